What follows belongs to an exercise in optimizing a design on an open flow for small area, a short achievable clock period and few clock cycles per item; a production flow would make more cautious choices.
Where RTL was checked, it was by simulation tests only, not by an equivalence proof against the original.
The runs stand in the order in which they began. Some may have run side by side, so a run need not build on the results above it, and the first need not be the original design.
The series may have gaps, and a smaller design here may also do less where the tests do not look.
Function not checked in runs 1 to 9, 18, 22, 23, 26, 27, 32, 33 and 36: the RTL went through the layout flow alone.
Power is estimated from default activity; no workload was simulated.

==> design/flow/design.v <==
`timescale 1ns / 1ps
module mul (	
            input clk, reset, enable,
			input [8-1 :0]num_1, num_2,
			output reg [2*8 - 1 :0] out_num
			);
parameter word_length = 2* 8;
always@(posedge clk)
    begin
        if (!reset)
            out_num <={word_length{1'b0}};
        else if (enable)
            out_num <= num_1 * num_2;
        end            
endmodule
`timescale 1ns / 1ps
module adder #(parameter num_width = (2*8))(
                input [num_width -1 : 0] num_1, num_2,
                input clk, reset, enable,
                output reg [num_width : 0] out_num
                );
parameter word_length = num_width + 1;
always@(posedge clk)
    begin
        if (!reset)
            out_num <= {word_length{1'b0}};
            else if (enable)
            out_num <= num_1 + num_2;
    end
endmodule
`timescale 1ns / 1ps
module multiplier_array #(parameter array_size = 16,
                          parameter num_width = 8 )(
                    clk,
                    reset,
                    enable,
                    num_1,
                    num_2,
                    out_num
                    );
input clk;
input reset;
input enable;
input [(num_width * array_size )-1:0] num_1;
input [(num_width * array_size )-1:0] num_2;
output  [(2*num_width * array_size) -1 : 0] out_num;
wire [num_width - 1: 0] w_num_1 [array_size - 1 : 0];
wire [num_width - 1: 0] w_num_2 [array_size - 1 : 0];
wire [2*num_width - 1 : 0] w_out_num [array_size -1 : 0];
parameter input_width = (num_width * array_size);
genvar i;
for (i = 0; i < array_size ; i = i + 1) begin
    assign w_num_1[i] = num_1[((i+1)*input_width/(array_size) -1 ):(i*input_width/(array_size))];
    assign w_num_2[i] = num_2[((i+1)*input_width/(array_size) -1 ):(i*input_width/(array_size))];
    end
generate 
for (i = 0; i < array_size; i = i + 1) begin
        mul #(num_width) mo(
               .clk(clk),
               .reset(reset),
               .enable(enable),
               .num_1(w_num_1[i]),
               .num_2(w_num_2[i]),
               .out_num(w_out_num[i])         
                );
    end 
    endgenerate   
assign out_num = { w_out_num[15], w_out_num[14], w_out_num[13], w_out_num[12],
                         w_out_num[11],w_out_num[10],w_out_num[9],w_out_num[8],
                         w_out_num[7], w_out_num[6], w_out_num[5], w_out_num[4], 
                         w_out_num[3], w_out_num[2], w_out_num[1], w_out_num[0]};        
endmodule
`timescale 1ns / 1ps
module L1_adder_array #(parameter data_width = 16,
                        parameter array_size = 8)
                        (
                        clk,
                        reset,
                        enable,
                        num_1,
                        num_2,
                        out_num                            
                        );
input clk;
input reset;
input enable;
input [(data_width * array_size )-1:0] num_1;           
input [(data_width * array_size )-1:0] num_2; 
output [((data_width  * array_size ) + array_size - 1) :0] out_num;         
wire [data_width-1: 0]w_num_1[array_size-1 : 0];
wire [data_width-1: 0]w_num_2[array_size-1 : 0];
wire [data_width : 0] w_out_num [array_size -1 : 0];
parameter output_width = (data_width  * array_size ) + array_size ;      
genvar i;
for (i = 0 ; i < array_size ; i = i +1) begin
    assign w_num_1[i] = num_1[((i+1)*data_width - 1 ): (i*data_width)];
    assign w_num_2[i] = num_2[((i+1)*data_width - 1 ): (i*data_width)];
 end
generate
for(i = 0; i < array_size; i = i + 1) begin
        adder #(.num_width(16)) a0(
                  .clk(clk),
                  .reset(reset),
                  .enable(enable),
                  .num_1(w_num_1[i]),
                  .num_2(w_num_2[i]),
                  .out_num(w_out_num[i])  
                  );
end
endgenerate
for (i = 0 ; i < array_size; i = i + 1) begin
assign out_num[((i+1)*output_width/array_size)-1 : ((i)*output_width/array_size)] = w_out_num[i];
end
endmodule
`timescale 1ns / 1ps
module L2_adder_array #(parameter data_width = 17,
                        parameter array_size = 4
                        )(
                        clk,
                        reset,
                        enable,
                        num_1,
                        num_2,
                        out_num                            
                        );
input clk;
input reset;
input enable;
input [(data_width * array_size )-1:0] num_1;           
input [(data_width * array_size )-1:0] num_2; 
output [((data_width  * array_size ) + array_size - 1) :0] out_num;         
wire [data_width-1: 0] w_num_1 [array_size-1 : 0];
wire [data_width-1: 0] w_num_2[array_size-1 : 0];
wire [data_width : 0] w_out_num [array_size -1 : 0];
parameter output_width = (data_width  * array_size ) + array_size;
genvar i;
for (i = 0 ; i < array_size ; i = i + 1) begin
    assign w_num_1[i] = num_1[((i+1)*data_width) -1 :(i*data_width)];
    assign w_num_2[i] = num_2[((i+1)*data_width) -1 :(i*data_width)];
end
generate
for(i = 0; i < array_size; i = i + 1) begin
        adder #(.num_width(17)) a0(
                  .clk(clk),
                  .reset(reset),
                  .enable(enable),
                  .num_1(w_num_1[i]),
                  .num_2(w_num_2[i]),
                  .out_num(w_out_num[i])  
                  );
end
endgenerate
for (i = 0 ; i < array_size; i = i + 1) begin
assign out_num[((i+1)*output_width/array_size)-1 : ((i)*output_width/array_size)] = w_out_num[i];
end
endmodule
`timescale 1ns / 1ps
module L3_adder_array #(parameter data_width = 18,
                        parameter array_size = 2
                        )(
                        clk,
                        reset,
                        enable,
                        num_1,
                        num_2,
                        out_num                            
                        );
input clk;
input reset;
input enable;
input [(data_width * array_size )-1:0] num_1;           
input [(data_width * array_size )-1:0] num_2; 
output [((data_width  * array_size ) + array_size - 1) :0] out_num;         
wire [data_width-1: 0] w_num_1 [array_size-1 : 0];
wire [data_width-1: 0] w_num_2[array_size-1 : 0];
wire [data_width : 0] w_out_num [array_size -1 : 0];
parameter output_width = (data_width  * array_size ) + array_size;
genvar i;
for (i = 0 ; i < array_size ; i = i + 1) begin
    assign w_num_1[i] = num_1[((i+1)*data_width) -1 :(i*data_width)];
    assign w_num_2[i] = num_2[((i+1)*data_width) -1 :(i*data_width)];
end
generate
for(i = 0; i < array_size; i = i + 1) begin
        adder #(.num_width(18)) a0(
                  .clk(clk),
                  .reset(reset),
                  .enable(enable),
                  .num_1(w_num_1[i]),
                  .num_2(w_num_2[i]),
                  .out_num(w_out_num[i])  
                  );
end
endgenerate
    for (i = 0 ; i < array_size; i = i + 1) begin
    assign out_num[((i+1)*output_width/array_size)-1 : ((i)*output_width/array_size)] = w_out_num[i];
    end
endmodule
`timescale 1ns / 1ps
module L4_adder_array #(parameter data_width = 19,
                        parameter array_size = 1
                        )(
                        clk,
                        reset,
                        enable,
                        num_1,
                        num_2,
                        out_num                            
                        );
input clk;
input reset;
input enable;
input [(data_width * array_size )-1:0] num_1;           
input [(data_width * array_size )-1:0] num_2; 
output  [((data_width  * array_size ) + array_size - 1) :0] out_num;         
wire [data_width-1: 0] w_num_1 [array_size-1 : 0];
wire [data_width-1: 0] w_num_2[array_size-1 : 0];
wire [data_width : 0] w_out_num [array_size -1 : 0];
parameter output_width = (data_width  * array_size ) + array_size;
genvar i;
for (i = 0 ; i < array_size ; i = i + 1) begin
    assign w_num_1[i] = num_1[((i+1)*data_width) -1 :(i*data_width)];
    assign w_num_2[i] = num_2[((i+1)*data_width) -1 :(i*data_width)];
end
generate
for(i = 0; i < array_size; i = i + 1) begin
        adder #(.num_width(19)) a0(
                  .clk(clk),
                  .reset(reset),
                  .enable(enable),
                  .num_1(w_num_1[i]),
                  .num_2(w_num_2[i]),
                  .out_num(w_out_num[i])  
                  );
end
endgenerate
    for (i = 0 ; i < array_size; i = i + 1) begin
    assign out_num[((i+1)*output_width/array_size)-1 : ((i)*output_width/array_size)] = w_out_num[i];
    end
endmodule
`timescale 1ns / 1ps
module DataPath #(parameter mul_out_width = 256, 
                  parameter l1_adder_out_width = 136,
                  parameter l2_adder_out_width = 72,
                  parameter l3_adder_out_width = 38,
                  parameter l4_adder_out_width = 20)(
                clk, reset,
                mul_enable,
                l1_add_enable,
                l2_add_enable,
                l3_add_enable,
                l4_add_enable,
                input_matrix_reg,
                filter_matrix_reg,
                conv_out
                );
input clk;
input reset;
input mul_enable;
input l1_add_enable;
input l2_add_enable;
input l3_add_enable;
input l4_add_enable;
input [127:0]input_matrix_reg;      
input [127:0] filter_matrix_reg;    
output reg [l4_adder_out_width -1 :0] conv_out;
wire [mul_out_width -1 : 0] multiplier_out;
wire [l1_adder_out_width -1 : 0] l1_adder_out;
wire [l2_adder_out_width -1 : 0] l2_adder_out;
wire [l3_adder_out_width -1 : 0] l3_adder_out;
wire [l4_adder_out_width -1 : 0] l4_adder_out;
multiplier_array #(16,8) m0 (
                          .clk(clk),
                          .reset(reset),
                          .enable(mul_enable),
                          .num_1(input_matrix_reg),
                          .num_2(filter_matrix_reg),
                          .out_num(multiplier_out)  
                          );
L1_adder_array a0 (
                        .clk(clk),
                        .reset(reset),
                        .enable(l1_add_enable),
                        .num_1(multiplier_out[255:128]),
                        .num_2(multiplier_out[127:0]),
                        .out_num(l1_adder_out)
                        );
L2_adder_array a1 (
                    .clk(clk),
                    .reset(reset),
                    .enable(l2_add_enable),
                    .num_1(l1_adder_out[135:68]),
                    .num_2(l1_adder_out[67:0]),
                    .out_num(l2_adder_out)
                    );
L3_adder_array a2 (
                    .clk(clk),
                    .reset(reset),
                    .enable(l3_add_enable),
                    .num_1(l2_adder_out[71:36]),
                    .num_2(l2_adder_out[35:0]),
                    .out_num(l3_adder_out)
                    );          
L4_adder_array a3 (
                    .clk(clk),
                    .reset(reset),
                    .enable(l4_add_enable),
                    .num_1(l3_adder_out[37:19]),
                    .num_2(l3_adder_out[18:0]),
                    .out_num(l4_adder_out)
                    );                              
always@(posedge clk)
    begin
        if(!reset)
        conv_out <= {l4_adder_out_width{1'b0}};
        else
        conv_out <= l4_adder_out;
    end                                           
endmodule
`timescale 1ns / 1ps
module controller(  
                    clk,
                    reset,   
                    START,
                    BUSY,
                    DONE,
                    input_matrix_ram_en,
                    input_matrix_ram_read_en,
                    input_matrix_ram_address,
                    filter_matrix_rom_en,
                    filter_matrix_rom_read_en,
                    filter_matrix_rom_address,
                    data_path_signal,
                    result_valid                             
    );
input clk;
input reset;
input START;      
output reg BUSY;
output reg DONE;
output reg input_matrix_ram_en;
output reg input_matrix_ram_read_en;
output reg [9:0] input_matrix_ram_address;
output reg filter_matrix_rom_en;
output reg filter_matrix_rom_read_en;
output reg filter_matrix_rom_address;
output reg [4:0] data_path_signal;           
output reg result_valid;                     
parameter counter_size = 10;
reg [counter_size-1:0] count, count_next;
reg [counter_size-1:0] state_counter, state_counter_next; 
reg [9:0] w_input_matrix_ram_address, w_input_matrix_ram_address_next; 
reg w_filter_matrix_rom_address, w_filter_matrix_rom_address_next;
   parameter STATE_SIZE = 8;
   parameter INIT = 8'd0,
             LOAD = 8'd1,
             MULT = 8'd2,
             L1_ADD = 8'd3,
             L2_ADD = 8'd4,
             L3_ADD = 8'd5,
             L4_ADD = 8'd6,
             MEM_STORE = 8'd7;
reg [STATE_SIZE-1: 0] current_state, next_state;
always@(posedge clk)
    begin
    if(!reset) begin
        current_state <= INIT;
        count <= {counter_size{1'b0}};
        state_counter <= {counter_size{1'b0}};
        w_input_matrix_ram_address <= {10{1'b0}};
        w_filter_matrix_rom_address <= 1'b0;
        end
        else
        begin
        current_state <= next_state;
        count <= count_next;
        state_counter <= state_counter_next;
        w_input_matrix_ram_address <= w_input_matrix_ram_address_next;
        w_filter_matrix_rom_address <= w_filter_matrix_rom_address_next;
        end  
        end           
always@(*)
begin
    next_state = current_state;       
    count_next = count + 1;           
    state_counter_next = state_counter;     
    w_input_matrix_ram_address_next = w_input_matrix_ram_address;  
    w_filter_matrix_rom_address_next = w_filter_matrix_rom_address;    
    DONE = 1'b0;
    case(current_state)
    INIT: if(START) begin
            next_state = LOAD;           
            w_input_matrix_ram_address_next = {10{1'b0}};  
            w_filter_matrix_rom_address_next = 1'b0;
            state_counter_next = {counter_size{1'b0}}; 
            count_next = {counter_size{1'b0}}; 
          end  
    LOAD: begin
            w_filter_matrix_rom_address_next = w_filter_matrix_rom_address + 1 ; 
            w_input_matrix_ram_address_next = w_input_matrix_ram_address + 1;
            if(count == 1) begin
            next_state = MULT;                           
            count_next = {counter_size{1'b0}};           
           end 
           end
    MULT: 
            if(count == 15) begin
            next_state = L1_ADD;
            count_next = {counter_size{1'b0}};
            end
    L1_ADD: if (count == 7)begin
            next_state = L2_ADD;
            count_next = {counter_size{1'b0}};
            end
    L2_ADD: if (count == 7)begin
            next_state = L3_ADD;
            count_next = {counter_size{1'b0}};
            end
    L3_ADD: if (count == 7)begin
            next_state = L4_ADD;
            count_next = {counter_size{1'b0}};
            end
    L4_ADD: if (count == 7)begin
            next_state = MEM_STORE;
            count_next = {counter_size{1'b0}};
            end
   MEM_STORE:  
            if (state_counter == 256) begin
                next_state = INIT;
                DONE = 1'b1;
                end
                else
                    begin
                        if (count == 10)begin            
                        next_state = LOAD;
                        state_counter_next = state_counter + 1; 
                        count_next = {counter_size{1'b0}};
                        end
                        end
   default: next_state = INIT;
    endcase
end
always@(*)
begin
    BUSY = 1'b1;
    input_matrix_ram_en = 1'b0;
    input_matrix_ram_read_en = 1'b0;
    filter_matrix_rom_en = 1'b0;
    filter_matrix_rom_read_en = 1'b0;   
    data_path_signal = 5'b00000;   
    input_matrix_ram_address = w_input_matrix_ram_address;
    filter_matrix_rom_address = w_filter_matrix_rom_address;
    result_valid = 1'b0;
    case(current_state)
    INIT: begin
          BUSY = 1'b0;
          end
    LOAD: 
           begin           
           input_matrix_ram_en = 1'b1;
           filter_matrix_rom_en = 1'b1;
           data_path_signal = 5'b00000;
           end  
    MULT:
           begin          
           data_path_signal = 5'b10000;          
           end           
    L1_ADD:
           begin
           data_path_signal = 5'b01000;
           end 
    L2_ADD:
           begin
           data_path_signal = 5'b00100;
           end 
    L3_ADD:
           begin
           data_path_signal = 5'b00010;
           end 
    L4_ADD:
           begin
           data_path_signal = 5'b00001;
           end 
    MEM_STORE:
           begin
           data_path_signal = 5'b00000;
           result_valid = (count == 0);
           end              
    default : 
           begin
           data_path_signal = 5'b00000;   
           end                                                                      
    endcase
end
endmodule   
`timescale 1ns / 1ps
module top_module(  clk,
                    reset,
                    INIT,
                    READY,
                    DONE,
                    input_ram_en,
                    input_ram_addr,
                    input_ram_data,
                    filter_rom_en,
                    filter_rom_addr,
                    filter_rom_data,
                    conv_valid,
                    conv_out
                    );
input clk;
input reset;
input INIT;
output reg READY;
output reg DONE;
output input_ram_en;
output [9:0] input_ram_addr;
input [63:0] input_ram_data;
output filter_rom_en;
output filter_rom_addr;
input [63:0] filter_rom_data;
output conv_valid;
output [19:0] conv_out;
wire w_START;
wire w_ready;
wire w_input_matrix_ram_en;
reg w_input_matrix_ram_wea;
wire [9:0] w_input_matrix_ram_address;
reg [63:0] w_input_matrix_ram_dina;             
wire [63:0] w_input_matrix_ram_douta;
wire w_filter_matrix_rom_read_en;
wire w_filter_matrix_rom_en;
wire [0:0] w_filter_matrix_rom_address;      
wire [63:0]w_filter_matrix_rom_douta;
reg [127:0] w_input_matrix_reg;
reg [127:0] w_filter_matrix_reg;
wire [4:0]w_data_path_signal;
wire w_mul_enable;
wire w_l1_add_enable;
wire w_l2_add_enable;
wire w_l3_add_enable;
wire w_l4_add_enable;
wire [19:0] w_conv_out;
wire w_BUSY;
wire w_DONE;
wire w_conv_valid;
wire w_input_matrix_ram_read_en;
assign input_ram_en = w_input_matrix_ram_en;
assign input_ram_addr = w_input_matrix_ram_address;
assign w_input_matrix_ram_douta = input_ram_data;
assign filter_rom_en = w_filter_matrix_rom_en;
assign filter_rom_addr = w_filter_matrix_rom_address;
assign w_filter_matrix_rom_douta = filter_rom_data;
 controller controller_0(  
                    .clk(clk),
                    .reset(reset),   
                    .START(w_START),         
                    .BUSY(w_BUSY),
                    .DONE(w_DONE),
                    .input_matrix_ram_en(w_input_matrix_ram_en),
                    .input_matrix_ram_read_en(w_input_matrix_ram_read_en),
                    .input_matrix_ram_address(w_input_matrix_ram_address),
                    .filter_matrix_rom_en(w_filter_matrix_rom_en),
                    .filter_matrix_rom_read_en(w_filter_matrix_rom_read_en),
                    .filter_matrix_rom_address(w_filter_matrix_rom_address),
                    .data_path_signal(w_data_path_signal),
                    .result_valid(w_conv_valid)                             
    );
assign {w_mul_enable, w_l1_add_enable, w_l2_add_enable, w_l3_add_enable, w_l4_add_enable} = {w_data_path_signal};
DataPath data_path_0 (
                    .clk(clk), 
                    .reset(reset),
                    .mul_enable(w_mul_enable),                           
                    .l1_add_enable(w_l1_add_enable),                     
                    .l2_add_enable(w_l2_add_enable),                     
                    .l3_add_enable(w_l3_add_enable),                     
                    .l4_add_enable(w_l4_add_enable),                     
                    .input_matrix_reg(w_input_matrix_reg),
                    .filter_matrix_reg(w_filter_matrix_reg),
                    .conv_out(w_conv_out)
                    );
assign conv_out = w_conv_out;
assign conv_valid = w_conv_valid;
reg w_input_matrix_ram_valid;
reg w_filter_matrix_rom_valid;
always@(posedge clk)
    begin
    if(!reset) begin
    w_input_matrix_ram_valid <= 1'b0;
    w_filter_matrix_rom_valid <= 1'b0;
    end
    else begin
    w_input_matrix_ram_valid <= w_input_matrix_ram_en;
    w_filter_matrix_rom_valid <= w_filter_matrix_rom_en;
    end
    end
always@(posedge clk)
    begin
    if(w_input_matrix_ram_valid) begin
    w_input_matrix_reg[63:0] <= w_input_matrix_ram_douta;
    w_input_matrix_reg[127:64] <= w_input_matrix_reg[63:0];
    end
    if(w_filter_matrix_rom_valid) begin   
    w_filter_matrix_reg[63:0] <= w_filter_matrix_rom_douta;
    w_filter_matrix_reg[127:64] <= w_filter_matrix_reg[63:0];
    end
end
always@(*)
    begin
     w_input_matrix_ram_wea = 1'b0;    
     w_input_matrix_ram_dina = {64{1'b0}};
     READY = ~ w_BUSY;
     DONE = w_DONE;
    end
assign w_START = INIT;   
endmodule
==> design/flow/run.sh <==
#!/bin/bash
# synth_recipe.tcl (not shown) runs the flow's synth.tcl, then flattens the netlist and writes it again
# the make line also repeats each setting of config.mk as NAME=value (left out here)
make -C /OpenROAD-flow-scripts/flow DESIGN_CONFIG=/design/flow/config.mk WORK_HOME=/design/flow/orfs CLKGATE_MAP_FILE= SYNTH_SCRIPT=/design/flow/synth_recipe.tcl finish
==> design/flow/config.mk <==
export PLATFORM = sky130hd
export DESIGN_NAME = top_module
export DESIGN_NICKNAME = top_module
export VERILOG_FILES = /design/flow/design.v
export SDC_FILE = /design/flow/constraint.sdc
export NUM_CORES = 4
export LEC_CHECK = 0
export CAP_MARGIN = 20
export CORE_MARGIN = 2
export CORE_UTILIZATION = 40
export PLACE_DENSITY = 0.6
export SLEW_MARGIN = 20
==> design/flow/constraint.sdc <==
create_clock -name core_clock -period 6.0 [get_ports {clk}]
set_input_delay 1.2000 -clock core_clock [delete_from_list [all_inputs] [get_ports {clk}]]
set_output_delay 1.2000 -clock core_clock [all_outputs]
set_load 0.01 [all_outputs]
==> results_dict.tcl, run 1 <==
set metrics [dict create \
    area_growth_pct 10.8 \
    grt_usage_pct 19.1 \
    synth_top_area_share_pct 16.6 \
    synth_cell_types 82 \
    holdPathStages 2 \
    dr_total_vias 53700 \
    synth_compound_gate_area_share_pct 12.4 \
    syn_inst 7915 \
    timing.final.max_slew_violations 0 \
    cts_setup_buffers 0 \
    final_core_util_pct 44.4 \
    yosys.area_share.simple_pct 19.4 \
    ioPinCount 167 \
    period_needed_ns 4.69 \
    antenna_found_initial 0 \
    seq_area_frac_synth_pct 26.9 \
    tritoncts "done" \
    wl_per_cell_microns 16.5 \
    synth_fa_ha_area_share_pct 31.2 \
    ant_nets 0 \
    via_per_inst 5.14 \
    ir_drop_v 0.000373 \
    core-area_sq_um 178000 \
    multi_input_area_sq_um 48000 \
    first_iter_violations 3064 \
    grt_pass1_wl_mm 286 \
    hold_class "reg -> reg" \
    cp.depth 16 \
    synth.area.mux_share_pct 0.0560 \
    rsz0062_at_grt "no" \
    clk_latency_ns 0.73 \
    chipWidth_microns 427 \
    maxCapViolations 0 \
    cts_made_buffers 103 \
    max_freq_mhz 213 \
    drtPass1Iterations 6 \
    drive_gt1_share_pct 2.88 \
    cts_htree_levels 3 \
    nNetsFinal 9551 \
    rows 155 \
    synth_edf_count 256 \
    die_h_microns 427 \
    fin_total_pwr_mw 40.4 \
    fillers 17400 \
    clock-skew-final_ns 0.0223 \
    routabilityCongestion 0.860 \
    drc 0 \
    yosys-top-cells-count "nand2_1 (1043), inv_1 (912), ha_1 (834), and2_1 (830), a21oi_1 (615)" \
    wl_mm 173 \
    max_slew_margin_pct 28.2 \
    start_kind "flop" \
    path_buf_inv 4 \
    reg2regPathDepth 16 \
    cts_resized 0 \
    regMostFlops "data_path_0.m0.genblk2.mo.out_num" \
    synth.avg_cell_area_sq_um 9.03 \
    grt_pass1_vias 54500 \
    dp_hpwl_mm 131 \
    synthFlopType "dfxtp_1" \
    synth-xor-area-share_pct 4.02 \
    cp-end-kind "flop" \
    crit_type "reg -> reg" \
    largest_reg_flops 256 \
    fp.dieArea_sq_um 182000 \
    worstPathMaxFanout 9 \
    status "complete, no violations" \
    top_regs "data_path_0.m0.genblk2.mo.out_num x256, data_path_0.a0.genblk2.a0.out_num x136" \
    critPathSlowestCell "fa_1" \
    post-route-period-util_pct 78.2 \
    synth_top_family_by_area "adder cells" \
    cp_top_family "adder cells" \
    postCtsHoldBufs 0 \
    critPathMaxStageDelay_ns 0.53 \
    path_cells "and2_1 > fa_1 > inv_1 > fa_1 > inv_1 > fa_1 > inv_1 > fa_1 > inv_1 > ha_1 > a21boi_0 > o21ai_0 > o21ai_0 > a22oi_1 > or4_1 > nand4_1" \
    cp.required_ns 6.65 \
    grt_start_max_net_pins 176 \
    total_leakage_power_nw 35.6 \
    register_area_sq_um 19200 \
    netlist_area_sq_um 71400 \
    antennaDiodeCount 0 \
    synthTopCellsByArea "fa_1 (17%), dfxtp_1 (16%), ha_1 (15%)" \
    powerDensity_nw_per_um2 510 \
    synth-async-reset-ratio_pct 0 \
    clock_path_buffers 3 \
    port_buffers 166 \
    overflow 0 \
    start_util_pct 40.1 \
    yosysWarnings 13 \
    cts_root_buffer "clkbuf_16" \
    hold_ws_ns 0.450 \
    tns_ns 0 \
    yosysMostFrequentCell "nand2_1" \
    hold_viol_final 0 \
    clkSinkCount 833 \
    clk_transition_reported_paths_ns 0.06 \
    synth-seq-cells 833 \
    yosysTopAreaCell "fa_1" \
    worstPathArrival_ns 5.35 \
    tightest_slew_ns 1.08 \
    report.final.setup_viol 0 \
]
## cell usage in the layout (no fill, tap or decap), types with 34 or more instances in the layout
cell / count
nand2b_1: 57
o211ai_1: 45
nor2_1: 232
nand2_1: 1042
clkdlybuf4s50_1: 165
a31oi_1: 34
or3_1: 53
nand4_1: 70
a21oi_1: 615
nor3_1: 36
nor2b_1: 71
and3_1: 85
dfxtp_1: 576
clkbuf_16: 109
and2_1: 830
xor2_1: 109
o21a_1: 36
fa_1: 591
a21o_1: 162
ha_1: 834
o21ai_0: 242
nand3_1: 172
edfxtp_1: 256
inv_1: 911
a211oi_1: 109
xnor2_1: 219
## report_power, final
| part | internal [mW] | leakage, nW | total (mW) | switching [mW] |
|---|---|---|---|---|
| combinational | 11.0 | 26.8 | 25.8 | 14.8 |
| clock | 3.92 | 1.76 | 6.60 | 2.68 |
| sequential | 6.84 | 7.01 | 7.98 | 1.14 |
| total | 21.8 | 35.6 | 40.4 | 18.6 |
## layout make-up
cell class,count,area share [%]
timing repair buffer,187,2.45
clock buffer,140,3.77
inverter,913,4.34
sequential,833,24.3
clock inverter,53,0.756
multi-input combinational,5957,60.6
tap,2355,3.72
## through the flow
stage	std cells	worst slack [ns]	instance area (sq um)
6_report	10400	1.31	79100
5_1_grt	10400	0.995	79100
4_1_cts	10400	1.31	79100
3_5_place_dp	10200	1.32	75500
3_3_place_gp	10200	1.37	75500
2_1_floorplan	7915	1.72	71400
## kinds of logic after synthesis
family,Yosys count
and+or+nand+nor,2748
AOI/OAI and AO/OA,1452
adders and majority gates,1425
buffers and inverters,1125
DFF,833
xor gates and xnor gates,328
muxes,4
## metal layers
layer / GRT usage (%) / vias to the layer above / routed length, microns
met5: 0 / - / 0
met1: 25.7 / 26000 / 80500
met3: 1.95 / 200 / 5530
met4: 5.16 / 0 / 3870
li1: - / 26700 / -
met2: 32.6 / 787 / 82600
## worst paths after layout
check                                                        startpoint                                  endpoint  slack [ns]
worst min-delay path            data_path_0.a3.genblk2[0].a0.out_num[9]   data_path_0.a3.genblk2[0].a0.out_num[9]        0.45
worst max-delay path                            w_filter_matrix_reg[34]  data_path_0.m0.genblk2[4].mo.out_num[13]        1.31
worst min register to register  data_path_0.a3.genblk2[0].a0.out_num[9]   data_path_0.a3.genblk2[0].a0.out_num[9]        0.45
worst max register to register                  w_filter_matrix_reg[34]  data_path_0.m0.genblk2[4].mo.out_num[13]        1.31
## worst min-delay path, stage by stage, from the launching register on
cell,delay [ns]
dfxtp_1,0.31
nand2_1,0.05
a21oi_1,0.05
==> run 2: too many edits to list; what changed since run 1 <==
design/flow/design.v: 616 -> 2832 lines; modules unchanged: 0
  top_module: edited, 120 -> 2828 lines, shown in part
  fa_cell: new, 4 lines
  removed: mul, adder, multiplier_array, L1_adder_array, L2_adder_array, L3_adder_array, L4_adder_array, DataPath, controller
  code outside the modules changed too, not shown
==> module top_module, changes in run 2, first 20 of 2933 lines <==
@@ -1,22 +1,12 @@
-module top_module(  clk,
-                    reset,
-                    INIT,
-                    READY,
-                    DONE,
-                    input_ram_en,
-                    input_ram_addr,
-                    input_ram_data,
-                    filter_rom_en,
-                    filter_rom_addr,
-                    filter_rom_data,
-                    conv_valid,
-                    conv_out
-                    );
+module top_module(clk, reset, INIT, READY, DONE,
+                  input_ram_en, input_ram_addr, input_ram_data,
+                  filter_rom_en, filter_rom_addr, filter_rom_data,
+                  conv_valid, conv_out);
 input clk;
==> module fa_cell as of run 2 <==
module fa_cell(input a, input b, input c, output s, output co);
assign s = a ^ b ^ c;
assign co = (a & b) | (a & c) | (b & c);
endmodule
--- a/design/flow/config.mk
+++ b/design/flow/config.mk
@@ -10,3 +10,5 @@
 export CORE_UTILIZATION = 40
 export PLACE_DENSITY = 0.6
 export SLEW_MARGIN = 20
+export SYNTH_HIERARCHICAL = 1
+export SYNTH_MINIMUM_KEEP_SIZE = 0
==> results_dict.tcl, run 2 <==
set metrics [dict create \
    status "complete, no violations" \
    nNetsFinal 2442 \
    clock-skew-final_ns 0.0359 \
    cts_made_buffers 37 \
    grt_pass1_wl_mm 84.5 \
    area_growth_pct 16.2 \
    core-area_sq_um 50200 \
    timing.final.max_slew_violations 0 \
    drc 0 \
    grt_usage_pct 21.3 \
    cts_root_buffer "clkbuf_16" \
    post-route-period-util_pct 61.5 \
    grt_start_max_net_pins 22 \
    tightest_slew_ns 0.759 \
    final_cell_mix "nand2_1 (539), fa_1 (495), dfxtp_1 (317)" \
    yosys-top-cells-count "nand2_1 (539), fa_1 (495), dfxtp_1 (317), clkbuf_1 (131), ha_1 (41)" \
    cp_top_family "adder cells" \
    clk_latency_ns 0.56 \
    critPathLaunch "vo_p[3]" \
    final_common_cell "nand2_1" \
    drtPass1Iterations 4 \
    via_per_inst 4.98 \
    cts_resized 0 \
    synthFlopType "dfxtp_1" \
    wl_per_cell_microns 21.6 \
    top_regs "f_q x64, x_q x64, acc x20" \
    worstPathArrival_ns 4.14 \
    yosysWarnings 7 \
    clk_transition_reported_paths_ns 0.06 \
    worstHoldStart "r1308" \
    ioPinCount 167 \
    worstPathMaxFanout 21 \
    max_freq_mhz 271 \
    synth-seq-cells 317 \
    hold_viol_final 0 \
    maxCapViolations 0 \
    path_buf_inv 0 \
    ir_drop_v 0.000359 \
    synth_cell_types 38 \
    die_h_microns 230 \
    critPathMaxStageDelay_ns 0.81 \
    clkSinkCount 317 \
    chipWidth_microns 230 \
    first_iter_violations 745 \
    port_buffers 166 \
    synth_top_area_share_pct 48.6 \
    p_int_mw 7.60 \
    overflow 0 \
    synthTopCellsByArea "fa_1 (49%), dfxtp_1 (31%), nand2_1 (9.9%)" \
    cts_htree_levels 2 \
    clock_path_buffers 3 \
    combPwrFrac_pct 54.4 \
    routabilityCongestion 0.906 \
    synth-async-reset-ratio_pct 0 \
    p_sw_share_pct 39.4 \
    fin_total_pwr_mw 12.5 \
    report.final.setup_viol 0 \
    postCtsHoldBufs 0 \
    powerDensity_nw_per_um2 530 \
    clkPwrFrac_pct 19.3 \
    final_core_util_pct 47.2 \
    synth_edf_count 0 \
    period_needed_ns 3.69 \
    r2r_start "vo_p[3]" \
    r2r_slack_ns 2.31 \
    netlist_area_sq_um 20400 \
    antenna_found_initial 1 \
    tritoncts "done" \
    syn_inst 1706 \
    drive_gt1_share_pct 3.61 \
    fp.dieArea_sq_um 52700 \
    dr_total_vias 12300 \
    antennaDiodeCount 0 \
    total_leakage_power_nw 8.77 \
    ant_nets 0 \
    hold_class "reg -> reg" \
    p_sw_mw 4.94 \
    crit_type "reg -> reg" \
    cts_setup_buffers 0 \
    seq_power_share_pct 26.4 \
    grt_pass1_vias 14300 \
    start_kind "flop" \
    tns_ns 0 \
    rows 82 \
    max_slew_margin_pct 49.3 \
    synth.avg_cell_area_sq_um 11.9 \
    rsz0062_at_grt "no" \
    start_util_pct 40.6 \
    yosysMostFrequentCell "nand2_1" \
    yosysTopAreaCell "fa_1" \
    fillers 4469 \
    seq_area_frac_synth_pct 31.2 \
    path_cells "and2_1 > fa_1 > ha_1 > fa_1 > a211o_1 > a21oi_2 > a21oi_2 > a2111oi_2 > xnor2_1" \
    dp_hpwl_mm 46.4 \
    cp.required_ns 6.45 \
    critPathSlowestCell "dfxtp_1" \
    wl_mm 53.4 \
    cp-end-kind "flop" \
]
[run 2: cell types whose count changed after synthesis, moves of 97 or more]
cell / before / now
a21o_1: 162 / 5
inv_1: 912 / 35
and2_1: 830 / 21
ha_1: 834 / 41
a211oi_1: 109 / 6
nor2_1: 235 / 19
o21ai_0: 242 / 7
edfxtp_1: 256 / 0
dfxtp_1: 577 / 317
xor2_1: 109 / 12
nand2_1: 1043 / 539
xnor2_1: 219 / 10
a21oi_1: 615 / 15
nand3_1: 172 / 3
[run 2: path summary, 6_finish.rpt]
check,endpoint,cells past startpoint
setup reg to reg,acc[18],9
hold reg to reg,r1589,0
setup / recovery,acc[18],9
hold / removal,r1589,0
[run 2: final cells by class]
| class | count | area, sq um | share of cell area [%] |
|---|---|---|---|
| Multi-Input combinational cell | 1218 | 13400 | 56.5 |
| Sequential cell | 317 | 6350 | 26.8 |
| Timing Repair Buffer | 166 | 1660 | 7.02 |
| Clock buffer | 50 | 1080 | 4.55 |
| Tap cell | 672 | 841 | 3.55 |
| Clock inverter | 16 | 245 | 1.04 |
| Inverter | 35 | 131 | 0.555 |
[run 2: power by group through the flow]
| stage | combinational, mW | sequential (mW) | clock (mW) |
|---|---|---|---|
| after global placement | 6.73 | 3.36 | 0 |
| after detailed placement | 6.97 | 3.36 | 0 |
| final | 6.82 | 3.31 | 2.42 |
| after CTS | 6.98 | 3.32 | 2.48 |
| after global routing | 7.91 | 3.38 | 2.57 |
| after floorplan | 4.66 | 3.17 | 0 |
[run 2: kinds of logic (layout without fill, tap and decap cells)]
logic type,after synthesis,in the layout,synth area share [%]
compound gates,55,55,1.83
xor+xnor,22,22,0.946
fa+ha+maj,536,536,51.2
buf+inv,171,267,3.19
flops,317,317,31.2
simple gates,605,605,11.7
[run 2: worst register-to-register path: cells and delay by family (launching register included)]
family | cells | cell delay (ns)
adders and majority gates | 3 | 1.26
AOI/OAI and AO/OA | 4 | 1.13
DFF | 1 | 0.81
and+or+nand+nor | 1 | 0.25
xor gates and xnor gates | 1 | 0.16
[run 2: through the flow]
step                      instance area (sq um)  setup WS, ns  std cells  hold WS (ns)
after global placement                    22400          2.38       2408         0.313
final                                     23700          2.31       2474         0.327
after floorplan                           20400          2.88       1706         0.310
after CTS                                 23700          2.28       2474         0.326
after detailed placement                  22400          2.30       2408         0.316
after global routing                      23700          2.07       2474         0.340
[run 2: modules after synthesis (local to each module, per instance)]
| module | flops+latches | times used | cells inside |
|---|---|---|---|
| fa_cell | 0 | 480 | 1 |
| top_module | 317 | 1 | 1226 |
[run 2: routing by layer]
metal / vias up / track usage [%] / wire length, microns
met4: 0 / 4.95 / 1030
met2: 406 / 38.1 / 27500
li1: 5281 / - / -
met1: 6544 / 26.8 / 21500
met5: - / 0 / 0
met3: 82 / 3.94 / 3260
==> run 3, diff against run 2 <==
--- a/design/flow/config.mk
+++ b/design/flow/config.mk
@@ -9,6 +9,7 @@
 export CORE_MARGIN = 2
 export CORE_UTILIZATION = 40
 export PLACE_DENSITY = 0.6
+export SETUP_SLACK_MARGIN = 3.6
 export SLEW_MARGIN = 20
 export SYNTH_HIERARCHICAL = 1
 export SYNTH_MINIMUM_KEEP_SIZE = 0
==> results_dict.tcl, run 3 <==
set metrics [dict create \
    nNetsFinal 2565 \
    cp-end-kind "flop" \
    synthTopCellsByArea "fa_1 (49%), dfxtp_1 (31%), nand2_1 (9.9%)" \
    clock_path_buffers 3 \
    synth-async-reset-ratio_pct 0 \
    wl_mm 58.3 \
    overflow 0 \
    grt_pass1_vias 15200 \
    cts_made_buffers 37 \
    synthFlopType "dfxtp_1" \
    tightest_slew_ns 0.365 \
    cts_htree_levels 2 \
    crit_type "reg -> reg" \
    post-route-period-util_pct 50.0 \
    final_common_cell "nand2_1" \
    r2r_start "vo_p[3]" \
    netlist_area_sq_um 20400 \
    hold_viol_final 0 \
    ant_nets 0 \
    fp.dieArea_sq_um 52700 \
    top_regs "f_q x64, x_q x64, acc x20" \
    r2r_slack_ns 3.00 \
    dr_total_vias 13000 \
    fin_total_pwr_mw 13.7 \
    report.final.setup_viol 0 \
    fillers 4160 \
    die_h_microns 230 \
    reg2regPathDepth 11 \
    place_inst 2408 \
    routabilityCongestion 0.919 \
    via_per_inst 4.99 \
    tns_ns 0 \
    drc 0 \
    clk_latency_ns 0.58 \
    maxCapViolations 0 \
    synth_edf_count 0 \
    grt_start_max_net_pins 14 \
    yosysTopAreaCell "fa_1" \
    rsz0062_at_grt "yes" \
    grt_usage_pct 23.0 \
    worstHoldStart "r1308" \
    timing.final.max_slew_violations 0 \
    period_needed_ns 3.00 \
    synth-seq-cells 317 \
    port_buffers 166 \
    synth.avg_cell_area_sq_um 11.9 \
    status "complete, no violations" \
    max_slew_margin_pct 75.6 \
    drtPass1Iterations 5 \
    total_leakage_power_nw 9.82 \
    grt_pass1_wl_mm 89.7 \
    hold_class "reg -> reg" \
    ioPinCount 167 \
    yosys-top-cells-count "nand2_1 (539), fa_1 (495), dfxtp_1 (317), clkbuf_1 (131), ha_1 (41)" \
    start_util_pct 40.6 \
    final_cell_mix "nand2_1 (361), fa_2 (320), fa_1 (175)" \
    wl_per_cell_microns 22.4 \
    synth_cell_types 38 \
    syn_inst 1706 \
    final_core_util_pct 54.3 \
    core-area_sq_um 50200 \
    holdPathStages 0 \
    max_freq_mhz 333 \
    cp.required_ns 6.44 \
    clk_transition_reported_paths_ns 0.06 \
    seq_area_frac_synth_pct 31.2 \
    cts_root_buffer "clkbuf_16" \
    r2r-end "acc[18]" \
    yosysMostFrequentCell "nand2_1" \
    clock-skew-final_ns 0.0247 \
    rows 82 \
    postCtsHoldBufs 0 \
    area_growth_pct 33.7 \
    ir_drop_v 0.000350 \
    antenna_found_initial 1 \
    start_kind "flop" \
    synth_top_area_share_pct 48.6 \
    multi_input_area_sq_um 15200 \
    final_cells 2599 \
    worstPathArrival_ns 3.44 \
    powerDensity_nw_per_um2 504 \
    chipWidth_microns 230 \
    dp_hpwl_mm 48.7 \
    drive_gt1_share_pct 47.1 \
    tritoncts "done" \
    worstPathMaxFanout 10 \
    yosysWarnings 7 \
    clkSinkCount 317 \
    hold_path_end "r1589" \
    register_area_sq_um 6890 \
    first_iter_violations 721 \
]
-- run 3: changes by cell type in the layout (fill, tap and decap cells not counted), moves of 27 or more --
cell / previous run / this run
fa_1: 495 / 175
buf_4: 0 / 61
nand2_4: 0 / 60
dfxtp_2: 0 / 27
clkdlybuf4s50_1: 166 / 130
dfxtp_4: 0 / 136
nand2_1: 539 / 361
fa_2: 0 / 320
nand2_2: 0 / 118
buf_6: 0 / 55
dfxtp_1: 317 / 154
-- run 3: where the power goes --
part | switching, mW | leakage (nW) | internal [mW] | total, mW
logic | 4.03 | 6.48 | 3.95 | 7.98
registers | 0.470 | 2.71 | 2.87 | 3.34
clock network | 0.944 | 0.639 | 1.48 | 2.42
total | 5.44 | 9.82 | 8.30 | 13.7
-- run 3: how the worst max path moves through the flow --
stage | endpoint | slack, ns | from
after detailed placement | acc[19] | 2.75 | vo_p[3]
after global placement | acc[19] | 2.75 | vo_p[3]
final | acc[18] | 3.00 | vo_p[3]
after CTS | acc[18] | 2.94 | vo_p[3]
after global routing | acc[18] | 2.89 | vo_p[3]
after floorplan | acc[18] | 3.18 | vo_p[3]
-- run 3: Yosys stat by module, one instance, submodules excluded --
module	flops+latches	cells inside	cell area (sq um)
top_module	317	1226	10800
fa_cell	0	1	20.0
-- run 3: layout make-up --
type / instances / area share, %
flip-flops and latches: 317 / 25.3
repair buffers: 289 / 10.6
multi-input cells: 1218 / 55.7
clock buffers: 49 / 3.75
inverters: 35 / 0.482
diodes: 1 / 0.00918
well taps: 672 / 3.09
clock inverters: 18 / 1.12
-- run 3: worst max-delay path, cell delays in order, from the launching register on --
cell and delay [ns]:
dfxtp_4 0.36, buf_6 0.15, and2_1 0.15, fa_2 0.35, ha_4 0.18, ha_4 0.17
fa_2 0.41, a211o_1 0.32, a21oi_4 0.24, a21oi_4 0.11, a2111oi_4 0.31, xnor2_1 0.10
-- run 3: per-layer routing --
layer,vias up,global-route usage [%],share of wire [%]
met4,2,7.45,3.2
met2,406,41.2,52
met1,6895,28.4,40
li1,5538,-,-
met5,-,0,0.022
met3,126,3.67,5.1
-- run 3: timing repair --
action / in CTS / in global routing
endpoints found under the setup margin: 172 / 138
setup buffers: 78 / 45
resized for setup: 620 / 116
cloned: 0 / 0
pin swaps: 181 / 111
hold endpoints to repair: 0 / 0
-- run 3: logic make-up after synthesis --
family	share of synthesized area, %
compound gates	1.83
xor+xnor	0.946
fa+ha+maj	51.2
buf+inv	3.19
flops	31.2
simple gates	11.7
-- run 3: per-stage QoR --
stage / setup slack, ns / cell area (sq um) / hold WS [ns]
floorplan: 3.18 / 22600 / 0.310
global placement: 2.75 / 23300 / 0.316
detailed placement: 2.75 / 23300 / 0.312
CTS: 2.94 / 26500 / 0.327
global route: 2.89 / 27200 / 0.336
finish: 3.00 / 27200 / 0.326
==> run 4, diff against run 3 <==
--- a/design/flow/config.mk
+++ b/design/flow/config.mk
@@ -9,7 +9,7 @@
 export CORE_MARGIN = 2
 export CORE_UTILIZATION = 40
 export PLACE_DENSITY = 0.6
-export SETUP_SLACK_MARGIN = 3.6
+export SETUP_SLACK_MARGIN = 3.0
 export SLEW_MARGIN = 20
 export SYNTH_HIERARCHICAL = 1
 export SYNTH_MINIMUM_KEEP_SIZE = 0
==> results_dict.tcl, run 4 <==
set metrics [dict create \
    reg2regPathDepth 12 \
    antennaDiodeCount 0 \
    wl_mm 54.9 \
    total_leakage_power_nw 8.87 \
    cp-end-kind "flop" \
    synth_top_area_share_pct 48.6 \
    cp.required_ns 6.43 \
    antenna_found_initial 1 \
    yosys-top-cells-count "nand2_1 (539), fa_1 (495), dfxtp_1 (317), clkbuf_1 (131), ha_1 (41)" \
    yosysWarnings 7 \
    clock_path_buffers 3 \
    tns_ns 0 \
    port_buffers 166 \
    rows 82 \
    max_slew_margin_pct 68.5 \
    critPathSlowestCell "fa_2" \
    max_freq_mhz 335 \
    synth_cell_types 38 \
    critPathMaxStageDelay_ns 0.37 \
    hold_class "reg -> reg" \
    r2r_slack_ns 3.01 \
    report.final.setup_viol 0 \
    rsz0062_at_grt "yes" \
    dr_total_vias 12500 \
    drtPass1Iterations 5 \
    synth-async-reset-ratio_pct 0 \
    synth.avg_cell_area_sq_um 11.9 \
    critPathCapture "acc[18]" \
    first_iter_violations 745 \
    holdPathStages 0 \
    clk_transition_reported_paths_ns 0.06 \
    hold_viol_final 0 \
    cts_root_buffer "clkbuf_16" \
    wl_per_cell_microns 22.0 \
    powerDensity_nw_per_um2 535 \
    synth_edf_count 0 \
    hold_ws_ns 0.324 \
    die_h_microns 230 \
    fin_total_pwr_mw 13.0 \
    worstPathArrival_ns 3.42 \
    start_util_pct 40.6 \
    syn_inst 1706 \
    cp_top_family "adder cells" \
    grt_pass1_vias 14800 \
    via_per_inst 5.00 \
    grt_start_max_net_pins 15 \
    grt_usage_pct 21.7 \
    synthTopCellsByArea "fa_1 (49%), dfxtp_1 (31%), nand2_1 (9.9%)" \
    routabilityCongestion 0.909 \
    worstPathMaxFanout 5 \
    core-area_sq_um 50200 \
    final_core_util_pct 48.4 \
    r2r-end "acc[18]" \
    maxCapViolations 0 \
    status "complete, no violations" \
    ioPinCount 167 \
    final_cells 2496 \
    nNetsFinal 2465 \
    cts_made_buffers 37 \
    top_regs "f_q x64, x_q x64, acc x20" \
    grt_pass1_wl_mm 85.2 \
    cts_htree_levels 2 \
    critPathLaunch "vo_p[3]" \
    crit_type "reg -> reg" \
    place_inst 2408 \
    ant_nets 0 \
    period_needed_ns 2.99 \
    clkSinkCount 317 \
    cp.depth 12 \
    drc 0 \
    drive_gt1_share_pct 12.6 \
    dp_hpwl_mm 46.6 \
    start_kind "flop" \
    final_common_cell "nand2_1" \
    timing.final.max_slew_violations 0 \
    seq_area_frac_synth_pct 31.2 \
    yosysTopAreaCell "fa_1" \
    clk_latency_ns 0.57 \
    post-route-period-util_pct 49.8 \
    chipWidth_microns 230 \
    tritoncts "done" \
    area_growth_pct 19.1 \
    netlist_area_sq_um 20400 \
    yosysMostFrequentCell "nand2_1" \
    fillers 4390 \
    ir_drop_v 0.000343 \
    synthFlopType "dfxtp_1" \
    overflow 0 \
    path_cells "buf_6 > buf_8 > and2_4 > fa_2 > ha_4 > ha_4 > fa_2 > a211o_1 > a21oi_4 > a21oi_4 > a2111oi_4 > xnor2_1" \
    tightest_slew_ns 0.472 \
    path_buf_inv 2 \
    synth-seq-cells 317 \
    r2r_start "vo_p[3]" \
    clock-skew-final_ns 0.0196 \
    fp.dieArea_sq_um 52700 \
    final_cell_mix "nand2_1 (538), fa_1 (485), dfxtp_1 (221)" \
]
-- run 4: power by group --
group / internal (mW) / switching [mW]
registers: 2.89 / 0.437
clock network: 1.39 / 0.915
logic: 3.51 / 3.85
total: 7.78 / 5.20
-- run 4: timing repair --
item	CTS	global route
setup buffers	12	11
endpoints found under the setup margin	27	42
resized for setup	59	110
hold buffers	0	0
pin swaps	12	30
-- run 4: worst min path at each step --
stage	from	endpoint	slack (ns)
final	r1309	r1590	0.32
after global routing	r1309	r1590	0.32
after CTS	r1309	r1590	0.32
after detailed placement	r1309	r1590	0.31
after global placement	r1308	r1589	0.31
after floorplan	r1307	r1588	0.31
-- run 4: cell families (layout without fill, tap and decap cells) --
group                    Yosys count  count (layout)  synth area share, %
buffers and inverters            171             289                 3.19
XOR/XNOR                          22              22                0.946
AND/OR/NAND/NOR                  605             605                 11.7
flip-flops                       317             317                 31.2
adder cells (fa/ha/maj)          536             536                 51.2
AO/OA/AOI/OAI                     55              55                 1.83
-- run 4: through the flow --
stage               cell area (sq um)  worst slack [ns]
floorplan                       20400              3.01
global placement                22400              2.43
detailed placement              22400              2.34
CTS                             23900              2.93
global route                    24300              2.87
finish                          24300              3.01
-- run 4: per-module statistics from Yosys (local to each module, per instance) --
module	times used	cells inside
top_module	1	1226
fa_cell	480	1
-- run 4: area by class of cell --
cell class              instances  area, sq um  area share, %
clock buffers                  47         1030           4.23
clock inverters                18          221          0.912
well taps                     672          841           3.46
repair buffers                189         1880           7.74
flip-flops and latches        317         6470           26.7
multi-input cells            1218        13700           56.5
inverters                      35          131          0.541
-- run 4: routing by layer --
metal	vias to the layer above	share of wire (%)	global-route usage, %
li1	5324	-	-
met1	6512	38	25.4
met2	510	51	38.1
met3	143	7.7	6.23
met4	2	3.5	7.75
met5	-	0.027	0
==> run 5, diff against run 4 <==
--- a/design/flow/design.v
+++ b/design/flow/design.v
@@ -42,24 +42,29 @@
 assign input_ram_addr = rd_addr;
 assign filter_rom_en = rd_en;
 assign filter_rom_addr = rd_addr[0];
-reg [4:0] vo_p;    
-reg [4:0] last_p;
+reg [5:0] vo_p;
+reg [5:0] last_p;
 always @(posedge clk) begin
     if (!reset) begin
-        vo_p <= 5'd0;
-        last_p <= 5'd0;
+        vo_p <= 6'd0;
+        last_p <= 6'd0;
     end else begin
-        vo_p <= {vo_p[3:0], rd_en & rd_addr[0]};
-        last_p <= {last_p[3:0], rd_en & rd_last};
+        vo_p <= {vo_p[4:0], rd_en & rd_addr[0]};
+        last_p <= {last_p[4:0], rd_en & rd_last};
     end
 end
-assign conv_valid = vo_p[4];
-assign DONE = last_p[4];
+assign conv_valid = vo_p[5];
+assign DONE = last_p[5];
+reg [0:0] g_q;
+always @(posedge clk)
+    g_q <= {1{vo_p[2]}};
 reg [63:0] x_q, f_q;
 always @(posedge clk) begin
     x_q <= input_ram_data;
     f_q <= filter_rom_data;
 end
+reg [19:0] cs0, cs1;    
+reg [19:0] acc;
 wire p1;
 wire p2;
 wire p3;
@@ -1518,20 +1523,142 @@
 wire c1571;
 wire s1572;
 wire c1573;
-wire s1574;
-wire c1575;
-wire s1576;
-wire c1577;
-wire s1578;
-wire c1579;
-wire s1580;
-wire c1581;
-wire s1582;
-wire c1583;
-wire s1584;
-wire c1585;
-wire s1586;
-wire c1587;
+wire a1613;
+wire a1614;
+wire a1615;
+wire a1616;
+wire a1617;
+wire a1618;
+wire a1619;
+wire a1620;
+wire a1621;
+wire a1622;
+wire a1623;
+wire a1624;
+wire a1625;
+wire a1626;
+wire a1627;
+wire a1628;
+wire a1629;
+wire a1630;
+wire a1631;
+wire a1632;
+wire a1633;
+wire a1634;
+wire a1635;
+wire a1636;
+wire a1637;
+wire a1638;
+wire a1639;
+wire a1640;
+wire a1641;
+wire a1642;
+wire a1643;
+wire a1644;
+wire a1645;
+wire a1646;
+wire a1647;
+wire a1648;
+wire a1649;
+wire a1650;
+wire a1651;
+wire a1652;
+wire s1653;
+wire c1654;
+wire s1655;
+wire c1656;
+wire s1657;
+wire c1658;
+wire s1659;
+wire c1660;
+wire s1661;
+wire c1662;
+wire s1663;
+wire c1664;
+wire s1665;
+wire c1666;
+wire s1667;
+wire c1668;
+wire s1669;
+wire c1670;
+wire s1671;
+wire c1672;
+wire s1673;
+wire c1674;
+wire s1675;
+wire c1676;
+wire s1677;
+wire c1678;
+wire s1679;
+wire c1680;
+wire s1681;
+wire c1682;
+wire s1683;
+wire c1684;
+wire s1685;
+wire c1686;
+wire s1687;
+wire c1688;
+wire s1689;
+wire c1690;
+wire s1691;
+wire c1692;
+wire s1693;
+wire c1694;
+wire s1695;
+wire c1696;
+wire s1697;
+wire c1698;
+wire s1699;
+wire c1700;
+wire s1701;
+wire c1702;
+wire s1703;
+wire c1704;
+wire s1705;
+wire c1706;
+wire s1707;
+wire c1708;
+wire s1709;
+wire c1710;
+wire s1711;
+wire c1712;
+wire s1713;
+wire c1714;
+wire s1715;
+wire c1716;
+wire s1717;
+wire c1718;
+wire s1719;
+wire c1720;
+wire s1721;
+wire c1722;
+wire s1723;
+wire c1724;
+wire s1725;
+wire c1726;
+wire s1727;
+wire c1728;
+wire s1729;
+wire c1730;
+wire s1731;
+wire c1732;
+wire s1733;
+wire c1734;
+wire s1735;
+wire c1736;
+wire s1737;
+wire c1738;
+wire s1739;
+wire c1740;
+wire s1741;
+wire c1742;
+wire s1743;
+wire c1744;
+wire s1745;
+wire c1746;
+wire s1747;
+wire c1748;
 assign p1 = ~(x_q[0] & f_q[0]);
 assign p2 = ~(x_q[0] & f_q[1]);
 assign p3 = ~(x_q[0] & f_q[2]);
@@ -2441,72 +2568,72 @@
 fa_cell u_s1301 (.a(c1196), .b(c1198), .c(c1200), .s(s1301), .co(c1302));
 fa_cell u_s1303 (.a(c1202), .b(s1203), .c(s1205), .s(s1303), .co(c1304));
 fa_cell u_s1305 (.a(c1204), .b(c1206), .c(s1207), .s(s1305), .co(c1306));
-fa_cell u_s1422 (.a(r1310), .b(r1311), .c(r1312), .s(s1422), .co(c1423));
-fa_cell u_s1424 (.a(r1313), .b(r1314), .c(r1315), .s(s1424), .co(c1425));
-fa_cell u_s1426 (.a(r1316), .b(r1317), .c(r1318), .s(s1426), .co(c1427));
-fa_cell u_s1428 (.a(r1319), .b(r1320), .c(r1321), .s(s1428), .co(c1429));
-fa_cell u_s1430 (.a(r1322), .b(r1323), .c(r1324), .s(s1430), .co(c1431));
-fa_cell u_s1432 (.a(r1325), .b(r1326), .c(r1327), .s(s1432), .co(c1433));
-fa_cell u_s1434 (.a(r1330), .b(r1331), .c(r1332), .s(s1434), .co(c1435));
-fa_cell u_s1436 (.a(r1333), .b(r1334), .c(r1335), .s(s1436), .co(c1437));
-fa_cell u_s1438 (.a(r1338), .b(r1339), .c(r1340), .s(s1438), .co(c1439));
-fa_cell u_s1440 (.a(r1341), .b(r1342), .c(r1343), .s(s1440), .co(c1441));
-fa_cell u_s1442 (.a(r1344), .b(r1345), .c(r1346), .s(s1442), .co(c1443));
-fa_cell u_s1444 (.a(r1349), .b(r1350), .c(r1351), .s(s1444), .co(c1445));
-fa_cell u_s1446 (.a(r1352), .b(r1353), .c(r1354), .s(s1446), .co(c1447));
-fa_cell u_s1448 (.a(r1355), .b(r1356), .c(r1357), .s(s1448), .co(c1449));
-fa_cell u_s1450 (.a(r1360), .b(r1361), .c(r1362), .s(s1450), .co(c1451));
-fa_cell u_s1452 (.a(r1363), .b(r1364), .c(r1365), .s(s1452), .co(c1453));
-fa_cell u_s1454 (.a(r1366), .b(r1367), .c(r1368), .s(s1454), .co(c1455));
-fa_cell u_s1456 (.a(r1369), .b(r1370), .c(r1371), .s(s1456), .co(c1457));
-fa_cell u_s1458 (.a(r1372), .b(r1373), .c(r1374), .s(s1458), .co(c1459));
-fa_cell u_s1460 (.a(r1375), .b(r1376), .c(r1377), .s(s1460), .co(c1461));
-fa_cell u_s1462 (.a(r1378), .b(r1379), .c(r1380), .s(s1462), .co(c1463));
-fa_cell u_s1464 (.a(r1383), .b(r1384), .c(r1385), .s(s1464), .co(c1465));
-fa_cell u_s1466 (.a(r1386), .b(r1387), .c(r1388), .s(s1466), .co(c1467));
-fa_cell u_s1468 (.a(r1389), .b(r1390), .c(r1391), .s(s1468), .co(c1469));
-fa_cell u_s1470 (.a(r1394), .b(r1395), .c(r1396), .s(s1470), .co(c1471));
-fa_cell u_s1472 (.a(r1397), .b(r1398), .c(r1399), .s(s1472), .co(c1473));
-fa_cell u_s1474 (.a(r1402), .b(r1403), .c(r1404), .s(s1474), .co(c1475));
-fa_cell u_s1476 (.a(r1405), .b(r1406), .c(r1407), .s(s1476), .co(c1477));
-fa_cell u_s1478 (.a(r1410), .b(r1411), .c(r1412), .s(s1478), .co(c1479));
-fa_cell u_s1480 (.a(r1415), .b(r1416), .c(r1417), .s(s1480), .co(c1481));
+fa_cell u_s1422 (.a(k1_1310), .b(k1_1311), .c(k1_1312), .s(s1422), .co(c1423));
+fa_cell u_s1424 (.a(k1_1313), .b(k1_1314), .c(k1_1315), .s(s1424), .co(c1425));
+fa_cell u_s1426 (.a(k1_1316), .b(k1_1317), .c(k1_1318), .s(s1426), .co(c1427));
+fa_cell u_s1428 (.a(k1_1319), .b(k1_1320), .c(k1_1321), .s(s1428), .co(c1429));
+fa_cell u_s1430 (.a(k1_1322), .b(k1_1323), .c(k1_1324), .s(s1430), .co(c1431));
+fa_cell u_s1432 (.a(k1_1325), .b(k1_1326), .c(k1_1327), .s(s1432), .co(c1433));
+fa_cell u_s1434 (.a(k1_1330), .b(k1_1331), .c(k1_1332), .s(s1434), .co(c1435));
+fa_cell u_s1436 (.a(k1_1333), .b(k1_1334), .c(k1_1335), .s(s1436), .co(c1437));
+fa_cell u_s1438 (.a(k1_1338), .b(k1_1339), .c(k1_1340), .s(s1438), .co(c1439));
+fa_cell u_s1440 (.a(k1_1341), .b(k1_1342), .c(k1_1343), .s(s1440), .co(c1441));
+fa_cell u_s1442 (.a(k1_1344), .b(k1_1345), .c(k1_1346), .s(s1442), .co(c1443));
+fa_cell u_s1444 (.a(k1_1349), .b(k1_1350), .c(k1_1351), .s(s1444), .co(c1445));
+fa_cell u_s1446 (.a(k1_1352), .b(k1_1353), .c(k1_1354), .s(s1446), .co(c1447));
+fa_cell u_s1448 (.a(k1_1355), .b(k1_1356), .c(k1_1357), .s(s1448), .co(c1449));
+fa_cell u_s1450 (.a(k1_1360), .b(k1_1361), .c(k1_1362), .s(s1450), .co(c1451));
+fa_cell u_s1452 (.a(k1_1363), .b(k1_1364), .c(k1_1365), .s(s1452), .co(c1453));
+fa_cell u_s1454 (.a(k1_1366), .b(k1_1367), .c(k1_1368), .s(s1454), .co(c1455));
+fa_cell u_s1456 (.a(k1_1369), .b(k1_1370), .c(k1_1371), .s(s1456), .co(c1457));
+fa_cell u_s1458 (.a(k1_1372), .b(k1_1373), .c(k1_1374), .s(s1458), .co(c1459));
+fa_cell u_s1460 (.a(k1_1375), .b(k1_1376), .c(k1_1377), .s(s1460), .co(c1461));
+fa_cell u_s1462 (.a(k1_1378), .b(k1_1379), .c(k1_1380), .s(s1462), .co(c1463));
+fa_cell u_s1464 (.a(k1_1383), .b(k1_1384), .c(k1_1385), .s(s1464), .co(c1465));
+fa_cell u_s1466 (.a(k1_1386), .b(k1_1387), .c(k1_1388), .s(s1466), .co(c1467));
+fa_cell u_s1468 (.a(k1_1389), .b(k1_1390), .c(k1_1391), .s(s1468), .co(c1469));
+fa_cell u_s1470 (.a(k1_1394), .b(k1_1395), .c(k1_1396), .s(s1470), .co(c1471));
+fa_cell u_s1472 (.a(k1_1397), .b(k1_1398), .c(k1_1399), .s(s1472), .co(c1473));
+fa_cell u_s1474 (.a(k1_1402), .b(k1_1403), .c(k1_1404), .s(s1474), .co(c1475));
+fa_cell u_s1476 (.a(k1_1405), .b(k1_1406), .c(k1_1407), .s(s1476), .co(c1477));
+fa_cell u_s1478 (.a(k1_1410), .b(k1_1411), .c(k1_1412), .s(s1478), .co(c1479));
+fa_cell u_s1480 (.a(k1_1415), .b(k1_1416), .c(k1_1417), .s(s1480), .co(c1481));
 fa_cell u_s1482 (.a(c1425), .b(s1426), .c(s1428), .s(s1482), .co(c1483));
 fa_cell u_s1484 (.a(c1427), .b(c1429), .c(s1430), .s(s1484), .co(c1485));
-fa_cell u_s1486 (.a(s1432), .b(r1328), .c(r1329), .s(s1486), .co(c1487));
+fa_cell u_s1486 (.a(s1432), .b(k1_1328), .c(k1_1329), .s(s1486), .co(c1487));
 fa_cell u_s1488 (.a(c1431), .b(c1433), .c(s1434), .s(s1488), .co(c1489));
-fa_cell u_s1490 (.a(s1436), .b(r1336), .c(r1337), .s(s1490), .co(c1491));
+fa_cell u_s1490 (.a(s1436), .b(k1_1336), .c(k1_1337), .s(s1490), .co(c1491));
 fa_cell u_s1492 (.a(c1435), .b(c1437), .c(s1438), .s(s1492), .co(c1493));
-fa_cell u_s1494 (.a(s1440), .b(s1442), .c(r1347), .s(s1494), .co(c1495));
+fa_cell u_s1494 (.a(s1440), .b(s1442), .c(k1_1347), .s(s1494), .co(c1495));
 fa_cell u_s1496 (.a(c1439), .b(c1441), .c(c1443), .s(s1496), .co(c1497));
 fa_cell u_s1498 (.a(s1444), .b(s1446), .c(s1448), .s(s1498), .co(c1499));
 fa_cell u_s1500 (.a(c1445), .b(c1447), .c(c1449), .s(s1500), .co(c1501));
 fa_cell u_s1502 (.a(s1450), .b(s1452), .c(s1454), .s(s1502), .co(c1503));
 fa_cell u_s1504 (.a(c1451), .b(c1453), .c(c1455), .s(s1504), .co(c1505));
 fa_cell u_s1506 (.a(c1457), .b(s1458), .c(s1460), .s(s1506), .co(c1507));
-fa_cell u_s1508 (.a(s1462), .b(r1381), .c(r1382), .s(s1508), .co(c1509));
+fa_cell u_s1508 (.a(s1462), .b(k1_1381), .c(k1_1382), .s(s1508), .co(c1509));
 fa_cell u_s1510 (.a(c1459), .b(c1461), .c(c1463), .s(s1510), .co(c1511));
 fa_cell u_s1512 (.a(s1464), .b(s1466), .c(s1468), .s(s1512), .co(c1513));
 fa_cell u_s1514 (.a(c1465), .b(c1467), .c(c1469), .s(s1514), .co(c1515));
-fa_cell u_s1516 (.a(s1470), .b(s1472), .c(r1400), .s(s1516), .co(c1517));
+fa_cell u_s1516 (.a(s1470), .b(s1472), .c(k1_1400), .s(s1516), .co(c1517));
 fa_cell u_s1518 (.a(c1471), .b(c1473), .c(s1474), .s(s1518), .co(c1519));
-fa_cell u_s1520 (.a(s1476), .b(r1408), .c(r1409), .s(s1520), .co(c1521));
+fa_cell u_s1520 (.a(s1476), .b(k1_1408), .c(k1_1409), .s(s1520), .co(c1521));
 fa_cell u_s1522 (.a(c1475), .b(c1477), .c(s1478), .s(s1522), .co(c1523));
-fa_cell u_s1524 (.a(c1479), .b(s1480), .c(r1418), .s(s1524), .co(c1525));
-fa_cell u_s1526 (.a(c1481), .b(r1420), .c(r1421), .s(s1526), .co(c1527));
+fa_cell u_s1524 (.a(c1479), .b(s1480), .c(k1_1418), .s(s1524), .co(c1525));
+fa_cell u_s1526 (.a(c1481), .b(k1_1420), .c(k1_1421), .s(s1526), .co(c1527));
 fa_cell u_s1528 (.a(c1483), .b(s1484), .c(s1486), .s(s1528), .co(c1529));
 fa_cell u_s1530 (.a(c1485), .b(c1487), .c(s1488), .s(s1530), .co(c1531));
 fa_cell u_s1532 (.a(c1489), .b(c1491), .c(s1492), .s(s1532), .co(c1533));
 fa_cell u_s1534 (.a(c1493), .b(c1495), .c(s1496), .s(s1534), .co(c1535));
-fa_cell u_s1536 (.a(s1498), .b(r1358), .c(r1359), .s(s1536), .co(c1537));
+fa_cell u_s1536 (.a(s1498), .b(k1_1358), .c(k1_1359), .s(s1536), .co(c1537));
 fa_cell u_s1538 (.a(c1497), .b(c1499), .c(s1500), .s(s1538), .co(c1539));
 fa_cell u_s1540 (.a(c1501), .b(c1503), .c(s1504), .s(s1540), .co(c1541));
 fa_cell u_s1542 (.a(c1505), .b(c1507), .c(c1509), .s(s1542), .co(c1543));
-fa_cell u_s1544 (.a(s1510), .b(s1512), .c(r1392), .s(s1544), .co(c1545));
+fa_cell u_s1544 (.a(s1510), .b(s1512), .c(k1_1392), .s(s1544), .co(c1545));
 fa_cell u_s1546 (.a(c1511), .b(c1513), .c(s1514), .s(s1546), .co(c1547));
 fa_cell u_s1548 (.a(c1515), .b(c1517), .c(s1518), .s(s1548), .co(c1549));
 fa_cell u_s1550 (.a(c1519), .b(c1521), .c(s1522), .s(s1550), .co(c1551));
-fa_cell u_s1552 (.a(c1523), .b(s1524), .c(r1419), .s(s1552), .co(c1553));
+fa_cell u_s1552 (.a(c1523), .b(s1524), .c(k1_1419), .s(s1552), .co(c1553));
 fa_cell u_s1554 (.a(c1529), .b(s1530), .c(s1490), .s(s1554), .co(c1555));
 fa_cell u_s1556 (.a(c1531), .b(s1532), .c(s1494), .s(s1556), .co(c1557));
 fa_cell u_s1558 (.a(c1533), .b(s1534), .c(s1536), .s(s1558), .co(c1559));
@@ -2515,318 +2642,418 @@
 fa_cell u_s1564 (.a(c1541), .b(s1542), .c(s1544), .s(s1564), .co(c1565));
 fa_cell u_s1566 (.a(c1543), .b(c1545), .c(s1546), .s(s1566), .co(c1567));
 fa_cell u_s1568 (.a(c1547), .b(s1548), .c(s1520), .s(s1568), .co(c1569));
-fa_cell u_s1570 (.a(c1549), .b(s1550), .c(r1413), .s(s1570), .co(c1571));
+fa_cell u_s1570 (.a(c1549), .b(s1550), .c(k1_1413), .s(s1570), .co(c1571));
 fa_cell u_s1572 (.a(c1553), .b(c1525), .c(s1526), .s(s1572), .co(c1573));
-fa_cell u_s1574 (.a(c1555), .b(s1556), .c(r1348), .s(s1574), .co(c1575));
-fa_cell u_s1576 (.a(c1559), .b(s1560), .c(s1502), .s(s1576), .co(c1577));
-fa_cell u_s1578 (.a(c1561), .b(s1562), .c(s1508), .s(s1578), .co(c1579));
-fa_cell u_s1580 (.a(c1563), .b(s1564), .c(r1393), .s(s1580), .co(c1581));
-fa_cell u_s1582 (.a(c1565), .b(s1566), .c(s1516), .s(s1582), .co(c1583));
-fa_cell u_s1584 (.a(c1569), .b(s1570), .c(r1414), .s(s1584), .co(c1585));
-fa_cell u_s1586 (.a(c1571), .b(c1551), .c(s1552), .s(s1586), .co(c1587));
-reg r1307;
-reg r1308;
-reg r1309;
-reg r1310;
-reg r1311;
-reg r1312;
-reg r1313;
-reg r1314;
-reg r1315;
-reg r1316;
-reg r1317;
-reg r1318;
-reg r1319;
-reg r1320;
-reg r1321;
-reg r1322;
-reg r1323;
-reg r1324;
-reg r1325;
-reg r1326;
-reg r1327;
-reg r1328;
-reg r1329;
-reg r1330;
-reg r1331;
-reg r1332;
-reg r1333;
-reg r1334;
-reg r1335;
-reg r1336;
-reg r1337;
-reg r1338;
-reg r1339;
-reg r1340;
-reg r1341;
-reg r1342;
-reg r1343;
-reg r1344;
-reg r1345;
-reg r1346;
-reg r1347;
-reg r1348;
-reg r1349;
-reg r1350;
-reg r1351;
-reg r1352;
-reg r1353;
-reg r1354;
-reg r1355;
-reg r1356;
-reg r1357;
-reg r1358;
-reg r1359;
-reg r1360;
-reg r1361;
-reg r1362;
-reg r1363;
-reg r1364;
-reg r1365;
-reg r1366;
-reg r1367;
-reg r1368;
-reg r1369;
-reg r1370;
-reg r1371;
-reg r1372;
-reg r1373;
-reg r1374;
-reg r1375;
-reg r1376;
-reg r1377;
-reg r1378;
-reg r1379;
-reg r1380;
-reg r1381;
-reg r1382;
-reg r1383;
-reg r1384;
-reg r1385;
-reg r1386;
-reg r1387;
-reg r1388;
-reg r1389;
-reg r1390;
-reg r1391;
-reg r1392;
-reg r1393;
-reg r1394;
-reg r1395;
-reg r1396;
-reg r1397;
-reg r1398;
-reg r1399;
-reg r1400;
-reg r1401;
-reg r1402;
-reg r1403;
-reg r1404;
-reg r1405;
-reg r1406;
-reg r1407;
-reg r1408;
-reg r1409;
-reg r1410;
-reg r1411;
-reg r1412;
-reg r1413;
-reg r1414;
-reg r1415;
-reg r1416;
-reg r1417;
-reg r1418;
-reg r1419;
-reg r1420;
-reg r1421;
-reg r1588;
-reg r1589;
-reg r1590;
-reg r1591;
-reg r1592;
-reg r1593;
-reg r1594;
-reg r1595;
-reg r1596;
-reg r1597;
-reg r1598;
-reg r1599;
-reg r1600;
-reg r1601;
-reg r1602;
-reg r1603;
-reg r1604;
-reg r1605;
-reg r1606;
-reg r1607;
-reg r1608;
-reg r1609;
-reg r1610;
-reg r1611;
-reg r1612;
-reg r1613;
-reg r1614;
-reg r1615;
-reg r1616;
-reg r1617;
-reg r1618;
-reg r1619;
+assign a1613 = ~(~cs0[0] & g_q[0]);
+assign a1614 = ~(~cs0[1] & g_q[0]);
+assign a1615 = ~(~cs0[2] & g_q[0]);
+assign a1616 = ~(~cs0[3] & g_q[0]);
+assign a1617 = ~(~cs0[4] & g_q[0]);
+assign a1618 = ~(~cs0[5] & g_q[0]);
+assign a1619 = ~(~cs0[6] & g_q[0]);
+assign a1620 = ~(~cs0[7] & g_q[0]);
+assign a1621 = ~(~cs0[8] & g_q[0]);
+assign a1622 = ~(~cs0[9] & g_q[0]);
+assign a1623 = ~(~cs0[10] & g_q[0]);
+assign a1624 = ~(~cs0[11] & g_q[0]);
+assign a1625 = ~(~cs0[12] & g_q[0]);
+assign a1626 = ~(~cs0[13] & g_q[0]);
+assign a1627 = ~(~cs0[14] & g_q[0]);
+assign a1628 = ~(~cs0[15] & g_q[0]);
+assign a1629 = ~(~cs0[16] & g_q[0]);
+assign a1630 = ~(~cs0[17] & g_q[0]);
+assign a1631 = ~(~cs0[18] & g_q[0]);
+assign a1632 = ~(~cs0[19] & g_q[0]);
+assign a1633 = ~(~cs1[0] & g_q[0]);
+assign a1634 = ~(~cs1[1] & g_q[0]);
+assign a1635 = ~(~cs1[2] & g_q[0]);
+assign a1636 = ~(~cs1[3] & g_q[0]);
+assign a1637 = ~(~cs1[4] & g_q[0]);
+assign a1638 = ~(~cs1[5] & g_q[0]);
+assign a1639 = ~(~cs1[6] & g_q[0]);
+assign a1640 = ~(~cs1[7] & g_q[0]);
+assign a1641 = ~(~cs1[8] & g_q[0]);
+assign a1642 = ~(~cs1[9] & g_q[0]);
+assign a1643 = ~(~cs1[10] & g_q[0]);
+assign a1644 = ~(~cs1[11] & g_q[0]);
+assign a1645 = ~(~cs1[12] & g_q[0]);
+assign a1646 = ~(~cs1[13] & g_q[0]);
+assign a1647 = ~(~cs1[14] & g_q[0]);
+assign a1648 = ~(~cs1[15] & g_q[0]);
+assign a1649 = ~(~cs1[16] & g_q[0]);
+assign a1650 = ~(~cs1[17] & g_q[0]);
+assign a1651 = ~(~cs1[18] & g_q[0]);
+assign a1652 = ~(~cs1[19] & g_q[0]);
+fa_cell u_s1653 (.a(k2_1574), .b(k2_1575), .c(a1613), .s(s1653), .co(c1654));
+fa_cell u_s1655 (.a(k2_1576), .b(a1614), .c(a1634), .s(s1655), .co(c1656));
+fa_cell u_s1657 (.a(k2_1577), .b(a1615), .c(a1635), .s(s1657), .co(c1658));
+fa_cell u_s1659 (.a(k2_1578), .b(k2_1579), .c(a1616), .s(s1659), .co(c1660));
+fa_cell u_s1661 (.a(k2_1580), .b(a1617), .c(a1637), .s(s1661), .co(c1662));
+fa_cell u_s1663 (.a(k2_1581), .b(a1618), .c(a1638), .s(s1663), .co(c1664));
+fa_cell u_s1665 (.a(k2_1582), .b(a1619), .c(a1639), .s(s1665), .co(c1666));
+fa_cell u_s1667 (.a(k2_1583), .b(k2_1584), .c(k2_1585), .s(s1667), .co(c1668));
+fa_cell u_s1669 (.a(k2_1586), .b(k2_1587), .c(a1621), .s(s1669), .co(c1670));
+fa_cell u_s1671 (.a(k2_1588), .b(k2_1589), .c(k2_1590), .s(s1671), .co(c1672));
+fa_cell u_s1673 (.a(k2_1591), .b(a1622), .c(a1642), .s(s1673), .co(c1674));
+fa_cell u_s1675 (.a(k2_1592), .b(k2_1593), .c(k2_1594), .s(s1675), .co(c1676));
+fa_cell u_s1677 (.a(k2_1595), .b(k2_1596), .c(k2_1597), .s(s1677), .co(c1678));
+fa_cell u_s1679 (.a(k2_1598), .b(k2_1599), .c(k2_1600), .s(s1679), .co(c1680));
+fa_cell u_s1681 (.a(k2_1601), .b(a1625), .c(a1645), .s(s1681), .co(c1682));
+fa_cell u_s1683 (.a(k2_1602), .b(k2_1603), .c(a1626), .s(s1683), .co(c1684));
+fa_cell u_s1685 (.a(k2_1604), .b(k2_1605), .c(k2_1606), .s(s1685), .co(c1686));
+fa_cell u_s1687 (.a(k2_1607), .b(k2_1608), .c(k2_1609), .s(s1687), .co(c1688));
+fa_cell u_s1689 (.a(k2_1610), .b(a1629), .c(a1649), .s(s1689), .co(c1690));
+fa_cell u_s1691 (.a(k2_1611), .b(k2_1612), .c(a1630), .s(s1691), .co(c1692));
+fa_cell u_s1693 (.a(c1658), .b(s1659), .c(a1636), .s(s1693), .co(c1694));
+fa_cell u_s1695 (.a(c1666), .b(s1667), .c(a1620), .s(s1695), .co(c1696));
+fa_cell u_s1697 (.a(c1668), .b(s1669), .c(a1641), .s(s1697), .co(c1698));
+fa_cell u_s1699 (.a(c1670), .b(s1671), .c(s1673), .s(s1699), .co(c1700));
+fa_cell u_s1701 (.a(c1672), .b(c1674), .c(s1675), .s(s1701), .co(c1702));
+fa_cell u_s1703 (.a(c1676), .b(s1677), .c(a1624), .s(s1703), .co(c1704));
+fa_cell u_s1705 (.a(c1678), .b(s1679), .c(s1681), .s(s1705), .co(c1706));
+fa_cell u_s1707 (.a(c1680), .b(c1682), .c(s1683), .s(s1707), .co(c1708));
+fa_cell u_s1709 (.a(c1684), .b(s1685), .c(a1627), .s(s1709), .co(c1710));
+fa_cell u_s1711 (.a(c1686), .b(s1687), .c(a1628), .s(s1711), .co(c1712));
+fa_cell u_s1713 (.a(c1690), .b(s1691), .c(a1650), .s(s1713), .co(c1714));
+fa_cell u_s1715 (.a(c1692), .b(a1631), .c(a1651), .s(s1715), .co(c1716));
+fa_cell u_s1717 (.a(c1694), .b(c1660), .c(s1661), .s(s1717), .co(c1718));
+fa_cell u_s1719 (.a(c1700), .b(s1701), .c(a1623), .s(s1719), .co(c1720));
+fa_cell u_s1721 (.a(c1702), .b(s1703), .c(a1644), .s(s1721), .co(c1722));
+fa_cell u_s1723 (.a(c1706), .b(s1707), .c(a1646), .s(s1723), .co(c1724));
+fa_cell u_s1725 (.a(c1708), .b(s1709), .c(a1647), .s(s1725), .co(c1726));
+fa_cell u_s1727 (.a(c1710), .b(s1711), .c(a1648), .s(s1727), .co(c1728));
+fa_cell u_s1729 (.a(c1712), .b(c1688), .c(s1689), .s(s1729), .co(c1730));
+fa_cell u_s1731 (.a(c1716), .b(a1632), .c(a1652), .s(s1731), .co(c1732));
+hai_cell u_s1733 (.a(c1718), .b(c1662), .s(s1733), .co(c1734));
+hai_cell u_s1735 (.a(c1664), .b(s1665), .s(s1735), .co(c1736));
+hai_cell u_s1737 (.a(s1695), .b(a1640), .s(s1737), .co(c1738));
+hai_cell u_s1739 (.a(c1696), .b(s1697), .s(s1739), .co(c1740));
+hai_cell u_s1741 (.a(c1698), .b(s1699), .s(s1741), .co(c1742));
+hai_cell u_s1743 (.a(s1719), .b(a1643), .s(s1743), .co(c1744));
+hai_cell u_s1745 (.a(c1720), .b(s1721), .s(s1745), .co(c1746));
+fa_cell u_s1747 (.a(c1722), .b(c1704), .c(s1705), .s(s1747), .co(c1748));
+reg k1_1307;
+reg k1_1308;
+reg k1_1309;
+reg k1_1310;
+reg k1_1311;
+reg k1_1312;
+reg k1_1313;
+reg k1_1314;
+reg k1_1315;
+reg k1_1316;
+reg k1_1317;
+reg k1_1318;
+reg k1_1319;
+reg k1_1320;
+reg k1_1321;
+reg k1_1322;
+reg k1_1323;
+reg k1_1324;
+reg k1_1325;
+reg k1_1326;
+reg k1_1327;
+reg k1_1328;
+reg k1_1329;
+reg k1_1330;
+reg k1_1331;
+reg k1_1332;
+reg k1_1333;
+reg k1_1334;
+reg k1_1335;
+reg k1_1336;
+reg k1_1337;
+reg k1_1338;
+reg k1_1339;
+reg k1_1340;
+reg k1_1341;
+reg k1_1342;
+reg k1_1343;
+reg k1_1344;
+reg k1_1345;
+reg k1_1346;
+reg k1_1347;
+reg k1_1348;
+reg k1_1349;
+reg k1_1350;
+reg k1_1351;
+reg k1_1352;
+reg k1_1353;
+reg k1_1354;
+reg k1_1355;
+reg k1_1356;
+reg k1_1357;
+reg k1_1358;
+reg k1_1359;
+reg k1_1360;
+reg k1_1361;
+reg k1_1362;
+reg k1_1363;
+reg k1_1364;
+reg k1_1365;
+reg k1_1366;
+reg k1_1367;
+reg k1_1368;
+reg k1_1369;
+reg k1_1370;
+reg k1_1371;
+reg k1_1372;
+reg k1_1373;
+reg k1_1374;
+reg k1_1375;
+reg k1_1376;
+reg k1_1377;
+reg k1_1378;
+reg k1_1379;
+reg k1_1380;
+reg k1_1381;
+reg k1_1382;
+reg k1_1383;
+reg k1_1384;
+reg k1_1385;
+reg k1_1386;
+reg k1_1387;
+reg k1_1388;
+reg k1_1389;
+reg k1_1390;
+reg k1_1391;
+reg k1_1392;
+reg k1_1393;
+reg k1_1394;
+reg k1_1395;
+reg k1_1396;
+reg k1_1397;
+reg k1_1398;
+reg k1_1399;
+reg k1_1400;
+reg k1_1401;
+reg k1_1402;
+reg k1_1403;
+reg k1_1404;
+reg k1_1405;
+reg k1_1406;
+reg k1_1407;
+reg k1_1408;
+reg k1_1409;
+reg k1_1410;
+reg k1_1411;
+reg k1_1412;
+reg k1_1413;
+reg k1_1414;
+reg k1_1415;
+reg k1_1416;
+reg k1_1417;
+reg k1_1418;
+reg k1_1419;
+reg k1_1420;
+reg k1_1421;
+reg k2_1574;
+reg k2_1575;
+reg k2_1576;
+reg k2_1577;
+reg k2_1578;
+reg k2_1579;
+reg k2_1580;
+reg k2_1581;
+reg k2_1582;
+reg k2_1583;
+reg k2_1584;
+reg k2_1585;
+reg k2_1586;
+reg k2_1587;
+reg k2_1588;
+reg k2_1589;
+reg k2_1590;
+reg k2_1591;
+reg k2_1592;
+reg k2_1593;
+reg k2_1594;
+reg k2_1595;
+reg k2_1596;
+reg k2_1597;
+reg k2_1598;
+reg k2_1599;
+reg k2_1600;
+reg k2_1601;
+reg k2_1602;
+reg k2_1603;
+reg k2_1604;
+reg k2_1605;
+reg k2_1606;
+reg k2_1607;
+reg k2_1608;
+reg k2_1609;
+reg k2_1610;
+reg k2_1611;
+reg k2_1612;
 always @(posedge clk) begin
-    r1307 <= s843;
-    r1308 <= p449;
-    r1309 <= s1209;
-    r1310 <= c1210;
-    r1311 <= s1211;
-    r1312 <= s541;
-    r1313 <= c1212;
-    r1314 <= s1213;
-    r1315 <= s1215;
-    r1316 <= c1214;
-    r1317 <= c1216;
-    r1318 <= s1217;
-    r1319 <= s1219;
-    r1320 <= s1221;
-    r1321 <= s883;
-    r1322 <= c1218;
-    r1323 <= c1220;
-    r1324 <= c1222;
-    r1325 <= s1223;
-    r1326 <= s1225;
-    r1327 <= s1227;
-    r1328 <= s1095;
-    r1329 <= s619;
-    r1330 <= c1224;
-    r1331 <= c1226;
-    r1332 <= c1228;
-    r1333 <= s1229;
-    r1334 <= s1231;
-    r1335 <= s1233;
-    r1336 <= s1235;
-    r1337 <= s1109;
-    r1338 <= c1230;
-    r1339 <= c1232;
-    r1340 <= c1234;
-    r1341 <= c1236;
-    r1342 <= s1237;
-    r1343 <= s1239;
-    r1344 <= s1241;
-    r1345 <= s1243;
-    r1346 <= s1245;
-    r1347 <= s951;
-    r1348 <= p505;
-    r1349 <= c1238;
-    r1350 <= c1240;
-    r1351 <= c1242;
-    r1352 <= c1244;
-    r1353 <= c1246;
-    r1354 <= s1247;
-    r1355 <= s1249;
-    r1356 <= s1251;
-    r1357 <= s1253;
-    r1358 <= s1255;
-    r1359 <= s1257;
-    r1360 <= c1248;
-    r1361 <= c1250;
-    r1362 <= c1252;
-    r1363 <= c1254;
-    r1364 <= c1256;
-    r1365 <= c1258;
-    r1366 <= s1259;
-    r1367 <= s1261;
-    r1368 <= s1263;
-    r1369 <= s1265;
-    r1370 <= s1267;
-    r1371 <= s1269;
-    r1372 <= c1260;
-    r1373 <= c1262;
-    r1374 <= c1264;
-    r1375 <= c1266;
-    r1376 <= c1268;
-    r1377 <= c1270;
-    r1378 <= s1271;
-    r1379 <= s1273;
-    r1380 <= s1275;
-    r1381 <= s1277;
-    r1382 <= s1279;
-    r1383 <= c1272;
-    r1384 <= c1274;
-    r1385 <= c1276;
-    r1386 <= c1278;
-    r1387 <= c1280;
-    r1388 <= s1281;
-    r1389 <= s1283;
-    r1390 <= s1285;
-    r1391 <= s1287;
-    r1392 <= s1185;
-    r1393 <= p509;
-    r1394 <= c1282;
-    r1395 <= c1284;
-    r1396 <= c1286;
-    r1397 <= c1288;
-    r1398 <= s1289;
-    r1399 <= s1291;
-    r1400 <= s1293;
-    r1401 <= s1295;
-    r1402 <= c1290;
-    r1403 <= c1292;
-    r1404 <= c1294;
-    r1405 <= c1296;
-    r1406 <= s1297;
-    r1407 <= s1299;
-    r1408 <= s1199;
-    r1409 <= s1201;
-    r1410 <= c1298;
-    r1411 <= c1300;
-    r1412 <= s1301;
-    r1413 <= s1303;
-    r1414 <= s1061;
-    r1415 <= c1302;
-    r1416 <= c1304;
-    r1417 <= s1305;
-    r1418 <= c840;
-    r1419 <= c842;
-    r1420 <= c1306;
-    r1421 <= c1208;
-    r1588 <= r1307;
-    r1589 <= r1308;
-    r1590 <= r1309;
-    r1591 <= s1422;
-    r1592 <= c1423;
-    r1593 <= s1424;
-    r1594 <= s1482;
-    r1595 <= s1528;
-    r1596 <= s1554;
-    r1597 <= s1574;
-    r1598 <= c1575;
-    r1599 <= c1557;
-    r1600 <= s1558;
-    r1601 <= s1576;
-    r1602 <= s1456;
-    r1603 <= c1577;
-    r1604 <= s1578;
-    r1605 <= c1579;
-    r1606 <= s1580;
-    r1607 <= c1581;
-    r1608 <= s1582;
-    r1609 <= r1401;
-    r1610 <= c1583;
-    r1611 <= c1567;
-    r1612 <= s1568;
-    r1613 <= s1584;
-    r1614 <= c1585;
-    r1615 <= s1586;
-    r1616 <= c1587;
-    r1617 <= s1572;
-    r1618 <= c1573;
-    r1619 <= c1527;
+    k1_1307 <= s843;
+    k1_1308 <= p449;
+    k1_1309 <= s1209;
+    k1_1310 <= c1210;
+    k1_1311 <= s1211;
+    k1_1312 <= s541;
+    k1_1313 <= c1212;
+    k1_1314 <= s1213;
+    k1_1315 <= s1215;
+    k1_1316 <= c1214;
+    k1_1317 <= c1216;
+    k1_1318 <= s1217;
+    k1_1319 <= s1219;
+    k1_1320 <= s1221;
+    k1_1321 <= s883;
+    k1_1322 <= c1218;
+    k1_1323 <= c1220;
+    k1_1324 <= c1222;
+    k1_1325 <= s1223;
+    k1_1326 <= s1225;
+    k1_1327 <= s1227;
+    k1_1328 <= s1095;
+    k1_1329 <= s619;
+    k1_1330 <= c1224;
+    k1_1331 <= c1226;
+    k1_1332 <= c1228;
+    k1_1333 <= s1229;
+    k1_1334 <= s1231;
+    k1_1335 <= s1233;
+    k1_1336 <= s1235;
+    k1_1337 <= s1109;
+    k1_1338 <= c1230;
+    k1_1339 <= c1232;
+    k1_1340 <= c1234;
+    k1_1341 <= c1236;
+    k1_1342 <= s1237;
+    k1_1343 <= s1239;
+    k1_1344 <= s1241;
+    k1_1345 <= s1243;
+    k1_1346 <= s1245;
+    k1_1347 <= s951;
+    k1_1348 <= p505;
+    k1_1349 <= c1238;
+    k1_1350 <= c1240;
+    k1_1351 <= c1242;
+    k1_1352 <= c1244;
+    k1_1353 <= c1246;
+    k1_1354 <= s1247;
+    k1_1355 <= s1249;
+    k1_1356 <= s1251;
+    k1_1357 <= s1253;
+    k1_1358 <= s1255;
+    k1_1359 <= s1257;
+    k1_1360 <= c1248;
+    k1_1361 <= c1250;
+    k1_1362 <= c1252;
+    k1_1363 <= c1254;
+    k1_1364 <= c1256;
+    k1_1365 <= c1258;
+    k1_1366 <= s1259;
+    k1_1367 <= s1261;
+    k1_1368 <= s1263;
+    k1_1369 <= s1265;
+    k1_1370 <= s1267;
+    k1_1371 <= s1269;
+    k1_1372 <= c1260;
+    k1_1373 <= c1262;
+    k1_1374 <= c1264;
+    k1_1375 <= c1266;
+    k1_1376 <= c1268;
+    k1_1377 <= c1270;
+    k1_1378 <= s1271;
+    k1_1379 <= s1273;
+    k1_1380 <= s1275;
+    k1_1381 <= s1277;
+    k1_1382 <= s1279;
+    k1_1383 <= c1272;
+    k1_1384 <= c1274;
+    k1_1385 <= c1276;
+    k1_1386 <= c1278;
+    k1_1387 <= c1280;
+    k1_1388 <= s1281;
+    k1_1389 <= s1283;
+    k1_1390 <= s1285;
+    k1_1391 <= s1287;
+    k1_1392 <= s1185;
+    k1_1393 <= p509;
+    k1_1394 <= c1282;
+    k1_1395 <= c1284;
+    k1_1396 <= c1286;
+    k1_1397 <= c1288;
+    k1_1398 <= s1289;
+    k1_1399 <= s1291;
+    k1_1400 <= s1293;
+    k1_1401 <= s1295;
+    k1_1402 <= c1290;
+    k1_1403 <= c1292;
+    k1_1404 <= c1294;
+    k1_1405 <= c1296;
+    k1_1406 <= s1297;
+    k1_1407 <= s1299;
+    k1_1408 <= s1199;
+    k1_1409 <= s1201;
+    k1_1410 <= c1298;
+    k1_1411 <= c1300;
+    k1_1412 <= s1301;
+    k1_1413 <= s1303;
+    k1_1414 <= s1061;
+    k1_1415 <= c1302;
+    k1_1416 <= c1304;
+    k1_1417 <= s1305;
+    k1_1418 <= c840;
+    k1_1419 <= c842;
+    k1_1420 <= c1306;
+    k1_1421 <= c1208;
+    k2_1574 <= k1_1307;
+    k2_1575 <= k1_1308;
+    k2_1576 <= k1_1309;
+    k2_1577 <= s1422;
+    k2_1578 <= c1423;
+    k2_1579 <= s1424;
+    k2_1580 <= s1482;
+    k2_1581 <= s1528;
+    k2_1582 <= s1554;
+    k2_1583 <= c1555;
+    k2_1584 <= s1556;
+    k2_1585 <= k1_1348;
+    k2_1586 <= c1557;
+    k2_1587 <= s1558;
+    k2_1588 <= c1559;
+    k2_1589 <= s1560;
+    k2_1590 <= s1502;
+    k2_1591 <= s1456;
+    k2_1592 <= c1561;
+    k2_1593 <= s1562;
+    k2_1594 <= s1508;
+    k2_1595 <= c1563;
+    k2_1596 <= s1564;
+    k2_1597 <= k1_1393;
+    k2_1598 <= c1565;
+    k2_1599 <= s1566;
+    k2_1600 <= s1516;
+    k2_1601 <= k1_1401;
+    k2_1602 <= c1567;
+    k2_1603 <= s1568;
+    k2_1604 <= c1569;
+    k2_1605 <= s1570;
+    k2_1606 <= k1_1414;
+    k2_1607 <= c1571;
+    k2_1608 <= c1551;
+    k2_1609 <= s1552;
+    k2_1610 <= s1572;
+    k2_1611 <= c1573;
+    k2_1612 <= c1527;
 end
-reg [19:0] acc;
-wire [19:0] acc_in = acc & {20{vo_p[3]}};
-always @(posedge clk)
-    acc <= acc_in + {1'b0, 1'b0, ~r1618, ~r1616, ~r1614, ~r1613, ~r1610, ~r1607, ~r1605, ~r1603, ~r1601, ~r1598, ~r1597, ~r1596, ~r1595, ~r1594, ~r1592, ~r1591, ~r1590, ~r1588} + {1'b0, 1'b0, ~r1619, ~r1617, ~r1615, 1'b0, ~r1611, ~r1608, ~r1606, ~r1604, ~r1602, ~r1599, 1'b0, 1'b0, 1'b0, 1'b0, ~r1593, 1'b0, 1'b0, ~r1589} + {1'b0, 1'b0, 1'b0, 1'b0, 1'b0, 1'b0, ~r1612, ~r1609, 1'b0, 1'b0, 1'b0, ~r1600, 1'b0, 1'b0, 1'b0, 1'b0, 1'b0, 1'b0, 1'b0, 1'b0};
-assign conv_out = acc[19:0];
+always @(posedge clk) begin
+    cs0 <= {s1731, c1714, c1730, c1728, c1726, c1724, s1723, s1747, s1745, s1743, s1741, s1739, s1737, s1735, s1733, s1717, s1693, c1656, c1654, s1653};
+    cs1 <= {1'b1, s1715, s1713, s1729, s1727, s1725, c1748, c1746, c1744, c1742, c1740, c1738, c1736, c1734, s1663, 1'b1, 1'b1, s1657, s1655, a1633};
+    acc <= ~(cs0 + cs1 + 20'd1);
+end
+assign conv_out = acc;
 endmodule
 module fa_cell(input a, input b, input c, output s, output co);
 assign s = a ^ b ^ c;
 assign co = (a & b) | (a & c) | (b & c);
 endmodule
+module hai_cell(input a, input b, output s, output co);
+assign s = ~(a ^ b);
+assign co = a | b;
+endmodule
--- a/design/flow/config.mk
+++ b/design/flow/config.mk
@@ -9,7 +9,7 @@
 export CORE_MARGIN = 2
 export CORE_UTILIZATION = 40
 export PLACE_DENSITY = 0.6
-export SETUP_SLACK_MARGIN = 3.0
+export SETUP_SLACK_MARGIN = 3.6
 export SLEW_MARGIN = 20
 export SYNTH_HIERARCHICAL = 1
 export SYNTH_MINIMUM_KEEP_SIZE = 0
==> results_dict.tcl, run 5 <==
set metrics [dict create \
    status "complete, no violations" \
    crit_type "reg -> reg" \
    rsz0062_at_grt "yes" \
    grt_pass1_wl_mm 90.9 \
    fp.dieArea_sq_um 55800 \
    report.final.setup_viol 0 \
    yosysMostFrequentCell "nand2_1" \
    via_per_inst 4.96 \
    die_h_microns 236 \
    path_cells "nand2_2 > fa_1 > fa_2 > fa_2 > fa_2" \
    synth.avg_cell_area_sq_um 12.3 \
    top_regs "f_q x64, x_q x64" \
    clk_latency_ns 0.58 \
    cts_root_buffer "clkbuf_16" \
    drtPass1Iterations 5 \
    netlist_area_sq_um 21600 \
    clock-skew-final_ns 0.0270 \
    yosysTopAreaCell "fa_1" \
    yosys-top-cells-count "nand2_1 (534), fa_1 (515), dfxtp_1 (364), clkbuf_1 (130)" \
    clk_transition_reported_paths_ns 0.06 \
    drive_gt1_share_pct 42.5 \
    dp_hpwl_mm 50.2 \
    clock_path_buffers 3 \
    port_buffers 166 \
    worstPathMaxFanout 8 \
    grt_usage_pct 22.3 \
    synthTopCellsByArea "fa_1 (48%), dfxtp_1 (34%), nand2_1 (9.3%)" \
    period_needed_ns 2.76 \
    dr_total_vias 13000 \
    timing.final.max_slew_violations 0 \
    yosysWarnings 7 \
    cp.required_ns 6.51 \
    synthFlopType "dfxtp_1" \
    post-route-period-util_pct 46.0 \
    ioPinCount 167 \
    antenna_found_initial 0 \
    synth-async-reset-ratio_pct 0 \
    start_kind "flop" \
    synth_top_area_share_pct 47.8 \
    ir_drop_v 0.000245 \
    start_util_pct 40.3 \
    cp_top_family "adder cells" \
    seq_area_frac_synth_pct 33.8 \
    maxCapViolations 0 \
    clkSinkCount 364 \
    routabilityCongestion 0.981 \
    total_leakage_power_nw 9.81 \
    hold_class "reg -> reg" \
    path_buf_inv 0 \
    fin_total_pwr_mw 12.8 \
    grt_start_max_net_pins 19 \
    cp-end-kind "flop" \
    tritoncts "done" \
    critPathSlowestCell "fa_2" \
    overflow 0 \
    wl_per_cell_microns 22.9 \
    hold_viol_final 0 \
    wl_mm 60.1 \
    syn_inst 1762 \
    path_common_cell "fa_2" \
    critPathMaxStageDelay_ns 0.67 \
    rows 85 \
    nNetsFinal 2571 \
    synth-seq-cells 364 \
    cts_htree_levels 2 \
    max_freq_mhz 362 \
    core-area_sq_um 53600 \
    multi_input_area_sq_um 15200 \
    area_growth_pct 29.0 \
    ant_nets 0 \
    synth_cell_types 43 \
    final_area_sq_um 27900 \
    placed_cell_area_sq_um 24100 \
    grt_pass1_vias 15300 \
    register_area_sq_um 7810 \
    chipWidth_microns 236 \
    drc 0 \
    fillers 4554 \
    first_iter_violations 744 \
    tns_ns 0 \
    cts_made_buffers 42 \
    hold_ws_ns 0.325 \
    final_cell_mix "nand2_1 (362), fa_2 (344), dfxtp_1 (218)" \
    synth_edf_count 0 \
    final_common_cell "nand2_1" \
    worstPathArrival_ns 3.27 \
    powerDensity_nw_per_um2 460 \
]
-- run 5: cell count changes in the layout (fill, tap and decap cells not counted), sizes merged, moves of 7 or more --
cell / delta
a21oi: -7
nand2b: +32
and2: -9
clkdlybuf4s50: -36
clkdlybuf4s15: +15
ha: -15
fa: +20
buf: +40
dlygate4sd2: +15
clkbuf: +10
dfxtp: +47
-- run 5: cells by family after synthesis --
| kind of cell | count (synthesis) | share of synthesized area (%) |
|---|---|---|
| mux | 1 | 0.0464 |
| flops | 364 | 33.8 |
| xor+xnor | 25 | 1.01 |
| compound gates | 39 | 1.23 |
| buf+inv | 170 | 2.99 |
| fa+ha+maj | 541 | 49.3 |
| simple gates | 621 | 11.7 |
| other cells | 1 | 0.0174 |
-- run 5: worst reg2reg max path: cells and delay by family (launching register included) --
kind / cells / cell delay [ns]
simple gates: 1 / 0.08
flops: 1 / 0.44
fa+ha+maj: 4 / 2.19
-- run 5: final cells by class --
type,count,area share [%]
Antenna cell,1,0.00898
Tap cell,696,3.13
Inverter,34,0.458
Multi-Input combinational cell,1230,54.6
Sequential cell,364,28.0
Timing Repair Buffer,227,8.23
Clock buffer,53,4.25
Clock inverter,21,1.30
-- run 5: timing repair --
| action | 4_1_cts | 5_1_grt |
|---|---|---|
| endpoints found under the setup margin | 160 | 134 |
| hold endpoints to repair | 0 | 0 |
| pin swaps | 150 | 137 |
| resized for setup | 578 | 164 |
| hold buffers | 0 | 0 |
| buffers inserted | 40 | 21 |
-- run 5: path summary, 6_finish.rpt --
kind,from,end,slack [ns],cells past startpoint
setup reg to reg,x_q[5],k1_1371,3.24,5
hold reg to reg,k1_1309,k2_1576,0.33,0
setup / recovery,x_q[5],k1_1371,3.24,5
hold / removal,k1_1309,k2_1576,0.33,0
-- run 5: power by group --
| part | total (mW) | switching [mW] | internal (mW) |
|---|---|---|---|
| sequential | 3.78 | 0.525 | 3.25 |
| combinational | 6.18 | 3.10 | 3.08 |
| clock | 2.85 | 1.06 | 1.79 |
| total | 12.8 | 4.69 | 8.12 |
-- run 5: modules after synthesis, one instance, submodules excluded --
module      area, sq um  cells
fa_cell            20.0      1
top_module        11100   1213
hai_cell           27.5      5
-- run 5: metrics by stage --
stage	setup slack (ns)	utilization, %	std cells
3_5_place_dp	2.92	45.0	2490
3_3_place_gp	2.95	45.0	2490
5_1_grt	3.22	52.0	2625
4_1_cts	3.29	50.8	2604
2_1_floorplan	3.41	-	1764
6_report	3.24	52.0	2626
-- run 5: per-layer routing --
| metal | GRT usage (%) | vias to the layer above | wire length (microns) |
|---|---|---|---|
| met1 | 27.2 | 6917 | 23600 |
| met3 | 4.63 | 125 | 3510 |
| met4 | 7.25 | 0 | 1950 |
| li1 | - | 5561 | - |
| met5 | 0 | - | 0 |
| met2 | 39.5 | 431 | 31000 |
==> run 6, diff against run 5 <==
--- a/design/flow/design.v
+++ b/design/flow/design.v
@@ -42,19 +42,19 @@
 assign input_ram_addr = rd_addr;
 assign filter_rom_en = rd_en;
 assign filter_rom_addr = rd_addr[0];
-reg [5:0] vo_p;
-reg [5:0] last_p;
+reg [4:0] vo_p;
+reg [4:0] last_p;
 always @(posedge clk) begin
     if (!reset) begin
-        vo_p <= 6'd0;
-        last_p <= 6'd0;
+        vo_p <= 5'd0;
+        last_p <= 5'd0;
     end else begin
-        vo_p <= {vo_p[4:0], rd_en & rd_addr[0]};
-        last_p <= {last_p[4:0], rd_en & rd_last};
+        vo_p <= {vo_p[3:0], rd_en & rd_addr[0]};
+        last_p <= {last_p[3:0], rd_en & rd_last};
     end
 end
-assign conv_valid = vo_p[5];
-assign DONE = last_p[5];
+assign conv_valid = vo_p[4];
+assign DONE = last_p[4];
 reg [0:0] g_q;
 always @(posedge clk)
     g_q <= {1{vo_p[2]}};
@@ -63,7 +63,6 @@
     x_q <= input_ram_data;
     f_q <= filter_rom_data;
 end
-reg [19:0] cs0, cs1;    
 reg [19:0] acc;
 wire p1;
 wire p2;
@@ -1523,13 +1522,20 @@
 wire c1571;
 wire s1572;
 wire c1573;
-wire a1613;
-wire a1614;
-wire a1615;
-wire a1616;
-wire a1617;
-wire a1618;
-wire a1619;
+wire s1574;
+wire c1575;
+wire s1576;
+wire c1577;
+wire s1578;
+wire c1579;
+wire s1580;
+wire c1581;
+wire s1582;
+wire c1583;
+wire s1584;
+wire c1585;
+wire s1586;
+wire c1587;
 wire a1620;
 wire a1621;
 wire a1622;
@@ -1550,115 +1556,54 @@
 wire a1637;
 wire a1638;
 wire a1639;
-wire a1640;
-wire a1641;
-wire a1642;
-wire a1643;
-wire a1644;
-wire a1645;
-wire a1646;
-wire a1647;
-wire a1648;
-wire a1649;
-wire a1650;
-wire a1651;
-wire a1652;
-wire s1653;
-wire c1654;
-wire s1655;
-wire c1656;
-wire s1657;
-wire c1658;
-wire s1659;
-wire c1660;
-wire s1661;
-wire c1662;
-wire s1663;
-wire c1664;
-wire s1665;
-wire c1666;
-wire s1667;
-wire c1668;
-wire s1669;
-wire c1670;
-wire s1671;
-wire c1672;
-wire s1673;
-wire c1674;
-wire s1675;
-wire c1676;
-wire s1677;
-wire c1678;
-wire s1679;
-wire c1680;
-wire s1681;
-wire c1682;
-wire s1683;
-wire c1684;
-wire s1685;
-wire c1686;
-wire s1687;
-wire c1688;
-wire s1689;
-wire c1690;
-wire s1691;
-wire c1692;
-wire s1693;
-wire c1694;
-wire s1695;
-wire c1696;
-wire s1697;
-wire c1698;
-wire s1699;
-wire c1700;
-wire s1701;
-wire c1702;
-wire s1703;
-wire c1704;
-wire s1705;
-wire c1706;
-wire s1707;
-wire c1708;
-wire s1709;
-wire c1710;
-wire s1711;
-wire c1712;
-wire s1713;
-wire c1714;
-wire s1715;
-wire c1716;
-wire s1717;
-wire c1718;
-wire s1719;
-wire c1720;
-wire s1721;
-wire c1722;
-wire s1723;
-wire c1724;
-wire s1725;
-wire c1726;
-wire s1727;
-wire c1728;
-wire s1729;
-wire c1730;
-wire s1731;
-wire c1732;
-wire s1733;
-wire c1734;
-wire s1735;
-wire c1736;
-wire s1737;
-wire c1738;
-wire s1739;
-wire c1740;
-wire s1741;
-wire c1742;
-wire s1743;
-wire c1744;
-wire s1745;
-wire c1746;
-wire s1747;
-wire c1748;
+wire s1640;
+wire c1641;
+wire s1642;
+wire c1643;
+wire s1644;
+wire c1645;
+wire s1646;
+wire c1647;
+wire s1648;
+wire c1649;
+wire s1650;
+wire c1651;
+wire s1652;
+wire c1653;
+wire s1654;
+wire c1655;
+wire s1656;
+wire c1657;
+wire s1658;
+wire c1659;
+wire s1660;
+wire c1661;
+wire s1662;
+wire c1663;
+wire s1664;
+wire c1665;
+wire s1666;
+wire c1667;
+wire s1668;
+wire c1669;
+wire s1670;
+wire c1671;
+wire s1672;
+wire c1673;
+wire s1674;
+wire c1675;
+wire s1676;
+wire c1677;
+wire s1678;
+wire c1679;
+wire s1680;
+wire c1681;
+wire s1682;
+wire c1683;
+wire s1684;
+wire c1685;
+wire s1686;
+wire c1687;
 assign p1 = ~(x_q[0] & f_q[0]);
 assign p2 = ~(x_q[0] & f_q[1]);
 assign p3 = ~(x_q[0] & f_q[2]);
@@ -2644,94 +2589,57 @@
 fa_cell u_s1568 (.a(c1547), .b(s1548), .c(s1520), .s(s1568), .co(c1569));
 fa_cell u_s1570 (.a(c1549), .b(s1550), .c(k1_1413), .s(s1570), .co(c1571));
 fa_cell u_s1572 (.a(c1553), .b(c1525), .c(s1526), .s(s1572), .co(c1573));
-assign a1613 = ~(~cs0[0] & g_q[0]);
-assign a1614 = ~(~cs0[1] & g_q[0]);
-assign a1615 = ~(~cs0[2] & g_q[0]);
-assign a1616 = ~(~cs0[3] & g_q[0]);
-assign a1617 = ~(~cs0[4] & g_q[0]);
-assign a1618 = ~(~cs0[5] & g_q[0]);
-assign a1619 = ~(~cs0[6] & g_q[0]);
-assign a1620 = ~(~cs0[7] & g_q[0]);
-assign a1621 = ~(~cs0[8] & g_q[0]);
-assign a1622 = ~(~cs0[9] & g_q[0]);
-assign a1623 = ~(~cs0[10] & g_q[0]);
-assign a1624 = ~(~cs0[11] & g_q[0]);
-assign a1625 = ~(~cs0[12] & g_q[0]);
-assign a1626 = ~(~cs0[13] & g_q[0]);
-assign a1627 = ~(~cs0[14] & g_q[0]);
-assign a1628 = ~(~cs0[15] & g_q[0]);
-assign a1629 = ~(~cs0[16] & g_q[0]);
-assign a1630 = ~(~cs0[17] & g_q[0]);
-assign a1631 = ~(~cs0[18] & g_q[0]);
-assign a1632 = ~(~cs0[19] & g_q[0]);
-assign a1633 = ~(~cs1[0] & g_q[0]);
-assign a1634 = ~(~cs1[1] & g_q[0]);
-assign a1635 = ~(~cs1[2] & g_q[0]);
-assign a1636 = ~(~cs1[3] & g_q[0]);
-assign a1637 = ~(~cs1[4] & g_q[0]);
-assign a1638 = ~(~cs1[5] & g_q[0]);
-assign a1639 = ~(~cs1[6] & g_q[0]);
-assign a1640 = ~(~cs1[7] & g_q[0]);
-assign a1641 = ~(~cs1[8] & g_q[0]);
-assign a1642 = ~(~cs1[9] & g_q[0]);
-assign a1643 = ~(~cs1[10] & g_q[0]);
-assign a1644 = ~(~cs1[11] & g_q[0]);
-assign a1645 = ~(~cs1[12] & g_q[0]);
-assign a1646 = ~(~cs1[13] & g_q[0]);
-assign a1647 = ~(~cs1[14] & g_q[0]);
-assign a1648 = ~(~cs1[15] & g_q[0]);
-assign a1649 = ~(~cs1[16] & g_q[0]);
-assign a1650 = ~(~cs1[17] & g_q[0]);
-assign a1651 = ~(~cs1[18] & g_q[0]);
-assign a1652 = ~(~cs1[19] & g_q[0]);
-fa_cell u_s1653 (.a(k2_1574), .b(k2_1575), .c(a1613), .s(s1653), .co(c1654));
-fa_cell u_s1655 (.a(k2_1576), .b(a1614), .c(a1634), .s(s1655), .co(c1656));
-fa_cell u_s1657 (.a(k2_1577), .b(a1615), .c(a1635), .s(s1657), .co(c1658));
-fa_cell u_s1659 (.a(k2_1578), .b(k2_1579), .c(a1616), .s(s1659), .co(c1660));
-fa_cell u_s1661 (.a(k2_1580), .b(a1617), .c(a1637), .s(s1661), .co(c1662));
-fa_cell u_s1663 (.a(k2_1581), .b(a1618), .c(a1638), .s(s1663), .co(c1664));
-fa_cell u_s1665 (.a(k2_1582), .b(a1619), .c(a1639), .s(s1665), .co(c1666));
-fa_cell u_s1667 (.a(k2_1583), .b(k2_1584), .c(k2_1585), .s(s1667), .co(c1668));
-fa_cell u_s1669 (.a(k2_1586), .b(k2_1587), .c(a1621), .s(s1669), .co(c1670));
-fa_cell u_s1671 (.a(k2_1588), .b(k2_1589), .c(k2_1590), .s(s1671), .co(c1672));
-fa_cell u_s1673 (.a(k2_1591), .b(a1622), .c(a1642), .s(s1673), .co(c1674));
-fa_cell u_s1675 (.a(k2_1592), .b(k2_1593), .c(k2_1594), .s(s1675), .co(c1676));
-fa_cell u_s1677 (.a(k2_1595), .b(k2_1596), .c(k2_1597), .s(s1677), .co(c1678));
-fa_cell u_s1679 (.a(k2_1598), .b(k2_1599), .c(k2_1600), .s(s1679), .co(c1680));
-fa_cell u_s1681 (.a(k2_1601), .b(a1625), .c(a1645), .s(s1681), .co(c1682));
-fa_cell u_s1683 (.a(k2_1602), .b(k2_1603), .c(a1626), .s(s1683), .co(c1684));
-fa_cell u_s1685 (.a(k2_1604), .b(k2_1605), .c(k2_1606), .s(s1685), .co(c1686));
-fa_cell u_s1687 (.a(k2_1607), .b(k2_1608), .c(k2_1609), .s(s1687), .co(c1688));
-fa_cell u_s1689 (.a(k2_1610), .b(a1629), .c(a1649), .s(s1689), .co(c1690));
-fa_cell u_s1691 (.a(k2_1611), .b(k2_1612), .c(a1630), .s(s1691), .co(c1692));
-fa_cell u_s1693 (.a(c1658), .b(s1659), .c(a1636), .s(s1693), .co(c1694));
-fa_cell u_s1695 (.a(c1666), .b(s1667), .c(a1620), .s(s1695), .co(c1696));
-fa_cell u_s1697 (.a(c1668), .b(s1669), .c(a1641), .s(s1697), .co(c1698));
-fa_cell u_s1699 (.a(c1670), .b(s1671), .c(s1673), .s(s1699), .co(c1700));
-fa_cell u_s1701 (.a(c1672), .b(c1674), .c(s1675), .s(s1701), .co(c1702));
-fa_cell u_s1703 (.a(c1676), .b(s1677), .c(a1624), .s(s1703), .co(c1704));
-fa_cell u_s1705 (.a(c1678), .b(s1679), .c(s1681), .s(s1705), .co(c1706));
-fa_cell u_s1707 (.a(c1680), .b(c1682), .c(s1683), .s(s1707), .co(c1708));
-fa_cell u_s1709 (.a(c1684), .b(s1685), .c(a1627), .s(s1709), .co(c1710));
-fa_cell u_s1711 (.a(c1686), .b(s1687), .c(a1628), .s(s1711), .co(c1712));
-fa_cell u_s1713 (.a(c1690), .b(s1691), .c(a1650), .s(s1713), .co(c1714));
-fa_cell u_s1715 (.a(c1692), .b(a1631), .c(a1651), .s(s1715), .co(c1716));
-fa_cell u_s1717 (.a(c1694), .b(c1660), .c(s1661), .s(s1717), .co(c1718));
-fa_cell u_s1719 (.a(c1700), .b(s1701), .c(a1623), .s(s1719), .co(c1720));
-fa_cell u_s1721 (.a(c1702), .b(s1703), .c(a1644), .s(s1721), .co(c1722));
-fa_cell u_s1723 (.a(c1706), .b(s1707), .c(a1646), .s(s1723), .co(c1724));
-fa_cell u_s1725 (.a(c1708), .b(s1709), .c(a1647), .s(s1725), .co(c1726));
-fa_cell u_s1727 (.a(c1710), .b(s1711), .c(a1648), .s(s1727), .co(c1728));
-fa_cell u_s1729 (.a(c1712), .b(c1688), .c(s1689), .s(s1729), .co(c1730));
-fa_cell u_s1731 (.a(c1716), .b(a1632), .c(a1652), .s(s1731), .co(c1732));
-hai_cell u_s1733 (.a(c1718), .b(c1662), .s(s1733), .co(c1734));
-hai_cell u_s1735 (.a(c1664), .b(s1665), .s(s1735), .co(c1736));
-hai_cell u_s1737 (.a(s1695), .b(a1640), .s(s1737), .co(c1738));
-hai_cell u_s1739 (.a(c1696), .b(s1697), .s(s1739), .co(c1740));
-hai_cell u_s1741 (.a(c1698), .b(s1699), .s(s1741), .co(c1742));
-hai_cell u_s1743 (.a(s1719), .b(a1643), .s(s1743), .co(c1744));
-hai_cell u_s1745 (.a(c1720), .b(s1721), .s(s1745), .co(c1746));
-fa_cell u_s1747 (.a(c1722), .b(c1704), .c(s1705), .s(s1747), .co(c1748));
+fa_cell u_s1574 (.a(c1555), .b(s1556), .c(k1_1348), .s(s1574), .co(c1575));
+fa_cell u_s1576 (.a(c1559), .b(s1560), .c(s1502), .s(s1576), .co(c1577));
+fa_cell u_s1578 (.a(c1561), .b(s1562), .c(s1508), .s(s1578), .co(c1579));
+fa_cell u_s1580 (.a(c1563), .b(s1564), .c(k1_1393), .s(s1580), .co(c1581));
+fa_cell u_s1582 (.a(c1565), .b(s1566), .c(s1516), .s(s1582), .co(c1583));
+fa_cell u_s1584 (.a(c1569), .b(s1570), .c(k1_1414), .s(s1584), .co(c1585));
+fa_cell u_s1586 (.a(c1571), .b(c1551), .c(s1552), .s(s1586), .co(c1587));
+assign a1620 = ~(acc[0] & g_q[0]);
+assign a1621 = ~(acc[1] & g_q[0]);
+assign a1622 = ~(acc[2] & g_q[0]);
+assign a1623 = ~(acc[3] & g_q[0]);
+assign a1624 = ~(acc[4] & g_q[0]);
+assign a1625 = ~(acc[5] & g_q[0]);
+assign a1626 = ~(acc[6] & g_q[0]);
+assign a1627 = ~(acc[7] & g_q[0]);
+assign a1628 = ~(acc[8] & g_q[0]);
+assign a1629 = ~(acc[9] & g_q[0]);
+assign a1630 = ~(acc[10] & g_q[0]);
+assign a1631 = ~(acc[11] & g_q[0]);
+assign a1632 = ~(acc[12] & g_q[0]);
+assign a1633 = ~(acc[13] & g_q[0]);
+assign a1634 = ~(acc[14] & g_q[0]);
+assign a1635 = ~(acc[15] & g_q[0]);
+assign a1636 = ~(acc[16] & g_q[0]);
+assign a1637 = ~(acc[17] & g_q[0]);
+assign a1638 = ~(acc[18] & g_q[0]);
+assign a1639 = ~(acc[19] & g_q[0]);
+fa_cell u_s1640 (.a(k2_1588), .b(k2_1589), .c(a1620), .s(s1640), .co(c1641));
+fa_cell u_s1642 (.a(k2_1592), .b(k2_1593), .c(a1623), .s(s1642), .co(c1643));
+fa_cell u_s1644 (.a(k2_1598), .b(k2_1599), .c(k2_1600), .s(s1644), .co(c1645));
+fa_cell u_s1646 (.a(k2_1601), .b(k2_1602), .c(a1629), .s(s1646), .co(c1647));
+fa_cell u_s1648 (.a(k2_1603), .b(k2_1604), .c(a1630), .s(s1648), .co(c1649));
+fa_cell u_s1650 (.a(k2_1605), .b(k2_1606), .c(a1631), .s(s1650), .co(c1651));
+fa_cell u_s1652 (.a(k2_1607), .b(k2_1608), .c(k2_1609), .s(s1652), .co(c1653));
+fa_cell u_s1654 (.a(k2_1610), .b(k2_1611), .c(k2_1612), .s(s1654), .co(c1655));
+fa_cell u_s1656 (.a(k2_1614), .b(k2_1615), .c(a1635), .s(s1656), .co(c1657));
+fa_cell u_s1658 (.a(k2_1616), .b(k2_1617), .c(a1636), .s(s1658), .co(c1659));
+fa_cell u_s1660 (.a(k2_1618), .b(k2_1619), .c(a1637), .s(s1660), .co(c1661));
+hai_cell u_s1662 (.a(c1641), .b(k2_1590), .s(s1662), .co(c1663));
+hai_cell u_s1664 (.a(k2_1591), .b(a1622), .s(s1664), .co(c1665));
+hai_cell u_s1666 (.a(c1643), .b(k2_1594), .s(s1666), .co(c1667));
+hai_cell u_s1668 (.a(k2_1595), .b(a1625), .s(s1668), .co(c1669));
+hai_cell u_s1670 (.a(k2_1596), .b(a1626), .s(s1670), .co(c1671));
+hai_cell u_s1672 (.a(k2_1597), .b(a1627), .s(s1672), .co(c1673));
+hai_cell u_s1674 (.a(s1644), .b(a1628), .s(s1674), .co(c1675));
+hai_cell u_s1676 (.a(c1645), .b(s1646), .s(s1676), .co(c1677));
+hai_cell u_s1678 (.a(c1647), .b(s1648), .s(s1678), .co(c1679));
+hai_cell u_s1680 (.a(c1649), .b(s1650), .s(s1680), .co(c1681));
+fa_cell u_s1682 (.a(c1651), .b(s1652), .c(a1632), .s(s1682), .co(c1683));
+fa_cell u_s1684 (.a(c1653), .b(s1654), .c(a1633), .s(s1684), .co(c1685));
+fa_cell u_s1686 (.a(c1655), .b(k2_1613), .c(a1634), .s(s1686), .co(c1687));
 reg k1_1307;
 reg k1_1308;
 reg k1_1309;
@@ -2847,20 +2755,6 @@
 reg k1_1419;
 reg k1_1420;
 reg k1_1421;
-reg k2_1574;
-reg k2_1575;
-reg k2_1576;
-reg k2_1577;
-reg k2_1578;
-reg k2_1579;
-reg k2_1580;
-reg k2_1581;
-reg k2_1582;
-reg k2_1583;
-reg k2_1584;
-reg k2_1585;
-reg k2_1586;
-reg k2_1587;
 reg k2_1588;
 reg k2_1589;
 reg k2_1590;
@@ -2886,6 +2780,13 @@
 reg k2_1610;
 reg k2_1611;
 reg k2_1612;
+reg k2_1613;
+reg k2_1614;
+reg k2_1615;
+reg k2_1616;
+reg k2_1617;
+reg k2_1618;
+reg k2_1619;
 always @(posedge clk) begin
     k1_1307 <= s843;
     k1_1308 <= p449;
@@ -3002,51 +2903,41 @@
     k1_1419 <= c842;
     k1_1420 <= c1306;
     k1_1421 <= c1208;
-    k2_1574 <= k1_1307;
-    k2_1575 <= k1_1308;
-    k2_1576 <= k1_1309;
-    k2_1577 <= s1422;
-    k2_1578 <= c1423;
-    k2_1579 <= s1424;
-    k2_1580 <= s1482;
-    k2_1581 <= s1528;
-    k2_1582 <= s1554;
-    k2_1583 <= c1555;
-    k2_1584 <= s1556;
-    k2_1585 <= k1_1348;
-    k2_1586 <= c1557;
-    k2_1587 <= s1558;
-    k2_1588 <= c1559;
-    k2_1589 <= s1560;
-    k2_1590 <= s1502;
-    k2_1591 <= s1456;
-    k2_1592 <= c1561;
-    k2_1593 <= s1562;
-    k2_1594 <= s1508;
-    k2_1595 <= c1563;
-    k2_1596 <= s1564;
-    k2_1597 <= k1_1393;
-    k2_1598 <= c1565;
-    k2_1599 <= s1566;
-    k2_1600 <= s1516;
-    k2_1601 <= k1_1401;
-    k2_1602 <= c1567;
-    k2_1603 <= s1568;
-    k2_1604 <= c1569;
-    k2_1605 <= s1570;
-    k2_1606 <= k1_1414;
-    k2_1607 <= c1571;
-    k2_1608 <= c1551;
-    k2_1609 <= s1552;
-    k2_1610 <= s1572;
-    k2_1611 <= c1573;
-    k2_1612 <= c1527;
-end
-always @(posedge clk) begin
-    cs0 <= {s1731, c1714, c1730, c1728, c1726, c1724, s1723, s1747, s1745, s1743, s1741, s1739, s1737, s1735, s1733, s1717, s1693, c1656, c1654, s1653};
-    cs1 <= {1'b1, s1715, s1713, s1729, s1727, s1725, c1748, c1746, c1744, c1742, c1740, c1738, c1736, c1734, s1663, 1'b1, 1'b1, s1657, s1655, a1633};
-    acc <= ~(cs0 + cs1 + 20'd1);
+    k2_1588 <= k1_1307;
+    k2_1589 <= k1_1308;
+    k2_1590 <= k1_1309;
+    k2_1591 <= s1422;
+    k2_1592 <= c1423;
+    k2_1593 <= s1424;
+    k2_1594 <= s1482;
+    k2_1595 <= s1528;
+    k2_1596 <= s1554;
+    k2_1597 <= s1574;
+    k2_1598 <= c1575;
+    k2_1599 <= c1557;
+    k2_1600 <= s1558;
+    k2_1601 <= s1576;
+    k2_1602 <= s1456;
+    k2_1603 <= c1577;
+    k2_1604 <= s1578;
+    k2_1605 <= c1579;
+    k2_1606 <= s1580;
+    k2_1607 <= c1581;
+    k2_1608 <= s1582;
+    k2_1609 <= k1_1401;
+    k2_1610 <= c1583;
+    k2_1611 <= c1567;
+    k2_1612 <= s1568;
+    k2_1613 <= s1584;
+    k2_1614 <= c1585;
+    k2_1615 <= s1586;
+    k2_1616 <= c1587;
+    k2_1617 <= s1572;
+    k2_1618 <= c1573;
+    k2_1619 <= c1527;
 end
+always @(posedge clk)
+    acc <= ~({a1639, c1661, c1659, c1657, s1656, s1686, s1684, s1682, s1680, s1678, s1676, s1674, s1672, s1670, s1668, s1666, s1642, s1664, s1662, s1640} + {1'b1, a1638, s1660, s1658, c1687, c1685, c1683, c1681, c1679, c1677, c1675, c1673, c1671, c1669, c1667, a1624, c1665, c1663, a1621, 1'b1} + 20'd1);
 assign conv_out = acc;
 endmodule
 module fa_cell(input a, input b, input c, output s, output co);
--- a/design/flow/config.mk
+++ b/design/flow/config.mk
@@ -9,7 +9,7 @@
 export CORE_MARGIN = 2
 export CORE_UTILIZATION = 40
 export PLACE_DENSITY = 0.6
-export SETUP_SLACK_MARGIN = 3.6
+export SETUP_SLACK_MARGIN = 3.4
 export SLEW_MARGIN = 20
 export SYNTH_HIERARCHICAL = 1
 export SYNTH_MINIMUM_KEEP_SIZE = 0
==> results_dict.tcl, run 6 <==
set metrics [dict create \
    met3_usage_pct 5.99 \
    syn_inst 1692 \
    wl_per_cell_microns 22.7 \
    grt_usage_pct 22.5 \
    dr_total_vias 12600 \
    path_buf_inv 0 \
    synth-async-reset-ratio_pct 0 \
    met2_usage_pct 40.4 \
    synth_edf_count 0 \
    hold_ws_ns 0.324 \
    hold_viol_final 0 \
    yosysMostFrequentCell "nand2_1" \
    routabilityCongestion 0.925 \
    period_needed_ns 2.97 \
    holdPathStages 0 \
    cts_root_buffer "clkbuf_16" \
    grtUsageMet1_pct 26.2 \
    wl_mm 57.6 \
    yosysTopAreaCell "fa_1" \
    post-route-period-util_pct 49.5 \
    cp_top_family "adder cells" \
    final_core_util_pct 51.7 \
    start_kind "flop" \
    grt_pass1_vias 14600 \
    overflow 0 \
    first_iter_violations 876 \
    timing.final.max_slew_violations 0 \
    status "complete, no violations" \
    dp_hpwl_mm 48.1 \
    ioPinCount 167 \
    cts_made_buffers 38 \
    tns_ns 0 \
    hold_path_end "k2_1590" \
    top_regs "f_q x64, x_q x64, acc x20" \
    fin_total_pwr_mw 14.4 \
    synthTopCellsByArea "fa_1 (49%), dfxtp_1 (32%), nand2_1 (10%)" \
    tightest_slew_ns 0.346 \
    fp.dieArea_sq_um 52300 \
    clkSinkCount 318 \
    postCtsHoldBufs 0 \
    final_cell_mix "nand2_1 (449), fa_1 (265), fa_2 (230)" \
    nNetsFinal 2488 \
    antenna_found_initial 2 \
    rsz0062_at_grt "yes" \
    area_growth_pct 27.9 \
    tritoncts "done" \
    final_common_cell "nand2_1" \
    drc 0 \
    reg2regPathDepth 5 \
    worstHoldStart "k1_1309" \
    maxCapViolations 0 \
    rows 82 \
    busiest_layer "met2" \
    r2r_start "k1_1412" \
    port_buffers 166 \
    yosysWarnings 7 \
    cp.depth 5 \
    grt_start_max_net_pins 14 \
    report.final.setup_viol 0 \
    total_leakage_power_nw 9.19 \
    path_common_cell "fa_1" \
    netlist_area_sq_um 20200 \
    cp.required_ns 6.42 \
    clock_path_buffers 3 \
    ant_nets 0 \
    critPathMaxStageDelay_ns 0.57 \
    final_area_sq_um 25800 \
    worstPathMaxFanout 1 \
    via_per_inst 4.99 \
    drive_gt1_share_pct 34.9 \
    synth_cell_types 39 \
    powerDensity_nw_per_um2 556 \
    die_h_microns 229 \
    cts_htree_levels 2 \
    clk_latency_ns 0.56 \
    worstPathArrival_ns 3.38 \
    hold_class "reg -> reg" \
    synthFlopType "dfxtp_1" \
    grt_pass1_wl_mm 86.8 \
    placed_cell_area_sq_um 22300 \
    synth_top_area_share_pct 49.1 \
    max_slew_margin_pct 76.9 \
    seq_area_frac_synth_pct 31.5 \
    core-area_sq_um 50000 \
    crit_type "reg -> reg" \
    r2r-end "k2_1613" \
    synth-seq-cells 318 \
    path_cells "fa_1 > fa_1 > fa_1 > fa_2 > fa_1" \
    antennaDiodeCount 0 \
    start_util_pct 40.4 \
    clk_transition_reported_paths_ns 0.06 \
    max_freq_mhz 337 \
    r2r_slack_ns 3.03 \
    cp-end-kind "flop" \
    synth.avg_cell_area_sq_um 11.9 \
    ir_drop_v 0.000391 \
    critPathSlowestCell "fa_2" \
    drtPass1Iterations 5 \
    chipWidth_microns 229 \
    clock-skew-final_ns 0.0249 \
    yosys-top-cells-count "nand2_1 (548), fa_1 (495), dfxtp_1 (318), clkbuf_1 (130), inv_1 (46)" \
]
-- run 6: area by class of cell --
type / count / area, sq um
repair buffers: 234 / 2280
clock buffers: 47 / 1030
well taps: 672 / 841
multi-input cells: 1194 / 14400
fillers: 4275 / 24100
inverters: 46 / 175
clock inverters: 20 / 229
flip-flops and latches: 318 / 6870
-- run 6: what timing repair did --
item                                    in CTS  in global routing
gates cloned                                 0                  0
pin swaps                                  136                157
setup buffers                               25                 43
gates resized for setup                    491                210
endpoints found under the setup margin     160                100
-- run 6: how the worst max path moves through the flow --
stage	start	slack (ns)	endpoint
floorplan	k1_1391	3.18	k2_1606
global placement	g_q	2.89	acc[18]
detailed placement	g_q	2.84	acc[18]
CTS	k1_1410	3.04	k2_1613
global route	k1_1412	3.00	k2_1613
finish	k1_1412	3.03	k2_1613
-- run 6: logic make-up (layout without fill, tap and decap cells) --
kind of cell,Yosys count,after routing,synth area share [%]
xor gates and xnor gates,24,24,1.04
and+or+nand+nor,600,600,11.6
buffers and inverters,180,347,3.39
adders and majority gates,525,525,51.0
AOI/OAI and AO/OA,45,45,1.48
DFF,318,318,31.5
-- run 6: worst register-to-register path: cells and delay by family, from the launching register on --
| family | cells | cell delay [ns] |
|---|---|---|
| fa+ha+maj | 5 | 2.51 |
| flops | 1 | 0.32 |
-- run 6: Yosys stat by module (local to each module, per instance) --
| module | cells inside | times used | area [sq um] | flip-flops and latches |
|---|---|---|---|---|
| hai_cell | 5 | 10 | 27.5 | 0 |
| fa_cell | 1 | 494 | 20.0 | 0 |
| top_module | 1148 | 1 | 10000 | 318 |
-- run 6: power breakdown --
group          switching [mW]  internal [mW]  total (mW)  leakage, nW
Sequential              0.456           2.89        3.35         2.71
Clock                   0.935           1.40        2.34        0.630
Combinational            4.37           4.30        8.67         5.85
-- run 6: metrics by stage --
stage | setup WS [ns] | instances
final | 3.03 | 2531
after global routing | 3.00 | 2531
after CTS | 3.04 | 2488
after detailed placement | 2.84 | 2396
after global placement | 2.89 | 2396
after floorplan | 3.18 | 1692
-- run 6: routing by layer --
metal  up-vias  part of all wire (%)
met1      6639                    38
met3       146                   7.6
met2       495                    51
li1       5346                     -
met5         -                 0.023
met4         2                   3.5
==> run 7: too many edits to list; what changed since run 6 <==
design/flow/design.v: 2950 -> 2945 lines; modules unchanged: 2
  top_module: edited, 2942 -> 2937 lines, shown in part
==> module top_module, changes in run 7, first 28 of 1068 lines <==
@@ -42,27 +42,22 @@
 assign input_ram_addr = rd_addr;
 assign filter_rom_en = rd_en;
 assign filter_rom_addr = rd_addr[0];
-reg [4:0] vo_p;
-reg [4:0] last_p;
+reg [3:0] vo_p;
+reg [3:0] last_p;
 always @(posedge clk) begin
     if (!reset) begin
-        vo_p <= 5'd0;
-        last_p <= 5'd0;
+        vo_p <= 4'd0;
+        last_p <= 4'd0;
     end else begin
-        vo_p <= {vo_p[3:0], rd_en & rd_addr[0]};
-        last_p <= {last_p[3:0], rd_en & rd_last};
+        vo_p <= {vo_p[2:0], rd_en & rd_addr[0]};
+        last_p <= {last_p[2:0], rd_en & rd_last};
     end
 end
-assign conv_valid = vo_p[4];
-assign DONE = last_p[4];
+assign conv_valid = vo_p[3];
+assign DONE = last_p[3];
 reg [0:0] g_q;
 always @(posedge clk)
-    g_q <= {1{vo_p[2]}};
--- a/design/flow/config.mk
+++ b/design/flow/config.mk
@@ -9,7 +9,7 @@
 export CORE_MARGIN = 2
 export CORE_UTILIZATION = 40
 export PLACE_DENSITY = 0.6
-export SETUP_SLACK_MARGIN = 3.4
+export SETUP_SLACK_MARGIN = 3.0
 export SLEW_MARGIN = 20
 export SYNTH_HIERARCHICAL = 1
 export SYNTH_MINIMUM_KEEP_SIZE = 0
==> results_dict.tcl, run 7 <==
set metrics [dict create \
    postCtsHoldBufs 0 \
    combPwrFrac_pct 69.9 \
    synth_edf_count 0 \
    yosys-top-cells-count "nand2_1 (548), fa_1 (495), dfxtp_1 (188), clkbuf_1 (129), inv_1 (46)" \
    ioPinCount 167 \
    multi_input_area_sq_um 14700 \
    post-route-period-util_pct 52.7 \
    wl_mm 53.2 \
    first_iter_violations 619 \
    synth-async-reset-ratio_pct 0 \
    cts_htree_levels 4 \
    rows 76 \
    worstPathArrival_ns 3.51 \
    path_cells "buf_12 > nand2_4 > fa_2 > fa_2 > fa_2 > fa_2" \
    cp-end-kind "flop" \
    register_area_sq_um 3770 \
    clock-skew-final_ns 0.0124 \
    critPathMaxStageDelay_ns 0.64 \
    fillers 3701 \
    largest_reg_flops 20 \
    port_buffers 166 \
    fp.dieArea_sq_um 45600 \
    die_h_microns 214 \
    grt_usage_pct 24.5 \
    rsz0062_at_grt "yes" \
    reg2regPathDepth 5 \
    synth-seq-cells 188 \
    crit_type "in -> reg" \
    p_sw_mw 5.07 \
    synthFlopType "dfxtp_1" \
    period_needed_ns 3.16 \
    syn_inst 1558 \
    maxCapViolations 0 \
    nNetsFinal 2290 \
    ant_nets 0 \
    critPathSlowestCell "fa_2" \
    tightest_slew_ns 0.394 \
    r2r_slack_ns 3.01 \
    path_buf_inv 1 \
    regMostFlops "acc" \
    yosysWarnings 7 \
    synthTopCellsByArea "fa_1 (56%), dfxtp_1 (21%), nand2_1 (12%)" \
    clkSinkCount 188 \
    cts_made_buffers 17 \
    via_per_inst 5.13 \
    overflow 0 \
    pre_cts_slack_ns 1.58 \
    yosysMostFrequentCell "nand2_1" \
    setup_slack_ns 2.84 \
    synth_top_area_share_pct 56.4 \
    antenna_found_initial 1 \
    start_util_pct 40.7 \
    p_int_mw 6.54 \
    hold_viol_final 0 \
    start_kind "input pin" \
    clk_transition_reported_paths_ns 0.07 \
    cp_top_family "adder cells" \
    antennaDiodeCount 0 \
    status "complete, no violations" \
    yosysTopAreaCell "fa_1" \
    hold_class "reg -> reg" \
    dr_total_vias 11400 \
    grt_start_max_net_pins 18 \
    ir_drop_v 0.000390 \
    top_regs "acc x20, rd_addr x10" \
    dp_hpwl_mm 46.3 \
    r2r_start "k1_1412" \
    cp.required_ns 6.34 \
    grt_pass1_wl_mm 79.4 \
    netlist_area_sq_um 17600 \
    powerDensity_nw_per_um2 510 \
    final_area_sq_um 22800 \
    tritoncts "done" \
    drc 0 \
    p_sw_share_pct 43.7 \
    fin_total_pwr_mw 11.6 \
    clk_latency_ns 0.47 \
    tns_ns 0 \
    wl_per_cell_microns 23.8 \
    cts_root_buffer "clkbuf_16" \
    critPathLaunch "input_ram_data[2]" \
    cp.depth 6 \
    path_common_cell "fa_2" \
    synth.avg_cell_area_sq_um 11.3 \
    timing.final.max_slew_violations 0 \
    routabilityCongestion 0.967 \
    seq_area_frac_synth_pct 21.4 \
    holdPathStages 0 \
    seq_power_share_pct 19.8 \
    drtPass1Iterations 5 \
    grt_pass1_vias 13200 \
    drive_gt1_share_pct 42.1 \
    worstHoldStart "k1_1309" \
    area_growth_pct 29.7 \
    final_cell_mix "nand2_1 (350), fa_2 (280), fa_1 (215)" \
    core-area_sq_um 43200 \
    synth_cell_types 39 \
    report.final.setup_viol 0 \
    placed_cell_area_sq_um 20200 \
    chipWidth_microns 214 \
    clock_path_buffers 2 \
    worstPathMaxFanout 8 \
    max_slew_margin_pct 73.7 \
    total_leakage_power_nw 8.08 \
    max_freq_mhz 316 \
    final_common_cell "nand2_1" \
    clkPwrFrac_pct 10.3 \
]
run 7: path summary, 6_finish.rpt:
path / end
max: k1_1346
min: k2_1590
max reg2reg: k2_1613
min reg2reg: k2_1590
run 7: routing by layer:
layer | part of all wire (%) | up-vias | GRT usage [%]
li1 | - | 4801 | -
met1 | 39 | 6170 | 29.9
met2 | 53 | 398 | 43.6
met3 | 6.2 | 76 | 5.30
met4 | 2.1 | 0 | 7.59
met5 | 0 | - | 0
run 7: metrics by stage:
step	hold slack (ns)	std cells	utilization, %
floorplan	0.310	1558	-
finish	0.330	2232	52.8
global placement	0.310	2176	46.9
global route	0.340	2232	52.8
detailed placement	0.313	2176	46.9
CTS	0.329	2220	50.9
run 7: power groups by stage:
stage                     Clock (mW)  Combinational, mW  Sequential (mW)
final                           1.20               8.12             2.30
after global routing            1.27               9.23             2.36
after CTS                       1.23               7.97             2.29
after detailed placement           0               7.64             2.32
after global placement             0               7.39             2.31
after floorplan                    0               5.26             2.26
run 7: cell families (layout without fill, tap and decap cells):
family	after synthesis	after routing	synth area share, %
AO/OA/AOI/OAI	41	41	1.59
flip-flops	188	188	21.4
adder cells (fa/ha/maj)	525	525	58.6
XOR/XNOR	26	26	1.30
buffers and inverters	180	269	3.90
AND/OR/NAND/NOR	598	598	13.2
run 7: layout make-up:
class / count / share of cell area, %
clock buffers: 20 / 2.00
clock inverters: 12 / 0.686
inverters: 46 / 0.758
multi-input cells: 1190 / 64.5
flip-flops and latches: 188 / 16.6
well taps: 585 / 3.21
repair buffers: 191 / 12.3
run 7: repair_timing:
action,CTS,global route
resized for setup,1140,211
endpoints found under the setup margin,116,69
pin swaps,142,177
buffers inserted,11,11
hold endpoints to repair,0,0
gates cloned,1,1
run 7: Yosys stat by module, one instance, submodules excluded:
module | cells inside | area, sq um
fa_cell | 1 | 20.0
hai_cell | 5 | 27.5
top_module | 1014 | 7400
==> run 8, diff against run 7 <==
--- a/design/flow/config.mk
+++ b/design/flow/config.mk
@@ -8,6 +8,8 @@
 export CAP_MARGIN = 20
 export CORE_MARGIN = 2
 export CORE_UTILIZATION = 40
+export CTS_BUF_LIST = sky130_fd_sc_hd__clkbuf_8
+export CTS_CLUSTER_SIZE = 20
 export PLACE_DENSITY = 0.6
 export SETUP_SLACK_MARGIN = 3.0
 export SLEW_MARGIN = 20
==> results_dict.tcl, run 8 <==
set metrics [dict create \
    status "complete, no violations" \
    top_regs "acc x20, rd_addr x10" \
    synth-seq-cells 188 \
    chipWidth_microns 214 \
    synth.avg_cell_area_sq_um 11.3 \
    tritoncts "done" \
    powerDensity_nw_per_um2 508 \
    start_kind "input pin" \
    path_common_cell "fa_2" \
    fillers 3759 \
    setup_slack_ns 2.91 \
    yosysMostFrequentCell "nand2_1" \
    grt_pass1_wl_mm 79.5 \
    cts_made_buffers 17 \
    max_freq_mhz 324 \
    postCtsHoldBufs 0 \
    final_cell_mix "nand2_1 (370), fa_1 (257), fa_2 (238)" \
    wl_mm 53.1 \
    start_util_pct 40.7 \
    dr_total_vias 11400 \
    cts_htree_levels 4 \
    grt_start_max_net_pins 18 \
    fp.dieArea_sq_um 45600 \
    clk_transition_reported_paths_ns 0.10 \
    period_needed_ns 3.09 \
    grt_pass1_vias 13200 \
    final_core_util_pct 51.5 \
    multi_input_area_sq_um 14500 \
    drtPass1Iterations 5 \
    dp_hpwl_mm 46.3 \
    tns_ns 0 \
    area_growth_pct 26.5 \
    die_h_microns 214 \
    critPathMaxStageDelay_ns 0.64 \
    rsz0062_at_grt "yes" \
    overflow 0 \
    path_cells "buf_12 > nand2_4 > fa_2 > fa_2 > fa_2 > fa_1" \
    hold_viol_final 0 \
    final_common_cell "nand2_1" \
    critPathSlowestCell "fa_2" \
    synthFlopType "dfxtp_1" \
    ioPinCount 167 \
    largest_reg_flops 20 \
    report.final.setup_viol 0 \
    ir_drop_v 0.000380 \
    worstPathMaxFanout 8 \
    cp.required_ns 6.39 \
    register_area_sq_um 3780 \
    ant_nets 0 \
    synth-async-reset-ratio_pct 0 \
    rows 76 \
    wl_per_cell_microns 23.8 \
    total_leakage_power_nw 7.88 \
    port_buffers 166 \
    post-route-period-util_pct 51.5 \
    timing.final.max_slew_violations 0 \
    tightest_slew_ns 0.378 \
    netlist_area_sq_um 17600 \
    antenna_found_initial 0 \
    synth_edf_count 0 \
    cp-end-kind "flop" \
    grt_usage_pct 24.5 \
    placed_cell_area_sq_um 20200 \
    seq_area_frac_synth_pct 21.4 \
    synth_top_area_share_pct 56.4 \
    clk_latency_ns 0.53 \
    drive_gt1_share_pct 38.3 \
    crit_type "in -> reg" \
    maxCapViolations 0 \
    pre_cts_slack_ns 1.58 \
    hold_ws_ns 0.335 \
    synth_cell_types 39 \
    final_area_sq_um 22200 \
    via_per_inst 5.10 \
    yosys-top-cells-count "nand2_1 (548), fa_1 (495), dfxtp_1 (188), clkbuf_1 (129), inv_1 (46)" \
    core-area_sq_um 43200 \
    drc 0 \
    clkSinkCount 188 \
    nNetsFinal 2283 \
    yosysTopAreaCell "fa_1" \
    synthTopCellsByArea "fa_1 (56%), dfxtp_1 (21%), nand2_1 (12%)" \
    max_slew_margin_pct 74.7 \
    hold_class "reg -> reg" \
    yosysWarnings 7 \
    cts_root_buffer "clkbuf_8" \
    worstPathArrival_ns 3.48 \
    clock_path_buffers 2 \
    clock-skew-final_ns 0.0219 \
    routabilityCongestion 0.967 \
    first_iter_violations 601 \
    regMostFlops "acc" \
    syn_inst 1558 \
]
==> run 8: critical path: cells and delay by family <==
family / cells / cell delay [ns]
adders and majority gates: 4 / 2.09
buffers and inverters: 1 / 0.12
and+or+nand+nor: 1 / 0.05
==> run 8: worst paths after layout <==
check	startpoint	to	slack [ns]	cells past startpoint
worst min-delay path	k1_1307	k2_1588	0.34	0
worst max-delay path	input_ram_data[1]	k1_1346	2.91	6
worst max register to register	g_q	acc[14]	3.01	11
worst min register to register	k1_1307	k2_1588	0.34	0
==> run 8: cells by family (layout without fill, tap and decap cells) <==
family | count (synthesis) | count (layout) | synth area share (%)
buffers and inverters | 180 | 262 | 3.90
XOR/XNOR | 26 | 26 | 1.30
AO/OA/AOI/OAI | 41 | 41 | 1.59
adder cells (fa/ha/maj) | 525 | 525 | 58.6
other | 0 | 1 | 0
AND/OR/NAND/NOR | 598 | 598 | 13.2
flip-flops | 188 | 188 | 21.4
==> run 8: area by class of cell <==
class	instances	area share, %
clock inverter	13	0.721
inverter	46	0.777
clock buffer	19	1.18
multi-input combinational	1190	65.3
tap	585	3.29
timing repair buffer	184	11.8
sequential	188	17.0
antenna	1	0.0113
==> run 8: what timing repair did <==
| action | CTS | global route |
|---|---|---|
| cloned | 1 | 0 |
| buffers inserted | 6 | 10 |
| pin swaps | 107 | 147 |
| resized for setup | 1060 | 197 |
| endpoints found under the setup margin | 117 | 55 |
==> run 8: power by group <==
group,switching (mW),total [mW],internal [mW]
logic,4.20,8.07,3.87
clock network,0.521,0.924,0.403
registers,0.302,2.29,1.99
==> run 8: routing by layer <==
| layer | vias up | global-route usage [%] | part of all wire (%) |
|---|---|---|---|
| met5 | - | 0 | 0 |
| met4 | 0 | 7.14 | 2.0 |
| met3 | 75 | 4.99 | 6.4 |
| met2 | 396 | 43.6 | 52 |
| met1 | 6101 | 30.3 | 39 |
| li1 | 4785 | - | - |
==> run 8: modules after synthesis, one instance, submodules excluded <==
module,cells inside,cell area (sq um)
hai_cell,5,27.5
top_module,1014,7400
fa_cell,1,20.0
==> run 8: stage by stage <==
stage	power, mW	instances
4_1_cts	11.1	2215
5_1_grt	12.5	2225
3_5_place_dp	9.97	2176
2_1_floorplan	7.52	1558
6_report	11.3	2226
3_3_place_gp	9.69	2176
==> run 9: too many edits to list; what changed since run 8 <==
design/flow/design.v: 2945 -> 3009 lines; modules unchanged: 2
  top_module: edited, 2937 -> 3001 lines, shown in part
==> module top_module as of run 9, first 29 of 3001 lines <==
module top_module(clk, reset, INIT, READY, DONE,
                  input_ram_en, input_ram_addr, input_ram_data,
                  filter_rom_en, filter_rom_addr, filter_rom_data,
                  conv_valid, conv_out);
input clk;
input reset;
input INIT;
output READY;
output DONE;
output input_ram_en;
output [9:0] input_ram_addr;
input [63:0] input_ram_data;
output filter_rom_en;
output filter_rom_addr;
input [63:0] filter_rom_data;
output conv_valid;
output [19:0] conv_out;
reg ready_q;
reg rd_en;
reg [9:0] rd_addr;
wire start = ready_q & INIT;
wire rd_last = (rd_addr == 10'd513);
always @(posedge clk) begin
    if (!reset) begin
        ready_q <= 1'b1;
        rd_en <= 1'b0;
        rd_addr <= 10'd0;
    end else begin
        if (start) begin
--- a/design/flow/config.mk
+++ b/design/flow/config.mk
@@ -9,7 +9,7 @@
 export CORE_MARGIN = 2
 export CORE_UTILIZATION = 40
 export CTS_BUF_LIST = sky130_fd_sc_hd__clkbuf_8
-export CTS_CLUSTER_SIZE = 20
+export CTS_CLUSTER_SIZE = 16
 export PLACE_DENSITY = 0.6
 export SETUP_SLACK_MARGIN = 3.0
 export SLEW_MARGIN = 20
==> results_dict.tcl, run 9 <==
set metrics [dict create \
    final_area_sq_um 21900 \
    cp.required_ns 6.52 \
    grt_pass1_vias 14000 \
    ant_nets 0 \
    ioPinCount 167 \
    regMostFlops "acc" \
    yosysMostFrequentCell "nand2_1" \
    grt_start_max_net_pins 21 \
    path_common_cell "fa_2" \
    fp.dieArea_sq_um 47700 \
    ir_drop_v 0.000355 \
    drive_gt1_share_pct 33.3 \
    worstPathMaxFanout 8 \
    rows 78 \
    synth_edf_count 0 \
    cp-end-kind "flop" \
    clock-skew-final_ns 0.0569 \
    overflow 0 \
    nNetsFinal 2353 \
    pre_cts_slack_ns 1.73 \
    cp.depth 6 \
    netlist_area_sq_um 18400 \
    antenna_found_initial 1 \
    synth_cell_types 46 \
    path_cells "buf_2 > nand2_1 > fa_2 > fa_2 > fa_2 > fa_2" \
    critPathLaunch "filter_rom_data[44]" \
    worstPathArrival_ns 3.53 \
    final_common_cell "nand2_1" \
    first_iter_violations 955 \
    synth.avg_cell_area_sq_um 11.3 \
    grt_pass1_wl_mm 91.0 \
    hold_class "reg -> reg" \
    place_inst 2253 \
    maxCapViolations 0 \
    cts_root_buffer "clkbuf_8" \
    routabilityCongestion 0.987 \
    tightest_slew_ns 0.504 \
    post-route-period-util_pct 50.3 \
    die_h_microns 218 \
    r2r_slack_ns 3.09 \
    via_per_inst 5.35 \
    cts_htree_levels 2 \
    final_cells 2325 \
    start_kind "input pin" \
    dp_hpwl_mm 51.6 \
    drtPass1Iterations 5 \
    tritoncts "done" \
    clock_path_buffers 3 \
    final_cell_mix "nand2_1 (460), fa_2 (267), fa_1 (227)" \
    path_buf_inv 1 \
    status "complete, no violations" \
    clk_transition_reported_paths_ns 0.06 \
    core-area_sq_um 45400 \
    rsz0062_at_grt "yes" \
    fin_total_pwr_mw 12.4 \
    tns_ns 0 \
    synth-seq-cells 220 \
    hold_viol_final 0 \
    total_leakage_power_nw 7.85 \
    reg2regPathDepth 10 \
    top_regs "acc x20, rd_addr x10" \
    critPathCapture "k1_1337" \
    yosys-top-cells-count "nand2_1 (552), fa_1 (494), dfxtp_1 (220), clkbuf_1 (128), inv_1 (52)" \
    synth_top_area_share_pct 53.8 \
    synthTopCellsByArea "fa_1 (54%), dfxtp_1 (24%), nand2_1 (11%)" \
    cts_made_buffers 39 \
    max_slew_margin_pct 66.2 \
    critPathSlowestCell "fa_2" \
    grt_usage_pct 27.0 \
    powerDensity_nw_per_um2 568 \
    start_util_pct 40.5 \
    drc 0 \
    clkSinkCount 220 \
    r2r-end "acc[15]" \
    syn_inst 1622 \
    chipWidth_microns 218 \
    largest_reg_flops 20 \
    period_needed_ns 3.02 \
    synthFlopType "dfxtp_1" \
    wl_mm 62.1 \
    seq_area_frac_synth_pct 23.9 \
    cp_top_family "adder cells" \
    postCtsHoldBufs 0 \
    yosysWarnings 7 \
    r2r_start "g_q" \
    yosysTopAreaCell "fa_1" \
    max_freq_mhz 332 \
    crit_type "in -> reg" \
    critPathMaxStageDelay_ns 0.53 \
    placed_cell_area_sq_um 21400 \
    dr_total_vias 12400 \
    report.final.setup_viol 0 \
    area_growth_pct 19.0 \
    wl_per_cell_microns 26.7 \
    synth-async-reset-ratio_pct 0 \
    clk_latency_ns 0.62 \
    setup_slack_ns 2.98 \
    port_buffers 166 \
    timing.final.max_slew_violations 0 \
]
run 9: cell count changes in the layout (fill, tap and decap cells not counted), moves of 29 or more:
cell | previous run | this run
nand2_1 | 370 | 460
buf_2 | 0 | 78
nand2_2 | 133 | 59
buf_12 | 57 | 1
buf_8 | 39 | 0
dfxtp_1 | 181 | 219
clkdlybuf4s15_2 | 0 | 34
fa_1 | 257 | 227
buf_6 | 29 | 0
clkbuf_8 | 19 | 48
fa_2 | 238 | 267
run 9: cell type report:
class                      count  area, sq um
fill                        4075        23500
multi-input combinational   1214        14400
sequential                   220         4410
timing repair buffer         169         1320
tap                          600          751
clock buffer                  48          661
inverter                      52          195
clock inverter                21          140
antenna                        1         2.50
run 9: cell families (layout without fill, tap and decap cells):
family,count (synthesis),after routing,share of synthesized area (%)
adders and majority gates,526,526,55.9
DFF,220,220,23.9
and+or+nand+nor,607,607,12.9
xor gates and xnor gates,25,25,1.19
other,0,1,0
buffers and inverters,188,290,3.90
AOI/OAI and AO/OA,56,56,2.14
run 9: metal layers:
| layer | GRT usage [%] | wire (microns) | vias up |
|---|---|---|---|
| met5 | 0 | 0 | - |
| met4 | 11.5 | 2900 | 0 |
| met3 | 6.07 | 5260 | 144 |
| met2 | 45.8 | 30400 | 683 |
| met1 | 33.3 | 23600 | 6607 |
| li1 | - | - | 4999 |
run 9: per-module statistics from Yosys, one instance, submodules excluded:
module / area [sq um] / cells
top_module: 8220 / 1074
hai_cell: 27.5 / 5
fa_cell: 20.0 / 1
run 9: through the flow:
stage / hold WS [ns] / utilization, %
4_1_cts: 0.322 / 48.8
2_1_floorplan: 0.310 / -
5_1_grt: 0.348 / 48.2
3_3_place_gp: 0.313 / 47.0
3_5_place_dp: 0.312 / 47.0
6_report: 0.326 / 48.2
run 9: worst reg2reg max path: stages (launching register included):
cell      delay [ns]
dfxtp_1         0.36
buf_12          0.17
nand2_1         0.09
fa_1            0.53
fa_1            0.45
ha_4            0.34
nand2_1         0.08
a211o_1         0.27
nand3b_1        0.18
a31oi_2         0.15
xor2_1          0.18
run 9: worst min path at each step:
stage                        from  depth (start not counted)  endpoint  slack [ns]
final                     k1_1254                          0   k2_1606        0.33
after global routing      k1_1253                          0   k2_1605        0.35
after CTS                 k1_1254                          0   k2_1606        0.32
after detailed placement  k1_1254                          0   k2_1606        0.31
after global placement    k1_1253                          0   k2_1605        0.31
after floorplan           k1_1253                          0   k2_1605        0.31
run 9: timing repair:
action                     4_1_cts  5_1_grt
pin swaps                        2        2
resized for setup              457      127
buffers inserted                 1        1
setup endpoints to repair      139       31
run 9: where the power goes:
group	leakage, nW	internal [mW]	switching (mW)
logic	5.57	3.87	4.50
clock network	0.444	0.773	0.668
registers	1.84	2.29	0.337
==> run 10: too many edits to list; what changed since run 9 <==
design/flow/design.v: 3009 -> 3173 lines; modules unchanged: 2
  top_module: edited, 3001 -> 3165 lines, shown in part
==> module top_module, changes in run 10, first 27 of 2017 lines <==
@@ -42,22 +42,22 @@
 assign input_ram_addr = rd_addr;
 assign filter_rom_en = rd_en;
 assign filter_rom_addr = rd_addr[0];
-reg [3:0] vo_p;
-reg [3:0] last_p;
+reg [4:0] vo_p;
+reg [4:0] last_p;
 always @(posedge clk) begin
     if (!reset) begin
-        vo_p <= 4'd0;
-        last_p <= 4'd0;
+        vo_p <= 5'd0;
+        last_p <= 5'd0;
     end else begin
-        vo_p <= {vo_p[2:0], rd_en & rd_addr[0]};
-        last_p <= {last_p[2:0], rd_en & rd_last};
+        vo_p <= {vo_p[3:0], rd_en & rd_addr[0]};
+        last_p <= {last_p[3:0], rd_en & rd_last};
     end
 end
-assign conv_valid = vo_p[3];
-assign DONE = last_p[3];
+assign conv_valid = vo_p[4];
+assign DONE = last_p[4];
 reg [0:0] g_q;
 always @(posedge clk)
--- a/design/flow/config.mk
+++ b/design/flow/config.mk
@@ -11,7 +11,7 @@
 export CTS_BUF_LIST = sky130_fd_sc_hd__clkbuf_8
 export CTS_CLUSTER_SIZE = 16
 export PLACE_DENSITY = 0.6
-export SETUP_SLACK_MARGIN = 3.0
+export SETUP_SLACK_MARGIN = 3.4
 export SLEW_MARGIN = 20
 export SYNTH_HIERARCHICAL = 1
 export SYNTH_MINIMUM_KEEP_SIZE = 0
==> results_dict.tcl, run 10 <==
set metrics [dict create \
    status "complete, no violations" \
    seq_area_frac_synth_pct 30.3 \
    multi_input_area_sq_um 14700 \
    clk_transition_reported_paths_ns 0.06 \
    register_area_sq_um 6100 \
    rows 82 \
    via_per_inst 5.20 \
    yosysTopAreaCell "fa_1" \
    yosys-top-cells-count "nand2_1 (552), fa_1 (494), dfxtp_1 (304), clkbuf_1 (128), inv_1 (52)" \
    area_growth_pct 21.7 \
    powerDensity_nw_per_um2 496 \
    top_regs "acc x20, rd_addr x10" \
    antenna_found_initial 3 \
    nNetsFinal 2457 \
    ioPinCount 167 \
    placed_cell_area_sq_um 23300 \
    grt_usage_pct 25.2 \
    start_util_pct 40.3 \
    synth_cell_types 46 \
    period_needed_ns 2.66 \
    chipWidth_microns 228 \
    synth_top_area_share_pct 49.2 \
    tightest_slew_ns 0.450 \
    synth_edf_count 0 \
    synth-seq-cells 304 \
    cts_htree_levels 2 \
    tritoncts "done" \
    cts_made_buffers 55 \
    synth-async-reset-ratio_pct 0 \
    first_iter_violations 863 \
    clk_latency_ns 0.66 \
    syn_inst 1709 \
    max_slew_margin_pct 69.8 \
    timing.final.max_slew_violations 0 \
    post-route-period-util_pct 44.3 \
    hold_ws_ns 0.323 \
    setup_slack_ns 3.34 \
    grt_pass1_wl_mm 95.2 \
    fillers 4507 \
    port_buffers 166 \
    synthFlopType "dfxtp_1" \
    regMostFlops "acc" \
    clock_path_buffers 3 \
    cp.required_ns 6.49 \
    drtPass1Iterations 5 \
    largest_reg_flops 20 \
    rsz0062_at_grt "yes" \
    ant_nets 0 \
    worstPathMaxFanout 8 \
    max_freq_mhz 376 \
    core-area_sq_um 49900 \
    final_cell_mix "nand2_1 (401), dfxtp_1 (296), fa_1 (256)" \
    synthTopCellsByArea "fa_1 (49%), dfxtp_1 (30%), nand2_1 (10%)" \
    pre_cts_slack_ns 2.05 \
    drc 0 \
    yosysWarnings 7 \
    die_h_microns 228 \
    drive_gt1_share_pct 35.4 \
    worstPathArrival_ns 3.15 \
    routabilityCongestion 0.955 \
    cp-end-kind "flop" \
    ir_drop_v 0.000267 \
    clock-skew-final_ns 0.0470 \
    maxCapViolations 0 \
    dp_hpwl_mm 52.6 \
    start_kind "input pin" \
    grt_start_max_net_pins 16 \
    cts_root_buffer "clkbuf_8" \
    overflow 0 \
    yosysMostFrequentCell "nand2_1" \
    report.final.setup_viol 0 \
    grt_pass1_vias 14900 \
    netlist_area_sq_um 20100 \
    wl_mm 64.2 \
    synth.avg_cell_area_sq_um 11.8 \
    hold_viol_final 0 \
    final_area_sq_um 24400 \
    dr_total_vias 13100 \
    hold_class "reg -> reg" \
    fin_total_pwr_mw 12.1 \
    clkSinkCount 304 \
    final_common_cell "nand2_1" \
    fp.dieArea_sq_um 52000 \
    crit_type "in -> reg" \
    postCtsHoldBufs 0 \
    total_leakage_power_nw 9.06 \
    wl_per_cell_microns 25.5 \
    tns_ns 0 \
]
[run 10: cell count changes in the layout (fill, tap and decap cells not counted), moves of 18 or more]
cell	before	now
dfxtp_1	219	296
clkbuf_8	48	73
dlygate4sd2_1	0	36
clkdlybuf4s50_1	38	2
fa_1	227	256
nand2_4	33	51
nand2_2	59	100
fa_2	267	238
nand2_1	460	401
[run 10: where the power goes]
group / leakage [nW] / internal, mW / switching [mW]
clock network: 0.716 / 1.36 / 0.931
registers: 2.55 / 2.96 / 0.454
logic: 5.80 / 2.95 / 3.47
[run 10: layer usage]
metal | vias to the layer above | part of all wire [%] | track usage [%]
met5 | - | 0 | 0
met4 | 0 | 2.9 | 7.88
met3 | 139 | 9.8 | 6.28
met2 | 748 | 47 | 41.6
met1 | 6896 | 40 | 33.0
li1 | 5316 | - | -
[run 10: kinds of logic after synthesis]
kind of cell / Yosys count / synth area share [%]
simple gates: 610 / 11.9
fa+ha+maj: 526 / 51.2
compound gates: 56 / 1.96
xor+xnor: 25 / 1.09
buf+inv: 188 / 3.56
flops: 304 / 30.3
[run 10: per-module statistics from Yosys, one instance, submodules excluded]
module | copies in the design | area, sq um | flops+latches | cells
top_module | 1 | 9920 | 304 | 1161
hai_cell | 11 | 27.5 | 0 | 5
fa_cell | 493 | 20.0 | 0 | 1
[run 10: worst paths after layout]
| path | startpoint | endpoint | slack, ns | cells past startpoint |
|---|---|---|---|---|
| worst min-delay path | k2_1624 | k3_1716 | 0.32 | 0 |
| worst max-delay path | input_ram_data[26] | k1_1213 | 3.34 | 5 |
| worst min register to register | k2_1624 | k3_1716 | 0.32 | 0 |
| worst max register to register | g_q | acc[13] | 3.46 | 9 |
[run 10: what timing repair did]
action | 4_1_cts | 5_1_grt
resized for setup | 494 | 131
setup buffers | 3 | 1
endpoints found under the setup margin | 229 | 47
pin swaps | 2 | 7
[run 10: cell type report]
cell class | instances | area share [%]
multi-input cells | 1217 | 60.0
flip-flops and latches | 304 | 25.0
repair buffers | 170 | 5.42
clock buffers | 73 | 4.11
well taps | 672 | 3.44
clock inverters | 31 | 1.30
inverters | 52 | 0.798
diodes | 2 | 0.0205
[run 10: through the flow]
step           std cells  utilization, %
2_1_floorplan       1709               -
3_3_place_gp        2411            46.7
3_5_place_dp        2411            46.7
4_1_cts             2518            49.4
5_1_grt             2520            49.0
6_report            2521            49.0
[run 10: worst max-delay path, cell delays in order]
cell,delay [ns]
clkdlybuf4s18_2,0.34
nand2_2,0.11
fa_2,0.40
fa_1,0.54
fa_1,0.55
Testbench counts for the RTL of run 10, summed over its fixed seeds: cycles 8,320, items 4,112.
==> run 11, diff against run 10 <==
==> design/flow/flow/run.sh (new file) <==
#!/bin/bash
# Layout flow: the standard ORFS flow (standard.sh), unchanged except that the
# port buffers that global placement inserts on every input and output are
# sky130_fd_sc_hd__buf_1 cells (timing repair may still resize them).
# The whole make output goes to flow_make.log in the work folder; ORFS also keeps
# each step's own log under orfs/logs/.
set -euo pipefail
export BUFFER_PORTS_ARGS="-buffer_cell sky130_fd_sc_hd__buf_1"
bash standard.sh "BUFFER_PORTS_ARGS=-buffer_cell sky130_fd_sc_hd__buf_1" finish > flow_make.log 2>&1
==> design/flow/standard.sh (new file) <==
#!/bin/bash
# synth_recipe.tcl (not shown) runs the flow's synth.tcl, then flattens the netlist and writes it again
# the make line also repeats each setting of config.mk as NAME=value (left out here)
make -C /OpenROAD-flow-scripts/flow DESIGN_CONFIG=/design/flow/config.mk WORK_HOME=/design/flow/orfs CLKGATE_MAP_FILE= SYNTH_SCRIPT=/design/flow/synth_recipe.tcl "${@:-finish}"
removed: design/flow/run.sh
==> results_dict.tcl, run 11 <==
set metrics [dict create \
    wl_per_cell_microns 25.5 \
    ioPinCount 167 \
    final_common_cell "nand2_1" \
    postCtsHoldBufs 0 \
    area_growth_pct 19.0 \
    chipWidth_microns 228 \
    cp.required_ns 6.52 \
    grt_start_max_net_pins 16 \
    core-area_sq_um 49900 \
    synth_top_area_share_pct 49.2 \
    max_freq_mhz 383 \
    rows 82 \
    synthFlopType "dfxtp_1" \
    rsz0062_at_grt "yes" \
    status "complete, no violations" \
    largest_reg_flops 20 \
    crit_type "reg -> reg" \
    r2r_slack_ns 3.39 \
    period_needed_ns 2.61 \
    placed_cell_area_sq_um 22300 \
    ant_nets 0 \
    final_area_sq_um 23900 \
    tns_ns 0 \
    start_kind "flop" \
    seq_area_frac_synth_pct 30.3 \
    clock_path_buffers 3 \
    synth_cell_types 46 \
    synth_edf_count 0 \
    antenna_found_initial 3 \
    synth-async-reset-ratio_pct 0 \
    max_slew_margin_pct 60.4 \
    fp.dieArea_sq_um 52000 \
    tritoncts "done" \
    r2r-end "acc[18]" \
    cp-end-kind "flop" \
    ir_drop_v 0.000249 \
    synthTopCellsByArea "fa_1 (49%), dfxtp_1 (30%), nand2_1 (10%)" \
    clk_transition_reported_paths_ns 0.06 \
    yosysWarnings 7 \
    timing.final.max_slew_violations 0 \
    worstPathMaxFanout 5 \
    syn_inst 1709 \
    worstPathArrival_ns 3.13 \
    die_h_microns 228 \
    drc 0 \
    top_regs "acc x20, rd_addr x10" \
    critPathLaunch "g_q" \
    drtPass1Iterations 5 \
    reg2regPathDepth 13 \
    yosysTopAreaCell "fa_1" \
    antennaDiodeCount 0 \
    yosysMostFrequentCell "nand2_1" \
    critPathCapture "acc[18]" \
    regMostFlops "acc" \
    drive_gt1_share_pct 35.2 \
    netlist_area_sq_um 20100 \
    synth-seq-cells 304 \
    nNetsFinal 2464 \
    synth.avg_cell_area_sq_um 11.8 \
    via_per_inst 5.19 \
    clock-skew-final_ns 0.0385 \
    total_leakage_power_nw 8.81 \
    final_cell_mix "nand2_1 (400), dfxtp_1 (302), fa_1 (256)" \
    dp_hpwl_mm 52.4 \
    grt_pass1_vias 14800 \
    report.final.setup_viol 0 \
    start_util_pct 40.3 \
    overflow 0 \
    clk_latency_ns 0.67 \
    clkSinkCount 304 \
    routabilityCongestion 0.961 \
    grt_usage_pct 25.1 \
    hold_viol_final 0 \
    wl_mm 64.1 \
    port_buffers 166 \
    yosys-top-cells-count "nand2_1 (552), fa_1 (494), dfxtp_1 (304), clkbuf_1 (128), inv_1 (52)" \
    hold_class "reg -> reg" \
    powerDensity_nw_per_um2 500 \
    first_iter_violations 977 \
    dr_total_vias 13100 \
    maxCapViolations 0 \
    cts_made_buffers 55 \
    cts_root_buffer "clkbuf_8" \
    post-route-period-util_pct 43.5 \
    grt_pass1_wl_mm 94.6 \
    tightest_slew_ns 0.587 \
    r2r_start "g_q" \
    cts_htree_levels 2 \
]
run 11: changes by cell type in the layout (fill, tap and decap cells not counted), moves of 3 or more:
cell / delta
buf_1: +38
buf_2: +48
buf_4: +4
clkbuf_2: +3
clkbuf_8: -7
clkdlybuf4s15_2: -38
clkdlybuf4s18_2: -14
dfxtp_1: +6
dfxtp_2: -5
dlygate4sd2_1: -36
run 11: cell type report:
type                    instances  area, sq um
clock inverters                29          251
inverters                      52          195
flip-flops and latches        304         6090
well taps                     672          841
repair buffers                177          925
clock buffers                  66          908
fillers                      4544        26000
multi-input cells            1217        14700
run 11: cell families after synthesis:
group / share of synthesized area, %
xor+xnor: 1.09
simple gates: 11.9
fa+ha+maj: 51.2
compound gates: 1.96
buf+inv: 3.56
flops: 30.3
run 11: Yosys stat by module, one instance, submodules excluded:
module | times used | flops+latches
hai_cell | 11 | 0
top_module | 1 | 304
fa_cell | 493 | 0
run 11: report_power, final:
group | switching [mW] | internal [mW] | leakage [nW]
registers | 0.465 | 2.96 | 2.55
logic | 3.50 | 2.94 | 5.62
clock network | 0.905 | 1.17 | 0.646
run 11: timing repair:
action	CTS	global route
buffers inserted	2	6
pin swaps	5	19
cloned	1	1
gates resized for setup	163	36
endpoints found under the setup margin	117	35
run 11: critical path: stages, from the launching register on:
cell,delay (ns)
dfxtp_4,0.37
buf_12,0.14
nand2_1,0.05
inv_1,0.05
ha_1,0.26
inv_1,0.07
inv_1,0.06
fa_2,0.40
nand2b_4,0.17
a21oi_4,0.18
o2111ai_4,0.19
a21oi_4,0.24
o221a_2,0.22
o211ai_1,0.08
run 11: how the worst min path moves through the flow:
stage	from	end	slack (ns)	depth (start not counted)
3_5_place_dp	k2_1621	k3_1713	0.31	0
3_3_place_gp	k2_1619	k3_1711	0.31	0
6_report	k2_1625	k3_1717	0.32	0
2_1_floorplan	k1_1173	k2_1619	0.31	0
4_1_cts	k2_1622	k3_1714	0.33	0
5_1_grt	k2_1620	k3_1712	0.33	0
run 11: stage by stage:
stage,hold WS [ns],cells,setup WS [ns],utilization (%),power (mW)
5_1_grt,0.335,2517,3.27,47.9,13.1
4_1_cts,0.326,2510,3.39,47.7,11.9
6_report,0.325,2517,3.39,47.9,11.9
3_3_place_gp,0.313,2412,2.37,44.7,9.47
2_1_floorplan,0.310,1709,3.14,-,7.70
3_5_place_dp,0.312,2412,2.35,44.7,9.66
run 11: layer usage:
| metal | vias to the layer above | track usage (%) | part of all wire (%) |
|---|---|---|---|
| met5 | - | 0 | 0.020 |
| met4 | 2 | 7.60 | 2.7 |
| met3 | 126 | 5.96 | 8.6 |
| met2 | 662 | 40.8 | 47 |
| met1 | 6939 | 33.5 | 42 |
| li1 | 5329 | - | - |
==> run 12, diff against run 11 <==
--- a/design/flow/config.mk
+++ b/design/flow/config.mk
@@ -8,8 +8,6 @@
 export CAP_MARGIN = 20
 export CORE_MARGIN = 2
 export CORE_UTILIZATION = 40
-export CTS_BUF_LIST = sky130_fd_sc_hd__clkbuf_8
-export CTS_CLUSTER_SIZE = 16
 export PLACE_DENSITY = 0.6
 export SETUP_SLACK_MARGIN = 3.4
 export SLEW_MARGIN = 20
==> results_dict.tcl, run 12 <==
set metrics [dict create \
    worstPathArrival_ns 3.03 \
    total_leakage_power_nw 8.81 \
    largest_reg_flops 20 \
    seq_area_frac_synth_pct 30.3 \
    grt_pass1_wl_mm 94.2 \
    synth-xor-area-share_pct 1.09 \
    worstPathMaxFanout 8 \
    multi_input_area_sq_um 14800 \
    grt_usage_pct 25.0 \
    yosys-top-cells-count "nand2_1 (552), fa_1 (494), dfxtp_1 (304), clkbuf_1 (128), inv_1 (52)" \
    fillers 4501 \
    maxCapViolations 0 \
    critPathLaunch "input_ram_data[21]" \
    drive_gt1_share_pct 35.0 \
    period_needed_ns 2.63 \
    place_inst 2412 \
    cp.required_ns 6.40 \
    clock-skew-final_ns 0.0202 \
    synth-seq-cells 304 \
    crit_type "in -> reg" \
    p_int_mw 7.39 \
    synth.area.mux_share_pct 0 \
    cts_root_buffer "clkbuf_16" \
    port_buffers 166 \
    tns_ns 0 \
    via_per_inst 5.20 \
    cp-end-kind "flop" \
    hold_class "reg -> reg" \
    synth_top_area_share_pct 49.2 \
    clk_latency_ns 0.55 \
    dp_hpwl_mm 52.4 \
    yosys.area_share.simple_pct 11.9 \
    ioPinCount 167 \
    synth-async-reset-ratio_pct 0 \
    yosysMostFrequentCell "nand2_1" \
    ant_nets 0 \
    rows 82 \
    core-area_sq_um 49900 \
    final_core_util_pct 48.5 \
    final_common_cell "nand2_1" \
    nNetsFinal 2443 \
    syn_inst 1709 \
    synth_edf_count 0 \
    die_h_microns 228 \
    regMostFlops "acc" \
    cts_made_buffers 35 \
    post-route-period-util_pct 43.9 \
    cts_htree_levels 2 \
    wl_per_cell_microns 25.7 \
    max_freq_mhz 380 \
    overflow 0 \
    met3_usage_pct 5.86 \
    yosysWarnings 7 \
    clock_path_buffers 3 \
    chipWidth_microns 228 \
    clk_transition_reported_paths_ns 0.06 \
    area_growth_pct 20.4 \
    synth_fa_ha_area_share_pct 51.2 \
    first_iter_violations 1143 \
    tritoncts "done" \
    timing.final.max_slew_violations 0 \
    hold_viol_final 0 \
    final_cells 2485 \
    antenna_found_initial 3 \
    grt_start_max_net_pins 14 \
    start_util_pct 40.3 \
    grt_pass1_vias 14400 \
    synthFlopType "dfxtp_1" \
    max_slew_margin_pct 74.0 \
    seq_power_share_pct 27.9 \
    clkPwrFrac_pct 18.3 \
    postCtsHoldBufs 0 \
    worstHoldStart "k2_1621" \
    synth_cell_types 46 \
    top_regs "acc x20, rd_addr x10" \
    netlist_area_sq_um 20100 \
    drc 0 \
    antennaDiodeCount 0 \
    clkSinkCount 304 \
    synth.avg_cell_area_sq_um 11.8 \
    r2r_start "g_q" \
    register_area_sq_um 6090 \
    p_sw_share_pct 39.8 \
    final_cell_mix "nand2_1 (397), dfxtp_1 (303), fa_1 (254)" \
    rsz0062_at_grt "yes" \
    ir_drop_v 0.000292 \
    grtUsageMet1_pct 33.9 \
    dr_total_vias 12900 \
    yosysTopAreaCell "fa_1" \
    routabilityCongestion 0.961 \
    p_sw_mw 4.89 \
    synthTopCellsByArea "fa_1 (49%), dfxtp_1 (30%), nand2_1 (10%)" \
    hold_ws_ns 0.325 \
    start_kind "input pin" \
    met2_usage_pct 40.7 \
    powerDensity_nw_per_um2 508 \
    busiest_layer "met2" \
    report.final.setup_viol 0 \
    drtPass1Iterations 5 \
    synth_compound_gate_area_share_pct 1.96 \
    wl_mm 63.9 \
    synth_top_family_by_area "adder cells" \
    combPwrFrac_pct 53.8 \
    tightest_slew_ns 0.387 \
    status "complete, no violations" \
    fp.dieArea_sq_um 52000 \
]
## run 12: path summary, 6_finish.rpt
check / slack [ns] / end / depth (start not counted)
min: 0.32 / k3_1713 / 0
max: 3.37 / k1_1229 / 5
min reg2reg: 0.32 / k3_1713 / 0
max reg2reg: 3.42 / acc[15] / 10
## run 12: cell families (layout without fill, tap and decap cells)
logic type	Yosys count	count (layout)
xor gates and xnor gates	25	25
buffers and inverters	188	292
adders and majority gates	526	526
AOI/OAI and AO/OA	56	56
and+or+nand+nor	610	610
DFF	304	304
## run 12: timing repair
item / in CTS / in global routing
gates resized for setup: 185 / 101
endpoints found under the setup margin: 150 / 40
pin swaps: 8 / 17
setup buffers: 2 / 6
cloned: 1 / 0
## run 12: worst max-delay path, stage by stage
cell and delay (ns):
buf_2 0.28, nand2_1 0.13, fa_2 0.40, fa_2 0.56, fa_1 0.46
## run 12: routing by layer
| layer | part of all wire [%] | wire length [microns] |
|---|---|---|
| met1 | 41 | 26100 |
| met2 | 47 | 29900 |
| met3 | 9.9 | 6300 |
| met4 | 2.5 | 1570 |
| met5 | 0 | 0 |
## run 12: per-stage QoR
step / worst slack, ns / power (mW) / cell area, sq um
finish: 3.37 / 12.3 / 24200
global route: 3.30 / 13.5 / 24200
floorplan: 3.14 / 7.70 / 23300
detailed placement: 2.35 / 9.66 / 22300
CTS: 3.37 / 12.1 / 23800
global placement: 2.37 / 9.47 / 22300
## run 12: power by group through the flow
stage / registers (mW) / logic, mW / clock network (mW)
final: 3.42 / 6.61 / 2.25
after global routing: 3.51 / 7.58 / 2.38
after CTS: 3.43 / 6.36 / 2.30
after detailed placement: 3.47 / 6.18 / 0
after global placement: 3.45 / 6.02 / 0
after floorplan: 3.35 / 4.35 / 0
## run 12: area by class of cell
class                   instances  area share, %
multi-input cells            1217           61.1
well taps                     672           3.48
clock inverters                17          0.869
inverters                      52          0.807
clock buffers                  47           4.14
flip-flops and latches        304           25.2
repair buffers                176           4.47
## run 12: modules after synthesis (local to each module, per instance)
module	cell area, sq um	cells inside	copies in the design
hai_cell	27.5	5	11
fa_cell	20.0	1	493
top_module	9920	1161	1
==> run 13, diff against run 12 <==
--- a/design/flow/config.mk
+++ b/design/flow/config.mk
@@ -8,6 +8,8 @@
 export CAP_MARGIN = 20
 export CORE_MARGIN = 2
 export CORE_UTILIZATION = 40
+export CTS_BUF_LIST = sky130_fd_sc_hd__clkbuf_8
+export CTS_CLUSTER_SIZE = 30
 export PLACE_DENSITY = 0.6
 export SETUP_SLACK_MARGIN = 3.4
 export SLEW_MARGIN = 20
==> results_dict.tcl, run 13 <==
set metrics [dict create \
    tns_ns 0 \
    regMostFlops "acc" \
    yosys-top-cells-count "nand2_1 (552), fa_1 (494), dfxtp_1 (304), clkbuf_1 (128), inv_1 (52)" \
    grt_start_max_net_pins 16 \
    largest_reg_flops 20 \
    tightest_slew_ns 0.587 \
    ir_drop_v 0.000249 \
    p_sw_mw 4.86 \
    synth_edf_count 0 \
    crit_type "reg -> reg" \
    cts_made_buffers 55 \
    drtPass1Iterations 5 \
    clk_latency_ns 0.67 \
    syn_inst 1709 \
    postCtsHoldBufs 0 \
    dr_total_vias 13100 \
    status "complete, no violations" \
    top_regs "acc x20, rd_addr x10" \
    fin_total_pwr_mw 11.9 \
    r2r_start "g_q" \
    clkSinkCount 304 \
    grt_pass1_vias 14800 \
    critPathCapture "acc[18]" \
    clock_path_buffers 3 \
    wl_per_cell_microns 25.5 \
    antenna_found_initial 3 \
    synthFlopType "dfxtp_1" \
    hold_class "reg -> reg" \
    tritoncts "done" \
    synth-async-reset-ratio_pct 0 \
    clk_transition_reported_paths_ns 0.06 \
    port_buffers 166 \
    final_cells 2517 \
    p_sw_share_pct 40.7 \
    final_common_cell "nand2_1" \
    hold_viol_final 0 \
    cp.required_ns 6.52 \
    ant_nets 0 \
    maxCapViolations 0 \
    ioPinCount 167 \
    place_inst 2412 \
    worstPathMaxFanout 5 \
    seq_power_share_pct 28.7 \
    start_kind "flop" \
    clock-skew-final_ns 0.0385 \
    total_leakage_power_nw 8.81 \
    seq_area_frac_synth_pct 30.3 \
    via_per_inst 5.19 \
    die_h_microns 228 \
    max_slew_margin_pct 60.4 \
    fp.dieArea_sq_um 52000 \
    critPathLaunch "g_q" \
    routabilityCongestion 0.961 \
    worstPathArrival_ns 3.13 \
    yosysWarnings 7 \
    clkPwrFrac_pct 17.4 \
    rows 82 \
    synth_cell_types 46 \
    synth.avg_cell_area_sq_um 11.8 \
    first_iter_violations 977 \
    drc 0 \
    yosysTopAreaCell "fa_1" \
    rsz0062_at_grt "yes" \
    overflow 0 \
    wl_mm 64.1 \
    drive_gt1_share_pct 35.2 \
    r2r_slack_ns 3.39 \
    report.final.setup_viol 0 \
    grt_pass1_wl_mm 94.6 \
    nNetsFinal 2464 \
    netlist_area_sq_um 20100 \
    final_cell_mix "nand2_1 (400), dfxtp_1 (302), fa_1 (256)" \
    powerDensity_nw_per_um2 500 \
    cp-end-kind "flop" \
    r2r-end "acc[18]" \
    antennaDiodeCount 0 \
    period_needed_ns 2.61 \
    post-route-period-util_pct 43.5 \
    core-area_sq_um 49900 \
    synthTopCellsByArea "fa_1 (49%), dfxtp_1 (30%), nand2_1 (10%)" \
    max_freq_mhz 383 \
    cts_root_buffer "clkbuf_8" \
    cts_htree_levels 2 \
    chipWidth_microns 228 \
    combPwrFrac_pct 53.9 \
    timing.final.max_slew_violations 0 \
    grt_usage_pct 25.1 \
    yosysMostFrequentCell "nand2_1" \
    start_util_pct 40.3 \
    fillers 4544 \
    reg2regPathDepth 13 \
    synth_top_area_share_pct 49.2 \
    p_int_mw 7.07 \
    synth-seq-cells 304 \
    dp_hpwl_mm 52.4 \
    area_growth_pct 19.0 \
]
-- run 13: cell counts after synthesis --
Identical to the previous run, type by type.
-- run 13: timing repair --
item,4_1_cts,5_1_grt
pin swaps,5,19
endpoints found under the hold margin,0,0
gates cloned,1,1
resized for setup,163,36
endpoints found under the setup margin,117,35
setup buffers,2,6
-- run 13: cell type report --
class | count | area (sq um) | area share [%]
Timing Repair Buffer | 177 | 925 | 3.87
Multi-Input combinational cell | 1217 | 14700 | 61.5
Sequential cell | 304 | 6090 | 25.5
Inverter | 52 | 195 | 0.817
Tap cell | 672 | 841 | 3.52
Clock buffer | 66 | 908 | 3.80
Clock inverter | 29 | 251 | 1.05
-- run 13: cell families (layout without fill, tap and decap cells) --
family | Yosys count | in the layout | synth area share (%)
xor+xnor | 25 | 25 | 1.09
simple gates | 610 | 610 | 11.9
flops | 304 | 304 | 30.3
fa+ha+maj | 526 | 526 | 51.2
buf+inv | 188 | 324 | 3.56
compound gates | 56 | 56 | 1.96
-- run 13: power groups by stage --
stage | clock network [mW] | registers (mW) | logic, mW
2_1_floorplan | 0 | 3.35 | 4.35
3_3_place_gp | 0 | 3.45 | 6.02
3_5_place_dp | 0 | 3.47 | 6.18
4_1_cts | 2.12 | 3.43 | 6.35
5_1_grt | 2.22 | 3.51 | 7.41
6_report | 2.07 | 3.43 | 6.44
-- run 13: per-stage QoR --
step           utilization [%]  worst slack, ns  instance area (sq um)  hold slack (ns)
2_1_floorplan                -             3.14                  23300            0.310
3_3_place_gp              44.7             2.37                  22300            0.313
3_5_place_dp              44.7             2.35                  22300            0.312
4_1_cts                   47.7             3.39                  23800            0.326
5_1_grt                   47.9             3.27                  23900            0.335
6_report                  47.9             3.39                  23900            0.325
-- run 13: worst min path at each step --
| stage | from | end | slack, ns | depth (start not counted) |
|---|---|---|---|---|
| 2_1_floorplan | k1_1173 | k2_1619 | 0.31 | 0 |
| 3_3_place_gp | k2_1619 | k3_1711 | 0.31 | 0 |
| 3_5_place_dp | k2_1621 | k3_1713 | 0.31 | 0 |
| 4_1_cts | k2_1622 | k3_1714 | 0.33 | 0 |
| 5_1_grt | k2_1620 | k3_1712 | 0.33 | 0 |
| 6_report | k2_1625 | k3_1717 | 0.32 | 0 |
-- run 13: per-module statistics from Yosys, one instance, submodules excluded --
module | copies in the design | area [sq um] | flops+latches | cells
top_module | 1 | 9920 | 304 | 1161
hai_cell | 11 | 27.5 | 0 | 5
fa_cell | 493 | 20.0 | 0 | 1
-- run 13: layer usage --
layer | wire (microns) | part of all wire [%] | global-route usage (%) | up-vias
li1 | - | - | - | 5329
met2 | 30000 | 47 | 40.8 | 662
met4 | 1750 | 2.7 | 7.60 | 2
met3 | 5530 | 8.6 | 5.96 | 126
met5 | 13 | 0.020 | 0 | -
met1 | 26800 | 42 | 33.5 | 6939
-- run 13: critical path: stages, from the launching register on --
cell	delay, ns
dfxtp_4	0.37
buf_12	0.14
nand2_1	0.05
inv_1	0.05
ha_1	0.26
inv_1	0.07
inv_1	0.06
fa_2	0.40
nand2b_4	0.17
a21oi_4	0.18
o2111ai_4	0.19
a21oi_4	0.24
o221a_2	0.22
o211ai_1	0.08
==> run 14, diff against run 13 <==
==> design/flow/flow/run.sh (replaced) <==
#!/bin/bash
# Layout flow: the standard ORFS flow (standard.sh), with two changes:
#  - the port buffers that global placement puts on every input and output are
#    sky130_fd_sc_hd__buf_1 cells (timing repair may still resize them);
#  - clock tree synthesis arguments: -sink_clustering_enable -repair_clock_nets -dont_use_dummy_load -buf_list sky130_fd_sc_hd__clkbuf_8 -sink_clustering_size 15 -sink_clustering_max_diameter 60
# The whole make output goes to flow_make.log in the work folder; ORFS also keeps
# each step's own log under orfs/logs/.
set -euo pipefail
export BUFFER_PORTS_ARGS="-buffer_cell sky130_fd_sc_hd__buf_1"
export CTS_ARGS="-sink_clustering_enable -repair_clock_nets -dont_use_dummy_load -buf_list sky130_fd_sc_hd__clkbuf_8 -sink_clustering_size 15 -sink_clustering_max_diameter 60"
bash standard.sh "BUFFER_PORTS_ARGS=$BUFFER_PORTS_ARGS" "CTS_ARGS=$CTS_ARGS" finish > flow_make.log 2>&1
--- a/design/flow/config.mk
+++ b/design/flow/config.mk
@@ -8,8 +8,6 @@
 export CAP_MARGIN = 20
 export CORE_MARGIN = 2
 export CORE_UTILIZATION = 40
-export CTS_BUF_LIST = sky130_fd_sc_hd__clkbuf_8
-export CTS_CLUSTER_SIZE = 30
 export PLACE_DENSITY = 0.6
 export SETUP_SLACK_MARGIN = 3.4
 export SLEW_MARGIN = 20
==> results_dict.tcl, run 14 <==
set metrics [dict create \
    worstPathMaxFanout 8 \
    start_kind "input pin" \
    netlist_area_sq_um 20100 \
    tritoncts "done" \
    first_iter_violations 1028 \
    yosys-top-cells-count "nand2_1 (552), fa_1 (494), dfxtp_1 (304), clkbuf_1 (128), inv_1 (52)" \
    synth_edf_count 0 \
    fp.dieArea_sq_um 52000 \
    start_util_pct 40.3 \
    grt_pass1_vias 14500 \
    dr_total_vias 12800 \
    core-area_sq_um 49900 \
    postCtsHoldBufs 0 \
    tns_ns 0 \
    worstPathArrival_ns 3.10 \
    status "complete, no violations" \
    cp.required_ns 6.49 \
    synth_cell_types 46 \
    regMostFlops "acc" \
    grt_usage_pct 24.8 \
    cts_htree_levels 1 \
    max_freq_mhz 383 \
    timing.final.max_slew_violations 0 \
    grt_start_max_net_pins 16 \
    r2r_slack_ns 3.40 \
    antenna_found_initial 2 \
    die_h_microns 228 \
    area_growth_pct 15.1 \
    overflow 0 \
    top_layer_used "met4" \
    port_buffers 166 \
    cts_made_buffers 31 \
    final_core_util_pct 46.4 \
    yosysTopAreaCell "fa_1" \
    total_leakage_power_nw 8.34 \
    powerDensity_nw_per_um2 475 \
    yosysWarnings 7 \
    cp.depth 5 \
    clk_transition_reported_paths_ns 0.09 \
    ant_nets 0 \
    critPathSlowestCell "fa_2" \
    top_regs "acc x20, rd_addr x10" \
    clkSinkCount 304 \
    fin_total_pwr_mw 11.0 \
    report.final.setup_viol 0 \
    maxCapViolations 0 \
    r2r-end "acc[15]" \
    syn_inst 1709 \
    routabilityCongestion 0.961 \
    critPathLaunch "filter_rom_data[2]" \
    drt-met1-wl_mm 26.0 \
    yosysMostFrequentCell "nand2_1" \
    path_cells "buf_2 > nand2_4 > fa_2 > fa_2 > fa_1" \
    drive_gt1_share_pct 33.5 \
    synth-seq-cells 304 \
    clk_latency_ns 0.66 \
    clock_path_buffers 3 \
    ir_drop_v 0.000249 \
    period_needed_ns 2.61 \
    crit_type "in -> reg" \
    seq_area_frac_synth_pct 30.3 \
    rows 82 \
    ioPinCount 167 \
    cts_root_buffer "clkbuf_8" \
    hold_viol_final 0 \
    clock-skew-final_ns 0.0590 \
    rsz0062_at_grt "yes" \
    synthTopCellsByArea "fa_1 (49%), dfxtp_1 (30%), nand2_1 (10%)" \
    cp_top_family "adder cells" \
    final_cell_mix "nand2_1 (401), dfxtp_1 (302), fa_1 (256)" \
    synth-async-reset-ratio_pct 0 \
    holdPathStages 0 \
    final_common_cell "nand2_1" \
    post-route-period-util_pct 43.5 \
    hold_class "reg -> reg" \
    chipWidth_microns 228 \
    grt_pass1_wl_mm 93.8 \
    critPathCapture "k1_1229" \
    wl_per_cell_microns 25.9 \
    max_slew_margin_pct 71.8 \
    path_common_cell "fa_2" \
    critPathMaxStageDelay_ns 0.63 \
    path_buf_inv 1 \
    reg2regPathDepth 10 \
    dp_hpwl_mm 52.4 \
    r2r_start "g_q" \
    drtPass1Iterations 7 \
    drc 0 \
    wl_met3_mm 6.13 \
    via_per_inst 5.24 \
    met2WireLength_mm 29.4 \
    synthFlopType "dfxtp_1" \
    cp-end-kind "flop" \
    synth.avg_cell_area_sq_um 11.8 \
    largest_reg_flops 20 \
    tightest_slew_ns 0.423 \
    nNetsFinal 2434 \
    wl_mm 63.4 \
    synth_top_area_share_pct 49.2 \
]
## run 14: cell counts after synthesis
Identical to the previous run, type by type.
## run 14: per-module statistics from Yosys (local to each module, per instance)
| module | cells inside | copies in the design |
|---|---|---|
| top_module | 1161 | 1 |
| hai_cell | 5 | 11 |
| fa_cell | 1 | 493 |
## run 14: area by class of cell
type	instances	area, sq um
multi-input combinational	1217	14700
inverter	52	195
sequential	304	6090
clock buffer	31	427
antenna	1	2.50
timing repair buffer	171	863
tap	672	841
fill	4607	26700
## run 14: layer usage
| metal | up-vias | track usage (%) |
|---|---|---|
| met4 | 0 | 6.19 |
| met5 | - | 0 |
| met2 | 704 | 40.5 |
| met3 | 136 | 5.81 |
| li1 | 5225 | - |
| met1 | 6763 | 33.5 |
## run 14: power breakdown
group / internal, mW / switching, mW
Combinational: 2.93 / 3.48
Clock: 0.455 / 0.695
Sequential: 2.96 / 0.463
## run 14: cells by family after synthesis
group	Yosys count	share of synthesized area, %
and+or+nand+nor	610	11.9
DFF	304	30.3
adders and majority gates	526	51.2
xor gates and xnor gates	25	1.09
buffers and inverters	188	3.56
AOI/OAI and AO/OA	56	1.96
## run 14: timing repair
item / in CTS / in global routing
endpoints found under the setup margin: 119 / 39
hold endpoints to repair: 0 / 0
pin swaps: 4 / 8
gates resized for setup: 165 / 36
buffers inserted: 1 / 2
gates cloned: 1 / 0
## run 14: worst min-delay path by stage
stage                        from      end  slack (ns)
after floorplan           k1_1173  k2_1619        0.31
after global placement    k2_1619  k3_1711        0.31
after detailed placement  k2_1621  k3_1713        0.31
after CTS                 k2_1621  k3_1713        0.33
after global routing      k2_1620  k3_1712        0.34
final                     k2_1621  k3_1713        0.33
## run 14: worst register-to-register path: stages, from the launching register on
cell and delay [ns]:
dfxtp_4 0.37, buf_12 0.13, nand2_1 0.07, fa_1 0.48, ha_4 0.32, o211a_1 0.18
o31ai_4 0.10, a211o_1 0.35, nand3b_1 0.18, a31oi_2 0.13, xor2_1 0.16
## run 14: metrics by stage
step | worst slack [ns] | cells | area (sq um) | hold slack (ns)
after floorplan | 3.14 | 1709 | 23300 | 0.310
after global placement | 2.37 | 2412 | 22300 | 0.313
after detailed placement | 2.35 | 2412 | 22300 | 0.312
after CTS | 3.40 | 2445 | 23000 | 0.333
after global routing | 3.27 | 2448 | 23100 | 0.344
final | 3.39 | 2448 | 23100 | 0.332
==> run 15, diff against run 14 <==
--- a/design/flow/design.v
+++ b/design/flow/design.v
@@ -2614,18 +2614,29 @@
 assign a1757 = ~(acc[17] & g_q[0]);
 assign a1758 = ~(acc[18] & g_q[0]);
 assign a1759 = ~(acc[19] & g_q[0]);
-hai_cell u_s1760 (.a(k3_1722), .b(k3_1723), .s(s1760), .co(c1761));
-hai_cell u_s1762 (.a(k3_1725), .b(k3_1726), .s(s1762), .co(c1763));
-hai_cell u_s1764 (.a(k3_1727), .b(k3_1728), .s(s1764), .co(c1765));
-hai_cell u_s1766 (.a(k3_1711), .b(k3_1712), .s(s1766), .co(c1767));
-hai_cell u_s1768 (.a(k3_1713), .b(a1741), .s(s1768), .co(c1769));
-hai_cell u_s1770 (.a(k3_1714), .b(a1742), .s(s1770), .co(c1771));
+xnor_cell u_s1760 (.a(k3_1722), .b(k3_1723), .y(s1760));
+or_cell u_c1761 (.a(k3_1722), .b(k3_1723), .y(c1761));
+xnor_cell u_s1762 (.a(k3_1725), .b(k3_1726), .y(s1762));
+or_cell u_c1763 (.a(k3_1725), .b(k3_1726), .y(c1763));
+xnor_cell u_s1764 (.a(k3_1727), .b(k3_1728), .y(s1764));
+or_cell u_c1765 (.a(k3_1727), .b(k3_1728), .y(c1765));
+xnor_cell u_s1766 (.a(k3_1711), .b(k3_1712), .y(s1766));
+or_cell u_c1767 (.a(k3_1711), .b(k3_1712), .y(c1767));
+xnor_cell u_s1768 (.a(k3_1713), .b(a1741), .y(s1768));
+or_cell u_c1769 (.a(k3_1713), .b(a1741), .y(c1769));
+xnor_cell u_s1770 (.a(k3_1714), .b(a1742), .y(s1770));
+or_cell u_c1771 (.a(k3_1714), .b(a1742), .y(c1771));
 fa_cell u_s1772 (.a(k3_1715), .b(k3_1716), .c(a1743), .s(s1772), .co(c1773));
-hai_cell u_s1774 (.a(k3_1717), .b(a1744), .s(s1774), .co(c1775));
-hai_cell u_s1776 (.a(k3_1718), .b(a1745), .s(s1776), .co(c1777));
-hai_cell u_s1778 (.a(k3_1719), .b(a1746), .s(s1778), .co(c1779));
-hai_cell u_s1780 (.a(k3_1720), .b(a1747), .s(s1780), .co(c1781));
-hai_cell u_s1782 (.a(k3_1721), .b(a1748), .s(s1782), .co(c1783));
+xnor_cell u_s1774 (.a(k3_1717), .b(a1744), .y(s1774));
+or_cell u_c1775 (.a(k3_1717), .b(a1744), .y(c1775));
+xnor_cell u_s1776 (.a(k3_1718), .b(a1745), .y(s1776));
+or_cell u_c1777 (.a(k3_1718), .b(a1745), .y(c1777));
+xnor_cell u_s1778 (.a(k3_1719), .b(a1746), .y(s1778));
+or_cell u_c1779 (.a(k3_1719), .b(a1746), .y(c1779));
+xnor_cell u_s1780 (.a(k3_1720), .b(a1747), .y(s1780));
+or_cell u_c1781 (.a(k3_1720), .b(a1747), .y(c1781));
+xnor_cell u_s1782 (.a(k3_1721), .b(a1748), .y(s1782));
+or_cell u_c1783 (.a(k3_1721), .b(a1748), .y(c1783));
 fa_cell u_s1784 (.a(k3_1724), .b(a1749), .c(s1760), .s(s1784), .co(c1785));
 fa_cell u_s1786 (.a(a1750), .b(c1761), .c(s1762), .s(s1786), .co(c1787));
 fa_cell u_s1788 (.a(a1751), .b(c1763), .c(s1764), .s(s1788), .co(c1789));
@@ -3167,7 +3178,9 @@
 assign s = a ^ b ^ c;
 assign co = (a & b) | (a & c) | (b & c);
 endmodule
-module hai_cell(input a, input b, output s, output co);
-assign s = ~(a ^ b);
-assign co = a | b;
+module xnor_cell(input a, input b, output y);
+assign y = ~(a ^ b);
+endmodule
+module or_cell(input a, input b, output y);
+assign y = a | b;
 endmodule
==> results_dict.tcl, run 15 <==
set metrics [dict create \
    synthTopCellsByArea "fa_1 (50%), dfxtp_1 (31%), nand2_1 (10%)" \
    path_buf_inv 1 \
    fp.dieArea_sq_um 51700 \
    final_cells 2413 \
    final_common_cell "nand2_1" \
    regMostFlops "acc" \
    cp.required_ns 6.46 \
    postCtsHoldBufs 0 \
    nNetsFinal 2395 \
    status "complete, no violations" \
    drtPass1Iterations 5 \
    drive_gt1_share_pct 33.9 \
    synth-seq-cells 304 \
    syn_inst 1676 \
    fin_total_pwr_mw 10.9 \
    post-route-period-util_pct 44.0 \
    rsz0062_at_grt "yes" \
    drc 0 \
    cts_made_buffers 30 \
    ant_nets 0 \
    hold_class "reg -> reg" \
    overflow 0 \
    report.final.setup_viol 0 \
    hold_viol_final 0 \
    routabilityCongestion 0.951 \
    dr_total_vias 12500 \
    port_buffers 166 \
    clk_transition_reported_paths_ns 0.09 \
    powerDensity_nw_per_um2 474 \
    start_util_pct 40.7 \
    die_h_microns 227 \
    cp_top_family "adder cells" \
    area_growth_pct 15.3 \
    rows 81 \
    path_cells "buf_2 > nand2_1 > fa_2 > fa_1 > fa_1" \
    netlist_area_sq_um 20000 \
    synthFlopType "dfxtp_1" \
    setup_slack_ns 3.36 \
    clock-skew-final_ns 0.0785 \
    yosysTopAreaCell "fa_1" \
    start_kind "input pin" \
    top_regs "acc x20, rd_addr x10" \
    critPathSlowestCell "fa_1" \
    chipWidth_microns 227 \
    fillers 4460 \
    dp_hpwl_mm 51.8 \
    timing.final.max_slew_violations 0 \
    cp-end-kind "flop" \
    total_leakage_power_nw 8.09 \
    wl_mm 62.1 \
    worstPathMaxFanout 8 \
    synth_cell_types 47 \
    grt_usage_pct 25.1 \
    ioPinCount 167 \
    clock_path_buffers 3 \
    synth.avg_cell_area_sq_um 11.9 \
    max_freq_mhz 379 \
    max_slew_margin_pct 72.8 \
    yosysWarnings 7 \
    cts_root_buffer "clkbuf_8" \
    seq_area_frac_synth_pct 30.5 \
    synth_top_area_share_pct 49.6 \
    maxCapViolations 0 \
    cts_htree_levels 1 \
    largest_reg_flops 20 \
    cp.depth 5 \
    holdPathStages 0 \
    tns_ns 0 \
    via_per_inst 5.18 \
    clkSinkCount 304 \
    crit_type "in -> reg" \
    reg2regPathDepth 10 \
    path_common_cell "fa_1" \
    clk_latency_ns 0.65 \
    wl_per_cell_microns 25.7 \
    ir_drop_v 0.000264 \
    first_iter_violations 913 \
    antenna_found_initial 1 \
    grt_pass1_vias 14400 \
    synth-async-reset-ratio_pct 0 \
    worstPathArrival_ns 3.11 \
    tritoncts "done" \
    critPathMaxStageDelay_ns 0.62 \
    final_cell_mix "nand2_1 (400), dfxtp_1 (302), fa_1 (255)" \
    pre_cts_slack_ns 2.33 \
    place_inst 2371 \
    tightest_slew_ns 0.408 \
    synth_edf_count 0 \
    core-area_sq_um 49100 \
    grt_pass1_wl_mm 92.0 \
    period_needed_ns 2.64 \
    grt_start_max_net_pins 16 \
    yosys-top-cells-count "nand2_1 (552), fa_1 (494), dfxtp_1 (304), clkbuf_1 (128), nor2_1 (22)" \
    yosysMostFrequentCell "nand2_1" \
]
==> run 15: worst paths after layout <==
path,from,end,slack (ns)
setup / recovery,filter_rom_data[29],k1_1268,3.36
hold / removal,k2_1620,k3_1712,0.33
setup reg to reg,g_q,acc[15],3.43
hold reg to reg,k2_1620,k3_1712,0.33
==> run 15: final cells by class <==
class / count / area (sq um) / share of cell area [%]
multi-input combinational: 1228 / 14700 / 63.8
sequential: 304 / 6090 / 26.5
timing repair buffer: 177 / 956 / 4.16
tap: 664 / 831 / 3.61
clock buffer: 30 / 413 / 1.79
inverter: 8 / 30.0 / 0.131
antenna: 2 / 5.00 / 0.0218
==> run 15: Yosys stat by module, one instance, submodules excluded <==
| module | flops+latches | times used |
|---|---|---|
| fa_cell | 0 | 493 |
| top_module | 304 | 1 |
| or_cell | 0 | 11 |
| xnor_cell | 0 | 11 |
==> run 15: through the flow <==
stage | hold WS, ns | utilization, % | instance area [sq um]
final | 0.332 | 46.9 | 23000
after global routing | 0.337 | 46.9 | 23000
after CTS | 0.334 | 46.6 | 22800
after detailed placement | 0.312 | 45.1 | 22100
after global placement | 0.313 | 45.1 | 22100
after floorplan | 0.310 | - | 23200
==> run 15: layer usage <==
| metal | vias to the layer above | track usage [%] | part of all wire (%) |
|---|---|---|---|
| met4 | 0 | 7.44 | 2.8 |
| met3 | 132 | 8.21 | 10 |
| li1 | 5172 | - | - |
| met5 | - | 0 | 0 |
| met1 | 6601 | 32.3 | 40 |
| met2 | 583 | 40.6 | 47 |
==> run 15: kinds of logic (layout without fill, tap and decap cells) <==
family	Yosys count	count (layout)	synth area share, %
simple gates	621	621	12.3
fa+ha+maj	515	515	50.9
flops	304	304	30.5
buf+inv	144	215	2.76
compound gates	56	56	1.98
xor+xnor	36	36	1.58
other cells	0	2	0
==> run 15: power by group <==
group          internal [mW]  leakage, nW  switching, mW
Clock                  0.442        0.216          0.686
Combinational           2.92         5.33           3.43
Sequential              2.96         2.55          0.471
==> run 15: what timing repair did <==
action	4_1_cts	5_1_grt
resized for setup	144	45
endpoints found under the setup margin	115	32
gates cloned	1	0
setup buffers	3	6
pin swaps	6	17
Testbench counts for the RTL of run 15, summed over its fixed seeds: cycles 8,320, items 4,112.
==> run 16, diff against run 15 <==
--- a/design/flow/config.mk
+++ b/design/flow/config.mk
@@ -7,8 +7,8 @@
 export LEC_CHECK = 0
 export CAP_MARGIN = 20
 export CORE_MARGIN = 2
-export CORE_UTILIZATION = 40
-export PLACE_DENSITY = 0.6
+export CORE_UTILIZATION = 55
+export PLACE_DENSITY = 0.75
 export SETUP_SLACK_MARGIN = 3.4
 export SLEW_MARGIN = 20
 export SYNTH_HIERARCHICAL = 1
==> results_dict.tcl, run 16 <==
set metrics [dict create \
    drtPass1Iterations 5 \
    final_area_sq_um 22600 \
    worstHoldStart "k2_1620" \
    ant_nets 0 \
    status "complete, no violations" \
    synthTopCellsByArea "fa_1 (50%), dfxtp_1 (31%), nand2_1 (10%)" \
    regMostFlops "acc" \
    r2r_start "g_q" \
    ir_drop_v 0.000231 \
    grt_start_max_net_pins 16 \
    clk_transition_reported_paths_ns 0.09 \
    final_cell_mix "nand2_1 (401), dfxtp_1 (302), fa_1 (256)" \
    syn_inst 1676 \
    start_util_pct 56.0 \
    period_needed_ns 2.61 \
    p_sw_share_pct 41.8 \
    cts_htree_levels 1 \
    p_sw_mw 4.51 \
    cts_root_buffer "clkbuf_8" \
    report.final.setup_viol 0 \
    synth-async-reset-ratio_pct 0 \
    synthFlopType "dfxtp_1" \
    post-route-period-util_pct 43.5 \
    die_h_microns 194 \
    synth.avg_cell_area_sq_um 11.9 \
    tritoncts "done" \
    netlist_area_sq_um 20000 \
    yosysMostFrequentCell "nand2_1" \
    top_regs "acc x20, rd_addr x10" \
    grt_pass1_wl_mm 86.9 \
    yosysWarnings 7 \
    combPwrFrac_pct 58.0 \
    tns_ns 0 \
    clock-skew-final_ns 0.0471 \
    chipWidth_microns 194 \
    clkSinkCount 304 \
    ioPinCount 167 \
    grt_usage_pct 31.9 \
    largest_reg_flops 20 \
    tightest_slew_ns 0.424 \
    overflow 0 \
    rows 69 \
    clock_path_buffers 3 \
    setup_slack_ns 3.39 \
    worstPathArrival_ns 3.07 \
    drive_gt1_share_pct 33.5 \
    synth-seq-cells 304 \
    p_int_mw 6.28 \
    total_leakage_power_nw 8.03 \
    wl_per_cell_microns 26.4 \
    final_common_cell "nand2_1" \
    cp-end-kind "flop" \
    timing.final.max_slew_violations 0 \
    synth_cell_types 47 \
    port_buffers 166 \
    worstPathMaxFanout 8 \
    clkPwrFrac_pct 10.1 \
    start_kind "input pin" \
    routabilityCongestion 0.993 \
    antenna_found_initial 1 \
    area_growth_pct 13.3 \
    yosysTopAreaCell "fa_1" \
    first_iter_violations 963 \
    seq_area_frac_synth_pct 30.5 \
    crit_type "in -> reg" \
    dp_hpwl_mm 48.8 \
    seq_power_share_pct 31.9 \
    maxCapViolations 0 \
    nNetsFinal 2386 \
    via_per_inst 5.74 \
    max_slew_margin_pct 71.5 \
    powerDensity_nw_per_um2 477 \
    cts_made_buffers 29 \
    r2r_slack_ns 3.46 \
    drc 0 \
    yosys-top-cells-count "nand2_1 (552), fa_1 (494), dfxtp_1 (304), clkbuf_1 (128), nor2_1 (22)" \
    core-area_sq_um 35700 \
    synth_edf_count 0 \
    rsz0062_at_grt "yes" \
    dr_total_vias 12600 \
    synth_top_area_share_pct 49.6 \
    hold_class "reg -> reg" \
    hold_viol_final 0 \
    grt_pass1_vias 14300 \
    pre_cts_slack_ns 2.44 \
    wl_mm 58.1 \
    antennaDiodeCount 0 \
    placed_cell_area_sq_um 21900 \
    critPathLaunch "input_ram_data[3]" \
    fp.dieArea_sq_um 37800 \
    cp.required_ns 6.46 \
    max_freq_mhz 384 \
    clk_latency_ns 0.61 \
]
## run 16: cell counts after synthesis
No cell type changed its count.
## run 16: cell type report
| cell class | instances | area [sq um] |
|---|---|---|
| tap | 461 | 577 |
| inverter | 8 | 30.0 |
| clock buffer | 29 | 399 |
| fill | 2759 | 13000 |
| sequential | 304 | 6090 |
| multi-input combinational | 1228 | 14700 |
| timing repair buffer | 169 | 840 |
## run 16: what timing repair did
item	4_1_cts	5_1_grt
setup buffers	3	0
pin swaps	4	5
setup endpoints to repair	122	24
hold buffers	0	0
gates resized for setup	141	37
## run 16: worst paths after layout
| kind | end | cells past startpoint |
|---|---|---|
| max | k1_1229 | 5 |
| min | k3_1712 | 0 |
| max reg2reg | acc[16] | 9 |
| min reg2reg | k3_1712 | 0 |
## run 16: metrics by stage
stage	hold slack [ns]	total power [mW]	util [%]	instances
floorplan	0.310	7.70	-	1676
global placement	0.315	9.27	61.3	2167
detailed placement	0.313	9.61	61.3	2167
CTS	0.336	10.8	63.1	2199
global route	0.336	11.9	63.4	2199
finish	0.332	10.8	63.4	2199
## run 16: kinds of logic after synthesis
kind of cell    count (synthesis)  share of synthesized area (%)
simple gates                  621                           12.3
fa+ha+maj                     515                           50.9
flops                         304                           30.5
buf+inv                       144                           2.76
compound gates                 56                           1.98
xor+xnor                       36                           1.58
## run 16: worst max-delay path, cell delays in order
cell     delay [ns]
buf_2          0.27
nand2_4        0.08
fa_2           0.41
fa_2           0.63
fa_1           0.47
## run 16: routing by layer
layer  global-route usage [%]  vias to the layer above  routed length [microns]
met5                        0                        -                       10
met2                     51.0                      728                    26900
met4                     10.7                        2                     2130
li1                         -                     5145                        -
met1                     40.9                     6583                    22200
met3                     11.2                      166                     6980
## run 16: modules after synthesis (local to each module, per instance)
| module | copies in the design | cell area (sq um) | flip-flops and latches | cells inside |
|---|---|---|---|---|
| fa_cell | 493 | 20.0 | 0 | 1 |
| xnor_cell | 11 | 8.76 | 0 | 1 |
| top_module | 1 | 9920 | 304 | 1161 |
| or_cell | 11 | 6.26 | 0 | 1 |
## run 16: power by group through the flow
stage                     clock network [mW]  registers, mW  logic (mW)
after floorplan                            0           3.36        4.34
after global placement                     0           3.47        5.80
after detailed placement                   0           3.49        6.12
after CTS                               1.12           3.44        6.19
after global routing                    1.20           3.53        7.16
final                                   1.09           3.44        6.26
==> run 17, diff against run 16 <==
--- a/design/flow/config.mk
+++ b/design/flow/config.mk
@@ -7,8 +7,8 @@
 export LEC_CHECK = 0
 export CAP_MARGIN = 20
 export CORE_MARGIN = 2
-export CORE_UTILIZATION = 55
-export PLACE_DENSITY = 0.75
+export CORE_UTILIZATION = 70
+export PLACE_DENSITY = 0.85
 export SETUP_SLACK_MARGIN = 3.4
 export SLEW_MARGIN = 20
 export SYNTH_HIERARCHICAL = 1
==> results_dict.tcl, run 17 <==
set metrics [dict create \
    status "complete, no violations" \
    max_slew_margin_pct 69.1 \
    cts_made_buffers 25 \
    timing.final.max_slew_violations 0 \
    postCtsHoldBufs 0 \
    clk_transition_reported_paths_ns 0.10 \
    synth_top_area_share_pct 49.6 \
    final_common_cell "nand2_1" \
    start_util_pct 71.4 \
    clock_path_buffers 3 \
    worstHoldStart "k2_1620" \
    cp.required_ns 6.52 \
    drive_gt1_share_pct 33.6 \
    synthTopCellsByArea "fa_1 (50%), dfxtp_1 (31%), nand2_1 (10%)" \
    critPathSlowestCell "ha_1" \
    core-area_sq_um 27900 \
    synth_edf_count 0 \
    r2r_slack_ns 3.33 \
    synthFlopType "dfxtp_1" \
    grt_pass1_wl_mm 92.1 \
    chipWidth_microns 173 \
    netlist_area_sq_um 20000 \
    area_growth_pct 13.0 \
    rsz0062_at_grt "yes" \
    ioPinCount 167 \
    worstPathMaxFanout 9 \
    synth-seq-cells 304 \
    synth.avg_cell_area_sq_um 11.9 \
    tightest_slew_ns 0.456 \
    cts_htree_levels 1 \
    ant_nets 0 \
    synth_cell_types 47 \
    maxCapViolations 0 \
    crit_type "reg -> reg" \
    cp-end-kind "flop" \
    grt_start_max_net_pins 16 \
    synth-async-reset-ratio_pct 0 \
    ir_drop_v 0.000330 \
    total_leakage_power_nw 8.03 \
    dr_total_vias 13300 \
    clk_latency_ns 0.59 \
    wl_mm 62.7 \
    via_per_inst 6.29 \
    hold_ws_ns 0.331 \
    first_iter_violations 1520 \
    die_h_microns 173 \
    period_needed_ns 2.67 \
    r2r-end "acc[19]" \
    max_freq_mhz 375 \
    port_buffers 166 \
    seq_area_frac_synth_pct 30.5 \
    hold_viol_final 0 \
    dp_hpwl_mm 50.3 \
    path_common_cell "nand2_1" \
    drc 0 \
    cp_top_family "adder cells" \
    pre_cts_slack_ns 2.35 \
    synth_top_family_by_area "adder cells" \
    post-route-period-util_pct 44.4 \
    nNetsFinal 2384 \
    yosysTopAreaCell "fa_1" \
    r2r_start "g_q" \
    yosysMostFrequentCell "nand2_1" \
    start_kind "flop" \
    path_buf_inv 1 \
    grt_usage_pct 42.8 \
    worstPathArrival_ns 3.18 \
    clkSinkCount 304 \
    fin_total_pwr_mw 11.4 \
    regMostFlops "acc" \
    yosysWarnings 7 \
    synth_compound_gate_area_share_pct 1.98 \
    powerDensity_nw_per_um2 506 \
    setup_slack_ns 3.33 \
    final_cell_mix "nand2_1 (400), dfxtp_1 (303), fa_1 (254)" \
    hold_path_end "k3_1712" \
    reg2regPathDepth 10 \
    syn_inst 1676 \
    report.final.setup_viol 0 \
    holdPathStages 0 \
    cts_root_buffer "clkbuf_8" \
    fp.dieArea_sq_um 29900 \
    routabilityCongestion 1.01 \
    wl_per_cell_microns 29.7 \
    synth_fa_ha_area_share_pct 50.9 \
    synth-xor-area-share_pct 1.58 \
    tritoncts "done" \
    yosys.area_share.simple_pct 12.3 \
    overflow 0 \
    rows 61 \
    largest_reg_flops 20 \
    synth.area.mux_share_pct 0 \
    clock-skew-final_ns 0.0484 \
    top_regs "acc x20, rd_addr x10" \
    tns_ns 0 \
    yosys-top-cells-count "nand2_1 (552), fa_1 (494), dfxtp_1 (304), clkbuf_1 (128), nor2_1 (22)" \
    path_cells "buf_6 > nand2_1 > fa_1 > ha_1 > nand2_1 > o21ai_0 > nor2_1 > a21oi_1 > nand2_1 > xnor2_1" \
    critPathMaxStageDelay_ns 0.50 \
    hold_class "reg -> reg" \
    antenna_found_initial 5 \
    drtPass1Iterations 7 \
    grt_pass1_vias 15000 \
]
## run 17: layout make-up
class / instances / area (sq um)
antenna: 1 / 2.50
multi-input combinational: 1228 / 14700
tap: 378 / 473
clock buffer: 25 / 344
timing repair buffer: 171 / 925
fill: 1548 / 5390
sequential: 304 / 6090
inverter: 8 / 30.0
## run 17: metrics by stage
step / cells / util (%) / instance area (sq um)
detailed placement: 2084 / 77.9 / 21800
global route: 2114 / 80.7 / 22500
finish: 2115 / 80.7 / 22500
global placement: 2084 / 77.9 / 21800
CTS: 2110 / 79.9 / 22300
floorplan: 1676 / - / 23200
## run 17: timing repair
item,in CTS,in global routing
pin swaps,3,12
resized for setup,145,52
cloned,0,1
endpoints found under the setup margin,130,27
setup buffers,1,3
## run 17: logic make-up after synthesis
logic type | Yosys count
xor gates and xnor gates | 36
and+or+nand+nor | 621
buffers and inverters | 144
AOI/OAI and AO/OA | 56
DFF | 304
adders and majority gates | 515
## run 17: per-layer routing
metal / share of wire (%) / vias to the layer above / global-route usage, %
met3: 13 / 230 / 12.8
met1: 35 / 6813 / 56.2
li1: - / 5142 / -
met5: 0.059 / - / 0
met2: 47 / 1116 / 69.5
met4: 4.0 / 4 / 14.4
## run 17: where the power goes
group	leakage, nW	internal [mW]	switching (mW)	total (mW)
clock	0.180	0.371	0.669	1.04
sequential	2.55	2.96	0.506	3.46
combinational	5.30	3.10	3.80	6.90
## run 17: worst max-delay path by stage
| stage | from | endpoint | slack (ns) | cells past startpoint |
|---|---|---|---|---|
| 5_1_grt | g_q | acc[19] | 3.23 | 10 |
| 3_5_place_dp | filter_rom_data[12] | k1_1333 | 2.35 | 5 |
| 3_3_place_gp | filter_rom_data[12] | k1_1333 | 2.43 | 5 |
| 6_report | g_q | acc[19] | 3.33 | 10 |
| 4_1_cts | filter_rom_data[35] | k1_1249 | 3.40 | 5 |
| 2_1_floorplan | input_ram_data[34] | k1_1229 | 3.14 | 5 |
## run 17: modules after synthesis, one instance, submodules excluded
| module | times used | flip-flops and latches | area (sq um) | cells inside |
|---|---|---|---|---|
| top_module | 1 | 304 | 9920 | 1161 |
| fa_cell | 493 | 0 | 20.0 | 1 |
| xnor_cell | 11 | 0 | 8.76 | 1 |
| or_cell | 11 | 0 | 6.26 | 1 |
==> run 18: too many edits to list; what changed since run 17 <==
design/flow/design.v: 3186 -> 3302 lines; modules unchanged: 3
  top_module: edited, 3176 -> 3292 lines, shown in part
==> module top_module as of run 18, first 25 of 3292 lines <==
module top_module(clk, reset, INIT, READY, DONE,
                  input_ram_en, input_ram_addr, input_ram_data,
                  filter_rom_en, filter_rom_addr, filter_rom_data,
                  conv_valid, conv_out);
input clk;
input reset;
input INIT;
output READY;
output DONE;
output input_ram_en;
output [9:0] input_ram_addr;
input [63:0] input_ram_data;
output filter_rom_en;
output filter_rom_addr;
input [63:0] filter_rom_data;
output conv_valid;
output [19:0] conv_out;
reg ready_q;
reg rd_en;
reg [9:0] rd_addr;
wire start = ready_q & INIT;
wire rd_last = (rd_addr == 10'd513);
always @(posedge clk) begin
    if (!reset) begin
        ready_q <= 1'b1;
--- a/design/flow/config.mk
+++ b/design/flow/config.mk
@@ -7,9 +7,9 @@
 export LEC_CHECK = 0
 export CAP_MARGIN = 20
 export CORE_MARGIN = 2
-export CORE_UTILIZATION = 70
-export PLACE_DENSITY = 0.85
-export SETUP_SLACK_MARGIN = 3.4
+export CORE_UTILIZATION = 55
+export PLACE_DENSITY = 0.75
+export SETUP_SLACK_MARGIN = 3.55
 export SLEW_MARGIN = 20
 export SYNTH_HIERARCHICAL = 1
 export SYNTH_MINIMUM_KEEP_SIZE = 0
==> results_dict.tcl, run 18 <==
set metrics [dict create \
    tritoncts "done" \
    clock_path_buffers 3 \
    ir_drop_v 0.000293 \
    cts_made_buffers 36 \
    grt_usage_pct 32.7 \
    final_core_util_pct 64.2 \
    status "complete, no violations" \
    yosysWarnings 7 \
    drtPass1Iterations 5 \
    max_slew_margin_pct 59.9 \
    fp.dieArea_sq_um 40000 \
    port_buffers 166 \
    first_iter_violations 1036 \
    yosys-top-cells-count "nand2_1 (552), fa_1 (494), dfxtp_1 (362), clkbuf_1 (128), nor2_1 (22)" \
    nNetsFinal 2466 \
    crit_type "reg -> reg" \
    synth_cell_types 47 \
    grt_pass1_vias 14600 \
    synth-async-reset-ratio_pct 0 \
    core-area_sq_um 37800 \
    start_kind "flop" \
    final_common_cell "nand2_1" \
    tns_ns 0 \
    wl_per_cell_microns 26.5 \
    ioPinCount 167 \
    grt_start_max_net_pins 16 \
    yosysMostFrequentCell "nand2_1" \
    total_leakage_power_nw 8.79 \
    powerDensity_nw_per_um2 498 \
    timing.final.max_slew_violations 0 \
    top_regs "acc x20, rd_addr x10" \
    synthTopCellsByArea "fa_1 (47%), dfxtp_1 (34%), nand2_1 (9.8%)" \
    wl_mm 61.7 \
    regMostFlops "acc" \
    netlist_area_sq_um 21100 \
    clkSinkCount 362 \
    drive_gt1_share_pct 31.7 \
    dp_hpwl_mm 50.8 \
    dr_total_vias 13200 \
    drc 0 \
    maxCapViolations 0 \
    synth_top_area_share_pct 46.8 \
    grt_pass1_wl_mm 91.5 \
    postCtsHoldBufs 0 \
    rsz0062_at_grt "yes" \
    largest_reg_flops 20 \
    clock-skew-final_ns 0.0711 \
    clk_latency_ns 0.58 \
    cts_root_buffer "clkbuf_8" \
    start_util_pct 55.9 \
    clk_transition_reported_paths_ns 0.09 \
    post-route-period-util_pct 43.1 \
    fin_total_pwr_mw 12.1 \
    antenna_found_initial 5 \
    hold_viol_final 0 \
    worstPathArrival_ns 3.04 \
    synth.avg_cell_area_sq_um 12.2 \
    report.final.setup_viol 0 \
    cts_htree_levels 2 \
    final_cell_mix "nand2_1 (371), dfxtp_1 (356), fa_1 (332)" \
    tightest_slew_ns 0.602 \
    synth_edf_count 0 \
    routabilityCongestion 1.02 \
    syn_inst 1734 \
    chipWidth_microns 200 \
    die_h_microns 200 \
    hold_class "reg -> reg" \
    overflow 0 \
    cp-end-kind "flop" \
    synth-seq-cells 362 \
    seq_area_frac_synth_pct 34.3 \
    via_per_inst 5.66 \
    area_growth_pct 14.7 \
    worstPathMaxFanout 4 \
    synthFlopType "dfxtp_1" \
    rows 71 \
    period_needed_ns 2.58 \
    ant_nets 0 \
    cp.required_ns 6.45 \
    max_freq_mhz 387 \
    yosysTopAreaCell "fa_1" \
]
==> run 18: cell types whose count changed in the layout (fill, tap and decap cells not counted), moves of 6 or more <==
cell / before / now
fa_2: 240 / 162
fa_1: 254 / 332
nand2_4: 51 / 61
dfxtp_1: 303 / 356
buf_2: 96 / 83
nand2_2: 101 / 120
clkbuf_4: 25 / 36
buf_4: 7 / 21
ha_4: 2 / 8
nand2_1: 400 / 371
clkbuf_8: 25 / 36
==> run 18: modules after synthesis (local to each module, per instance) <==
module	flops+latches	area, sq um	copies in the design	cells inside
xnor_cell	0	8.76	11	1
top_module	362	11100	1	1219
or_cell	0	6.26	11	1
fa_cell	0	20.0	493	1
==> run 18: final timing paths <==
check                from       to  slack, ns  cells after the start
setup reg to reg  k3_1782  acc[17]       3.42                     10
setup / recovery  k3_1782  acc[17]       3.42                     10
hold / removal    k2_1686  k3_1792       0.33                      0
hold reg to reg   k2_1686  k3_1792       0.33                      0
==> run 18: worst max-delay path, stage by stage, from the launching register on <==
cell and delay (ns):
dfxtp_2 0.33, fa_2 0.57, fa_2 0.45, ha_4 0.26
buf_4 0.14, buf_6 0.12, nand3_1 0.07, a31oi_1 0.08
o21ai_1 0.16, o311ai_2 0.15, xnor2_1 0.15
==> run 18: report_power, final <==
group,internal [mW],leakage (nW),total (mW),switching (mW)
clock network,0.537,0.259,1.34,0.805
logic,3.26,5.50,6.92,3.66
registers,3.35,3.03,3.81,0.461
==> run 18: per-stage QoR <==
stage          instance area, sq um  setup WS [ns]  instances  hold slack (ns)
2_1_floorplan                 24400           3.26       1734            0.310
3_3_place_gp                  23000           2.54       2275            0.314
3_5_place_dp                  23000           2.50       2275            0.312
4_1_cts                       24000           3.49       2323            0.329
5_1_grt                       24200           3.34       2330            0.333
6_report                      24200           3.42       2331            0.328
==> run 18: cell type report <==
type                            instances  area [sq um]
Inverter                                8          30.0
Tap cell                              511           639
Antenna cell                            2          5.00
Multi-Input combinational cell       1228         14800
Clock buffer                           36           495
Timing Repair Buffer                  184          1050
Sequential cell                       362          7260
Fill cell                            2815         13500
==> run 18: kinds of logic (layout without fill, tap and decap cells) <==
group | after synthesis | after routing | synth area share, %
AO/OA/AOI/OAI | 56 | 56 | 1.87
XOR/XNOR | 36 | 36 | 1.49
adder cells (fa/ha/maj) | 515 | 515 | 48.1
buffers and inverters | 144 | 228 | 2.61
flip-flops | 362 | 362 | 34.3
other | 0 | 2 | 0
AND/OR/NAND/NOR | 621 | 621 | 11.6
==> run 18: per-layer routing <==
layer / routed length [microns] / GRT usage, % / vias to the layer above
li1: - / - / 5368
met1: 24000 / 43.1 / 6886
met2: 28800 / 52.0 / 763
met3: 6390 / 9.39 / 175
met4: 2500 / 12.0 / 4
met5: 27 / 0 / -
==> run 18: what timing repair did <==
item	in CTS	in global routing
setup endpoints to repair	145	33
gates resized for setup	189	68
setup buffers	12	6
pin swaps	33	20
gates cloned	0	0
==> run 19, diff against run 18 <==
==> design/flow/design.v: back to that of run 15 <==
==> design/flow/flow/run.sh (replaced) <==
#!/bin/bash
# Layout flow: the standard ORFS flow (standard.sh), with these changes:
#  - port buffers: at the start of global placement, flow/pre_gpl.tcl removes the
#    synthesis buffers (as the standard flow does there) and puts a
#    sky130_fd_sc_hd__buf_2 on every input port and a sky130_fd_sc_hd__buf_1 on every
#    output port, in place of the standard buffer_ports call; they are kept through
#    the step's own remove_buffers and released for timing repair by
#    flow/post_gpl.tcl;
#  - clock tree synthesis arguments: -sink_clustering_enable -repair_clock_nets -dont_use_dummy_load -buf_list sky130_fd_sc_hd__clkbuf_8 -sink_clustering_size 15 -sink_clustering_max_diameter 60
# The whole make output goes to flow_make.log in the work folder; ORFS also keeps
# each step's own log under orfs/logs/.
set -euo pipefail
export CTS_ARGS="-sink_clustering_enable -repair_clock_nets -dont_use_dummy_load -buf_list sky130_fd_sc_hd__clkbuf_8 -sink_clustering_size 15 -sink_clustering_max_diameter 60"
bash standard.sh "DONT_BUFFER_PORTS=1" "PRE_GLOBAL_PLACE_TCL=$PWD/flow/pre_gpl.tcl" "POST_GLOBAL_PLACE_TCL=$PWD/flow/post_gpl.tcl" "CTS_ARGS=$CTS_ARGS" finish > flow_make.log 2>&1
==> design/flow/flow/post_gpl.tcl (new file) <==
# Let timing repair resize the port buffers again.
unset_dont_touch [get_cells {input* output*}]
==> design/flow/flow/pre_gpl.tcl (new file) <==
# Buffer every input and output port (the standard flow's buffer_ports, with chosen cells).
remove_buffers
buffer_ports -inputs -buffer_cell sky130_fd_sc_hd__buf_2
buffer_ports -outputs -buffer_cell sky130_fd_sc_hd__buf_1
set_dont_touch [get_cells {input* output*}]
puts "port buffers: [llength [get_cells {input* output*}]]"
--- a/design/flow/config.mk
+++ b/design/flow/config.mk
@@ -9,7 +9,7 @@
 export CORE_MARGIN = 2
 export CORE_UTILIZATION = 55
 export PLACE_DENSITY = 0.75
-export SETUP_SLACK_MARGIN = 3.55
+export SETUP_SLACK_MARGIN = 3.4
 export SLEW_MARGIN = 20
 export SYNTH_HIERARCHICAL = 1
 export SYNTH_MINIMUM_KEEP_SIZE = 0
==> results_dict.tcl, run 19 <==
set metrics [dict create \
    grt_usage_pct 32.1 \
    tightest_slew_ns 0.488 \
    yosysMostFrequentCell "nand2_1" \
    synthTopCellsByArea "fa_1 (50%), dfxtp_1 (31%), nand2_1 (10%)" \
    drtPass1Iterations 5 \
    clk_transition_reported_paths_ns 0.09 \
    final_cell_mix "nand2_1 (401), dfxtp_1 (302), fa_1 (255)" \
    maxCapViolations 0 \
    critPathMaxStageDelay_ns 0.53 \
    grt_start_max_net_pins 16 \
    via_per_inst 5.68 \
    chipWidth_microns 194 \
    busiest_layer "met2" \
    dr_total_vias 12500 \
    syn_inst 1676 \
    nNetsFinal 2387 \
    seq_area_frac_synth_pct 30.5 \
    met3_usage_pct 10.0 \
    timing.final.max_slew_violations 0 \
    cts_made_buffers 29 \
    die_h_microns 194 \
    clk_latency_ns 0.61 \
    tritoncts "done" \
    regMostFlops "acc" \
    ant_nets 0 \
    synth-async-reset-ratio_pct 0 \
    rows 69 \
    cp.required_ns 6.48 \
    port_buffers 166 \
    yosysWarnings 7 \
    total_leakage_power_nw 8.04 \
    synthFlopType "dfxtp_1" \
    powerDensity_nw_per_um2 474 \
    critPathSlowestCell "fa_1" \
    wl_per_cell_microns 26.6 \
    antenna_found_initial 3 \
    fin_total_pwr_mw 10.7 \
    clock-skew-final_ns 0.0708 \
    synth_cell_types 47 \
    clkSinkCount 304 \
    clock_path_buffers 3 \
    drive_gt1_share_pct 33.4 \
    worstPathArrival_ns 3.08 \
    netlist_area_sq_um 20000 \
    drc 0 \
    postCtsHoldBufs 0 \
    max_slew_margin_pct 67.3 \
    start_kind "input pin" \
    ir_drop_v 0.000277 \
    top_regs "acc x20, rd_addr x10" \
    start_util_pct 56.0 \
    grtUsageMet1_pct 40.2 \
    met2_usage_pct 53.8 \
    grt_pass1_vias 14200 \
    first_iter_violations 913 \
    cp-end-kind "flop" \
    synth_edf_count 0 \
    rsz0062_at_grt "yes" \
    final_common_cell "nand2_1" \
    fp.dieArea_sq_um 37800 \
    ioPinCount 167 \
    dp_hpwl_mm 49.3 \
    yosysTopAreaCell "fa_1" \
    yosys-top-cells-count "nand2_1 (552), fa_1 (494), dfxtp_1 (304), clkbuf_1 (128), nor2_1 (22)" \
    hold_class "reg -> reg" \
    report.final.setup_viol 0 \
    core-area_sq_um 35700 \
    cts_htree_levels 1 \
    tns_ns 0 \
    period_needed_ns 2.60 \
    post-route-period-util_pct 43.4 \
    worstPathMaxFanout 8 \
    wl_mm 58.4 \
    grt_pass1_wl_mm 86.7 \
    path_cells "buf_2 > nand2_1 > fa_1 > fa_1 > fa_1" \
    status "complete, no violations" \
    cts_root_buffer "clkbuf_8" \
    overflow 0 \
    synth-seq-cells 304 \
    synth.avg_cell_area_sq_um 11.9 \
    path_common_cell "fa_1" \
    max_freq_mhz 384 \
    largest_reg_flops 20 \
    antennaDiodeCount 0 \
    crit_type "in -> reg" \
    hold_viol_final 0 \
    area_growth_pct 13.2 \
    synth_top_area_share_pct 49.6 \
]
==> run 19: final cells by class <==
type	instances	area, sq um
multi-input cells	1228	14600
inverters	8	30.0
clock buffers	29	399
repair buffers	170	865
well taps	461	577
fillers	2764	13100
flip-flops and latches	304	6090
==> run 19: per-stage QoR <==
stage	hold WS, ns	worst slack, ns	cell area, sq um	util, %	cells
final	0.334	3.40	22600	63.4	2200
after global routing	0.343	3.38	22600	63.4	2200
after CTS	0.334	3.40	22500	63.0	2200
after detailed placement	0.312	2.74	22000	61.8	2167
after global placement	0.313	2.77	22000	61.8	2167
after floorplan	0.310	3.14	23200	-	1676
==> run 19: per-layer routing <==
metal	share of wire [%]	vias to the layer above
met5	0	-
met4	3.6	0
met3	11	148
met2	48	684
met1	38	6528
li1	-	5146
==> run 19: cells by family (layout without fill, tap and decap cells) <==
| group | Yosys count | in the layout | synth area share [%] |
|---|---|---|---|
| and+or+nand+nor | 621 | 621 | 12.3 |
| buffers and inverters | 144 | 207 | 2.76 |
| adders and majority gates | 515 | 515 | 50.9 |
| DFF | 304 | 304 | 30.5 |
| AOI/OAI and AO/OA | 56 | 56 | 1.98 |
| xor gates and xnor gates | 36 | 36 | 1.58 |
==> run 19: power by group <==
part	switching, mW	internal, mW	total (mW)
logic	3.35	2.85	6.20
clock network	0.659	0.427	1.09
registers	0.460	2.96	3.42
total	4.47	6.24	10.7
==> run 19: modules after synthesis, one instance, submodules excluded <==
module      copies in the design  cells
top_module                     1   1161
xnor_cell                     11      1
fa_cell                      493      1
or_cell                       11      1
==> run 19: worst max-delay path, delay by kind of cell <==
family                     cells  cell delay [ns]
adders and majority gates      3             1.46
buffers and inverters          1             0.28
and+or+nand+nor                1             0.13
==> run 19: worst paths after layout <==
path,start,endpoint,slack (ns),cells past startpoint
setup reg to reg,g_q,acc[13],3.49,9
hold reg to reg,k2_1620,k3_1712,0.33,0
hold / removal,k2_1620,k3_1712,0.33,0
setup / recovery,input_ram_data[1],k1_1288,3.40,5
==> run 19: timing repair <==
item,in CTS,in global routing
endpoints found under the hold margin,0,0
pin swaps,3,1
resized for setup,8,34
setup buffers,4,0
gates cloned,0,0
setup endpoints to repair,16,24
Testbench counts for the RTL of run 19, summed over its fixed seeds: cycles 8,320, items 4,112.
==> run 20, diff against run 19 <==
--- a/design/flow/flow/run.sh
+++ b/design/flow/flow/run.sh
@@ -2,7 +2,7 @@
 # Layout flow: the standard ORFS flow (standard.sh), with these changes:
 #  - port buffers: at the start of global placement, flow/pre_gpl.tcl removes the
 #    synthesis buffers (as the standard flow does there) and puts a
-#    sky130_fd_sc_hd__buf_2 on every input port and a sky130_fd_sc_hd__buf_1 on every
+#    sky130_fd_sc_hd__buf_4 on every input port and a sky130_fd_sc_hd__buf_1 on every
 #    output port, in place of the standard buffer_ports call; they are kept through
 #    the step's own remove_buffers and released for timing repair by
 #    flow/post_gpl.tcl;
==> design/flow/flow/pre_gpl.tcl (replaced) <==
# Buffer every input and output port (the standard flow's buffer_ports, with chosen cells).
remove_buffers
buffer_ports -inputs -buffer_cell sky130_fd_sc_hd__buf_4
buffer_ports -outputs -buffer_cell sky130_fd_sc_hd__buf_1
set_dont_touch [get_cells {input* output*}]
puts "port buffers: [llength [get_cells {input* output*}]]"
==> results_dict.tcl, run 20 <==
set metrics [dict create \
    cts_made_buffers 27 \
    netlist_area_sq_um 20000 \
    tritoncts "done" \
    rows 69 \
    yosysTopAreaCell "fa_1" \
    wl_per_cell_microns 26.8 \
    via_per_inst 5.69 \
    worstHoldStart "k2_1620" \
    antenna_found_initial 4 \
    hold_viol_final 0 \
    maxCapViolations 0 \
    ioPinCount 167 \
    grt_start_max_net_pins 16 \
    core-area_sq_um 35700 \
    start_util_pct 56.0 \
    fp.dieArea_sq_um 37800 \
    final_common_cell "nand2_1" \
    worstPathMaxFanout 8 \
    dp_hpwl_mm 49.8 \
    timing.final.max_slew_violations 0 \
    critPathMaxStageDelay_ns 0.67 \
    path_common_cell "fa_1" \
    powerDensity_nw_per_um2 477 \
    start_kind "input pin" \
    clock-skew-final_ns 0.0479 \
    synth_edf_count 0 \
    tns_ns 0 \
    r2r_slack_ns 3.49 \
    fillers 2730 \
    drive_gt1_share_pct 33.6 \
    clk_latency_ns 0.59 \
    synth_cell_types 47 \
    postCtsHoldBufs 0 \
    holdPathStages 0 \
    final_cells 2197 \
    critPathLaunch "filter_rom_data[6]" \
    first_iter_violations 912 \
    syn_inst 1676 \
    hold_path_end "k3_1712" \
    grt_usage_pct 32.2 \
    path_cells "buf_4 > nand2_2 > fa_2 > fa_1 > fa_1" \
    ant_nets 0 \
    wl_mm 58.8 \
    chipWidth_microns 194 \
    max_freq_mhz 389 \
    nNetsFinal 2384 \
    crit_type "in -> reg" \
    overflow 0 \
    place_inst 2167 \
    synth.avg_cell_area_sq_um 11.9 \
    grt_pass1_wl_mm 87.4 \
    r2r-end "k2_1637" \
    worstPathArrival_ns 3.05 \
    cp_top_family "adder cells" \
    hold_ws_ns 0.334 \
    synth-async-reset-ratio_pct 0 \
    port_buffers 166 \
    yosysMostFrequentCell "nand2_1" \
    yosys-top-cells-count "nand2_1 (552), fa_1 (494), dfxtp_1 (304), clkbuf_1 (128), nor2_1 (22)" \
    regMostFlops "acc" \
    cp-end-kind "flop" \
    max_slew_margin_pct 69.9 \
    period_needed_ns 2.57 \
    cp.required_ns 6.48 \
    critPathSlowestCell "fa_1" \
    cp.depth 5 \
    top_regs "acc x20, rd_addr x10" \
    largest_reg_flops 20 \
    drc 0 \
    die_h_microns 194 \
    tightest_slew_ns 0.449 \
    path_buf_inv 1 \
    antennaDiodeCount 0 \
    synth_top_area_share_pct 49.6 \
    hold_class "reg -> reg" \
    rsz0062_at_grt "yes" \
    area_growth_pct 14.6 \
    status "complete, no violations" \
    clock_path_buffers 3 \
    clkSinkCount 304 \
    total_leakage_power_nw 8.12 \
    report.final.setup_viol 0 \
    final_cell_mix "nand2_1 (400), dfxtp_1 (303), fa_1 (256)" \
    drtPass1Iterations 7 \
    synth-seq-cells 304 \
    reg2regPathDepth 4 \
    synthTopCellsByArea "fa_1 (50%), dfxtp_1 (31%), nand2_1 (10%)" \
    seq_area_frac_synth_pct 30.5 \
    post-route-period-util_pct 42.8 \
    ir_drop_v 0.000264 \
    yosysWarnings 7 \
    cts_root_buffer "clkbuf_8" \
    dr_total_vias 12500 \
    synthFlopType "dfxtp_1" \
    clk_transition_reported_paths_ns 0.09 \
    cts_htree_levels 1 \
    grt_pass1_vias 14000 \
    r2r_start "k1_1234" \
]
==> run 20: cell counts after synthesis <==
No cell type changed its count.
==> run 20: cells by family after synthesis <==
group                      synth area share, %
buffers and inverters                     2.76
xor gates and xnor gates                  1.58
and+or+nand+nor                           12.3
AOI/OAI and AO/OA                         1.98
adders and majority gates                 50.9
DFF                                       30.5
==> run 20: how the worst max path moves through the flow <==
stage / endpoint
floorplan: k1_1229
global placement: k1_1319
detailed placement: k1_1289
CTS: acc[18]
global route: acc[16]
finish: k1_1289
==> run 20: routing by layer <==
| layer | global-route usage, % | up-vias | routed length (microns) |
|---|---|---|---|
| met1 | 42.4 | 6483 | 22500 |
| li1 | - | 5147 | - |
| met2 | 52.4 | 726 | 27800 |
| met5 | 0 | - | 13 |
| met3 | 8.42 | 147 | 6170 |
| met4 | 11.0 | 2 | 2280 |
==> run 20: report_power, final <==
part           leakage, nW  switching (mW)  internal [mW]
registers             2.55           0.451           2.96
clock network        0.194           0.661          0.400
logic                 5.38            3.45           2.99
==> run 20: layout make-up <==
type	count	area, sq um	area share [%]
multi-input combinational	1228	14700	64.1
sequential	304	6090	26.6
timing repair buffer	169	1140	4.97
tap	461	577	2.52
clock buffer	27	372	1.62
inverter	8	30.0	0.131
==> run 20: per-module statistics from Yosys, one instance, submodules excluded <==
module | copies in the design | area (sq um)
or_cell | 11 | 6.26
fa_cell | 493 | 20.0
top_module | 1 | 9920
xnor_cell | 11 | 8.76
==> run 20: metrics by stage <==
stage	setup slack, ns	power [mW]	utilization [%]	instance area, sq um
final	3.43	10.9	64.1	22900
after detailed placement	2.86	9.76	62.7	22300
after global routing	3.38	12.0	64.1	22900
after global placement	2.88	9.40	62.7	22300
after CTS	3.44	10.8	63.8	22800
after floorplan	3.14	7.70	-	23200
==> run 20: timing repair <==
item / 4_1_cts / 5_1_grt
setup endpoints to repair: 13 / 7
cloned: 0 / 0
pin swaps: 3 / 4
setup buffers: 3 / 0
resized for setup: 7 / 25
hold endpoints to repair: 0 / 0
--- run 21: outline of the changes from run 20 ---
design/flow/design.v: 3186 -> 3282 lines; modules unchanged: 3
  top_module: edited, 3176 -> 3272 lines, shown in part
==> module top_module as of run 21, first 29 of 3272 lines <==
module top_module(clk, reset, INIT, READY, DONE,
                  input_ram_en, input_ram_addr, input_ram_data,
                  filter_rom_en, filter_rom_addr, filter_rom_data,
                  conv_valid, conv_out);
input clk;
input reset;
input INIT;
output READY;
output DONE;
output input_ram_en;
output [9:0] input_ram_addr;
input [63:0] input_ram_data;
output filter_rom_en;
output filter_rom_addr;
input [63:0] filter_rom_data;
output conv_valid;
output [19:0] conv_out;
reg ready_q;
reg rd_en;
reg [9:0] rd_addr;
wire start = ready_q & INIT;
wire rd_last = (rd_addr == 10'd513);
always @(posedge clk) begin
    if (!reset) begin
        ready_q <= 1'b1;
        rd_en <= 1'b0;
        rd_addr <= 10'd0;
    end else begin
        if (start) begin
changed, not shown: design/flow/flow/run.sh
--- a/design/flow/config.mk
+++ b/design/flow/config.mk
@@ -9,7 +9,7 @@
 export CORE_MARGIN = 2
 export CORE_UTILIZATION = 55
 export PLACE_DENSITY = 0.75
-export SETUP_SLACK_MARGIN = 3.4
+export SETUP_SLACK_MARGIN = 3.5
 export SLEW_MARGIN = 20
 export SYNTH_HIERARCHICAL = 1
 export SYNTH_MINIMUM_KEEP_SIZE = 0
==> results_dict.tcl, run 21 <==
set metrics [dict create \
    synth_top_area_share_pct 47.3 \
    regMostFlops "acc" \
    first_iter_violations 1393 \
    clk_transition_reported_paths_ns 0.09 \
    setup_slack_ns 3.46 \
    final_cells 2304 \
    synthTopCellsByArea "fa_1 (47%), dfxtp_1 (34%), nand2_1 (9.9%)" \
    tns_ns 0 \
    critPathMaxStageDelay_ns 0.43 \
    largest_reg_flops 20 \
    drtPass1Iterations 6 \
    fp.dieArea_sq_um 39600 \
    status "complete, no violations" \
    hold_viol_final 0 \
    rows 71 \
    synth-async-reset-ratio_pct 0 \
    grt_pass1_vias 14400 \
    powerDensity_nw_per_um2 492 \
    r2r_slack_ns 3.46 \
    cp_top_family "compound AO/OA/AOI/OAI gates" \
    crit_type "reg -> reg" \
    critPathLaunch "g_q" \
    chipWidth_microns 199 \
    fillers 2916 \
    area_growth_pct 9.33 \
    max_slew_margin_pct 69.4 \
    synthFlopType "dfxtp_1" \
    critPathSlowestCell "dfxtp_4" \
    max_freq_mhz 394 \
    path_cells "buf_4 > nand2_1 > or2_1 > ha_1 > a21o_1 > nor2b_4 > a211o_1 > nand3b_1 > a31oi_2 > xor2_1" \
    r2r_start "g_q" \
    start_kind "flop" \
    overflow 0 \
    pre_cts_slack_ns 2.82 \
    yosysWarnings 7 \
    netlist_area_sq_um 20900 \
    dp_hpwl_mm 49.8 \
    clk_latency_ns 0.62 \
    grt_start_max_net_pins 16 \
    nNetsFinal 2439 \
    place_inst 2265 \
    post-route-period-util_pct 42.3 \
    die_h_microns 199 \
    dr_total_vias 13200 \
    cp.depth 10 \
    top_regs "acc x20, rd_addr x10" \
    clkSinkCount 352 \
    start_util_pct 55.7 \
    via_per_inst 5.74 \
    drc 0 \
    rsz0062_at_grt "yes" \
    cts_htree_levels 1 \
    reg2regPathDepth 10 \
    cts_made_buffers 29 \
    drive_gt1_share_pct 12.3 \
    clock-skew-final_ns 0.0615 \
    ioPinCount 167 \
    yosysMostFrequentCell "nand2_1" \
    tightest_slew_ns 0.456 \
    report.final.setup_viol 0 \
    seq_area_frac_synth_pct 33.7 \
    core-area_sq_um 37600 \
    antenna_found_initial 12 \
    synth.avg_cell_area_sq_um 12.1 \
    worstPathArrival_ns 3.10 \
    synth_cell_types 47 \
    final_common_cell "nand2_1" \
    worstPathMaxFanout 8 \
    ir_drop_v 0.000237 \
    maxCapViolations 0 \
    postCtsHoldBufs 0 \
    final_cell_mix "nand2_1 (550), fa_1 (488), dfxtp_1 (347)" \
    clock_path_buffers 3 \
    total_leakage_power_nw 8.32 \
    critPathCapture "acc[15]" \
    yosys-top-cells-count "nand2_1 (552), fa_1 (494), dfxtp_1 (352), clkbuf_1 (128), nor2_1 (22)" \
    port_buffers 166 \
    r2r-end "acc[15]" \
    cts_root_buffer "clkbuf_8" \
    period_needed_ns 2.54 \
    wl_per_cell_microns 25.7 \
    path_buf_inv 1 \
    yosysTopAreaCell "fa_1" \
    syn_inst 1724 \
    hold_class "reg -> reg" \
    cp.required_ns 6.56 \
    ant_nets 0 \
    tritoncts "done" \
    synth_edf_count 0 \
    timing.final.max_slew_violations 0 \
    grt_pass1_wl_mm 87.8 \
    synth-seq-cells 352 \
    grt_usage_pct 31.3 \
    cp-end-kind "flop" \
    wl_mm 59.3 \
]
[run 21: worst register-to-register path: stages, from the launching register on]
cell      delay, ns
dfxtp_4        0.43
buf_4          0.14
nand2_1        0.07
or2_1          0.25
ha_1           0.39
a21o_1         0.23
nor2b_4        0.15
a211o_1        0.18
nand3b_1       0.19
a31oi_2        0.29
xor2_1         0.16
[run 21: how the worst min path moves through the flow]
stage,slack (ns),start,to,cells after the start
6_report,0.33,k2_1637,k3_1757,0
5_1_grt,0.35,k2_1640,k3_1760,0
4_1_cts,0.33,k2_1637,k3_1757,0
3_5_place_dp,0.31,k2_1637,k3_1757,0
3_3_place_gp,0.31,k2_1638,k3_1758,0
2_1_floorplan,0.31,k1_1099,k2_1636,0
[run 21: cells by family (layout without fill, tap and decap cells)]
| family | after synthesis | count (layout) | synth area share (%) |
|---|---|---|---|
| adder cells (fa/ha/maj) | 515 | 515 | 48.5 |
| XOR/XNOR | 36 | 36 | 1.51 |
| AO/OA/AOI/OAI | 56 | 56 | 1.88 |
| AND/OR/NAND/NOR | 621 | 621 | 11.7 |
| buffers and inverters | 144 | 211 | 2.63 |
| flip-flops | 352 | 352 | 33.7 |
| other | 0 | 2 | 0 |
[run 21: per-module statistics from Yosys, one instance, submodules excluded]
| module | area (sq um) | cells |
|---|---|---|
| or_cell | 6.26 | 1 |
| top_module | 10900 | 1209 |
| xnor_cell | 8.76 | 1 |
| fa_cell | 20.0 | 1 |
[run 21: layer usage]
layer  up-vias  track usage (%)  part of all wire (%)
li1       5294                -                     -
met1      6709             40.4                    36
met2       990             51.3                    47
met3       221             8.31                    13
met4         2             11.6                   4.6
met5         -                0                 0.022
[run 21: where the power goes]
part | internal, mW | switching [mW]
Combinational | 2.93 | 3.46
Clock | 0.429 | 0.741
Sequential | 3.25 | 0.437
[run 21: per-stage QoR]
step	utilization, %	area, sq um	hold WS, ns	power [mW]
floorplan	-	20900	0.310	7.59
global placement	58.9	22100	0.312	9.44
detailed placement	58.9	22100	0.312	9.73
CTS	60.5	22700	0.335	11.1
global route	60.8	22900	0.348	12.2
finish	60.8	22900	0.333	11.2
[run 21: area by class of cell]
type                    count  area, sq um  share of cell area [%]
diodes                      2         5.00                  0.0219
flip-flops and latches    352         7060                    30.9
clock buffers              29          399                    1.75
inverters                   8         30.0                   0.131
repair buffers            174         1170                    5.14
well taps                 511          639                    2.80
multi-input cells        1228        13600                    59.3
[run 21: what timing repair did]
action,4_1_cts,5_1_grt
gates resized for setup,29,29
buffers inserted,4,4
setup endpoints to repair,19,17
pin swaps,7,9
Testbench counts for the RTL of run 21, summed over its fixed seeds: cycles 8,320, items 4,112.
--- run 22: outline of the changes from run 21 ---
design/flow/design.v: 3282 -> 3206 lines; modules unchanged: 3
  top_module: edited, 3272 -> 3196 lines, not shown
==> design/flow/flow/run.sh (replaced) <==
#!/bin/bash
# Layout flow: the standard ORFS flow (standard.sh), with these changes:
#  - port buffers: at the start of global placement, flow/pre_gpl.tcl removes the
#    synthesis buffers (as the standard flow does there) and puts a
#    sky130_fd_sc_hd__buf_4 on every input port and a sky130_fd_sc_hd__buf_1 on every
#    output port, in place of the standard buffer_ports call; they are kept through
#    the step's own remove_buffers and released for timing repair by
#    flow/post_gpl.tcl;
#  - clock tree synthesis arguments: -sink_clustering_enable -repair_clock_nets -dont_use_dummy_load -buf_list sky130_fd_sc_hd__clkbuf_8 -sink_clustering_size 15 -sink_clustering_max_diameter 60
# The whole make output goes to flow_make.log in the work folder; ORFS also keeps
# each step's own log under orfs/logs/.
set -euo pipefail
export CTS_ARGS="-sink_clustering_enable -repair_clock_nets -dont_use_dummy_load -buf_list sky130_fd_sc_hd__clkbuf_8 -sink_clustering_size 15 -sink_clustering_max_diameter 60"
bash standard.sh "DONT_BUFFER_PORTS=1" "PRE_GLOBAL_PLACE_TCL=$PWD/flow/pre_gpl.tcl" "POST_GLOBAL_PLACE_TCL=$PWD/flow/post_gpl.tcl" "CTS_ARGS=$CTS_ARGS" finish > flow_make.log 2>&1
--- a/design/flow/config.mk
+++ b/design/flow/config.mk
@@ -9,7 +9,7 @@
 export CORE_MARGIN = 2
 export CORE_UTILIZATION = 55
 export PLACE_DENSITY = 0.75
-export SETUP_SLACK_MARGIN = 3.5
+export SETUP_SLACK_MARGIN = 3.55
 export SLEW_MARGIN = 20
 export SYNTH_HIERARCHICAL = 1
 export SYNTH_MINIMUM_KEEP_SIZE = 0
==> results_dict.tcl, run 22 <==
set metrics [dict create \
    cts_htree_levels 1 \
    chipWidth_microns 195 \
    fp.dieArea_sq_um 38200 \
    dp_hpwl_mm 49.9 \
    max_slew_margin_pct 73.3 \
    via_per_inst 5.64 \
    rows 70 \
    largest_reg_flops 20 \
    ir_drop_v 0.000232 \
    clkSinkCount 314 \
    crit_type "in -> reg" \
    final_cell_mix "nand2_1 (334), dfxtp_1 (307), fa_2 (247), fa_1 (247), nand2_2 (126)" \
    worstPathArrival_ns 2.86 \
    yosys-top-cells-count "nand2_1 (552), fa_1 (494), dfxtp_1 (314), clkbuf_1 (128), nor2_1 (22)" \
    drc 0 \
    p_int_mw 6.47 \
    dr_total_vias 12600 \
    status "complete, no violations" \
    register_area_sq_um 6300 \
    top_regs "acc x20, rd_addr x10" \
    r2r-end "acc[13]" \
    placed_cell_area_sq_um 22900 \
    drive_gt1_share_pct 39.3 \
    max_freq_mhz 404 \
    die_h_microns 195 \
    synth.avg_cell_area_sq_um 12.0 \
    period_needed_ns 2.47 \
    maxCapViolations 0 \
    wl_per_cell_microns 26.6 \
    port_buffers 166 \
    synth_cell_types 47 \
    synth-seq-cells 314 \
    area_growth_pct 21.6 \
    synthTopCellsByArea "fa_1 (49%), dfxtp_1 (31%), nand2_1 (10%)" \
    clkPwrFrac_pct 10.0 \
    place_inst 2184 \
    worstPathMaxFanout 8 \
    r2r_start "g_q" \
    regMostFlops "acc" \
    setup_slack_ns 3.53 \
    timing.final.max_slew_violations 0 \
    report.final.setup_viol 0 \
    final_cells 2232 \
    fillers 2566 \
    combPwrFrac_pct 58.0 \
    core-area_sq_um 36300 \
    holdPathStages 0 \
    grt_usage_pct 32.0 \
    hold_viol_final 0 \
    overflow 0 \
    total_leakage_power_nw 8.80 \
    first_iter_violations 1094 \
    cts_root_buffer "clkbuf_8" \
    start_kind "input pin" \
    antenna_found_initial 2 \
    critPathLaunch "filter_rom_data[44]" \
    final_common_cell "nand2_1" \
    drtPass1Iterations 6 \
    clk_latency_ns 0.61 \
    synth_top_area_share_pct 49.1 \
    cp.required_ns 6.38 \
    reg2regPathDepth 9 \
    seq_power_share_pct 32.1 \
    grt_pass1_wl_mm 87.3 \
    ioPinCount 167 \
    antennaDiodeCount 0 \
    grt_start_max_net_pins 16 \
    syn_inst 1686 \
    tightest_slew_ns 0.397 \
    clock_path_buffers 3 \
    multi_input_area_sq_um 15200 \
    start_util_pct 55.4 \
    rsz0062_at_grt "yes" \
    critPathCapture "k1_1269" \
    netlist_area_sq_um 20200 \
    seq_area_frac_synth_pct 31.2 \
    synthFlopType "dfxtp_1" \
    yosysMostFrequentCell "nand2_1" \
    p_sw_share_pct 40.9 \
    yosysWarnings 7 \
    nNetsFinal 2412 \
    yosysTopAreaCell "fa_1" \
    post-route-period-util_pct 41.2 \
    fin_total_pwr_mw 10.9 \
    powerDensity_nw_per_um2 446 \
    hold_class "reg -> reg" \
    wl_mm 59.3 \
    final_area_sq_um 24500 \
    cp-end-kind "flop" \
    tritoncts "done" \
    synth-async-reset-ratio_pct 0 \
    cts_made_buffers 28 \
    synth_edf_count 0 \
    clk_transition_reported_paths_ns 0.10 \
    grt_pass1_vias 14300 \
    clock-skew-final_ns 0.0825 \
    p_sw_mw 4.47 \
    tns_ns 0 \
    r2r_slack_ns 3.53 \
    ant_nets 0 \
    pre_cts_slack_ns 2.87 \
    postCtsHoldBufs 0 \
]
## run 22: metal layers
metal | wire length [microns] | global-route usage [%]
met5 | 0 | 0
met4 | 1790 | 9.92
met3 | 5630 | 7.10
met2 | 28700 | 52.8
met1 | 23200 | 42.7
## run 22: layout make-up
| class | count | area share (%) |
|---|---|---|
| multi-input combinational | 1228 | 61.9 |
| sequential | 314 | 25.7 |
| timing repair buffer | 186 | 8.30 |
| tap | 468 | 2.39 |
| clock buffer | 28 | 1.57 |
| inverter | 8 | 0.123 |
## run 22: modules after synthesis (local to each module, per instance)
module	flops+latches	times used	cell area, sq um
top_module	314	1	10100
xnor_cell	0	11	8.76
fa_cell	0	493	20.0
or_cell	0	11	6.26
## run 22: repair_timing
item / in CTS / in global routing
pin swaps: 21 / 44
setup endpoints to repair: 36 / 40
gates resized for setup: 108 / 156
setup buffers: 8 / 12
## run 22: how the worst min path moves through the flow
stage,from,end
after floorplan,k1_1173,k2_1601
final,k2_1604,k3_1721
after global routing,k2_1604,k3_1721
after global placement,k2_1601,k3_1718
after detailed placement,k1_1174,k2_1602
after CTS,k2_1604,k3_1721
## run 22: critical path, stage by stage
cell and delay (ns):
buf_6 0.13, nand2_1 0.10, fa_2 0.38, fa_1 0.55, fa_1 0.49
## run 22: kinds of logic after synthesis
group | after synthesis | share of synthesized area (%)
flip-flops | 314 | 31.2
AND/OR/NAND/NOR | 621 | 12.2
AO/OA/AOI/OAI | 56 | 1.96
adder cells (fa/ha/maj) | 515 | 50.4
XOR/XNOR | 36 | 1.56
buffers and inverters | 144 | 2.73
## run 22: stage by stage
| stage | hold WS [ns] | util [%] |
|---|---|---|
| after detailed placement | 0.313 | 62.9 |
| after global placement | 0.313 | 62.9 |
| after floorplan | 0.310 | - |
| after global routing | 0.333 | 67.4 |
| final | 0.326 | 67.4 |
| after CTS | 0.329 | 65.3 |
## run 22: power groups by stage
stage	clock network, mW	registers (mW)	logic (mW)
3_5_place_dp	0	3.56	5.88
6_report	1.09	3.51	6.34
3_3_place_gp	0	3.53	5.66
2_1_floorplan	0	3.46	4.11
4_1_cts	1.11	3.51	6.09
5_1_grt	1.19	3.60	7.14
--- run 23: outline of the changes from run 22 ---
design/flow/design.v: 3206 -> 3150 lines; modules unchanged: 3
  top_module: edited, 3196 -> 3140 lines, shown in part
==> module top_module, changes in run 23, first 58 of 1944 lines <==
@@ -1231,24 +1231,42 @@
 wire c1170;
 wire s1171;
 wire c1172;
-wire s1355;
-wire c1356;
-wire s1357;
-wire c1358;
-wire s1359;
-wire c1360;
-wire s1361;
-wire c1362;
-wire s1363;
-wire c1364;
-wire s1365;
-wire c1366;
-wire s1367;
-wire c1368;
-wire s1369;
-wire c1370;
-wire s1371;
-wire c1372;
+wire s1173;
+wire c1174;
+wire s1175;
+wire c1176;
+wire s1177;
+wire c1178;
+wire s1179;
+wire c1180;
+wire s1181;
+wire c1182;
+wire s1183;
+wire c1184;
+wire s1185;
+wire c1186;
+wire s1187;
+wire c1188;
+wire s1189;
+wire c1190;
+wire s1191;
+wire c1192;
+wire s1193;
+wire c1194;
+wire s1195;
+wire c1196;
+wire s1197;
+wire c1198;
+wire s1199;
+wire c1200;
+wire s1201;
+wire c1202;
+wire s1203;
+wire c1204;
+wire s1205;
+wire c1206;
+wire s1207;
+wire c1208;
--- a/design/flow/config.mk
+++ b/design/flow/config.mk
@@ -9,7 +9,7 @@
 export CORE_MARGIN = 2
 export CORE_UTILIZATION = 55
 export PLACE_DENSITY = 0.75
-export SETUP_SLACK_MARGIN = 3.55
+export SETUP_SLACK_MARGIN = 3.45
 export SLEW_MARGIN = 20
 export SYNTH_HIERARCHICAL = 1
 export SYNTH_MINIMUM_KEEP_SIZE = 0
==> results_dict.tcl, run 23 <==
set metrics [dict create \
    clk_latency_ns 0.57 \
    drtPass1Iterations 6 \
    synthTopCellsByArea "fa_1 (50%), dfxtp_1 (29%), nand2_1 (11%)" \
    hold_class "reg -> reg" \
    worstPathArrival_ns 3.08 \
    worstHoldStart "k2_1601" \
    report.final.setup_viol 0 \
    multi_input_area_sq_um 14700 \
    seq_area_frac_synth_pct 29.2 \
    timing.final.max_slew_violations 0 \
    p_sw_share_pct 41.7 \
    status "complete, no violations" \
    ir_drop_v 0.000355 \
    wl_per_cell_microns 27.6 \
    overflow 0 \
    nNetsFinal 2364 \
    dr_total_vias 12600 \
    regMostFlops "acc" \
    synth_top_area_share_pct 50.5 \
    path_common_cell "fa_2" \
    clock-skew-final_ns 0.0580 \
    yosysWarnings 7 \
    tns_ns 0 \
    path_cells "buf_8 > nand2_2 > fa_2 > fa_1 > fa_2" \
    ioPinCount 167 \
    area_growth_pct 18.1 \
    synth-async-reset-ratio_pct 0 \
    synth-seq-cells 286 \
    rsz0062_at_grt "yes" \
    holdPathStages 0 \
    hold_path_end "k3_1693" \
    r2r_slack_ns 3.51 \
    post-route-period-util_pct 43.0 \
    drc 0 \
    final_common_cell "nand2_1" \
    p_int_mw 6.00 \
    yosysMostFrequentCell "nand2_1" \
    powerDensity_nw_per_um2 445 \
    grt_pass1_wl_mm 87.8 \
    max_slew_margin_pct 69.0 \
    dp_hpwl_mm 50.2 \
    critPathSlowestCell "fa_2" \
    port_buffers 166 \
    start_kind "input pin" \
    reg2regPathDepth 4 \
    total_leakage_power_nw 8.20 \
    critPathMaxStageDelay_ns 0.66 \
    grt_start_max_net_pins 16 \
    via_per_inst 5.77 \
    maxCapViolations 0 \
    netlist_area_sq_um 19600 \
    yosysTopAreaCell "fa_1" \
    tightest_slew_ns 0.462 \
    synth_cell_types 47 \
    period_needed_ns 2.58 \
    seq_power_share_pct 31.5 \
    yosys-top-cells-count "nand2_1 (552), fa_1 (494), dfxtp_1 (286), clkbuf_1 (128), nor2_1 (22)" \
    syn_inst 1658 \
    antennaDiodeCount 0 \
    synth_edf_count 0 \
    clock_path_buffers 3 \
    clkPwrFrac_pct 9.4 \
    wl_mm 60.1 \
    first_iter_violations 1097 \
    fp.dieArea_sq_um 37100 \
    worstPathMaxFanout 8 \
    die_h_microns 193 \
    placed_cell_area_sq_um 21800 \
    chipWidth_microns 193 \
    cts_htree_levels 1 \
    hold_viol_final 0 \
    largest_reg_flops 20 \
    grt_pass1_vias 13700 \
    start_util_pct 55.5 \
    register_area_sq_um 5730 \
    antenna_found_initial 3 \
    combPwrFrac_pct 59.1 \
    crit_type "in -> reg" \
    fillers 2654 \
    top_regs "acc x20, rd_addr x10" \
    r2r-end "k2_1640" \
    p_sw_mw 4.29 \
    postCtsHoldBufs 0 \
    grt_usage_pct 34.0 \
    cts_root_buffer "clkbuf_8" \
    rows 69 \
    cp.required_ns 6.50 \
    cp-end-kind "flop" \
    tritoncts "done" \
    final_cell_mix "nand2_1 (382), dfxtp_1 (284), fa_1 (280)" \
    final_area_sq_um 23100 \
    synth.avg_cell_area_sq_um 11.8 \
    max_freq_mhz 388 \
    cts_made_buffers 25 \
    ant_nets 0 \
    synthFlopType "dfxtp_1" \
    drive_gt1_share_pct 33.6 \
    clk_transition_reported_paths_ns 0.09 \
    clkSinkCount 286 \
    r2r_start "k1_1326" \
    core-area_sq_um 35300 \
]
## run 23: changes by cell type in the layout (fill, tap and decap cells not counted), moves of 7 or more
| cell | delta |
|---|---|
| nand2_4 | -41 |
| fa_2 | -33 |
| fa_1 | +33 |
| dfxtp_1 | -23 |
| buf_4 | -26 |
| nand2_1 | +48 |
| buf_8 | +16 |
| nand2_2 | -7 |
| buf_6 | +20 |
| buf_12 | -27 |
## run 23: cell families (layout without fill, tap and decap cells)
kind of cell	after synthesis	in the layout	share of synthesized area, %
simple gates	621	621	12.5
fa+ha+maj	515	515	51.8
flops	286	286	29.2
buf+inv	144	202	2.81
compound gates	56	56	2.01
xor+xnor	36	36	1.61
## run 23: layout make-up
| type | count | share of cell area (%) |
|---|---|---|
| Multi-Input combinational cell | 1228 | 63.5 |
| Sequential cell | 286 | 24.8 |
| Timing Repair Buffer | 169 | 7.62 |
| Tap cell | 461 | 2.49 |
| Clock buffer | 25 | 1.49 |
| Inverter | 8 | 0.130 |
## run 23: power by group through the flow
| stage | clock network [mW] | registers, mW | logic, mW |
|---|---|---|---|
| 4_1_cts | 0.996 | 3.25 | 5.91 |
| 3_3_place_gp | 0 | 3.27 | 5.61 |
| 5_1_grt | 1.06 | 3.33 | 6.88 |
| 2_1_floorplan | 0 | 3.20 | 4.03 |
| 3_5_place_dp | 0 | 3.30 | 5.82 |
| 6_report | 0.972 | 3.24 | 6.08 |
## run 23: metrics by stage
stage	setup WS (ns)	utilization (%)	std cells	hold slack, ns	total power, mW
floorplan	3.03	-	1658	0.310	7.22
global placement	2.72	61.7	2149	0.312	8.88
detailed placement	2.74	61.7	2149	0.312	9.12
CTS	3.43	63.9	2176	0.330	10.2
global route	3.41	65.5	2177	0.341	11.3
finish	3.42	65.5	2177	0.328	10.3
## run 23: layer usage
| layer | share of wire [%] | GRT usage, % | vias to the layer above | routed length [microns] |
|---|---|---|---|---|
| li1 | - | - | 5093 | - |
| met1 | 38 | 45.6 | 6554 | 22800 |
| met2 | 47 | 55.7 | 761 | 28500 |
| met3 | 9.3 | 5.42 | 160 | 5590 |
| met4 | 5.4 | 14.1 | 0 | 3260 |
| met5 | 0 | 0 | - | 0 |
## run 23: critical path: cells and delay by family
| kind | cells | cell delay, ns |
|---|---|---|
| adder cells (fa/ha/maj) | 3 | 1.69 |
| buffers and inverters | 1 | 0.12 |
| AND/OR/NAND/NOR | 1 | 0.07 |
## run 23: worst max path at each step
stage                                    from      end  slack, ns  cells past startpoint
after global placement     filter_rom_data[0]  k1_1244       2.72                      5
final                     filter_rom_data[54]  k1_1257       3.42                      5
after global routing                      g_q  acc[18]       3.41                      9
after floorplan           filter_rom_data[31]  k1_1273       3.03                      5
after CTS                                 g_q  acc[18]       3.43                     10
after detailed placement   filter_rom_data[0]  k1_1244       2.74                      5
## run 23: Yosys stat by module, one instance, submodules excluded
module	flip-flops and latches	times used
top_module	286	1
fa_cell	0	493
xnor_cell	0	11
or_cell	0	11
## run 23: what timing repair did
item / 4_1_cts / 5_1_grt
endpoints found under the setup margin: 48 / 35
gates resized for setup: 114 / 152
cloned: 0 / 0
pin swaps: 33 / 66
buffers inserted: 2 / 1
==> run 24, diff against run 23 <==
==> design/flow/design.v: back to that of run 21 <==
--- a/design/flow/config.mk
+++ b/design/flow/config.mk
@@ -9,7 +9,7 @@
 export CORE_MARGIN = 2
 export CORE_UTILIZATION = 55
 export PLACE_DENSITY = 0.75
-export SETUP_SLACK_MARGIN = 3.45
+export SETUP_SLACK_MARGIN = 3.6
 export SLEW_MARGIN = 20
 export SYNTH_HIERARCHICAL = 1
 export SYNTH_MINIMUM_KEEP_SIZE = 0
==> results_dict.tcl, run 24 <==
set metrics [dict create \
    status "complete, no violations" \
    largest_reg_flops 20 \
    clkSinkCount 352 \
    synth_top_family_by_area "adder cells" \
    hold_ws_ns 0.333 \
    post-route-period-util_pct 41.3 \
    r2r_start "g_q" \
    synth-seq-cells 352 \
    clk_transition_reported_paths_ns 0.09 \
    fp.dieArea_sq_um 39600 \
    die_h_microns 199 \
    yosysMostFrequentCell "nand2_1" \
    grt_pass1_wl_mm 91.3 \
    netlist_area_sq_um 20900 \
    regMostFlops "acc" \
    total_leakage_power_nw 8.74 \
    synth_fa_ha_area_share_pct 48.5 \
    port_buffers 166 \
    clock_path_buffers 3 \
    dr_total_vias 12900 \
    worstHoldStart "k2_1640" \
    cp.required_ns 6.51 \
    core-area_sq_um 37600 \
    first_iter_violations 814 \
    synth-xor-area-share_pct 1.51 \
    dp_hpwl_mm 51.9 \
    max_slew_margin_pct 75.2 \
    path_cells "buf_12 > nand2_4 > fa_1 > ha_4 > o211a_1 > o31ai_4 > a211o_1 > nand3b_1 > a31oi_1 > xor2_1" \
    tritoncts "done" \
    rsz0062_at_grt "yes" \
    tns_ns 0 \
    cp-end-kind "flop" \
    yosys-top-cells-count "nand2_1 (552), fa_1 (494), dfxtp_1 (352), clkbuf_1 (128), nor2_1 (22)" \
    final_cells 2308 \
    via_per_inst 5.58 \
    ioPinCount 167 \
    drtPass1Iterations 8 \
    synth.avg_cell_area_sq_um 12.1 \
    drive_gt1_share_pct 35.8 \
    grt_start_max_net_pins 16 \
    clock-skew-final_ns 0.0537 \
    synthFlopType "dfxtp_1" \
    maxCapViolations 0 \
    hold_class "reg -> reg" \
    drc 0 \
    ir_drop_v 0.000295 \
    crit_type "reg -> reg" \
    synth_top_area_share_pct 47.3 \
    cts_htree_levels 1 \
    timing.final.max_slew_violations 0 \
    yosys.area_share.simple_pct 11.7 \
    synth.area.mux_share_pct 0 \
    critPathLaunch "g_q" \
    yosysTopAreaCell "fa_1" \
    tightest_slew_ns 0.370 \
    postCtsHoldBufs 0 \
    fin_total_pwr_mw 11.5 \
    cp_top_family "adder cells" \
    setup_slack_ns 3.52 \
    powerDensity_nw_per_um2 473 \
    worstPathMaxFanout 4 \
    cts_made_buffers 31 \
    grt_pass1_vias 14500 \
    max_freq_mhz 403 \
    synth_compound_gate_area_share_pct 1.88 \
    seq_area_frac_synth_pct 33.7 \
    overflow 0 \
    ant_nets 0 \
    start_kind "flop" \
    wl_mm 62.4 \
    final_common_cell "nand2_1" \
    grt_usage_pct 33.2 \
    synth_edf_count 0 \
    critPathSlowestCell "fa_1" \
    place_inst 2265 \
    period_needed_ns 2.48 \
    cts_root_buffer "clkbuf_8" \
    path_buf_inv 1 \
    synthTopCellsByArea "fa_1 (47%), dfxtp_1 (34%), nand2_1 (9.9%)" \
    wl_per_cell_microns 27.1 \
    rows 71 \
    clk_latency_ns 0.64 \
    chipWidth_microns 199 \
    start_util_pct 55.7 \
    nNetsFinal 2444 \
    synth_cell_types 47 \
    area_growth_pct 15.9 \
    synth-async-reset-ratio_pct 0 \
    syn_inst 1724 \
    final_cell_mix "nand2_1 (354), dfxtp_1 (335), fa_1 (297)" \
    top_regs "acc x20, rd_addr x10" \
    pre_cts_slack_ns 2.99 \
    yosysWarnings 7 \
    antenna_found_initial 5 \
    hold_viol_final 0 \
    report.final.setup_viol 0 \
    worstPathArrival_ns 2.99 \
    critPathMaxStageDelay_ns 0.48 \
]
==> run 24: cell types whose count changed in the layout (fill, tap and decap cells not counted), moves of 7 or more <==
cell	before	now
dfxtp_1	284	335
nand2_2	119	139
dfxtp_2	1	12
fa_2	214	197
nand2_4	51	59
nand2_1	382	354
buf_6	65	1
buf_8	37	0
buf_2	0	9
buf_4	23	139
fa_1	280	297
buf_1	36	21
ha_1	11	4
==> run 24: stage by stage <==
step / area (sq um) / utilization, %
3_5_place_dp: 23400 / 62.2
5_1_grt: 24200 / 64.5
3_3_place_gp: 23400 / 62.2
2_1_floorplan: 24300 / -
4_1_cts: 24100 / 64.0
6_report: 24200 / 64.5
==> run 24: cells by family (layout without fill, tap and decap cells) <==
group / Yosys count / in the layout
compound gates: 56 / 56
xor+xnor: 36 / 36
fa+ha+maj: 515 / 515
buf+inv: 144 / 216
flops: 352 / 352
other cells: 0 / 1
simple gates: 621 / 621
==> run 24: area by class of cell <==
type                       count  area [sq um]
multi-input combinational   1228         14800
fill                        2760         13300
sequential                   352          7080
timing repair buffer         177          1230
tap                          511           639
clock buffer                  31           427
inverter                       8          30.0
antenna                        1          2.50
==> run 24: worst register-to-register path, stage by stage (launching register included) <==
cell      delay (ns)
dfxtp_4         0.38
buf_12          0.12
nand2_4         0.04
fa_1            0.48
ha_4            0.31
o211a_1         0.18
o31ai_4         0.11
a211o_1         0.32
nand3b_1        0.16
a31oi_1         0.13
xor2_1          0.15
==> run 24: worst paths after layout <==
check | end | slack, ns | depth (start not counted)
max | acc[15] | 3.52 | 10
min | k3_1760 | 0.33 | 0
max reg2reg | acc[15] | 3.52 | 10
min reg2reg | k3_1760 | 0.33 | 0
==> run 24: what timing repair did <==
item | 4_1_cts | 5_1_grt
endpoints found under the setup margin | 33 | 30
hold endpoints to repair | 0 | 0
buffers inserted | 8 | 3
pin swaps | 16 | 18
gates resized for setup | 59 | 50
==> run 24: where the power goes <==
| group | switching, mW | leakage (nW) | internal (mW) | total, mW |
|---|---|---|---|---|
| Sequential | 0.439 | 2.95 | 3.26 | 3.70 |
| Combinational | 3.47 | 5.57 | 3.09 | 6.56 |
| Clock | 0.763 | 0.223 | 0.457 | 1.22 |
==> run 24: per-layer routing <==
layer  track usage, %  wire length, microns
met1             42.4                 23800
met2             55.2                 30200
met3             7.56                  5520
met4             14.0                  2900
met5                0                    36
==> run 24: per-module statistics from Yosys (local to each module, per instance) <==
module	cells inside	flip-flops and latches	times used	area (sq um)
fa_cell	1	0	493	20.0
xnor_cell	1	0	11	8.76
or_cell	1	0	11	6.26
top_module	1209	352	1	10900
Testbench counts for the RTL of run 24, summed over its fixed seeds: cycles 8,320, items 4,112.
==> run 25, diff against run 24 <==
--- a/design/flow/config.mk
+++ b/design/flow/config.mk
@@ -9,7 +9,7 @@
 export CORE_MARGIN = 2
 export CORE_UTILIZATION = 55
 export PLACE_DENSITY = 0.75
-export SETUP_SLACK_MARGIN = 3.6
+export SETUP_SLACK_MARGIN = 3.7
 export SLEW_MARGIN = 20
 export SYNTH_HIERARCHICAL = 1
 export SYNTH_MINIMUM_KEEP_SIZE = 0
==> results_dict.tcl, run 25 <==
set metrics [dict create \
    clk_transition_reported_paths_ns 0.09 \
    port_buffers 166 \
    path_cells "buf_12 > nand2_4 > fa_1 > ha_4 > o211ai_4 > a21oi_4 > o2111ai_4 > a21oi_4 > o41ai_2 > xnor2_1" \
    path_common_cell "a21oi_4" \
    post-route-period-util_pct 41.8 \
    final_cell_mix "fa_2 (309), nand2_1 (300), dfxtp_1 (293)" \
    ioPinCount 167 \
    via_per_inst 5.51 \
    worstPathArrival_ns 3.04 \
    rsz0062_at_grt "yes" \
    final_core_util_pct 67.8 \
    powerDensity_nw_per_um2 470 \
    clk_latency_ns 0.62 \
    clkPwrFrac_pct 10.1 \
    synth_top_area_share_pct 47.3 \
    hold_viol_final 0 \
    hold_class "reg -> reg" \
    start_kind "flop" \
    period_needed_ns 2.51 \
    grt_pass1_wl_mm 89.4 \
    r2r_start "g_q" \
    r2r-end "acc[16]" \
    status "complete, no violations" \
    multi_input_area_sq_um 15500 \
    overflow 0 \
    ant_nets 0 \
    chipWidth_microns 199 \
    fillers 2668 \
    final_common_cell "fa_2" \
    regMostFlops "acc" \
    busiest_layer "met2" \
    seq_power_share_pct 31.4 \
    reg2regPathDepth 10 \
    ir_drop_v 0.000243 \
    grtUsageMet1_pct 40.5 \
    start_util_pct 55.7 \
    cp_top_family "compound AO/OA/AOI/OAI gates" \
    grt_pass1_vias 14600 \
    synth.avg_cell_area_sq_um 12.1 \
    timing.final.max_slew_violations 0 \
    core-area_sq_um 37600 \
    path_buf_inv 1 \
    place_inst 2265 \
    combPwrFrac_pct 58.5 \
    nNetsFinal 2463 \
    max_slew_margin_pct 69.5 \
    drtPass1Iterations 7 \
    largest_reg_flops 20 \
    antenna_found_initial 4 \
    synth-seq-cells 352 \
    seq_area_frac_synth_pct 33.7 \
    clock_path_buffers 3 \
    cts_made_buffers 31 \
    worstHoldStart "k1_1099" \
    synth-async-reset-ratio_pct 0 \
    p_sw_mw 4.84 \
    rows 71 \
    yosysMostFrequentCell "nand2_1" \
    netlist_area_sq_um 20900 \
    hold_path_end "k2_1636" \
    grt_start_max_net_pins 16 \
    tritoncts "done" \
    cts_root_buffer "clkbuf_8" \
    report.final.setup_viol 0 \
    dp_hpwl_mm 50.4 \
    tns_ns 0 \
    worstPathMaxFanout 5 \
    maxCapViolations 0 \
    p_sw_share_pct 40.4 \
    cts_htree_levels 1 \
    max_freq_mhz 399 \
    postCtsHoldBufs 0 \
    area_growth_pct 21.9 \
    clock-skew-final_ns 0.0470 \
    met2_usage_pct 53.0 \
    met3_usage_pct 9.41 \
    yosysTopAreaCell "fa_1" \
    wl_mm 61.3 \
    drc 0 \
    synthTopCellsByArea "fa_1 (47%), dfxtp_1 (34%), nand2_1 (9.9%)" \
    crit_type "reg -> reg" \
    p_int_mw 7.13 \
    r2r_slack_ns 3.49 \
    die_h_microns 199 \
    register_area_sq_um 7140 \
    synth_edf_count 0 \
    critPathSlowestCell "fa_1" \
    clkSinkCount 352 \
    grt_usage_pct 32.2 \
    critPathMaxStageDelay_ns 0.53 \
    first_iter_violations 838 \
    cp.required_ns 6.53 \
    tightest_slew_ns 0.455 \
    top_regs "acc x20, rd_addr x10" \
    cp-end-kind "flop" \
    wl_per_cell_microns 26.3 \
    holdPathStages 0 \
    drive_gt1_share_pct 49.3 \
    dr_total_vias 12800 \
    yosys-top-cells-count "nand2_1 (552), fa_1 (494), dfxtp_1 (352), clkbuf_1 (128), nor2_1 (22)" \
    final_cells 2327 \
    yosysWarnings 7 \
    synthFlopType "dfxtp_1" \
    fp.dieArea_sq_um 39600 \
    total_leakage_power_nw 9.23 \
    syn_inst 1724 \
    synth_cell_types 47 \
]
## run 25: cell counts after synthesis
No cell type changed its count.
## run 25: what timing repair did
item | 4_1_cts | 5_1_grt
pin swaps | 33 | 44
setup buffers | 17 | 12
gates cloned | 0 | 1
gates resized for setup | 163 | 125
setup endpoints to repair | 79 | 80
## run 25: through the flow
stage	power, mW	hold slack (ns)	cell area [sq um]	worst slack [ns]
finish	12.0	0.321	25500	3.49
global route	13.0	0.339	25500	3.40
CTS	11.5	0.330	24900	3.45
detailed placement	9.88	0.313	23900	3.04
global placement	9.64	0.313	23900	3.05
floorplan	7.93	0.310	25100	3.26
## run 25: layer usage
layer / part of all wire [%] / wire length [microns]
met5: 0.16 / 97
met4: 4.0 / 2440
met3: 9.2 / 5660
met2: 49 / 29900
met1: 38 / 23200
## run 25: layout make-up
type / count / share of cell area [%]
Antenna cell: 1 / 0.00982
Clock buffer: 31 / 1.67
Inverter: 8 / 0.118
Multi-Input combinational cell: 1228 / 61.0
Sequential cell: 352 / 28.0
Tap cell: 511 / 2.51
Timing Repair Buffer: 196 / 6.71
## run 25: cells by family after synthesis
group,Yosys count,synth area share [%]
adder cells (fa/ha/maj),515,48.5
buffers and inverters,144,2.63
XOR/XNOR,36,1.51
flip-flops,352,33.7
AND/OR/NAND/NOR,621,11.7
AO/OA/AOI/OAI,56,1.88
## run 25: power groups by stage
stage | Clock (mW) | Combinational, mW | Sequential (mW)
after detailed placement | 0 | 6.10 | 3.78
after CTS | 1.23 | 6.52 | 3.74
after global routing | 1.32 | 7.84 | 3.84
final | 1.21 | 7.00 | 3.76
after global placement | 0 | 5.89 | 3.75
after floorplan | 0 | 4.26 | 3.67
## run 25: worst reg2reg max path, delay by kind of cell, from the launching register on
family	cells	cell delay, ns
AO/OA/AOI/OAI	5	0.98
AND/OR/NAND/NOR	1	0.05
buffers and inverters	1	0.12
flip-flops	1	0.36
adder cells (fa/ha/maj)	2	0.76
XOR/XNOR	1	0.16
## run 25: how the worst max path moves through the flow
stage | start | endpoint | slack [ns] | depth (start not counted)
3_5_place_dp | filter_rom_data[5] | k1_1263 | 3.04 | 5
4_1_cts | g_q | acc[16] | 3.45 | 9
2_1_floorplan | filter_rom_data[41] | k1_1222 | 3.26 | 5
6_report | g_q | acc[16] | 3.49 | 10
5_1_grt | g_q | acc[15] | 3.40 | 11
3_3_place_gp | filter_rom_data[7] | k1_1295 | 3.05 | 5
## run 25: modules after synthesis (local to each module, per instance)
| module | copies in the design | area [sq um] |
|---|---|---|
| xnor_cell | 11 | 8.76 |
| fa_cell | 493 | 20.0 |
| top_module | 1 | 10900 |
| or_cell | 11 | 6.26 |
## Run 26: large edit since run 25, in outline
design/flow/design.v: 3282 -> 3194 lines; modules unchanged: 3
  top_module: edited, 3272 -> 3184 lines, shown in part
==> module top_module as of run 26, first 29 of 3184 lines <==
module top_module(clk, reset, INIT, READY, DONE,
                  input_ram_en, input_ram_addr, input_ram_data,
                  filter_rom_en, filter_rom_addr, filter_rom_data,
                  conv_valid, conv_out);
input clk;
input reset;
input INIT;
output READY;
output DONE;
output input_ram_en;
output [9:0] input_ram_addr;
input [63:0] input_ram_data;
output filter_rom_en;
output filter_rom_addr;
input [63:0] filter_rom_data;
output conv_valid;
output [19:0] conv_out;
reg ready_q;
reg rd_en;
reg [9:0] rd_addr;
wire start = ready_q & INIT;
wire rd_last = (rd_addr == 10'd513);
always @(posedge clk) begin
    if (!reset) begin
        ready_q <= 1'b1;
        rd_en <= 1'b0;
        rd_addr <= 10'd0;
    end else begin
        if (start) begin
--- a/design/flow/config.mk
+++ b/design/flow/config.mk
@@ -9,7 +9,7 @@
 export CORE_MARGIN = 2
 export CORE_UTILIZATION = 55
 export PLACE_DENSITY = 0.75
-export SETUP_SLACK_MARGIN = 3.7
+export SETUP_SLACK_MARGIN = 3.5
 export SLEW_MARGIN = 20
 export SYNTH_HIERARCHICAL = 1
 export SYNTH_MINIMUM_KEEP_SIZE = 0
==> results_dict.tcl, run 26 <==
set metrics [dict create \
    status "complete, no violations" \
    worstPathMaxFanout 8 \
    crit_type "in -> reg" \
    dr_total_vias 12600 \
    postCtsHoldBufs 0 \
    overflow 0 \
    hold_ws_ns 0.332 \
    final_common_cell "nand2_1" \
    drc 0 \
    yosysWarnings 7 \
    yosys-top-cells-count "nand2_1 (552), fa_1 (494), dfxtp_1 (308), clkbuf_1 (128), nor2_1 (22)" \
    powerDensity_nw_per_um2 460 \
    timing.final.max_slew_violations 0 \
    hold_class "reg -> reg" \
    total_leakage_power_nw 8.38 \
    clk_transition_reported_paths_ns 0.09 \
    clkSinkCount 308 \
    grt_pass1_vias 14200 \
    max_freq_mhz 392 \
    ant_nets 0 \
    regMostFlops "acc" \
    rows 69 \
    setup_slack_ns 3.45 \
    worstHoldStart "k1_1173" \
    post-route-period-util_pct 42.6 \
    cts_made_buffers 29 \
    synthTopCellsByArea "fa_1 (49%), dfxtp_1 (31%), nand2_1 (10%)" \
    first_iter_violations 883 \
    top_regs "acc x20, rd_addr x10" \
    wl_mm 58.7 \
    maxCapViolations 0 \
    synth-async-reset-ratio_pct 0 \
    nNetsFinal 2396 \
    largest_reg_flops 20 \
    syn_inst 1680 \
    r2r_start "g_q" \
    chipWidth_microns 195 \
    max_slew_margin_pct 71.3 \
    grt_usage_pct 32.0 \
    die_h_microns 195 \
    start_kind "input pin" \
    ir_drop_v 0.000224 \
    critPathLaunch "input_ram_data[45]" \
    hold_viol_final 0 \
    yosysMostFrequentCell "nand2_1" \
    synthFlopType "dfxtp_1" \
    grt_pass1_wl_mm 87.3 \
    core-area_sq_um 35700 \
    cp.required_ns 6.45 \
    yosysTopAreaCell "fa_1" \
    drtPass1Iterations 5 \
    wl_per_cell_microns 26.6 \
    drive_gt1_share_pct 37.1 \
    worstPathArrival_ns 3.00 \
    netlist_area_sq_um 20000 \
    ioPinCount 167 \
    antenna_found_initial 5 \
    clk_latency_ns 0.60 \
    clock-skew-final_ns 0.0515 \
    seq_area_frac_synth_pct 30.8 \
    place_inst 2172 \
    synth-seq-cells 308 \
    dp_hpwl_mm 49.5 \
    grt_start_max_net_pins 16 \
    cts_htree_levels 1 \
    synth_cell_types 47 \
    pre_cts_slack_ns 2.83 \
    tns_ns 0 \
    synth_edf_count 0 \
    start_util_pct 56.0 \
    period_needed_ns 2.55 \
    cts_root_buffer "clkbuf_8" \
    cp-end-kind "flop" \
    clock_path_buffers 3 \
    report.final.setup_viol 0 \
    synth.avg_cell_area_sq_um 11.9 \
    fp.dieArea_sq_um 38000 \
    tritoncts "done" \
    rsz0062_at_grt "yes" \
    tightest_slew_ns 0.428 \
    synth_top_area_share_pct 49.4 \
    final_cells 2210 \
    area_growth_pct 17.0 \
    port_buffers 166 \
    final_cell_mix "nand2_1 (358), dfxtp_1 (305), fa_1 (252)" \
    via_per_inst 5.72 \
]
==> run 26: cell types whose count changed in the layout (fill, tap and decap cells not counted), moves of 12 or more <==
cell | previous run | this run
buf_1 | 0 | 36
nand2_1 | 300 | 358
nand2_4 | 109 | 72
nand2_2 | 143 | 122
dfxtp_1 | 293 | 305
buf_6 | 59 | 19
dfxtp_2 | 52 | 2
fa_2 | 309 | 242
fa_1 | 185 | 252
==> run 26: stage by stage <==
stage / util, % / power (mW) / instance area [sq um]
5_1_grt: 65.6 / 11.8 / 23400
3_3_place_gp: 63.4 / 9.15 / 22700
6_report: 65.6 / 10.8 / 23400
4_1_cts: 65.2 / 10.7 / 23300
3_5_place_dp: 63.4 / 9.48 / 22700
2_1_floorplan: - / 7.55 / 23700
==> run 26: what timing repair did <==
item / 4_1_cts / 5_1_grt
setup endpoints to repair: 14 / 16
resized for setup: 28 / 42
cloned: 2 / 0
setup buffers: 5 / 1
pin swaps: 8 / 16
==> run 26: path summary, 6_finish.rpt <==
check	to	slack, ns	cells after the start
worst max-delay path	k1_1333	3.45	5
worst min-delay path	k2_1611	0.33	0
worst max register to register	acc[16]	3.52	10
worst min register to register	k2_1611	0.33	0
==> run 26: final cells by class <==
type / instances / area (sq um)
well taps: 461 / 577
clock buffers: 29 / 399
flip-flops and latches: 308 / 6170
repair buffers: 175 / 1300
diodes: 1 / 2.50
multi-input cells: 1228 / 15000
fillers: 2737 / 12300
inverters: 8 / 30.0
==> run 26: power breakdown <==
| group | leakage [nW] | total [mW] | internal [mW] | switching (mW) |
|---|---|---|---|---|
| logic | 5.59 | 6.23 | 2.95 | 3.28 |
| clock network | 0.209 | 1.10 | 0.427 | 0.668 |
| registers | 2.58 | 3.45 | 2.99 | 0.465 |
| total | 8.38 | 10.8 | 6.37 | 4.41 |
==> run 26: worst max-delay path, stage by stage <==
cell     delay (ns)
buf_4          0.21
nand2_2        0.11
fa_2           0.50
fa_2           0.43
fa_1           0.54
==> run 26: layer usage <==
| metal | up-vias | global-route usage (%) | wire length (microns) |
|---|---|---|---|
| met5 | - | 0 | 27 |
| met4 | 4 | 10.6 | 2090 |
| li1 | 5174 | - | - |
| met1 | 6617 | 42.6 | 22900 |
| met3 | 148 | 7.10 | 5660 |
| met2 | 692 | 52.7 | 28100 |
==> run 26: kinds of logic after synthesis <==
logic type | count (synthesis) | synth area share (%)
buffers and inverters | 144 | 2.75
xor gates and xnor gates | 36 | 1.57
and+or+nand+nor | 621 | 12.3
DFF | 308 | 30.8
adders and majority gates | 515 | 50.7
AOI/OAI and AO/OA | 56 | 1.97
==> run 26: per-module statistics from Yosys, one instance, submodules excluded <==
module	flops+latches	copies in the design
fa_cell	0	493
or_cell	0	11
top_module	308	1
xnor_cell	0	11
==> run 27: too many edits to list; what changed since run 26 <==
design/flow/design.v: 3194 -> 3282 lines; modules unchanged: 3
  top_module: edited, 3184 -> 3272 lines, shown in part
==> module top_module as of run 27, first 29 of 3272 lines <==
module top_module(clk, reset, INIT, READY, DONE,
                  input_ram_en, input_ram_addr, input_ram_data,
                  filter_rom_en, filter_rom_addr, filter_rom_data,
                  conv_valid, conv_out);
input clk;
input reset;
input INIT;
output READY;
output DONE;
output input_ram_en;
output [9:0] input_ram_addr;
input [63:0] input_ram_data;
output filter_rom_en;
output filter_rom_addr;
input [63:0] filter_rom_data;
output conv_valid;
output [19:0] conv_out;
reg ready_q;
reg rd_en;
reg [9:0] rd_addr;
wire start = ready_q & INIT;
wire rd_last = (rd_addr == 10'd513);
always @(posedge clk) begin
    if (!reset) begin
        ready_q <= 1'b1;
        rd_en <= 1'b0;
        rd_addr <= 10'd0;
    end else begin
        if (start) begin
--- a/design/flow/config.mk
+++ b/design/flow/config.mk
@@ -9,7 +9,7 @@
 export CORE_MARGIN = 2
 export CORE_UTILIZATION = 55
 export PLACE_DENSITY = 0.75
-export SETUP_SLACK_MARGIN = 3.5
+export SETUP_SLACK_MARGIN = 3.6
 export SLEW_MARGIN = 20
 export SYNTH_HIERARCHICAL = 1
 export SYNTH_MINIMUM_KEEP_SIZE = 0
==> results_dict.tcl, run 27 <==
set metrics [dict create \
    synth_cell_types 47 \
    port_buffers 166 \
    clk_latency_ns 0.57 \
    yosysWarnings 7 \
    antenna_found_initial 3 \
    synthTopCellsByArea "fa_1 (47%), dfxtp_1 (34%), nand2_1 (9.9%)" \
    synthFlopType "dfxtp_1" \
    final_cell_mix "nand2_1 (349), dfxtp_1 (341), fa_1 (304)" \
    report.final.setup_viol 0 \
    total_leakage_power_nw 8.78 \
    critPathSlowestCell "fa_1" \
    cts_htree_levels 2 \
    first_iter_violations 1024 \
    tritoncts "done" \
    hold_ws_ns 0.331 \
    wl_per_cell_microns 27.6 \
    grt_pass1_wl_mm 92.9 \
    cts_root_buffer "clkbuf_8" \
    holdPathStages 0 \
    clk_transition_reported_paths_ns 0.09 \
    netlist_area_sq_um 20900 \
    synth_edf_count 0 \
    post-route-period-util_pct 41.7 \
    yosysTopAreaCell "fa_1" \
    critPathMaxStageDelay_ns 0.54 \
    synth_top_area_share_pct 47.3 \
    hold_path_end "k3_1768" \
    path_buf_inv 1 \
    final_core_util_pct 65.0 \
    nNetsFinal 2444 \
    reg2regPathDepth 10 \
    met3_usage_pct 7.46 \
    worstPathMaxFanout 8 \
    fp.dieArea_sq_um 39600 \
    grt_start_max_net_pins 16 \
    wl_mm 63.8 \
    maxCapViolations 0 \
    top_regs "acc x20, rd_addr x10" \
    tightest_slew_ns 0.457 \
    area_growth_pct 16.9 \
    drc 0 \
    hold_viol_final 0 \
    start_kind "flop" \
    synth-async-reset-ratio_pct 0 \
    chipWidth_microns 199 \
    clock-skew-final_ns 0.0615 \
    rsz0062_at_grt "yes" \
    timing.final.max_slew_violations 0 \
    worstPathArrival_ns 2.98 \
    worstHoldStart "k2_1640" \
    rows 71 \
    dr_total_vias 13100 \
    yosysMostFrequentCell "nand2_1" \
    dp_hpwl_mm 52.9 \
    cp.required_ns 6.48 \
    ioPinCount 167 \
    synth-seq-cells 352 \
    cp_top_family "adder cells" \
    ant_nets 0 \
    period_needed_ns 2.50 \
    core-area_sq_um 37600 \
    final_area_sq_um 24400 \
    synth.avg_cell_area_sq_um 12.1 \
    cp-end-kind "flop" \
    grt_pass1_vias 14500 \
    placed_cell_area_sq_um 23400 \
    regMostFlops "acc" \
    largest_reg_flops 20 \
    busiest_layer "met2" \
    status "complete, no violations" \
    via_per_inst 5.67 \
    drtPass1Iterations 5 \
    final_common_cell "nand2_1" \
    start_util_pct 55.7 \
    hold_class "reg -> reg" \
    max_freq_mhz 400 \
    overflow 0 \
    ir_drop_v 0.000251 \
    r2r-end "acc[15]" \
    max_slew_margin_pct 69.3 \
    postCtsHoldBufs 0 \
    yosys-top-cells-count "nand2_1 (552), fa_1 (494), dfxtp_1 (352), clkbuf_1 (128), nor2_1 (22)" \
    cts_made_buffers 34 \
    clock_path_buffers 3 \
    tns_ns 0 \
    clkSinkCount 352 \
    grtUsageMet1_pct 43.5 \
    syn_inst 1724 \
    path_cells "buf_4 > nand2_1 > fa_1 > ha_4 > a21oi_2 > nor2_1 > a21oi_1 > nand3b_1 > a31oi_1 > xor2_1" \
    r2r_start "g_q" \
    seq_area_frac_synth_pct 33.7 \
    crit_type "reg -> reg" \
    die_h_microns 199 \
    grt_usage_pct 33.8 \
    drive_gt1_share_pct 34.4 \
    r2r_slack_ns 3.50 \
    powerDensity_nw_per_um2 468 \
    met2_usage_pct 56.2 \
]
==> run 27: how the worst max path moves through the flow <==
stage	start	to	slack (ns)	cells past startpoint
6_report	g_q	acc[15]	3.50	10
5_1_grt	g_q	acc[15]	3.41	10
4_1_cts	g_q	acc[18]	3.52	10
3_5_place_dp	filter_rom_data[55]	k1_1281	2.97	5
3_3_place_gp	filter_rom_data[55]	k1_1281	2.95	5
2_1_floorplan	filter_rom_data[41]	k1_1222	3.26	5
==> run 27: report_power, final <==
part	internal, mW	total, mW	switching [mW]
clock network	0.508	1.30	0.789
registers	3.25	3.69	0.434
logic	3.07	6.46	3.39
total	6.83	11.4	4.62
==> run 27: final cells by class <==
class	instances	area, sq um
Multi-Input combinational cell	1228	14800
Fill cell	2748	13100
Sequential cell	352	7070
Timing Repair Buffer	174	1430
Tap cell	511	639
Clock buffer	34	468
Inverter	8	30.0
Antenna cell	3	7.51
==> run 27: worst reg2reg max path, delay by kind of cell (launching register included) <==
kind | cells | cell delay [ns]
AND/OR/NAND/NOR | 3 | 0.30
adder cells (fa/ha/maj) | 2 | 0.78
AO/OA/AOI/OAI | 3 | 0.59
XOR/XNOR | 1 | 0.16
buffers and inverters | 1 | 0.15
flip-flops | 1 | 0.43
==> run 27: what timing repair did <==
action | 4_1_cts | 5_1_grt
buffers inserted | 6 | 2
setup endpoints to repair | 25 | 35
pin swaps | 15 | 22
resized for setup | 54 | 92
==> run 27: logic make-up (layout without fill, tap and decap cells) <==
logic type	count (synthesis)	count (layout)	synth area share [%]
buffers and inverters	144	216	2.63
other	0	3	0
XOR/XNOR	36	36	1.51
flip-flops	352	352	33.7
AO/OA/AOI/OAI	56	56	1.88
adder cells (fa/ha/maj)	515	515	48.5
AND/OR/NAND/NOR	621	621	11.7
==> run 27: per-module statistics from Yosys (local to each module, per instance) <==
module | flops+latches | copies in the design | cells | cell area [sq um]
fa_cell | 0 | 493 | 1 | 20.0
top_module | 352 | 1 | 1209 | 10900
xnor_cell | 0 | 11 | 1 | 8.76
or_cell | 0 | 11 | 1 | 6.26
==> run 27: metal layers <==
| layer | vias to the layer above | wire (microns) |
|---|---|---|
| met1 | 6853 | 24000 |
| li1 | 5319 | - |
| met2 | 743 | 30800 |
| met4 | 0 | 3090 |
| met3 | 189 | 5920 |
| met5 | - | 0 |
==> run 27: stage by stage <==
stage | cells | total power [mW] | setup slack (ns)
floorplan | 1724 | 7.84 | 3.26
global placement | 2265 | 9.53 | 2.95
detailed placement | 2265 | 9.79 | 2.97
CTS | 2305 | 11.3 | 3.52
global route | 2307 | 12.4 | 3.41
finish | 2310 | 11.4 | 3.50
==> run 28, diff against run 27 <==
==> design/flow/design.v: back to that of run 21 <==
--- a/design/flow/config.mk
+++ b/design/flow/config.mk
@@ -7,9 +7,9 @@
 export LEC_CHECK = 0
 export CAP_MARGIN = 20
 export CORE_MARGIN = 2
-export CORE_UTILIZATION = 55
-export PLACE_DENSITY = 0.75
-export SETUP_SLACK_MARGIN = 3.6
+export CORE_UTILIZATION = 50
+export PLACE_DENSITY = 0.7
+export SETUP_SLACK_MARGIN = 3.5
 export SLEW_MARGIN = 20
 export SYNTH_HIERARCHICAL = 1
 export SYNTH_MINIMUM_KEEP_SIZE = 0
==> results_dict.tcl, run 28 <==
set metrics [dict create \
    antennaDiodeCount 0 \
    regMostFlops "acc" \
    critPathSlowestCell "fa_1" \
    core-area_sq_um 41000 \
    p_int_mw 6.89 \
    critPathMaxStageDelay_ns 0.54 \
    synthFlopType "dfxtp_1" \
    area_growth_pct 13.4 \
    maxCapViolations 0 \
    yosysWarnings 7 \
    wl_per_cell_microns 26.3 \
    tightest_slew_ns 0.440 \
    nNetsFinal 2449 \
    final_common_cell "nand2_1" \
    clock_path_buffers 3 \
    combPwrFrac_pct 56.5 \
    max_slew_margin_pct 70.5 \
    start_util_pct 51.0 \
    path_cells "fa_1 > fa_1 > fa_1 > fa_1" \
    setup_slack_ns 3.51 \
    seq_area_frac_synth_pct 33.7 \
    worstPathMaxFanout 1 \
    synth.avg_cell_area_sq_um 12.1 \
    via_per_inst 5.51 \
    yosys-top-cells-count "nand2_1 (552), fa_1 (494), dfxtp_1 (352), clkbuf_1 (128), nor2_1 (22)" \
    period_needed_ns 2.49 \
    post-route-period-util_pct 41.4 \
    final_cell_mix "nand2_1 (480), dfxtp_1 (347), fa_1 (336)" \
    cp_top_family "adder cells" \
    hold_class "reg -> reg" \
    grtUsageMet1_pct 36.4 \
    total_leakage_power_nw 8.53 \
    die_h_microns 209 \
    critPathLaunch "k1_1268" \
    grt_start_max_net_pins 16 \
    status "complete, no violations" \
    drc 0 \
    fp.dieArea_sq_um 43500 \
    hold_viol_final 0 \
    synth_top_area_share_pct 47.3 \
    clkPwrFrac_pct 11.4 \
    pre_cts_slack_ns 2.98 \
    rsz0062_at_grt "yes" \
    dp_hpwl_mm 50.7 \
    largest_reg_flops 20 \
    chipWidth_microns 209 \
    powerDensity_nw_per_um2 491 \
    cts_root_buffer "clkbuf_8" \
    antenna_found_initial 4 \
    synth_edf_count 0 \
    postCtsHoldBufs 0 \
    top_regs "acc x20, rd_addr x10" \
    met3_usage_pct 9.45 \
    path_common_cell "fa_1" \
    clkSinkCount 352 \
    synth-async-reset-ratio_pct 0 \
    cts_htree_levels 2 \
    busiest_layer "met2" \
    seq_power_share_pct 32.0 \
    tritoncts "done" \
    dr_total_vias 12900 \
    yosysTopAreaCell "fa_1" \
    yosysMostFrequentCell "nand2_1" \
    synthTopCellsByArea "fa_1 (47%), dfxtp_1 (34%), nand2_1 (9.9%)" \
    grt_pass1_wl_mm 91.1 \
    drive_gt1_share_pct 25.3 \
    p_sw_mw 4.76 \
    timing.final.max_slew_violations 0 \
    drtPass1Iterations 5 \
    overflow 0 \
    worstPathArrival_ns 2.94 \
    grt_pass1_vias 14900 \
    synth_cell_types 47 \
    cp.required_ns 6.45 \
    ioPinCount 167 \
    netlist_area_sq_um 20900 \
    worstHoldStart "k2_1695" \
    synth-seq-cells 352 \
    port_buffers 166 \
    path_buf_inv 0 \
    report.final.setup_viol 0 \
    ir_drop_v 0.000305 \
    first_iter_violations 1024 \
    clk_transition_reported_paths_ns 0.10 \
    crit_type "reg -> reg" \
    cp-end-kind "flop" \
    cts_made_buffers 36 \
    max_freq_mhz 402 \
    rows 74 \
    grt_usage_pct 29.3 \
    p_sw_share_pct 40.9 \
    clk_latency_ns 0.61 \
    tns_ns 0 \
    fin_total_pwr_mw 11.6 \
    ant_nets 0 \
    r2r_start "k1_1268" \
    met2_usage_pct 47.9 \
    syn_inst 1724 \
    wl_mm 61.4 \
    start_kind "flop" \
    clock-skew-final_ns 0.0609 \
]
## run 28: cell counts after synthesis
No cell type changed its count.
## run 28: cells by family after synthesis
logic type	share of synthesized area, %
fa+ha+maj	48.5
xor+xnor	1.51
flops	33.7
simple gates	11.7
compound gates	1.88
buf+inv	2.63
## run 28: through the flow
step / hold WS [ns] / std cells / utilization, % / instance area, sq um
finish: 0.287 / 2333 / 57.8 / 23700
global route: 0.295 / 2333 / 57.8 / 23700
CTS: 0.295 / 2326 / 57.1 / 23400
detailed placement: 0.314 / 2286 / 55.7 / 22800
global placement: 0.312 / 2286 / 55.7 / 22800
floorplan: 0.310 / 1724 / - / 23200
## run 28: worst register-to-register path: cells and delay by family (launching register included)
| family | cells | cell delay (ns) |
|---|---|---|
| fa+ha+maj | 4 | 1.94 |
| flops | 1 | 0.38 |
## run 28: final cells by class
class / count / area [sq um]
repair buffers: 177 / 1220
multi-input cells: 1228 / 14300
well taps: 532 / 666
inverters: 8 / 30.0
fillers: 3358 / 17300
flip-flops and latches: 352 / 7060
clock buffers: 36 / 495
## run 28: metal layers
| layer | routed length (microns) | part of all wire [%] | vias up |
|---|---|---|---|
| met2 | 29200 | 47 | 651 |
| met4 | 2370 | 3.9 | 6 |
| met1 | 23600 | 38 | 6732 |
| met5 | 137 | 0.22 | - |
| met3 | 6200 | 10 | 155 |
| li1 | - | - | 5314 |
## run 28: repair_timing
| item | CTS | global route |
|---|---|---|
| cloned | 0 | 1 |
| pin swaps | 5 | 22 |
| setup endpoints to repair | 18 | 12 |
| gates resized for setup | 16 | 47 |
| buffers inserted | 4 | 6 |
## run 28: power by group through the flow
stage,clock network [mW],registers [mW],logic (mW)
finish,1.33,3.73,6.59
global route,1.46,3.81,7.38
CTS,1.38,3.74,6.08
detailed placement,0,3.79,5.99
global placement,0,3.76,5.78
floorplan,0,3.67,4.09
## run 28: modules after synthesis, one instance, submodules excluded
module	cells	times used	flops+latches
fa_cell	1	493	0
or_cell	1	11	0
xnor_cell	1	11	0
top_module	1209	1	352
## run 28: path summary, 6_finish.rpt
| path | endpoint | slack (ns) | cells after the start |
|---|---|---|---|
| setup reg to reg | k2_1686 | 3.51 | 4 |
| hold / removal | k3_1784 | 0.29 | 0 |
| setup / recovery | k2_1686 | 3.51 | 4 |
| hold reg to reg | k3_1784 | 0.29 | 0 |
Testbench counts for the RTL of run 28, summed over its fixed seeds: cycles 8,320, items 4,112.
==> run 29, diff against run 28 <==
--- a/design/flow/config.mk
+++ b/design/flow/config.mk
@@ -7,8 +7,8 @@
 export LEC_CHECK = 0
 export CAP_MARGIN = 20
 export CORE_MARGIN = 2
-export CORE_UTILIZATION = 50
-export PLACE_DENSITY = 0.7
+export CORE_UTILIZATION = 60
+export PLACE_DENSITY = 0.8
 export SETUP_SLACK_MARGIN = 3.5
 export SLEW_MARGIN = 20
 export SYNTH_HIERARCHICAL = 1
==> results_dict.tcl, run 29 <==
set metrics [dict create \
    grt_pass1_vias 15000 \
    critPathSlowestCell "fa_1" \
    synth_edf_count 0 \
    chipWidth_microns 191 \
    largest_reg_flops 20 \
    clock-skew-final_ns 0.0395 \
    timing.final.max_slew_violations 0 \
    drive_gt1_share_pct 24.5 \
    path_cells "nand2_2 > fa_1 > ha_4 > o211ai_4 > a21oi_4 > o2111ai_4 > a21oi_4 > o41ai_2 > xnor2_1" \
    placed_cell_area_sq_um 22800 \
    seq_area_frac_synth_pct 33.7 \
    clkPwrFrac_pct 11.4 \
    synth_fa_ha_area_share_pct 48.5 \
    antennaDiodeCount 0 \
    synth-seq-cells 352 \
    cts_root_buffer "clkbuf_8" \
    port_buffers 166 \
    grt_start_max_net_pins 16 \
    yosysMostFrequentCell "nand2_1" \
    grt_pass1_wl_mm 89.8 \
    drtPass1Iterations 6 \
    synth.area.mux_share_pct 0 \
    clk_latency_ns 0.57 \
    drc 0 \
    synth_cell_types 47 \
    post-route-period-util_pct 41.3 \
    clkSinkCount 352 \
    p_sw_share_pct 40.7 \
    via_per_inst 5.89 \
    worstPathMaxFanout 7 \
    dr_total_vias 13300 \
    hold_class "reg -> reg" \
    p_int_mw 6.83 \
    area_growth_pct 12.4 \
    yosysTopAreaCell "fa_1" \
    rsz0062_at_grt "yes" \
    period_needed_ns 2.48 \
    hold_viol_final 0 \
    tns_ns 0 \
    yosys.area_share.simple_pct 11.7 \
    final_cell_mix "nand2_1 (481), dfxtp_1 (349), fa_1 (335)" \
    total_leakage_power_nw 8.48 \
    synth.avg_cell_area_sq_um 12.1 \
    register_area_sq_um 7050 \
    report.final.setup_viol 0 \
    tightest_slew_ns 0.400 \
    maxCapViolations 0 \
    wl_per_cell_microns 26.5 \
    tritoncts "done" \
    path_buf_inv 0 \
    ant_nets 0 \
    p_sw_mw 4.69 \
    cp.required_ns 6.44 \
    max_freq_mhz 404 \
    combPwrFrac_pct 56.2 \
    top_regs "acc x20, rd_addr x10" \
    syn_inst 1724 \
    first_iter_violations 1295 \
    clk_transition_reported_paths_ns 0.08 \
    die_h_microns 191 \
    yosys-top-cells-count "nand2_1 (552), fa_1 (494), dfxtp_1 (352), clkbuf_1 (128), nor2_1 (22)" \
    worstPathArrival_ns 2.92 \
    synthFlopType "dfxtp_1" \
    start_util_pct 60.7 \
    clock_path_buffers 3 \
    synth-xor-area-share_pct 1.51 \
    powerDensity_nw_per_um2 490 \
    wl_mm 59.5 \
    multi_input_area_sq_um 14200 \
    final_area_sq_um 23500 \
    final_common_cell "nand2_1" \
    synth-async-reset-ratio_pct 0 \
    core-area_sq_um 34500 \
    cp_top_family "compound AO/OA/AOI/OAI gates" \
    synth_compound_gate_area_share_pct 1.88 \
    antenna_found_initial 3 \
    max_slew_margin_pct 73.2 \
    fp.dieArea_sq_um 36400 \
    critPathMaxStageDelay_ns 0.54 \
    synthTopCellsByArea "fa_1 (47%), dfxtp_1 (34%), nand2_1 (9.9%)" \
    start_kind "flop" \
    seq_power_share_pct 32.4 \
    regMostFlops "acc" \
    cp-end-kind "flop" \
    synth_top_area_share_pct 47.3 \
    cts_htree_levels 2 \
    synth_top_family_by_area "adder cells" \
    cts_made_buffers 35 \
    overflow 0 \
    netlist_area_sq_um 20900 \
    yosysWarnings 7 \
    grt_usage_pct 34.4 \
    crit_type "reg -> reg" \
    final_core_util_pct 68.2 \
    ir_drop_v 0.000442 \
    ioPinCount 167 \
    path_common_cell "a21oi_4" \
    fillers 2519 \
    rows 68 \
    status "complete, no violations" \
    dp_hpwl_mm 48.8 \
    nNetsFinal 2443 \
]
[run 29: power by group through the flow]
stage,sequential (mW),clock [mW],combinational [mW]
after floorplan,3.67,0,4.09
after global placement,3.75,0,5.71
after detailed placement,3.78,0,5.98
after CTS,3.73,1.34,6.02
after global routing,3.81,1.42,7.26
final,3.73,1.32,6.47
[run 29: final timing paths]
| kind | start | endpoint | slack, ns | cells past startpoint |
|---|---|---|---|---|
| setup / recovery | g_q | acc[16] | 3.52 | 9 |
| setup reg to reg | g_q | acc[16] | 3.52 | 9 |
| hold reg to reg | k2_1695 | k3_1784 | 0.30 | 0 |
| hold / removal | k2_1695 | k3_1784 | 0.30 | 0 |
[run 29: cell families after synthesis]
| logic type | after synthesis |
|---|---|
| and+or+nand+nor | 621 |
| AOI/OAI and AO/OA | 56 |
| xor gates and xnor gates | 36 |
| DFF | 352 |
| buffers and inverters | 144 |
| adders and majority gates | 515 |
[run 29: layout make-up]
class | instances | area share [%]
multi-input cells | 1228 | 60.5
flip-flops and latches | 352 | 30.0
repair buffers | 172 | 4.95
well taps | 455 | 2.42
clock buffers | 35 | 2.05
inverters | 8 | 0.128
[run 29: modules after synthesis (local to each module, per instance)]
module / cells / copies in the design / flops+latches / area (sq um)
or_cell: 1 / 11 / 0 / 6.26
xnor_cell: 1 / 11 / 0 / 8.76
fa_cell: 1 / 493 / 0 / 20.0
top_module: 1209 / 1 / 352 / 10900
[run 29: per-stage QoR]
step	instances	hold slack [ns]	power [mW]	worst slack (ns)
floorplan	1724	0.310	7.76	3.26
global placement	2209	0.314	9.46	3.09
detailed placement	2209	0.313	9.77	3.04
CTS	2245	0.310	11.1	3.48
global route	2250	0.307	12.5	3.45
finish	2250	0.301	11.5	3.52
[run 29: layer usage]
layer  wire (microns)  track usage [%]
met5               27                0
met4             2320             12.2
met3             7130             10.6
met2            28400             56.3
met1            21700             43.7
[run 29: what timing repair did]
action	CTS	global route
cloned	0	0
setup buffers	1	5
endpoints found under the hold margin	0	0
hold buffers	0	0
setup endpoints to repair	16	12
pin swaps	4	13
gates resized for setup	10	44
[run 29: worst register-to-register path: stages (launching register included)]
cell and delay (ns):
dfxtp_4 0.43, nand2_2 0.08, fa_1 0.54, ha_4 0.23, o211ai_4 0.18, a21oi_4 0.06, o2111ai_4 0.27, a21oi_4 0.11
o41ai_2 0.35, xnor2_1 0.12
==> run 30, diff against run 29 <==
--- a/design/flow/config.mk
+++ b/design/flow/config.mk
@@ -7,8 +7,8 @@
 export LEC_CHECK = 0
 export CAP_MARGIN = 20
 export CORE_MARGIN = 2
-export CORE_UTILIZATION = 60
-export PLACE_DENSITY = 0.8
+export CORE_UTILIZATION = 55
+export PLACE_DENSITY = 0.75
 export SETUP_SLACK_MARGIN = 3.5
 export SLEW_MARGIN = 20
 export SYNTH_HIERARCHICAL = 1
==> results_dict.tcl, run 30 <==
set metrics [dict create \
    status "complete, no violations" \
    crit_type "reg -> reg" \
    synth_cell_types 47 \
    maxCapViolations 0 \
    ant_nets 0 \
    synth_top_area_share_pct 47.3 \
    multi_input_area_sq_um 14200 \
    synth-async-reset-ratio_pct 0 \
    cts_htree_levels 2 \
    hold_viol_final 0 \
    tns_ns 0 \
    final_area_sq_um 23500 \
    total_leakage_power_nw 8.46 \
    tritoncts "done" \
    yosys-top-cells-count "nand2_1 (552), fa_1 (494), dfxtp_1 (352), clkbuf_1 (128), nor2_1 (22)" \
    drt-met1-wl_mm 21.8 \
    core-area_sq_um 37600 \
    worstPathArrival_ns 2.89 \
    synth_edf_count 0 \
    clock-skew-final_ns 0.0636 \
    area_growth_pct 12.6 \
    register_area_sq_um 7050 \
    clock_path_buffers 3 \
    netlist_area_sq_um 20900 \
    final_common_cell "nand2_1" \
    met2WireLength_mm 28.4 \
    ir_drop_v 0.000228 \
    dp_hpwl_mm 49.0 \
    post-route-period-util_pct 41.2 \
    cts_root_buffer "clkbuf_8" \
    fillers 2879 \
    overflow 0 \
    placed_cell_area_sq_um 22800 \
    synthFlopType "dfxtp_1" \
    start_kind "flop" \
    path_cells "fa_2 > fa_1 > fa_1 > fa_1" \
    fp.dieArea_sq_um 39600 \
    grt_start_max_net_pins 16 \
    drc 0 \
    grt_usage_pct 31.4 \
    postCtsHoldBufs 0 \
    drive_gt1_share_pct 24.7 \
    start_util_pct 55.7 \
    chipWidth_microns 199 \
    wl_per_cell_microns 25.6 \
    max_slew_margin_pct 72.4 \
    fin_total_pwr_mw 11.5 \
    hold_class "reg -> reg" \
    cp.required_ns 6.42 \
    dr_total_vias 13100 \
    synth-seq-cells 352 \
    syn_inst 1724 \
    final_core_util_pct 62.7 \
    tightest_slew_ns 0.411 \
    clkSinkCount 352 \
    top_layer_used "met5" \
    cts_made_buffers 34 \
    powerDensity_nw_per_um2 488 \
    period_needed_ns 2.47 \
    grt_pass1_wl_mm 88.3 \
    grt_pass1_vias 14800 \
    clk_latency_ns 0.58 \
    path_common_cell "fa_1" \
    report.final.setup_viol 0 \
    drtPass1Iterations 5 \
    first_iter_violations 1070 \
    port_buffers 166 \
    yosysWarnings 7 \
    rows 71 \
    timing.final.max_slew_violations 0 \
    yosysMostFrequentCell "nand2_1" \
    synthTopCellsByArea "fa_1 (47%), dfxtp_1 (34%), nand2_1 (9.9%)" \
    rsz0062_at_grt "yes" \
    synth.avg_cell_area_sq_um 12.1 \
    via_per_inst 5.69 \
    die_h_microns 199 \
    regMostFlops "acc" \
    worstPathMaxFanout 1 \
    cp-end-kind "flop" \
    top_regs "acc x20, rd_addr x10" \
    final_cell_mix "nand2_1 (482), dfxtp_1 (348), fa_1 (333)" \
    yosysTopAreaCell "fa_1" \
    critPathSlowestCell "fa_2" \
    nNetsFinal 2440 \
    antenna_found_initial 4 \
    wl_mm 58.9 \
    largest_reg_flops 20 \
    clk_transition_reported_paths_ns 0.09 \
    wl_met3_mm 6.35 \
    ioPinCount 167 \
    seq_area_frac_synth_pct 33.7 \
    critPathMaxStageDelay_ns 0.51 \
    max_freq_mhz 404 \
]
## run 30: area by class of cell
cell class              count  area share [%]
repair buffers            170            4.86
clock buffers              34            1.99
flip-flops and latches    352            30.0
multi-input cells        1228            60.3
well taps                 511            2.72
diodes                      1          0.0106
inverters                   8           0.128
## run 30: worst paths after layout
kind / to / cells after the start / start / slack [ns]
setup / recovery: k2_1669 / 4 / k1_1210 / 3.53
setup reg to reg: k2_1669 / 4 / k1_1210 / 3.53
hold reg to reg: k3_1784 / 0 / k2_1695 / 0.32
hold / removal: k3_1784 / 0 / k2_1695 / 0.32
## run 30: report_power, final
group,internal [mW],switching [mW]
clock network,0.509,0.774
logic,3.04,3.45
registers,3.26,0.467
total,6.80,4.70
## run 30: layer usage
layer  vias to the layer above  global-route usage (%)
met5                         -                       0
met4                         2                    11.9
met3                       160                    8.05
met2                       831                    51.9
met1                      6826                    40.3
li1                       5297                       -
## run 30: cells by family after synthesis
| group | Yosys count | synth area share (%) |
|---|---|---|
| compound gates | 56 | 1.88 |
| xor+xnor | 36 | 1.51 |
| fa+ha+maj | 515 | 48.5 |
| buf+inv | 144 | 2.63 |
| flops | 352 | 33.7 |
| simple gates | 621 | 11.7 |
## run 30: metrics by stage
step	hold slack [ns]	cells	setup WS, ns
detailed placement	0.312	2265	3.01
global placement	0.311	2265	3.06
finish	0.315	2304	3.53
CTS	0.325	2302	3.48
floorplan	0.310	1724	3.26
global route	0.320	2303	3.46
## run 30: what timing repair did
action / CTS / global route
hold endpoints to repair: 0 / 0
pin swaps: 3 / 8
setup buffers: 3 / 1
resized for setup: 11 / 41
endpoints found under the setup margin: 13 / 13
## run 30: Yosys stat by module, one instance, submodules excluded
module      area [sq um]  cells  copies in the design
fa_cell             20.0      1                   493
xnor_cell           8.76      1                    11
top_module         10900   1209                     1
or_cell             6.26      1                    11
## run 30: worst max-delay path: cells and delay by family, from the launching register on
kind / cells / cell delay, ns
flops: 1 / 0.41
fa+ha+maj: 4 / 1.92
==> run 31, diff against run 30 <==
--- a/design/flow/flow/run.sh
+++ b/design/flow/flow/run.sh
@@ -11,4 +11,4 @@
 # each step's own log under orfs/logs/.
 set -euo pipefail
 export CTS_ARGS="-sink_clustering_enable -repair_clock_nets -dont_use_dummy_load -buf_list sky130_fd_sc_hd__clkbuf_8 -sink_clustering_size 15 -sink_clustering_max_diameter 60"
-bash standard.sh "DONT_BUFFER_PORTS=1" "PRE_GLOBAL_PLACE_TCL=$PWD/flow/pre_gpl.tcl" "POST_GLOBAL_PLACE_TCL=$PWD/flow/post_gpl.tcl" "CTS_ARGS=$CTS_ARGS" finish > flow_make.log 2>&1
+bash standard.sh "DONT_BUFFER_PORTS=1" "PRE_GLOBAL_PLACE_TCL=$PWD/flow/pre_gpl.tcl" "POST_GLOBAL_PLACE_TCL=$PWD/flow/post_gpl.tcl" "CTS_ARGS=$CTS_ARGS" "POST_GLOBAL_ROUTE_TCL=$PWD/flow/post_grt.tcl" finish > flow_make.log 2>&1
==> design/flow/flow/post_grt.tcl (new file) <==
# Area recovery after global routing: downsize cells on paths whose slack exceeds
# the flow's setup margin (repair_timing's power-recovery mode), then reroute the
# changed nets and rewrite the route guides.
global_route -start_incremental
repair_timing -recover_power 100 -setup_margin $::env(SETUP_SLACK_MARGIN) -verbose
global_route -end_incremental
estimate_parasitics -global_routing
report_worst_slack -max
write_guides $::env(RESULTS_DIR)/route.guide
==> results_dict.tcl, run 31 <==
set metrics [dict create \
    status "complete, no violations" \
    register_area_sq_um 7050 \
    area_growth_pct 11.1 \
    yosysTopAreaCell "fa_1" \
    powerDensity_nw_per_um2 487 \
    regMostFlops "acc" \
    drive_gt1_share_pct 19.6 \
    total_leakage_power_nw 8.36 \
    final_common_cell "nand2_1" \
    synth-async-reset-ratio_pct 0 \
    first_iter_violations 1214 \
    cts_setup_buffers 3 \
    die_h_microns 199 \
    drc 0 \
    ant_nets 0 \
    cts_htree_levels 2 \
    grt_start_max_net_pins 16 \
    hold_class "reg -> reg" \
    yosysWarnings 7 \
    drtPass1Iterations 6 \
    path_cells "clkbuf_1 > nand2_1 > or2_0 > ha_4 > o211ai_1 > a21oi_4 > o2111ai_1 > a21oi_1 > o41ai_1 > xnor2_1" \
    syn_inst 1724 \
    final_area_sq_um 23200 \
    synth_cell_types 47 \
    dp_hpwl_mm 49.0 \
    timing.final.max_slew_violations 0 \
    ioPinCount 167 \
    fillers 2951 \
    critPathMaxStageDelay_ns 0.54 \
    nNetsFinal 2440 \
    clock_path_buffers 3 \
    cts_root_buffer "clkbuf_8" \
    postCtsHoldBufs 0 \
    synthFlopType "dfxtp_1" \
    seq_area_frac_synth_pct 33.7 \
    grt_usage_pct 31.4 \
    yosysMostFrequentCell "nand2_1" \
    tns_ns 0 \
    critPathSlowestCell "dfxtp_1" \
    worstPathArrival_ns 3.78 \
    synth.avg_cell_area_sq_um 12.1 \
    grt_pass1_wl_mm 88.3 \
    maxCapViolations 0 \
    yosys-top-cells-count "nand2_1 (552), fa_1 (494), dfxtp_1 (352), clkbuf_1 (128), nor2_1 (22)" \
    overflow 0 \
    period_needed_ns 3.31 \
    crit_type "reg -> reg" \
    post-route-period-util_pct 55.1 \
    ir_drop_v 0.000227 \
    cp.required_ns 6.47 \
    cp-end-kind "flop" \
    tritoncts "done" \
    synth_top_area_share_pct 47.3 \
    max_slew_margin_pct 41.8 \
    clkSinkCount 352 \
    tightest_slew_ns 0.872 \
    clk_transition_reported_paths_ns 0.08 \
    start_util_pct 55.7 \
    start_kind "flop" \
    netlist_area_sq_um 20900 \
    wl_per_cell_microns 25.6 \
    cp_top_family "compound AO/OA/AOI/OAI gates" \
    antenna_found_initial 4 \
    core-area_sq_um 37600 \
    clk_latency_ns 0.59 \
    max_freq_mhz 302 \
    synth-seq-cells 352 \
    synthTopCellsByArea "fa_1 (47%), dfxtp_1 (34%), nand2_1 (9.9%)" \
    rows 71 \
    clock-skew-final_ns 0.0645 \
    final_cell_mix "nand2_1 (485), fa_1 (392), dfxtp_1 (351)" \
    hold_viol_final 0 \
    worstPathMaxFanout 10 \
    chipWidth_microns 199 \
    synth_edf_count 0 \
    dr_total_vias 13100 \
    path_buf_inv 1 \
    report.final.setup_viol 0 \
    wl_mm 58.9 \
    cts_made_buffers 34 \
    grt_pass1_vias 14800 \
    fp.dieArea_sq_um 39600 \
    port_buffers 166 \
    largest_reg_flops 20 \
    top_regs "acc x20, rd_addr x10" \
    multi_input_area_sq_um 14000 \
    via_per_inst 5.70 \
    placed_cell_area_sq_um 22800 \
    cts_resized 11 \
]
==> run 31: cell types whose count changed in the layout (fill, tap and decap cells not counted), sizes merged <==
cell	before	now
buf	170	151
clkbuf	34	53
==> run 31: stage by stage <==
stage                     total power [mW]  setup WS [ns]  util [%]  hold WS, ns  instances
after floorplan                       7.76           3.26         -        0.310       1724
after global placement                9.50           3.06      60.7        0.311       2265
after detailed placement              9.81           3.01      60.7        0.312       2265
after CTS                             11.1           3.48      62.2        0.325       2302
final                                 11.3           2.69      61.8        0.315       2304
==> run 31: layout make-up <==
class,count,area share (%)
Multi-Input combinational cell,1228,60.2
Sequential cell,352,30.3
Timing Repair Buffer,170,4.60
Tap cell,511,2.75
Clock buffer,34,2.01
Inverter,8,0.129
Antenna cell,1,0.0108
==> run 31: per-module statistics from Yosys (local to each module, per instance) <==
module	cell area (sq um)	copies in the design	flip-flops and latches	cells
xnor_cell	8.76	11	0	1
or_cell	6.26	11	0	1
fa_cell	20.0	493	0	1
top_module	10900	1	352	1209
==> run 31: where the power goes <==
part | total [mW] | switching (mW) | leakage [nW] | internal (mW)
Combinational | 6.31 | 3.37 | 5.17 | 2.94
Sequential | 3.72 | 0.468 | 2.95 | 3.26
Clock | 1.28 | 0.774 | 0.244 | 0.509
Total | 11.3 | 4.61 | 8.36 | 6.71
==> run 31: layer usage <==
layer	vias to the layer above	wire [microns]	track usage [%]
li1	5296	-	-
met1	6796	21700	40.3
met2	864	28200	51.9
met3	180	6520	8.05
met4	0	2500	11.9
met5	-	0	0
==> run 31: worst paths after layout <==
path	from	end	slack [ns]	depth (start not counted)
max	g_q	acc[16]	2.69	10
min	k2_1695	k3_1784	0.32	0
max reg2reg	g_q	acc[16]	2.69	10
min reg2reg	k2_1695	k3_1784	0.32	0
==> run 31: kinds of logic after synthesis <==
kind of cell | count (synthesis) | share of synthesized area (%)
adder cells (fa/ha/maj) | 515 | 48.5
flip-flops | 352 | 33.7
XOR/XNOR | 36 | 1.51
buffers and inverters | 144 | 2.63
AO/OA/AOI/OAI | 56 | 1.88
AND/OR/NAND/NOR | 621 | 11.7
==> run 31: worst reg2reg max path: stages, from the launching register on <==
cell and delay, ns:
dfxtp_1 0.54, clkbuf_1 0.44, nand2_1 0.19, or2_0 0.31, ha_4 0.28, o211ai_1 0.25
a21oi_4 0.06, o2111ai_1 0.31, a21oi_1 0.20, o41ai_1 0.50, xnor2_1 0.17
--- run 32: outline of the changes from run 31 ---
design/flow/design.v: 3282 -> 2131 lines; modules unchanged: 3
  top_module: edited, 3272 -> 2113 lines, not shown
  dec_cell: new, 5 lines, not shown
  sel_cell: new, 3 lines, not shown
removed: design/flow/flow/post_grt.tcl
--- a/design/flow/flow/run.sh
+++ b/design/flow/flow/run.sh
@@ -11,4 +11,4 @@
 # each step's own log under orfs/logs/.
 set -euo pipefail
 export CTS_ARGS="-sink_clustering_enable -repair_clock_nets -dont_use_dummy_load -buf_list sky130_fd_sc_hd__clkbuf_8 -sink_clustering_size 15 -sink_clustering_max_diameter 60"
-bash standard.sh "DONT_BUFFER_PORTS=1" "PRE_GLOBAL_PLACE_TCL=$PWD/flow/pre_gpl.tcl" "POST_GLOBAL_PLACE_TCL=$PWD/flow/post_gpl.tcl" "CTS_ARGS=$CTS_ARGS" "POST_GLOBAL_ROUTE_TCL=$PWD/flow/post_grt.tcl" finish > flow_make.log 2>&1
+bash standard.sh "DONT_BUFFER_PORTS=1" "PRE_GLOBAL_PLACE_TCL=$PWD/flow/pre_gpl.tcl" "POST_GLOBAL_PLACE_TCL=$PWD/flow/post_gpl.tcl" "CTS_ARGS=$CTS_ARGS" finish > flow_make.log 2>&1
--- a/design/flow/config.mk
+++ b/design/flow/config.mk
@@ -9,7 +9,7 @@
 export CORE_MARGIN = 2
 export CORE_UTILIZATION = 55
 export PLACE_DENSITY = 0.75
-export SETUP_SLACK_MARGIN = 3.5
+export SETUP_SLACK_MARGIN = 3.6
 export SLEW_MARGIN = 20
 export SYNTH_HIERARCHICAL = 1
 export SYNTH_MINIMUM_KEEP_SIZE = 0
==> results_dict.tcl, run 32 <==
set metrics [dict create \
    status "complete, no violations" \
    fp.dieArea_sq_um 35800 \
    port_buffers 166 \
    final_common_cell "dfxtp_1" \
    dp_hpwl_mm 49.9 \
    timing.final.max_slew_violations 0 \
    ir_drop_v 0.000545 \
    rsz0062_at_grt "yes" \
    grtUsageMet1_pct 48.8 \
    report.final.setup_viol 0 \
    drc 0 \
    drtPass1Iterations 21 \
    first_iter_violations 3838 \
    tritoncts "done" \
    yosysMostFrequentCell "dfxtp_1" \
    wl_mm 66.1 \
    yosysTopAreaCell "dfxtp_1" \
    tightest_slew_ns 1.41 \
    rows 67 \
    synth_edf_count 0 \
    chipWidth_microns 189 \
    ioPinCount 167 \
    worstHoldStart "k1_685" \
    post-route-period-util_pct 55.3 \
    synth.avg_cell_area_sq_um 13.4 \
    grt_pass1_wl_mm 95.3 \
    final_cell_mix "dfxtp_1 (357), a222oi_1 (256), fa_1 (204)" \
    wl_per_cell_microns 31.1 \
    hold_ws_ns 0.306 \
    antenna_found_initial 2 \
    top_regs "f_q x64, fab_q x36, acc x20" \
    r2r_start "f_q[4]" \
    tns_ns 0 \
    max_freq_mhz 301 \
    max_slew_margin_pct 6.27 \
    period_needed_ns 3.32 \
    multi_input_area_sq_um 12500 \
    clkSinkCount 365 \
    cp-end-kind "flop" \
    via_per_inst 6.98 \
    worstPathArrival_ns 3.72 \
    cts_htree_levels 2 \
    holdPathStages 0 \
    hold_class "reg -> reg" \
    largest_reg_flops 64 \
    hold_viol_final 0 \
    area_growth_pct 21.5 \
    syn_inst 1405 \
    maxCapViolations 0 \
    synth-async-reset-ratio_pct 0 \
    synthFlopType "dfxtp_1" \
    final_core_util_pct 68.2 \
    total_leakage_power_nw 8.39 \
    seq_area_frac_synth_pct 38.7 \
    drive_gt1_share_pct 29.7 \
    r2r_slack_ns 3.04 \
    synthTopCellsByArea "dfxtp_1 (39%), fa_1 (29%), a222oi_1 (14%)" \
    register_area_sq_um 7320 \
    postCtsHoldBufs 0 \
    hold_path_end "k2_995" \
    start_util_pct 56.1 \
    overflow 0 \
    yosys-top-cells-count "dfxtp_1 (365), fa_1 (274), a222oi_1 (256), nand2_1 (69), ha_1 (54)" \
    cts_made_buffers 35 \
    regMostFlops "f_q" \
    start_kind "input pin" \
    met2_usage_pct 56.8 \
    netlist_area_sq_um 18900 \
    worstPathMaxFanout 3 \
    fillers 2357 \
    synth-seq-cells 365 \
    nNetsFinal 2142 \
    antennaDiodeCount 0 \
    die_h_microns 189 \
    clock-skew-final_ns 0.0567 \
    cts_root_buffer "clkbuf_8" \
    cp.required_ns 6.40 \
    core-area_sq_um 33600 \
    grt_pass1_vias 14900 \
    grt_usage_pct 36.3 \
    powerDensity_nw_per_um2 510 \
    clk_transition_reported_paths_ns 0.08 \
    met3_usage_pct 8.47 \
    yosysWarnings 7 \
    synth_top_area_share_pct 38.7 \
    reg2regPathDepth 3 \
    crit_type "in -> reg" \
    grt_start_max_net_pins 16 \
    clock_path_buffers 3 \
    busiest_layer "met2" \
    r2r-end "k1_715" \
    ant_nets 0 \
    clk_latency_ns 0.57 \
    dr_total_vias 14900 \
    synth_cell_types 53 \
]
run 32: changes by cell type in the layout (fill, tap and decap cells not counted), sizes merged, moves of 15 or more:
cell | before | now
clkbuf | 53 | 35
and2b | 0 | 32
nor2 | 22 | 37
fa | 494 | 274
xnor2 | 21 | 38
nand2 | 552 | 70
a21oi | 19 | 36
buf | 151 | 250
a222oi | 0 | 256
and2 | 10 | 47
ha | 21 | 54
nor2b | 2 | 37
run 32: worst max path at each step:
stage,from,endpoint,cells past startpoint
floorplan,input_ram_data[33],k1_692,4
global placement,input_ram_data[31],k1_801,5
detailed placement,input_ram_data[31],k1_801,5
CTS,input_ram_data[23],k1_801,5
global route,input_ram_data[1],k1_715,5
finish,input_ram_data[1],k1_715,5
run 32: routing by layer:
layer  share of wire, %  wire (microns)
met5              0.023              15
met4                5.5            3660
met3                 12            7960
met2                 44           29300
met1                 38           25200
run 32: layout make-up:
type	instances	area share (%)
Multi-Input combinational cell	1024	54.4
Clock buffer	35	2.10
Inverter	7	0.115
Sequential cell	365	31.9
Tap cell	448	2.44
Timing Repair Buffer	250	8.99
run 32: logic make-up after synthesis:
kind of cell,count (synthesis),synth area share (%)
XOR/XNOR,53,2.46
adder cells (fa/ha/maj),328,32.7
flip-flops,365,38.7
AO/OA/AOI/OAI,363,17.3
buffers and inverters,19,0.458
multiplexers,2,0.113
AND/OR/NAND/NOR,275,8.31
run 32: timing repair:
item                                    in CTS  in global routing
gates cloned                                 0                  3
hold endpoints to repair                     0                  0
buffers inserted                            54                 30
pin swaps                                  124                 99
endpoints found under the setup margin     104                117
gates resized for setup                    144                102
run 32: worst max-delay path, cell delays in order:
cell	delay (ns)
buf_6	0.10
nor2b_4	0.13
a222oi_1	1.16
fa_2	0.70
fa_1	0.43
run 32: where the power goes:
part	internal [mW]	switching [mW]	leakage, nW
Combinational	3.01	3.38	5.07
Sequential	3.32	0.665	3.07
Clock	0.522	0.788	0.252
Total	6.85	4.84	8.39
run 32: modules after synthesis (local to each module, per instance):
module,flip-flops and latches,cells inside
top_module,365,764
dec_cell,0,3
fa_cell,0,1
sel_cell,0,1
xnor_cell,0,1
or_cell,0,1
run 32: metrics by stage:
step                      worst slack [ns]  cells  cell area (sq um)  power (mW)
final                                 2.68   2129              22900        11.7
after global routing                  2.89   2129              22900        12.4
after CTS                             2.99   2096              22200        10.9
after detailed placement              2.33   2007              20800        9.07
after global placement                2.31   2007              20800        8.81
after floorplan                       3.15   1405              19200        7.18
==> run 33, diff against run 32 <==
--- a/design/flow/design.v
+++ b/design/flow/design.v
@@ -930,50 +930,62 @@
 wire c992;
 wire s993;
 wire c994;
-wire s1047;
-wire c1048;
-wire s1049;
-wire c1050;
-wire s1051;
-wire c1052;
-wire s1053;
-wire c1054;
-wire s1055;
-wire c1056;
-wire s1057;
-wire c1058;
-wire s1059;
-wire c1060;
-wire s1061;
-wire c1062;
-wire s1063;
-wire c1064;
-wire s1065;
-wire c1066;
-wire s1067;
-wire c1068;
-wire s1069;
-wire c1070;
-wire s1071;
-wire c1072;
-wire s1073;
-wire c1074;
-wire s1075;
-wire c1076;
-wire s1077;
-wire c1078;
-wire s1079;
-wire c1080;
-wire s1081;
-wire c1082;
-wire s1083;
-wire c1084;
-wire s1085;
-wire c1086;
-wire s1087;
-wire c1088;
-wire s1089;
-wire c1090;
+wire s995;
+wire c996;
+wire s997;
+wire c998;
+wire s999;
+wire c1000;
+wire s1001;
+wire c1002;
+wire s1003;
+wire c1004;
+wire s1005;
+wire c1006;
+wire s1007;
+wire c1008;
+wire s1009;
+wire c1010;
+wire s1011;
+wire c1012;
+wire s1056;
+wire c1057;
+wire s1058;
+wire c1059;
+wire s1060;
+wire c1061;
+wire s1062;
+wire c1063;
+wire s1064;
+wire c1065;
+wire s1066;
+wire c1067;
+wire s1068;
+wire c1069;
+wire s1070;
+wire c1071;
+wire s1072;
+wire c1073;
+wire s1074;
+wire c1075;
+wire s1076;
+wire c1077;
+wire s1078;
+wire c1079;
+wire s1080;
+wire c1081;
+wire s1082;
+wire c1083;
+wire s1084;
+wire c1085;
+wire s1086;
+wire c1087;
+wire a1115;
+wire a1116;
+wire a1117;
+wire a1118;
+wire a1119;
+wire a1120;
 wire a1121;
 wire a1122;
 wire a1123;
@@ -988,12 +1000,12 @@
 wire a1132;
 wire a1133;
 wire a1134;
-wire a1135;
-wire a1136;
-wire a1137;
-wire a1138;
-wire a1139;
-wire a1140;
+wire s1135;
+wire c1136;
+wire s1137;
+wire c1138;
+wire s1139;
+wire c1140;
 wire s1141;
 wire c1142;
 wire s1143;
@@ -1024,18 +1036,6 @@
 wire c1168;
 wire s1169;
 wire c1170;
-wire s1171;
-wire c1172;
-wire s1173;
-wire c1174;
-wire s1175;
-wire c1176;
-wire s1177;
-wire c1178;
-wire s1179;
-wire c1180;
-wire s1181;
-wire c1182;
 dec_cell u_d1 (.a(input_ram_data[0]), .b(input_ram_data[8]), .s1(d1), .s2(d2), .s3(d3));
 sel_cell u_p4 (.s1(d1), .s2(d2), .s3(d3), .a(f_q[0]), .b(f_q[8]), .c(fab_q[0]), .y(p4));
 sel_cell u_p5 (.s1(d1), .s2(d2), .s3(d3), .a(f_q[1]), .b(f_q[9]), .c(fab_q[1]), .y(p5));
@@ -1522,149 +1522,149 @@
 fa_cell u_s849 (.a(k1_716), .b(c834), .c(c836), .s(s849), .co(c850));
 fa_cell u_s851 (.a(s843), .b(s845), .c(s847), .s(s851), .co(c852));
 fa_cell u_s853 (.a(c838), .b(c840), .c(s849), .s(s853), .co(c854));
-fa_cell u_s855 (.a(k1_717), .b(k1_718), .c(k1_719), .s(s855), .co(c856));
-fa_cell u_s857 (.a(k1_720), .b(k1_721), .c(k1_722), .s(s857), .co(c858));
-fa_cell u_s859 (.a(k1_723), .b(k1_724), .c(k1_725), .s(s859), .co(c860));
-fa_cell u_s861 (.a(k1_726), .b(c844), .c(c846), .s(s861), .co(c862));
-fa_cell u_s863 (.a(c848), .b(s855), .c(s857), .s(s863), .co(c864));
-fa_cell u_s865 (.a(s859), .b(c850), .c(c852), .s(s865), .co(c866));
-fa_cell u_s867 (.a(k1_727), .b(k1_728), .c(k1_729), .s(s867), .co(c868));
-fa_cell u_s869 (.a(k1_730), .b(k1_731), .c(k1_732), .s(s869), .co(c870));
-fa_cell u_s871 (.a(k1_733), .b(k1_734), .c(k1_735), .s(s871), .co(c872));
-fa_cell u_s873 (.a(k1_736), .b(k1_737), .c(k1_738), .s(s873), .co(c874));
-fa_cell u_s875 (.a(k1_739), .b(c856), .c(c858), .s(s875), .co(c876));
-fa_cell u_s877 (.a(c860), .b(s867), .c(s869), .s(s877), .co(c878));
-fa_cell u_s879 (.a(s871), .b(s873), .c(c862), .s(s879), .co(c880));
-fa_cell u_s881 (.a(c864), .b(s875), .c(s877), .s(s881), .co(c882));
-fa_cell u_s883 (.a(k1_740), .b(k1_741), .c(k1_742), .s(s883), .co(c884));
-fa_cell u_s885 (.a(k1_743), .b(k1_744), .c(k1_745), .s(s885), .co(c886));
-fa_cell u_s887 (.a(k1_746), .b(k1_747), .c(k1_748), .s(s887), .co(c888));
-fa_cell u_s889 (.a(k1_749), .b(k1_750), .c(k1_751), .s(s889), .co(c890));
-fa_cell u_s891 (.a(k1_752), .b(k1_753), .c(k1_754), .s(s891), .co(c892));
-fa_cell u_s893 (.a(c868), .b(c870), .c(c872), .s(s893), .co(c894));
-fa_cell u_s895 (.a(c874), .b(s883), .c(s885), .s(s895), .co(c896));
-fa_cell u_s897 (.a(s887), .b(s889), .c(s891), .s(s897), .co(c898));
-fa_cell u_s899 (.a(c876), .b(c878), .c(s893), .s(s899), .co(c900));
-fa_cell u_s901 (.a(s895), .b(s897), .c(c880), .s(s901), .co(c902));
-fa_cell u_s903 (.a(k1_755), .b(k1_756), .c(k1_757), .s(s903), .co(c904));
-fa_cell u_s905 (.a(k1_758), .b(k1_759), .c(k1_760), .s(s905), .co(c906));
-fa_cell u_s907 (.a(k1_761), .b(k1_762), .c(k1_763), .s(s907), .co(c908));
-fa_cell u_s909 (.a(k1_764), .b(k1_765), .c(k1_766), .s(s909), .co(c910));
-fa_cell u_s911 (.a(k1_767), .b(k1_768), .c(k1_769), .s(s911), .co(c912));
-fa_cell u_s913 (.a(c884), .b(c886), .c(c888), .s(s913), .co(c914));
-fa_cell u_s915 (.a(c890), .b(c892), .c(s903), .s(s915), .co(c916));
-fa_cell u_s917 (.a(s905), .b(s907), .c(s909), .s(s917), .co(c918));
-fa_cell u_s919 (.a(s911), .b(c894), .c(c896), .s(s919), .co(c920));
-fa_cell u_s921 (.a(c898), .b(s913), .c(s915), .s(s921), .co(c922));
-fa_cell u_s923 (.a(k1_770), .b(k1_771), .c(k1_772), .s(s923), .co(c924));
-fa_cell u_s925 (.a(k1_773), .b(k1_774), .c(k1_775), .s(s925), .co(c926));
-fa_cell u_s927 (.a(k1_776), .b(k1_777), .c(k1_778), .s(s927), .co(c928));
-fa_cell u_s929 (.a(k1_779), .b(k1_780), .c(k1_781), .s(s929), .co(c930));
-fa_cell u_s931 (.a(k1_782), .b(c904), .c(c906), .s(s931), .co(c932));
-fa_cell u_s933 (.a(c908), .b(c910), .c(c912), .s(s933), .co(c934));
-fa_cell u_s935 (.a(s923), .b(s925), .c(s927), .s(s935), .co(c936));
-fa_cell u_s937 (.a(s929), .b(c914), .c(c916), .s(s937), .co(c938));
-fa_cell u_s939 (.a(c918), .b(s931), .c(s933), .s(s939), .co(c940));
-fa_cell u_s941 (.a(k1_783), .b(k1_784), .c(k1_785), .s(s941), .co(c942));
-fa_cell u_s943 (.a(k1_786), .b(k1_787), .c(k1_788), .s(s943), .co(c944));
-fa_cell u_s945 (.a(k1_789), .b(k1_790), .c(k1_791), .s(s945), .co(c946));
-fa_cell u_s947 (.a(k1_792), .b(k1_793), .c(c924), .s(s947), .co(c948));
-fa_cell u_s949 (.a(c926), .b(c928), .c(c930), .s(s949), .co(c950));
-fa_cell u_s951 (.a(s941), .b(s943), .c(s945), .s(s951), .co(c952));
-fa_cell u_s953 (.a(c932), .b(c934), .c(c936), .s(s953), .co(c954));
-fa_cell u_s955 (.a(s947), .b(s949), .c(s951), .s(s955), .co(c956));
-fa_cell u_s957 (.a(k1_794), .b(k1_795), .c(k1_796), .s(s957), .co(c958));
-fa_cell u_s959 (.a(k1_797), .b(k1_798), .c(k1_799), .s(s959), .co(c960));
-fa_cell u_s961 (.a(k1_800), .b(k1_801), .c(k1_802), .s(s961), .co(c962));
-fa_cell u_s963 (.a(c942), .b(c944), .c(c946), .s(s963), .co(c964));
-fa_cell u_s965 (.a(s957), .b(s959), .c(s961), .s(s965), .co(c966));
-fa_cell u_s967 (.a(c948), .b(c950), .c(c952), .s(s967), .co(c968));
-fa_cell u_s969 (.a(k1_803), .b(k1_804), .c(k1_805), .s(s969), .co(c970));
-fa_cell u_s971 (.a(k1_806), .b(k1_807), .c(k1_808), .s(s971), .co(c972));
-fa_cell u_s973 (.a(k1_809), .b(c958), .c(c960), .s(s973), .co(c974));
-fa_cell u_s975 (.a(c962), .b(s969), .c(s971), .s(s975), .co(c976));
-fa_cell u_s977 (.a(c964), .b(c966), .c(s973), .s(s977), .co(c978));
-fa_cell u_s979 (.a(k1_810), .b(k1_811), .c(k1_812), .s(s979), .co(c980));
-fa_cell u_s981 (.a(k1_813), .b(k1_814), .c(k1_815), .s(s981), .co(c982));
-fa_cell u_s983 (.a(k1_816), .b(c970), .c(c972), .s(s983), .co(c984));
-fa_cell u_s985 (.a(s979), .b(s981), .c(c974), .s(s985), .co(c986));
-fa_cell u_s987 (.a(k1_817), .b(k1_818), .c(k1_819), .s(s987), .co(c988));
-fa_cell u_s989 (.a(k1_820), .b(c980), .c(c982), .s(s989), .co(c990));
-fa_cell u_s991 (.a(s987), .b(c984), .c(s989), .s(s991), .co(c992));
-fa_cell u_s993 (.a(k1_821), .b(k1_822), .c(c988), .s(s993), .co(c994));
-fa_cell u_s1047 (.a(k2_1002), .b(k2_1003), .c(k2_1004), .s(s1047), .co(c1048));
-fa_cell u_s1049 (.a(k2_1005), .b(k2_1006), .c(k2_1007), .s(s1049), .co(c1050));
-fa_cell u_s1051 (.a(k2_1008), .b(c1048), .c(s1049), .s(s1051), .co(c1052));
-fa_cell u_s1053 (.a(k2_1009), .b(k2_1010), .c(k2_1011), .s(s1053), .co(c1054));
-fa_cell u_s1055 (.a(c1050), .b(s1053), .c(c1052), .s(s1055), .co(c1056));
-fa_cell u_s1057 (.a(k2_1012), .b(k2_1013), .c(k2_1014), .s(s1057), .co(c1058));
-fa_cell u_s1059 (.a(k2_1015), .b(k2_1016), .c(k2_1017), .s(s1059), .co(c1060));
-fa_cell u_s1061 (.a(k2_1018), .b(k2_1019), .c(c1058), .s(s1061), .co(c1062));
-fa_cell u_s1063 (.a(k2_1020), .b(k2_1021), .c(k2_1022), .s(s1063), .co(c1064));
-fa_cell u_s1065 (.a(k2_1023), .b(k2_1024), .c(c1060), .s(s1065), .co(c1066));
-fa_cell u_s1067 (.a(s1063), .b(c1062), .c(s1065), .s(s1067), .co(c1068));
-fa_cell u_s1069 (.a(k2_1025), .b(k2_1026), .c(k2_1027), .s(s1069), .co(c1070));
-fa_cell u_s1071 (.a(k2_1028), .b(c1064), .c(s1069), .s(s1071), .co(c1072));
-fa_cell u_s1073 (.a(k2_1029), .b(k2_1030), .c(k2_1031), .s(s1073), .co(c1074));
-fa_cell u_s1075 (.a(k2_1032), .b(k2_1033), .c(c1070), .s(s1075), .co(c1076));
-fa_cell u_s1077 (.a(s1073), .b(c1072), .c(s1075), .s(s1077), .co(c1078));
-fa_cell u_s1079 (.a(k2_1034), .b(k2_1035), .c(k2_1036), .s(s1079), .co(c1080));
-fa_cell u_s1081 (.a(c1074), .b(s1079), .c(c1076), .s(s1081), .co(c1082));
-fa_cell u_s1083 (.a(k2_1037), .b(k2_1038), .c(k2_1039), .s(s1083), .co(c1084));
-fa_cell u_s1085 (.a(k2_1040), .b(c1080), .c(s1083), .s(s1085), .co(c1086));
-fa_cell u_s1087 (.a(k2_1041), .b(k2_1042), .c(c1084), .s(s1087), .co(c1088));
-fa_cell u_s1089 (.a(k2_1043), .b(k2_1044), .c(k2_1045), .s(s1089), .co(c1090));
-assign a1121 = ~(acc[0] & g_q[0]);
-assign a1122 = ~(acc[1] & g_q[0]);
-assign a1123 = ~(acc[2] & g_q[0]);
-assign a1124 = ~(acc[3] & g_q[0]);
-assign a1125 = ~(acc[4] & g_q[0]);
-assign a1126 = ~(acc[5] & g_q[0]);
-assign a1127 = ~(acc[6] & g_q[0]);
-assign a1128 = ~(acc[7] & g_q[0]);
-assign a1129 = ~(acc[8] & g_q[0]);
-assign a1130 = ~(acc[9] & g_q[0]);
-assign a1131 = ~(acc[10] & g_q[0]);
-assign a1132 = ~(acc[11] & g_q[0]);
-assign a1133 = ~(acc[12] & g_q[0]);
-assign a1134 = ~(acc[13] & g_q[0]);
-assign a1135 = ~(acc[14] & g_q[0]);
-assign a1136 = ~(acc[15] & g_q[0]);
-assign a1137 = ~(acc[16] & g_q[0]);
-assign a1138 = ~(acc[17] & g_q[0]);
-assign a1139 = ~(acc[18] & g_q[0]);
-assign a1140 = ~(acc[19] & g_q[0]);
-xnor_cell u_s1141 (.a(k3_1101), .b(k3_1102), .y(s1141));
-or_cell u_c1142 (.a(k3_1101), .b(k3_1102), .y(c1142));
-xnor_cell u_s1143 (.a(k3_1104), .b(k3_1105), .y(s1143));
-or_cell u_c1144 (.a(k3_1104), .b(k3_1105), .y(c1144));
-xnor_cell u_s1145 (.a(k3_1107), .b(k3_1108), .y(s1145));
-or_cell u_c1146 (.a(k3_1107), .b(k3_1108), .y(c1146));
-xnor_cell u_s1147 (.a(k3_1091), .b(k3_1092), .y(s1147));
-or_cell u_c1148 (.a(k3_1091), .b(k3_1092), .y(c1148));
-xnor_cell u_s1149 (.a(k3_1093), .b(a1122), .y(s1149));
-or_cell u_c1150 (.a(k3_1093), .b(a1122), .y(c1150));
-fa_cell u_s1151 (.a(k3_1094), .b(k3_1095), .c(a1123), .s(s1151), .co(c1152));
-xnor_cell u_s1153 (.a(k3_1096), .b(a1124), .y(s1153));
-or_cell u_c1154 (.a(k3_1096), .b(a1124), .y(c1154));
-xnor_cell u_s1155 (.a(k3_1097), .b(a1125), .y(s1155));
-or_cell u_c1156 (.a(k3_1097), .b(a1125), .y(c1156));
-xnor_cell u_s1157 (.a(k3_1098), .b(a1126), .y(s1157));
-or_cell u_c1158 (.a(k3_1098), .b(a1126), .y(c1158));
-xnor_cell u_s1159 (.a(k3_1099), .b(a1127), .y(s1159));
-or_cell u_c1160 (.a(k3_1099), .b(a1127), .y(c1160));
-xnor_cell u_s1161 (.a(k3_1100), .b(a1128), .y(s1161));
-or_cell u_c1162 (.a(k3_1100), .b(a1128), .y(c1162));
-fa_cell u_s1163 (.a(k3_1103), .b(a1129), .c(s1141), .s(s1163), .co(c1164));
-fa_cell u_s1165 (.a(a1130), .b(c1142), .c(s1143), .s(s1165), .co(c1166));
-fa_cell u_s1167 (.a(k3_1106), .b(a1131), .c(c1144), .s(s1167), .co(c1168));
-fa_cell u_s1169 (.a(k3_1109), .b(a1132), .c(s1145), .s(s1169), .co(c1170));
-fa_cell u_s1171 (.a(k3_1110), .b(a1133), .c(c1146), .s(s1171), .co(c1172));
-fa_cell u_s1173 (.a(k3_1111), .b(k3_1112), .c(a1134), .s(s1173), .co(c1174));
-fa_cell u_s1175 (.a(k3_1113), .b(k3_1114), .c(a1135), .s(s1175), .co(c1176));
-fa_cell u_s1177 (.a(k3_1115), .b(k3_1116), .c(a1136), .s(s1177), .co(c1178));
-fa_cell u_s1179 (.a(k3_1117), .b(k3_1118), .c(a1137), .s(s1179), .co(c1180));
-fa_cell u_s1181 (.a(k3_1119), .b(k3_1120), .c(a1138), .s(s1181), .co(c1182));
+fa_cell u_s855 (.a(s851), .b(c842), .c(s853), .s(s855), .co(c856));
+fa_cell u_s857 (.a(k1_717), .b(k1_718), .c(k1_719), .s(s857), .co(c858));
+fa_cell u_s859 (.a(k1_720), .b(k1_721), .c(k1_722), .s(s859), .co(c860));
+fa_cell u_s861 (.a(k1_723), .b(k1_724), .c(k1_725), .s(s861), .co(c862));
+fa_cell u_s863 (.a(k1_726), .b(c844), .c(c846), .s(s863), .co(c864));
+fa_cell u_s865 (.a(c848), .b(s857), .c(s859), .s(s865), .co(c866));
+fa_cell u_s867 (.a(s861), .b(c850), .c(c852), .s(s867), .co(c868));
+fa_cell u_s869 (.a(s863), .b(s865), .c(c854), .s(s869), .co(c870));
+fa_cell u_s871 (.a(k1_727), .b(k1_728), .c(k1_729), .s(s871), .co(c872));
+fa_cell u_s873 (.a(k1_730), .b(k1_731), .c(k1_732), .s(s873), .co(c874));
+fa_cell u_s875 (.a(k1_733), .b(k1_734), .c(k1_735), .s(s875), .co(c876));
+fa_cell u_s877 (.a(k1_736), .b(k1_737), .c(k1_738), .s(s877), .co(c878));
+fa_cell u_s879 (.a(k1_739), .b(c858), .c(c860), .s(s879), .co(c880));
+fa_cell u_s881 (.a(c862), .b(s871), .c(s873), .s(s881), .co(c882));
+fa_cell u_s883 (.a(s875), .b(s877), .c(c864), .s(s883), .co(c884));
+fa_cell u_s885 (.a(c866), .b(s879), .c(s881), .s(s885), .co(c886));
+fa_cell u_s887 (.a(k1_740), .b(k1_741), .c(k1_742), .s(s887), .co(c888));
+fa_cell u_s889 (.a(k1_743), .b(k1_744), .c(k1_745), .s(s889), .co(c890));
+fa_cell u_s891 (.a(k1_746), .b(k1_747), .c(k1_748), .s(s891), .co(c892));
+fa_cell u_s893 (.a(k1_749), .b(k1_750), .c(k1_751), .s(s893), .co(c894));
+fa_cell u_s895 (.a(k1_752), .b(k1_753), .c(k1_754), .s(s895), .co(c896));
+fa_cell u_s897 (.a(c872), .b(c874), .c(c876), .s(s897), .co(c898));
+fa_cell u_s899 (.a(c878), .b(s887), .c(s889), .s(s899), .co(c900));
+fa_cell u_s901 (.a(s891), .b(s893), .c(s895), .s(s901), .co(c902));
+fa_cell u_s903 (.a(c880), .b(c882), .c(s897), .s(s903), .co(c904));
+fa_cell u_s905 (.a(s899), .b(s901), .c(c884), .s(s905), .co(c906));
+fa_cell u_s907 (.a(k1_755), .b(k1_756), .c(k1_757), .s(s907), .co(c908));
+fa_cell u_s909 (.a(k1_758), .b(k1_759), .c(k1_760), .s(s909), .co(c910));
+fa_cell u_s911 (.a(k1_761), .b(k1_762), .c(k1_763), .s(s911), .co(c912));
+fa_cell u_s913 (.a(k1_764), .b(k1_765), .c(k1_766), .s(s913), .co(c914));
+fa_cell u_s915 (.a(k1_767), .b(k1_768), .c(k1_769), .s(s915), .co(c916));
+fa_cell u_s917 (.a(c888), .b(c890), .c(c892), .s(s917), .co(c918));
+fa_cell u_s919 (.a(c894), .b(c896), .c(s907), .s(s919), .co(c920));
+fa_cell u_s921 (.a(s909), .b(s911), .c(s913), .s(s921), .co(c922));
+fa_cell u_s923 (.a(s915), .b(c898), .c(c900), .s(s923), .co(c924));
+fa_cell u_s925 (.a(c902), .b(s917), .c(s919), .s(s925), .co(c926));
+fa_cell u_s927 (.a(s921), .b(c904), .c(s923), .s(s927), .co(c928));
+fa_cell u_s929 (.a(k1_770), .b(k1_771), .c(k1_772), .s(s929), .co(c930));
+fa_cell u_s931 (.a(k1_773), .b(k1_774), .c(k1_775), .s(s931), .co(c932));
+fa_cell u_s933 (.a(k1_776), .b(k1_777), .c(k1_778), .s(s933), .co(c934));
+fa_cell u_s935 (.a(k1_779), .b(k1_780), .c(k1_781), .s(s935), .co(c936));
+fa_cell u_s937 (.a(k1_782), .b(c908), .c(c910), .s(s937), .co(c938));
+fa_cell u_s939 (.a(c912), .b(c914), .c(c916), .s(s939), .co(c940));
+fa_cell u_s941 (.a(s929), .b(s931), .c(s933), .s(s941), .co(c942));
+fa_cell u_s943 (.a(s935), .b(c918), .c(c920), .s(s943), .co(c944));
+fa_cell u_s945 (.a(c922), .b(s937), .c(s939), .s(s945), .co(c946));
+fa_cell u_s947 (.a(s941), .b(c924), .c(c926), .s(s947), .co(c948));
+fa_cell u_s949 (.a(k1_783), .b(k1_784), .c(k1_785), .s(s949), .co(c950));
+fa_cell u_s951 (.a(k1_786), .b(k1_787), .c(k1_788), .s(s951), .co(c952));
+fa_cell u_s953 (.a(k1_789), .b(k1_790), .c(k1_791), .s(s953), .co(c954));
+fa_cell u_s955 (.a(k1_792), .b(k1_793), .c(c930), .s(s955), .co(c956));
+fa_cell u_s957 (.a(c932), .b(c934), .c(c936), .s(s957), .co(c958));
+fa_cell u_s959 (.a(s949), .b(s951), .c(s953), .s(s959), .co(c960));
+fa_cell u_s961 (.a(c938), .b(c940), .c(c942), .s(s961), .co(c962));
+fa_cell u_s963 (.a(s955), .b(s957), .c(s959), .s(s963), .co(c964));
+fa_cell u_s965 (.a(c944), .b(c946), .c(s961), .s(s965), .co(c966));
+fa_cell u_s967 (.a(k1_794), .b(k1_795), .c(k1_796), .s(s967), .co(c968));
+fa_cell u_s969 (.a(k1_797), .b(k1_798), .c(k1_799), .s(s969), .co(c970));
+fa_cell u_s971 (.a(k1_800), .b(k1_801), .c(k1_802), .s(s971), .co(c972));
+fa_cell u_s973 (.a(c950), .b(c952), .c(c954), .s(s973), .co(c974));
+fa_cell u_s975 (.a(s967), .b(s969), .c(s971), .s(s975), .co(c976));
+fa_cell u_s977 (.a(c956), .b(c958), .c(c960), .s(s977), .co(c978));
+fa_cell u_s979 (.a(s973), .b(s975), .c(c962), .s(s979), .co(c980));
+fa_cell u_s981 (.a(k1_803), .b(k1_804), .c(k1_805), .s(s981), .co(c982));
+fa_cell u_s983 (.a(k1_806), .b(k1_807), .c(k1_808), .s(s983), .co(c984));
+fa_cell u_s985 (.a(k1_809), .b(c968), .c(c970), .s(s985), .co(c986));
+fa_cell u_s987 (.a(c972), .b(s981), .c(s983), .s(s987), .co(c988));
+fa_cell u_s989 (.a(c974), .b(c976), .c(s985), .s(s989), .co(c990));
+fa_cell u_s991 (.a(s987), .b(c978), .c(s989), .s(s991), .co(c992));
+fa_cell u_s993 (.a(k1_810), .b(k1_811), .c(k1_812), .s(s993), .co(c994));
+fa_cell u_s995 (.a(k1_813), .b(k1_814), .c(k1_815), .s(s995), .co(c996));
+fa_cell u_s997 (.a(k1_816), .b(c982), .c(c984), .s(s997), .co(c998));
+fa_cell u_s999 (.a(s993), .b(s995), .c(c986), .s(s999), .co(c1000));
+fa_cell u_s1001 (.a(c988), .b(s997), .c(c990), .s(s1001), .co(c1002));
+fa_cell u_s1003 (.a(k1_817), .b(k1_818), .c(k1_819), .s(s1003), .co(c1004));
+fa_cell u_s1005 (.a(k1_820), .b(c994), .c(c996), .s(s1005), .co(c1006));
+fa_cell u_s1007 (.a(s1003), .b(c998), .c(s1005), .s(s1007), .co(c1008));
+fa_cell u_s1009 (.a(k1_821), .b(k1_822), .c(c1004), .s(s1009), .co(c1010));
+fa_cell u_s1011 (.a(c1006), .b(s1009), .c(c1008), .s(s1011), .co(c1012));
+fa_cell u_s1056 (.a(k2_1021), .b(k2_1022), .c(k2_1023), .s(s1056), .co(c1057));
+fa_cell u_s1058 (.a(k2_1024), .b(k2_1025), .c(k2_1026), .s(s1058), .co(c1059));
+fa_cell u_s1060 (.a(k2_1027), .b(c1057), .c(s1058), .s(s1060), .co(c1061));
+fa_cell u_s1062 (.a(k2_1028), .b(k2_1029), .c(k2_1030), .s(s1062), .co(c1063));
+fa_cell u_s1064 (.a(c1059), .b(s1062), .c(c1061), .s(s1064), .co(c1065));
+fa_cell u_s1066 (.a(k2_1031), .b(k2_1032), .c(k2_1033), .s(s1066), .co(c1067));
+fa_cell u_s1068 (.a(c1063), .b(s1066), .c(c1065), .s(s1068), .co(c1069));
+fa_cell u_s1070 (.a(k2_1034), .b(k2_1035), .c(k2_1036), .s(s1070), .co(c1071));
+fa_cell u_s1072 (.a(k2_1037), .b(c1067), .c(s1070), .s(s1072), .co(c1073));
+fa_cell u_s1074 (.a(k2_1038), .b(k2_1039), .c(k2_1040), .s(s1074), .co(c1075));
+fa_cell u_s1076 (.a(c1071), .b(s1074), .c(c1073), .s(s1076), .co(c1077));
+fa_cell u_s1078 (.a(k2_1041), .b(k2_1042), .c(k2_1043), .s(s1078), .co(c1079));
+fa_cell u_s1080 (.a(k2_1044), .b(c1075), .c(s1078), .s(s1080), .co(c1081));
+fa_cell u_s1082 (.a(k2_1045), .b(k2_1046), .c(c1079), .s(s1082), .co(c1083));
+fa_cell u_s1084 (.a(k2_1047), .b(k2_1048), .c(k2_1049), .s(s1084), .co(c1085));
+fa_cell u_s1086 (.a(k2_1050), .b(k2_1051), .c(k2_1052), .s(s1086), .co(c1087));
+assign a1115 = ~(acc[0] & g_q[0]);
+assign a1116 = ~(acc[1] & g_q[0]);
+assign a1117 = ~(acc[2] & g_q[0]);
+assign a1118 = ~(acc[3] & g_q[0]);
+assign a1119 = ~(acc[4] & g_q[0]);
+assign a1120 = ~(acc[5] & g_q[0]);
+assign a1121 = ~(acc[6] & g_q[0]);
+assign a1122 = ~(acc[7] & g_q[0]);
+assign a1123 = ~(acc[8] & g_q[0]);
+assign a1124 = ~(acc[9] & g_q[0]);
+assign a1125 = ~(acc[10] & g_q[0]);
+assign a1126 = ~(acc[11] & g_q[0]);
+assign a1127 = ~(acc[12] & g_q[0]);
+assign a1128 = ~(acc[13] & g_q[0]);
+assign a1129 = ~(acc[14] & g_q[0]);
+assign a1130 = ~(acc[15] & g_q[0]);
+assign a1131 = ~(acc[16] & g_q[0]);
+assign a1132 = ~(acc[17] & g_q[0]);
+assign a1133 = ~(acc[18] & g_q[0]);
+assign a1134 = ~(acc[19] & g_q[0]);
+xnor_cell u_s1135 (.a(k3_1088), .b(k3_1089), .y(s1135));
+or_cell u_c1136 (.a(k3_1088), .b(k3_1089), .y(c1136));
+xnor_cell u_s1137 (.a(k3_1090), .b(a1116), .y(s1137));
+or_cell u_c1138 (.a(k3_1090), .b(a1116), .y(c1138));
+fa_cell u_s1139 (.a(k3_1091), .b(k3_1092), .c(a1117), .s(s1139), .co(c1140));
+xnor_cell u_s1141 (.a(k3_1093), .b(a1118), .y(s1141));
+or_cell u_c1142 (.a(k3_1093), .b(a1118), .y(c1142));
+xnor_cell u_s1143 (.a(k3_1094), .b(a1119), .y(s1143));
+or_cell u_c1144 (.a(k3_1094), .b(a1119), .y(c1144));
+xnor_cell u_s1145 (.a(k3_1095), .b(a1120), .y(s1145));
+or_cell u_c1146 (.a(k3_1095), .b(a1120), .y(c1146));
+xnor_cell u_s1147 (.a(k3_1096), .b(a1121), .y(s1147));
+or_cell u_c1148 (.a(k3_1096), .b(a1121), .y(c1148));
+xnor_cell u_s1149 (.a(k3_1097), .b(a1122), .y(s1149));
+or_cell u_c1150 (.a(k3_1097), .b(a1122), .y(c1150));
+xnor_cell u_s1151 (.a(k3_1098), .b(a1123), .y(s1151));
+or_cell u_c1152 (.a(k3_1098), .b(a1123), .y(c1152));
+xnor_cell u_s1153 (.a(k3_1099), .b(a1124), .y(s1153));
+or_cell u_c1154 (.a(k3_1099), .b(a1124), .y(c1154));
+fa_cell u_s1155 (.a(k3_1100), .b(k3_1101), .c(a1125), .s(s1155), .co(c1156));
+xnor_cell u_s1157 (.a(k3_1102), .b(a1126), .y(s1157));
+or_cell u_c1158 (.a(k3_1102), .b(a1126), .y(c1158));
+fa_cell u_s1159 (.a(k3_1103), .b(k3_1104), .c(a1127), .s(s1159), .co(c1160));
+fa_cell u_s1161 (.a(k3_1105), .b(k3_1106), .c(a1128), .s(s1161), .co(c1162));
+fa_cell u_s1163 (.a(k3_1107), .b(k3_1108), .c(a1129), .s(s1163), .co(c1164));
+fa_cell u_s1165 (.a(k3_1109), .b(k3_1110), .c(a1130), .s(s1165), .co(c1166));
+fa_cell u_s1167 (.a(k3_1111), .b(k3_1112), .c(a1131), .s(s1167), .co(c1168));
+fa_cell u_s1169 (.a(k3_1113), .b(k3_1114), .c(a1132), .s(s1169), .co(c1170));
 reg k1_685;
 reg k1_686;
 reg k1_687;
@@ -1803,24 +1803,6 @@
 reg k1_820;
 reg k1_821;
 reg k1_822;
-reg k2_995;
-reg k2_996;
-reg k2_997;
-reg k2_998;
-reg k2_999;
-reg k2_1000;
-reg k2_1001;
-reg k2_1002;
-reg k2_1003;
-reg k2_1004;
-reg k2_1005;
-reg k2_1006;
-reg k2_1007;
-reg k2_1008;
-reg k2_1009;
-reg k2_1010;
-reg k2_1011;
-reg k2_1012;
 reg k2_1013;
 reg k2_1014;
 reg k2_1015;
@@ -1855,6 +1837,18 @@
 reg k2_1044;
 reg k2_1045;
 reg k2_1046;
+reg k2_1047;
+reg k2_1048;
+reg k2_1049;
+reg k2_1050;
+reg k2_1051;
+reg k2_1052;
+reg k2_1053;
+reg k2_1054;
+reg k2_1055;
+reg k3_1088;
+reg k3_1089;
+reg k3_1090;
 reg k3_1091;
 reg k3_1092;
 reg k3_1093;
@@ -1879,12 +1873,6 @@
 reg k3_1112;
 reg k3_1113;
 reg k3_1114;
-reg k3_1115;
-reg k3_1116;
-reg k3_1117;
-reg k3_1118;
-reg k3_1119;
-reg k3_1120;
 always @(posedge clk) begin
     k1_685 <= p4;
     k1_686 <= s385;
@@ -2024,91 +2012,79 @@
     k1_820 <= s683;
     k1_821 <= c682;
     k1_822 <= c684;
-    k2_995 <= k1_685;
-    k2_996 <= k1_686;
-    k2_997 <= s823;
-    k2_998 <= c824;
-    k2_999 <= s825;
-    k2_1000 <= s831;
-    k2_1001 <= s841;
-    k2_1002 <= s851;
-    k2_1003 <= c842;
-    k2_1004 <= s853;
-    k2_1005 <= s861;
-    k2_1006 <= s863;
-    k2_1007 <= c854;
-    k2_1008 <= s865;
-    k2_1009 <= c866;
-    k2_1010 <= s879;
-    k2_1011 <= s881;
-    k2_1012 <= c882;
-    k2_1013 <= s899;
-    k2_1014 <= s901;
-    k2_1015 <= s917;
-    k2_1016 <= c900;
-    k2_1017 <= s919;
-    k2_1018 <= s921;
-    k2_1019 <= c902;
-    k2_1020 <= s935;
-    k2_1021 <= c920;
-    k2_1022 <= c922;
-    k2_1023 <= s937;
-    k2_1024 <= s939;
-    k2_1025 <= c938;
-    k2_1026 <= c940;
-    k2_1027 <= s953;
-    k2_1028 <= s955;
-    k2_1029 <= s963;
-    k2_1030 <= s965;
-    k2_1031 <= c954;
-    k2_1032 <= c956;
-    k2_1033 <= s967;
-    k2_1034 <= s975;
-    k2_1035 <= c968;
-    k2_1036 <= s977;
-    k2_1037 <= c976;
-    k2_1038 <= s983;
-    k2_1039 <= c978;
-    k2_1040 <= s985;
-    k2_1041 <= c986;
-    k2_1042 <= s991;
-    k2_1043 <= c990;
-    k2_1044 <= s993;
-    k2_1045 <= c992;
-    k2_1046 <= c994;
-    k3_1091 <= k2_995;
-    k3_1092 <= k2_996;
-    k3_1093 <= k2_997;
-    k3_1094 <= k2_998;
-    k3_1095 <= k2_999;
-    k3_1096 <= k2_1000;
-    k3_1097 <= k2_1001;
-    k3_1098 <= s1047;
-    k3_1099 <= s1051;
-    k3_1100 <= s1055;
-    k3_1101 <= c1054;
-    k3_1102 <= s1057;
-    k3_1103 <= c1056;
-    k3_1104 <= s1059;
-    k3_1105 <= s1061;
-    k3_1106 <= s1067;
-    k3_1107 <= c1066;
-    k3_1108 <= s1071;
-    k3_1109 <= c1068;
-    k3_1110 <= s1077;
-    k3_1111 <= c1078;
-    k3_1112 <= s1081;
-    k3_1113 <= s1085;
-    k3_1114 <= c1082;
-    k3_1115 <= c1086;
-    k3_1116 <= s1087;
-    k3_1117 <= s1089;
-    k3_1118 <= c1088;
-    k3_1119 <= k2_1046;
-    k3_1120 <= c1090;
+    k2_1013 <= k1_685;
+    k2_1014 <= k1_686;
+    k2_1015 <= s823;
+    k2_1016 <= c824;
+    k2_1017 <= s825;
+    k2_1018 <= s831;
+    k2_1019 <= s841;
+    k2_1020 <= s855;
+    k2_1021 <= s867;
+    k2_1022 <= c856;
+    k2_1023 <= s869;
+    k2_1024 <= c868;
+    k2_1025 <= s883;
+    k2_1026 <= s885;
+    k2_1027 <= c870;
+    k2_1028 <= c886;
+    k2_1029 <= s903;
+    k2_1030 <= s905;
+    k2_1031 <= s925;
+    k2_1032 <= c906;
+    k2_1033 <= s927;
+    k2_1034 <= s943;
+    k2_1035 <= s945;
+    k2_1036 <= c928;
+    k2_1037 <= s947;
+    k2_1038 <= s963;
+    k2_1039 <= c948;
+    k2_1040 <= s965;
+    k2_1041 <= c964;
+    k2_1042 <= s977;
+    k2_1043 <= c966;
+    k2_1044 <= s979;
+    k2_1045 <= c980;
+    k2_1046 <= s991;
+    k2_1047 <= s999;
+    k2_1048 <= c992;
+    k2_1049 <= s1001;
+    k2_1050 <= c1000;
+    k2_1051 <= s1007;
+    k2_1052 <= c1002;
+    k2_1053 <= s1011;
+    k2_1054 <= c1010;
+    k2_1055 <= c1012;
+    k3_1088 <= k2_1013;
+    k3_1089 <= k2_1014;
+    k3_1090 <= k2_1015;
+    k3_1091 <= k2_1016;
+    k3_1092 <= k2_1017;
+    k3_1093 <= k2_1018;
+    k3_1094 <= k2_1019;
+    k3_1095 <= k2_1020;
+    k3_1096 <= s1056;
+    k3_1097 <= s1060;
+    k3_1098 <= s1064;
+    k3_1099 <= s1068;
+    k3_1100 <= s1072;
+    k3_1101 <= c1069;
+    k3_1102 <= s1076;
+    k3_1103 <= s1080;
+    k3_1104 <= c1077;
+    k3_1105 <= c1081;
+    k3_1106 <= s1082;
+    k3_1107 <= s1084;
+    k3_1108 <= c1083;
+    k3_1109 <= c1085;
+    k3_1110 <= s1086;
+    k3_1111 <= k2_1053;
+    k3_1112 <= c1087;
+    k3_1113 <= k2_1054;
+    k3_1114 <= k2_1055;
 end
 always @(posedge clk)
-    acc <= ~({a1140, a1139, s1181, s1179, s1177, s1175, s1173, s1171, s1169, s1167, s1165, s1163, s1161, s1159, s1157, s1155, s1153, s1151, s1149, s1147} + {1'b1, c1182, c1180, c1178, c1176, c1174, c1172, c1170, c1168, c1166, c1164, c1162, c1160, c1158, c1156, c1154, c1152, c1150, c1148, a1121} + 20'd1);
+    acc <= ~({a1134, a1133, s1169, s1167, s1165, s1163, s1161, s1159, s1157, s1155, s1153, s1151, s1149, s1147, s1145, s1143, s1141, s1139, s1137, s1135} + {1'b1, c1170, c1168, c1166, c1164, c1162, c1160, c1158, c1156, c1154, c1152, c1150, c1148, c1146, c1144, c1142, c1140, c1138, c1136, a1115} + 20'd1);
 assign conv_out = acc;
 endmodule
 module fa_cell(input a, input b, input c, output s, output co);
--- a/design/flow/config.mk
+++ b/design/flow/config.mk
@@ -7,9 +7,9 @@
 export LEC_CHECK = 0
 export CAP_MARGIN = 20
 export CORE_MARGIN = 2
-export CORE_UTILIZATION = 55
-export PLACE_DENSITY = 0.75
-export SETUP_SLACK_MARGIN = 3.6
+export CORE_UTILIZATION = 35
+export PLACE_DENSITY = 0.5
+export SETUP_SLACK_MARGIN = 3.5
 export SLEW_MARGIN = 20
 export SYNTH_HIERARCHICAL = 1
 export SYNTH_MINIMUM_KEEP_SIZE = 0
==> results_dict.tcl, run 33 <==
set metrics [dict create \
    cts_root_buffer "clkbuf_8" \
    clk_latency_ns 0.64 \
    core-area_sq_um 52600 \
    status "complete, no violations" \
    dp_hpwl_mm 53.8 \
    ir_drop_v 0.000244 \
    wl_mm 69.4 \
    first_iter_violations 3067 \
    final_cell_mix "dfxtp_1 (340), a222oi_1 (256), fa_1 (217)" \
    ant_nets 0 \
    final_core_util_pct 43.5 \
    tightest_slew_ns 1.04 \
    regMostFlops "f_q" \
    synth-seq-cells 353 \
    tns_ns 0 \
    cts_made_buffers 38 \
    dr_total_vias 14200 \
    rows 84 \
    grt_usage_pct 24.5 \
    clock-skew-final_ns 0.0776 \
    postCtsHoldBufs 0 \
    ioPinCount 167 \
    synth-async-reset-ratio_pct 0 \
    period_needed_ns 2.98 \
    yosysTopAreaCell "dfxtp_1" \
    yosysMostFrequentCell "dfxtp_1" \
    max_freq_mhz 336 \
    seq_area_frac_synth_pct 37.9 \
    p_sw_share_pct 41.0 \
    cp-end-kind "flop" \
    top_layer_used "met5" \
    die_h_microns 235 \
    report.final.setup_viol 0 \
    antenna_found_initial 4 \
    drtPass1Iterations 14 \
    rsz0062_at_grt "yes" \
    total_leakage_power_nw 8.24 \
    clock_path_buffers 3 \
    synthTopCellsByArea "dfxtp_1 (38%), fa_1 (29%), a222oi_1 (14%)" \
    powerDensity_nw_per_um2 489 \
    worstPathMaxFanout 5 \
    largest_reg_flops 64 \
    reg2regPathDepth 3 \
    critPathSlowestCell "a222oi_1" \
    timing.final.max_slew_violations 0 \
    max_slew_margin_pct 30.6 \
    nNetsFinal 2121 \
    met2WireLength_mm 31.9 \
    drt-met1-wl_mm 28.5 \
    clk_transition_reported_paths_ns 0.10 \
    area_growth_pct 22.6 \
    setup_slack_ns 3.02 \
    worstPathArrival_ns 3.57 \
    path_common_cell "fa_2" \
    place_inst 2239 \
    cts_htree_levels 2 \
    start_kind "input pin" \
    fp.dieArea_sq_um 55100 \
    pre_cts_slack_ns 2.35 \
    synth_edf_count 0 \
    post-route-period-util_pct 49.6 \
    tritoncts "done" \
    maxCapViolations 0 \
    grt_pass1_vias 14400 \
    critPathMaxStageDelay_ns 0.90 \
    drive_gt1_share_pct 28.7 \
    synth_cell_types 53 \
    drc 0 \
    final_cells 2349 \
    top_regs "f_q x64, fab_q x36, acc x20" \
    p_sw_mw 4.58 \
    wl_met3_mm 6.39 \
    port_buffers 166 \
    grt_start_max_net_pins 16 \
    clkPwrFrac_pct 12.2 \
    via_per_inst 6.05 \
    cp.required_ns 6.60 \
    clkSinkCount 353 \
    grt_pass1_wl_mm 99.5 \
    synth.avg_cell_area_sq_um 13.4 \
    yosys-top-cells-count "dfxtp_1 (353), fa_1 (274), a222oi_1 (256), nand2_1 (69), ha_1 (54)" \
    holdPathStages 0 \
    hold_viol_final 0 \
    start_util_pct 35.4 \
    crit_type "in -> reg" \
    yosysWarnings 7 \
    final_common_cell "dfxtp_1" \
    p_int_mw 6.58 \
    hold_class "reg -> reg" \
    seq_power_share_pct 34.5 \
    netlist_area_sq_um 18600 \
    combPwrFrac_pct 53.2 \
    wl_per_cell_microns 29.6 \
    overflow 0 \
    syn_inst 1393 \
    synth_top_area_share_pct 37.9 \
    chipWidth_microns 235 \
    path_cells "buf_4 > nor2b_4 > a222oi_1 > fa_2 > fa_2" \
    fin_total_pwr_mw 11.2 \
    synthFlopType "dfxtp_1" \
]
## run 33: changes by cell type in the layout (fill, tap and decap cells not counted), sizes merged
cell,delta
diode,+1
clkbuf,+4
buf,-11
dfxtp,-12
and2,-2
## run 33: through the flow
step / instance area, sq um / hold WS [ns]
5_1_grt: 22800 / 0.330
3_5_place_dp: 20900 / 0.313
3_3_place_gp: 20900 / 0.314
4_1_cts: 22200 / 0.330
2_1_floorplan: 19000 / 0.310
6_report: 22800 / 0.331
## run 33: final timing paths
path,from,to,slack [ns]
worst max-delay path,input_ram_data[50],k1_692,3.02
worst max register to register,f_q[35],k1_698,3.38
worst min-delay path,k2_1015,k3_1090,0.33
worst min register to register,k2_1015,k3_1090,0.33
## run 33: power by group through the flow
stage / registers [mW] / clock network, mW / logic, mW
5_1_grt: 3.92 / 1.52 / 6.64
6_report: 3.86 / 1.37 / 5.94
3_5_place_dp: 3.90 / 0 / 5.17
4_1_cts: 3.84 / 1.43 / 5.55
3_3_place_gp: 3.90 / 0 / 5.10
2_1_floorplan: 3.67 / 0 / 3.39
## run 33: Yosys stat by module (local to each module, per instance)
module | area (sq um) | flops+latches | cells inside
fa_cell | 20.0 | 0 | 1
dec_cell | 22.5 | 0 | 3
top_module | 9810 | 353 | 752
or_cell | 6.26 | 0 | 1
sel_cell | 10.0 | 0 | 1
xnor_cell | 8.76 | 0 | 1
## run 33: cell type report
class / instances / area, sq um
Fill cell: 4940 / 29700
Multi-Input combinational cell: 1022 / 12400
Sequential cell: 353 / 7090
Timing Repair Buffer: 240 / 1970
Tap cell: 688 / 861
Clock buffer: 38 / 523
Inverter: 7 / 26.3
Antenna cell: 1 / 2.50
## run 33: routing by layer
metal	global-route usage, %	vias to the layer above
met5	0	-
met4	7.79	2
met3	5.72	158
met2	39.3	887
met1	32.8	7187
li1	-	5984
## run 33: logic make-up (layout without fill, tap and decap cells)
| group | Yosys count | count (layout) | share of synthesized area, % |
|---|---|---|---|
| xor gates and xnor gates | 53 | 53 | 2.49 |
| DFF | 353 | 353 | 37.9 |
| AOI/OAI and AO/OA | 363 | 363 | 17.5 |
| and+or+nand+nor | 275 | 276 | 8.42 |
| other | 0 | 1 | 0 |
| buffers and inverters | 19 | 285 | 0.463 |
| muxes | 2 | 2 | 0.114 |
| adders and majority gates | 328 | 328 | 33.1 |
## run 33: repair_timing
action / 4_1_cts / 5_1_grt
buffers inserted: 50 / 18
resized for setup: 112 / 111
hold endpoints to repair: 0 / 0
gates cloned: 2 / 1
pin swaps: 109 / 109
endpoints found under the setup margin: 72 / 77
## run 33: critical path: cells and delay by family
kind | cells | cell delay [ns]
buf+inv | 1 | 0.12
simple gates | 1 | 0.14
fa+ha+maj | 2 | 1.22
compound gates | 1 | 0.90
==> run 34, diff against run 33 <==
==> design/flow/design.v: back to that of run 21 <==
==> design/flow/flow/run.sh (replaced) <==
#!/bin/bash
# Layout flow: the standard ORFS flow (standard.sh), with these changes:
#  - port buffers: at the start of global placement, flow/pre_gpl.tcl removes the
#    synthesis buffers (as the standard flow does there) and puts a
#    sky130_fd_sc_hd__buf_4 on every input port and a sky130_fd_sc_hd__buf_1 on every
#    output port, in place of the standard buffer_ports call; they are kept through
#    the step's own remove_buffers and released for timing repair by
#    flow/post_gpl.tcl;
#  - clock tree synthesis arguments: -sink_clustering_enable -repair_clock_nets -dont_use_dummy_load -buf_list sky130_fd_sc_hd__clkbuf_8 -sink_clustering_size 20 -sink_clustering_max_diameter 50
# The whole make output goes to flow_make.log in the work folder; ORFS also keeps
# each step's own log under orfs/logs/.
set -euo pipefail
export CTS_ARGS="-sink_clustering_enable -repair_clock_nets -dont_use_dummy_load -buf_list sky130_fd_sc_hd__clkbuf_8 -sink_clustering_size 20 -sink_clustering_max_diameter 50"
bash standard.sh "DONT_BUFFER_PORTS=1" "PRE_GLOBAL_PLACE_TCL=$PWD/flow/pre_gpl.tcl" "POST_GLOBAL_PLACE_TCL=$PWD/flow/post_gpl.tcl" "CTS_ARGS=$CTS_ARGS" finish > flow_make.log 2>&1
--- a/design/flow/config.mk
+++ b/design/flow/config.mk
@@ -7,8 +7,8 @@
 export LEC_CHECK = 0
 export CAP_MARGIN = 20
 export CORE_MARGIN = 2
-export CORE_UTILIZATION = 35
-export PLACE_DENSITY = 0.5
+export CORE_UTILIZATION = 55
+export PLACE_DENSITY = 0.75
 export SETUP_SLACK_MARGIN = 3.5
 export SLEW_MARGIN = 20
 export SYNTH_HIERARCHICAL = 1
==> results_dict.tcl, run 34 <==
set metrics [dict create \
    p_sw_share_pct 40.6 \
    yosysMostFrequentCell "nand2_1" \
    p_int_mw 6.89 \
    synth.avg_cell_area_sq_um 12.1 \
    final_common_cell "nand2_1" \
    crit_type "reg -> reg" \
    grt_pass1_vias 14800 \
    clk_latency_ns 0.59 \
    nNetsFinal 2447 \
    yosysWarnings 7 \
    synth-seq-cells 352 \
    fillers 2883 \
    period_needed_ns 2.47 \
    seq_area_frac_synth_pct 33.7 \
    netlist_area_sq_um 20900 \
    final_cells 2311 \
    tns_ns 0 \
    port_buffers 166 \
    maxCapViolations 0 \
    ir_drop_v 0.000273 \
    syn_inst 1724 \
    antenna_found_initial 3 \
    fp.dieArea_sq_um 39600 \
    report.final.setup_viol 0 \
    cts_root_buffer "clkbuf_8" \
    synth_cell_types 47 \
    combPwrFrac_pct 56.2 \
    cp-end-kind "flop" \
    timing.final.max_slew_violations 0 \
    start_util_pct 55.7 \
    clock_path_buffers 3 \
    chipWidth_microns 199 \
    seq_power_share_pct 32.1 \
    hold_viol_final 0 \
    final_cell_mix "nand2_1 (481), dfxtp_1 (348), fa_1 (336)" \
    top_regs "acc x20, rd_addr x10" \
    synth_top_area_share_pct 47.3 \
    p_sw_mw 4.72 \
    total_leakage_power_nw 8.52 \
    clock-skew-final_ns 0.0787 \
    via_per_inst 5.64 \
    area_growth_pct 13.1 \
    cts_htree_levels 2 \
    synthTopCellsByArea "fa_1 (47%), dfxtp_1 (34%), nand2_1 (9.9%)" \
    worstPathMaxFanout 1 \
    tightest_slew_ns 0.423 \
    postCtsHoldBufs 0 \
    drc 0 \
    synth_edf_count 0 \
    cp.required_ns 6.44 \
    clkSinkCount 352 \
    drtPass1Iterations 5 \
    grt_pass1_wl_mm 88.6 \
    die_h_microns 199 \
    first_iter_violations 1160 \
    post-route-period-util_pct 41.2 \
    powerDensity_nw_per_um2 491 \
    tritoncts "done" \
    overflow 0 \
    status "complete, no violations" \
    grt_usage_pct 31.6 \
    ant_nets 0 \
    yosysTopAreaCell "fa_1" \
    ioPinCount 167 \
    clkPwrFrac_pct 11.7 \
    synthFlopType "dfxtp_1" \
    place_inst 2265 \
    rsz0062_at_grt "yes" \
    core-area_sq_um 37600 \
    start_kind "flop" \
    clk_transition_reported_paths_ns 0.10 \
    synth-async-reset-ratio_pct 0 \
    hold_class "reg -> reg" \
    dr_total_vias 13000 \
    fin_total_pwr_mw 11.6 \
    grt_start_max_net_pins 21 \
    dp_hpwl_mm 49.0 \
    largest_reg_flops 20 \
    final_core_util_pct 63.0 \
    yosys-top-cells-count "nand2_1 (552), fa_1 (494), dfxtp_1 (352), clkbuf_1 (128), nor2_1 (22)" \
    rows 71 \
    worstPathArrival_ns 2.92 \
    wl_per_cell_microns 25.6 \
    max_freq_mhz 404 \
    max_slew_margin_pct 71.6 \
    wl_mm 59.1 \
    drive_gt1_share_pct 24.9 \
    regMostFlops "acc" \
    cts_made_buffers 38 \
]
## run 34: through the flow
step	setup slack [ns]	hold WS (ns)	instance area, sq um
after floorplan	3.26	0.310	23200
after global placement	3.06	0.311	22800
after detailed placement	3.01	0.312	22800
after CTS	3.50	0.292	23500
after global routing	3.44	0.284	23700
final	3.53	0.288	23700
## run 34: path summary, 6_finish.rpt
kind / startpoint / end / slack (ns) / cells past startpoint
max: k1_1223 / k2_1670 / 3.53 / 4
min: k2_1695 / k3_1784 / 0.29 / 0
max reg2reg: k1_1223 / k2_1670 / 3.53 / 4
min reg2reg: k2_1695 / k3_1784 / 0.29 / 0
## run 34: repair_timing
action                                  4_1_cts  5_1_grt
resized for setup                            16       39
endpoints found under the setup margin       14       16
pin swaps                                     4       15
setup buffers                                 5        2
## run 34: critical path, cell delays in order, from the launching register on
cell and delay, ns:
dfxtp_1 0.37, fa_1 0.60, fa_1 0.45, fa_1 0.44
fa_1 0.50
## run 34: power groups by stage
stage	logic [mW]	registers, mW	clock network [mW]
after CTS	6.17	3.73	1.39
after global routing	7.34	3.80	1.47
after global placement	5.75	3.75	0
final	6.53	3.73	1.36
after floorplan	4.09	3.67	0
after detailed placement	6.03	3.78	0
## run 34: layer usage
metal	part of all wire, %	routed length [microns]	vias to the layer above	global-route usage (%)
li1	-	-	5311	-
met1	37	22100	6715	40.8
met2	48	28100	815	51.7
met3	11	6290	197	8.09
met4	4.4	2600	2	12.1
met5	0.019	11	-	0
## run 34: final cells by class
class | instances | area (sq um) | share of cell area (%)
Antenna cell | 1 | 2.50 | 0.0106
Sequential cell | 352 | 7050 | 29.8
Multi-Input combinational cell | 1228 | 14200 | 60.2
Inverter | 8 | 30.0 | 0.127
Clock buffer | 38 | 523 | 2.21
Timing Repair Buffer | 173 | 1170 | 4.95
Tap cell | 511 | 639 | 2.70
## run 34: cells by family (layout without fill, tap and decap cells)
kind of cell    count (synthesis)  count (layout)  share of synthesized area (%)
simple gates                  621             621                           11.7
fa+ha+maj                     515             515                           48.5
flops                         352             352                           33.7
buf+inv                       144             219                           2.63
compound gates                 56              56                           1.88
xor+xnor                       36              36                           1.51
other cells                     0               1                              0
## run 34: per-module statistics from Yosys (local to each module, per instance)
module / flip-flops and latches / cells / times used / cell area [sq um]
xnor_cell: 0 / 1 / 11 / 8.76
fa_cell: 0 / 1 / 493 / 20.0
or_cell: 0 / 1 / 11 / 6.26
top_module: 352 / 1209 / 1 / 10900
Testbench counts for the RTL of run 34, summed over its fixed seeds: cycles 8,320, items 4,112.
==> run 35, diff against run 34 <==
==> design/flow/flow/run.sh (replaced) <==
#!/bin/bash
# Layout flow: the standard ORFS flow (standard.sh), with these changes:
#  - port buffers: at the start of global placement, flow/pre_gpl.tcl removes the
#    synthesis buffers (as the standard flow does there) and puts a
#    sky130_fd_sc_hd__buf_4 on every input port and a sky130_fd_sc_hd__buf_1 on every
#    output port, in place of the standard buffer_ports call; they are kept through
#    the step's own remove_buffers and released for timing repair by
#    flow/post_gpl.tcl;
#  - clock tree synthesis arguments: -sink_clustering_enable -repair_clock_nets -dont_use_dummy_load -buf_list sky130_fd_sc_hd__clkbuf_8 -sink_clustering_size 15 -sink_clustering_max_diameter 60
# The whole make output goes to flow_make.log in the work folder; ORFS also keeps
# each step's own log under orfs/logs/.
set -euo pipefail
export CTS_ARGS="-sink_clustering_enable -repair_clock_nets -dont_use_dummy_load -buf_list sky130_fd_sc_hd__clkbuf_8 -sink_clustering_size 15 -sink_clustering_max_diameter 60"
bash standard.sh "DONT_BUFFER_PORTS=1" "PRE_GLOBAL_PLACE_TCL=$PWD/flow/pre_gpl.tcl" "POST_GLOBAL_PLACE_TCL=$PWD/flow/post_gpl.tcl" "CTS_ARGS=$CTS_ARGS" finish > flow_make.log 2>&1
--- a/design/flow/config.mk
+++ b/design/flow/config.mk
@@ -13,3 +13,4 @@
 export SLEW_MARGIN = 20
 export SYNTH_HIERARCHICAL = 1
 export SYNTH_MINIMUM_KEEP_SIZE = 0
+export TNS_END_PERCENT = 5
==> results_dict.tcl, run 35 <==
set metrics [dict create \
    cp.required_ns 6.41 \
    place_inst 2265 \
    drt-met1-wl_mm 22.7 \
    synth-xor-area-share_pct 1.51 \
    final_cells 2307 \
    dr_total_vias 13100 \
    yosys.area_share.simple_pct 11.7 \
    yosysWarnings 7 \
    placed_cell_area_sq_um 22700 \
    clkSinkCount 352 \
    crit_type "reg -> reg" \
    ioPinCount 167 \
    hold_viol_final 0 \
    postCtsHoldBufs 0 \
    die_h_microns 199 \
    synth_compound_gate_area_share_pct 1.88 \
    critPathSlowestCell "fa_1" \
    status "complete, no violations" \
    timing.final.max_slew_violations 0 \
    synth_fa_ha_area_share_pct 48.5 \
    overflow 0 \
    antenna_found_initial 2 \
    dp_hpwl_mm 49.4 \
    port_buffers 166 \
    clk_transition_reported_paths_ns 0.08 \
    top_regs "acc x20, rd_addr x10" \
    tns_ns 0 \
    total_leakage_power_nw 8.42 \
    maxCapViolations 0 \
    wl_per_cell_microns 25.7 \
    seq_area_frac_synth_pct 33.7 \
    via_per_inst 5.66 \
    final_area_sq_um 23400 \
    synthTopCellsByArea "fa_1 (47%), dfxtp_1 (34%), nand2_1 (9.9%)" \
    yosysTopAreaCell "fa_1" \
    report.final.setup_viol 0 \
    period_needed_ns 2.50 \
    tritoncts "done" \
    drive_gt1_share_pct 22.1 \
    post-route-period-util_pct 41.7 \
    rows 71 \
    max_freq_mhz 400 \
    wl_mm 59.3 \
    synth.area.mux_share_pct 0 \
    synthFlopType "dfxtp_1" \
    synth_top_family_by_area "adder cells" \
    regMostFlops "acc" \
    start_util_pct 55.7 \
    wl_met3_mm 6.41 \
    fp.dieArea_sq_um 39600 \
    top_layer_used "met4" \
    synth_edf_count 0 \
    worstPathArrival_ns 2.91 \
    grt_pass1_vias 14500 \
    clock-skew-final_ns 0.0589 \
    syn_inst 1724 \
    area_growth_pct 11.8 \
    core-area_sq_um 37600 \
    cp-end-kind "flop" \
    powerDensity_nw_per_um2 484 \
    cts_root_buffer "clkbuf_8" \
    tightest_slew_ns 0.422 \
    grt_pass1_wl_mm 87.9 \
    grt_start_max_net_pins 16 \
    ir_drop_v 0.000283 \
    chipWidth_microns 199 \
    nNetsFinal 2442 \
    fillers 2878 \
    yosysMostFrequentCell "nand2_1" \
    met2WireLength_mm 28.4 \
    synth.avg_cell_area_sq_um 12.1 \
    netlist_area_sq_um 20900 \
    cts_made_buffers 35 \
    critPathMaxStageDelay_ns 0.57 \
    worstPathMaxFanout 1 \
    register_area_sq_um 7050 \
    clock_path_buffers 3 \
    hold_class "reg -> reg" \
    ant_nets 0 \
    multi_input_area_sq_um 14000 \
    path_common_cell "fa_1" \
    synth-seq-cells 352 \
    clk_latency_ns 0.57 \
    yosys-top-cells-count "nand2_1 (552), fa_1 (494), dfxtp_1 (352), clkbuf_1 (128), nor2_1 (22)" \
    final_common_cell "nand2_1" \
    final_cell_mix "nand2_1 (504), fa_1 (354), dfxtp_1 (350)" \
    cts_htree_levels 2 \
    synth-async-reset-ratio_pct 0 \
    grt_usage_pct 31.3 \
    max_slew_margin_pct 71.7 \
    first_iter_violations 1151 \
    rsz0062_at_grt "yes" \
    start_kind "flop" \
    largest_reg_flops 20 \
    drc 0 \
    drtPass1Iterations 6 \
    synth_top_area_share_pct 47.3 \
    synth_cell_types 47 \
    path_cells "fa_1 > fa_1 > fa_1 > fa_1" \
]
[run 35: cell counts after synthesis]
Identical to the previous run, type by type.
[run 35: modules after synthesis (local to each module, per instance)]
| module | cells | flops+latches |
|---|---|---|
| top_module | 1209 | 352 |
| fa_cell | 1 | 0 |
| xnor_cell | 1 | 0 |
| or_cell | 1 | 0 |
[run 35: cell type report]
type | instances | area share (%)
antenna | 2 | 0.0214
clock buffer | 35 | 2.06
inverter | 8 | 0.128
multi-input combinational | 1228 | 60.0
sequential | 352 | 30.2
tap | 511 | 2.73
timing repair buffer | 171 | 4.94
[run 35: layer usage]
metal	vias up	global-route usage (%)
li1	5304	-
met5	-	0
met3	146	7.85
met4	0	9.98
met2	796	51.6
met1	6805	41.0
[run 35: what timing repair did]
action / 4_1_cts / 5_1_grt
buffers inserted: 3 / 2
setup endpoints to repair: 15 / 12
gates resized for setup: 10 / 35
pin swaps: 4 / 11
[run 35: cell families (layout without fill, tap and decap cells)]
kind of cell | count (synthesis) | in the layout
xor+xnor | 36 | 36
buf+inv | 144 | 214
other cells | 0 | 2
compound gates | 56 | 56
simple gates | 621 | 621
fa+ha+maj | 515 | 515
flops | 352 | 352
[run 35: final timing paths]
| kind | from | endpoint | slack [ns] | depth (start not counted) |
|---|---|---|---|---|
| min reg2reg | k2_1695 | k3_1784 | 0.33 | 0 |
| min | k2_1695 | k3_1784 | 0.33 | 0 |
| max | k1_1234 | k2_1670 | 3.50 | 4 |
| max reg2reg | k1_1234 | k2_1670 | 3.50 | 4 |
[run 35: power breakdown]
group | total (mW) | switching (mW) | leakage [nW] | internal (mW)
logic | 6.28 | 3.36 | 5.22 | 2.92
clock network | 1.31 | 0.784 | 0.252 | 0.523
registers | 3.74 | 0.486 | 2.95 | 3.26
total | 11.3 | 4.63 | 8.42 | 6.70
[run 35: through the flow]
step / total power, mW / setup WS, ns / hold slack [ns] / utilization, %
2_1_floorplan: 7.72 / 3.26 / 0.310 / -
3_3_place_gp: 9.45 / 2.98 / 0.314 / 60.3
3_5_place_dp: 9.71 / 2.90 / 0.312 / 60.3
4_1_cts: 11.0 / 3.47 / 0.332 / 61.7
5_1_grt: 12.3 / 3.41 / 0.341 / 62.2
6_report: 11.3 / 3.50 / 0.330 / 62.2
[run 35: worst max-delay path: cells and delay by family (launching register included)]
| family | cells | cell delay [ns] |
|---|---|---|
| flops | 1 | 0.43 |
| fa+ha+maj | 4 | 1.93 |
## Run 36: large edit since run 35, in outline
design/flow/design.v: 3282 -> 2101 lines; modules unchanged: 3
  top_module: edited, 3272 -> 2079 lines, shown in part
  dec_cell: new, 5 lines
  sel_cell: new, 3 lines, not shown
  ha_cell: new, 4 lines
==> module top_module, changes in run 36, first 14 of 4207 lines <==
@@ -16,32 +16,38 @@
 output conv_valid;
 output [19:0] conv_out;
 reg ready_q;
+reg fen_q, faddr_q;
 reg rd_en;
 reg [9:0] rd_addr;
 wire start = ready_q & INIT;
 wire rd_last = (rd_addr == 10'd513);
+wire f_last = rd_en & (rd_addr == 10'd512);    
 always @(posedge clk) begin
     if (!reset) begin
         ready_q <= 1'b1;
+        fen_q <= 1'b0;
==> module dec_cell as of run 36 <==
module dec_cell(input a, input b, output s1, output s2, output s3);
assign s1 = a & ~b;
assign s2 = ~a & b;
assign s3 = a & b;
endmodule
==> module ha_cell as of run 36 <==
module ha_cell(input a, input b, output s, output co);
assign s = a ^ b;
assign co = a & b;
endmodule
--- a/design/flow/config.mk
+++ b/design/flow/config.mk
@@ -7,10 +7,9 @@
 export LEC_CHECK = 0
 export CAP_MARGIN = 20
 export CORE_MARGIN = 2
-export CORE_UTILIZATION = 55
-export PLACE_DENSITY = 0.75
+export CORE_UTILIZATION = 30
+export PLACE_DENSITY = 0.45
 export SETUP_SLACK_MARGIN = 3.5
 export SLEW_MARGIN = 20
 export SYNTH_HIERARCHICAL = 1
 export SYNTH_MINIMUM_KEEP_SIZE = 0
-export TNS_END_PERCENT = 5
==> results_dict.tcl, run 36 <==
set metrics [dict create \
    tightest_slew_ns 0.851 \
    worstPathArrival_ns 3.31 \
    synthTopCellsByArea "dfxtp_1 (36%), fa_1 (28%), a222oi_1 (13%)" \
    grt_start_max_net_pins 16 \
    max_freq_mhz 358 \
    syn_inst 1626 \
    final_cells 2726 \
    total_leakage_power_nw 10.6 \
    netlist_area_sq_um 19600 \
    nNetsFinal 2340 \
    grt_pass1_vias 15300 \
    rows 93 \
    final_common_cell "dfxtp_1" \
    powerDensity_nw_per_um2 439 \
    synth_top_family_by_area "adder cells" \
    top_regs "f_q x64, fab_q x36, acc x20" \
    regMostFlops "f_q" \
    rsz0062_at_grt "yes" \
    synth.avg_cell_area_sq_um 12.0 \
    via_per_inst 5.33 \
    overflow 0 \
    clkSinkCount 353 \
    yosysMostFrequentCell "dfxtp_1" \
    final_cell_mix "dfxtp_1 (346), inv_1 (261), a222oi_1 (256)" \
    synth-async-reset-ratio_pct 0 \
    largest_reg_flops 64 \
    dr_total_vias 14500 \
    place_inst 2638 \
    yosys.area_share.simple_pct 8.13 \
    cts_made_buffers 38 \
    synth_fa_ha_area_share_pct 32.1 \
    cp-end-kind "flop" \
    yosysTopAreaCell "dfxtp_1" \
    crit_type "in -> reg" \
    fin_total_pwr_mw 10.5 \
    cts_root_buffer "clkbuf_8" \
    cp.required_ns 6.51 \
    status "complete, no violations" \
    max_slew_margin_pct 43.2 \
    ir_drop_v 0.000221 \
    fp.dieArea_sq_um 67300 \
    seq_area_frac_synth_pct 36.1 \
    report.final.setup_viol 0 \
    met2_usage_pct 34.7 \
    yosys-top-cells-count "dfxtp_1 (353), fa_1 (274), inv_1 (268), a222oi_1 (256), ha_1 (64)" \
    clock_path_buffers 3 \
    grtUsageMet1_pct 25.8 \
    port_buffers 166 \
    cts_htree_levels 2 \
    synth_compound_gate_area_share_pct 16.4 \
    clk_latency_ns 0.63 \
    busiest_layer "met2" \
    grt_pass1_wl_mm 101 \
    wl_mm 68.8 \
    synthFlopType "dfxtp_1" \
    worstPathMaxFanout 4 \
    wl_per_cell_microns 25.2 \
    synth_edf_count 0 \
    ioPinCount 167 \
    yosysWarnings 7 \
    synth-xor-area-share_pct 2.01 \
    start_util_pct 30.4 \
    dp_hpwl_mm 54.4 \
    timing.final.max_slew_violations 0 \
    first_iter_violations 3114 \
    tritoncts "done" \
    antenna_found_initial 2 \
    pre_cts_slack_ns 2.35 \
    hold_class "reg -> reg" \
    drc 0 \
    period_needed_ns 2.79 \
    core-area_sq_um 64500 \
    setup_slack_ns 3.21 \
    synth.area.mux_share_pct 0 \
    ant_nets 0 \
    post-route-period-util_pct 46.6 \
    die_h_microns 260 \
    grt_usage_pct 20.3 \
    met3_usage_pct 4.35 \
    synth_top_area_share_pct 36.1 \
    chipWidth_microns 260 \
    synth-seq-cells 353 \
    clk_transition_reported_paths_ns 0.09 \
    drive_gt1_share_pct 27.0 \
    maxCapViolations 0 \
    clock-skew-final_ns 0.0768 \
    synth_cell_types 48 \
    drtPass1Iterations 15 \
    tns_ns 0 \
    hold_viol_final 0 \
    start_kind "input pin" \
    area_growth_pct 21.5 \
]
## run 36: final timing paths
check,start,end,slack [ns],depth (start not counted)
worst max-delay path,input_ram_data[34],k1_706,3.21,7
worst min-delay path,k2_1015,k3_1090,0.33,0
worst max register to register,g_q,acc[12],3.45,11
worst min register to register,k2_1015,k3_1090,0.33,0
## run 36: worst max-delay path, stage by stage
cell and delay, ns:
buf_6 0.09, nor2b_4 0.13, buf_4 0.14, a222oi_1 0.34, inv_1 0.11, fa_1 0.77, fa_2 0.51
## run 36: final cells by class
class,count,area (sq um)
Tap cell,855,1070
Multi-Input combinational cell,998,12500
Inverter,268,1010
Fill cell,6380,40700
Timing Repair Buffer,212,1640
Clock buffer,38,523
Antenna cell,2,5.00
Sequential cell,353,7080
## run 36: per-stage QoR
stage                     util (%)  hold slack [ns]  area [sq um]
final                         36.9            0.330         23800
after CTS                     36.2            0.333         23300
after floorplan                  -            0.310         20100
after detailed placement      34.4            0.312         22200
after global placement        34.4            0.312         22200
after global routing          36.9            0.336         23800
## run 36: metal layers
metal  share of wire (%)  up-vias  routed length [microns]
met5                   0        -                        0
met4                 3.3        0                     2250
met3                 7.8      128                     5350
met2                  48      746                    33300
met1                  41     7290                    28000
li1                    -     6371                        -
## run 36: Yosys stat by module (local to each module, per instance)
module,area (sq um),cells,copies in the design,flops+latches
dec_cell,22.5,3,32,0
sel_cell,13.8,2,256,0
top_module,9830,739,1,353
fa_cell,20.0,1,269,0
ha_cell,12.5,1,10,0
## run 36: kinds of logic after synthesis
kind of cell             after synthesis
flip-flops                           353
AO/OA/AOI/OAI                        349
adder cells (fa/ha/maj)              338
buffers and inverters                277
AND/OR/NAND/NOR                      264
XOR/XNOR                              45
## run 36: power by group
group / switching (mW) / internal, mW / total, mW / leakage (nW)
logic: 2.79 / 2.50 / 5.29 / 7.32
registers: 0.587 / 3.21 / 3.80 / 2.96
clock network: 0.812 / 0.564 / 1.38 / 0.273
total: 4.19 / 6.27 / 10.5 / 10.6
## run 36: what timing repair did
item / 4_1_cts / 5_1_grt
cloned: 0 / 2
gates resized for setup: 99 / 91
pin swaps: 104 / 110
buffers inserted: 29 / 17
hold buffers: 0 / 0
endpoints found under the setup margin: 73 / 91
==> run 37, diff against run 36 <==
==> design/flow/design.v: back to that of run 21 <==
--- a/design/flow/flow/run.sh
+++ b/design/flow/flow/run.sh
@@ -2,7 +2,7 @@
 # Layout flow: the standard ORFS flow (standard.sh), with these changes:
 #  - port buffers: at the start of global placement, flow/pre_gpl.tcl removes the
 #    synthesis buffers (as the standard flow does there) and puts a
-#    sky130_fd_sc_hd__buf_4 on every input port and a sky130_fd_sc_hd__buf_1 on every
+#    sky130_fd_sc_hd__buf_2 on every input port and a sky130_fd_sc_hd__buf_1 on every
 #    output port, in place of the standard buffer_ports call; they are kept through
 #    the step's own remove_buffers and released for timing repair by
 #    flow/post_gpl.tcl;
==> design/flow/flow/pre_gpl.tcl (replaced) <==
# Buffer every input and output port (the standard flow's buffer_ports, with chosen cells).
remove_buffers
buffer_ports -inputs -buffer_cell sky130_fd_sc_hd__buf_2
buffer_ports -outputs -buffer_cell sky130_fd_sc_hd__buf_1
set_dont_touch [get_cells {input* output*}]
puts "port buffers: [llength [get_cells {input* output*}]]"
--- a/design/flow/config.mk
+++ b/design/flow/config.mk
@@ -7,8 +7,8 @@
 export LEC_CHECK = 0
 export CAP_MARGIN = 20
 export CORE_MARGIN = 2
-export CORE_UTILIZATION = 30
-export PLACE_DENSITY = 0.45
+export CORE_UTILIZATION = 55
+export PLACE_DENSITY = 0.75
 export SETUP_SLACK_MARGIN = 3.5
 export SLEW_MARGIN = 20
 export SYNTH_HIERARCHICAL = 1
==> results_dict.tcl, run 37 <==
set metrics [dict create \
    syn_inst 1724 \
    synthFlopType "dfxtp_1" \
    yosysTopAreaCell "fa_1" \
    pre_cts_slack_ns 2.88 \
    path_buf_inv 1 \
    final_cell_mix "nand2_1 (481), dfxtp_1 (349), fa_1 (337)" \
    area_growth_pct 11.3 \
    via_per_inst 5.71 \
    synthTopCellsByArea "fa_1 (47%), dfxtp_1 (34%), nand2_1 (9.9%)" \
    drc 0 \
    tightest_slew_ns 0.464 \
    dr_total_vias 13200 \
    clk_transition_reported_paths_ns 0.08 \
    cp.depth 5 \
    chipWidth_microns 199 \
    netlist_area_sq_um 20900 \
    tns_ns 0 \
    die_h_microns 199 \
    fillers 2923 \
    path_cells "buf_2 > nand2_1 > fa_2 > fa_2 > fa_1" \
    crit_type "in -> reg" \
    core-area_sq_um 37600 \
    wl_mm 59.2 \
    critPathMaxStageDelay_ns 0.45 \
    drtPass1Iterations 5 \
    nNetsFinal 2444 \
    timing.final.max_slew_violations 0 \
    cts_made_buffers 35 \
    reg2regPathDepth 9 \
    yosys-top-cells-count "nand2_1 (552), fa_1 (494), dfxtp_1 (352), clkbuf_1 (128), nor2_1 (22)" \
    grt_pass1_vias 14800 \
    grt_pass1_wl_mm 88.8 \
    first_iter_violations 1248 \
    status "complete, no violations" \
    path_common_cell "fa_2" \
    ioPinCount 167 \
    synth.avg_cell_area_sq_um 12.1 \
    synth_top_area_share_pct 47.3 \
    grt_start_max_net_pins 16 \
    max_slew_margin_pct 68.8 \
    drive_gt1_share_pct 24.6 \
    synth_cell_types 47 \
    cp-end-kind "flop" \
    hold_class "reg -> reg" \
    cp.required_ns 6.40 \
    fp.dieArea_sq_um 39600 \
    rsz0062_at_grt "yes" \
    yosysMostFrequentCell "nand2_1" \
    dp_hpwl_mm 49.4 \
    placed_cell_area_sq_um 22500 \
    worstPathMaxFanout 8 \
    wl_per_cell_microns 25.7 \
    post-route-period-util_pct 41.5 \
    largest_reg_flops 20 \
    top_regs "acc x20, rd_addr x10" \
    maxCapViolations 0 \
    final_core_util_pct 62.0 \
    total_leakage_power_nw 8.37 \
    synth-seq-cells 352 \
    holdPathStages 0 \
    report.final.setup_viol 0 \
    yosysWarnings 7 \
    period_needed_ns 2.49 \
    powerDensity_nw_per_um2 490 \
    cts_root_buffer "clkbuf_8" \
    antennaDiodeCount 0 \
    critPathSlowestCell "fa_1" \
    overflow 0 \
    fin_total_pwr_mw 11.4 \
    start_util_pct 55.7 \
    cts_htree_levels 2 \
    synth_edf_count 0 \
    final_common_cell "nand2_1" \
    start_kind "input pin" \
    antenna_found_initial 7 \
    seq_area_frac_synth_pct 33.7 \
    tritoncts "done" \
    port_buffers 166 \
    clock_path_buffers 3 \
    synth-async-reset-ratio_pct 0 \
    clk_latency_ns 0.57 \
    ir_drop_v 0.000251 \
    worstPathArrival_ns 2.89 \
    postCtsHoldBufs 0 \
    cp_top_family "adder cells" \
    setup_slack_ns 3.51 \
    ant_nets 0 \
    grt_usage_pct 31.6 \
    regMostFlops "acc" \
    rows 71 \
    hold_viol_final 0 \
    clock-skew-final_ns 0.0811 \
    final_area_sq_um 23300 \
    clkSinkCount 352 \
    max_freq_mhz 402 \
]
[run 37: per-stage QoR]
step | cells | hold WS, ns
after floorplan | 1724 | 0.310
after global placement | 2265 | 0.312
after detailed placement | 2265 | 0.312
after CTS | 2305 | 0.331
after global routing | 2307 | 0.341
final | 2307 | 0.331
[run 37: cell families after synthesis]
family                   share of synthesized area, %
adder cells (fa/ha/maj)                          48.5
XOR/XNOR                                         1.51
buffers and inverters                            2.63
flip-flops                                       33.7
AND/OR/NAND/NOR                                  11.7
AO/OA/AOI/OAI                                    1.88
[run 37: repair_timing]
| action | in CTS | in global routing |
|---|---|---|
| resized for setup | 22 | 33 |
| buffers inserted | 5 | 2 |
| gates cloned | 0 | 0 |
| endpoints found under the setup margin | 14 | 18 |
| pin swaps | 5 | 10 |
| hold endpoints to repair | 0 | 0 |
[run 37: final timing paths]
| kind | from | end | slack, ns |
|---|---|---|---|
| hold / removal | k1_1100 | k2_1637 | 0.33 |
| setup reg to reg | g_q | acc[18] | 3.55 |
| hold reg to reg | k1_1100 | k2_1637 | 0.33 |
| setup / recovery | input_ram_data[18] | k1_1173 | 3.51 |
[run 37: Yosys stat by module (local to each module, per instance)]
module      cell area [sq um]  flops+latches  copies in the design
top_module              10900            352                     1
fa_cell                  20.0              0                   493
xnor_cell                8.76              0                    11
or_cell                  6.26              0                    11
[run 37: layout make-up]
type	instances	area [sq um]	share of cell area, %
clock buffer	35	482	2.07
timing repair buffer	173	858	3.69
inverter	8	30.0	0.129
multi-input combinational	1228	14200	61.1
sequential	352	7050	30.3
tap	511	639	2.75
[run 37: layer usage]
layer / part of all wire [%] / track usage (%)
met3: 11 / 7.77
met1: 37 / 39.8
met5: 0.042 / 0
met2: 48 / 52.9
met4: 4.4 / 12.5
[run 37: power breakdown]
part           internal, mW  switching [mW]
clock network         0.523           0.778
registers              3.26           0.454
logic                  3.00            3.40
Testbench counts for the RTL of run 37, summed over its fixed seeds: cycles 8,320, items 4,112.
==> run 38, diff against run 37 <==
--- a/design/flow/flow/run.sh
+++ b/design/flow/flow/run.sh
@@ -2,7 +2,7 @@
 # Layout flow: the standard ORFS flow (standard.sh), with these changes:
 #  - port buffers: at the start of global placement, flow/pre_gpl.tcl removes the
 #    synthesis buffers (as the standard flow does there) and puts a
-#    sky130_fd_sc_hd__buf_2 on every input port and a sky130_fd_sc_hd__buf_1 on every
+#    sky130_fd_sc_hd__buf_1 on every input port and a sky130_fd_sc_hd__buf_1 on every
 #    output port, in place of the standard buffer_ports call; they are kept through
 #    the step's own remove_buffers and released for timing repair by
 #    flow/post_gpl.tcl;
==> design/flow/flow/pre_gpl.tcl (replaced) <==
# Buffer every input and output port (the standard flow's buffer_ports, with chosen cells).
remove_buffers
buffer_ports -inputs -buffer_cell sky130_fd_sc_hd__buf_1
buffer_ports -outputs -buffer_cell sky130_fd_sc_hd__buf_1
set_dont_touch [get_cells {input* output*}]
puts "port buffers: [llength [get_cells {input* output*}]]"
==> results_dict.tcl, run 38 <==
set metrics [dict create \
    reg2regPathDepth 4 \
    clock_path_buffers 3 \
    clk_transition_reported_paths_ns 0.09 \
    port_buffers 166 \
    synth_edf_count 0 \
    ioPinCount 167 \
    overflow 0 \
    syn_inst 1724 \
    hold_class "reg -> reg" \
    cp.required_ns 6.43 \
    fin_total_pwr_mw 11.6 \
    start_kind "input pin" \
    ant_nets 0 \
    grt_start_max_net_pins 16 \
    tns_ns 0 \
    wl_mm 59.5 \
    final_common_cell "nand2_1" \
    clk_latency_ns 0.55 \
    worstPathMaxFanout 8 \
    yosysMostFrequentCell "nand2_1" \
    yosysWarnings 7 \
    synth-async-reset-ratio_pct 0 \
    grt_usage_pct 31.8 \
    via_per_inst 5.66 \
    seq_area_frac_synth_pct 33.7 \
    drtPass1Iterations 5 \
    total_leakage_power_nw 8.44 \
    clkSinkCount 352 \
    die_h_microns 199 \
    period_needed_ns 2.53 \
    area_growth_pct 12.1 \
    synthFlopType "dfxtp_1" \
    largest_reg_flops 20 \
    clock-skew-final_ns 0.0498 \
    worstPathArrival_ns 2.96 \
    fp.dieArea_sq_um 39600 \
    cts_htree_levels 2 \
    grt_pass1_vias 14600 \
    tritoncts "done" \
    rows 71 \
    top_regs "acc x20, rd_addr x10" \
    final_cell_mix "nand2_1 (476), dfxtp_1 (349), fa_1 (336)" \
    timing.final.max_slew_violations 0 \
    first_iter_violations 1062 \
    max_slew_margin_pct 51.4 \
    wl_per_cell_microns 25.7 \
    powerDensity_nw_per_um2 495 \
    crit_type "in -> reg" \
    synthTopCellsByArea "fa_1 (47%), dfxtp_1 (34%), nand2_1 (9.9%)" \
    cts_made_buffers 35 \
    r2r_slack_ns 3.52 \
    synth_top_area_share_pct 47.3 \
    maxCapViolations 0 \
    chipWidth_microns 199 \
    regMostFlops "acc" \
    tightest_slew_ns 0.728 \
    synth_cell_types 47 \
    report.final.setup_viol 0 \
    holdPathStages 0 \
    rsz0062_at_grt "yes" \
    final_cells 2315 \
    yosysTopAreaCell "fa_1" \
    netlist_area_sq_um 20900 \
    cts_root_buffer "clkbuf_8" \
    grt_pass1_wl_mm 89.0 \
    nNetsFinal 2451 \
    final_core_util_pct 62.4 \
    dp_hpwl_mm 49.0 \
    dr_total_vias 13100 \
    ir_drop_v 0.000281 \
    cp-end-kind "flop" \
    yosys-top-cells-count "nand2_1 (552), fa_1 (494), dfxtp_1 (352), clkbuf_1 (128), nor2_1 (22)" \
    antenna_found_initial 1 \
    start_util_pct 55.7 \
    drive_gt1_share_pct 25.4 \
    post-route-period-util_pct 42.2 \
    hold_viol_final 0 \
    synth-seq-cells 352 \
    core-area_sq_um 37600 \
    postCtsHoldBufs 0 \
    synth.avg_cell_area_sq_um 12.1 \
    drc 0 \
    place_inst 2265 \
    max_freq_mhz 395 \
    status "complete, no violations" \
]
-- run 38: changes by cell type in the layout (fill, tap and decap cells not counted), moves of 3 or more --
cell	delta
ha_4	+3
nand2_1	-5
nand2_2	+4
buf_1	+5
buf_4	+4
buf_2	-5
-- run 38: what timing repair did --
item                       4_1_cts  5_1_grt
buffers inserted                 3       11
setup endpoints to repair       83       19
cloned                           0        0
gates resized for setup        156       48
pin swaps                        9       31
-- run 38: path summary, 6_finish.rpt --
check	start	end
max	input_ram_data[11]	k1_1133
min	k1_1099	k2_1636
max reg2reg	k1_1230	k2_1670
min reg2reg	k1_1099	k2_1636
-- run 38: cell type report --
class                   count  area, sq um
diodes                      1         2.50
fillers                  2895        14100
well taps                 511          639
multi-input cells        1228        14300
flip-flops and latches    352         7050
repair buffers            180          926
clock buffers              35          482
inverters                   8         30.0
-- run 38: metal layers --
layer,vias to the layer above,track usage [%],wire length [microns]
li1,5325,-,-
met2,785,51.8,28100
met4,0,12.5,2550
met1,6825,41.7,22800
met5,-,0,0
met3,170,7.41,6080
-- run 38: critical path, stage by stage --
cell and delay, ns:
buf_1 0.54, nand2_1 0.15, fa_1 0.62, fa_1 0.44
-- run 38: per-module statistics from Yosys, one instance, submodules excluded --
module / cells / flops+latches / copies in the design / cell area [sq um]
top_module: 1209 / 352 / 1 / 10900
fa_cell: 1 / 0 / 493 / 20.0
xnor_cell: 1 / 0 / 11 / 8.76
or_cell: 1 / 0 / 11 / 6.26
-- run 38: cells by family (layout without fill, tap and decap cells) --
logic type,Yosys count,in the layout,share of synthesized area (%)
simple gates,621,621,11.7
xor+xnor,36,36,1.51
compound gates,56,56,1.88
buf+inv,144,223,2.63
other cells,0,1,0
fa+ha+maj,515,515,48.5
flops,352,352,33.7
-- run 38: report_power, final --
part           total, mW  internal (mW)  switching (mW)
clock               1.28          0.523           0.761
combinational       6.60           3.14            3.46
sequential          3.72           3.26           0.468
-- run 38: metrics by stage --
| step | hold slack [ns] | area (sq um) | setup slack (ns) |
|---|---|---|---|
| after floorplan | 0.310 | 23200 | 3.26 |
| after global placement | 0.313 | 22300 | 2.62 |
| after detailed placement | 0.312 | 22300 | 2.58 |
| after CTS | 0.329 | 23200 | 3.47 |
| after global routing | 0.338 | 23400 | 3.40 |
| final | 0.327 | 23400 | 3.47 |
==> run 39, diff against run 38 <==
--- a/design/flow/flow/run.sh
+++ b/design/flow/flow/run.sh
@@ -2,7 +2,7 @@
 # Layout flow: the standard ORFS flow (standard.sh), with these changes:
 #  - port buffers: at the start of global placement, flow/pre_gpl.tcl removes the
 #    synthesis buffers (as the standard flow does there) and puts a
-#    sky130_fd_sc_hd__buf_1 on every input port and a sky130_fd_sc_hd__buf_1 on every
+#    sky130_fd_sc_hd__buf_2 on every input port and a sky130_fd_sc_hd__buf_1 on every
 #    output port, in place of the standard buffer_ports call; they are kept through
 #    the step's own remove_buffers and released for timing repair by
 #    flow/post_gpl.tcl;
==> design/flow/flow/pre_gpl.tcl (replaced) <==
# Buffer every input and output port (the standard flow's buffer_ports, with chosen cells).
remove_buffers
buffer_ports -inputs -buffer_cell sky130_fd_sc_hd__buf_2
buffer_ports -outputs -buffer_cell sky130_fd_sc_hd__buf_1
set_dont_touch [get_cells {input* output*}]
puts "port buffers: [llength [get_cells {input* output*}]]"
--- a/design/flow/config.mk
+++ b/design/flow/config.mk
@@ -8,6 +8,7 @@
 export CAP_MARGIN = 20
 export CORE_MARGIN = 2
 export CORE_UTILIZATION = 55
+export GPL_ROUTABILITY_DRIVEN = 0
 export PLACE_DENSITY = 0.75
 export SETUP_SLACK_MARGIN = 3.5
 export SLEW_MARGIN = 20
==> results_dict.tcl, run 39 <==
set metrics [dict create \
    status "complete, no violations" \
    drive_gt1_share_pct 24.1 \
    chipWidth_microns 199 \
    total_leakage_power_nw 8.33 \
    place_inst 2265 \
    p_int_mw 6.70 \
    maxCapViolations 0 \
    cts_made_buffers 31 \
    wl_mm 58.9 \
    hold_class "reg -> reg" \
    synth_cell_types 47 \
    syn_inst 1724 \
    path_cells "fa_1 > fa_1 > fa_1 > fa_1" \
    final_common_cell "nand2_1" \
    core-area_sq_um 37600 \
    max_slew_margin_pct 69.7 \
    timing.final.max_slew_violations 0 \
    dr_total_vias 13100 \
    post-route-period-util_pct 41.7 \
    grt_start_max_net_pins 16 \
    overflow 0 \
    drc 0 \
    clock-skew-final_ns 0.0526 \
    synthTopCellsByArea "fa_1 (47%), dfxtp_1 (34%), nand2_1 (9.9%)" \
    clkSinkCount 352 \
    synth_top_area_share_pct 47.3 \
    synth-async-reset-ratio_pct 0 \
    final_cell_mix "nand2_1 (482), dfxtp_1 (347), fa_1 (339)" \
    start_kind "flop" \
    seq_power_share_pct 32.7 \
    rsz0062_at_grt "yes" \
    top_regs "acc x20, rd_addr x10" \
    grt_pass1_wl_mm 88.2 \
    period_needed_ns 2.50 \
    critPathSlowestCell "fa_1" \
    drtPass1Iterations 5 \
    p_sw_mw 4.65 \
    synth.avg_cell_area_sq_um 12.1 \
    ioPinCount 167 \
    cp.required_ns 6.48 \
    clk_latency_ns 0.63 \
    synth-seq-cells 352 \
    wl_per_cell_microns 25.6 \
    synth_edf_count 0 \
    cts_htree_levels 1 \
    path_buf_inv 0 \
    worstPathMaxFanout 1 \
    p_sw_share_pct 41.0 \
    yosysTopAreaCell "fa_1" \
    cp-end-kind "flop" \
    hold_viol_final 0 \
    area_growth_pct 10.9 \
    critPathMaxStageDelay_ns 0.67 \
    rows 71 \
    powerDensity_nw_per_um2 489 \
    nNetsFinal 2438 \
    tns_ns 0 \
    postCtsHoldBufs 0 \
    netlist_area_sq_um 20900 \
    first_iter_violations 1273 \
    max_freq_mhz 400 \
    yosys-top-cells-count "nand2_1 (552), fa_1 (494), dfxtp_1 (352), clkbuf_1 (128), nor2_1 (22)" \
    die_h_microns 199 \
    tightest_slew_ns 0.452 \
    regMostFlops "acc" \
    port_buffers 166 \
    report.final.setup_viol 0 \
    antennaDiodeCount 0 \
    cp_top_family "adder cells" \
    final_cells 2301 \
    start_util_pct 55.7 \
    clk_transition_reported_paths_ns 0.09 \
    clock_path_buffers 3 \
    grt_usage_pct 31.3 \
    combPwrFrac_pct 56.5 \
    fp.dieArea_sq_um 39600 \
    antenna_found_initial 3 \
    cts_root_buffer "clkbuf_8" \
    dp_hpwl_mm 48.9 \
    seq_area_frac_synth_pct 33.7 \
    crit_type "reg -> reg" \
    ir_drop_v 0.000252 \
    path_common_cell "fa_1" \
    largest_reg_flops 20 \
    via_per_inst 5.70 \
    clkPwrFrac_pct 10.7 \
    grt_pass1_vias 14700 \
    yosysMostFrequentCell "nand2_1" \
    synthFlopType "dfxtp_1" \
    tritoncts "done" \
    ant_nets 0 \
    worstPathArrival_ns 2.98 \
    yosysWarnings 7 \
]
==> run 39: cell counts after synthesis <==
No cell type changed its count.
==> run 39: modules after synthesis (local to each module, per instance) <==
module / cell area, sq um / copies in the design
xnor_cell: 8.76 / 11
top_module: 10900 / 1
fa_cell: 20.0 / 493
or_cell: 6.26 / 11
==> run 39: cell type report <==
cell class | count | area, sq um
clock buffer | 31 | 427
sequential | 352 | 7060
tap | 511 | 639
fill | 2883 | 14400
timing repair buffer | 171 | 827
inverter | 8 | 30.0
multi-input combinational | 1228 | 14200
==> run 39: power by group through the flow <==
stage / Combinational (mW) / Sequential (mW) / Clock [mW]
finish: 6.41 / 3.72 / 1.22
global route: 7.20 / 3.80 / 1.32
CTS: 6.11 / 3.72 / 1.23
detailed placement: 5.92 / 3.78 / 0
global placement: 5.65 / 3.75 / 0
floorplan: 4.09 / 3.67 / 0
==> run 39: final timing paths <==
check	from	end	slack (ns)	depth (start not counted)
hold reg to reg	k1_1099	k2_1636	0.32	0
setup reg to reg	k1_1203	k2_1665	3.50	4
hold / removal	k1_1099	k2_1636	0.32	0
setup / recovery	k1_1203	k2_1665	3.50	4
==> run 39: per-layer routing <==
layer	vias to the layer above	wire length, microns	track usage [%]	share of wire, %
met4	2	2840	12.1	4.8
met3	214	6720	7.90	11
met2	917	28100	52.0	48
met5	-	18	0	0.031
li1	5293	-	-	-
met1	6690	21200	39.8	36
==> run 39: worst reg2reg max path: stages, from the launching register on <==
cell	delay (ns)
dfxtp_1	0.34
fa_1	0.67
fa_1	0.48
fa_1	0.44
fa_1	0.46
==> run 39: cells by family (layout without fill, tap and decap cells) <==
family,Yosys count,after routing,synth area share [%]
xor gates and xnor gates,36,36,1.51
DFF,352,352,33.7
AOI/OAI and AO/OA,56,56,1.88
and+or+nand+nor,621,621,11.7
buffers and inverters,144,210,2.63
adders and majority gates,515,515,48.5
==> run 39: stage by stage <==
step           setup WS (ns)  utilization, %  hold slack [ns]  total power [mW]  instance area (sq um)
3_3_place_gp            2.95            59.9            0.312              9.40                  22500
2_1_floorplan           3.26               -            0.310              7.76                  23200
3_5_place_dp            2.94            59.9            0.314              9.70                  22500
6_report                3.50            61.7            0.324              11.3                  23200
5_1_grt                 3.38            61.7            0.336              12.3                  23200
4_1_cts                 3.47            61.4            0.327              11.1                  23100
==> run 39: timing repair <==
item | 4_1_cts | 5_1_grt
setup endpoints to repair | 16 | 12
pin swaps | 5 | 7
buffers inserted | 3 | 2
resized for setup | 23 | 24
==> run 40, diff against run 39 <==
--- a/design/flow/config.mk
+++ b/design/flow/config.mk
@@ -8,7 +8,7 @@
 export CAP_MARGIN = 20
 export CORE_MARGIN = 2
 export CORE_UTILIZATION = 55
-export GPL_ROUTABILITY_DRIVEN = 0
+export GPL_TIMING_DRIVEN = 0
 export PLACE_DENSITY = 0.75
 export SETUP_SLACK_MARGIN = 3.5
 export SLEW_MARGIN = 20
==> results_dict.tcl, run 40 <==
set metrics [dict create \
    p_sw_mw 4.75 \
    busiest_layer "met2" \
    path_common_cell "fa_2" \
    worstPathMaxFanout 8 \
    r2r_start "k1_1229" \
    grt_usage_pct 31.7 \
    overflow 0 \
    core-area_sq_um 37600 \
    synth-seq-cells 352 \
    clk_latency_ns 0.60 \
    fp.dieArea_sq_um 39600 \
    clk_transition_reported_paths_ns 0.10 \
    seq_area_frac_synth_pct 33.7 \
    r2r_slack_ns 3.50 \
    start_util_pct 55.7 \
    first_iter_violations 1042 \
    cp.required_ns 6.43 \
    wl_per_cell_microns 25.7 \
    grtUsageMet1_pct 39.9 \
    postCtsHoldBufs 0 \
    setup_slack_ns 3.49 \
    clock-skew-final_ns 0.0905 \
    via_per_inst 5.72 \
    rsz0062_at_grt "yes" \
    start_kind "input pin" \
    ir_drop_v 0.000263 \
    clock_path_buffers 3 \
    max_freq_mhz 399 \
    drc 0 \
    drive_gt1_share_pct 25.3 \
    critPathMaxStageDelay_ns 0.51 \
    reg2regPathDepth 4 \
    top_regs "acc x20, rd_addr x10" \
    final_cell_mix "nand2_1 (481), dfxtp_1 (346), fa_1 (327)" \
    synth_cell_types 47 \
    hold_path_end "k3_1760" \
    final_area_sq_um 23300 \
    period_needed_ns 2.51 \
    largest_reg_flops 20 \
    synth.avg_cell_area_sq_um 12.1 \
    synthTopCellsByArea "fa_1 (47%), dfxtp_1 (34%), nand2_1 (9.9%)" \
    timing.final.max_slew_violations 0 \
    wl_mm 59.3 \
    cts_made_buffers 34 \
    synth-async-reset-ratio_pct 0 \
    cp-end-kind "flop" \
    grt_pass1_wl_mm 88.9 \
    critPathSlowestCell "fa_1" \
    met3_usage_pct 7.90 \
    synth_top_area_share_pct 47.3 \
    port_buffers 166 \
    synth_edf_count 0 \
    report.final.setup_viol 0 \
    ant_nets 0 \
    dr_total_vias 13200 \
    final_common_cell "nand2_1" \
    antennaDiodeCount 0 \
    pre_cts_slack_ns 2.88 \
    holdPathStages 0 \
    tns_ns 0 \
    dp_hpwl_mm 48.3 \
    yosysMostFrequentCell "nand2_1" \
    drtPass1Iterations 5 \
    hold_viol_final 0 \
    critPathLaunch "input_ram_data[0]" \
    nNetsFinal 2444 \
    rows 71 \
    hold_class "reg -> reg" \
    cts_root_buffer "clkbuf_8" \
    grt_start_max_net_pins 16 \
    ioPinCount 167 \
    fin_total_pwr_mw 11.6 \
    clkSinkCount 352 \
    tightest_slew_ns 0.349 \
    combPwrFrac_pct 56.4 \
    r2r-end "k2_1670" \
    met2_usage_pct 52.9 \
    powerDensity_nw_per_um2 496 \
    p_sw_share_pct 41.1 \
    post-route-period-util_pct 41.8 \
    total_leakage_power_nw 8.37 \
    p_int_mw 6.81 \
    clkPwrFrac_pct 11.2 \
    tritoncts "done" \
    maxCapViolations 0 \
    seq_power_share_pct 32.4 \
    max_slew_margin_pct 76.7 \
    syn_inst 1724 \
    regMostFlops "acc" \
    yosysWarnings 7 \
    worstHoldStart "k2_1640" \
    path_cells "buf_2 > nand2_1 > fa_2 > fa_2 > fa_1" \
    worstPathArrival_ns 2.93 \
    yosys-top-cells-count "nand2_1 (552), fa_1 (494), dfxtp_1 (352), clkbuf_1 (128), nor2_1 (22)" \
    yosysTopAreaCell "fa_1" \
    grt_pass1_vias 14900 \
    synthFlopType "dfxtp_1" \
    antenna_found_initial 1 \
    status "complete, no violations" \
    chipWidth_microns 199 \
    netlist_area_sq_um 20900 \
    crit_type "in -> reg" \
    hold_ws_ns 0.325 \
    die_h_microns 199 \
    cts_htree_levels 2 \
    area_growth_pct 11.4 \
    placed_cell_area_sq_um 22500 \
]
-- run 40: metal layers --
layer	share of wire (%)	wire, microns	vias to the layer above
li1	-	-	5304
met1	36	21500	6841
met2	48	28700	844
met3	11	6400	213
met4	4.6	2710	0
met5	0	0	-
-- run 40: layout make-up --
| class | instances | area (sq um) |
|---|---|---|
| inverters | 8 | 30.0 |
| repair buffers | 174 | 880 |
| multi-input cells | 1228 | 14200 |
| flip-flops and latches | 352 | 7060 |
| clock buffers | 34 | 468 |
| fillers | 2895 | 14300 |
| well taps | 511 | 639 |
-- run 40: timing repair --
action / 4_1_cts / 5_1_grt
gates cloned: 0 / 0
setup buffers: 3 / 5
gates resized for setup: 28 / 47
setup endpoints to repair: 20 / 20
pin swaps: 6 / 18
-- run 40: power groups by stage --
stage / sequential (mW) / clock (mW) / combinational, mW
floorplan: 3.67 / 0 / 4.09
global placement: 3.76 / 0 / 5.61
detailed placement: 3.80 / 0 / 5.97
CTS: 3.74 / 1.33 / 6.17
global route: 3.82 / 1.40 / 7.27
finish: 3.74 / 1.30 / 6.52
-- run 40: kinds of logic (layout without fill, tap and decap cells) --
family | count (synthesis) | count (layout) | share of synthesized area, %
xor+xnor | 36 | 36 | 1.51
compound gates | 56 | 56 | 1.88
fa+ha+maj | 515 | 515 | 48.5
simple gates | 621 | 621 | 11.7
flops | 352 | 352 | 33.7
buf+inv | 144 | 216 | 2.63
-- run 40: worst max-delay path by stage --
| stage | endpoint | slack (ns) | depth (start not counted) |
|---|---|---|---|
| 4_1_cts | acc[15] | 3.49 | 9 |
| 6_report | k1_1122 | 3.49 | 5 |
| 2_1_floorplan | k1_1222 | 3.26 | 5 |
| 3_5_place_dp | acc[18] | 2.88 | 10 |
| 3_3_place_gp | k1_1281 | 2.88 | 5 |
| 5_1_grt | acc[18] | 3.46 | 9 |
-- run 40: per-module statistics from Yosys, one instance, submodules excluded --
| module | cells | flip-flops and latches | area [sq um] |
|---|---|---|---|
| xnor_cell | 1 | 0 | 8.76 |
| fa_cell | 1 | 0 | 20.0 |
| or_cell | 1 | 0 | 6.26 |
| top_module | 1209 | 352 | 10900 |
-- run 40: worst max-delay path: cells and delay by family --
family        cells  cell delay [ns]
buf+inv           1             0.29
fa+ha+maj         3             1.30
simple gates      1             0.14
-- run 40: metrics by stage --
step                      utilization [%]  std cells
final                                62.0       2307
after global routing                 62.0       2307
after CTS                            61.5       2302
after detailed placement             59.9       2265
after global placement               59.9       2265
after floorplan                         -       1724

[re-timing with driven ports]
How much do the figures lean on ideal ports? The routed layouts below were timed once more, with nothing changed but the port constraints.
Step 1 (the two cells are an assumption about what drives the block):
set clk [get_ports {clk}]
set_driving_cell -lib_cell sky130_fd_sc_hd__clkbuf_16 $clk
set_driving_cell -lib_cell sky130_fd_sc_hd__buf_2 [delete_from_list [all_inputs] $clk]
Step 2 adds t to the input delays and takes it off the output delays; t is the mean of the earliest and latest rising clock arrival at the registers after step 1. Input paths then give back, and output paths get back, about the clock's delay inside the block.
Three values: ideal ports, drivers, drivers and shift; two values: the first two.
run	t (ns)	setup slack, ns	worst setup path at the end	latest minus earliest clock arrival (ns)	pins driven straight from the clock port
run 1	0.804	1.307 / 1.307 / 1.307	register to register	0.031 / 0.031	1
run 2	0.597	2.312 / 2.312 / 2.312	register to register	0.039 / 0.039	1
run 3	0.619	3.000 / 3.000 / 3.000	register to register	0.026 / 0.026	1
run 4	0.613	3.011 / 3.011 / 3.011	register to register	0.023 / 0.023	1
run 5	0.623	3.239 / 3.239 / 3.239	register to register	0.028 / 0.028	1
run 6	0.607	3.031 / 3.031 / 3.031	register to register	0.024 / 0.025	1
run 7	0.518	2.836 / 2.826 / 2.308	input to register	0.015 / 0.015	1
run 8	0.558	2.912 / 2.892 / 2.334	input to register	0.026 / 0.027	1
run 9	0.641	2.984 / 2.987 / 2.346	input to register	0.057 / 0.057	1
run 10	0.696	3.342 / 3.364 / 2.668	input to register	0.047 / 0.047	1
run 11	0.706	3.392 / 3.392 / 2.730	input to register	0.043 / 0.043	1
run 12	0.608	3.368 / 3.400 / 2.792	input to register	0.020 / 0.020	1
run 13	0.706	3.392 / 3.392 / 2.730	input to register	0.043 / 0.043	1
run 14	0.689	3.390 / 3.404 / 2.732	input to register	0.060 / 0.060	1
run 15	0.662	3.358 / 3.393 / 2.731	input to register	0.104 / 0.104	1
run 16	0.635	3.393 / 3.418 / 2.782	input to register	0.056 / 0.055	1
run 17	0.615	3.335 / 3.335 / 2.788	input to register	0.062 / 0.062	1
run 18	0.604	3.415 / 3.415 / 2.954	input to register	0.078 / 0.078	1
run 19	0.627	3.396 / 3.412 / 2.785	input to register	0.077 / 0.077	1
run 20	0.615	3.429 / 3.447 / 2.837	input to register	0.049 / 0.050	1
run 21	0.641	3.459 / 3.459 / 2.894	input to register	0.064 / 0.063	1
run 22	0.619	3.526 / 3.504 / 2.885	input to register	0.086 / 0.085	1
run 23	0.597	3.423 / 3.403 / 2.807	input to register	0.063 / 0.063	1
run 24	0.665	3.520 / 3.520 / 2.985	input to register	0.059 / 0.060	1
run 25	0.645	3.491 / 3.491 / 3.062	input to register	0.051 / 0.051	1
run 26	0.635	3.447 / 3.472 / 2.838	input to register	0.063 / 0.063	1
run 27	0.593	3.499 / 3.499 / 3.018	input to register	0.065 / 0.066	1
run 28	0.633	3.514 / 3.514 / 3.053	input to register	0.073 / 0.073	1
run 29	0.599	3.522 / 3.522 / 3.004	input to register	0.042 / 0.041	1
run 30	0.602	3.527 / 3.527 / 2.990	input to register	0.070 / 0.070	1
run 31	0.601	2.692 / 2.692 / 2.355	input to register	0.076 / 0.076	1
run 32	0.597	2.681 / 2.693 / 2.096	input to register	0.057 / 0.057	1
run 33	0.658	3.024 / 3.047 / 2.389	input to register	0.085 / 0.085	1
run 34	0.608	3.526 / 3.526 / 3.020	input to register	0.080 / 0.080	1
run 35	0.597	3.499 / 3.499 / 3.026	input to register	0.061 / 0.061	1
run 36	0.652	3.206 / 3.233 / 2.581	input to register	0.077 / 0.076	1
run 37	0.581	3.509 / 3.536 / 2.955	input to register	0.086 / 0.087	1
run 38	0.588	3.467 / 3.489 / 2.901	input to register	0.061 / 0.060	1
run 39	0.655	3.500 / 3.500 / 2.895	input to register	0.058 / 0.058	1
run 40	0.604	3.492 / 3.504 / 2.915	input to register	0.092 / 0.092	1
After both steps setup and hold are still met in every run listed. For run 10, which loses most, drivers alone change the setup slack by +0.022 ns; drivers and shift together by -0.674 ns.
